This design comes from an exercise in tuning for small area, a short achievable clock period and few clock cycles on the open sky130 flow, not from production work. RTL that was checked went through simulation tests only; none was proved equivalent to the original. Runs are listed by start time; runs that overlapped did not see each other's results, and the first one shown may already differ from the original design. Not every run is shown, and edits may drop behaviour that the tests do not exercise. Function not checked in runs 5 to 15, 17, 18, 23 to 33, 36, 41, 53 and 56: the RTL went through the layout flow alone. Power and IR drop assume default switching activity.

**flow/run.sh**
```bash
#!/bin/bash
# synth_recipe.tcl (not shown) runs the flow's synth.tcl, then flattens the netlist and writes it again
# the make line also repeats each setting of config.mk as NAME=value (left out here)
make -C /OpenROAD-flow-scripts/flow DESIGN_CONFIG=/design/flow/config.mk WORK_HOME=/design/flow/orfs CLKGATE_MAP_FILE= SYNTH_SCRIPT=/design/flow/synth_recipe.tcl finish
```
**flow/config.mk**
```make
export PLATFORM = sky130hd
export DESIGN_NAME = cpu_hazard
export DESIGN_NICKNAME = cpu_hazard
export VERILOG_FILES = /design/flow/design.v
export SDC_FILE = /design/flow/constraint.sdc
export NUM_CORES = 4
export LEC_CHECK = 0
export CAP_MARGIN = 20
export CORE_MARGIN = 2
export CORE_UTILIZATION = 40
export SLEW_MARGIN = 20
```
**flow/constraint.sdc**
```tcl
create_clock -name core_clock -period 6.0 [get_ports {clk}]
set_input_delay 1.2000 -clock core_clock [delete_from_list [all_inputs] [get_ports {clk}]]
set_output_delay 1.2000 -clock core_clock [all_outputs]
set_load 0.01 [all_outputs]
```
**flow/design.v**
```verilog
`timescale 1ns / 1ps
module cpu_hazard(input wire clk,
           input wire rst,
           input wire enable,
           input wire start,
           output wire d_we,
           output wire [7:0] i_addr,
           output wire [7:0] d_addr,
           input  wire [15:0] i_datain,
           input  wire [15:0] d_datain,
           output wire [15:0] d_dataout,
           output wire busy
    );
    reg [7:0] pc;
    assign i_addr = pc;
    function automatic wr_reg(input [4:0] op);
      wr_reg = (op == 5'b00010) || (op == 5'b01000) || (op == 5'b10001) || (op == 5'b01010) || (op == 5'b10010)
            || (op == 5'b10000) || (op == 5'b01001) || (op == 5'b01011) || (op == 5'b01101) || (op == 5'b01110)
            || (op == 5'b01111)  || (op == 5'b00100)  || (op == 5'b00101)  || (op == 5'b00110) || (op == 5'b00111);
    endfunction
    function automatic rd_r1(input [4:0] op);
      rd_r1 = (op == 5'b00011) || (op == 5'b00010) || (op == 5'b01000) || (op == 5'b10001) || (op == 5'b01010)
           || (op == 5'b10010) || (op == 5'b01100) || (op == 5'b01101) || (op == 5'b01110) || (op == 5'b01111)
           || (op == 5'b00100) || (op == 5'b00110) || (op == 5'b00101) || (op == 5'b00111);
    endfunction
    function automatic rd_r2(input [4:0] op);
      rd_r2 = (op == 5'b01000) || (op == 5'b10001) || (op == 5'b01010) || (op == 5'b10010) || (op == 5'b01100)
           || (op == 5'b01101) || (op == 5'b01110) || (op == 5'b01111);
    endfunction
    function automatic rd_r0(input [4:0] op);
      rd_r0 = (op == 5'b10000) || (op == 5'b01011) || (op == 5'b01001) || (op == 5'b11001) || (op == 5'b11010)
           || (op == 5'b11011) || (op == 5'b11100) || (op == 5'b11101) || (op == 5'b11110) || (op == 5'b11111)
           || (op == 5'b00011);
    endfunction
    function automatic set_flags(input [4:0] op);
      set_flags = (op == 5'b01100) || (op == 5'b01000) || (op == 5'b01001) || (op == 5'b10001) || (op == 5'b01010)
               || (op == 5'b01011) || (op == 5'b10010) || (op == 5'b10000);
    endfunction
    reg state;
    reg next_state;
    reg [15:0] wb_ir;
    reg [15:0] id_ir;
    reg [15:0] ex_ir;
    reg [15:0] mem_ir;
    reg [15:0] reg_A;
    reg [15:0] reg_B;
    reg [15:0] smdr;
    reg [15:0] smdr1;
    reg [15:0] reg_C;
    reg [15:0] reg_C1;
    reg [15:0] gr [0:7];
    reg [15:0] ALUo;
    reg alu_cf;
    reg cf, nf, zf;
    reg dw;
    assign busy = state;
    always @(posedge clk or negedge rst)
    begin
      if (!rst) state <= 1'b0;
      else state <= next_state;
    end
    always @(*)
    begin
      case (state)
        1'b0: if (enable == 1 && start == 1) next_state = 1'b1;
               else next_state = 1'b0;
        default: if (enable == 0 || wb_ir[15:11] == 5'b00001) next_state = 1'b0;
               else next_state = 1'b1;
      endcase
    end
    wire branch_taken = ((ex_ir[15:11] == 5'b11010) && (zf == 1)) || ((ex_ir[15:11] == 5'b11100) && (nf == 1))
                     || ((ex_ir[15:11] == 5'b11011) && (zf == 0)) || ((ex_ir[15:11] == 5'b11101) && (nf == 0))
                     || ((ex_ir[15:11] == 5'b11110) && (cf == 1)) || ((ex_ir[15:11] == 5'b11111) && (cf == 0))
                     || (ex_ir[15:11] == 5'b11001);
    wire [4:0] if_op = i_datain[15:11];
    wire load_use = (id_ir[15:11] == 5'b00010) &&
                    ((rd_r1(if_op) && id_ir[10:8] == i_datain[6:4]) ||
                     (rd_r2(if_op) && id_ir[10:8] == i_datain[2:0]) ||
                     (rd_r0(if_op) && id_ir[10:8] == i_datain[10:8]));
    always @(posedge clk or negedge rst)
    begin
      if (!rst)
      begin
        id_ir <= 16'b0;
        pc <= 8'b0;
      end
      else if (state == 1'b1)
      begin
        if (branch_taken)
        begin
          pc <= ALUo[7:0];
          id_ir <= 16'b0;
        end
        else if (id_ir[15:11] == 5'b11000)
        begin
          pc <= id_ir[7:0];
          id_ir <= 16'b0;
        end
        else if (load_use)
        begin
          pc <= pc;
          id_ir <= 16'b0;
        end
        else
        begin
          pc <= pc + 1;
          id_ir <= i_datain;
        end
      end
    end
    function automatic [15:0] fwd(input [2:0] r);
      if (wr_reg(ex_ir[15:11]) && ex_ir[15:11] != 5'b00010 && ex_ir[10:8] == r)
        fwd = ALUo;
      else if (wr_reg(mem_ir[15:11]) && mem_ir[10:8] == r)
        fwd = (mem_ir[15:11] == 5'b00010) ? d_datain : reg_C;
      else if (wr_reg(wb_ir[15:11]) && wb_ir[10:8] == r)
        fwd = reg_C1;
      else
        fwd = gr[r];
    endfunction
    wire [4:0] id_op = id_ir[15:11];
    always @(posedge clk or negedge rst)
    begin
      if (!rst)
      begin
        ex_ir <= 0;
        reg_A <= 0;
        reg_B <= 0;
        smdr <= 0;
      end
      else if (state == 1'b1)
      begin
        if (branch_taken)
        begin
          ex_ir <= 16'b0;
          reg_A <= 16'b0;
          reg_B <= 16'b0;
        end
        else
        begin
          ex_ir <= id_ir;
          if (rd_r0(id_op) && id_op != 5'b00011)
            reg_A <= fwd(id_ir[10:8]);
          else if (rd_r1(id_op))
            reg_A <= fwd(id_ir[6:4]);
          if (id_op == 5'b00010 || id_op == 5'b00011 || id_op == 5'b00100 || id_op == 5'b00110
              || id_op == 5'b00101 || id_op == 5'b00111)
            reg_B <= {12'b0, id_ir[3:0]};
          else if (id_op == 5'b10000)
            reg_B <= {id_ir[7:0], 8'b0};
          else if (rd_r0(id_op))
            reg_B <= {8'b0, id_ir[7:0]};
          else if (rd_r2(id_op))
            reg_B <= fwd(id_ir[2:0]);
        end
        if (id_op == 5'b00011)
          smdr <= fwd(id_ir[10:8]);
      end
    end
    always @(*)
    begin
      alu_cf = cf;
      ALUo = reg_A + reg_B;
      case (ex_ir[15:11])
        5'b01000, 5'b01001, 5'b10000: {alu_cf, ALUo} = {1'b0, reg_A} + {1'b0, reg_B};
        5'b10001:              {alu_cf, ALUo} = {1'b0, reg_A} + {1'b0, reg_B} + {16'b0, cf};
        5'b01010, 5'b01011, 5'b01100:  {alu_cf, ALUo} = {1'b0, reg_A} - {1'b0, reg_B};
        5'b10010:              {alu_cf, ALUo} = {1'b0, reg_A} - {1'b0, reg_B} - {16'b0, cf};
        5'b01101:               ALUo = reg_A & reg_B;
        5'b01110:                ALUo = reg_A | reg_B;
        5'b01111:               ALUo = reg_A ^ reg_B;
        5'b00100, 5'b00101:         ALUo = reg_A << reg_B[3:0];
        5'b00110:               ALUo = reg_A >> reg_B[3:0];
        5'b00111:               ALUo = $signed(reg_A) >>> reg_B[3:0];
        default:            ALUo = reg_A + reg_B;
      endcase
    end
    always @(posedge clk or negedge rst)
    begin
      if (!rst)
      begin
        mem_ir <= 0;
        reg_C <= 0;
        zf <= 0;
        nf <= 0;
        cf <= 0;
        dw <= 0;
        smdr1 <= 0;
      end
      else if (state == 1'b1)
      begin
        mem_ir <= ex_ir;
        reg_C <= ALUo;
        smdr1 <= smdr;
        if (set_flags(ex_ir[15:11]))
        begin
          zf <= (ALUo == 0);
          nf <= ALUo[15];
          cf <= alu_cf;
        end
        dw <= (ex_ir[15:11] == 5'b00011);
      end
    end
    assign d_addr = reg_C[7:0];
    assign d_dataout = smdr1;
    assign d_we = dw;
    always @(posedge clk or negedge rst)
    begin
      if (!rst)
      begin
        wb_ir <= 0;
        reg_C1 <= 0;
      end
      else if (state == 1'b1)
      begin
        wb_ir <= mem_ir;
        if (mem_ir[15:11] == 5'b00010)
          reg_C1 <= d_datain;
        else
          reg_C1 <= reg_C;
      end
    end
    integer k;
    always @(posedge clk or negedge rst)
    begin
      if (!rst)
      begin
        for (k = 0; k < 8; k = k + 1) gr[k] <= 16'b0;
      end
      else if (state == 1'b1)
      begin
        if (wr_reg(wb_ir[15:11]))
          gr[wb_ir[10:8]] <= reg_C1;
      end
    end
endmodule
```
==> summary.md, run 1 <==
| Metric | Value |
|---|---|
| Fin Clk Skew | 0.0241 ns |
| Top FF cell, synth | dfrtp_1 |
| Leakage power total | 10.0 nW |
| Slowest CP cell | a21oi_1 |
| Total CTS buffers | 35 |
| P_sw | 8.87 mW |
| Initial antenna violation count | 0 |
| Die Ht | 239 um |
| Setup TNS | 0 ns |
| Fmax | 0.206 GHz |
| Post-CTS setup buffer count | 0 |
| CTS resizes | 0 |
| Routability-driven placement congestion ratio | 0.994 |
| Post-place instance area | 0.0235 mm^2 |
| Clk pwr share | 13.7% |
| Grt ovf | 0 |
| DR pass1 iterations | 13 |
| Crit path launch type | register |
| Layout cells sized above 1 | 17.4% |
| Unrepaired setup endpoints after global routing | false |
| Placeable Area | 0.0550 mm^2 |
| DRT antenna net count | 0 |
| Count of pins over their slew limit | 0 |
| Worst Setup End Kind | register |
| Largest net degree at the start of global routing | 93 |
| CTS tree | yes |
| Starting Density | 40.3% |
| Ys async rst share | 100% |
| FF/Latch Area | 0.00694 mm^2 |
| Post-Syn Area per Cell | 8.87 um^2 |
| Clock slew at reported path FFs | 0.07 ns |
| Period utilization | 80.8% |
| Wire per inst | 26.8 um |
| Critical path fanouts, max | 13 |
| CP arrival | 5.32 ns |
| Dpl hpwl | 61700 um |
| Hold Vio Cnt, Final | 0 |
| H-tree depth | 2 |
| Ys Warns | 2 |
| Worst hold path class | register to register |
| Multi-input gate area | 0.0140 mm^2 |
| Tmin final | 4.85 ns |
| Outcome | finished clean |
| First DRT Iteration DRCs | 2567 |
| Seq pwr share | 23.4% |
| Internal | 8.37 mW |
| Hold buffers post-CTS | 0 |
| DR vias/cell | 6.51 |
| Filler cells | 5317 |
| Area Growth Syn to Fin | 11.8% |
| Vias | 21.1k |
| I/O Buffers | 69 |
| CP Class | register to register |
| Number of max-cap violations | 0 |
| First-pass GRT wire length | 130000 um |
| Clk root buf | clkbuf_16 |
| Die area | 0.0573 mm^2 |
| Cells along the critical path | inv_1 > ha_1 > a21oi_1 > o22ai_1 > and4_1 > nor4b_4 > nand4_4 > xnor2_1 > a221oi_1 > or4b_1 > o21ai_1 |
| Commonest non-fill, non-tap cell in the layout | dfrtp_1 |
| Max Buffers Root-to-Sink | 3 |
| Register bit total from synthesis | 277 |
| Commonest non-fill, non-tap cells in the layout | 270 x dfrtp_1, 222 x nor2_1, 199 x o21ai_0 |
| Die W | 239 um |
| VDD IR max | 0.275 mV |
| Clock latency (worst-skew pair) | 0.56 ns |
| Pwr Total | 17.2 mW |
| Post-Route WL | 87100 um |
| Mapped Cells | 2500 |
| Vias in the first global route | 20.0k |
| Antenna cells | 0 |
| Mapped cell area | 0.0222 mm^2 |
| Worst slew pin tran | 1.30 ns |
| Max transition margin | 13.1% |
| Sequential element share of the synthesized area | 31.3% |
| Comb power frac | 62.9% |
| WP data required | 6.46 ns |
| Final setup fails | 0 |
| Ports | 70 |
| Synth unique cells | 111 |
| Sink Count | 277 |
| Total global-route track usage | 30.2% |
| CP peak stage delay | 0.81 ns |
| Post-synth EDFFs | 0 |
| Num rows | 86 |
| DRC viols | 0 |
| Design area | 0.0248 mm^2 |
| Nets | 2564 |
| Switching share of total power | 51.5% |
| Cell Pwr Density | 696 mW/mm^2 |
==> layout make-up <==
class | count | share of cell area (%)
clock buffers | 45 | 3.98
clock inverters | 15 | 1.13
inverters | 96 | 1.45
multi-input cells | 1923 | 56.7
flip-flops and latches | 277 | 28.0
well taps | 748 | 3.78
repair buffers | 139 | 4.98
==> sequential cells by signal, summed over array words and instances, names as in the netlist <==
signal,count
cf,1
dw,1
ex_ir,8
gr,128
id_ir,16
mem_ir,8
nf,1
pc,8
reg_A,16
reg_B,16
reg_C,16
reg_C1,16
smdr,16
smdr1,16
state,1
wb_ir,8
zf,1
==> routing by layer <==
metal | share of wire (%) | GRT usage (%) | vias to the layer above
li1 | - | - | 9151
met1 | 40 | 40.3 | 10500
met2 | 46 | 47.8 | 1223
met3 | 9.5 | 4.82 | 242
met4 | 4.7 | 14.1 | 0
met5 | 0 | 0 | -
==> path summary, 6_finish.rpt <==
kind,start,endpoint,slack (ns),cells past startpoint
min in group asynchronous,rst,gr[7][7],0.62,1
worst min register to register,smdr1[14],smdr1[14],0.51,1
max in group asynchronous,rst,reg_C1[11],4.09,2
worst min-delay path,smdr1[14],smdr1[14],0.51,1
worst max-delay path,reg_A[4],zf,1.15,11
worst max register to register,reg_A[4],zf,1.15,11
==> logic make-up (layout without fill, tap and decap cells) <==
kind of cell,after synthesis,after routing,synth area share (%)
adder cells (fa/ha/maj),56,56,3.23
multiplexers,357,357,19.5
AO/OA/AOI/OAI,747,747,22.3
buffers and inverters,300,295,5.58
AND/OR/NAND/NOR,685,685,14.9
XOR/XNOR,78,78,3.22
flip-flops,277,277,31.3
==> Yosys cell counts, types with 12 or more instances <==
cell      count  area share, %
clkbuf_1    139            2.4
buf_1        23           0.39
nand2b_1     15           0.42
ha_1         54            3.0
a31oi_1      22           0.62
nand3_1      66            1.5
o22ai_1      36            1.0
xnor2_1      39            1.5
nor3_1       42           0.95
a221oi_1     19           0.75
a211oi_1     19           0.64
nand4_1      26           0.73
o211ai_1     39            1.3
mux4_2       40            4.1
nand2_1     186            3.1
inv_1        90            1.5
xor2_1       35            1.4
nor2b_1      39            1.1
nor2_1      223            3.8
mux2_2      189            9.6
a22oi_1      39            1.3
a22o_1       15           0.59
mux2i_1     127            5.7
o21ai_0     200            4.5
o221ai_1     24           0.95
o21a_1       12           0.41
a21oi_1     177            4.0
buf_2        25           0.56
dfrtp_1     277             31
==> power by group through the flow <==
| stage | Sequential [mW] | Clock, mW | Combinational [mW] |
|---|---|---|---|
| 4_1_cts | 3.98 | 2.39 | 10.6 |
| 3_3_place_gp | 3.95 | 0 | 10.5 |
| 3_5_place_dp | 4.01 | 0 | 10.5 |
| 2_1_floorplan | 3.34 | 0 | 7.51 |
| 5_1_grt | 4.14 | 2.46 | 11.5 |
| 6_report | 4.03 | 2.36 | 10.9 |
==> worst max-delay path, delay by kind of cell (launching register included) <==
family	cells	cell delay, ns
AOI/OAI and AO/OA	4	1.94
xor gates and xnor gates	1	0.18
adders and majority gates	1	0.49
buffers and inverters	1	0.09
DFF	1	0.56
and+or+nand+nor	4	1.49
==> stage by stage <==
step                      cells  util, %  worst slack (ns)  hold slack [ns]
after global routing       3243     45.1             0.870            0.528
after detailed placement   3183     42.8              1.26            0.499
after CTS                  3243     45.1              1.27            0.513
final                      3243     45.1              1.15            0.507
after floorplan            2500        -              1.90            0.450
after global placement     3183     42.8              1.45            0.489
Testbench counts, summed over its fixed seeds: cycles 104,304.
==> run 2: changes to the inputs <==
==> flow/design.v (replaced) <==
`timescale 1ns / 1ps
module cpu_hazard(input wire clk,
           input wire rst,
           input wire enable,
           input wire start,
           output wire d_we,
           output wire [7:0] i_addr,
           output wire [7:0] d_addr,
           input  wire [15:0] i_datain,
           input  wire [15:0] d_datain,
           output wire [15:0] d_dataout,
           output wire busy
    );
    reg state;
    reg [7:0] pc;
    reg [15:0] gr [0:7];
    reg zf, nf, cf;
    assign i_addr = pc;
    assign busy = state;
    wire ex = state & enable;
    wire [4:0] op = i_datain[15:11];
    wire [2:0] rd = i_datain[10:8];
    wire [2:0] r1 = i_datain[6:4];
    wire [2:0] r2 = i_datain[2:0];
    wire [7:0] imm8 = i_datain[7:0];
    wire [3:0] imm4 = i_datain[3:0];
    wire op_halt  = (op == 5'b00001);
    wire op_load  = (op == 5'b00010);
    wire op_store = (op == 5'b00011);
    wire op_shl   = (op == 5'b00100) || (op == 5'b00101);
    wire op_srl   = (op == 5'b00110);
    wire op_sra   = (op == 5'b00111);
    wire op_and   = (op == 5'b01101);
    wire op_or    = (op == 5'b01110);
    wire op_xor   = (op == 5'b01111);
    wire op_ldih  = (op == 5'b10000);
    wire op_imm   = (op == 5'b01001) || (op == 5'b01011);
    wire op_sub   = (op == 5'b01010) || (op == 5'b01011) || (op == 5'b01100) || (op == 5'b10010);
    wire op_addc  = (op == 5'b10001);
    wire op_subc  = (op == 5'b10010);
    wire op_ctl   = (op[4:3] == 2'b11);             
    wire op_arith = (op == 5'b01000) || (op == 5'b01001) || (op == 5'b01010) || (op == 5'b01011) || (op == 5'b01100)
                 || (op == 5'b10000) || (op == 5'b10001) || (op == 5'b10010);
    wire wr_reg   = op_load || op_shl || op_srl || op_sra || op_and || op_or || op_xor
                 || (op_arith && op != 5'b01100);
    wire a_is_rd = op_imm || op_ldih || op_ctl;
    wire [2:0] ra = a_is_rd ? rd : r1;
    wire [2:0] rb = op_store ? rd : r2;
    wire [15:0] A = gr[ra];
    wire [15:0] Bv = gr[rb];
    wire [15:0] B = op_ldih ? {imm8, 8'b0} : (op_imm || op_ctl) ? {8'b0, imm8} : Bv;
    wire cin = op_sub ? ~(op_subc & cf) : (op_addc & cf);
    wire [16:0] sum = {1'b0, A} + {1'b0, (op_sub ? ~B : B)} + {16'b0, cin};
    wire alu_cf = op_sub ? ~sum[16] : sum[16];
    reg [15:0] res;
    always @(*)
    begin
      if (op_shl)      res = A << imm4;
      else if (op_srl) res = A >> imm4;
      else if (op_sra) res = $signed(A) >>> imm4;
      else if (op_and) res = A & Bv;
      else if (op_or)  res = A | Bv;
      else if (op_xor) res = A ^ Bv;
      else             res = sum[15:0];
    end
    assign d_addr = A[7:0] + {4'b0, imm4};
    assign d_dataout = Bv;
    assign d_we = ex & op_store;
    wire taken = (op == 5'b11001) || ((op == 5'b11010) && zf) || ((op == 5'b11011) && !zf)
              || ((op == 5'b11100) && nf) || ((op == 5'b11101) && !nf)
              || ((op == 5'b11110) && cf) || ((op == 5'b11111) && !cf);
    always @(posedge clk or negedge rst)
    begin
      if (!rst) state <= 1'b0;
      else if (!state) state <= enable & start;
      else state <= enable & ~op_halt;
    end
    always @(posedge clk or negedge rst)
    begin
      if (!rst) pc <= 8'b0;
      else if (ex)
      begin
        if (op == 5'b11000) pc <= imm8;
        else if (taken) pc <= sum[7:0];
        else if (!op_halt) pc <= pc + 8'd1;
      end
    end
    always @(posedge clk or negedge rst)
    begin
      if (!rst)
      begin
        zf <= 1'b0;
        nf <= 1'b0;
        cf <= 1'b0;
      end
      else if (ex && op_arith)
      begin
        zf <= (sum[15:0] == 16'b0);
        nf <= sum[15];
        cf <= alu_cf;
      end
    end
    integer k;
    always @(posedge clk or negedge rst)
    begin
      if (!rst)
      begin
        for (k = 0; k < 8; k = k + 1) gr[k] <= 16'b0;
      end
      else if (ex && wr_reg)
        gr[rd] <= op_load ? d_datain : res;
    end
endmodule
==> summary.md, run 2 <==
| Metric | Value |
|---|---|
| Crit path launch type | input pin |
| Leakage power total | 7.96 nW (-21%) |
| Total CTS buffers | 17 (-51%) |
| Clock latency (worst-skew pair) | 0.46 ns (-0.10 ns) |
| CP arrival | 4.66 ns (-0.66 ns) |
| Ys Warns | 2 (unchanged) |
| Initial antenna violation count | 0 (unchanged) |
| Biggest register | gr |
| Placeable Area | 0.0334 mm^2 (-39%) |
| Dpl hpwl | 50500 um (-18%) |
| WHS | 0.505 ns (-0.00207 ns) |
| Synth Area in Adders | 4.88% (+1.7 points) |
| Die Ht | 188 um (-22%) |
| Largest family of logic cells by synthesized area | compound AO/OA/AOI/OAI gates |
| Top cells by instance count after synthesis | 235 x nand2_1, 140 x dfrtp_1, 132 x nor2_1, 104 x o21ai_0, 96 x a21oi_1 |
| Grt ovf | 0 (unchanged) |
| First DRT Iteration DRCs | 1549 (-40%) |
| Area fraction in compound gates after synthesis | 28.0% (+5.7 points) |
| Post-Syn Area per Cell | 8.09 um^2 (-8.7%) |
| Wire per inst | 26.2 um (-2.6%) |
| Routability-driven placement congestion ratio | 1.04 (+4.8%) |
| Cell Pwr Density | 313 mW/mm^2 (-55%) |
| Number of max-cap violations | 0 (unchanged) |
| Synth Area in XOR/XNOR | 2.46% (-0.76 points) |
| Max reg flops | 128 (unchanged) |
| DRC viols | 0 (unchanged) |
| Max Buffers Root-to-Sink | 2 (-1) |
| FF/Latch Area | 0.00350 mm^2 (-50%) |
| VDD IR max | 0.232 mV (-15%) |
| Pwr Total | 5.68 mW (-67%) |
| Slowest CP cell | or4b_4 |
| Starting Density | 40.4% (+0.066 points) |
| Worst path top cell family by delay | buffers and inverters |
| Post-synth top area share | 26.0% (-5.3 points) |
| Mapped Cells | 1665 (-33%) |
| Top FF cell, synth | dfrtp_1 |
| Commonest non-fill, non-tap cells in the layout | 345 x buf_4, 232 x nand2_1, 140 x dfrtp_1 |
| Antenna cells | 0 (unchanged) |
| Ports | 70 (unchanged) |
| Commonest non-fill, non-tap cell in the layout | buf_4 |
| Filler cells | 3215 (-40%) |
| Synth Area in Simple Gates | 19.7% (+4.8 points) |
| Ys async rst share | 100% (unchanged) |
| GR Layer Usage met3 | 5.45% (+0.63 points) |
| Nets | 2085 (-19%) |
| Post-synth EDFFs | 0 (unchanged) |
| Met3 WL | 5150 um (-38%) |
| Vias | 15.5k (-27%) |
| Fmax | 0.171 GHz (-17%) |
| Multi-input gate area | 0.00961 mm^2 (-32%) |
| Synth top area cells | dfrtp_1 26%, nand2_1 6.5%, mux2_2 5.3% |
| Total global-route track usage | 36.3% (+6.2 points) |
| Worst reg-to-reg setup slack | 1.83 ns (+0.68 ns) |
| Die W | 188 um (-22%) |
| Num rows | 67 (-22%) |
| Worst slew pin tran | 0.878 ns (-0.417 ns) |
| Count of pins over their slew limit | 0 (unchanged) |
| Biggest regs | gr: 128 flops, pc: 8 flops |
| DP Cell Count | 2412 (-24%) |
| Met2 Routed Length | 29000 um (-27%) |
| Register bit total from synthesis | 140 (-49%) |
| H-tree depth | 4 (+2) |
| Mux contribution to synthesized area | 13.2% (-6.3 points) |
| Cells along the critical path | dlygate4sd2_1 > or4b_4 > and3_4 > buf_12 > buf_12 > mux2i_4 > o22ai_2 > a31oi_2 > a21oi_2 > inv_1 > ha_1 > a21o_1 > a21oi_2 > buf_4 > buf_4 > xnor2_1 > buf_4 > dlygate4sd2_1 |
| Dominant cell type by area after synthesis | dfrtp_1 |
| Worst Setup End Kind | primary output |
| Fin Clk Skew | 0.0125 ns (-0.0117 ns) |
| Largest net degree at the start of global routing | 64 (-31%) |
| Outcome | finished clean |
| WP data required | 4.80 ns (-1.66 ns) |
| Mapped cell area | 0.0135 mm^2 (-39%) |
## run 2: cell types whose count changed after synthesis, moves of 33 or more
cell      previous run  this run
dfrtp_1            277       140
mux2_2             189        63
o21ai_0            200       104
nor2_1             223       132
mux2i_1            127        45
a21oi_1            177        96
clkbuf_1           139        82
nand2_1            186       235
inv_1               90        57
## run 2: what timing repair did
action,in CTS,in global routing
resized for setup,44,70
gates cloned,0,1
setup buffers,8,7
hold endpoints to repair,0,0
pin swaps,14,30
endpoints found under the setup margin,66,118
## run 2: final cells by class
| class | instances | share of cell area [%] |
|---|---|---|
| Multi-Input combinational cell | 1343 | 53.0 |
| Timing Repair Buffer | 437 | 20.0 |
| Sequential cell | 140 | 19.3 |
| Tap cell | 448 | 3.09 |
| Clock buffer | 19 | 2.44 |
| Inverter | 60 | 1.26 |
| Clock inverter | 13 | 0.856 |
## run 2: final timing paths
| path | depth (start not counted) | start | endpoint |
|---|---|---|---|
| setup / recovery | 18 | i_datain[15] | d_addr[3] |
| hold / removal | 1 | state | state |
| setup reg to reg | 17 | gr[5][0] | gr[6][6] |
| hold reg to reg | 1 | state | state |
| max in group asynchronous | 2 | rst | gr[7][13] |
| min in group asynchronous | 1 | rst | pc[2] |
## run 2: worst register-to-register path: stages, from the launching register on
cell and delay [ns]:
dfrtp_1 0.48, a22oi_2 0.12, a21oi_1 0.15, a31oi_1 0.07, a21oi_2 0.20, nand2_1 0.08
a21oi_1 0.19, xnor2_1 0.11, fa_2 0.38, fa_2 0.43, a22oi_1 0.17, o31ai_1 0.11
a21oi_2 0.16, nor3b_1 0.07, or4_4 0.55, a211o_4 0.39, a21oi_4 0.24, mux2_2 0.19
## run 2: stage by stage
stage	TNS, ns	utilization (%)	instance area (um^2)
6_report	0	54.3	18100
5_1_grt	-0.00442	54.3	18100
4_1_cts	0	53.4	17800
3_5_place_dp	-56.29	51.0	17000
3_3_place_gp	-55.03	50.9	17000
2_1_floorplan	0	-	13500
## run 2: where the power goes
| part | switching [mW] | internal, mW | total, mW |
|---|---|---|---|
| clock network | 0.475 | 0.634 | 1.11 |
| registers | 0.277 | 1.19 | 1.47 |
| logic | 1.66 | 1.43 | 3.10 |
| total | 2.42 | 3.26 | 5.68 |
Testbench counts for the RTL of run 2, summed over its fixed seeds: cycles 82,088.
==> run 3: changes to the inputs <==
==> flow/design.v (replaced) <==
`timescale 1ns / 1ps
module cpu_hazard(input wire clk,
           input wire rst,
           input wire enable,
           input wire start,
           output wire d_we,
           output wire [7:0] i_addr,
           output wire [7:0] d_addr,
           input  wire [15:0] i_datain,
           input  wire [15:0] d_datain,
           output wire [15:0] d_dataout,
           output wire busy
    );
    reg state;
    reg [7:0] pc;
    reg [15:0] gr [0:7];
    reg zf, nf, cf;
    reg [15:0] ex_a;           
    reg [15:0] ex_b;           
    reg [3:0]  ex_sh;          
    reg [2:0]  ex_rd;          
    reg        ex_wr;          
    reg        ex_load;
    reg        ex_store;
    reg        ex_flags;       
    reg        ex_sub;         
    reg        ex_addc;
    reg        ex_subc;
    reg        ex_shl, ex_srl, ex_sra, ex_and, ex_or, ex_xor;
    assign i_addr = pc;
    assign busy = state;
    wire ex = state & enable;
    wire cin = ex_sub ? ~(ex_subc & cf) : (ex_addc & cf);
    wire [16:0] sum = {1'b0, ex_a} + {1'b0, (ex_sub ? ~ex_b : ex_b)} + {16'b0, cin};
    wire alu_cf = ex_sub ? ~sum[16] : sum[16];
    wire alu_zf = (sum[15:0] == 16'b0);
    wire alu_nf = sum[15];
    reg [15:0] res;
    always @(*)
    begin
      if (ex_shl)      res = ex_a << ex_sh;
      else if (ex_srl) res = ex_a >> ex_sh;
      else if (ex_sra) res = $signed(ex_a) >>> ex_sh;
      else if (ex_and) res = ex_a & ex_b;
      else if (ex_or)  res = ex_a | ex_b;
      else if (ex_xor) res = ex_a ^ ex_b;
      else             res = sum[15:0];
    end
    wire [15:0] wd = ex_load ? d_datain : res;
    assign d_addr = ex_a[7:0] + {4'b0, ex_sh};
    assign d_dataout = ex_b;
    assign d_we = ex_store;
    wire zf_n = ex_flags ? alu_zf : zf;
    wire nf_n = ex_flags ? alu_nf : nf;
    wire cf_n = ex_flags ? alu_cf : cf;
    always @(posedge clk or negedge rst)
    begin
      if (!rst)
      begin
        zf <= 1'b0;
        nf <= 1'b0;
        cf <= 1'b0;
      end
      else
      begin
        zf <= zf_n;
        nf <= nf_n;
        cf <= cf_n;
      end
    end
    integer k;
    always @(posedge clk or negedge rst)
    begin
      if (!rst)
      begin
        for (k = 0; k < 8; k = k + 1) gr[k] <= 16'b0;
      end
      else if (ex_wr)
        gr[ex_rd] <= wd;
    end
    wire [4:0] op = i_datain[15:11];
    wire [2:0] rd = i_datain[10:8];
    wire [2:0] r1 = i_datain[6:4];
    wire [2:0] r2 = i_datain[2:0];
    wire [7:0] imm8 = i_datain[7:0];
    wire [3:0] imm4 = i_datain[3:0];
    wire op_halt  = (op == 5'b00001);
    wire op_load  = (op == 5'b00010);
    wire op_store = (op == 5'b00011);
    wire op_shl   = (op == 5'b00100) || (op == 5'b00101);
    wire op_srl   = (op == 5'b00110);
    wire op_sra   = (op == 5'b00111);
    wire op_and   = (op == 5'b01101);
    wire op_or    = (op == 5'b01110);
    wire op_xor   = (op == 5'b01111);
    wire op_ldih  = (op == 5'b10000);
    wire op_imm   = (op == 5'b01001) || (op == 5'b01011);
    wire op_sub   = (op == 5'b01010) || (op == 5'b01011) || (op == 5'b01100) || (op == 5'b10010);
    wire op_addc  = (op == 5'b10001);
    wire op_subc  = (op == 5'b10010);
    wire op_jump  = (op == 5'b11000);
    wire op_br    = (op[4:3] == 2'b11) && !op_jump;   
    wire op_arith = (op == 5'b01000) || (op == 5'b01001) || (op == 5'b01010) || (op == 5'b01011) || (op == 5'b01100)
                 || (op == 5'b10000) || (op == 5'b10001) || (op == 5'b10010);
    wire wr_reg   = op_load || op_shl || op_srl || op_sra || op_and || op_or || op_xor
                 || (op_arith && op != 5'b01100);
    wire a_is_rd  = op_imm || op_ldih;
    wire [15:0] v_rd = (ex_wr && ex_rd == rd) ? wd : gr[rd];
    wire [15:0] v_r1 = (ex_wr && ex_rd == r1) ? wd : gr[r1];
    wire [15:0] v_r2 = (ex_wr && ex_rd == r2) ? wd : gr[r2];
    wire br_stall = op_br && ex_wr && (ex_rd == rd);
    wire [7:0] target = gr[rd][7:0] + imm8;
    wire taken = (op == 5'b11001) || ((op == 5'b11010) && zf_n) || ((op == 5'b11011) && !zf_n)
              || ((op == 5'b11100) && nf_n) || ((op == 5'b11101) && !nf_n)
              || ((op == 5'b11110) && cf_n) || ((op == 5'b11111) && !cf_n);
    wire go = ex && !br_stall;      
    always @(posedge clk or negedge rst)
    begin
      if (!rst) state <= 1'b0;
      else if (!state) state <= enable & start;
      else state <= enable & ~op_halt;
    end
    always @(posedge clk or negedge rst)
    begin
      if (!rst) pc <= 8'b0;
      else if (go)
      begin
        if (op_jump) pc <= imm8;
        else if (taken) pc <= target;
        else if (!op_halt) pc <= pc + 8'd1;
      end
    end
    always @(posedge clk or negedge rst)
    begin
      if (!rst)
      begin
        ex_wr <= 1'b0;
        ex_load <= 1'b0;
        ex_store <= 1'b0;
        ex_flags <= 1'b0;
      end
      else
      begin
        ex_wr <= go && wr_reg;
        ex_load <= go && op_load;
        ex_store <= go && op_store;
        ex_flags <= go && op_arith;
      end
    end
    always @(posedge clk)
    begin
      ex_rd <= rd;
      ex_sub <= op_sub;
      ex_addc <= op_addc;
      ex_subc <= op_subc;
      ex_shl <= op_shl;
      ex_srl <= op_srl;
      ex_sra <= op_sra;
      ex_and <= op_and;
      ex_or <= op_or;
      ex_xor <= op_xor;
      ex_sh <= imm4;
      ex_a <= a_is_rd ? v_rd : v_r1;
      ex_b <= op_ldih ? {imm8, 8'b0} : op_imm ? {8'b0, imm8} : op_store ? v_rd : v_r2;
    end
endmodule
==> summary.md, run 3 <==
| Metric | Value |
|---|---|
| Hold Vio Cnt, Final | 0 |
| Starting Density | 40.6% (+0.19 points) |
| Top FF cell, synth | dfrtp_1 |
| Placeable Area | 0.0377 mm^2 (+13%) |
| WP data required | 6.29 ns (+1.49 ns) |
| Clk root buf | clkbuf_16 |
| Fin Clk Skew | 0.0126 ns (+0.000103 ns) |
| Cell Pwr Density | 369 mW/mm^2 (+18%) |
| Sequential element share of the synthesized area | 29.9% |
| Routability-driven placement congestion ratio | 1.02 (-1.6%) |
| Biggest register | gr |
| Worst hold path class | register to register |
| Outcome | finished clean |
| Most used cell, CP | a211oi_1 |
| Logic power comb | 3.00 mW (-3%) |
| Clock latency (worst-skew pair) | 0.45 ns (about the same) |
| Sequential cell power | 2.15 mW (+46%) |
| Clk pwr share | 17.6% (-1.9 points) |
| CP Class | register to register |
| Antenna cells | 0 (unchanged) |
| Worst path top cell family by delay | compound AO/OA/AOI/OAI gates |
| Commonest non-fill, non-tap cell in the layout | nand2_1 |
| Hold buffers post-CTS | 0 |
| Ports | 70 (unchanged) |
| Worst slew pin tran | 1.15 ns (+0.274 ns) |
| DR pass1 iterations | 6 |
| Comb power frac | 48.0% (-6.5 points) |
| Largest net degree at the start of global routing | 103 (+61%) |
| Register bit total from synthesis | 192 (+37%) |
| CP arrival | 4.84 ns (+0.18 ns) |
| Unrepaired setup endpoints after global routing | false |
| Fmax | 0.220 GHz (+29%) |
| Critical path buffers and inverters | 2 |
| Setup TNS | 0 ns (unchanged) |
| Fin util | 44.9% (-9.4 points) |
| Synth unique cells | 80 |
| Initial antenna violation count | 0 (unchanged) |
| Vias | 14.8k (-4.3%) |
| Count of pins over their slew limit | 0 (unchanged) |
| Critical path fanouts, max | 18 |
| Top power group | combinational cells |
| Final setup fails | 0 |
| Commonest non-fill, non-tap cells in the layout | 267 x nand2_1, 238 x o21ai_0, 147 x nor2_1 |
| Biggest regs | gr: 128 flops, ex_a: 16 flops, ex_b: 16 flops |
| Mapped Cells | 1883 (+13%) |
| Period utilization | 75.8% |
| Dominant cell type by area after synthesis | dfrtp_1 |
| First-pass GRT wire length | 88700 um |
| WHS | 0.503 ns (-0.00209 ns) |
| Number of max-cap violations | 0 (unchanged) |
| Total CTS buffers | 17 (unchanged) |
| VDD IR max | 0.160 mV (-31%) |
| P_sw | 2.81 mW (+16%) |
| Most common cell in the netlist | nand2_1 |
| Die area | 0.0398 mm^2 |
| DRC viols | 0 (unchanged) |
| Area Growth Syn to Fin | 10.7% |
| Die Ht | 199 um (+6.4%) |
| Post-CTS setup buffer count | 0 (-8) |
| Top cells by instance count after synthesis | 267 x nand2_1, 238 x o21ai_0, 147 x nor2_1, 144 x dfrtp_1, 135 x clkbuf_1 |
| Post-Syn Area per Cell | 8.12 um^2 (+0.30%) |
| Dpl hpwl | 41800 um (-17%) |
| Clock slew at reported path FFs | 0.08 ns |
| Max reg flops | 128 (unchanged) |
| Post-synth EDFFs | 0 (unchanged) |
| Layout cells sized above 1 | 10.2% |
| Num rows | 71 (+6.0%) |
| Max transition margin | 23.2% |
| Nets | 1963 (-5.9%) |
| First DRT Iteration DRCs | 1692 (+9.2%) |
| Synth top area cells | dfrtp_1 24%, o21ai_0 7.8%, mux4_2 7.4% |
| Seq pwr share | 34.4% (+8.5 points) |
| Ys async rst share | 75.0% (-25 points) |
| Total global-route track usage | 29.6% (-6.7 points) |
| DRT antenna net count | 0 |
| I/O Buffers | 69 |
| Crit path launch type | register |
| H-tree depth | 4 (unchanged) |
| Clock group power | 1.10 mW (about the same) |
| CTS resizes | 0 (-100%) |
| Leakage power total | 7.25 nW (-8.9%) |
| Post-synth top area share | 23.6% (-2.4 points) |
| Internal | 3.44 mW (+5.4%) |
| Wire per inst | 24.4 um (-6.7%) |
| CP peak stage delay | 0.88 ns |
| Sink Count | 192 |
| Worst reg-to-reg setup slack | 1.45 ns (-0.38 ns) |
| CTS tree | yes |
| Worst Setup End Kind | register |
| Mapped cell area | 0.0153 mm^2 (+13%) |
| Vias in the first global route | 14.2k |
| Tmin final | 4.55 ns |
| Die W | 199 um (+6.4%) |
| Max Buffers Root-to-Sink | 2 (unchanged) |
| Slowest CP cell | o221ai_1 |
| Grt ovf | 0 (unchanged) |
| Post-Route WL | 58200 um |
| Cells along the critical path | buf_4 > xor2_1 > fa_1 > inv_1 > fa_1 > nand2b_1 > a21oi_1 > xor2_1 > a211oi_1 > o31ai_1 > a221o_1 > o221ai_1 > o21ai_0 > a211oi_1 > a211oi_1 |
| Ys Warns | 2 (unchanged) |
| Switching share of total power | 45.0% (+2.5 points) |
| DR vias/cell | 6.20 |
-- run 3: cell types whose count changed in the layout (fill, tap and decap cells not counted), moves of 17 or more --
cell	change
nand2_1	+35
mux4_2	+27
a21oi_1	+39
o21ai_0	+142
dfxtp_1	+47
mux2i_1	+20
ha_1	+17
buf_4	-292
o31ai_1	-22
xor2_1	+21
nor2_1	+20
mux2_2	-40
o21ai_1	-38
-- run 3: per-stage QoR --
step / cells / power [mW] / worst slack, ns / cell area [um^2]
6_report: 2386 / 6.25 / 1.45 / 16900
5_1_grt: 2386 / 6.64 / 1.17 / 16900
4_1_cts: 2384 / 6.21 / 1.54 / 16900
3_5_place_dp: 2352 / 5.10 / 1.53 / 16400
3_3_place_gp: 2352 / 5.06 / 1.49 / 16400
2_1_floorplan: 1883 / 3.93 / 1.60 / 15300
-- run 3: routing by layer --
| metal | GRT usage (%) | up-vias | routed length (um) |
|---|---|---|---|
| met1 | 39.6 | 7096 | 24500 |
| li1 | - | 6811 | - |
| met3 | 3.97 | 159 | 4360 |
| met2 | 48.0 | 723 | 26700 |
| met5 | 0 | - | 0 |
| met4 | 13.1 | 0 | 2660 |
-- run 3: worst paths after layout --
| kind | from | endpoint | depth (start not counted) |
|---|---|---|---|
| setup / recovery | ex_sub | ex_b[4] | 15 |
| hold / removal | gr[1][11] | gr[1][11] | 2 |
| setup reg to reg | ex_sub | ex_b[4] | 15 |
| hold reg to reg | gr[1][11] | gr[1][11] | 2 |
| max in group asynchronous | rst | pc[0] | 2 |
| min in group asynchronous | rst | gr[2][6] | 1 |
-- run 3: cells by family after synthesis --
family / after synthesis / share of synthesized area (%)
buffers and inverters: 236 / 5.89
AO/OA/AOI/OAI: 627 / 25.9
multiplexers: 135 / 13.1
adder cells (fa/ha/maj): 65 / 5.52
AND/OR/NAND/NOR: 573 / 16.6
flip-flops: 192 / 29.9
XOR/XNOR: 55 / 3.15
-- run 3: cell type report --
cell class                 count  area [um^2]
tap                          511          639
sequential                   192         4570
timing repair buffer         124         1080
clock inverter                13          101
multi-input combinational   1455         9830
fill                        3812        20700
inverter                      72          270
clock buffer                  19          443
Testbench counts for the RTL of run 3, summed over its fixed seeds: cycles 82,400.
==> run 4: changes to the inputs <==
--- a/flow/config.mk
+++ b/flow/config.mk
@@ -7,2 +7,3 @@
 export LEC_CHECK = 0
+export ABC_CLOCK_PERIOD_IN_PS = 3000
 export CAP_MARGIN = 20
@@ -10,2 +11,3 @@
 export CORE_UTILIZATION = 40
+export SETUP_SLACK_MARGIN = 2.5
 export SLEW_MARGIN = 20
==> summary.md, run 4 <==
| Metric | Value |
|---|---|
| Worst reg2reg startpoint | cf |
| Switching share of total power | 43.8% (-1.2 points) |
| Top FF cell, synth | dfrtp_1 |
| Ys async rst share | 75.0% (unchanged) |
| Post-Syn Area per Cell | 8.12 um^2 (unchanged) |
| VDD IR max | 0.173 mV (+8.0%) |
| Starting Density | 40.6% (unchanged) |
| Crit path launch type | register |
| Layout cells sized above 1 | 20.3% (+10 points) |
| Worst slew pin tran | 1.20 ns (+0.0491 ns) |
| CLK BUF | 21 (+2) |
| DP Cell Count | 2352 (unchanged) |
| Nets | 2017 (+2.8%) |
| Worst Setup End Kind | register |
| Multi-input gates | 1455 (unchanged) |
| Mapped cell area | 0.0153 mm^2 (unchanged) |
| Vias | 15.6k (+5.1%) |
| Met1 usage | 39.6% (about the same) |
| Tmin final | 4.01 ns (-0.534 ns) |
| Crit. Startpoint | cf |
| DR vias/cell | 6.37 (+2.8%) |
| Critical path fanouts, max | 7 (-11) |
| Non-clock buffers | 177 (+43%) |
| Worst-case reg-to-reg path depth | 15 (unchanged) |
| Wire per inst | 24.8 um (+1.6%) |
| Final setup fails | 0 (unchanged) |
| Synth unique cells | 80 (unchanged) |
| Sequential share of cell area | 24.8% (-2.1 points) |
| Worst hold path class | register to register |
| Non-clk buf share | 9.06% (+2.7 points) |
| Max reg flops | 128 (unchanged) |
| First-pass GRT wire length | 90700 um (+2.2%) |
| Largest net degree at the start of global routing | 94 (-8.7%) |
| WP data required | 6.33 ns (+0.04 ns) |
| Placeable Area | 0.0377 mm^2 (unchanged) |
| Period utilization | 66.9% (-8.9 points) |
| Non-CTS inverters | 73 (+1.4%) |
| Post-place instance area | 0.0164 mm^2 (+0.50%) |
| FF/Latch Area | 0.00459 mm^2 (+0.58%) |
| Max transition margin | 19.7% (-3.5 points) |
| Post-Route WL | 60500 um (+3.9%) |
| Design area | 0.0185 mm^2 (+9.2%) |
| Mapped Cells | 1883 (unchanged) |
| Clock slew at reported path FFs | 0.07 ns (about the same) |
| Multi-input gate area | 0.0107 mm^2 (+8.7%) |
| Hold buffers post-CTS | 0 (unchanged) |
| Register bit total from synthesis | 192 (unchanged) |
| Commonest non-fill, non-tap cell in the layout | nand2_1 |
| Non-Filler Instances | 2441 (+2.3%) |
| Hold Vio Cnt, Final | 0 (unchanged) |
| Final clock-cell share | 3.24% (+0.027 points) |
| Unrepaired setup endpoints after global routing | true |
| Number of max-cap violations | 0 (unchanged) |
| CP arrival | 4.35 ns (-0.49 ns) |
| Total CTS buffers | 17 (unchanged) |
| Dominant cell type by area after synthesis | dfrtp_1 |
| Filler cells | 3647 (-4.3%) |
| Post-synth top area share | 23.6% (unchanged) |
| Internal | 4.05 mW (+18%) |
| Grt ovf | 0 (unchanged) |
| Most Crowded Layer GR | met2 |
| Outcome | finished clean |
| Synth top area cells | dfrtp_1 24%, o21ai_0 7.8%, mux4_2 7.4% |
| Initial antenna violation count | 0 (unchanged) |
| H-tree depth | 4 (unchanged) |
| Post-CTS setup buffer count | 29 (+29) |
| Sequential element share of the synthesized area | 29.9% (unchanged) |
| Max Buffers Root-to-Sink | 2 (unchanged) |
| Comb power frac | 53.9% (+5.9 points) |
| Seq pwr share | 29.7% (-4.7 points) |
| DRC viols | 0 (unchanged) |
==> run 4: cell count changes in the layout (fill, tap and decap cells not counted), moves of 11 or more <==
cell,previous run,this run
a21oi_1,128,109
a21oi_2,0,15
buf_4,53,82
buf_6,2,16
dfxtp_1,47,36
o21ai_0,238,185
o21ai_1,5,16
o21ai_2,0,39
==> run 4: power by group through the flow <==
stage / sequential (mW) / clock [mW] / combinational, mW
floorplan: 1.96 / 0 / 2.01
global placement: 2.12 / 0 / 2.92
detailed placement: 2.14 / 0 / 2.96
CTS: 2.11 / 1.20 / 3.27
global route: 2.18 / 1.25 / 4.16
finish: 2.14 / 1.18 / 3.89
==> run 4: critical path: stages, from the launching register on <==
cell and delay, ns:
dfrtp_1 0.43, a21oi_2 0.09, a31oi_2 0.20, fa_2 0.25
inv_2 0.04, fa_2 0.35, nand2b_4 0.17, a211oi_4 0.44
o21ai_2 0.14, a2111oi_4 0.35, nand3_2 0.16, or4_4 0.53
o211ai_4 0.26, o21ai_4 0.14, mux2i_1 0.23, o22ai_1 0.11
==> run 4: metrics by stage <==
stage                     power, mW  hold WS (ns)  setup slack, ns  util (%)
final                          7.21         0.494             1.99      49.1
after global routing           7.59         0.519             1.81      49.1
after CTS                      6.58         0.502             2.16      46.8
after detailed placement       5.10         0.484             1.38      43.6
after global placement         5.04         0.465             1.40      43.6
after floorplan                3.97         0.450             2.42         -
==> run 4: per-layer routing <==
metal  vias to the layer above  part of all wire, %
met5                         -                    0
li1                       6939                    -
met2                       848                   46
met1                      7574                   41
met3                       189                  8.1
met4                         0                  5.2
==> run 4: worst min-delay path by stage <==
stage                    from        end  depth (start not counted)
global route        gr[1][11]  gr[1][11]                          2
global placement    gr[1][11]  gr[1][11]                          2
detailed placement  gr[1][11]  gr[1][11]                          2
finish              gr[1][11]  gr[1][11]                          2
CTS                 gr[1][11]  gr[1][11]                          2
floorplan           gr[1][11]  gr[1][11]                          2
==> run 4: logic make-up after synthesis <==
group | after synthesis | share of synthesized area (%)
AOI/OAI and AO/OA | 627 | 25.9
xor gates and xnor gates | 55 | 3.15
adders and majority gates | 65 | 5.52
buffers and inverters | 236 | 5.89
DFF | 192 | 29.9
muxes | 135 | 13.1
and+or+nand+nor | 573 | 16.6
==> run 5: changes to the inputs <==
--- a/flow/design.v
+++ b/flow/design.v
@@ -17,2 +17,32 @@
     reg zf, nf, cf;
+    function automatic [8:0] add8(input [7:0] x, input [7:0] y, input ci);
+      reg [7:0] p, g, pp, gg;
+      integer d, i;
+      begin
+        p = x ^ y;
+        g = x & y;
+        gg = g;
+        pp = p;
+        gg[0] = g[0] | (p[0] & ci);
+        for (d = 1; d < 8; d = d * 2)
+          for (i = 7; i >= d; i = i - 1)
+          begin
+            gg[i] = gg[i] | (pp[i] & gg[i - d]);
+            pp[i] = pp[i] & pp[i - d];
+          end
+        add8 = {gg[7], p ^ {gg[6:0], ci}};
+      end
+    endfunction
+    function automatic [7:0] inc8(input [7:0] x);
+      integer i;
+      reg c;
+      begin
+        c = 1'b1;
+        for (i = 0; i < 8; i = i + 1)
+        begin
+          inc8[i] = x[i] ^ c;
+          c = c & x[i];
+        end
+      end
+    endfunction
     reg [15:0] ex_a;           
@@ -33,5 +63,23 @@
     wire cin = ex_sub ? ~(ex_subc & cf) : (ex_addc & cf);
-    wire [16:0] sum = {1'b0, ex_a} + {1'b0, (ex_sub ? ~ex_b : ex_b)} + {16'b0, cin};
+    wire [15:0] y = ex_sub ? ~ex_b : ex_b;
+    wire [15:0] ap = ex_a ^ y;
+    wire [15:0] ag = ex_a & y;
+    wire [15:0] ao = ex_a | y;
+    reg [15:0] kg, kp;
+    integer d, i;
+    always @(*)
+    begin
+      kg = ag;
+      kp = ap;
+      kg[0] = ag[0] | (ap[0] & cin);
+      for (d = 1; d < 16; d = d * 2)
+        for (i = 15; i >= d; i = i - 1)
+        begin
+          kg[i] = kg[i] | (kp[i] & kg[i - d]);
+          kp[i] = kp[i] & kp[i - d];
+        end
+    end
+    wire [16:0] sum = {kg[15], ap ^ {kg[14:0], cin}};
     wire alu_cf = ex_sub ? ~sum[16] : sum[16];
-    wire alu_zf = (sum[15:0] == 16'b0);
+    wire alu_zf = (ap == {ao[14:0], cin});
     wire alu_nf = sum[15];
@@ -49,3 +97,4 @@
     wire [15:0] wd = ex_load ? d_datain : res;
-    assign d_addr = ex_a[7:0] + {4'b0, ex_sh};
+    wire [8:0] d_sum = add8(ex_a[7:0], {4'b0, ex_sh}, 1'b0);
+    assign d_addr = d_sum[7:0];
     assign d_dataout = ex_b;
@@ -111,3 +160,5 @@
     wire br_stall = op_br && ex_wr && (ex_rd == rd);
-    wire [7:0] target = gr[rd][7:0] + imm8;
+    wire [15:0] g_rd = gr[rd];
+    wire [8:0] t_sum = add8(g_rd[7:0], imm8, 1'b0);
+    wire [7:0] target = t_sum[7:0];
     wire taken = (op == 5'b11001) || ((op == 5'b11010) && zf_n) || ((op == 5'b11011) && !zf_n)
@@ -129,3 +180,3 @@
         else if (taken) pc <= target;
-        else if (!op_halt) pc <= pc + 8'd1;
+        else if (!op_halt) pc <= inc8(pc);
       end
--- a/flow/config.mk
+++ b/flow/config.mk
@@ -7,3 +7,2 @@
 export LEC_CHECK = 0
-export ABC_CLOCK_PERIOD_IN_PS = 3000
 export CAP_MARGIN = 20
@@ -11,3 +10,3 @@
 export CORE_UTILIZATION = 40
-export SETUP_SLACK_MARGIN = 2.5
+export SETUP_SLACK_MARGIN = 3.5
 export SLEW_MARGIN = 20
==> summary.md, run 5 <==
| Metric | Value |
|---|---|
| Synth top area cells | dfrtp_1 23%, o21ai_0 7.1%, mux4_2 6.9% |
| Sequential element share of the synthesized area | 28.7% (-1.1 points) |
| Final setup fails | 0 (unchanged) |
| Internal | 4.32 mW (+6.6%) |
| DRC viols | 0 (unchanged) |
| Cells along the critical path | buf_16 > mux2_4 > a22o_1 > a221oi_2 > a21oi_2 > ha_2 > fa_2 > a21o_1 > a21o_1 > a21o_1 > a21oi_2 > xnor2_1 > nand2_1 > o211ai_1 |
| Synth Area in Simple Gates | 15.6% (-0.98 points) |
| Max reg flops | 128 (unchanged) |
| DP Cell Count | 2381 (+1.2%) |
| Worst Setup End Kind | register |
| Nets | 2109 (+4.6%) |
| Mux contribution to synthesized area | 13.4% (+0.26 points) |
| Mapped Cells | 1930 (+2.5%) |
| Hold depth | 2 (unchanged) |
| Critical path fanouts, max | 4 (-3) |
| Grt ovf | 0 (unchanged) |
| Seq pwr share | 27.9% (-1.8 points) |
| Wire per inst | 24.6 um (-0.62%) |
| H-tree depth | 4 (unchanged) |
| Switching share of total power | 44.5% (+0.72 points) |
| Post-Route WL | 62000 um (+2.6%) |
| Slowest CP cell | fa_2 |
| Most used cell, CP | a21o_1 |
| Total CTS buffers | 17 (unchanged) |
| Period utilization | 58.1% (-8.8 points) |
| Critical path buffers and inverters | 1 (unchanged) |
| Placeable Area | 0.0389 mm^2 (+3.3%) |
| Largest net degree at the start of global routing | 105 (+12%) |
| Ys async rst share | 75.0% (unchanged) |
| Layout cells sized above 1 | 30.4% (+10 points) |
| Hold Path End | gr[1][7] |
| WP data required | 6.37 ns (+0.04 ns) |
| Clock latency (worst-skew pair) | 0.46 ns |
| DR vias/cell | 6.40 (+0.46%) |
| Area fraction in compound gates after synthesis | 25.2% (-0.69 points) |
| Top cells by instance count after synthesis | 253 x nand2_1, 226 x o21ai_0, 144 x dfrtp_1, 126 x nor2_1, 122 x a21oi_1 |
| Unrepaired setup endpoints after global routing | true |
| Hold_sp | gr[1][7] |
| Clock slew at reported path FFs | 0.08 ns (about the same) |
| Max transition margin | 35.3% (+16 points) |
| Non-Filler Instances | 2519 (+3.2%) |
| Worst-case reg-to-reg path depth | 15 (unchanged) |
| Routability-driven placement congestion ratio | 1.02 |
| Synth Area in Adders | 6.81% (+1.3 points) |
| Outcome | finished clean |
| Cell Pwr Density | 383 mW/mm^2 |
| Clk root buf | clkbuf_16 |
| Mapped cell area | 0.0159 mm^2 (+3.9%) |
| Hold buffers post-CTS | 0 (unchanged) |
| VDD IR max | 0.245 mV (+41%) |
| Post-Syn Area per Cell | 8.23 um^2 (+1.4%) |
| Hold Vio Cnt, Final | 0 (unchanged) |
| Tmin final | 3.49 ns (-0.527 ns) |
| Synth unique cells | 99 (+24%) |
| Comb power frac | 58.0% (+4.1 points) |
| Vias | 16.1k (+3.7%) |
| First-pass GRT wire length | 94800 um (+4.6%) |
| Largest family of logic cells by synthesized area | compound AO/OA/AOI/OAI gates |
| Worst reg2reg startpoint | ex_sub |
| Top FF cell, synth | dfrtp_1 |
| Starting Density | 40.8% (+0.23 points) |
| Initial antenna violation count | 0 (unchanged) |
| Commonest non-fill, non-tap cell in the layout | nand2_1 |
| Number of max-cap violations | 0 (unchanged) |
| Vias in the first global route | 15.4k |
| Post-synth top area share | 22.7% (-0.89 points) |
| Worst hold path class | register to register |
| Max Buffers Root-to-Sink | 2 (unchanged) |
| Register bit total from synthesis | 192 (unchanged) |
| CP peak stage delay | 0.35 ns (-0.18 ns) |
| CP arrival | 3.86 ns (-0.49 ns) |
-- run 5: metrics by stage --
stage	worst slack [ns]	total power [mW]	util (%)	hold WS, ns	cell area (um^2)
after floorplan	2.26	4.30	-	0.450	16500
after global placement	1.43	5.23	43.8	0.468	17000
after detailed placement	1.32	5.27	43.8	0.476	17000
after CTS	2.55	7.38	50.8	0.482	19800
after global routing	2.43	8.19	52.2	0.515	20300
final	2.51	7.78	52.2	0.479	20300
-- run 5: how the worst max path moves through the flow --
stage / startpoint / slack [ns] / cells after the start / end
after floorplan: i_datain[9] / 2.26 / 14 / pc[6]
after global placement: i_datain[10] / 1.43 / 14 / pc[6]
after detailed placement: i_datain[10] / 1.32 / 14 / pc[6]
after CTS: i_datain[9] / 2.55 / 14 / pc[6]
after global routing: i_datain[9] / 2.43 / 14 / pc[6]
final: i_datain[9] / 2.51 / 14 / pc[6]
-- run 5: final cells by class --
type / instances / area (um^2)
Fill cell: 3584 / 18600
Multi-Input combinational cell: 1472 / 11900
Sequential cell: 192 / 4640
Timing Repair Buffer: 210 / 2230
Tap cell: 518 / 648
Clock buffer: 18 / 439
Inverter: 96 / 388
Clock inverter: 13 / 108
-- run 5: power groups by stage --
stage | Clock [mW] | Sequential (mW) | Combinational, mW
floorplan | 0 | 1.93 | 2.37
global placement | 0 | 2.14 | 3.09
detailed placement | 0 | 2.16 | 3.12
CTS | 1.12 | 2.14 | 4.12
global route | 1.17 | 2.20 | 4.82
finish | 1.10 | 2.17 | 4.52
-- run 5: per-layer routing --
| layer | vias up | share of wire [%] | global-route usage, % |
|---|---|---|---|
| met4 | 0 | 5.5 | 14.8 |
| li1 | 7160 | - | - |
| met2 | 826 | 46 | 46.7 |
| met1 | 7957 | 41 | 40.2 |
| met3 | 177 | 7.9 | 4.87 |
| met5 | - | 0 | 0 |
-- run 5: kinds of logic (layout without fill, tap and decap cells) --
| group | Yosys count | count (layout) |
|---|---|---|
| AOI/OAI and AO/OA | 628 | 628 |
| buffers and inverters | 266 | 337 |
| xor gates and xnor gates | 57 | 57 |
| adders and majority gates | 84 | 84 |
| DFF | 192 | 192 |
| and+or+nand+nor | 557 | 557 |
| muxes | 146 | 146 |
==> run 6: changes to the inputs <==
--- a/flow/config.mk
+++ b/flow/config.mk
@@ -10,3 +10,3 @@
 export CORE_UTILIZATION = 40
-export SETUP_SLACK_MARGIN = 3.5
+export SETUP_SLACK_MARGIN = 2.5
 export SLEW_MARGIN = 20
==> summary.md, run 6 <==
| Metric | Value |
|---|---|
| Outcome | finished clean |
| Worst reg-to-reg setup slack | 2.56 ns |
| Max Buffers Root-to-Sink | 2 (unchanged) |
| Slowest CP cell | fa_2 |
| Biggest register | gr |
| Tmin final | 3.50 ns (+0.00987 ns) |
| Leakage power total | 7.88 nW |
| CP peak stage delay | 0.35 ns (about the same) |
| Die Ht | 203 um |
| Crit path launch type | input pin |
| Post-synth top area share | 22.7% (unchanged) |
| Unrepaired setup endpoints after global routing | true |
| Die W | 203 um |
| Period utilization | 58.3% (+0.16 points) |
| Routability-driven placement congestion ratio | 0.991 (-2.8%) |
| Vias in the first global route | 14.8k (-3.9%) |
| Placeable Area | 0.0389 mm^2 (unchanged) |
| Top cells by instance count after synthesis | 253 x nand2_1, 226 x o21ai_0, 144 x dfrtp_1, 126 x nor2_1, 122 x a21oi_1 |
| Dominant cell type by area after synthesis | dfrtp_1 |
| Commonest non-fill, non-tap cell in the layout | nand2_1 |
| DR pass1 iterations | 5 |
| Starting Density | 40.8% (unchanged) |
| Fmax | 0.286 GHz |
| Cells along the critical path | buf_16 > mux2_4 > a22o_1 > a221oi_2 > a21oi_2 > ha_2 > fa_2 > a21o_1 > a21o_1 > a21o_1 > a21oi_2 > xnor2_1 > nand2_1 > o211ai_1 |
| Antenna cells | 0 |
| Setup TNS | 0 ns |
| Ys Warns | 2 |
| CTS tree | yes |
| Ys async rst share | 75.0% (unchanged) |
| CP arrival | 3.87 ns (about the same) |
| WP data required | 6.37 ns (about the same) |
| Critical path buffers and inverters | 1 (unchanged) |
| Clock latency (worst-skew pair) | 0.46 ns (about the same) |
| Largest net degree at the start of global routing | 99 (-5.7%) |
| Cell Pwr Density | 367 mW/mm^2 (-4.2%) |
| Max reg flops | 128 (unchanged) |
| Worst hold path class | register to register |
| Hold buffers post-CTS | 0 (unchanged) |
| Register bit total from synthesis | 192 (unchanged) |
| Biggest regs | gr: 128 flops, ex_a: 16 flops, ex_b: 16 flops |
| Number of max-cap violations | 0 (unchanged) |
| Worst slew pin tran | 0.991 ns |
| Top FF cell, synth | dfrtp_1 |
| Initial antenna violation count | 0 (unchanged) |
| Clock slew at reported path FFs | 0.08 ns (about the same) |
| VDD IR max | 0.279 mV (+14%) |
| Mapped cell area | 0.0159 mm^2 (unchanged) |
| Most used cell, CP | a21o_1 |
| First-pass GRT wire length | 91700 um (-3.2%) |
| Dpl hpwl | 41900 um |
| Clk root buf | clkbuf_16 |
| Post-Route WL | 60000 um (-3.2%) |
| I/O Buffers | 69 |
| Total CTS buffers | 17 (unchanged) |
| Max transition margin | 33.7% (-1.6 points) |
| Ports | 70 |
| Critical path fanouts, max | 10 (+6) |
| H-tree depth | 4 (unchanged) |
| Vias | 15.6k (-3.5%) |
| Layout cells sized above 1 | 16.4% (-14 points) |
| Nets | 2057 (-2.5%) |
| Die area | 0.0413 mm^2 |
| Area Growth Syn to Fin | 16.0% |
| Fin Clk Skew | 0.0148 ns |
| Pwr Total | 6.76 mW (-13%) |
| Sink Count | 192 |
| Mapped Cells | 1930 (unchanged) |
| Worst path top cell family by delay | compound AO/OA/AOI/OAI gates |
| Post-synth EDFFs | 0 |
| First DRT Iteration DRCs | 1733 |
| Worst Setup End Kind | register |
| Most common cell in the netlist | nand2_1 |
| DR vias/cell | 6.31 (-1.5%) |
| Total global-route track usage | 29.0% |
| Hold Vio Cnt, Final | 0 (unchanged) |
| DRC viols | 0 (unchanged) |
| Grt ovf | 0 (unchanged) |
| Synth top area cells | dfrtp_1 23%, o21ai_0 7.1%, mux4_2 6.9% |
| Wire per inst | 24.3 um (-1.2%) |
| Count of pins over their slew limit | 0 |
| Commonest non-fill, non-tap cells in the layout | 251 x nand2_1, 218 x o21ai_0, 144 x dfrtp_1 |
| CP Class | input pin to register |
| Sequential element share of the synthesized area | 28.7% (unchanged) |
| Synth unique cells | 99 (unchanged) |
| DRT antenna net count | 0 |
| Post-Syn Area per Cell | 8.23 um^2 (unchanged) |
| Num rows | 72 |
| Final setup fails | 0 (unchanged) |
==> run 6: cell counts after synthesis <==
Identical to the previous run, type by type.
==> run 6: where the power goes <==
part / internal (mW) / switching (mW) / leakage, nW
sequential: 1.63 / 0.499 / 1.97
clock: 0.636 / 0.579 / 0.303
combinational: 1.51 / 1.91 / 5.61
==> run 6: metrics by stage <==
stage	std cells	hold slack [ns]	cell area, um^2	util (%)	setup WS (ns)
floorplan	1930	0.450	16000	-	2.26
global placement	2390	0.466	16800	43.1	1.48
detailed placement	2390	0.474	16800	43.1	1.41
CTS	2444	0.492	17900	46.0	2.45
global route	2468	0.502	18400	47.4	2.38
finish	2468	0.490	18400	47.4	2.50
==> run 6: area by class of cell <==
cell class,instances,area [um^2]
multi-input combinational,1473,10600
fill,3833,20500
clock inverter,15,194
tap,518,648
inverter,96,374
clock buffer,17,425
sequential,192,4590
timing repair buffer,157,1560
==> run 6: final timing paths <==
path / from / end / cells after the start
hold / removal: gr[1][2] / gr[1][2] / 2
min in group asynchronous: rst / gr[5][9] / 1
setup reg to reg: ex_sub / ex_a[5] / 15
max in group asynchronous: rst / gr[5][0] / 2
setup / recovery: i_datain[9] / pc[6] / 14
hold reg to reg: gr[1][2] / gr[1][2] / 2
==> run 6: kinds of logic after synthesis <==
kind of cell | share of synthesized area (%)
and+or+nand+nor | 15.6
muxes | 13.4
AOI/OAI and AO/OA | 25.2
DFF | 28.7
buffers and inverters | 7.14
xor gates and xnor gates | 3.14
adders and majority gates | 6.81
==> run 6: what timing repair did <==
action                     in CTS  in global routing
pin swaps                      11                 37
gates resized for setup        83                 68
gates cloned                    4                  2
setup endpoints to repair     115                108
setup buffers                  18                 22
==> run 6: per-layer routing <==
metal | global-route usage [%] | routed length [um] | part of all wire [%] | vias up
met5 | 0 | 0 | 0 | -
met3 | 4.39 | 4750 | 7.9 | 143
li1 | - | - | - | 7031
met2 | 44.7 | 27000 | 45 | 815
met1 | 39.5 | 25200 | 42 | 7572
met4 | 14.8 | 3050 | 5.1 | 0
==> run 6: tightest hold or removal path: stages, from the launching register on <==
cell	delay, ns
dfrtp_1	0.35
nand2_1	0.04
o21ai_0	0.06
==> run 7: changes to the inputs <==
--- a/flow/design.v
+++ b/flow/design.v
@@ -13,6 +13,2 @@
     );
-    reg state;
-    reg [7:0] pc;
-    reg [15:0] gr [0:7];
-    reg zf, nf, cf;
     function automatic [8:0] add8(input [7:0] x, input [7:0] y, input ci);
@@ -47,2 +43,10 @@
     endfunction
+    function automatic [15:0] rev16(input [15:0] x);
+      integer i;
+      for (i = 0; i < 16; i = i + 1) rev16[i] = x[15 - i];
+    endfunction
+    reg state;
+    reg [7:0] pc;
+    reg [15:0] gr [0:7];
+    reg zf, nf, cf;
     reg [15:0] ex_a;           
@@ -58,3 +62,4 @@
     reg        ex_subc;
-    reg        ex_shl, ex_srl, ex_sra, ex_and, ex_or, ex_xor;
+    reg        ex_sra;         
+    reg        ex_s_add, ex_s_and, ex_s_or, ex_s_xor, ex_s_shr, ex_s_shl;
     assign i_addr = pc;
@@ -81,17 +86,10 @@
     end
-    wire [16:0] sum = {kg[15], ap ^ {kg[14:0], cin}};
-    wire alu_cf = ex_sub ? ~sum[16] : sum[16];
+    wire [15:0] sum = ap ^ {kg[14:0], cin};
+    wire alu_cf = ex_sub ? ~kg[15] : kg[15];
     wire alu_zf = (ap == {ao[14:0], cin});
     wire alu_nf = sum[15];
-    reg [15:0] res;
-    always @(*)
-    begin
-      if (ex_shl)      res = ex_a << ex_sh;
-      else if (ex_srl) res = ex_a >> ex_sh;
-      else if (ex_sra) res = $signed(ex_a) >>> ex_sh;
-      else if (ex_and) res = ex_a & ex_b;
-      else if (ex_or)  res = ex_a | ex_b;
-      else if (ex_xor) res = ex_a ^ ex_b;
-      else             res = sum[15:0];
-    end
+    wire [31:0] shr = {{16{ex_sra & ex_a[15]}}, ex_a} >> ex_sh;
+    wire [15:0] res = ({16{ex_s_add}} & sum) | ({16{ex_s_and}} & ag) | ({16{ex_s_or}} & ao)
+                    | ({16{ex_s_xor}} & ap) | ({16{ex_s_shr}} & shr[15:0])
+                    | ({16{ex_s_shl}} & rev16(shr[15:0]));
     wire [15:0] wd = ex_load ? d_datain : res;
@@ -156,3 +154,4 @@
     wire a_is_rd  = op_imm || op_ldih;
-    wire [15:0] v_rd = (ex_wr && ex_rd == rd) ? wd : gr[rd];
+    wire [15:0] g_rd = gr[rd];
+    wire [15:0] v_rd = (ex_wr && ex_rd == rd) ? wd : g_rd;
     wire [15:0] v_r1 = (ex_wr && ex_rd == r1) ? wd : gr[r1];
@@ -160,5 +159,3 @@
     wire br_stall = op_br && ex_wr && (ex_rd == rd);
-    wire [15:0] g_rd = gr[rd];
     wire [8:0] t_sum = add8(g_rd[7:0], imm8, 1'b0);
-    wire [7:0] target = t_sum[7:0];
     wire taken = (op == 5'b11001) || ((op == 5'b11010) && zf_n) || ((op == 5'b11011) && !zf_n)
@@ -179,3 +176,3 @@
         if (op_jump) pc <= imm8;
-        else if (taken) pc <= target;
+        else if (taken) pc <= t_sum[7:0];
         else if (!op_halt) pc <= inc8(pc);
@@ -206,10 +203,11 @@
       ex_subc <= op_subc;
-      ex_shl <= op_shl;
-      ex_srl <= op_srl;
       ex_sra <= op_sra;
-      ex_and <= op_and;
-      ex_or <= op_or;
-      ex_xor <= op_xor;
+      ex_s_add <= op_arith;
+      ex_s_and <= op_and;
+      ex_s_or <= op_or;
+      ex_s_xor <= op_xor;
+      ex_s_shr <= op_srl || op_sra;
+      ex_s_shl <= op_shl;
       ex_sh <= imm4;
-      ex_a <= a_is_rd ? v_rd : v_r1;
+      ex_a <= a_is_rd ? v_rd : op_shl ? rev16(v_r1) : v_r1;
       ex_b <= op_ldih ? {imm8, 8'b0} : op_imm ? {8'b0, imm8} : op_store ? v_rd : v_r2;
==> summary.md, run 7 <==
| Metric | Value |
|---|---|
| Number of max-cap violations | 0 (unchanged) |
| Post-Syn Area per Cell | 8.31 um^2 (+0.92%) |
| Internal | 3.40 mW (-9.9%) |
| Met2 Routed Length | 25900 um (-4.1%) |
| Total global-route track usage | 29.0% (+0.044 points) |
| Hold depth | 2 (unchanged) |
| Sink Count | 193 (+0.52%) |
| DRT antenna net count | 0 (unchanged) |
| Crit path launch type | register |
| Outcome | finished clean |
| Worst hold path class | register to register |
| Worst reg2reg startpoint | ex_sub |
| Fin Clk Skew | 0.0158 ns (+0.000990 ns) |
| Initial antenna violation count | 0 (unchanged) |
| Top cells by instance count after synthesis | 236 x nand2_1, 201 x o21ai_0, 144 x dfrtp_1, 114 x clkbuf_1 |
| Placeable Area | 0.0356 mm^2 (-8.6%) |
| Area fraction in compound gates after synthesis | 27.5% (+2.3 points) |
| First DRT Iteration DRCs | 1510 (-13%) |
| Most Crowded Layer GR | met2 |
| Cell Pwr Density | 338 mW/mm^2 (-7.8%) |
| Switching share of total power | 41.5% (-2.7 points) |
| CP arrival | 3.92 ns (+0.05 ns) |
| Dpl hpwl | 39100 um (-6.7%) |
| Routability-driven placement congestion ratio | 1.01 (+1.6%) |
| Logic power comb | 2.53 mW (-26%) |
| Dominant cell type by area after synthesis | dfrtp_1 |
| Hold buffers post-CTS | 0 (unchanged) |
| Setup TNS | 0 ns (unchanged) |
| Worst-case reg-to-reg path depth | 16 (+1) |
| Largest family of logic cells by synthesized area | compound AO/OA/AOI/OAI gates |
| Layout cells sized above 1 | 18.0% (+1.6 points) |
| Register bit total from synthesis | 193 (+0.52%) |
| Total CTS buffers | 17 (unchanged) |
| Max Buffers Root-to-Sink | 2 (unchanged) |
| Mapped cell area | 0.0144 mm^2 (-9.1%) |
| GR Layer Usage met3 | 4.09% (-0.31 points) |
| Commonest non-fill, non-tap cell in the layout | nand2_1 |
| Die area | 0.0376 mm^2 (-8.9%) |
| Unrepaired setup endpoints after global routing | true |
| H-tree depth | 4 (unchanged) |
| Worst Setup End Kind | register |
| Synth Area in XOR/XNOR | 3.64% (+0.50 points) |
| Mapped Cells | 1739 (-9.9%) |
| I/O Buffers | 69 (unchanged) |
| Ys async rst share | 74.6% (-0.39 points) |
| Count of pins over their slew limit | 0 (unchanged) |
| Sequential element share of the synthesized area | 31.7% (+3.0 points) |
| Final setup fails | 0 (unchanged) |
| Synth top area cells | dfrtp_1 25%, o21ai_0 7.0%, dfxtp_1 6.8% |
| Leakage power total | 7.09 nW (-10%) |
| Seq pwr share | 34.9% (+3.4 points) |
| Commonest non-fill, non-tap cells in the layout | 233 x nand2_1, 193 x o21ai_0, 144 x dfrtp_1 |
| Post-Route WL | 56100 um (-6.6%) |
| M1 WL | 22400 um (-11%) |
| Critical path fanouts, max | 7 (-3) |
| WP data required | 6.31 ns (-0.06 ns) |
| Synth unique cells | 80 (-19%) |
| Starting Density | 40.6% (-0.21 points) |
| Synth Area in Simple Gates | 14.3% (-1.3 points) |
| Most common cell in the netlist | nand2_1 |
| Met2 Use GR | 47.6% (+2.9 points) |
| Tmin final | 3.61 ns (+0.111 ns) |
| Sequential cell power | 2.03 mW (-5%) |
| CP Class | register to register |
| First-pass GRT wire length | 84600 um (-7.8%) |
| DR vias/cell | 6.37 (+1.1%) |
| Die W | 194 um (-4.6%) |
| Hold Path End | gr[4][7] |
| Biggest regs | gr: 128 flops, ex_a: 16 flops, ex_b: 16 flops |
| Met1 usage | 37.9% (-1.6 points) |
| Period utilization | 60.1% (+1.9 points) |
-- run 7: cells by family (layout without fill, tap and decap cells) --
group | Yosys count | after routing
AOI/OAI and AO/OA | 619 | 619
xor gates and xnor gates | 60 | 60
adders and majority gates | 53 | 53
buffers and inverters | 224 | 251
DFF | 193 | 193
muxes | 123 | 123
and+or+nand+nor | 467 | 468
-- run 7: what timing repair did --
| action | 4_1_cts | 5_1_grt |
|---|---|---|
| resized for setup | 97 | 87 |
| setup buffers | 22 | 23 |
| gates cloned | 3 | 1 |
| endpoints found under the hold margin | 0 | 0 |
| setup endpoints to repair | 119 | 45 |
| pin swaps | 16 | 21 |
-- run 7: how the worst max path moves through the flow --
| stage | startpoint | to | slack [ns] | cells after the start |
|---|---|---|---|---|
| 2_1_floorplan | i_datain[8] | pc[6] | 2.35 | 15 |
| 3_3_place_gp | i_datain[9] | pc[6] | 1.31 | 14 |
| 3_5_place_dp | i_datain[9] | pc[6] | 1.27 | 14 |
| 4_1_cts | ex_sh[0] | d_addr[6] | 2.33 | 10 |
| 5_1_grt | ex_sub | pc[3] | 2.32 | 16 |
| 6_report | ex_sub | pc[2] | 2.39 | 16 |
-- run 7: stage by stage --
stage / instances / hold slack, ns / utilization (%) / worst slack [ns] / cell area (um^2)
global route: 2228 / 0.528 / 48.3 / 2.32 / 17200
floorplan: 1739 / 0.459 / - / 2.35 / 14500
global placement: 2147 / 0.494 / 43.1 / 1.31 / 15300
detailed placement: 2147 / 0.503 / 43.1 / 1.27 / 15300
CTS: 2204 / 0.515 / 46.6 / 2.33 / 16600
finish: 2228 / 0.520 / 48.3 / 2.39 / 17200
-- run 7: worst max-delay path, stage by stage, from the launching register on --
cell      delay, ns
dfxtp_4        0.40
buf_12         0.16
a21oi_4        0.11
a31oi_2        0.06
fa_2           0.42
inv_2          0.06
fa_2           0.20
nor2b_2        0.05
o31a_1         0.33
a311oi_2       0.37
nand2_2        0.19
a211oi_4       0.31
o21bai_4       0.12
mux2i_4        0.20
buf_12         0.15
mux2i_1        0.18
o221ai_1       0.13
-- run 7: area by class of cell --
class	instances	area, um^2
clock inverters	15	215
well taps	461	577
clock buffers	17	425
multi-input cells	1323	9640
inverters	69	274
repair buffers	150	1440
flip-flops and latches	193	4610
fillers	3452	18400
==> run 8: changes to the inputs <==
--- a/flow/design.v
+++ b/flow/design.v
@@ -13,20 +13,2 @@
     );
-    function automatic [8:0] add8(input [7:0] x, input [7:0] y, input ci);
-      reg [7:0] p, g, pp, gg;
-      integer d, i;
-      begin
-        p = x ^ y;
-        g = x & y;
-        gg = g;
-        pp = p;
-        gg[0] = g[0] | (p[0] & ci);
-        for (d = 1; d < 8; d = d * 2)
-          for (i = 7; i >= d; i = i - 1)
-          begin
-            gg[i] = gg[i] | (pp[i] & gg[i - d]);
-            pp[i] = pp[i] & pp[i - d];
-          end
-        add8 = {gg[7], p ^ {gg[6:0], ci}};
-      end
-    endfunction
     function automatic [7:0] inc8(input [7:0] x);
@@ -72,17 +54,5 @@
     wire [15:0] ao = ex_a | y;
-    reg [15:0] kg, kp;
-    integer d, i;
-    always @(*)
-    begin
-      kg = ag;
-      kp = ap;
-      kg[0] = ag[0] | (ap[0] & cin);
-      for (d = 1; d < 16; d = d * 2)
-        for (i = 15; i >= d; i = i - 1)
-        begin
-          kg[i] = kg[i] | (kp[i] & kg[i - d]);
-          kp[i] = kp[i] & kp[i - d];
-        end
-    end
-    wire [15:0] sum = ap ^ {kg[14:0], cin};
+    wire [15:0] sum;
+    wire [15:0] kg;
+    cpu_add16 u_add(.ap(ap), .ag(ag), .ci(cin), .s(sum), .co(kg[15]));
     wire alu_cf = ex_sub ? ~kg[15] : kg[15];
@@ -95,3 +65,4 @@
     wire [15:0] wd = ex_load ? d_datain : res;
-    wire [8:0] d_sum = add8(ex_a[7:0], {4'b0, ex_sh}, 1'b0);
+    wire [8:0] d_sum;
+    cpu_add8 u_dadd(.x(ex_a[7:0]), .y({4'b0, ex_sh}), .ci(1'b0), .s(d_sum));
     assign d_addr = d_sum[7:0];
@@ -159,3 +130,4 @@
     wire br_stall = op_br && ex_wr && (ex_rd == rd);
-    wire [8:0] t_sum = add8(g_rd[7:0], imm8, 1'b0);
+    wire [8:0] t_sum;
+    cpu_add8 u_tadd(.x(g_rd[7:0]), .y(imm8), .ci(1'b0), .s(t_sum));
     wire taken = (op == 5'b11001) || ((op == 5'b11010) && zf_n) || ((op == 5'b11011) && !zf_n)
@@ -215 +187,37 @@
 endmodule
+module cpu_add8(input wire [7:0] x, input wire [7:0] y, input wire ci, output wire [8:0] s);
+    reg [7:0] gg, pp;
+    integer d, i;
+    always @(*)
+    begin
+      gg = x & y;
+      pp = x ^ y;
+      gg[0] = gg[0] | (pp[0] & ci);
+      for (d = 1; d < 8; d = d * 2)
+        for (i = 7; i >= d; i = i - 1)
+        begin
+          gg[i] = gg[i] | (pp[i] & gg[i - d]);
+          pp[i] = pp[i] & pp[i - d];
+        end
+    end
+    assign s = {gg[7], (x ^ y) ^ {gg[6:0], ci}};
+endmodule
+module cpu_add16(input wire [15:0] ap, input wire [15:0] ag, input wire ci,
+                 output wire [15:0] s, output wire co);
+    reg [15:0] kg, kp;
+    integer d, i;
+    always @(*)
+    begin
+      kg = ag;
+      kp = ap;
+      kg[0] = ag[0] | (ap[0] & ci);
+      for (d = 1; d < 16; d = d * 2)
+        for (i = 15; i >= d; i = i - 1)
+        begin
+          kg[i] = kg[i] | (kp[i] & kg[i - d]);
+          kp[i] = kp[i] & kp[i - d];
+        end
+    end
+    assign s = ap ^ {kg[14:0], ci};
+    assign co = kg[15];
+endmodule
--- a/flow/config.mk
+++ b/flow/config.mk
@@ -12 +12,3 @@
 export SLEW_MARGIN = 20
+export SYNTH_HIERARCHICAL = 1
+export SYNTH_MINIMUM_KEEP_SIZE = 0
==> summary.md, run 8 <==
| Metric | Value |
|---|---|
| Comb power frac | 47.4% |
| Setup TNS | 0 ns (unchanged) |
| Antenna cells | 0 |
| DRC viols | 0 |
| Post-Route WL | 54200 um (-3.3%) |
| Period utilization | 64.3% (+4.2 points) |
| Switching share of total power | 41.4% (-0.10 points) |
| Routability-driven placement congestion ratio | 0.957 (-5.0%) |
| Vias | 14.2k |
| Fmax | 0.259 GHz |
| Worst hold path class | register to register |
| Die W | 197 um (+1.5%) |
| Max transition margin | 22.3% |
| Sequential cell power | 2.03 mW (about the same) |
| WP data required | 6.32 ns (about the same) |
| Grt ovf | 0 |
| Crit path launch type | register |
| H-tree depth | 4 (unchanged) |
| Max Used Layer | met4 |
| Leakage power total | 7.45 nW (+5.2%) |
| Worst slew pin tran | 1.16 ns |
| Clk pwr share | 19.4% |
| CP arrival | 4.18 ns (+0.26 ns) |
| Clk root buf | clkbuf_16 |
| I/O Buffers | 69 (unchanged) |
| Number of max-cap violations | 0 (unchanged) |
| Hold Vio Cnt, Final | 0 |
| Met2 Routed Length | 25300 um (-2.3%) |
| Cell Pwr Density | 337 mW/mm^2 (-0.37%) |
| Met3 WL | 3710 um |
| Area Growth Syn to Fin | 21.4% |
| Total global-route track usage | 28.0% (-1.0 points) |
| Vias in the first global route | 13.5k |
| M1 WL | 23000 um (+2.7%) |
| Clock latency (worst-skew pair) | 0.45 ns |
| Post-Syn Area per Cell | 8.57 um^2 (+3.2%) |
| Mapped Cells | 1738 (-0.058%) |
| Clock group power | 1.18 mW |
| Filler cells | 3472 (+0.58%) |
| DRT antenna net count | 0 (unchanged) |
| Dpl hpwl | 38300 um (-2.0%) |
| First DRT Iteration DRCs | 1377 (-8.8%) |
| Hold buffers post-CTS | 0 (unchanged) |
| DR pass1 iterations | 6 |
| First-pass GRT wire length | 83200 um (-1.6%) |
| Starting Density | 40.7% (+0.069 points) |
| Mapped cell area | 0.0149 mm^2 (+3.1%) |
| Clock slew at reported path FFs | 0.08 ns |
| Commonest non-fill, non-tap cells in the layout | 224 x nand2_1, 144 x dfrtp_1, 143 x o21ai_0 |
| Internal | 3.57 mW (+5.1%) |
| Worst Setup End Kind | register |
| Pwr Total | 6.09 mW |
| Unrepaired setup endpoints after global routing | true |
| CTS tree | yes |
| Logic power comb | 2.88 mW (+14%) |
| Layout cells sized above 1 | 22.6% (+4.6 points) |
| Commonest non-fill, non-tap cell in the layout | nand2_1 |
| Sink Count | 193 (unchanged) |
| Biggest regs | gr: 128 flops, ex_a: 16 flops, ex_b: 16 flops |
| DR vias/cell | 6.28 (-1.5%) |
| Seq pwr share | 33.3% (-1.6 points) |
| Die Ht | 197 um |
| Initial antenna violation count | 0 (unchanged) |
| Final setup fails | 0 (unchanged) |
| Max Buffers Root-to-Sink | 2 (unchanged) |
| Placeable Area | 0.0366 mm^2 (+2.9%) |
| VDD IR max | 0.227 mV |
| Num rows | 70 |
| Ports | 70 |
| Count of pins over their slew limit | 0 (unchanged) |
| Biggest register | gr |
| Nets | 1866 |
| Fin Clk Skew | 0.0127 ns (-0.00305 ns) |
| Total CTS buffers | 17 (unchanged) |
| Die area | 0.0388 mm^2 (+3.0%) |
| Multi-input gate area | 0.0105 mm^2 (+8.5%) |
| P_sw | 2.52 mW |
| Wire per inst | 24.1 um |
| Tmin final | 3.86 ns (+0.252 ns) |
| WHS | 0.491 ns (-0.0287 ns) |
| Top power group | combinational cells |
| Outcome | finished clean |
| Largest net degree at the start of global routing | 97 |
| FF/Latch Area | 0.00460 mm^2 (-0.19%) |
| Critical path fanouts, max | 8 (+1) |
| Max reg flops | 128 |
| CP Class | register to register |
| Ys Warns | 10 |
[run 8: area by class of cell]
class / instances / area share [%]
repair buffers: 155 / 8.55
well taps: 468 / 3.24
clock buffers: 17 / 2.35
multi-input cells: 1325 / 57.8
clock inverters: 15 / 0.906
inverters: 80 / 1.70
flip-flops and latches: 193 / 25.4
[run 8: routing by layer]
layer | track usage, % | vias to the layer above
li1 | - | 6454
met1 | 37.9 | 6976
met2 | 44.9 | 613
met3 | 3.92 | 111
met4 | 11.9 | 0
met5 | 0 | -
[run 8: path summary, 6_finish.rpt]
| kind | start | cells past startpoint | to | slack, ns |
|---|---|---|---|---|
| worst max-delay path | ex_sub | 16 | ex_a[7] | 2.14 |
| worst min-delay path | gr[1][2] | 2 | gr[1][2] | 0.49 |
| worst max register to register | ex_sub | 16 | ex_a[7] | 2.14 |
| worst min register to register | gr[1][2] | 2 | gr[1][2] | 0.49 |
| max in group asynchronous | rst | 2 | gr[7][5] | 4.00 |
| min in group asynchronous | rst | 1 | gr[7][7] | 0.83 |
[run 8: what timing repair did]
action | 4_1_cts | 5_1_grt
setup endpoints to repair | 160 | 141
setup buffers | 25 | 26
gates resized for setup | 94 | 222
gates cloned | 1 | 0
pin swaps | 37 | 96
[run 8: through the flow]
stage / setup WS [ns] / std cells / util (%) / area [um^2]
6_report: 2.14 / 2253 / 49.4 / 18100
5_1_grt: 2.00 / 2253 / 49.4 / 18100
4_1_cts: 2.17 / 2227 / 46.7 / 17100
3_5_place_dp: 1.25 / 2169 / 43.4 / 15900
3_3_place_gp: 1.33 / 2169 / 43.4 / 15900
2_1_floorplan: 2.33 / 1743 / - / 15100
[run 8: worst max-delay path: stages (launching register included)]
cell and delay (ns):
dfxtp_4 0.43, buf_12 0.19, buf_12 0.12, xor2_4 0.14, inv_2 0.07, ha_4 0.31
o21ai_2 0.08, a22oi_2 0.24, o22a_2 0.27, xor2_2 0.09, a222oi_1 0.65, o211ai_1 0.18
o32ai_1 0.32, buf_4 0.25, o22ai_4 0.10, mux2i_1 0.16, a21oi_1 0.08
==> run 9: changes to the inputs <==
--- a/flow/design.v
+++ b/flow/design.v
@@ -13,2 +13,20 @@
     );
+    function automatic [8:0] add8(input [7:0] x, input [7:0] y, input ci);
+      reg [7:0] p, g, pp, gg;
+      integer d, i;
+      begin
+        p = x ^ y;
+        g = x & y;
+        gg = g;
+        pp = p;
+        gg[0] = g[0] | (p[0] & ci);
+        for (d = 1; d < 8; d = d * 2)
+          for (i = 7; i >= d; i = i - 1)
+          begin
+            gg[i] = gg[i] | (pp[i] & gg[i - d]);
+            pp[i] = pp[i] & pp[i - d];
+          end
+        add8 = {gg[7], p ^ {gg[6:0], ci}};
+      end
+    endfunction
     function automatic [7:0] inc8(input [7:0] x);
@@ -42,4 +60,3 @@
     reg        ex_sub;         
-    reg        ex_addc;
-    reg        ex_subc;
+    reg        ex_cin;         
     reg        ex_sra;         
@@ -49,10 +66,21 @@
     wire ex = state & enable;
-    wire cin = ex_sub ? ~(ex_subc & cf) : (ex_addc & cf);
-    wire [15:0] y = ex_sub ? ~ex_b : ex_b;
-    wire [15:0] ap = ex_a ^ y;
-    wire [15:0] ag = ex_a & y;
-    wire [15:0] ao = ex_a | y;
-    wire [15:0] sum;
-    wire [15:0] kg;
-    cpu_add16 u_add(.ap(ap), .ag(ag), .ci(cin), .s(sum), .co(kg[15]));
+    wire cin = ex_cin;
+    wire [15:0] ap = ex_a ^ ex_b;
+    wire [15:0] ag = ex_a & ex_b;
+    wire [15:0] ao = ex_a | ex_b;
+    reg [15:0] kg, kp;
+    integer d, i;
+    always @(*)
+    begin
+      kg = ag;
+      kp = ap;
+      kg[0] = ag[0] | (ap[0] & cin);
+      for (d = 1; d < 16; d = d * 2)
+        for (i = 15; i >= d; i = i - 1)
+        begin
+          kg[i] = kg[i] | (kp[i] & kg[i - d]);
+          kp[i] = kp[i] & kp[i - d];
+        end
+    end
+    wire [15:0] sum = ap ^ {kg[14:0], cin};
     wire alu_cf = ex_sub ? ~kg[15] : kg[15];
@@ -61,8 +89,6 @@
     wire [31:0] shr = {{16{ex_sra & ex_a[15]}}, ex_a} >> ex_sh;
-    wire [15:0] res = ({16{ex_s_add}} & sum) | ({16{ex_s_and}} & ag) | ({16{ex_s_or}} & ao)
-                    | ({16{ex_s_xor}} & ap) | ({16{ex_s_shr}} & shr[15:0])
-                    | ({16{ex_s_shl}} & rev16(shr[15:0]));
-    wire [15:0] wd = ex_load ? d_datain : res;
-    wire [8:0] d_sum;
-    cpu_add8 u_dadd(.x(ex_a[7:0]), .y({4'b0, ex_sh}), .ci(1'b0), .s(d_sum));
+    wire [15:0] wd = ({16{ex_s_add}} & sum) | ({16{ex_s_and}} & ag) | ({16{ex_s_or}} & ao)
+                   | ({16{ex_s_xor}} & ap) | ({16{ex_s_shr}} & shr[15:0])
+                   | ({16{ex_s_shl}} & rev16(shr[15:0])) | ({16{ex_load}} & d_datain);
+    wire [8:0] d_sum = add8(ex_a[7:0], {4'b0, ex_sh}, 1'b0);
     assign d_addr = d_sum[7:0];
@@ -130,4 +156,3 @@
     wire br_stall = op_br && ex_wr && (ex_rd == rd);
-    wire [8:0] t_sum;
-    cpu_add8 u_tadd(.x(g_rd[7:0]), .y(imm8), .ci(1'b0), .s(t_sum));
+    wire [8:0] t_sum = add8(g_rd[7:0], imm8, 1'b0);
     wire taken = (op == 5'b11001) || ((op == 5'b11010) && zf_n) || ((op == 5'b11011) && !zf_n)
@@ -173,4 +198,3 @@
       ex_sub <= op_sub;
-      ex_addc <= op_addc;
-      ex_subc <= op_subc;
+      ex_cin <= op_sub ? ~(op_subc & cf_n) : (op_addc & cf_n);
       ex_sra <= op_sra;
@@ -184,40 +208,4 @@
       ex_a <= a_is_rd ? v_rd : op_shl ? rev16(v_r1) : v_r1;
-      ex_b <= op_ldih ? {imm8, 8'b0} : op_imm ? {8'b0, imm8} : op_store ? v_rd : v_r2;
+      ex_b <= {16{op_sub}} ^ (op_ldih ? {imm8, 8'b0} : op_imm ? {8'b0, imm8} : op_store ? v_rd : v_r2);
     end
 endmodule
-module cpu_add8(input wire [7:0] x, input wire [7:0] y, input wire ci, output wire [8:0] s);
-    reg [7:0] gg, pp;
-    integer d, i;
-    always @(*)
-    begin
-      gg = x & y;
-      pp = x ^ y;
-      gg[0] = gg[0] | (pp[0] & ci);
-      for (d = 1; d < 8; d = d * 2)
-        for (i = 7; i >= d; i = i - 1)
-        begin
-          gg[i] = gg[i] | (pp[i] & gg[i - d]);
-          pp[i] = pp[i] & pp[i - d];
-        end
-    end
-    assign s = {gg[7], (x ^ y) ^ {gg[6:0], ci}};
-endmodule
-module cpu_add16(input wire [15:0] ap, input wire [15:0] ag, input wire ci,
-                 output wire [15:0] s, output wire co);
-    reg [15:0] kg, kp;
-    integer d, i;
-    always @(*)
-    begin
-      kg = ag;
-      kp = ap;
-      kg[0] = ag[0] | (ap[0] & ci);
-      for (d = 1; d < 16; d = d * 2)
-        for (i = 15; i >= d; i = i - 1)
-        begin
-          kg[i] = kg[i] | (kp[i] & kg[i - d]);
-          kp[i] = kp[i] & kp[i - d];
-        end
-    end
-    assign s = ap ^ {kg[14:0], ci};
-    assign co = kg[15];
-endmodule
--- a/flow/config.mk
+++ b/flow/config.mk
@@ -10,5 +10,3 @@
 export CORE_UTILIZATION = 40
-export SETUP_SLACK_MARGIN = 2.5
+export SETUP_SLACK_MARGIN = 3.2
 export SLEW_MARGIN = 20
-export SYNTH_HIERARCHICAL = 1
-export SYNTH_MINIMUM_KEEP_SIZE = 0
==> summary.md, run 9 <==
| Metric | Value |
|---|---|
| Clock slew at reported path FFs | 0.07 ns (about the same) |
| Nets | 1891 (+1.3%) |
| DP Cell Count | 2137 (-1.5%) |
| RR Endpoint | pc[2] |
| Fmax | 0.289 GHz (+11%) |
| CP arrival | 2.26 ns (-1.92 ns) |
| Post-synth top area share | 24.8% |
| H-tree depth | 4 (unchanged) |
| I/O Buffers | 69 (unchanged) |
| Mapped cell area | 0.0145 mm^2 (-2.4%) |
| Clock latency (worst-skew pair) | 0.47 ns (+0.02 ns) |
| CP endpoint | d_addr[6] |
| Fin Clk Skew | 0.0162 ns (+0.00348 ns) |
| Final setup fails | 0 (unchanged) |
| Ys async rst share | 75.0% |
| Antenna cells | 0 (unchanged) |
| Synth top area cells | dfrtp_1 25%, dfxtp_1 6.6%, mux4_2 5.7% |
| Max Buffers Root-to-Sink | 2 (unchanged) |
| CP Class | register to primary output |
| Leakage power total | 7.39 nW (-0.84%) |
| DRT antenna net count | 0 (unchanged) |
| Sink Count | 192 (-0.52%) |
| Fin util | 51.9% (+2.5 points) |
| Worst-case reg-to-reg path depth | 12 (-4) |
| Post-Syn Area per Cell | 8.43 um^2 (-1.6%) |
| DR pass1 iterations | 6 (unchanged) |
| DR vias/cell | 6.38 (+1.6%) |
| Hold Vio Cnt, Final | 0 (unchanged) |
| Worst reg-to-reg setup slack | 2.55 ns (+0.41 ns) |
| Grt ovf | 0 (unchanged) |
| Routability-driven placement congestion ratio | 0.953 (-0.41%) |
| First DRT Iteration DRCs | 1881 (+37%) |
| Wire per inst | 25.0 um (+3.7%) |
| Crit. Startpoint | ex_a[0] |
| Non-Filler Instances | 2276 (+1.0%) |
| Outcome | finished clean |
| Cell Pwr Density | 344 mW/mm^2 (+2.0%) |
| Max transition margin | 29.9% (+7.6 points) |
| Area Growth Syn to Fin | 27.5% |
| Ys Warns | 2 (-8) |
| Post-synth EDFFs | 0 |
| Die area | 0.0379 mm^2 (-2.4%) |
| Pre-CTS setup slack | 0.916 ns (-0.336 ns) |
| Worst slew pin tran | 1.05 ns (-0.112 ns) |
| Max reg flops | 128 (unchanged) |
| Worst Setup End Kind | primary output |
| Ports | 70 (unchanged) |
| Worst hold path class | register to register |
| Placeable Area | 0.0357 mm^2 (-2.6%) |
| Die W | 195 um (-1.2%) |
| First-pass GRT wire length | 85200 um (+2.4%) |
| Count of pins over their slew limit | 0 (unchanged) |
| Die Ht | 195 um (-1.2%) |
| Largest net degree at the start of global routing | 110 (+13%) |
| Top FF cell, synth | dfrtp_1 |
| Commonest non-fill, non-tap cells in the layout | 195 x nand2_1, 144 x dfrtp_1, 139 x nor2_1 |
| GR Layer Usage met3 | 4.46% (+0.54 points) |
| Unrepaired setup endpoints after global routing | true |
| Dominant cell type by area after synthesis | dfrtp_1 |
| Met2 Use GR | 47.2% (+2.3 points) |
| Initial antenna violation count | 0 (unchanged) |
| Biggest regs | gr: 128 flops, ex_a: 16 flops, ex_b: 16 flops |
| CTS tree | yes |
| Post-Route WL | 56800 um (+4.8%) |
| Critical path fanouts, max | 4 (-4) |
| DRC viols | 0 (unchanged) |
| VDD IR max | 0.185 mV (-19%) |
| Starting Density | 40.7% (+0.071 points) |
| Number of max-cap violations | 0 (unchanged) |
| Total global-route track usage | 29.3% (+1.3 points) |
| Synth unique cells | 87 |
| Most common cell in the netlist | nand2_1 |
| Setup TNS | 0 ns (unchanged) |
| Dpl hpwl | 39000 um (+1.9%) |
| Multi-input gate area | 0.0103 mm^2 (-1.2%) |
| Commonest non-fill, non-tap cell in the layout | nand2_1 |
| Num rows | 69 (-1.4%) |
| Most Crowded Layer GR | met2 |
| Top cells by instance count after synthesis | 201 x nand2_1, 161 x a21oi_1, 156 x o21ai_0, 148 x nor2_1, 144 x dfrtp_1 |
| Crit path launch type | register |
| Mapped Cells | 1724 (-0.81%) |
| Met1 usage | 39.2% (+1.2 points) |
| Filler cells | 3302 (-4.9%) |
| WP data required | 4.80 ns (-1.52 ns) |
| Sequential element share of the synthesized area | 31.4% |
| Biggest register | gr |
| FF/Latch Area | 0.00461 mm^2 (+0.24%) |
| Vias in the first global route | 13.5k (-0.015%) |
| Clk root buf | clkbuf_16 |
| Layout cells sized above 1 | 29.0% (+6.3 points) |
| Worst setup margin | 2.54 ns (+0.397 ns) |
| Period utilization | 57.7% (-6.6 points) |
| Tmin final | 3.46 ns (-0.397 ns) |
| Register bit total from synthesis | 192 |
| Worst reg2reg startpoint | ex_a[0] |
| Total CTS buffers | 17 (unchanged) |
| Vias | 14.5k (+2.6%) |
## run 9: kinds of logic after synthesis
logic type               count (synthesis)  share of synthesized area (%)
buffers and inverters                  222                           6.26
XOR/XNOR                                55                           3.41
flip-flops                             192                           31.4
AND/OR/NAND/NOR                        484                           14.6
AO/OA/AOI/OAI                          588                           26.4
adder cells (fa/ha/maj)                 53                           4.77
multiplexers                           130                           13.2
## run 9: worst min path at each step
stage,depth (start not counted),from,end
floorplan,2,gr[7][13],gr[7][13]
global placement,2,gr[3][11],gr[3][11]
detailed placement,2,gr[5][14],gr[5][14]
CTS,2,gr[5][14],gr[5][14]
global route,2,gr[5][14],gr[5][14]
finish,2,gr[5][14],gr[5][14]
## run 9: layout make-up
type	instances	share of cell area (%)
Clock buffer	17	2.30
Clock inverter	15	0.905
Inverter	68	1.51
Multi-Input combinational cell	1312	55.8
Sequential cell	192	24.9
Tap cell	461	3.11
Timing Repair Buffer	211	11.5
## run 9: worst max-delay path, cell delays in order, from the launching register on
cell,delay [ns]
dfxtp_4,0.42
buf_6,0.12
ha_4,0.13
inv_2,0.04
fa_2,0.40
nor2b_1,0.13
o21ai_1,0.07
nand2b_1,0.12
nand3_2,0.10
xnor2_2,0.13
buf_2,0.14
## run 9: power breakdown
group          internal, mW  switching (mW)
clock network         0.595           0.587
logic                  1.47            1.64
registers              1.61           0.460
## run 9: stage by stage
stage	cell area (um^2)	hold WS, ns	total power, mW
after floorplan	14800	0.477	3.53
after global placement	15500	0.509	4.35
after detailed placement	15500	0.524	4.38
after CTS	17600	0.544	5.94
after global routing	18500	0.579	6.67
final	18500	0.540	6.36
## run 9: repair_timing
item,in CTS,in global routing
pin swaps,79,90
endpoints found under the setup margin,185,146
cloned,4,1
hold buffers,0,0
gates resized for setup,272,202
setup buffers,74,28
## run 9: per-layer routing
metal  vias up  share of wire (%)
met3       163                8.3
met1      7070                 41
met2       817                 46
met5         -                  0
met4         0                5.1
li1       6471                  -
==> run 10: changes to the inputs <==
--- a/flow/config.mk
+++ b/flow/config.mk
@@ -10,3 +10,3 @@
 export CORE_UTILIZATION = 40
-export SETUP_SLACK_MARGIN = 3.2
+export SETUP_SLACK_MARGIN = 2.5
 export SLEW_MARGIN = 20
==> summary.md, run 10 <==
| Metric | Value |
|---|---|
| Outcome | finished clean |
| First DRT Iteration DRCs | 1385 (-26%) |
| Non-CTS inverters | 68 (unchanged) |
| Filler cells | 3421 (+3.6%) |
| Worst slew pin tran | 1.17 ns (+0.117 ns) |
| DR pass1 iterations | 6 (unchanged) |
| Crit path launch type | register |
| Top FF cell, synth | dfrtp_1 |
| Nets | 1833 (-3.1%) |
| CLK BUF | 18 (+1) |
| Final clock-cell share | 3.75% (+0.54 points) |
| Fraction of area in multi-input gates | 55.9% (+0.081 points) |
| Post-synth top area share | 24.8% (unchanged) |
| Mapped cell area | 0.0145 mm^2 (unchanged) |
| First-pass GRT wire length | 82300 um (-3.4%) |
| Setup TNS | 0 ns (unchanged) |
| Logic power comb | 2.53 mW (-19%) |
| Commonest non-fill, non-tap cell in the layout | nand2_1 |
| Hold Vio Cnt, Final | 0 (unchanged) |
| Clock group power | 1.24 mW (+5%) |
| Most Crowded Layer GR | met2 |
| Placeable Area | 0.0357 mm^2 (unchanged) |
| Max Buffers Root-to-Sink | 2 (unchanged) |
| Synth unique cells | 87 (unchanged) |
| Number of max-cap violations | 0 (unchanged) |
| M1 WL | 23300 um (+0.77%) |
| Largest net degree at the start of global routing | 98 (-11%) |
| VDD IR max | 0.269 mV (+45%) |
| Hold_sp | gr[7][9] |
| Well Taps | 461 (unchanged) |
| Clock latency (worst-skew pair) | 0.46 ns (about the same) |
| Max-area cell class | multi-input combinational cells |
| Total global-route track usage | 28.2% (-1.1 points) |
| Clock slew at reported path FFs | 0.08 ns (about the same) |
| Unrepaired setup endpoints after global routing | true |
| Total CTS buffers | 17 (unchanged) |
| Ys async rst share | 75.0% (unchanged) |
| Clk pwr share | 21.3% (+2.7 points) |
| Most common cell in the netlist | nand2_1 |
| Cell Pwr Density | 345 mW/mm^2 (+0.38%) |
| Non-clock buffers | 155 (-27%) |
| Count of pins over their slew limit | 0 (unchanged) |
| DR vias/cell | 6.18 (-3.1%) |
| FF/Latch Area | 0.00459 mm^2 (-0.41%) |
| Met2 Routed Length | 23600 um (-9.6%) |
| Mapped Cells | 1724 (unchanged) |
| Max reg flops | 128 (unchanged) |
| Top cells by instance count after synthesis | 201 x nand2_1, 161 x a21oi_1, 156 x o21ai_0, 148 x nor2_1, 144 x dfrtp_1 |
| Non-clk buf share | 8.18% (-3.3 points) |
| Biggest register | gr |
| Worst Setup End Kind | register |
| Hold buffers post-CTS | 0 (unchanged) |
| Clk root buf | clkbuf_16 |
| Antenna cells | 0 (unchanged) |
| Num rows | 69 (unchanged) |
| CP Class | register to register |
| Vias in the first global route | 13.3k (-1.2%) |
| Switching share of total power | 41.1% (-1.1 points) |
| Worst-case reg-to-reg path depth | 11 (-1) |
| Vias | 13.7k (-5.6%) |
| Synth top area cells | dfrtp_1 25%, dfxtp_1 6.6%, mux4_2 5.7% |
| Hold Path End | gr[7][9] |
| Max Used Layer | met4 |
| Die area | 0.0379 mm^2 (unchanged) |
| Routability-driven placement congestion ratio | 0.981 (+2.9%) |
| Hold depth | 2 (unchanged) |
| Sequential cell power | 2.05 mW (about the same) |
| Post-Route WL | 53100 um (-6.5%) |
| Critical path fanouts, max | 7 (+3) |
| Design area | 0.0169 mm^2 (-8.8%) |
| Leakage power total | 6.84 nW (-7.5%) |
| CTS tree | yes |
| Final setup fails | 0 (unchanged) |
| Layout cells sized above 1 | 16.6% (-12 points) |
| Sequential share of cell area | 27.2% (+2.3 points) |
| Worst reg2reg startpoint | ex_a[0] |
| Dominant cell type by area after synthesis | dfrtp_1 |
| Die Ht | 195 um (unchanged) |
| Ports | 70 (unchanged) |
| Met1 usage | 39.0% (-0.15 points) |
| Starting Density | 40.7% (unchanged) |
| Biggest regs | gr: 128 flops, ex_a: 16 flops, ex_b: 16 flops |
| Post-synth EDFFs | 0 (unchanged) |
| Met3 WL | 3830 um (-19%) |
| Register bit total from synthesis | 192 (unchanged) |
| Fmax | 0.282 GHz (-2.2%) |
| Internal | 3.43 mW (-6.6%) |
| I/O Buffers | 69 (unchanged) |
| Ys Warns | 2 (unchanged) |
| Comb power frac | 43.5% (-5.4 points) |
| Sink Count | 192 (unchanged) |
| Dpl hpwl | 38200 um (-2.2%) |
| RR Endpoint | pc[6] |
| Area Growth Syn to Fin | 16.3% |
| Multi-input gates | 1310 (-0.15%) |
| Sequential element share of the synthesized area | 31.4% (unchanged) |
| P_sw | 2.40 mW (-11%) |
| H-tree depth | 4 (unchanged) |
| DRC viols | 0 (unchanged) |
| Worst hold path class | register to register |
| GR Layer Usage met3 | 5.05% (+0.59 points) |
| Worst reg-to-reg setup slack | 2.46 ns (-0.09 ns) |
-- run 10: cell types whose count changed in the layout (fill, tap and decap cells not counted), sizes merged --
cell and change:
buf -58, dlymetal6s2s +3, bufinv +2, bufbuf -2, clkinvlp -1, clkdlybuf4s15 +1, dlygate4sd2 -2, clkdlybuf4s50 +5
nand4 -2, inv -2, clkbuf -2
-- run 10: stage by stage --
step | cells | total power [mW] | hold WS (ns) | worst slack [ns] | utilization [%]
2_1_floorplan | 1724 | 3.51 | 0.477 | 2.24 | -
3_3_place_gp | 2141 | 4.32 | 0.503 | 1.00 | 43.5
3_5_place_dp | 2141 | 4.34 | 0.518 | 0.876 | 43.5
4_1_cts | 2203 | 5.71 | 0.537 | 2.34 | 46.5
5_1_grt | 2218 | 6.15 | 0.566 | 2.35 | 47.4
6_report | 2218 | 5.83 | 0.532 | 2.46 | 47.4
-- run 10: how the worst max path moves through the flow --
stage / from / endpoint / slack [ns] / cells after the start
global placement: i_datain[9] / pc[6] / 1.00 / 16
finish: ex_a[0] / pc[6] / 2.46 / 11
global route: i_datain[10] / pc[6] / 2.35 / 17
floorplan: i_datain[9] / pc[6] / 2.24 / 17
detailed placement: i_datain[9] / pc[6] / 0.88 / 16
CTS: ex_a[1] / d_addr[5] / 2.34 / 7
-- run 10: repair_timing --
item,CTS,global route
cloned,0,1
resized for setup,84,48
setup endpoints to repair,66,37
setup buffers,30,14
pin swaps,22,27
-- run 10: logic make-up (layout without fill, tap and decap cells) --
kind of cell,count (synthesis),count (layout),share of synthesized area (%)
multiplexers,130,130,13.2
XOR/XNOR,55,55,3.41
buffers and inverters,222,255,6.26
adder cells (fa/ha/maj),53,53,4.77
AO/OA/AOI/OAI,588,588,26.4
AND/OR/NAND/NOR,484,484,14.6
flip-flops,192,192,31.4
-- run 10: critical path, stage by stage, from the launching register on --
cell      delay (ns)
dfxtp_4         0.40
fa_2            0.42
fa_2            0.38
a211oi_2        0.29
o21ai_2         0.12
o221a_4         0.26
o31ai_4         0.32
a31oi_4         0.15
xnor3_1         0.20
or3_4           0.35
and2_4          0.18
a311o_1         0.35
==> run 11: changes to the inputs <==
--- a/flow/design.v
+++ b/flow/design.v
@@ -13,4 +13,4 @@
     );
-    function automatic [8:0] add8(input [7:0] x, input [7:0] y, input ci);
-      reg [7:0] p, g, pp, gg;
+    function automatic [7:0] add8(input [7:0] x, input [7:0] y);
+      reg [7:0] p, g, t, gg, tt;
       integer d, i;
@@ -19,5 +19,5 @@
         g = x & y;
+        t = x | y;
         gg = g;
-        pp = p;
-        gg[0] = g[0] | (p[0] & ci);
+        tt = t;
         for (d = 1; d < 8; d = d * 2)
@@ -25,6 +25,9 @@
           begin
-            gg[i] = gg[i] | (pp[i] & gg[i - d]);
-            pp[i] = pp[i] & pp[i - d];
+            if (d == 1 && i == 1)
+              gg[1] = g[1] | ((t[1] & x[0]) & y[0]);
+            else
+              gg[i] = gg[i] | (tt[i] & gg[i - d]);
+            tt[i] = tt[i] & tt[i - d];
           end
-        add8 = {gg[7], p ^ {gg[6:0], ci}};
+        add8 = p ^ {gg[6:0], 1'b0};
       end
@@ -33,10 +36,5 @@
       integer i;
-      reg c;
-      begin
-        c = 1'b1;
+      begin
         for (i = 0; i < 8; i = i + 1)
-        begin
-          inc8[i] = x[i] ^ c;
-          c = c & x[i];
-        end
+          inc8[i] = x[i] ^ ((i == 0) ? 1'b1 : &(x | ~((8'd1 << i) - 8'd1)));
       end
@@ -49,3 +47,4 @@
     reg [7:0] pc;
-    reg [15:0] gr [0:7];
+    reg [15:0] gr [0:7];       
+    reg [7:0]  vld;            
     reg zf, nf, cf;
@@ -70,3 +69,3 @@
     wire [15:0] ao = ex_a | ex_b;
-    reg [15:0] kg, kp;
+    reg [15:0] kg, kt;
     integer d, i;
@@ -75,4 +74,3 @@
       kg = ag;
-      kp = ap;
-      kg[0] = ag[0] | (ap[0] & cin);
+      kt = ao;
       for (d = 1; d < 16; d = d * 2)
@@ -80,8 +78,9 @@
         begin
-          kg[i] = kg[i] | (kp[i] & kg[i - d]);
-          kp[i] = kp[i] & kp[i - d];
+          kg[i] = kg[i] | (kt[i] & kg[i - d]);
+          kt[i] = kt[i] & kt[i - d];
         end
     end
-    wire [15:0] sum = ap ^ {kg[14:0], cin};
-    wire alu_cf = ex_sub ? ~kg[15] : kg[15];
+    wire [16:0] carry = {kg | (kt & {16{cin}}), cin};
+    wire [15:0] sum = ap ^ carry[15:0];
+    wire alu_cf = ex_sub ? ~carry[16] : carry[16];
     wire alu_zf = (ap == {ao[14:0], cin});
@@ -92,4 +91,3 @@
                    | ({16{ex_s_shl}} & rev16(shr[15:0])) | ({16{ex_load}} & d_datain);
-    wire [8:0] d_sum = add8(ex_a[7:0], {4'b0, ex_sh}, 1'b0);
-    assign d_addr = d_sum[7:0];
+    assign d_addr = add8(ex_a[7:0], {4'b0, ex_sh});
     assign d_dataout = ex_b;
@@ -114,11 +112,11 @@
     end
-    integer k;
-    always @(posedge clk or negedge rst)
-    begin
-      if (!rst)
-      begin
-        for (k = 0; k < 8; k = k + 1) gr[k] <= 16'b0;
-      end
-      else if (ex_wr)
+    always @(posedge clk)
+    begin
+      if (ex_wr)
         gr[ex_rd] <= wd;
+    end
+    always @(posedge clk or negedge rst)
+    begin
+      if (!rst) vld <= 8'b0;
+      else if (ex_wr) vld[ex_rd] <= 1'b1;
     end
@@ -151,8 +149,9 @@
     wire a_is_rd  = op_imm || op_ldih;
-    wire [15:0] g_rd = gr[rd];
+    wire [15:0] g_rd = gr[rd] & {16{vld[rd]}};
     wire [15:0] v_rd = (ex_wr && ex_rd == rd) ? wd : g_rd;
-    wire [15:0] v_r1 = (ex_wr && ex_rd == r1) ? wd : gr[r1];
-    wire [15:0] v_r2 = (ex_wr && ex_rd == r2) ? wd : gr[r2];
+    wire [15:0] v_r1 = (ex_wr && ex_rd == r1) ? wd : (gr[r1] & {16{vld[r1]}});
+    wire [15:0] v_r2 = (ex_wr && ex_rd == r2) ? wd : (gr[r2] & {16{vld[r2]}});
     wire br_stall = op_br && ex_wr && (ex_rd == rd);
-    wire [8:0] t_sum = add8(g_rd[7:0], imm8, 1'b0);
+    wire [7:0] target;
+    cpu_add8 u_target(.x(g_rd[7:0]), .y(imm8), .s(target));
     wire taken = (op == 5'b11001) || ((op == 5'b11010) && zf_n) || ((op == 5'b11011) && !zf_n)
@@ -173,3 +172,3 @@
         if (op_jump) pc <= imm8;
-        else if (taken) pc <= t_sum[7:0];
+        else if (taken) pc <= target;
         else if (!op_halt) pc <= inc8(pc);
@@ -211 +210,25 @@
 endmodule
+module cpu_add8(input wire [7:0] x, input wire [7:0] y, output wire [7:0] s);
+  function automatic [7:0] add8(input [7:0] x, input [7:0] y);
+    reg [7:0] p, g, t, gg, tt;
+    integer d, i;
+    begin
+    p = x ^ y;
+    g = x & y;
+    t = x | y;
+    gg = g;
+    tt = t;
+    for (d = 1; d < 8; d = d * 2)
+      for (i = 7; i >= d; i = i - 1)
+      begin
+      if (d == 1 && i == 1)
+        gg[1] = g[1] | ((t[1] & x[0]) & y[0]);
+      else
+        gg[i] = gg[i] | (tt[i] & gg[i - d]);
+      tt[i] = tt[i] & tt[i - d];
+      end
+    add8 = p ^ {gg[6:0], 1'b0};
+    end
+  endfunction
+  assign s = add8(x, y);
+endmodule
--- a/flow/config.mk
+++ b/flow/config.mk
@@ -12 +12,3 @@
 export SLEW_MARGIN = 20
+export SYNTH_HIERARCHICAL = 1
+export SYNTH_MINIMUM_KEEP_SIZE = 0
==> summary.md, run 11 <==
| Metric | Value |
|---|---|
| CP Class | register to primary output |
| Setup TNS | 0 ns (unchanged) |
| Number of max-cap violations | 0 (unchanged) |
| Leakage power total | 6.07 nW (-11%) |
| Critical path buffers and inverters | 3 (+3) |
| Worst-case reg-to-reg path depth | 10 (-1) |
| First DRT Iteration DRCs | 1083 (-22%) |
| Post-Route WL | 46600 um (-12%) |
| Most common cell in the netlist | edfxtp_1 |
| DR vias/cell | 6.25 (+1.1%) |
| Synth top area cells | edfxtp_1 27%, mux4_2 18%, dfxtp_1 6.7% |
| Vias in the first global route | 11.2k (-15%) |
| M1 WL | 19100 um (-18%) |
| Routability-driven placement congestion ratio | 0.950 (-3.2%) |
| Hold Path End | vld[5] |
| Nets | 1461 (-20%) |
| Cells along the critical path | clkinvlp_4 > ha_2 > inv_2 > a31oi_2 > nor2_1 > nor2_1 > nor2_1 > nor2_1 > or3_1 > xnor2_1 > buf_2 |
| Area Growth Syn to Fin | 15.2% |
| Worst Setup End Kind | primary output |
| I/O Buffers | 69 (unchanged) |
| Starting Density | 40.6% (-0.12 points) |
| Total CTS buffers | 17 (unchanged) |
| Biggest regs | gr: 128 flops, ex_a: 16 flops, ex_b: 16 flops |
| Crit path launch type | register |
| Met2 Routed Length | 22100 um (-6.2%) |
| Clk root buf | clkbuf_16 |
| Total global-route track usage | 24.3% (-3.9 points) |
| Worst reg2reg startpoint | ex_a[0] |
| Register bit total from synthesis | 200 (+4.2%) |
| Critical path fanouts, max | 4 (-3) |
| RR Endpoint | pc[6] |
| Ys async rst share | 12.0% (-63 points) |
| Most Crowded Layer GR | met2 |
| Die Ht | 194 um (-0.26%) |
| Vias | 11.5k (-16%) |
| Count of pins over their slew limit | 0 (unchanged) |
| Top FF cell, synth | edfxtp_1 |
| Largest net degree at the start of global routing | 25 (-74%) |
| Antenna cells | 0 (unchanged) |
| Synth unique cells | 80 (-8.0%) |
| Outcome | finished clean |
| Mapped Cells | 1317 (-24%) |
| H-tree depth | 4 (unchanged) |
| DR pass1 iterations | 5 (-1) |
| Die area | 0.0377 mm^2 (-0.53%) |
| Max reg flops | 128 (unchanged) |
| Worst hold path class | register to register |
| Fmax | 0.292 GHz (+3.4%) |
| Dpl hpwl | 34000 um (-11%) |
| Layout cells sized above 1 | 22.2% (+5.6 points) |
| DRC viols | 0 (unchanged) |
| Worst reg-to-reg setup slack | 2.57 ns (+0.12 ns) |
| CP peak stage delay | 0.41 ns (about the same) |
| VDD IR max | 0.211 mV (-22%) |
| Worst slew pin tran | 1.05 ns (-0.119 ns) |
| Max Buffers Root-to-Sink | 2 (unchanged) |
| Filler cells | 3268 (-4.5%) |
| Top cells by instance count after synthesis | 128 x edfxtp_1, 117 x mux4_2, 98 x nand2_1, 87 x nor2_1 |
| Met3 WL | 3530 um (-7.7%) |
| Dominant cell type by area after synthesis | edfxtp_1 |
| Mapped cell area | 0.0144 mm^2 (-0.54%) |
| Worst setup margin | 2.57 ns (+0.117 ns) |
| Clock slew at reported path FFs | 0.08 ns (about the same) |
| Max Used Layer | met4 |
| Final setup fails | 0 (unchanged) |
| Most used cell, CP | nor2_1 |
| Post-synth EDFFs | 128 (+128) |
| Hold_sp | vld[5] |
| Cell Pwr Density | 273 mW/mm^2 (-21%) |
| Clock latency (worst-skew pair) | 0.45 ns (about the same) |
| CTS tree | yes |
[run 11: cell count changes in the layout (fill, tap and decap cells not counted), moves of 22 or more]
cell / delta
a21oi_1: -91
buf_4: -37
dfrtp_1: -120
edfxtp_1: +128
mux2_2: -22
mux4_2: +80
nand2_1: -104
nor2_1: -62
o21ai_0: -73
[run 11: report_power, final]
group | internal, mW | switching, mW
Clock | 0.627 | 0.566
Sequential | 1.60 | 0.161
Combinational | 0.702 | 0.891
[run 11: worst max path at each step]
stage | start | to | slack (ns) | cells after the start
floorplan | i_datain[8] | pc[6] | 2.46 | 12
global placement | i_datain[10] | pc[1] | 1.59 | 9
detailed placement | i_datain[10] | pc[1] | 1.35 | 9
CTS | ex_a[1] | d_addr[6] | 2.39 | 11
global route | ex_a[1] | d_addr[6] | 2.42 | 11
finish | ex_a[1] | d_addr[6] | 2.57 | 11
[run 11: stage by stage]
stage	hold WS (ns)	std cells	power, mW	instance area (um^2)	utilization (%)
after floorplan	0.464	1317	2.74	14500	-
after global placement	0.492	1785	3.27	15600	43.8
after detailed placement	0.507	1785	3.28	15600	43.8
after CTS	0.524	1823	4.48	16400	46.0
after global routing	0.563	1838	4.74	16600	46.8
final	0.522	1838	4.55	16600	46.8
[run 11: Yosys stat by module (local to each module, per instance)]
module	cells inside	area [um^2]
cpu_hazard	1247	14000
cpu_add8	70	493
[run 11: cells by family (layout without fill, tap and decap cells)]
logic type | Yosys count | in the layout | share of synthesized area, %
AOI/OAI and AO/OA | 307 | 307 | 14.4
xor gates and xnor gates | 60 | 60 | 3.64
adders and majority gates | 61 | 61 | 5.33
buffers and inverters | 176 | 236 | 4.77
DFF | 200 | 200 | 37.4
muxes | 201 | 201 | 24.1
and+or+nand+nor | 312 | 312 | 10.4
[run 11: what timing repair did]
action / CTS / global route
pin swaps: 0 / 9
setup endpoints to repair: 83 / 46
gates resized for setup: 50 / 70
cloned: 0 / 1
setup buffers: 6 / 13
[run 11: area by class of cell]
type | instances | area, um^2 | share of cell area [%]
Inverter | 85 | 332 | 1.99
Multi-Input combinational cell | 941 | 8620 | 51.8
Tap cell | 461 | 577 | 3.47
Sequential cell | 200 | 5430 | 32.6
Clock inverter | 14 | 166 | 1.00
Clock buffer | 18 | 429 | 2.58
Timing Repair Buffer | 119 | 1090 | 6.52
==> run 12: changes to the inputs <==
--- a/flow/design.v
+++ b/flow/design.v
@@ -154,4 +154,3 @@
     wire br_stall = op_br && ex_wr && (ex_rd == rd);
-    wire [7:0] target;
-    cpu_add8 u_target(.x(g_rd[7:0]), .y(imm8), .s(target));
+    wire [7:0] target = add8(g_rd[7:0], imm8);
     wire taken = (op == 5'b11001) || ((op == 5'b11010) && zf_n) || ((op == 5'b11011) && !zf_n)
@@ -210,25 +209 @@
 endmodule
-module cpu_add8(input wire [7:0] x, input wire [7:0] y, output wire [7:0] s);
-  function automatic [7:0] add8(input [7:0] x, input [7:0] y);
-    reg [7:0] p, g, t, gg, tt;
-    integer d, i;
-    begin
-    p = x ^ y;
-    g = x & y;
-    t = x | y;
-    gg = g;
-    tt = t;
-    for (d = 1; d < 8; d = d * 2)
-      for (i = 7; i >= d; i = i - 1)
-      begin
-      if (d == 1 && i == 1)
-        gg[1] = g[1] | ((t[1] & x[0]) & y[0]);
-      else
-        gg[i] = gg[i] | (tt[i] & gg[i - d]);
-      tt[i] = tt[i] & tt[i - d];
-      end
-    add8 = p ^ {gg[6:0], 1'b0};
-    end
-  endfunction
-  assign s = add8(x, y);
-endmodule
--- a/flow/config.mk
+++ b/flow/config.mk
@@ -12,3 +12 @@
 export SLEW_MARGIN = 20
-export SYNTH_HIERARCHICAL = 1
-export SYNTH_MINIMUM_KEEP_SIZE = 0
==> summary.md, run 12 <==
| Metric | Value |
|---|---|
| Sequential element share of the synthesized area | 37.4% |
| Final setup fails | 0 (unchanged) |
| CP peak stage delay | 0.55 ns (+0.14 ns) |
| Setup TNS | 0 ns (unchanged) |
| Die Ht | 194 um (about the same) |
| Initial antenna violation count | 0 |
| Wire per inst | 25.9 um |
| DR vias/cell | 6.24 (-0.10%) |
| Fmax | 0.293 GHz (+0.46%) |
| Count of pins over their slew limit | 0 (unchanged) |
| Max transition margin | 45.2% |
| Crit path launch type | register |
| Sink Count | 200 |
| Commonest non-fill, non-tap cells in the layout | 128 x edfxtp_1, 127 x nand2_1, 114 x mux4_2 |
| Max Used Layer | met4 |
| Hold buffers post-CTS | 0 |
| Cell Pwr Density | 270 mW/mm^2 (-1.2%) |
| Register bit total from synthesis | 200 (unchanged) |
| Outcome | finished clean |
| Critical path buffers and inverters | 1 (-2) |
| Slowest CP cell | dfxtp_1 |
| Synth unique cells | 83 (+3.8%) |
| Post-Route WL | 48400 um (+3.9%) |
| Met2 Routed Length | 23900 um (+8.1%) |
| Period utilization | 56.8% |
| VDD IR max | 0.205 mV (-2.9%) |
| Tmin final | 3.41 ns |
| Number of max-cap violations | 0 (unchanged) |
| Die W | 194 um |
| Ports | 70 |
| WP data required | 6.30 ns |
| Ys Warns | 1 |
| Top FF cell, synth | edfxtp_1 |
| GR Layer Usage met3 | 3.72% |
| DP Cell Count | 1805 (+1.1%) |
| Grt ovf | 0 |
| Dominant cell type by area after synthesis | edfxtp_1 |
| DR pass1 iterations | 5 (unchanged) |
| Max reg flops | 128 (unchanged) |
| Hold Vio Cnt, Final | 0 |
| Nets | 1492 (+2.1%) |
| I/O Buffers | 69 (unchanged) |
| Biggest regs | gr: 128 flops, ex_a: 16 flops, ex_b: 16 flops |
| CTS tree | yes |
| Post-Syn Area per Cell | 10.8 um^2 |
| Commonest non-fill, non-tap cell in the layout | edfxtp_1 |
| Critical path fanouts, max | 6 (+2) |
| Ys async rst share | 12.0% (unchanged) |
| Routability-driven placement congestion ratio | 0.954 (+0.40%) |
| CP Class | register to register |
| Placeable Area | 0.0356 mm^2 |
| Worst path top cell family by delay | compound AO/OA/AOI/OAI gates |
| Most common cell in the netlist | nand2_1 |
| Stages on the worst setup path | 11 (unchanged) |
| Post-synth top area share | 26.6% |
| Vias in the first global route | 11.4k (+1.6%) |
| Fin Clk Skew | 0.0191 ns |
| Most Crowded Layer GR | met2 |
| Clock slew at reported path FFs | 0.08 ns (about the same) |
| Cells along the critical path | inv_1 > ha_1 > nor4_4 > nand2_1 > a31o_2 > a31oi_1 > mux2i_1 > a21oi_2 > o22ai_1 > mux2i_1 > o21ai_0 |
| Area Growth Syn to Fin | 15.7% |
| Fin util | 47.1% (+0.27 points) |
| Num rows | 69 |
| Biggest register | gr |
| Mapped cell area | 0.0145 mm^2 (+0.15%) |
| Filler cells | 3326 (+1.8%) |
| First DRT Iteration DRCs | 1152 (+6.4%) |
| Max Buffers Root-to-Sink | 2 (unchanged) |
| Clock latency (worst-skew pair) | 0.46 ns (about the same) |
| Worst reg-to-reg setup slack | 2.59 ns (+0.02 ns) |
| Total global-route track usage | 25.4% (+1.1 points) |
| Worst Setup End Kind | register |
| Met1 usage | 32.7% |
| Mapped Cells | 1340 (+1.7%) |
| Unrepaired setup endpoints after global routing | true |
| Non-Filler Instances | 1870 (+1.7%) |
| Starting Density | 40.7% (+0.060 points) |
| DRC viols | 0 (unchanged) |
| M1 WL | 19600 um (+2.9%) |
| Leakage power total | 6.11 nW (+0.66%) |
| Post-synth EDFFs | 128 (unchanged) |
| Dpl hpwl | 35900 um (+5.4%) |
| Synth top area cells | edfxtp_1 27%, mux4_2 18%, dfxtp_1 6.6% |
| Worst hold path class | register to register |
| Vias | 11.7k (+1.6%) |
| Die area | 0.0377 mm^2 (+0.14%) |
| DRT antenna net count | 0 |
| Total CTS buffers | 17 (unchanged) |
| CP arrival | 3.71 ns |
| Worst slew pin tran | 0.820 ns (-0.228 ns) |
| Most used cell, CP | mux2i_1 |
| Layout cells sized above 1 | 22.4% (+0.15 points) |
| Hold depth | 1 |
| Clk root buf | clkbuf_16 |
| Largest net degree at the start of global routing | 38 (+52%) |
| First-pass GRT wire length | 72300 um |
| Met3 WL | 3310 um (-6.3%) |
| Top cells by instance count after synthesis | 129 x nand2_1, 128 x edfxtp_1, 114 x mux4_2, 83 x inv_1, 76 x nor2_1 |
| H-tree depth | 4 (unchanged) |
| Met2 Use GR | 43.7% |
| Worst-case reg-to-reg path depth | 11 (+1) |
-- run 12: cell count changes after synthesis, moves of 6 or more --
cell      before  now
nor2_1        87   76
nor4_1        11    5
nand3_1       10   23
nand2b_1      16   10
nor3_1        21   30
a21o_1         2   14
nand2_1       98  129
clkbuf_1      65   59
o21ai_0       82   66
a211oi_1       5   13
mux2i_1       79   54
-- run 12: what timing repair did --
| action | in CTS | in global routing |
|---|---|---|
| buffers inserted | 13 | 18 |
| endpoints found under the setup margin | 52 | 36 |
| resized for setup | 52 | 63 |
| pin swaps | 2 | 11 |
| gates cloned | 0 | 0 |
-- run 12: layout make-up --
type / count / area [um^2] / share of cell area (%)
timing repair buffer: 128 / 1170 / 7.02
inverter: 85 / 342 / 2.04
tap: 461 / 577 / 3.45
antenna: 1 / 2.50 / 0.0149
clock inverter: 15 / 191 / 1.14
multi-input combinational: 963 / 8600 / 51.4
clock buffer: 17 / 425 / 2.54
sequential: 200 / 5430 / 32.4
-- run 12: where the power goes --
| group | internal [mW] | switching (mW) |
|---|---|---|
| Combinational | 0.682 | 0.902 |
| Sequential | 1.60 | 0.147 |
| Clock | 0.605 | 0.587 |
| Total | 2.89 | 1.64 |
-- run 12: path summary, 6_finish.rpt --
check | start | end
min in group asynchronous | rst | vld[7]
worst max register to register | ex_a[11] | ex_a[2]
max in group asynchronous | rst | pc[0]
worst min-delay path | vld[1] | vld[1]
worst min register to register | vld[1] | vld[1]
worst max-delay path | ex_a[11] | ex_a[2]
-- run 12: cells by family (layout without fill, tap and decap cells) --
logic type | count (synthesis) | after routing | share of synthesized area, %
compound gates | 321 | 321 | 15.2
xor+xnor | 65 | 65 | 3.93
fa+ha+maj | 61 | 61 | 5.33
buf+inv | 177 | 245 | 5.00
flops | 200 | 200 | 37.4
mux | 174 | 174 | 22.2
other cells | 0 | 1 | 0
simple gates | 342 | 342 | 11.0
-- run 12: per-stage QoR --
step                hold slack [ns]  worst slack (ns)  cell area (um^2)  total power, mW
detailed placement            0.493              1.32             15500             3.25
finish                        0.515              2.59             16700             4.52
global route                  0.540              2.40             16700             4.72
global placement              0.492              1.34             15600             3.26
CTS                           0.514              2.40             16400             4.47
floorplan                     0.455              2.48             14600             2.70
==> run 13: changes to the inputs <==
--- a/flow/config.mk
+++ b/flow/config.mk
@@ -10,3 +10,3 @@
 export CORE_UTILIZATION = 40
-export SETUP_SLACK_MARGIN = 2.5
+export SETUP_SLACK_MARGIN = 3.5
 export SLEW_MARGIN = 20
==> summary.md, run 13 <==
| Metric | Value |
|---|---|
| Clock slew at reported path FFs | 0.08 ns (about the same) |
| Post-Syn Area per Cell | 10.8 um^2 (unchanged) |
| Clk pwr share | 23.7% (-2.6 points) |
| Worst reg-to-reg setup slack | 2.76 ns (+0.17 ns) |
| Die area | 0.0377 mm^2 (unchanged) |
| Fmax | 0.302 GHz (+3.1%) |
| Worst slew pin tran | 0.893 ns (+0.0723 ns) |
| Die W | 194 um (unchanged) |
| Post-synth top area share | 26.6% (unchanged) |
| Num rows | 69 (unchanged) |
| Post-synth EDFFs | 128 (unchanged) |
| Starting Density | 40.7% (unchanged) |
| CP Class | register to primary output |
| Tmin final | 3.31 ns (-0.101 ns) |
| P_sw | 1.89 mW (+16%) |
| Nets | 1620 (+8.6%) |
| Synth Area in Adders | 5.33% (unchanged) |
| Max reg flops | 128 (unchanged) |
| Antenna cells | 0 (-1) |
| Final setup fails | 0 (unchanged) |
| WP data required | 4.80 ns (-1.50 ns) |
| Fin Clk Skew | 0.0157 ns (-0.00345 ns) |
| Mux contribution to synthesized area | 22.2% (unchanged) |
| Unrepaired setup endpoints after global routing | true |
| DR pass1 iterations | 6 (+1) |
| Comb power frac | 42.1% (+7.1 points) |
| Multi-input gate area | 0.00995 mm^2 (+16%) |
| First DRT Iteration DRCs | 1554 (+35%) |
| Biggest regs | gr: 128 flops, ex_a: 16 flops, ex_b: 16 flops |
| Sequential element share of the synthesized area | 37.4% (unchanged) |
| Layout cells sized above 1 | 41.9% (+20 points) |
| CP endpoint | d_addr[6] |
| Post-place instance area | 0.0157 mm^2 (+1.1%) |
| Commonest non-fill, non-tap cell in the layout | edfxtp_1 |
| DRT antenna net count | 0 (unchanged) |
| Hold depth | 1 (unchanged) |
| Die Ht | 194 um (unchanged) |
| Ys Warns | 1 (unchanged) |
| Commonest non-fill, non-tap cells in the layout | 128 x edfxtp_1, 124 x nand2_1, 117 x buf_4 |
| CTS tree | yes |
| DRC viols | 0 (unchanged) |
| DR vias/cell | 6.37 (+2.1%) |
| Outcome | finished clean |
| Worst Setup End Kind | primary output |
| Synth unique cells | 83 (unchanged) |
| CTS resizes | 472 (+810%) |
| Ys async rst share | 12.0% (unchanged) |
| Mapped cell area | 0.0145 mm^2 (unchanged) |
| Critical path fanouts, max | 4 (-2) |
| Area Growth Syn to Fin | 35.0% |
| Max Buffers Root-to-Sink | 2 (unchanged) |
| Hold buffers post-CTS | 0 (unchanged) |
| Register bit total from synthesis | 200 (unchanged) |
| Hold Vio Cnt, Final | 0 (unchanged) |
| Area fraction in compound gates after synthesis | 15.2% (unchanged) |
| Synth top area cells | edfxtp_1 27%, mux4_2 18%, dfxtp_1 6.6% |
| Cell Pwr Density | 262 mW/mm^2 (-3.0%) |
| Vias | 12.7k (+9.0%) |
| Clock latency (worst-skew pair) | 0.46 ns (about the same) |
| Internal | 3.23 mW (+12%) |
| Ports | 70 (unchanged) |
| Synth Area in XOR/XNOR | 3.93% (unchanged) |
| Routability-driven placement congestion ratio | 0.943 (-1.1%) |
| Synth Area in Simple Gates | 11.0% (unchanged) |
| Filler cells | 3018 (-9.3%) |
| Design area | 0.0195 mm^2 (+17%) |
| Switching share of total power | 37.0% (+0.83 points) |
| VDD IR max | 0.247 mV (+21%) |
| Setup TNS | 0 ns (unchanged) |
| CP arrival | 2.11 ns (-1.60 ns) |
| Dominant cell type by area after synthesis | edfxtp_1 |
==> run 13: cell types whose count changed in the layout (fill, tap and decap cells not counted), sizes merged, moves of 2 or more <==
cell,previous run,this run
clkdlybuf4s15,0,2
clkdlybuf4s50,51,15
dlymetal6s2s,4,1
inv,88,86
clkbuf,21,19
bufbuf,0,2
buf,66,204
dlygate4sd2,3,30
==> run 13: worst max-delay path, stage by stage (launching register included) <==
cell     delay [ns]
dfxtp_4        0.40
inv_4          0.05
ha_4           0.15
inv_4          0.05
a31oi_4        0.08
nor2_1         0.09
nor2_1         0.05
nor2_1         0.11
nor2_2         0.06
or3_4          0.33
xnor2_2        0.14
buf_2          0.14
==> run 13: power by group through the flow <==
| stage | sequential, mW | combinational, mW | clock [mW] |
|---|---|---|---|
| finish | 1.75 | 2.16 | 1.21 |
| detailed placement | 1.79 | 1.50 | 0 |
| global route | 1.76 | 2.27 | 1.29 |
| CTS | 1.75 | 1.95 | 1.23 |
| global placement | 1.78 | 1.50 | 0 |
| floorplan | 1.72 | 1.03 | 0 |
==> run 13: metal layers <==
metal / global-route usage, % / part of all wire (%) / wire [um] / up-vias
met5: 0 / 0 / 0 / -
met4: 12.4 / 4.8 / 2570 / 0
met3: 4.16 / 7.7 / 4100 / 176
met2: 45.1 / 48 / 25200 / 740
met1: 36.1 / 40 / 21000 / 6342
li1: - / - / - / 5470
==> run 13: layout make-up <==
class                      count  area share, %
multi-input combinational    963           50.9
tap                          461           2.95
inverter                      85           1.86
clock buffer                  17           2.18
clock inverter                15           1.09
timing repair buffer         256           12.9
sequential                   200           28.1
==> run 13: metrics by stage <==
step                      hold WS (ns)  setup slack [ns]  std cells  utilization (%)
after floorplan                  0.455              2.48       1340                -
after global placement           0.488              1.69       1801             44.2
after detailed placement         0.489              1.63       1801             44.2
after CTS                        0.507              2.68       1962             53.2
after global routing             0.532              2.58       1997             54.9
final                            0.514              2.69       1997             54.9
==> run 13: how the worst min path moves through the flow <==
stage	start	end	slack [ns]
2_1_floorplan	vld[2]	vld[2]	0.45
3_3_place_gp	vld[7]	vld[7]	0.49
3_5_place_dp	vld[7]	vld[7]	0.49
4_1_cts	vld[7]	vld[7]	0.51
5_1_grt	vld[7]	vld[7]	0.53
6_report	vld[7]	vld[7]	0.51
==> run 14: changes to the inputs <==
--- a/flow/config.mk
+++ b/flow/config.mk
@@ -10,3 +10,3 @@
 export CORE_UTILIZATION = 40
-export SETUP_SLACK_MARGIN = 3.5
+export SETUP_SLACK_MARGIN = 3.0
 export SLEW_MARGIN = 20
==> summary.md, run 14 <==
| Metric | Value |
|---|---|
| Most common cell in the netlist | nand2_1 |
| DR vias/cell | 6.29 (-1.3%) |
| Worst reg2reg startpoint | ex_sh[1] |
| Hold buffers post-CTS | 0 (unchanged) |
| Synth Area in XOR/XNOR | 3.93% (unchanged) |
| Die Ht | 194 um (unchanged) |
| Mux contribution to synthesized area | 22.2% (unchanged) |
| Dominant cell type by area after synthesis | edfxtp_1 |
| Area Growth Syn to Fin | 25.5% |
| First DRT Iteration DRCs | 1285 (-17%) |
| Count of pins over their slew limit | 0 |
| Grt ovf | 0 |
| Tmin final | 3.36 ns (+0.0564 ns) |
| Fmax | 0.297 GHz (-1.7%) |
| Total global-route track usage | 26.5% |
| Biggest regs | gr: 128 flops, ex_a: 16 flops, ex_b: 16 flops |
| Clock slew at reported path FFs | 0.07 ns (about the same) |
| Area fraction in compound gates after synthesis | 15.2% (unchanged) |
| Wire per inst | 26.3 um |
| Top FF cell, synth | edfxtp_1 |
| CP endpoint | pc[5] |
| CP Class | input pin to register |
| Synth top area cells | edfxtp_1 27%, mux4_2 18%, dfxtp_1 6.6% |
| Worst-case reg-to-reg path depth | 13 |
| Fin Clk Skew | 0.0117 ns (-0.00395 ns) |
| Max reg flops | 128 (unchanged) |
| Clock latency (worst-skew pair) | 0.46 ns (about the same) |
| Starting Density | 40.7% (unchanged) |
| Comb power frac | 39.5% (-2.6 points) |
| DR pass1 iterations | 6 (unchanged) |
| Ports | 70 (unchanged) |
| Post-place instance area | 0.0156 mm^2 (-1.0%) |
| Largest net degree at the start of global routing | 38 |
| Post-Syn Area per Cell | 10.8 um^2 (unchanged) |
| Synth Area in Adders | 5.33% (unchanged) |
| Register bit total from synthesis | 200 (unchanged) |
| CTS tree | yes |
| Number of max-cap violations | 0 |
| Leakage power total | 6.61 nW |
| I/O Buffers | 69 |
| Post-Route WL | 50800 um |
| Max Buffers Root-to-Sink | 2 (unchanged) |
| Top cells by instance count after synthesis | 129 x nand2_1, 128 x edfxtp_1, 114 x mux4_2, 83 x inv_1, 76 x nor2_1 |
| Unrepaired setup endpoints after global routing | true |
| Ys Warns | 1 (unchanged) |
| Synth Area in Simple Gates | 11.0% (unchanged) |
| Antenna cells | 0 (unchanged) |
| Max transition margin | 51.3% |
| Vias | 12.1k (-4.6%) |
| Biggest register | gr |
| Ys async rst share | 12.0% (unchanged) |
| Hold Vio Cnt, Final | 0 (unchanged) |
| Internal | 3.03 mW (-6.2%) |
| Synth unique cells | 83 (unchanged) |
| Num rows | 69 (unchanged) |
| Worst hold path class | register to register |
| Worst Setup End Kind | register |
| Clk pwr share | 23.7% (about the same) |
| Dpl hpwl | 36000 um |
| Setup TNS | 0 ns (unchanged) |
| H-tree depth | 4 |
| CP arrival | 3.73 ns (+1.62 ns) |
| Die area | 0.0377 mm^2 (unchanged) |
| Commonest non-fill, non-tap cell in the layout | edfxtp_1 |
| Clk root buf | clkbuf_16 |
| P_sw | 1.75 mW (-7.4%) |
| Vias in the first global route | 11.8k |
| Post-synth EDFFs | 128 (unchanged) |
| Final setup fails | 0 (unchanged) |
| Routability-driven placement congestion ratio | 0.970 (+2.9%) |
| Hold Path End | zf |
| DRT antenna net count | 0 (unchanged) |
| Sequential element share of the synthesized area | 37.4% (unchanged) |
| Worst reg-to-reg setup slack | 2.96 ns (+0.20 ns) |
| Commonest non-fill, non-tap cells in the layout | 128 x edfxtp_1, 125 x nand2_1, 114 x mux4_2 |
| Outcome | finished clean |
| Initial antenna violation count | 0 |
| Mapped cell area | 0.0145 mm^2 (unchanged) |
| VDD IR max | 0.290 mV (+17%) |
| First-pass GRT wire length | 76000 um |
| Die W | 194 um (unchanged) |
| Layout cells sized above 1 | 34.2% (-7.7 points) |
| WP data required | 6.36 ns (+1.56 ns) |
| Sink Count | 200 |
| Crit path launch type | input pin |
| Placeable Area | 0.0356 mm^2 |
| Nets | 1554 (-4.1%) |
| Switching share of total power | 36.7% (-0.30 points) |
| Seq pwr share | 36.8% |
| Critical path fanouts, max | 6 (+2) |
| Period utilization | 56.1% |
| Mapped Cells | 1340 |
| RR Endpoint | ex_b[4] |
| DRC viols | 0 (unchanged) |
| Hold depth | 2 (+1) |
| Crit. Startpoint | i_datain[10] |
| Cell Pwr Density | 263 mW/mm^2 (+0.46%) |
| Post-synth top area share | 26.6% (unchanged) |
| Total CTS buffers | 17 |
| Hold_sp | zf |
| Design area | 0.0182 mm^2 (-7.1%) |
| Worst slew pin tran | 0.730 ns (-0.163 ns) |
| Largest family of logic cells by synthesized area | multiplexers |
run 14: power by group through the flow:
stage	registers, mW	logic, mW	clock network [mW]
2_1_floorplan	1.72	0.981	0
3_3_place_gp	1.78	1.48	0
3_5_place_dp	1.78	1.48	0
4_1_cts	1.75	1.68	1.16
5_1_grt	1.77	2.01	1.21
6_report	1.76	1.89	1.14
run 14: stage by stage:
| step | setup slack (ns) | hold WS (ns) | total power [mW] | instances | util (%) |
|---|---|---|---|---|---|
| 5_1_grt | 2.55 | 0.548 | 4.99 | 1931 | 51.1 |
| 3_3_place_gp | 1.36 | 0.494 | 3.26 | 1806 | 43.8 |
| 2_1_floorplan | 2.48 | 0.455 | 2.70 | 1340 | - |
| 4_1_cts | 2.63 | 0.514 | 4.59 | 1887 | 48.5 |
| 3_5_place_dp | 1.34 | 0.489 | 3.27 | 1806 | 43.7 |
| 6_report | 2.64 | 0.512 | 4.78 | 1931 | 51.1 |
run 14: critical path: stages:
cell and delay [ns]:
buf_8 0.08, buf_12 0.10, mux4_2 0.49, mux2i_1 0.14, buf_4 0.19, buf_6 0.11
nor2_4 0.04, ha_4 0.17, nor2b_4 0.11, o21a_1 0.19, o21bai_1 0.13, a21oi_1 0.09
nor2_1 0.18, buf_4 0.15, xnor2_2 0.12, a21oi_2 0.04, o31ai_1 0.19
run 14: routing by layer:
metal / wire length [um] / track usage [%] / up-vias / share of wire, %
li1: - / - / 5352 / -
met1: 20300 / 34.4 / 6156 / 40
met2: 24900 / 44.1 / 521 / 49
met3: 3450 / 4.31 / 113 / 6.8
met4: 2120 / 11.4 / 0 / 4.2
met5: 0 / 0 / - / 0
run 14: what timing repair did:
| item | CTS | global route |
|---|---|---|
| buffers inserted | 46 | 44 |
| gates resized for setup | 224 | 143 |
| hold endpoints to repair | 0 | 0 |
| endpoints found under the setup margin | 166 | 61 |
| gates cloned | 3 | 0 |
| pin swaps | 43 | 67 |
run 14: layout make-up:
cell class              count  area, um^2
multi-input cells         963        9370
repair buffers            190        1820
clock buffers              18         429
flip-flops and latches    200        5470
clock inverters            14         144
fillers                  3140       17400
well taps                 461         577
inverters                  85         350
==> run 15: changes to the inputs <==
--- a/flow/design.v
+++ b/flow/design.v
@@ -53,2 +53,3 @@
     reg [3:0]  ex_sh;          
+    reg [7:0]  ex_addr;        
     reg [2:0]  ex_rd;          
@@ -91,3 +92,3 @@
                    | ({16{ex_s_shl}} & rev16(shr[15:0])) | ({16{ex_load}} & d_datain);
-    assign d_addr = add8(ex_a[7:0], {4'b0, ex_sh});
+    assign d_addr = ex_addr;
     assign d_dataout = ex_b;
@@ -205,2 +206,3 @@
       ex_sh <= imm4;
+      ex_addr <= add8(v_r1[7:0], {4'b0, imm4});
       ex_a <= a_is_rd ? v_rd : op_shl ? rev16(v_r1) : v_r1;
--- a/flow/config.mk
+++ b/flow/config.mk
@@ -10,3 +10,3 @@
 export CORE_UTILIZATION = 40
-export SETUP_SLACK_MARGIN = 3.0
+export SETUP_SLACK_MARGIN = 2.5
 export SLEW_MARGIN = 20
==> summary.md, run 15 <==
| Metric | Value |
|---|---|
| Hold depth | 2 (unchanged) |
| Worst hold path class | register to register |
| Mapped Cells | 1292 (-3.6%) |
| DRC viols | 0 (unchanged) |
| Synth Area in Simple Gates | 9.96% (-1.0 points) |
| Sequential element share of the synthesized area | 38.5% (+1.2 points) |
| Hold Path End | zf |
| Commonest non-fill, non-tap cell in the layout | edfxtp_1 |
| Fmax | 0.281 GHz (-5.5%) |
| Dpl hpwl | 33400 um (-7.3%) |
| Critical path buffers and inverters | 1 (-4) |
| Biggest register | gr |
| DR vias/cell | 6.22 (-1.0%) |
| Max reg flops | 128 (unchanged) |
| Setup TNS | 0 ns (unchanged) |
| Max Buffers Root-to-Sink | 3 (+1) |
| Period utilization | 59.3% (+3.3 points) |
| Commonest non-fill, non-tap cells in the layout | 128 x edfxtp_1, 117 x mux4_2, 101 x nand2_1 |
| Most common cell in the netlist | edfxtp_1 |
| Placeable Area | 0.0356 mm^2 (unchanged) |
| Worst reg-to-reg setup slack | 2.44 ns (-0.52 ns) |
| Mux contribution to synthesized area | 23.5% (+1.3 points) |
| Slowest CP cell | or4_4 |
| Clk root buf | clkbuf_16 |
| CP arrival | 4.01 ns (+0.28 ns) |
| CTS tree | yes |
| Hold Vio Cnt, Final | 0 (unchanged) |
| Synth Area in Adders | 5.16% (-0.17 points) |
| Max transition margin | 33.2% (-18 points) |
| Post-place instance area | 0.0155 mm^2 (-0.10%) |
| Ys async rst share | 11.5% (-0.46 points) |
| FF/Latch Area | 0.00560 mm^2 (+2.4%) |
| Outcome | finished clean |
| Ports | 70 (unchanged) |
| Num rows | 69 (unchanged) |
| Final setup fails | 0 (unchanged) |
| I/O Buffers | 69 (unchanged) |
| Sink Count | 208 (+4.0%) |
| Tmin final | 3.56 ns (+0.196 ns) |
| Area Growth Syn to Fin | 18.7% |
| Worst slew pin tran | 0.992 ns (+0.262 ns) |
| Largest family of logic cells by synthesized area | multiplexers |
| Worst-case reg-to-reg path depth | 12 (-1) |
| Dominant cell type by area after synthesis | edfxtp_1 |
| WHS | 0.467 ns (-0.0448 ns) |
| Wire per inst | 24.8 um (-5.6%) |
| Ys Warns | 1 (unchanged) |
| Layout cells sized above 1 | 24.9% (-9.3 points) |
| Die Ht | 194 um (about the same) |
| CP peak stage delay | 0.55 ns (+0.06 ns) |
| Routability-driven placement congestion ratio | 0.961 (-0.95%) |
| Worst reg2reg startpoint | ex_b[11] |
| Starting Density | 40.6% (-0.049 points) |
| CP Class | register to register |
| Synth Area in XOR/XNOR | 3.39% (-0.54 points) |
| Post-Route WL | 45900 um (-9.7%) |
| Count of pins over their slew limit | 0 (unchanged) |
| WP data required | 6.45 ns (+0.09 ns) |
| First-pass GRT wire length | 69100 um (-9.1%) |
| Vias | 11.5k (-5.3%) |
| Initial antenna violation count | 0 (unchanged) |
| Design area | 0.0172 mm^2 (-5.6%) |
| Post-synth top area share | 26.6% (+0.032 points) |
| Synth top area cells | edfxtp_1 27%, mux4_2 18%, dfxtp_1 7.8% |
| Worst Setup End Kind | register |
| Filler cells | 3235 (+3.0%) |
| H-tree depth | 1 (-3) |
| DR pass1 iterations | 5 (-1) |
| Multi-input gate area | 0.00854 mm^2 (-8.9%) |
| Grt ovf | 0 (unchanged) |
| Hold_sp | zf |
run 15: cell types whose count changed in the layout (fill, tap and decap cells not counted), moves of 13 or more:
cell and change:
a21oi_1 +22, buf_4 -33, buf_6 -13, dfxtp_1 +21
inv_1 +16, mux2i_1 +21, nand2_1 -24
run 15: final cells by class:
type,count,share of cell area (%)
Clock inverter,5,0.372
Sequential cell,208,32.7
Tap cell,461,3.36
Inverter,94,2.12
Clock buffer,39,4.49
Timing Repair Buffer,136,7.22
Multi-Input combinational cell,904,49.8
run 15: stage by stage:
step,setup WS (ns),util [%],cells
after floorplan,2.45,-,1292
after global placement,1.44,43.7,1765
after detailed placement,1.39,43.7,1765
after CTS,2.37,46.7,1824
after global routing,2.38,48.2,1847
final,2.44,48.2,1847
run 15: worst register-to-register path, cell delays in order (launching register included):
cell and delay, ns:
dfxtp_4 0.36, inv_1 0.06, ha_4 0.18, or4_4 0.55
or3_4 0.43, a2111oi_4 0.46, nor2_1 0.08, or3b_4 0.28
xnor2_4 0.09, o21ai_4 0.30, a21oi_4 0.12, a211oi_4 0.33
mux2i_1 0.25
run 15: routing by layer:
metal | GRT usage, % | vias up | part of all wire (%)
met5 | 0 | - | 0
li1 | - | 5102 | -
met1 | 32.0 | 5674 | 40
met2 | 39.1 | 580 | 47
met4 | 9.68 | 0 | 4.7
met3 | 2.75 | 137 | 7.8
run 15: cells by family after synthesis:
family	Yosys count
muxes	192
adders and majority gates	59
xor gates and xnor gates	56
DFF	208
AOI/OAI and AO/OA	301
and+or+nand+nor	296
buffers and inverters	180
run 15: worst max-delay path by stage:
stage,cells past startpoint,slack [ns],endpoint,startpoint
floorplan,15,2.45,pc[6],i_datain[9]
finish,12,2.44,ex_b[15],ex_b[11]
global placement,15,1.44,ex_addr[7],i_datain[6]
CTS,11,2.37,ex_addr[6],ex_sh[0]
global route,12,2.38,ex_a[7],ex_b[3]
detailed placement,15,1.39,ex_addr[7],i_datain[6]
run 15: report_power, final:
part           total (mW)  internal (mW)  switching, mW
sequential           1.81           1.66          0.144
combinational        1.54          0.700          0.836
clock                1.48          0.886          0.596
total                4.82           3.25           1.58
run 15: what timing repair did:
item,4_1_cts,5_1_grt
endpoints found under the setup margin,49,33
pin swaps,9,24
buffers inserted,15,23
resized for setup,42,85
==> run 16: changes to the inputs <==
--- a/flow/design.v
+++ b/flow/design.v
@@ -151,5 +151,17 @@
     wire [15:0] g_rd = gr[rd] & {16{vld[rd]}};
-    wire [15:0] v_rd = (ex_wr && ex_rd == rd) ? wd : g_rd;
-    wire [15:0] v_r1 = (ex_wr && ex_rd == r1) ? wd : (gr[r1] & {16{vld[r1]}});
-    wire [15:0] v_r2 = (ex_wr && ex_rd == r2) ? wd : (gr[r2] & {16{vld[r2]}});
+    wire [15:0] g_r1 = gr[r1] & {16{vld[r1]}};
+    wire [15:0] g_r2 = gr[r2] & {16{vld[r2]}};
+    wire f_rd = ex_wr && (ex_rd == rd);
+    wire f_r1 = ex_wr && (ex_rd == r1);
+    wire f_r2 = ex_wr && (ex_rd == r2);
+    wire [15:0] v_r1 = f_r1 ? wd : g_r1;
+    wire a_fwd = a_is_rd ? f_rd : f_r1;
+    wire [15:0] a_reg = a_is_rd ? g_rd : op_shl ? rev16(g_r1) : g_r1;
+    wire [15:0] a_wd = op_shl ? rev16(wd) : wd;
+    wire [15:0] a_next = a_fwd ? a_wd : a_reg;
+    wire b_imm = op_ldih || op_imm;
+    wire b_fwd = !b_imm && (op_store ? f_rd : f_r2);
+    wire [15:0] b_reg = {16{op_sub}} ^ (op_ldih ? {imm8, 8'b0} : op_imm ? {8'b0, imm8} : op_store ? g_rd : g_r2);
+    wire [15:0] b_wd = {16{op_sub}} ^ wd;
+    wire [15:0] b_next = b_fwd ? b_wd : b_reg;
     wire br_stall = op_br && ex_wr && (ex_rd == rd);
@@ -166,2 +178,4 @@
     end
+    wire [7:0] pc_seq = !go ? pc : op_jump ? imm8 : op_halt ? pc : inc8(pc);
+    wire take = go && op_br && taken;
     always @(posedge clk or negedge rst)
@@ -169,8 +183,3 @@
       if (!rst) pc <= 8'b0;
-      else if (go)
-      begin
-        if (op_jump) pc <= imm8;
-        else if (taken) pc <= target;
-        else if (!op_halt) pc <= inc8(pc);
-      end
+      else pc <= take ? target : pc_seq;
     end
@@ -207,4 +216,4 @@
       ex_addr <= add8(v_r1[7:0], {4'b0, imm4});
-      ex_a <= a_is_rd ? v_rd : op_shl ? rev16(v_r1) : v_r1;
-      ex_b <= {16{op_sub}} ^ (op_ldih ? {imm8, 8'b0} : op_imm ? {8'b0, imm8} : op_store ? v_rd : v_r2);
+      ex_a <= a_next;
+      ex_b <= b_next;
     end
==> summary.md, run 16 <==
| Metric | Value |
|---|---|
| Dominant cell type by area after synthesis | edfxtp_1 |
| Initial antenna violation count | 0 (unchanged) |
| Sequential element share of the synthesized area | 38.4% (-0.11 points) |
| Final setup fails | 0 (unchanged) |
| Design area | 0.0167 mm^2 (-2.4%) |
| DP Cell Count | 1814 (+2.8%) |
| Hold Vio Cnt, Final | 0 (unchanged) |
| Non-Filler Instances | 1876 (+1.6%) |
| Pre-CTS setup slack | 1.36 ns (-0.0331 ns) |
| H-tree depth | 1 (unchanged) |
| Worst Setup End Kind | register |
| Mapped Cells | 1338 (+3.6%) |
| Ys Warns | 1 (unchanged) |
| Worst slew pin tran | 0.999 ns (+0.00739 ns) |
| CTS tree | yes |
| Critical path buffers and inverters | 3 (+2) |
| CP peak stage delay | 0.53 ns (-0.02 ns) |
| Setup TNS | 0 ns (unchanged) |
| I/O Buffers | 69 (unchanged) |
| Wire per inst | 24.6 um (-0.75%) |
| Placeable Area | 0.0357 mm^2 (+0.24%) |
| Count of pins over their slew limit | 0 (unchanged) |
| Switching share of total power | 34.0% (+1.3 points) |
| Worst hold path class | register to register |
| Worst path top cell family by delay | compound AO/OA/AOI/OAI gates |
| DRT antenna net count | 0 |
| Comb power frac | 33.0% (+1.2 points) |
| Clk root buf | clkbuf_16 |
| Period utilization | 56.4% (-3.0 points) |
| Worst-case reg-to-reg path depth | 11 (-1) |
| Most common cell in the netlist | nand2_1 |
| WHS | 0.502 ns (+0.0354 ns) |
| Filler cells | 3268 (+1.0%) |
| Post-synth top area share | 26.5% (-0.076 points) |
| CP endpoint | pc[7] |
| CP arrival | 3.80 ns (-0.21 ns) |
| Top FF cell, synth | edfxtp_1 |
| Crit. Startpoint | i_datain[9] |
| Max Buffers Root-to-Sink | 3 (unchanged) |
| DR pass1 iterations | 24 (+19) |
| Clk pwr share | 28.6% (-2.1 points) |
| Area Growth Syn to Fin | 15.5% |
| P_sw | 1.62 mW (+2.7%) |
| Max reg flops | 128 (unchanged) |
| Worst reg-to-reg setup slack | 2.66 ns (+0.22 ns) |
| DRC viols | 0 (unchanged) |
| Max transition margin | 32.8% (-0.36 points) |
| Worst setup margin | 2.62 ns (+0.179 ns) |
| WP data required | 6.42 ns (-0.03 ns) |
| Starting Density | 40.6% (about the same) |
| Synth top area cells | edfxtp_1 27%, mux4_2 18%, dfxtp_1 7.7% |
| Stages on the worst setup path | 15 (+3) |
| Die Ht | 194 um (+0.14%) |
| DR vias/cell | 6.14 (-1.3%) |
| FF/Latch Area | 0.00558 mm^2 (-0.51%) |
| Dpl hpwl | 33700 um (+0.91%) |
| Routability-driven placement congestion ratio | 0.980 (+2.0%) |
| Grt ovf | 0 (unchanged) |
| Num rows | 69 (unchanged) |
| CP Class | input pin to register |
| Antenna cells | 0 |
| Worst reg2reg startpoint | ex_a[8] |
| Ports | 70 (unchanged) |
| Commonest non-fill, non-tap cells in the layout | 132 x nand2_1, 128 x edfxtp_1, 116 x mux4_2 |
| Outcome | finished clean |
| First-pass GRT wire length | 69800 um (+1.1%) |
| Fmax | 0.296 GHz (+5.3%) |
| Sink Count | 208 (unchanged) |
| Post-Route WL | 46200 um (+0.81%) |
| Post-place instance area | 0.0157 mm^2 (+0.68%) |
| Commonest non-fill, non-tap cell in the layout | nand2_1 |
-- run 16: cell count changes in the layout (fill, tap and decap cells not counted), sizes merged, moves of 15 or more --
cell	change
xnor2	+17
o21ai	+15
a21oi	-28
nor2	+33
buf	-15
mux2i	-23
nand2	+30
-- run 16: timing repair --
action	CTS	global route
setup buffers	10	9
hold buffers	0	0
pin swaps	3	6
gates cloned	1	0
resized for setup	36	38
setup endpoints to repair	53	44
-- run 16: cells by family after synthesis --
logic type,Yosys count,synth area share (%)
XOR/XNOR,70,4.23
buffers and inverters,176,4.82
AND/OR/NAND/NOR,345,10.7
flip-flops,208,38.4
adder cells (fa/ha/maj),60,5.23
AO/OA/AOI/OAI,304,14.2
multiplexers,175,22.4
-- run 16: power by group through the flow --
| stage | logic [mW] | clock network (mW) | registers, mW |
|---|---|---|---|
| 3_3_place_gp | 1.49 | 0 | 1.85 |
| 4_1_cts | 1.53 | 1.39 | 1.82 |
| 5_1_grt | 1.69 | 1.44 | 1.84 |
| 2_1_floorplan | 0.988 | 0 | 1.81 |
| 3_5_place_dp | 1.50 | 0 | 1.85 |
| 6_report | 1.57 | 1.36 | 1.82 |
-- run 16: layout make-up --
cell class                      instances  area share (%)
Clock buffer                           30            3.90
Clock inverter                         12           0.471
Inverter                               89            2.07
Multi-Input combinational cell        954            49.9
Sequential cell                       208            33.3
Tap cell                              461            3.44
Timing Repair Buffer                  121            6.87
Timing Repair inverter                  1          0.0448
-- run 16: routing by layer --
metal,routed length [um],up-vias,GRT usage [%],share of wire [%]
met5,0,-,0,0
met4,1390,0,7.21,3.0
met3,3690,101,4.25,8.0
met2,21500,512,39.2,47
met1,19600,5759,33.6,42
li1,-,5144,-,-
-- run 16: how the worst min path moves through the flow --
| stage | start | to | slack [ns] | cells past startpoint |
|---|---|---|---|---|
| final | vld[6] | vld[6] | 0.50 | 1 |
| after global placement | vld[6] | vld[6] | 0.48 | 1 |
| after floorplan | vld[6] | vld[6] | 0.45 | 1 |
| after CTS | vld[6] | vld[6] | 0.50 | 1 |
| after global routing | vld[6] | vld[6] | 0.52 | 1 |
| after detailed placement | vld[6] | vld[6] | 0.49 | 1 |
Testbench counts for the RTL of run 16, summed over its fixed seeds: cycles 82,400.
==> run 17: changes to the inputs <==
--- a/flow/design.v
+++ b/flow/design.v
@@ -66,28 +66,9 @@
     wire ex = state & enable;
-    wire cin = ex_cin;
-    wire [15:0] ap = ex_a ^ ex_b;
-    wire [15:0] ag = ex_a & ex_b;
-    wire [15:0] ao = ex_a | ex_b;
-    reg [15:0] kg, kt;
-    integer d, i;
-    always @(*)
-    begin
-      kg = ag;
-      kt = ao;
-      for (d = 1; d < 16; d = d * 2)
-        for (i = 15; i >= d; i = i - 1)
-        begin
-          kg[i] = kg[i] | (kt[i] & kg[i - d]);
-          kt[i] = kt[i] & kt[i - d];
-        end
-    end
-    wire [16:0] carry = {kg | (kt & {16{cin}}), cin};
-    wire [15:0] sum = ap ^ carry[15:0];
-    wire alu_cf = ex_sub ? ~carry[16] : carry[16];
-    wire alu_zf = (ap == {ao[14:0], cin});
-    wire alu_nf = sum[15];
-    wire [31:0] shr = {{16{ex_sra & ex_a[15]}}, ex_a} >> ex_sh;
-    wire [15:0] wd = ({16{ex_s_add}} & sum) | ({16{ex_s_and}} & ag) | ({16{ex_s_or}} & ao)
-                   | ({16{ex_s_xor}} & ap) | ({16{ex_s_shr}} & shr[15:0])
-                   | ({16{ex_s_shl}} & rev16(shr[15:0])) | ({16{ex_load}} & d_datain);
+    wire [15:0] wd;
+    wire alu_c16, alu_zf, alu_nf;
+    cpu_alu u_alu(.a(ex_a), .b(ex_b), .cin(ex_cin), .sh(ex_sh), .sra(ex_sra),
+                  .s_add(ex_s_add), .s_and(ex_s_and), .s_or(ex_s_or), .s_xor(ex_s_xor),
+                  .s_shr(ex_s_shr), .s_shl(ex_s_shl), .load(ex_load), .ld(d_datain),
+                  .wd(wd), .c16(alu_c16), .zf(alu_zf), .nf(alu_nf));
+    wire alu_cf = ex_sub ? ~alu_c16 : alu_c16;
     assign d_addr = ex_addr;
@@ -157,2 +138,4 @@
     wire [15:0] v_r1 = f_r1 ? wd : g_r1;
+    wire [7:0] addr_next;
+    cpu_add8 u_addr(.x(v_r1[7:0]), .y({4'b0, imm4}), .s(addr_next));
     wire a_fwd = a_is_rd ? f_rd : f_r1;
@@ -167,3 +150,4 @@
     wire br_stall = op_br && ex_wr && (ex_rd == rd);
-    wire [7:0] target = add8(g_rd[7:0], imm8);
+    wire [7:0] target;
+    cpu_add8 u_target(.x(g_rd[7:0]), .y(imm8), .s(target));
     wire taken = (op == 5'b11001) || ((op == 5'b11010) && zf_n) || ((op == 5'b11011) && !zf_n)
@@ -215,3 +199,3 @@
       ex_sh <= imm4;
-      ex_addr <= add8(v_r1[7:0], {4'b0, imm4});
+      ex_addr <= addr_next;
       ex_a <= a_next;
@@ -220 +204,60 @@
 endmodule
+module cpu_add8(input wire [7:0] x, input wire [7:0] y, output wire [7:0] s);
+    function automatic [7:0] add8(input [7:0] x, input [7:0] y);
+      reg [7:0] p, g, t, gg, tt;
+      integer d, i;
+      begin
+        p = x ^ y;
+        g = x & y;
+        t = x | y;
+        gg = g;
+        tt = t;
+        for (d = 1; d < 8; d = d * 2)
+          for (i = 7; i >= d; i = i - 1)
+          begin
+            if (d == 1 && i == 1)
+              gg[1] = g[1] | ((t[1] & x[0]) & y[0]);
+            else
+              gg[i] = gg[i] | (tt[i] & gg[i - d]);
+            tt[i] = tt[i] & tt[i - d];
+          end
+        add8 = p ^ {gg[6:0], 1'b0};
+      end
+    endfunction
+    assign s = add8(x, y);
+endmodule
+module cpu_alu(input wire [15:0] a, input wire [15:0] b, input wire cin, input wire [3:0] sh,
+               input wire sra, input wire s_add, input wire s_and, input wire s_or,
+               input wire s_xor, input wire s_shr, input wire s_shl, input wire load,
+               input wire [15:0] ld,
+               output wire [15:0] wd, output wire c16, output wire zf, output wire nf);
+    function automatic [15:0] rev16(input [15:0] x);
+      integer i;
+      for (i = 0; i < 16; i = i + 1) rev16[i] = x[15 - i];
+    endfunction
+    wire [15:0] ap = a ^ b;
+    wire [15:0] ag = a & b;
+    wire [15:0] ao = a | b;
+    reg [15:0] kg, kt;
+    integer d, i;
+    always @(*)
+    begin
+      kg = ag;
+      kt = ao;
+      for (d = 1; d < 16; d = d * 2)
+        for (i = 15; i >= d; i = i - 1)
+        begin
+          kg[i] = kg[i] | (kt[i] & kg[i - d]);
+          kt[i] = kt[i] & kt[i - d];
+        end
+    end
+    wire [16:0] carry = {kg | (kt & {16{cin}}), cin};
+    wire [15:0] sum = ap ^ carry[15:0];
+    assign zf = (ap == {ao[14:0], cin});
+    assign nf = sum[15];
+    wire [31:0] shr = {{16{sra & a[15]}}, a} >> sh;
+    assign wd = ({16{s_add}} & sum) | ({16{s_and}} & ag) | ({16{s_or}} & ao)
+                   | ({16{s_xor}} & ap) | ({16{s_shr}} & shr[15:0])
+                   | ({16{s_shl}} & rev16(shr[15:0])) | ({16{load}} & ld);
+    assign c16 = carry[16];
+endmodule
--- a/flow/config.mk
+++ b/flow/config.mk
@@ -12 +12,3 @@
 export SLEW_MARGIN = 20
+export SYNTH_HIERARCHICAL = 1
+export SYNTH_MINIMUM_KEEP_SIZE = 0
==> summary.md, run 17 <==
| Metric | Value |
|---|---|
| Hold Vio Cnt, Final | 0 (unchanged) |
| Commonest non-fill, non-tap cells in the layout | 128 x edfxtp_1, 107 x mux4_2, 105 x inv_1 |
| Period utilization | 56.8% (+0.45 points) |
| CP arrival | 3.87 ns (+0.07 ns) |
| H-tree depth | 1 (unchanged) |
| Hold_sp | vld[6] |
| Ys async rst share | 11.5% |
| Setup TNS | 0 ns (unchanged) |
| VDD IR max | 0.329 mV |
| Tmin final | 3.41 ns |
| Post-synth EDFFs | 128 |
| WP data required | 6.46 ns (+0.04 ns) |
| Total global-route track usage | 24.9% |
| Worst-case reg-to-reg path depth | 11 (unchanged) |
| Filler cells | 3375 (+3.3%) |
| I/O Buffers | 69 (unchanged) |
| Unrepaired setup endpoints after global routing | true |
| Worst path top cell family by delay | simple AND/OR/NAND/NOR gates |
| Layout cells sized above 1 | 27.7% |
| Slowest CP cell | or4b_1 |
| Cell Pwr Density | 281 mW/mm^2 |
| Crit path launch type | input pin |
| Num rows | 71 (+2.9%) |
| Ys Warns | 9 (+8) |
| Ports | 70 (unchanged) |
| Clock latency (worst-skew pair) | 0.56 ns |
| Met3 WL | 4410 um (+20%) |
| Worst reg-to-reg setup slack | 2.61 ns (-0.05 ns) |
| Area Growth Syn to Fin | 20.3% |
| Biggest regs | gr: 128 flops, ex_a: 16 flops, ex_b: 16 flops |
| Number of max-cap violations | 0 |
| DR vias/cell | 6.15 (+0.25%) |
| Leakage power total | 6.63 nW |
| Final setup fails | 0 (unchanged) |
| Die area | 0.0397 mm^2 |
| Pwr Total | 5.16 mW |
| Commonest non-fill, non-tap cell in the layout | edfxtp_1 |
| DR pass1 iterations | 5 (-79%) |
| M1 WL | 20100 um (+2.3%) |
| Outcome | finished clean |
| Largest net degree at the start of global routing | 39 |
| CTS tree | yes |
| Critical path fanouts, max | 26 |
| Starting Density | 40.6% (-0.051 points) |
| Met2 Routed Length | 23200 um (+7.9%) |
| Top FF cell, synth | edfxtp_1 |
| Fmax | 0.293 GHz (-0.79%) |
| Stages on the worst setup path | 6 (-9) |
| Dpl hpwl | 34900 um (+3.5%) |
| Max Buffers Root-to-Sink | 3 (unchanged) |
| Hold Path End | vld[6] |
| Grt ovf | 0 (unchanged) |
| Cells along the critical path | clkdlybuf4s50_1 > or4b_1 > a21o_2 > and2_4 > a22oi_1 > xnor2_1 |
| Vias in the first global route | 12.1k |
| Worst slew pin tran | 1.11 ns (+0.107 ns) |
| First-pass GRT wire length | 74100 um (+6.0%) |
| First DRT Iteration DRCs | 1161 |
| Routability-driven placement congestion ratio | 0.947 (-3.4%) |
| Total CTS buffers | 24 |
| CP peak stage delay | 0.67 ns (+0.14 ns) |
| RR Endpoint | ex_addr[6] |
| Fin Clk Skew | 0.0214 ns |
| Vias | 12.4k |
| Placeable Area | 0.0376 mm^2 (+5.4%) |
| CP endpoint | ex_b[1] |
| Wire per inst | 24.4 um (-0.85%) |
| Synth unique cells | 88 |
| Max Used Layer | met4 |
| Initial antenna violation count | 0 (unchanged) |
| DRC viols | 0 (unchanged) |
| DRT antenna net count | 0 (unchanged) |
| Clock slew at reported path FFs | 0.06 ns |
| Worst hold path class | register to register |
| Hold depth | 1 (unchanged) |
| Die Ht | 199 um (+2.5%) |
| Dominant cell type by area after synthesis | edfxtp_1 |
| Mapped Cells | 1410 (+5.4%) |
| Hold buffers post-CTS | 0 (unchanged) |
| Register bit total from synthesis | 208 |
| DP Cell Count | 1931 (+6.4%) |
| Crit. Startpoint | i_datain[14] |
| Worst reg2reg startpoint | ex_sh[1] |
| Post-synth top area share | 25.2% (-1.3 points) |
| Critical path buffers and inverters | 1 (-2) |
| Sink Count | 208 (unchanged) |
| Post-Route WL | 49300 um (+6.7%) |
| Nets | 1594 |
| Mapped cell area | 0.0153 mm^2 |
| CP Class | input pin to register |
| Count of pins over their slew limit | 0 (unchanged) |
| Clk root buf | clkbuf_16 |
| Sequential element share of the synthesized area | 36.5% (-1.9 points) |
| Top cells by instance count after synthesis | 128 x edfxtp_1, 110 x inv_1, 107 x mux4_2, 104 x nand2_1, 90 x nor2_1 |
| Fin util | 48.8% |
| Worst Setup End Kind | register |
| Max transition margin | 26.1% (-6.7 points) |
| Die W | 199 um |
| Biggest register | gr |
| Non-Filler Instances | 2019 (+7.6%) |
| Max reg flops | 128 (unchanged) |
| Synth top area cells | edfxtp_1 25%, mux4_2 16%, dfxtp_1 7.3% |
| Most common cell in the netlist | edfxtp_1 |
| Antenna cells | 0 (unchanged) |
| Post-Syn Area per Cell | 10.8 um^2 |
[run 17: cell count changes in the layout (fill, tap and decap cells not counted), sizes merged, moves of 13 or more]
cell   delta
o21ai    -24
o31a     +21
xor2     +15
buf      +20
nor2     -15
inv      +27
nand2    -27
nand3    +44
a21o     -13
nor3     +15
xnor2    -29
mux2     +27
[run 17: area by class of cell]
class                   instances  area [um^2]  share of cell area [%]
multi-input cells            1000         9530                    51.9
flip-flops and latches        208         5620                    30.6
repair buffers                142         1330                    7.27
clock buffers                  32          672                    3.66
well taps                     511          639                    3.48
inverters                     114          428                    2.33
clock inverters                12          135                   0.736
[run 17: stage by stage]
step	hold WS [ns]	area, um^2	worst slack, ns
3_5_place_dp	0.481	16400	1.31
4_1_cts	0.500	17800	2.48
2_1_floorplan	0.447	15400	2.35
3_3_place_gp	0.472	16400	1.37
5_1_grt	0.527	18400	2.43
6_report	0.509	18400	2.59
[run 17: cell families after synthesis]
logic type	synth area share, %
xor+xnor	3.21
compound gates	14.6
buf+inv	5.90
simple gates	12.2
flops	36.5
mux	22.0
other cells	0.0246
fa+ha+maj	5.63
[run 17: repair_timing]
action                                  4_1_cts  5_1_grt
pin swaps                                    10       23
endpoints found under the setup margin       47       42
gates resized for setup                      95       88
cloned                                        1        0
setup buffers                                14       29
[run 17: power by group]
part | internal (mW) | switching, mW | leakage [nW]
logic | 0.824 | 1.03 | 4.29
clock network | 0.878 | 0.606 | 0.388
registers | 1.68 | 0.143 | 1.95
total | 3.39 | 1.78 | 6.63
[run 17: per-module statistics from Yosys (local to each module, per instance)]
module	area, um^2	cells	times used	flip-flops and latches
cpu_add8	493	70	2	0
cpu_alu	2780	389	1	0
cpu_hazard	11500	881	1	208
[run 17: metal layers]
layer / track usage (%) / vias to the layer above
met1: 33.5 / 6251
li1: - / 5522
met4: 7.99 / 0
met5: 0 / -
met3: 4.88 / 103
met2: 40.4 / 549
[run 17: worst reg2reg max path: cells and delay by family (launching register included)]
kind                       cells  cell delay [ns]
adders and majority gates      1             0.21
muxes                          3             1.15
and+or+nand+nor                3             0.62
buffers and inverters          1             0.07
DFF                            1             0.44
AOI/OAI and AO/OA              3             0.79
==> run 18: changes to the inputs <==
==> flow/design.v: back to that of run 12 <==
--- a/flow/config.mk
+++ b/flow/config.mk
@@ -10,5 +10,2 @@
 export CORE_UTILIZATION = 40
-export SETUP_SLACK_MARGIN = 2.5
 export SLEW_MARGIN = 20
-export SYNTH_HIERARCHICAL = 1
-export SYNTH_MINIMUM_KEEP_SIZE = 0
==> summary.md, run 18 <==
| Metric | Value |
|---|---|
| Outcome | finished clean |
| Total CTS buffers | 17 (-29%) |
| Fmax | 0.222 GHz (-24%) |
| Multi-input gate area | 0.00835 mm^2 (-12%) |
| Post-Route WL | 46900 um (-5.0%) |
| Post-Syn Area per Cell | 10.8 um^2 (-0.20%) |
| Grt ovf | 0 (unchanged) |
| Top cells by instance count after synthesis | 129 x nand2_1, 128 x edfxtp_1, 114 x mux4_2, 83 x inv_1, 76 x nor2_1 |
| Setup TNS | 0 ns (unchanged) |
| Starting Density | 40.7% (+0.083 points) |
| Fin Clk Skew | 0.0151 ns (-0.00629 ns) |
| Mapped cell area | 0.0145 mm^2 (-5.2%) |
| CP Class | input pin to register |
| Most common cell in the netlist | nand2_1 |
| Unrepaired setup endpoints after global routing | false |
| WP data required | 6.36 ns (-0.10 ns) |
| Dpl hpwl | 35700 um (+2.3%) |
| CTS resizes | 0 (-100%) |
| Hold Vio Cnt, Final | 0 (unchanged) |
| First DRT Iteration DRCs | 936 (-19%) |
| Die area | 0.0377 mm^2 (-5.0%) |
| Clock slew at reported path FFs | 0.07 ns (about the same) |
| H-tree depth | 4 (+3) |
| Post-CTS setup buffer count | 0 (-14) |
| DR pass1 iterations | 6 (+1) |
| Wire per inst | 25.5 um (+4.4%) |
| First-pass GRT wire length | 71000 um (-4.1%) |
| Biggest register | gr |
| Filler cells | 3325 (-1.5%) |
| Die Ht | 194 um (-2.6%) |
| Vias in the first global route | 11.1k (-8.4%) |
| Sink Count | 200 (-3.8%) |
| DR vias/cell | 6.20 (+0.72%) |
| Post-place instance area | 0.0155 mm^2 (-5.5%) |
| Ports | 70 (unchanged) |
| CP peak stage delay | 0.66 ns (about the same) |
| Layout cells sized above 1 | 15.8% (-12 points) |
| Routability-driven placement congestion ratio | 0.947 (about the same) |
| Number of max-cap violations | 0 (unchanged) |
| Synth unique cells | 83 (-5.7%) |
| Post-synth top area share | 26.6% (+1.4 points) |
| Die W | 194 um (-2.6%) |
| Commonest non-fill, non-tap cells in the layout | 129 x nand2_1, 128 x edfxtp_1, 114 x mux4_2 |
| Final setup fails | 0 (unchanged) |
| Hold buffers post-CTS | 0 (unchanged) |
| Design area | 0.0161 mm^2 (-12%) |
| Post-synth EDFFs | 128 (unchanged) |
| DRT antenna net count | 0 (unchanged) |
| Placeable Area | 0.0356 mm^2 (-5.3%) |
| Antenna cells | 0 (unchanged) |
| Register bit total from synthesis | 200 (-3.8%) |
| Ys Warns | 1 (-8) |
| Biggest regs | gr: 128 flops, ex_a: 16 flops, ex_b: 16 flops |
| Max transition margin | 25.5% (-0.62 points) |
| Mapped Cells | 1340 (-5.0%) |
| Clk root buf | clkbuf_16 |
| Synth top area cells | edfxtp_1 27%, mux4_2 18%, dfxtp_1 6.6% |
| Period utilization | 75.1% (+18 points) |
| Area Growth Syn to Fin | 11.3% |
| Cells along the critical path | clkdlybuf4s50_1 > buf_4 > mux4_2 > mux2i_1 > nor2_1 > ha_1 > nor2b_1 > o21a_1 > o21bai_1 > a21oi_1 > nor2_1 > o31ai_1 > xnor2_1 > a21oi_1 > o31ai_1 |
| Initial antenna violation count | 0 (unchanged) |
| VDD IR max | 0.307 mV (-6.9%) |
| Dominant cell type by area after synthesis | edfxtp_1 |
| Crit path launch type | input pin |
| Worst slew pin tran | 1.11 ns (+0.00626 ns) |
| CP arrival | 4.87 ns (+1.00 ns) |
| Critical path buffers and inverters | 2 (+1) |
| Count of pins over their slew limit | 0 (unchanged) |
| Leakage power total | 5.87 nW (-11%) |
| Cell Pwr Density | 272 mW/mm^2 (-3.2%) |
| Nets | 1461 (-8.3%) |
| Top FF cell, synth | edfxtp_1 |
| Max Buffers Root-to-Sink | 2 (-1) |
| Pwr Total | 4.39 mW (-15%) |
| Commonest non-fill, non-tap cell in the layout | nand2_1 |
| Clock latency (worst-skew pair) | 0.46 ns (-0.10 ns) |
| Ys async rst share | 12.0% (+0.46 points) |
| Tmin final | 4.51 ns (+1.10 ns) |
| Total global-route track usage | 24.8% (-0.089 points) |
| Worst Setup End Kind | register |
| Sequential element share of the synthesized area | 37.4% (+0.87 points) |
| Worst path top cell family by delay | multiplexers |
| Critical path fanouts, max | 12 (-54%) |
| CTS tree | yes |
| Worst hold path class | register to register |
| FF/Latch Area | 0.00541 mm^2 (-3.8%) |
| I/O Buffers | 69 (unchanged) |
| Vias | 11.4k (-8.3%) |
| Num rows | 69 (-2.8%) |
| Slowest CP cell | mux2i_1 |
| DRC viols | 0 (unchanged) |
| Largest net degree at the start of global routing | 38 (-2.6%) |
| Max reg flops | 128 (unchanged) |
## run 18: per-layer routing
metal  vias up  track usage, %  part of all wire (%)
li1       5157               -                     -
met1      5632            33.1                    41
met2       522            40.8                    48
met3        81            3.39                   7.2
met4         0            10.3                   3.9
met5         -               0                     0
## run 18: kinds of logic after synthesis
group | after synthesis | synth area share, %
compound gates | 321 | 15.2
flops | 200 | 37.4
xor+xnor | 65 | 3.93
buf+inv | 177 | 5.00
fa+ha+maj | 61 | 5.33
simple gates | 342 | 11.0
mux | 174 | 22.2
## run 18: layout make-up
cell class	count	area share [%]
repair buffers	97	5.41
multi-input cells	963	51.8
well taps	461	3.58
clock buffers	18	2.66
flip-flops and latches	200	33.6
clock inverters	14	0.971
inverters	85	1.98
## run 18: metrics by stage
stage	util [%]	std cells	worst slack (ns)	hold slack, ns
2_1_floorplan	-	1340	2.05	0.455
3_3_place_gp	43.6	1806	0.993	0.477
3_5_place_dp	43.6	1806	1.00	0.490
4_1_cts	45.3	1838	1.50	0.506
5_1_grt	45.3	1838	1.22	0.544
6_report	45.3	1838	1.49	0.510
## run 18: worst paths after layout
path / from / to / slack [ns] / cells after the start
min: vld[2] / vld[2] / 0.51 / 1
max: i_datain[10] / pc[7] / 1.49 / 15
max in group asynchronous: rst / state / 4.63 / 2
min reg2reg: vld[2] / vld[2] / 0.51 / 1
min in group asynchronous: rst / vld[4] / 1.11 / 2
max reg2reg: ex_b[1] / ex_b[10] / 1.94 / 10
## run 18: power by group
group / internal, mW / leakage [nW] / switching (mW)
logic: 0.624 / 3.71 / 0.848
clock network: 0.592 / 0.291 / 0.568
registers: 1.60 / 1.88 / 0.154
total: 2.82 / 5.87 / 1.57
==> run 19: changes to the inputs <==
--- a/flow/design.v
+++ b/flow/design.v
@@ -53,2 +53,3 @@
     reg [3:0]  ex_sh;          
+    reg [7:0]  ex_addr;        
     reg [2:0]  ex_rd;          
@@ -91,3 +92,3 @@
                    | ({16{ex_s_shl}} & rev16(shr[15:0])) | ({16{ex_load}} & d_datain);
-    assign d_addr = add8(ex_a[7:0], {4'b0, ex_sh});
+    assign d_addr = ex_addr;
     assign d_dataout = ex_b;
@@ -150,5 +151,17 @@
     wire [15:0] g_rd = gr[rd] & {16{vld[rd]}};
-    wire [15:0] v_rd = (ex_wr && ex_rd == rd) ? wd : g_rd;
-    wire [15:0] v_r1 = (ex_wr && ex_rd == r1) ? wd : (gr[r1] & {16{vld[r1]}});
-    wire [15:0] v_r2 = (ex_wr && ex_rd == r2) ? wd : (gr[r2] & {16{vld[r2]}});
+    wire [15:0] g_r1 = gr[r1] & {16{vld[r1]}};
+    wire [15:0] g_r2 = gr[r2] & {16{vld[r2]}};
+    wire f_rd = ex_wr && (ex_rd == rd);
+    wire f_r1 = ex_wr && (ex_rd == r1);
+    wire f_r2 = ex_wr && (ex_rd == r2);
+    wire [15:0] v_r1 = f_r1 ? wd : g_r1;
+    wire a_fwd = a_is_rd ? f_rd : f_r1;
+    wire [15:0] a_reg = a_is_rd ? g_rd : op_shl ? rev16(g_r1) : g_r1;
+    wire [15:0] a_wd = op_shl ? rev16(wd) : wd;
+    wire [15:0] a_next = a_fwd ? a_wd : a_reg;
+    wire b_imm = op_ldih || op_imm;
+    wire b_fwd = !b_imm && (op_store ? f_rd : f_r2);
+    wire [15:0] b_reg = {16{op_sub}} ^ (op_ldih ? {imm8, 8'b0} : op_imm ? {8'b0, imm8} : op_store ? g_rd : g_r2);
+    wire [15:0] b_wd = {16{op_sub}} ^ wd;
+    wire [15:0] b_next = b_fwd ? b_wd : b_reg;
     wire br_stall = op_br && ex_wr && (ex_rd == rd);
@@ -165,2 +178,4 @@
     end
+    wire [7:0] pc_seq = !go ? pc : op_jump ? imm8 : op_halt ? pc : inc8(pc);
+    wire take = go && op_br && taken;
     always @(posedge clk or negedge rst)
@@ -168,8 +183,3 @@
       if (!rst) pc <= 8'b0;
-      else if (go)
-      begin
-        if (op_jump) pc <= imm8;
-        else if (taken) pc <= target;
-        else if (!op_halt) pc <= inc8(pc);
-      end
+      else pc <= take ? target : pc_seq;
     end
@@ -205,4 +215,5 @@
       ex_sh <= imm4;
-      ex_a <= a_is_rd ? v_rd : op_shl ? rev16(v_r1) : v_r1;
-      ex_b <= {16{op_sub}} ^ (op_ldih ? {imm8, 8'b0} : op_imm ? {8'b0, imm8} : op_store ? v_rd : v_r2);
+      ex_addr <= add8(v_r1[7:0], {4'b0, imm4});
+      ex_a <= a_next;
+      ex_b <= b_next;
     end
--- a/flow/config.mk
+++ b/flow/config.mk
@@ -7,2 +7,3 @@
 export LEC_CHECK = 0
+export ABC_AREA = 1
 export CAP_MARGIN = 20
@@ -10,2 +11,3 @@
 export CORE_UTILIZATION = 40
+export SETUP_SLACK_MARGIN = 2.5
 export SLEW_MARGIN = 20
==> summary.md, run 19 <==
| Metric | Value |
|---|---|
| Fmax | 0.296 GHz (+33%) |
| Setup TNS | 0 ns (unchanged) |
| Worst reg2reg startpoint | ex_a[15] |
| Placeable Area | 0.0377 mm^2 (+5.9%) |
| DRC viols | 0 (unchanged) |
| Starting Density | 40.6% (-0.076 points) |
| I/O Buffers | 69 (unchanged) |
| Die area | 0.0398 mm^2 (+5.6%) |
| Ys Warns | 1 (unchanged) |
| H-tree depth | 1 (-3) |
| WP data required | 6.46 ns (+0.10 ns) |
| Antenna cells | 0 (unchanged) |
| Dpl hpwl | 41600 um (+17%) |
| Biggest register | gr |
| Max Buffers Root-to-Sink | 3 (+1) |
| Tmin final | 3.38 ns (-1.13 ns) |
| Top cells by instance count after synthesis | 454 x nand2_1, 369 x o21ai_0, 202 x nor2_1, 191 x a21oi_1, 163 x inv_1 |
| Worst Setup End Kind | register |
| Worst path top cell family by delay | compound AO/OA/AOI/OAI gates |
| Biggest regs | gr: 128 flops, ex_a: 16 flops, ex_b: 16 flops |
| Die Ht | 200 um (+2.7%) |
| Count of pins over their slew limit | 0 (unchanged) |
| CTS tree | yes |
| Synth unique cells | 64 (-23%) |
| Sequential element share of the synthesized area | 36.4% (-0.97 points) |
| Mapped cell area | 0.0153 mm^2 (+5.7%) |
| Design area | 0.0174 mm^2 (+7.8%) |
| RR Endpoint | ex_addr[7] |
| Leakage power total | 7.16 nW (+22%) |
| Area Growth Syn to Fin | 13.5% |
| VDD IR max | 0.207 mV (-32%) |
| CP peak stage delay | 0.64 ns (-0.02 ns) |
| CP Class | input pin to register |
| Hold Path End | vld[2] |
| Commonest non-fill, non-tap cell in the layout | nand2_1 |
| Sink Count | 208 (+4.0%) |
| Hold_sp | vld[2] |
| Clock slew at reported path FFs | 0.06 ns (about the same) |
| Outcome | finished clean |
| Initial antenna violation count | 1 (+1) |
| Critical path fanouts, max | 71 (+59) |
| Worst reg-to-reg setup slack | 2.76 ns (+0.82 ns) |
| CP arrival | 3.84 ns (-1.03 ns) |
| Most common cell in the netlist | nand2_1 |
| Crit path launch type | input pin |
| Dominant cell type by area after synthesis | edfxtp_1 |
| Max reg flops | 128 (unchanged) |
| Num rows | 71 (+2.9%) |
| Fin Clk Skew | 0.0397 ns (+0.0246 ns) |
| Slowest CP cell | buf_4 |
| Final setup fails | 0 (unchanged) |
| Post-Route WL | 58900 um (+26%) |
| DP Cell Count | 2621 (+45%) |
| Routability-driven placement congestion ratio | 0.939 (-0.84%) |
| Clock latency (worst-skew pair) | 0.56 ns (+0.10 ns) |
| DR vias/cell | 5.74 (-7.4%) |
| Vias | 15.5k (+36%) |
| Vias in the first global route | 14.2k (+29%) |
| Worst slew pin tran | 0.852 ns (-0.261 ns) |
| Largest net degree at the start of global routing | 105 (+180%) |
| Die W | 200 um (+2.7%) |
| Post-place instance area | 0.0162 mm^2 (+4.3%) |
| Pwr Total | 4.55 mW (+3.6%) |
| Register bit total from synthesis | 208 (+4.0%) |
| Unrepaired setup endpoints after global routing | true |
| Post-Syn Area per Cell | 7.17 um^2 (-34%) |
| Layout cells sized above 1 | 9.08% (-6.7 points) |
| Total global-route track usage | 29.0% (+4.2 points) |
| Worst-case reg-to-reg path depth | 16 (+6) |
| Wire per inst | 21.9 um (-14%) |
| Ports | 70 (unchanged) |
[run 19: layout make-up]
type | instances | area, um^2 | share of cell area [%]
multi-input combinational | 1617 | 8450 | 48.7
clock inverter | 12 | 103 | 0.591
tap | 511 | 639 | 3.68
clock buffer | 32 | 693 | 3.99
sequential | 208 | 5570 | 32.1
timing repair buffer | 120 | 1150 | 6.61
inverter | 190 | 749 | 4.32
timing repair inverter | 2 | 10.0 | 0.0576
[run 19: cell families after synthesis]
| logic type | after synthesis | share of synthesized area (%) |
|---|---|---|
| AND/OR/NAND/NOR | 806 | 22.3 |
| AO/OA/AOI/OAI | 710 | 25.2 |
| buffers and inverters | 308 | 8.79 |
| multiplexers | 1 | 0.0654 |
| adder cells (fa/ha/maj) | 60 | 4.96 |
| flip-flops | 208 | 36.4 |
| XOR/XNOR | 40 | 2.29 |
[run 19: where the power goes]
| part | leakage (nW) | internal (mW) | switching, mW |
|---|---|---|---|
| clock | 0.400 | 0.858 | 0.620 |
| combinational | 4.81 | 0.453 | 0.867 |
| sequential | 1.95 | 1.64 | 0.104 |
| total | 7.16 | 2.96 | 1.59 |
[run 19: worst max path at each step]
stage / startpoint / endpoint / slack [ns] / cells past startpoint
final: i_datain[1] / ex_b[13] / 2.62 / 11
after global routing: i_datain[9] / pc[5] / 2.45 / 19
after floorplan: i_datain[5] / ex_addr[7] / 2.58 / 19
after CTS: i_datain[8] / pc[5] / 2.43 / 21
after global placement: i_datain[8] / pc[5] / 1.63 / 21
after detailed placement: i_datain[8] / pc[5] / 1.55 / 21
[run 19: routing by layer]
| layer | share of wire, % | global-route usage [%] |
|---|---|---|
| met2 | 46 | 47.6 |
| met3 | 8.1 | 4.57 |
| met5 | 0.029 | 0 |
| met4 | 4.2 | 11.6 |
| met1 | 42 | 38.2 |
[run 19: what timing repair did]
action | in CTS | in global routing
hold buffers | 0 | 0
pin swaps | 2 | 4
resized for setup | 14 | 40
buffers inserted | 6 | 19
cloned | 0 | 2
endpoints found under the hold margin | 0 | 0
setup endpoints to repair | 21 | 29
[run 19: through the flow]
step / util [%] / worst slack [ns]
2_1_floorplan: - / 2.58
3_3_place_gp: 43.0 / 1.63
3_5_place_dp: 43.0 / 1.55
4_1_cts: 45.4 / 2.43
5_1_grt: 46.1 / 2.45
6_report: 46.1 / 2.62
Testbench counts for the RTL of run 19, summed over its fixed seeds: cycles 82,400.
==> run 20: changes to the inputs <==
--- a/flow/config.mk
+++ b/flow/config.mk
@@ -7,6 +7,5 @@
 export LEC_CHECK = 0
-export ABC_AREA = 1
 export CAP_MARGIN = 20
 export CORE_MARGIN = 2
-export CORE_UTILIZATION = 40
+export CORE_UTILIZATION = 60
 export SETUP_SLACK_MARGIN = 2.5
==> summary.md, run 20 <==
| Metric | Value |
|---|---|
| Dpl hpwl | 32700 um (-21%) |
| Final setup fails | 0 (unchanged) |
| I/O Buffers | 69 (unchanged) |
| H-tree depth | 1 (unchanged) |
| Worst reg-to-reg setup slack | 2.58 ns (-0.18 ns) |
| Synth unique cells | 73 (+14%) |
| Worst Setup End Kind | register |
| Outcome | finished clean |
| Sequential element share of the synthesized area | 38.4% (+2.0 points) |
| Initial antenna violation count | 0 (-1) |
| CP arrival | 3.88 ns (+0.04 ns) |
| Seq pwr share | 38.8% (+0.3 points) |
| Commonest non-fill, non-tap cell in the layout | nand2_1 |
| Post-synth top area share | 26.5% |
| Most common cell in the netlist | nand2_1 |
| Fin util | 70.2% (+24 points) |
| Synth Area in XOR/XNOR | 4.23% (+1.9 points) |
| Sink Count | 208 (unchanged) |
| Placeable Area | 0.0236 mm^2 (-37%) |
| Biggest regs | gr: 128 flops, ex_a: 16 flops, ex_b: 16 flops |
| Count of pins over their slew limit | 0 (unchanged) |
| VDD IR max | 0.310 mV (+49%) |
| Die W | 159 um (-20%) |
| Num rows | 56 (-21%) |
| P_sw | 1.58 mW (-0.69%) |
| Register bit total from synthesis | 208 (unchanged) |
| Setup TNS | 0 ns (unchanged) |
| Crit path launch type | input pin |
| Fmax | 0.288 GHz (-2.7%) |
| Mux contribution to synthesized area | 22.4% (+22 points) |
| Starting Density | 61.4% (+21 points) |
| Die area | 0.0254 mm^2 (-36%) |
| CP Class | input pin to register |
| Biggest register | gr |
| Die Ht | 159 um (-20%) |
| Total global-route track usage | 35.2% (+6.2 points) |
| Vias in the first global route | 11.4k (-20%) |
| Hold buffers post-CTS | 0 (unchanged) |
| Ys Warns | 1 (unchanged) |
| Dominant cell type by area after synthesis | edfxtp_1 |
| Ports | 70 (unchanged) |
| Worst slew pin tran | 1.11 ns (+0.263 ns) |
| Max Buffers Root-to-Sink | 3 (unchanged) |
| DR vias/cell | 6.78 (+18%) |
| Worst setup margin | 2.53 ns (-0.0946 ns) |
| Switching share of total power | 33.6% (-1.3 points) |
| Post-Syn Area per Cell | 10.8 um^2 (+51%) |
| Layout cells sized above 1 | 19.5% (+10 points) |
| Wire per inst | 26.3 um (+20%) |
| Top cells by instance count after synthesis | 133 x nand2_1, 128 x edfxtp_1, 116 x mux4_2, 107 x nor2_1, 86 x inv_1 |
| Critical path fanouts, max | 18 (-75%) |
| Design area | 0.0166 mm^2 (-4.5%) |
| WP data required | 6.40 ns (-0.06 ns) |
| Clk pwr share | 27.9% (-4.6 points) |
| CTS tree | yes |
| Crit. Startpoint | i_datain[9] |
| RR Endpoint | ex_addr[5] |
| Post-Route WL | 45500 um (-23%) |
| Leakage power total | 6.28 nW (-12%) |
| Comb power frac | 33.3% (+4.3 points) |
| Worst-case reg-to-reg path depth | 12 (-4) |
| Fin Clk Skew | 0.0242 ns (-0.0155 ns) |
| Synth Area in Adders | 5.23% (+0.27 points) |
| Largest net degree at the start of global routing | 34 (-68%) |
| Worst reg2reg startpoint | ex_sh[0] |
| Routability-driven placement congestion ratio | 0.946 (+0.76%) |
| Unrepaired setup endpoints after global routing | true |
| Synth Area in Simple Gates | 10.7% (-12 points) |
| Max reg flops | 128 (unchanged) |
| FF/Latch Area | 0.00557 mm^2 (about the same) |
| Mapped cell area | 0.0145 mm^2 (-5.2%) |
==> run 20: worst min-delay path by stage <==
stage	startpoint	to	slack, ns	depth (start not counted)
global route	vld[3]	vld[3]	0.53	1
global placement	vld[7]	vld[7]	0.49	1
CTS	vld[7]	vld[7]	0.51	1
detailed placement	vld[3]	vld[3]	0.49	1
floorplan	vld[6]	vld[6]	0.45	1
finish	vld[7]	vld[7]	0.51	1
==> run 20: power groups by stage <==
stage,registers [mW],logic [mW],clock network (mW)
floorplan,1.81,0.988,0
CTS,1.82,1.51,1.33
detailed placement,1.84,1.48,0
finish,1.82,1.56,1.31
global placement,1.84,1.46,0
global route,1.83,1.68,1.39
==> run 20: area by class of cell <==
type / count / share of cell area, %
clock buffer: 31 / 3.77
tap: 319 / 2.41
sequential: 208 / 33.6
clock inverter: 9 / 0.490
multi-input combinational: 954 / 50.5
inverter: 89 / 2.06
timing repair buffer: 122 / 7.17
==> run 20: timing repair <==
item	CTS	global route
buffers inserted	5	10
gates cloned	0	3
gates resized for setup	33	34
pin swaps	2	2
setup endpoints to repair	56	43
==> run 20: per-stage QoR <==
stage / cells / total power, mW
floorplan: 1338 / 2.80
global placement: 1674 / 3.30
detailed placement: 1674 / 3.32
CTS: 1719 / 4.65
global route: 1732 / 4.89
finish: 1732 / 4.70
==> run 20: cells by family (layout without fill, tap and decap cells) <==
family,after synthesis,count (layout)
and+or+nand+nor,345,345
AOI/OAI and AO/OA,304,304
DFF,208,208
buffers and inverters,176,251
muxes,175,175
xor gates and xnor gates,70,70
adders and majority gates,60,60
==> run 20: worst max-delay path: stages <==
cell and delay, ns:
clkbuf_4 0.32, mux4_2 0.55, mux2i_1 0.32, nor2_2 0.09, ha_2 0.21, nor2b_1 0.13, o21a_1 0.19, o21bai_1 0.13
a21oi_1 0.08, nor2_1 0.17, o21bai_1 0.08, a21oi_1 0.16, xnor2_1 0.14, a21oi_1 0.08
==> run 20: layer usage <==
layer / share of wire, % / global-route usage [%] / up-vias
met2: 49 / 59.2 / 691
met1: 38 / 46.9 / 5781
met5: 0 / 0 / -
met3: 8.7 / 4.38 / 136
met4: 4.6 / 14.3 / 0
li1: - / - / 5142
==> run 21: changes to the inputs <==
==> flow/flow/run.sh (new file) <==
#!/bin/bash
# Layout flow: the standard ORFS flow (standard synthesis, floorplan, power grid,
# placement, CTS, routing) with two changes to how the resizer works:
#  - ports are buffered with a plain buffer (buf_4) instead of the delay cell the
#    platform picks by default;
#  - the resizer may change a cell to any equivalent cell, not only one with the
#    same footprint (MATCH_CELL_FOOTPRINT=0).
# ORFS writes each step's full log under orfs/logs; make's own output goes to flow.log.
set -euo pipefail
bash standard.sh MATCH_CELL_FOOTPRINT=0 "BUFFER_PORTS_ARGS=-buffer_cell sky130_fd_sc_hd__buf_4" finish > flow.log 2>&1
==> flow/standard.sh (new file) <==
#!/bin/bash
# synth_recipe.tcl (not shown) runs the flow's synth.tcl, then flattens the netlist and writes it again
# the make line also repeats each setting of config.mk as NAME=value (left out here)
make -C /OpenROAD-flow-scripts/flow DESIGN_CONFIG=/design/flow/config.mk WORK_HOME=/design/flow/orfs CLKGATE_MAP_FILE= SYNTH_SCRIPT=/design/flow/synth_recipe.tcl "${@:-finish}"
--- a/flow/config.mk
+++ b/flow/config.mk
@@ -9,3 +9,3 @@
 export CORE_MARGIN = 2
-export CORE_UTILIZATION = 60
+export CORE_UTILIZATION = 40
 export SETUP_SLACK_MARGIN = 2.5
removed: flow/run.sh
==> summary.md, run 21 <==
| Metric | Value |
|---|---|
| Comb power frac | 32.8% (-0.5 points) |
| Count of pins over their slew limit | 0 (unchanged) |
| Slowest CP cell | or4_1 |
| Max reg flops | 128 (unchanged) |
| Mapped cell area | 0.0145 mm^2 (unchanged) |
| DP Cell Count | 1800 (+7.5%) |
| Total global-route track usage | 23.6% (-12 points) |
| Biggest regs | gr: 128 flops, ex_a: 16 flops, ex_b: 16 flops |
| Layout cells sized above 1 | 22.5% (+3.0 points) |
| Wire per inst | 24.4 um (-7.2%) |
| Routability-driven placement congestion ratio | 0.986 (+4.2%) |
| Synth unique cells | 73 (unchanged) |
| Fin Clk Skew | 0.0258 ns (+0.00165 ns) |
| Non-Filler Instances | 1859 (+7.3%) |
| Die Ht | 194 um (+22%) |
| Sink Count | 208 (unchanged) |
| Commonest non-fill, non-tap cell in the layout | nand2_1 |
| H-tree depth | 1 (unchanged) |
| Post-Route WL | 45300 um (-0.44%) |
| Top cells by instance count after synthesis | 133 x nand2_1, 128 x edfxtp_1, 116 x mux4_2, 107 x nor2_1, 86 x inv_1 |
| Initial antenna violation count | 0 (unchanged) |
| I/O Buffers | 69 (unchanged) |
| Num rows | 69 (+23%) |
| P_sw | 1.62 mW (+2.6%) |
| CTS tree | yes |
| Most common cell in the netlist | nand2_1 |
| CP Class | register to register |
| Most used cell, CP | a211oi_1 |
| Max transition margin | 30.0% |
| Ports | 70 (unchanged) |
| VDD IR max | 0.204 mV (-34%) |
| Post-Syn Area per Cell | 10.8 um^2 (unchanged) |
| CP peak stage delay | 0.63 ns (+0.08 ns) |
| Area Growth Syn to Fin | 13.6% |
| Grt ovf | 0 |
| Met2 Routed Length | 21100 um (-6.0%) |
| Starting Density | 40.6% (-21 points) |
| Seq pwr share | 38.7% (about the same) |
| DR vias/cell | 6.19 (-8.8%) |
| Die W | 194 um (+22%) |
| Met3 WL | 3660 um (-7.2%) |
| Critical path fanouts, max | 10 (-8) |
| Dominant cell type by area after synthesis | edfxtp_1 |
| Critical path buffers and inverters | 2 (+1) |
| Register bit total from synthesis | 208 (unchanged) |
| Leakage power total | 6.26 nW (-0.28%) |
| WP data required | 6.37 ns (-0.03 ns) |
| Dpl hpwl | 32600 um (-0.39%) |
| Unrepaired setup endpoints after global routing | true |
| Switching share of total power | 34.3% (+0.70 points) |
| Worst path top cell family by delay | compound AO/OA/AOI/OAI gates |
| Biggest register | gr |
| Crit path launch type | register |
| Largest net degree at the start of global routing | 43 (+26%) |
| Met2 Use GR | 38.0% (-21 points) |
| Sequential element share of the synthesized area | 38.4% (unchanged) |
| Die area | 0.0378 mm^2 (+49%) |
| Final setup fails | 0 (unchanged) |
| Placeable Area | 0.0357 mm^2 (+51%) |
| Hold buffers post-CTS | 0 (unchanged) |
| Ys Warns | 1 (unchanged) |
| Vias in the first global route | 11.1k (-2.9%) |
| Fmax | 0.290 GHz (+0.54%) |
| Most Crowded Layer GR | met2 |
| Clk pwr share | 28.6% (+0.7 points) |
| Outcome | finished clean |
| GR Layer Usage met3 | 3.00% (-1.4 points) |
| Met1 usage | 33.5% (-13 points) |
| Worst Setup End Kind | register |
| Post-synth top area share | 26.5% (unchanged) |
| Cells along the critical path | inv_1 > ha_1 > or4_1 > a211oi_1 > o21ai_0 > a211oi_1 > nand3b_1 > buf_4 > mux2i_1 > a21oi_1 |
[run 21: cell types whose count changed in the layout (fill, tap and decap cells not counted), moves of 4 or more]
cell	change
buf_4	+57
buf_2	-4
clkdlybuf4s50_1	-57
clkinv_1	+4
[run 21: kinds of logic (layout without fill, tap and decap cells)]
group | count (synthesis) | count (layout) | share of synthesized area, %
compound gates | 304 | 304 | 14.2
xor+xnor | 70 | 70 | 4.23
fa+ha+maj | 60 | 60 | 5.23
flops | 208 | 208 | 38.4
simple gates | 345 | 345 | 10.7
buf+inv | 176 | 236 | 4.82
mux | 175 | 175 | 22.4
[run 21: final timing paths]
path	startpoint	endpoint	slack [ns]	cells after the start
worst min register to register	vld[7]	vld[7]	0.51	1
worst max-delay path	ex_a[11]	pc[2]	2.55	10
worst max register to register	ex_a[11]	pc[2]	2.55	10
min in group asynchronous	rst	vld[6]	0.55	1
worst min-delay path	vld[7]	vld[7]	0.51	1
max in group asynchronous	rst	nf	5.18	1
[run 21: power by group through the flow]
stage	Clock, mW	Combinational [mW]	Sequential, mW
floorplan	0	0.987	1.81
global placement	0	1.46	1.85
detailed placement	0	1.46	1.85
CTS	1.37	1.50	1.82
global route	1.43	1.67	1.84
finish	1.35	1.55	1.83
[run 21: cell type report]
cell class / instances / area, um^2 / share of cell area, %
Clock inverter: 11 / 109 / 0.661
Multi-Input combinational cell: 954 / 8370 / 50.8
Sequential cell: 208 / 5580 / 33.9
Timing Repair Buffer: 108 / 905 / 5.49
Tap cell: 461 / 577 / 3.50
Inverter: 89 / 334 / 2.03
Clock buffer: 28 / 604 / 3.67
[run 21: repair_timing]
| action | CTS | global route |
|---|---|---|
| pin swaps | 3 | 2 |
| gates resized for setup | 19 | 28 |
| cloned | 0 | 1 |
| buffers inserted | 11 | 8 |
| setup endpoints to repair | 79 | 52 |
[run 21: stage by stage]
stage	setup WS, ns	total power [mW]	instance area, um^2	hold slack (ns)	utilization (%)
5_1_grt	2.49	4.94	16500	0.533	46.2
6_report	2.55	4.72	16500	0.511	46.2
3_5_place_dp	1.65	3.31	15400	0.497	43.2
3_3_place_gp	1.68	3.31	15400	0.485	43.2
2_1_floorplan	2.39	2.79	14600	0.455	-
4_1_cts	2.45	4.69	16300	0.514	45.7
==> run 22: changes to the inputs <==
--- a/flow/config.mk
+++ b/flow/config.mk
@@ -10,3 +10,3 @@
 export CORE_UTILIZATION = 40
-export SETUP_SLACK_MARGIN = 2.5
+export SETUP_SLACK_MARGIN = 3.0
 export SLEW_MARGIN = 20
==> summary.md, run 22 <==
| Metric | Value |
|---|---|
| Outcome | finished clean |
| Clock slew at reported path FFs | 0.06 ns |
| Total CTS buffers | 23 |
| Dpl hpwl | 32700 um (+0.24%) |
| Met3 WL | 3080 um (-16%) |
| Critical path fanouts, max | 7 (-3) |
| Max reg flops | 128 (unchanged) |
| Antenna cells | 0 |
| Worst slew pin tran | 1.01 ns |
| WP data required | 6.41 ns (+0.04 ns) |
| Die Ht | 194 um (unchanged) |
| Worst-case reg-to-reg path depth | 11 (+1) |
| Placeable Area | 0.0357 mm^2 (unchanged) |
| Slowest CP cell | mux4_2 |
| Grt ovf | 0 (unchanged) |
| Hold buffers post-CTS | 0 (unchanged) |
| Synth Area in Simple Gates | 10.7% (unchanged) |
| RR Endpoint | ex_addr[7] |
| Biggest regs | gr: 128 flops, ex_a: 16 flops, ex_b: 16 flops |
| Most used cell, CP | a21oi_1 |
| Starting Density | 40.6% (unchanged) |
| Hold Vio Cnt, Final | 0 |
| H-tree depth | 1 (unchanged) |
| Tmin final | 3.18 ns |
| Num rows | 69 (unchanged) |
| Ports | 70 (unchanged) |
| Most common cell in the netlist | nand2_1 |
| Layout cells sized above 1 | 30.2% (+7.8 points) |
| Largest net degree at the start of global routing | 43 (unchanged) |
| Met2 Routed Length | 21600 um (+2.7%) |
| Post-synth EDFFs | 128 |
| Filler cells | 3167 |
| Period utilization | 53.0% |
| Top FF cell, synth | edfxtp_1 |
| Vias | 11.5k |
| M1 WL | 19700 um |
| Cell Pwr Density | 280 mW/mm^2 |
| Nets | 1508 |
| Setup TNS | 0 ns |
| Max Used Layer | met4 |
| DRT antenna net count | 0 |
| Worst Setup End Kind | register |
| Worst hold path class | register to register |
| First-pass GRT wire length | 70600 um |
| Area fraction in compound gates after synthesis | 14.2% (unchanged) |
| VDD IR max | 0.193 mV (-5.7%) |
| Hold Path End | vld[6] |
| Routability-driven placement congestion ratio | 0.938 (-4.9%) |
| Final setup fails | 0 (unchanged) |
| Cells along the critical path | buf_16 > mux4_2 > mux2i_4 > a21o_1 > ha_2 > nor2b_1 > o21a_1 > o21bai_1 > a21oi_1 > nor2_1 > o21bai_1 > a21oi_1 > xnor2_1 > a21oi_1 |
| Synth unique cells | 73 (unchanged) |
| Leakage power total | 6.48 nW (+3.5%) |
| Total global-route track usage | 24.3% (+0.62 points) |
| Hold depth | 1 (unchanged) |
| Vias in the first global route | 11.4k (+2.8%) |
| Dominant cell type by area after synthesis | edfxtp_1 |
| Ys Warns | 1 (unchanged) |
| Post-Route WL | 46300 um (+2.1%) |
| Crit path launch type | input pin |
| Hold_sp | vld[6] |
| DRC viols | 0 |
| Sink Count | 208 (unchanged) |
| Biggest register | gr |
| Sequential element share of the synthesized area | 38.4% (unchanged) |
| Unrepaired setup endpoints after global routing | true |
| Mux contribution to synthesized area | 22.4% (unchanged) |
| Synth Area in Adders | 5.23% (unchanged) |
| Wire per inst | 24.5 um (+0.61%) |
| Clk root buf | clkbuf_16 |
| Commonest non-fill, non-tap cell in the layout | edfxtp_1 |
| CP arrival | 3.59 ns |
| Max Buffers Root-to-Sink | 3 |
| Initial antenna violation count | 0 (unchanged) |
| Count of pins over their slew limit | 0 (unchanged) |
| Die W | 194 um (unchanged) |
| Number of max-cap violations | 0 |
| I/O Buffers | 69 (unchanged) |
| Post-synth top area share | 26.5% (unchanged) |
| Fmax | 0.314 GHz (+8.5%) |
| Ys async rst share | 11.5% |
| CP Class | input pin to register |
| Die area | 0.0378 mm^2 (unchanged) |
| Worst reg-to-reg setup slack | 2.93 ns (+0.38 ns) |
| Stages on the worst setup path | 14 (+4) |
| Area Growth Syn to Fin | 19.3% |
| Register bit total from synthesis | 208 (unchanged) |
| First DRT Iteration DRCs | 1021 |
| DR pass1 iterations | 25 |
| Worst path top cell family by delay | compound AO/OA/AOI/OAI gates |
| Clock latency (worst-skew pair) | 0.54 ns |
| DR vias/cell | 6.12 (-1.1%) |
| Top cells by instance count after synthesis | 133 x nand2_1, 128 x edfxtp_1, 116 x mux4_2, 107 x nor2_1, 86 x inv_1 |
| Worst reg2reg startpoint | ex_sh[0] |
| CTS tree | yes |
| Critical path buffers and inverters | 1 (-1) |
| Commonest non-fill, non-tap cells in the layout | 128 x edfxtp_1, 127 x nand2_1, 117 x mux4_2, 117 x buf_4, 94 x nor2_1 |
| Post-Syn Area per Cell | 10.8 um^2 (unchanged) |
| Synth top area cells | edfxtp_1 27%, mux4_2 18%, dfxtp_1 7.7% |
| CP peak stage delay | 0.52 ns (-0.11 ns) |
| Mapped cell area | 0.0145 mm^2 (unchanged) |
| Mapped Cells | 1338 |
| Fin Clk Skew | 0.0276 ns (+0.00174 ns) |
| Synth Area in XOR/XNOR | 4.23% (unchanged) |
| Largest family of logic cells by synthesized area | multiplexers |
| Max transition margin | 32.4% (+2.4 points) |
| WHS | 0.516 ns (+0.00490 ns) |
## run 22: cell counts after synthesis
Identical to the previous run, type by type.
## run 22: final cells by class
cell class | instances | area, um^2 | area share, %
clock inverter | 9 | 68.8 | 0.398
clock buffer | 30 | 612 | 3.54
multi-input combinational | 955 | 8870 | 51.3
sequential | 208 | 5600 | 32.4
tap | 461 | 577 | 3.33
timing repair buffer | 135 | 1230 | 7.09
inverter | 89 | 349 | 2.02
## run 22: report_power, final
group          leakage, nW  total, mW  internal, mW  switching [mW]
Clock                0.336       1.31         0.725           0.580
Combinational         4.20       1.71         0.763           0.943
Sequential            1.95       1.83          1.68           0.153
Total                 6.48       4.85          3.17            1.68
## run 22: per-stage QoR
stage	total power [mW]	area, um^2	worst slack, ns	cells	utilization (%)
after floorplan	2.82	14800	2.41	1338	-
after global placement	3.32	15500	1.68	1799	43.5
after detailed placement	3.32	15500	1.63	1799	43.5
after CTS	4.73	16800	2.87	1873	47.2
after global routing	5.06	17300	2.67	1887	48.5
final	4.85	17300	2.82	1887	48.5
## run 22: worst max path at each step
stage,start,endpoint,slack [ns]
floorplan,i_datain[9],pc[7],2.41
finish,i_datain[9],pc[7],2.82
CTS,i_datain[9],pc[7],2.87
detailed placement,i_datain[9],pc[7],1.63
global route,i_datain[9],pc[7],2.67
global placement,i_datain[9],pc[7],1.68
## run 22: routing by layer
layer  vias to the layer above  track usage, %
li1                       5183               -
met1                      5747            33.1
met2                       503            39.9
met5                         -               0
met4                         0            8.26
met3                       116            3.47
## run 22: logic make-up after synthesis
group / after synthesis
simple gates: 345
compound gates: 304
flops: 208
buf+inv: 176
mux: 175
xor+xnor: 70
fa+ha+maj: 60
## run 22: what timing repair did
action | CTS | global route
gates cloned | 2 | 1
hold endpoints to repair | 0 | 0
setup endpoints to repair | 178 | 92
gates resized for setup | 86 | 86
pin swaps | 14 | 30
setup buffers | 33 | 13
==> run 23: changes to the inputs <==
--- a/flow/design.v
+++ b/flow/design.v
@@ -53,3 +53,2 @@
     reg [3:0]  ex_sh;          
-    reg [7:0]  ex_addr;        
     reg [2:0]  ex_rd;          
@@ -88,3 +87,4 @@
     wire alu_nf = sum[15];
-    wire [31:0] shr = {{16{ex_sra & ex_a[15]}}, ex_a} >> ex_sh;
+    wire [15:0] sh_in = ex_s_shl ? rev16(ex_a) : ex_a;
+    wire [31:0] shr = {{16{ex_sra & ex_a[15]}}, sh_in} >> ex_sh;
     wire [15:0] wd = ({16{ex_s_add}} & sum) | ({16{ex_s_and}} & ag) | ({16{ex_s_or}} & ao)
@@ -92,3 +92,3 @@
                    | ({16{ex_s_shl}} & rev16(shr[15:0])) | ({16{ex_load}} & d_datain);
-    assign d_addr = ex_addr;
+    assign d_addr = add8(ex_a[7:0], {4'b0, ex_sh});
     assign d_dataout = ex_b;
@@ -156,7 +156,5 @@
     wire f_r2 = ex_wr && (ex_rd == r2);
-    wire [15:0] v_r1 = f_r1 ? wd : g_r1;
     wire a_fwd = a_is_rd ? f_rd : f_r1;
-    wire [15:0] a_reg = a_is_rd ? g_rd : op_shl ? rev16(g_r1) : g_r1;
-    wire [15:0] a_wd = op_shl ? rev16(wd) : wd;
-    wire [15:0] a_next = a_fwd ? a_wd : a_reg;
+    wire [15:0] a_reg = a_is_rd ? g_rd : g_r1;
+    wire [15:0] a_next = a_fwd ? wd : a_reg;
     wire b_imm = op_ldih || op_imm;
@@ -215,3 +213,2 @@
       ex_sh <= imm4;
-      ex_addr <= add8(v_r1[7:0], {4'b0, imm4});
       ex_a <= a_next;
--- a/flow/config.mk
+++ b/flow/config.mk
@@ -10,3 +10,3 @@
 export CORE_UTILIZATION = 40
-export SETUP_SLACK_MARGIN = 3.0
+export SETUP_SLACK_MARGIN = 2.5
 export SLEW_MARGIN = 20
==> summary.md, run 23 <==
| Metric | Value |
|---|---|
| Non-Filler Instances | 1791 (-5.1%) |
| H-tree depth | 4 (+3) |
| CP arrival | 2.32 ns (-1.27 ns) |
| Clk root buf | clkbuf_16 |
| P_sw | 1.47 mW (-12%) |
| Biggest regs | gr: 128 flops, ex_a: 16 flops, ex_b: 16 flops |
| Worst slew pin tran | 0.935 ns (-0.0758 ns) |
| Clk pwr share | 29.4% (+2.5 points) |
| Fin Clk Skew | 0.0180 ns (-0.00955 ns) |
| Die Ht | 191 um (-1.9%) |
| Leakage power total | 6.09 nW (-6.1%) |
| First DRT Iteration DRCs | 1142 (+12%) |
| Die W | 191 um (-1.9%) |
| Largest net degree at the start of global routing | 43 (unchanged) |
| Post-place instance area | 0.0150 mm^2 (-3.5%) |
| Num rows | 68 (-1.4%) |
| Layout cells sized above 1 | 25.1% (-5.1 points) |
| Clock latency (worst-skew pair) | 0.45 ns (-0.09 ns) |
| Starting Density | 40.5% (-0.17 points) |
| Mapped cell area | 0.0139 mm^2 (-3.8%) |
| Area Growth Syn to Fin | 14.3% |
| DR vias/cell | 6.10 (-0.31%) |
| Final setup fails | 0 (unchanged) |
| Unrepaired setup endpoints after global routing | true |
| Count of pins over their slew limit | 0 (unchanged) |
| Multi-input gate area | 0.00804 mm^2 (-9.3%) |
| Sink Count | 200 (-3.8%) |
| Worst hold path class | register to register |
| DRT antenna net count | 0 (unchanged) |
| Dpl hpwl | 31100 um (-4.8%) |
| Switching share of total power | 35.0% (+0.34 points) |
| Filler cells | 3180 (+0.41%) |
| Number of max-cap violations | 0 (unchanged) |
| First-pass GRT wire length | 66000 um (-6.5%) |
| Fmax | 0.284 GHz (-9.5%) |
| Synth unique cells | 78 (+6.8%) |
| CTS tree | yes |
| Total CTS buffers | 17 (-26%) |
| Max Buffers Root-to-Sink | 2 (-1) |
| Clock slew at reported path FFs | 0.08 ns (+0.02 ns) |
| Worst setup margin | 2.48 ns (-0.335 ns) |
| Fin util | 46.3% (-2.3 points) |
| Worst Setup End Kind | primary output |
| Dominant cell type by area after synthesis | edfxtp_1 |
| WHS | 0.526 ns (+0.00987 ns) |
| Post-synth EDFFs | 128 (unchanged) |
| Post-Route WL | 43900 um (-5.0%) |
| Routability-driven placement congestion ratio | 0.957 (+2.0%) |
| Seq pwr share | 40.5% (+2.7 points) |
| Top FF cell, synth | edfxtp_1 |
| Grt ovf | 0 (unchanged) |
| Placeable Area | 0.0345 mm^2 (-3.4%) |
| Post-CTS setup buffer count | 4 (-88%) |
| Post-synth top area share | 27.6% (+1.0 points) |
| Antenna cells | 0 (unchanged) |
| Vias in the first global route | 10.6k (-6.9%) |
| Wire per inst | 24.5 um (about the same) |
| Most common cell in the netlist | nand2_1 |
| Die area | 0.0364 mm^2 (-3.7%) |
| Vias | 10.9k (-5.4%) |
| Nets | 1421 (-5.8%) |
| Commonest non-fill, non-tap cell in the layout | nand2_1 |
| Ys async rst share | 12.0% (+0.46 points) |
| Period utilization | 58.6% (+5.6 points) |
| Outcome | finished clean |
| Cell Pwr Density | 264 mW/mm^2 (-5.6%) |
| Comb power frac | 30.1% (-5.1 points) |
| Pwr Total | 4.21 mW (-13%) |
| Sequential element share of the synthesized area | 38.8% (+0.35 points) |
| Tmin final | 3.52 ns (+0.335 ns) |
| Hold Vio Cnt, Final | 0 (unchanged) |
run 23: cell types whose count changed after synthesis, sizes merged, moves of 11 or more:
cell and change:
nand2 +33, o21ai -27, a21o -21, nor2 -14, o211ai -12, inv +11
nor2b -11
run 23: cell families after synthesis:
| family | count (synthesis) | share of synthesized area (%) |
|---|---|---|
| simple gates | 337 | 10.4 |
| compound gates | 264 | 13.1 |
| flops | 200 | 38.8 |
| buf+inv | 178 | 4.96 |
| mux | 164 | 22.8 |
| xor+xnor | 69 | 4.33 |
| fa+ha+maj | 62 | 5.62 |
run 23: metal layers:
metal	routed length, um	vias to the layer above	GRT usage, %
met5	0	-	0
met4	958	0	6.83
met3	3300	57	3.05
met2	21000	500	40.5
met1	18700	5490	33.6
li1	-	4881	-
run 23: power by group through the flow:
| stage | Combinational [mW] | Clock [mW] | Sequential [mW] |
|---|---|---|---|
| after global placement | 1.20 | 0 | 1.73 |
| after detailed placement | 1.20 | 0 | 1.74 |
| after CTS | 1.23 | 1.26 | 1.71 |
| after floorplan | 0.817 | 0 | 1.69 |
| after global routing | 1.37 | 1.31 | 1.72 |
| final | 1.27 | 1.24 | 1.71 |
run 23: final timing paths:
check | to | cells past startpoint | startpoint | slack, ns
hold / removal | vld[3] | 1 | vld[3] | 0.53
setup reg to reg | pc[4] | 12 | ex_a[4] | 2.61
hold reg to reg | vld[3] | 1 | vld[3] | 0.53
max in group asynchronous | pc[7] | 1 | rst | 5.09
min in group asynchronous | vld[7] | 1 | rst | 0.64
setup / recovery | d_addr[6] | 11 | ex_a[1] | 2.48
run 23: cell type report:
cell class / instances / share of cell area, %
Multi-Input combinational cell: 896 / 50.5
Tap cell: 455 / 3.57
Timing Repair Buffer: 107 / 5.45
Sequential cell: 200 / 34.1
Clock inverter: 15 / 1.28
Clock buffer: 17 / 2.67
Inverter: 101 / 2.44
run 23: worst max-delay path: stages, from the launching register on:
cell and delay (ns):
dfxtp_4 0.37, inv_1 0.11, ha_1 0.21, inv_1 0.07
a31oi_1 0.12, nor2_1 0.11, nor2_1 0.05, nor2_1 0.08
nor2_1 0.07, or3_1 0.36, xnor2_2 0.17, buf_4 0.15
==> run 24: changes to the inputs <==
--- a/flow/config.mk
+++ b/flow/config.mk
@@ -10,3 +10,3 @@
 export CORE_UTILIZATION = 40
-export SETUP_SLACK_MARGIN = 2.5
+export SETUP_SLACK_MARGIN = 3.0
 export SLEW_MARGIN = 20
==> summary.md, run 24 <==
| Metric | Value |
|---|---|
| Antenna cells | 0 (unchanged) |
| Setup TNS | 0 ns |
| Max reg flops | 128 |
| Vias in the first global route | 11.1k (+4.8%) |
| Register bit total from synthesis | 200 |
| Starting Density | 40.5% (unchanged) |
| Synth unique cells | 78 (unchanged) |
| Biggest register | gr |
| Worst-case reg-to-reg path depth | 13 (+1) |
| Dominant cell type by area after synthesis | edfxtp_1 |
| Period utilization | 56.7% (-2.0 points) |
| Synth top area cells | edfxtp_1 28%, mux4_2 20%, dfxtp_1 6.9% |
| Post-synth top area share | 27.6% (unchanged) |
| WP data required | 4.80 ns |
| Worst reg-to-reg setup slack | 2.60 ns (about the same) |
| CP arrival | 2.20 ns (-0.12 ns) |
| Worst hold path class | register to register |
| Mapped Cells | 1274 |
| Initial antenna violation count | 0 |
| Leakage power total | 6.38 nW (+4.7%) |
| Most common cell in the netlist | nand2_1 |
| Commonest non-fill, non-tap cells in the layout | 164 x nand2_1, 128 x edfxtp_1, 122 x mux4_2 |
| Total global-route track usage | 25.2% |
| Largest net degree at the start of global routing | 43 (unchanged) |
| Hold Vio Cnt, Final | 0 (unchanged) |
| Mapped cell area | 0.0139 mm^2 (unchanged) |
| Area Growth Syn to Fin | 22.1% |
| First DRT Iteration DRCs | 1121 (-1.8%) |
| Top FF cell, synth | edfxtp_1 |
| Worst setup margin | 2.60 ns (+0.117 ns) |
| Fmax | 0.294 GHz (+3.4%) |
| Final setup fails | 0 (unchanged) |
| Hold depth | 1 (unchanged) |
| Ys Warns | 1 |
| Fin util | 49.4% (+3.2 points) |
| Post-synth EDFFs | 128 (unchanged) |
| DRC viols | 0 |
| Wire per inst | 24.6 um (+0.19%) |
| Critical path fanouts, max | 2 |
| First-pass GRT wire length | 68300 um (+3.5%) |
| Nets | 1465 (+3.1%) |
| Clock latency (worst-skew pair) | 0.45 ns (about the same) |
| Die Ht | 191 um (unchanged) |
| WHS | 0.523 ns (-0.00287 ns) |
| Design area | 0.0170 mm^2 |
| DP Cell Count | 1744 |
| Dpl hpwl | 30400 um (-2.2%) |
| Unrepaired setup endpoints after global routing | true |
| RR Endpoint | pc[7] |
| H-tree depth | 4 (unchanged) |
| Total CTS buffers | 17 (unchanged) |
| Biggest regs | gr: 128 flops, ex_a: 16 flops, ex_b: 16 flops |
| DR vias/cell | 6.10 (about the same) |
| CTS tree | yes |
| I/O Buffers | 69 |
| DRT antenna net count | 0 (unchanged) |
| Top cells by instance count after synthesis | 166 x nand2_1, 128 x edfxtp_1, 122 x mux4_2, 96 x inv_1, 93 x nor2_1 |
| Commonest non-fill, non-tap cell in the layout | nand2_1 |
| Tmin final | 3.40 ns (-0.117 ns) |
| CP Class | register to primary output |
| Non-Filler Instances | 1835 (+2.5%) |
| Worst reg2reg startpoint | ex_a[4] |
| Vias | 11.2k (+2.5%) |
| Cell Pwr Density | 255 mW/mm^2 (-3.4%) |
| Number of max-cap violations | 0 (unchanged) |
| Clock slew at reported path FFs | 0.08 ns (about the same) |
| Placeable Area | 0.0345 mm^2 (unchanged) |
| Max Buffers Root-to-Sink | 2 (unchanged) |
| Post-Route WL | 45100 um (+2.7%) |
| Sink Count | 200 (unchanged) |
| Num rows | 68 (unchanged) |
| VDD IR max | 0.231 mV |
| Pre-CTS setup slack | 1.50 ns |
| Grt ovf | 0 (unchanged) |
| Fin Clk Skew | 0.0191 ns (+0.00107 ns) |
| Ports | 70 |
| Post-place instance area | 0.0150 mm^2 (about the same) |
| Worst Setup End Kind | primary output |
| DR pass1 iterations | 5 |
| Layout cells sized above 1 | 33.6% (+8.5 points) |
| Count of pins over their slew limit | 0 (unchanged) |
| Sequential element share of the synthesized area | 38.8% (unchanged) |
| Hold Path End | vld[5] |
| Crit path launch type | register |
| Post-Syn Area per Cell | 10.9 um^2 |
| Hold_sp | vld[5] |
| Max transition margin | 33.9% |
| Pwr Total | 4.35 mW (+3.2%) |
| Die W | 191 um (unchanged) |
| Clk root buf | clkbuf_16 |
| Routability-driven placement congestion ratio | 0.997 (+4.2%) |
| Ys async rst share | 12.0% (unchanged) |
| Outcome | finished clean |
| Die area | 0.0364 mm^2 (unchanged) |
| Worst slew pin tran | 0.991 ns (+0.0562 ns) |
[run 24: changes by cell type in the layout (fill, tap and decap cells not counted), sizes merged]
cell,change
clkinvlp,+2
clkbuf,+2
buf,+42
inv,-7
o21bai,+1
clkinv,+4
[run 24: what timing repair did]
item	CTS	global route
endpoints found under the setup margin	169	118
endpoints found under the hold margin	0	0
setup buffers	34	22
gates cloned	3	0
pin swaps	44	41
hold buffers	0	0
gates resized for setup	158	68
[run 24: cells by family after synthesis]
| kind of cell | synth area share (%) |
|---|---|
| AND/OR/NAND/NOR | 10.4 |
| AO/OA/AOI/OAI | 13.1 |
| flip-flops | 38.8 |
| buffers and inverters | 4.96 |
| multiplexers | 22.8 |
| XOR/XNOR | 4.33 |
| adder cells (fa/ha/maj) | 5.62 |
[run 24: report_power, final]
group / internal [mW] / total (mW) / switching, mW
clock: 0.592 / 1.16 / 0.570
combinational: 0.676 / 1.48 / 0.808
sequential: 1.58 / 1.70 / 0.123
total: 2.85 / 4.35 / 1.50
[run 24: worst max-delay path by stage]
stage,startpoint,end,depth (start not counted)
6_report,ex_sh[1],d_addr[7],11
2_1_floorplan,i_datain[8],pc[6],14
5_1_grt,ex_sh[2],d_addr[6],9
3_5_place_dp,i_datain[8],pc[6],13
3_3_place_gp,i_datain[8],pc[6],13
4_1_cts,ex_sh[1],d_addr[6],11
[run 24: area by class of cell]
type / instances / area, um^2
Tap cell: 455 / 569
Timing Repair Buffer: 150 / 1400
Clock buffer: 18 / 429
Multi-Input combinational cell: 897 / 8590
Sequential cell: 200 / 5460
Inverter: 101 / 419
Fill cell: 3057 / 17400
Clock inverter: 14 / 156
[run 24: critical path, stage by stage (launching register included)]
cell        delay (ns)
dfxtp_4           0.38
clkinvlp_4        0.11
ha_4              0.18
inv_4             0.06
buf_4             0.10
a21oi_2           0.05
nor2_1            0.14
nor2_2            0.06
o21bai_1          0.18
nand4_1           0.12
xnor2_1           0.22
buf_4             0.15
[run 24: per-layer routing]
| layer | GRT usage, % | up-vias | share of wire, % |
|---|---|---|---|
| met5 | 0 | - | 0 |
| li1 | - | 4972 | - |
| met1 | 33.7 | 5571 | 42 |
| met4 | 8.56 | 0 | 3.1 |
| met3 | 4.62 | 88 | 7.8 |
| met2 | 41.3 | 568 | 47 |
==> run 25: changes to the inputs <==
--- a/flow/config.mk
+++ b/flow/config.mk
@@ -7,2 +7,3 @@
 export LEC_CHECK = 0
+export ABC_CLOCK_PERIOD_IN_PS = 1500
 export CAP_MARGIN = 20
@@ -10,3 +11,3 @@
 export CORE_UTILIZATION = 40
-export SETUP_SLACK_MARGIN = 3.0
+export SETUP_SLACK_MARGIN = 2.5
 export SLEW_MARGIN = 20
==> summary.md, run 25 <==
| Metric | Value |
|---|---|
| Outcome | finished clean |
| Worst slew pin tran | 0.935 ns (-0.0562 ns) |
| Dominant cell type by area after synthesis | edfxtp_1 |
| Mapped Cells | 1274 (unchanged) |
| CP arrival | 2.32 ns (+0.12 ns) |
| I/O Buffers | 69 (unchanged) |
| Most used cell, CP | nor2_1 |
| Period utilization | 58.6% (+2.0 points) |
| Fin Clk Skew | 0.0180 ns (-0.00107 ns) |
| Worst Setup End Kind | primary output |
| Die W | 191 um (unchanged) |
| Fmax | 0.284 GHz (-3.3%) |
| Largest net degree at the start of global routing | 43 (unchanged) |
| Slowest CP cell | dfxtp_4 |
| Leakage power total | 6.09 nW (-4.5%) |
| WP data required | 4.80 ns (about the same) |
| Max reg flops | 128 (unchanged) |
| Hold Vio Cnt, Final | 0 (unchanged) |
| M1 WL | 18700 um (-0.81%) |
| Max transition margin | 37.6% (+3.8 points) |
| Sequential element share of the synthesized area | 38.8% (unchanged) |
| First DRT Iteration DRCs | 1142 (+1.9%) |
| Clock slew at reported path FFs | 0.08 ns (about the same) |
| Top cells by instance count after synthesis | 166 x nand2_1, 128 x edfxtp_1, 122 x mux4_2, 96 x inv_1, 93 x nor2_1 |
| Cell Pwr Density | 264 mW/mm^2 (+3.5%) |
| Die area | 0.0364 mm^2 (unchanged) |
| Max Buffers Root-to-Sink | 2 (unchanged) |
| Routability-driven placement congestion ratio | 0.957 (-4.1%) |
| Post-place instance area | 0.0150 mm^2 (about the same) |
| Synth unique cells | 78 (unchanged) |
| Post-Syn Area per Cell | 10.9 um^2 (unchanged) |
| WHS | 0.526 ns (+0.00287 ns) |
| Biggest register | gr |
| CP peak stage delay | 0.37 ns (about the same) |
| Crit path launch type | register |
| Met3 WL | 3300 um (-6.4%) |
| Starting Density | 40.5% (unchanged) |
| Worst path top cell family by delay | simple AND/OR/NAND/NOR gates |
| Top FF cell, synth | edfxtp_1 |
| Count of pins over their slew limit | 0 (unchanged) |
| Ports | 70 (unchanged) |
| DRC viols | 0 (unchanged) |
| Mapped cell area | 0.0139 mm^2 (unchanged) |
| Clk root buf | clkbuf_16 |
| Largest family of logic cells by synthesized area | multiplexers |
| Biggest regs | gr: 128 flops, ex_a: 16 flops, ex_b: 16 flops |
| Critical path fanouts, max | 3 (+1) |
| Post-Route WL | 43900 um (-2.6%) |
| Layout cells sized above 1 | 25.1% (-8.5 points) |
| Ys async rst share | 12.0% (unchanged) |
| Post-synth top area share | 27.6% (unchanged) |
| Mux contribution to synthesized area | 22.8% (unchanged) |
| Clock latency (worst-skew pair) | 0.45 ns (about the same) |
| Ys Warns | 1 (unchanged) |
| Area fraction in compound gates after synthesis | 13.1% (unchanged) |
| Critical path buffers and inverters | 3 (-1) |
| Grt ovf | 0 (unchanged) |
| CP Class | register to primary output |
| Placeable Area | 0.0345 mm^2 (unchanged) |
| Wire per inst | 24.5 um (-0.19%) |
| First-pass GRT wire length | 66000 um (-3.4%) |
| Total global-route track usage | 24.4% (-0.82 points) |
| Most common cell in the netlist | nand2_1 |
| Num rows | 68 (unchanged) |
| H-tree depth | 4 (unchanged) |
| Synth top area cells | edfxtp_1 28%, mux4_2 20%, dfxtp_1 6.9% |
| Antenna cells | 0 (unchanged) |
| Synth Area in Simple Gates | 10.4% (unchanged) |
| VDD IR max | 0.223 mV (-3.6%) |
| CTS tree | yes |
| Cells along the critical path | inv_1 > ha_1 > inv_1 > a31oi_1 > nor2_1 > nor2_1 > nor2_1 > nor2_1 > or3_1 > xnor2_2 > buf_4 |
run 25: cell counts after synthesis:
No cell type changed its count.
run 25: timing repair:
item,4_1_cts,5_1_grt
gates cloned,0,1
setup buffers,4,6
resized for setup,37,22
pin swaps,0,3
setup endpoints to repair,73,51
run 25: final cells by class:
type                       count  area [um^2]
fill                        3180        18500
clock inverter                15          204
clock buffer                  17          425
timing repair buffer         107          868
tap                          455          569
sequential                   200         5440
inverter                     101          389
multi-input combinational    896         8040
run 25: metal layers:
| metal | vias to the layer above | track usage [%] |
|---|---|---|
| met5 | - | 0 |
| met4 | 0 | 6.83 |
| met3 | 57 | 3.05 |
| met2 | 500 | 40.5 |
| met1 | 5490 | 33.6 |
| li1 | 4881 | - |
run 25: worst reg2reg max path, delay by kind of cell, from the launching register on:
kind	cells	cell delay [ns]
compound gates	6	1.46
simple gates	2	0.73
buf+inv	3	0.45
flops	1	0.42
fa+ha+maj	1	0.24
run 25: power breakdown:
part	switching, mW	total [mW]	internal, mW	leakage, nW
combinational	0.722	1.27	0.545	3.89
clock	0.620	1.24	0.618	0.305
sequential	0.131	1.71	1.58	1.89
run 25: path summary, 6_finish.rpt:
path	start	to	slack [ns]	depth (start not counted)
hold reg to reg	vld[3]	vld[3]	0.53	1
setup / recovery	ex_a[1]	d_addr[6]	2.48	11
max in group asynchronous	rst	pc[7]	5.09	1
hold / removal	vld[3]	vld[3]	0.53	1
min in group asynchronous	rst	vld[7]	0.64	1
setup reg to reg	ex_a[4]	pc[4]	2.61	12
run 25: per-stage QoR:
stage | power (mW) | util (%) | worst slack (ns) | cells
2_1_floorplan | 2.50 | - | 2.39 | 1274
3_3_place_gp | 2.93 | 43.5 | 1.45 | 1748
3_5_place_dp | 2.94 | 43.5 | 1.44 | 1748
4_1_cts | 4.20 | 45.8 | 2.38 | 1784
5_1_grt | 4.40 | 46.3 | 2.39 | 1791
6_report | 4.21 | 46.3 | 2.48 | 1791
run 25: cell families (layout without fill, tap and decap cells):
group                    after synthesis  count (layout)
adder cells (fa/ha/maj)               62              62
flip-flops                           200             200
AND/OR/NAND/NOR                      337             337
AO/OA/AOI/OAI                        264             264
multiplexers                         164             164
buffers and inverters                178             240
XOR/XNOR                              69              69
==> run 26: changes to the inputs <==
--- a/flow/config.mk
+++ b/flow/config.mk
@@ -7,6 +7,5 @@
 export LEC_CHECK = 0
-export ABC_CLOCK_PERIOD_IN_PS = 1500
 export CAP_MARGIN = 20
 export CORE_MARGIN = 2
-export CORE_UTILIZATION = 40
+export CORE_UTILIZATION = 55
 export SETUP_SLACK_MARGIN = 2.5
==> summary.md, run 26 <==
| Metric | Value |
|---|---|
| Outcome | finished clean |
| Max transition margin | 29.2% (-8.5 points) |
| Critical path buffers and inverters | 3 (unchanged) |
| CP Class | register to primary output |
| Critical path fanouts, max | 3 (unchanged) |
| I/O Buffers | 69 (unchanged) |
| Layout cells sized above 1 | 25.3% (+0.26 points) |
| Sequential element share of the synthesized area | 38.8% (unchanged) |
| Starting Density | 55.7% (+15 points) |
| Worst setup margin | 2.44 ns (-0.0385 ns) |
| Ys Warns | 1 (unchanged) |
| Num rows | 58 (-15%) |
| Stages on the worst setup path | 11 (unchanged) |
| Wire per inst | 24.9 um (+1.6%) |
| Ys async rst share | 12.0% (unchanged) |
| Most common cell in the netlist | nand2_1 |
| Die area | 0.0267 mm^2 (-27%) |
| Period utilization | 59.3% (+0.64 points) |
| H-tree depth | 4 (unchanged) |
| WP data required | 4.80 ns (about the same) |
| Slowest CP cell | dfxtp_4 |
| DRC viols | 0 (unchanged) |
| Count of pins over their slew limit | 0 (unchanged) |
| Biggest regs | gr: 128 flops, ex_a: 16 flops, ex_b: 16 flops |
| Max reg flops | 128 (unchanged) |
| Worst slew pin tran | 1.06 ns (+0.127 ns) |
| Clk pwr share | 28.3% (-1.1 points) |
| Antenna cells | 0 (unchanged) |
| CTS tree | yes |
| Mapped cell area | 0.0139 mm^2 (unchanged) |
| First-pass GRT wire length | 62700 um (-5.0%) |
| Switching share of total power | 34.8% (-0.18 points) |
| Biggest register | gr |
| Max Buffers Root-to-Sink | 2 (unchanged) |
| Leakage power total | 6.08 nW (-0.15%) |
| Routability-driven placement congestion ratio | 0.982 (+2.6%) |
| Most used cell, CP | nor2_1 |
| Mapped Cells | 1274 (unchanged) |
| CP endpoint | d_addr[6] |
| Dominant cell type by area after synthesis | edfxtp_1 |
| Hold Vio Cnt, Final | 0 (unchanged) |
| Clock latency (worst-skew pair) | 0.45 ns (about the same) |
| Cells along the critical path | inv_1 > ha_1 > inv_1 > a31oi_1 > nor2_1 > nor2_1 > nor2_1 > nor2_2 > or3_1 > xnor2_1 > buf_4 |
| Synth unique cells | 78 (unchanged) |
| Area fraction in compound gates after synthesis | 13.1% (unchanged) |
| First DRT Iteration DRCs | 1275 (+12%) |
| Comb power frac | 30.5% (+0.4 points) |
| WHS | 0.522 ns (-0.00386 ns) |
| VDD IR max | 0.197 mV (-11%) |
| Grt ovf | 0 (unchanged) |
| P_sw | 1.44 mW (-2.4%) |
| Worst path top cell family by delay | simple AND/OR/NAND/NOR gates |
| Fin Clk Skew | 0.0238 ns (+0.00584 ns) |
| Fmax | 0.281 GHz (-1.1%) |
| Placeable Area | 0.0250 mm^2 (-27%) |
| Crit path launch type | register |
| Mux contribution to synthesized area | 22.8% (unchanged) |
| Synth top area cells | edfxtp_1 28%, mux4_2 20%, dfxtp_1 6.9% |
| CP peak stage delay | 0.37 ns (about the same) |
| CP arrival | 2.36 ns (+0.04 ns) |
| Synth Area in Simple Gates | 10.4% (unchanged) |
| Ports | 70 (unchanged) |
| Post-synth top area share | 27.6% (unchanged) |
| Die W | 163 um (-14%) |
| Clock slew at reported path FFs | 0.08 ns (about the same) |
| Post-Syn Area per Cell | 10.9 um^2 (unchanged) |
| Worst reg2reg startpoint | ex_a[8] |
| Hold_sp | vld[5] |
| Worst reg-to-reg setup slack | 2.56 ns (-0.05 ns) |
| Seq pwr share | 41.2% (+0.7 points) |
| Internal | 2.69 mW (-1.7%) |
run 26: metrics by stage:
step / utilization [%] / area [um^2] / total power, mW / std cells
after global routing: 63.2 / 15800 / 4.31 / 1668
final: 63.2 / 15800 / 4.13 / 1668
after detailed placement: 59.0 / 14800 / 2.91 / 1618
after CTS: 62.2 / 15600 / 4.09 / 1653
after global placement: 59.0 / 14800 / 2.90 / 1618
after floorplan: - / 14000 / 2.50 / 1274
run 26: power groups by stage:
stage / Combinational [mW] / Clock (mW) / Sequential (mW)
3_5_place_dp: 1.17 / 0 / 1.73
5_1_grt: 1.36 / 1.24 / 1.71
3_3_place_gp: 1.17 / 0 / 1.73
4_1_cts: 1.20 / 1.18 / 1.70
2_1_floorplan: 0.817 / 0 / 1.69
6_report: 1.26 / 1.17 / 1.70
run 26: worst min path at each step:
stage               endpoint  slack [ns]
detailed placement    vld[5]        0.50
finish                vld[5]        0.52
global placement      vld[5]        0.50
floorplan                 zf        0.46
CTS                   vld[5]        0.52
global route          vld[5]        0.54
run 26: area by class of cell:
class	count	area, um^2
Timing Repair Buffer	110	898
Fill cell	2084	9220
Multi-Input combinational cell	896	8080
Inverter	101	387
Clock inverter	14	178
Sequential cell	200	5430
Tap cell	330	413
Clock buffer	17	425
run 26: logic make-up (layout without fill, tap and decap cells):
| group | count (synthesis) | in the layout |
|---|---|---|
| buf+inv | 178 | 242 |
| simple gates | 337 | 337 |
| compound gates | 264 | 264 |
| xor+xnor | 69 | 69 |
| fa+ha+maj | 62 | 62 |
| mux | 164 | 164 |
| flops | 200 | 200 |
run 26: layer usage:
layer / global-route usage [%] / vias up / share of wire (%)
met5: 0 / - / 0
met4: 10.5 / 0 / 2.8
met3: 5.51 / 71 / 7.4
met2: 53.0 / 500 / 49
met1: 42.3 / 5362 / 41
li1: - / 4881 / -
run 26: worst register-to-register path, cell delays in order, from the launching register on:
cell and delay [ns]:
dfxtp_1 0.45, inv_1 0.10, ha_1 0.27, or2_0 0.31, or3_1 0.38, a21oi_2 0.20
o311ai_2 0.22, o31a_1 0.36, o211a_4 0.30, a2111oi_4 0.46, a221oi_1 0.14, a21oi_1 0.19
run 26: what timing repair did:
action,CTS,global route
pin swaps,1,3
gates cloned,1,0
endpoints found under the setup margin,86,79
gates resized for setup,33,30
setup buffers,3,14
==> run 27: changes to the inputs <==
--- a/flow/flow/run.sh
+++ b/flow/flow/run.sh
@@ -3,3 +3,3 @@
 # placement, CTS, routing) with two changes to how the resizer works:
-#  - ports are buffered with a plain buffer (buf_4) instead of the delay cell the
+#  - ports are buffered with a plain buffer (buf_2) instead of the delay cell the
 #    platform picks by default;
@@ -9,2 +9,2 @@
 set -euo pipefail
-bash standard.sh MATCH_CELL_FOOTPRINT=0 "BUFFER_PORTS_ARGS=-buffer_cell sky130_fd_sc_hd__buf_4" finish > flow.log 2>&1
+bash standard.sh MATCH_CELL_FOOTPRINT=0 "BUFFER_PORTS_ARGS=-buffer_cell sky130_fd_sc_hd__buf_2" finish > flow.log 2>&1
--- a/flow/config.mk
+++ b/flow/config.mk
@@ -9,3 +9,4 @@
 export CORE_MARGIN = 2
-export CORE_UTILIZATION = 55
+export CORE_UTILIZATION = 40
+export CTS_BUF_LIST = sky130_fd_sc_hd__clkbuf_4 sky130_fd_sc_hd__clkbuf_8
 export SETUP_SLACK_MARGIN = 2.5
==> summary.md, run 27 <==
| Metric | Value |
|---|---|
| Outcome | finished clean |
| Commonest non-fill, non-tap cells in the layout | 166 x nand2_1, 128 x edfxtp_1, 122 x mux4_2 |
| Synth top area cells | edfxtp_1 28%, mux4_2 20%, dfxtp_1 6.9% |
| Vias | 11.1k |
| Placeable Area | 0.0345 mm^2 (+38%) |
| Total global-route track usage | 24.2% |
| DR pass1 iterations | 6 |
| Post-synth EDFFs | 128 |
| Hold Vio Cnt, Final | 0 (unchanged) |
| Final setup fails | 0 |
| Starting Density | 40.5% (-15 points) |
| Routability-driven placement congestion ratio | 0.976 (-0.58%) |
| Max Buffers Root-to-Sink | 2 (unchanged) |
| Cells along the critical path | clkinvlp_4 > ha_4 > inv_4 > a31oi_4 > nor2_1 > nor2_1 > nor2_1 > nor2_2 > or3_1 > xnor2_1 > buf_2 |
| Worst slew pin tran | 0.889 ns (-0.173 ns) |
| Max reg flops | 128 (unchanged) |
| First DRT Iteration DRCs | 1107 (-13%) |
| Max transition margin | 40.6% (+11 points) |
| CP arrival | 2.27 ns (-0.09 ns) |
| Worst path top cell family by delay | simple AND/OR/NAND/NOR gates |
| Die area | 0.0364 mm^2 (+37%) |
| Number of max-cap violations | 0 |
| Post-synth top area share | 27.6% (unchanged) |
| Unrepaired setup endpoints after global routing | true |
| Largest net degree at the start of global routing | 41 |
| Mapped Cells | 1274 (unchanged) |
| Area Growth Syn to Fin | 13.9% |
| Grt ovf | 0 (unchanged) |
| Post-place instance area | 0.0148 mm^2 (+0.44%) |
| Register bit total from synthesis | 200 |
| Layout cells sized above 1 | 27.6% (+2.2 points) |
| Pwr Total | 3.88 mW (-6.2%) |
| Seq pwr share | 43.8% (+2.6 points) |
| Biggest regs | gr: 128 flops, ex_a: 16 flops, ex_b: 16 flops |
| CP Class | register to primary output |
| Worst hold path class | register to register |
| Top FF cell, synth | edfxtp_1 |
| Period utilization | 57.9% (-1.4 points) |
| Fmax | 0.288 GHz (+2.5%) |
| DR vias/cell | 6.11 |
| VDD IR max | 0.176 mV (-11%) |
| Post-Syn Area per Cell | 10.9 um^2 (unchanged) |
| Most common cell in the netlist | nand2_1 |
| WP data required | 4.80 ns (about the same) |
| Tmin final | 3.47 ns |
| Most used cell, CP | nor2_1 |
| Biggest register | gr |
| Count of pins over their slew limit | 0 (unchanged) |
| Ys Warns | 1 (unchanged) |
| Worst setup margin | 2.53 ns (+0.0852 ns) |
| CTS tree | yes |
| Clock latency (worst-skew pair) | 0.49 ns (+0.04 ns) |
| Clk pwr share | 23.0% (-5.3 points) |
| H-tree depth | 4 (unchanged) |
| WHS | 0.527 ns (+0.00505 ns) |
| Initial antenna violation count | 0 |
| Slowest CP cell | dfxtp_4 |
| Critical path buffers and inverters | 3 (unchanged) |
| DRC viols | 0 (unchanged) |
| Comb power frac | 33.1% (+2.6 points) |
| Antenna cells | 0 (unchanged) |
| Sequential element share of the synthesized area | 38.8% (unchanged) |
| Post-Route WL | 43800 um |
| Mapped cell area | 0.0139 mm^2 (unchanged) |
| Leakage power total | 6.06 nW (-0.31%) |
| Critical path fanouts, max | 2 (-1) |
| Nets | 1445 |
| Ys async rst share | 12.0% (unchanged) |
| CP peak stage delay | 0.38 ns (about the same) |
| Internal | 2.49 mW (-7.6%) |
| Total CTS buffers | 17 |
| Dominant cell type by area after synthesis | edfxtp_1 |
| Pre-CTS setup slack | 1.26 ns |
| Vias in the first global route | 10.7k |
| Wire per inst | 24.1 um (-3.1%) |
| Clk root buf | clkbuf_8 |
| Design area | 0.0159 mm^2 (+0.49%) |
| Crit path launch type | register |
| I/O Buffers | 69 (unchanged) |
| Ports | 70 (unchanged) |
| DRT antenna net count | 0 |
| Hold buffers post-CTS | 0 |
| First-pass GRT wire length | 66000 um (+5.2%) |
| Num rows | 68 (+17%) |
| Clock slew at reported path FFs | 0.11 ns (+0.03 ns) |
| Die Ht | 191 um |
| Worst Setup End Kind | primary output |
| Dpl hpwl | 31100 um |
| Fin Clk Skew | 0.0342 ns (+0.0104 ns) |
| P_sw | 1.38 mW (-3.6%) |
| Cell Pwr Density | 244 mW/mm^2 |
| Die W | 191 um (+17%) |
| Synth unique cells | 78 (unchanged) |
| Top cells by instance count after synthesis | 166 x nand2_1, 128 x edfxtp_1, 122 x mux4_2, 96 x inv_1, 93 x nor2_1 |
| Setup TNS | 0 ns |
| Sink Count | 200 |
| Commonest non-fill, non-tap cell in the layout | nand2_1 |
| Switching share of total power | 35.7% (+0.95 points) |
==> run 27: cell count changes in the layout (fill, tap and decap cells not counted), sizes merged <==
cell / before / now
bufinv: 0 / 1
clkinvlp: 2 / 5
clkinv: 11 / 4
clkbuf: 18 / 22
buf: 109 / 129
inv: 102 / 103
==> run 27: power by group through the flow <==
stage          clock [mW]  sequential, mW  combinational (mW)
2_1_floorplan           0            1.69               0.817
3_3_place_gp            0            1.72                1.17
3_5_place_dp            0            1.73                1.18
4_1_cts             0.908            1.69                1.22
5_1_grt             0.956            1.71                1.39
6_report            0.892            1.70                1.28
==> run 27: logic make-up after synthesis <==
family	after synthesis	share of synthesized area, %
xor+xnor	69	4.33
compound gates	264	13.1
fa+ha+maj	62	5.62
simple gates	337	10.4
buf+inv	178	4.96
mux	164	22.8
flops	200	38.8
==> run 27: routing by layer <==
metal  track usage, %  vias to the layer above  routed length [um]  part of all wire [%]
met2             38.5                      517               20400                    46
li1                 -                     4929                   -                     -
met5                0                        -                   0                     0
met1             33.8                     5571               18600                    42
met3             4.14                       79                3570                   8.2
met4             7.42                        0                1310                   3.0
==> run 27: stage by stage <==
stage,util [%],instances
2_1_floorplan,-,1274
3_3_place_gp,43.0,1749
3_5_place_dp,43.1,1751
4_1_cts,44.8,1790
5_1_grt,46.1,1815
6_report,46.1,1815
==> run 27: final timing paths <==
| kind | start | end | slack, ns | cells after the start |
|---|---|---|---|---|
| hold reg to reg | vld[7] | vld[7] | 0.53 | 1 |
| hold / removal | vld[7] | vld[7] | 0.53 | 1 |
| max in group asynchronous | rst | pc[6] | 4.87 | 1 |
| setup reg to reg | ex_a[5] | pc[4] | 2.63 | 12 |
| min in group asynchronous | rst | pc[1] | 0.70 | 1 |
| setup / recovery | ex_sh[1] | d_addr[6] | 2.53 | 11 |
==> run 27: what timing repair did <==
item	in CTS	in global routing
setup endpoints to repair	82	69
gates resized for setup	38	53
pin swaps	0	15
setup buffers	7	24
gates cloned	0	1
==> run 27: area by class of cell <==
class	instances	area, um^2
sequential	200	5440
clock buffer	20	263
multi-input combinational	896	8160
clock inverter	12	134
inverter	101	389
tap	455	569
fill	3186	18600
timing repair buffer	131	935
==> run 28: changes to the inputs <==
--- a/flow/design.v
+++ b/flow/design.v
@@ -150,5 +150,19 @@
     wire a_is_rd  = op_imm || op_ldih;
-    wire [15:0] g_rd = gr[rd] & {16{vld[rd]}};
-    wire [15:0] g_r1 = gr[r1] & {16{vld[r1]}};
-    wire [15:0] g_r2 = gr[r2] & {16{vld[r2]}};
+    wire [7:0] s_rd = (8'd1 << rd) & vld;
+    wire [7:0] s_r1 = (8'd1 << r1) & vld;
+    wire [7:0] s_r2 = (8'd1 << r2) & vld;
+    reg [15:0] g_rd, g_r1, g_r2;
+    integer m;
+    always @(*)
+    begin
+      g_rd = 16'b0;
+      g_r1 = 16'b0;
+      g_r2 = 16'b0;
+      for (m = 0; m < 8; m = m + 1)
+      begin
+        g_rd = g_rd | (gr[m] & {16{s_rd[m]}});
+        g_r1 = g_r1 | (gr[m] & {16{s_r1[m]}});
+        g_r2 = g_r2 | (gr[m] & {16{s_r2[m]}});
+      end
+    end
     wire f_rd = ex_wr && (ex_rd == rd);
--- a/flow/flow/run.sh
+++ b/flow/flow/run.sh
@@ -3,3 +3,3 @@
 # placement, CTS, routing) with two changes to how the resizer works:
-#  - ports are buffered with a plain buffer (buf_2) instead of the delay cell the
+#  - ports are buffered with a plain buffer (buf_4) instead of the delay cell the
 #    platform picks by default;
@@ -9,2 +9,2 @@
 set -euo pipefail
-bash standard.sh MATCH_CELL_FOOTPRINT=0 "BUFFER_PORTS_ARGS=-buffer_cell sky130_fd_sc_hd__buf_2" finish > flow.log 2>&1
+bash standard.sh MATCH_CELL_FOOTPRINT=0 "BUFFER_PORTS_ARGS=-buffer_cell sky130_fd_sc_hd__buf_4" finish > flow.log 2>&1
--- a/flow/config.mk
+++ b/flow/config.mk
@@ -10,3 +10,2 @@
 export CORE_UTILIZATION = 40
-export CTS_BUF_LIST = sky130_fd_sc_hd__clkbuf_4 sky130_fd_sc_hd__clkbuf_8
 export SETUP_SLACK_MARGIN = 2.5
==> summary.md, run 28 <==
| Metric | Value |
|---|---|
| Hold Vio Cnt, Final | 0 (unchanged) |
| Ys Warns | 1 (unchanged) |
| Fin Clk Skew | 0.0174 ns (-0.0169 ns) |
| Num rows | 66 (-2.9%) |
| Cell Pwr Density | 276 mW/mm^2 (+13%) |
| WP data required | 4.80 ns (about the same) |
| Cells along the critical path | clkinvlp_4 > ha_1 > inv_2 > a31oi_4 > nor2_2 > nor2_1 > nor2_1 > nor2_1 > or3_4 > xnor2_2 > buf_4 |
| Routability-driven placement congestion ratio | 0.978 (+0.25%) |
| Worst-case reg-to-reg path depth | 11 (-1) |
| Most used cell, CP | nor2_1 |
| Fmax | 0.286 GHz (-0.90%) |
| Wire per inst | 26.6 um (+10%) |
| Die area | 0.0345 mm^2 (-5.2%) |
| Top cells by instance count after synthesis | 149 x a22oi_1, 128 x edfxtp_1, 97 x nor2_1, 87 x clkbuf_1, 81 x nand2_1 |
| Post-synth EDFFs | 128 (unchanged) |
| Synth Area in Simple Gates | 13.6% (+3.2 points) |
| CP arrival | 2.30 ns (+0.03 ns) |
| CP Class | register to primary output |
| DRC viols | 0 (unchanged) |
| Logic power comb | 1.30 mW (about the same) |
| Clk root buf | clkbuf_16 |
| Unrepaired setup endpoints after global routing | true |
| Clock slew at reported path FFs | 0.09 ns (-0.02 ns) |
| Outcome | finished clean |
| Most common cell in the netlist | a22oi_1 |
| Largest family of logic cells by synthesized area | compound AO/OA/AOI/OAI gates |
| Vias | 12.1k (+9.2%) |
| First-pass GRT wire length | 72900 um (+10%) |
| VDD IR max | 0.197 mV (+12%) |
| Sequential cell power | 1.74 mW (+2%) |
| Initial antenna violation count | 0 (unchanged) |
| Synth Area in Adders | 5.83% (+0.22 points) |
| Mapped Cells | 1357 (+6.5%) |
| Placeable Area | 0.0325 mm^2 (-5.6%) |
| Worst Setup End Kind | primary output |
| Layout cells sized above 1 | 18.5% (-9.1 points) |
| Nets | 1495 (+3.5%) |
| Post-synth top area share | 29.1% (+1.5 points) |
| Worst slew pin tran | 1.10 ns (+0.207 ns) |
| Commonest non-fill, non-tap cell in the layout | a22oi_1 |
| DR vias/cell | 6.54 (+6.9%) |
| Vias in the first global route | 11.6k (+7.7%) |
| H-tree depth | 4 (unchanged) |
| Sequential element share of the synthesized area | 40.9% (+2.2 points) |
| Slowest CP cell | dfxtp_4 |
| Clk pwr share | 28.0% (+5.0 points) |
| Starting Density | 40.6% (+0.13 points) |
| Critical path fanouts, max | 2 (unchanged) |
| Sink Count | 200 (unchanged) |
| Biggest register | gr |
| P_sw | 1.52 mW (+10%) |
| Area fraction in compound gates after synthesis | 24.8% (+12 points) |
| Switching share of total power | 36.1% (+0.33 points) |
| Max transition margin | 26.9% (-14 points) |
| Synth top area cells | edfxtp_1 29%, a22oi_1 8.5%, dfxtp_1 7.3% |
| Period utilization | 58.4% (+0.53 points) |
| Hold buffers post-CTS | 0 (unchanged) |
| Area Growth Syn to Fin | 15.8% |
| Tmin final | 3.50 ns (+0.0316 ns) |
| Top power group | sequential cells |
| Grt ovf | 0 (unchanged) |
| CTS tree | yes |
| Final setup fails | 0 (unchanged) |
| Biggest regs | gr: 128 flops, ex_a: 16 flops, ex_b: 16 flops |
| Die W | 186 um (-2.6%) |
| Ys async rst share | 12.0% (unchanged) |
| Synth Area in XOR/XNOR | 4.50% (+0.17 points) |
| Total global-route track usage | 28.5% (+4.3 points) |
| Max reg flops | 128 (unchanged) |
| Leakage power total | 5.61 nW (-7.5%) |
| DRT antenna net count | 0 (unchanged) |
-- run 28: changes by cell type after synthesis, moves of 31 or more --
cell / delta
clkbuf_1: +31
a22o_1: +32
nand4_1: +35
nand2_1: -85
mux4_2: -110
a22oi_1: +121
-- run 28: worst paths after layout --
path / endpoint / start / slack (ns)
max in group asynchronous: cf / rst / 5.09
hold reg to reg: vld[7] / vld[7] / 0.56
setup / recovery: d_addr[6] / ex_sh[1] / 2.50
setup reg to reg: ex_b[14] / ex_a[3] / 2.58
hold / removal: vld[7] / vld[7] / 0.56
min in group asynchronous: vld[2] / rst / 0.65
-- run 28: layer usage --
layer / vias up / wire length, um / track usage (%)
li1: 5329 / - / -
met1: 5815 / 19800 / 37.2
met2: 805 / 22200 / 45.7
met3: 163 / 4800 / 5.44
met4: 0 / 2440 / 13.3
met5: - / 0 / 0
-- run 28: final cells by class --
class	instances	area, um^2	share of cell area [%]
clock buffers	18	429	2.80
well taps	442	553	3.61
multi-input cells	980	7480	48.9
clock inverters	14	166	1.09
flip-flops and latches	200	5430	35.5
repair buffers	122	950	6.20
inverters	77	297	1.94
-- run 28: critical path: cells and delay by family (launching register included) --
kind,cells,cell delay (ns)
DFF,1,0.39
adders and majority gates,1,0.18
buffers and inverters,3,0.32
xor gates and xnor gates,1,0.16
AOI/OAI and AO/OA,1,0.12
and+or+nand+nor,5,0.66
-- run 28: cells by family after synthesis --
family / count (synthesis)
AO/OA/AOI/OAI: 455
AND/OR/NAND/NOR: 354
flip-flops: 200
buffers and inverters: 178
XOR/XNOR: 67
adder cells (fa/ha/maj): 61
multiplexers: 42
-- run 28: timing repair --
item	in CTS	in global routing
gates resized for setup	31	34
cloned	0	1
buffers inserted	13	11
pin swaps	2	12
endpoints found under the setup margin	98	41
hold endpoints to repair	0	0
-- run 28: per-stage QoR --
step / util (%) / setup slack [ns] / cell area, um^2 / total power, mW / std cells
floorplan: - / 2.33 / 13300 / 2.51 / 1357
global placement: 43.9 / 1.65 / 14300 / 2.99 / 1795
detailed placement: 43.9 / 1.58 / 14300 / 2.99 / 1795
finish: 47.0 / 2.50 / 15300 / 4.22 / 1853
CTS: 46.3 / 2.43 / 15100 / 4.17 / 1840
global route: 47.0 / 2.39 / 15300 / 4.40 / 1853
==> run 29: changes to the inputs <==
--- a/flow/flow/run.sh
+++ b/flow/flow/run.sh
@@ -3,3 +3,3 @@
 # placement, CTS, routing) with two changes to how the resizer works:
-#  - ports are buffered with a plain buffer (buf_4) instead of the delay cell the
+#  - ports are buffered with a plain buffer (buf_2) instead of the delay cell the
 #    platform picks by default;
@@ -9,2 +9,2 @@
 set -euo pipefail
-bash standard.sh MATCH_CELL_FOOTPRINT=0 "BUFFER_PORTS_ARGS=-buffer_cell sky130_fd_sc_hd__buf_4" finish > flow.log 2>&1
+bash standard.sh MATCH_CELL_FOOTPRINT=0 "BUFFER_PORTS_ARGS=-buffer_cell sky130_fd_sc_hd__buf_2" finish > flow.log 2>&1
==> summary.md, run 29 <==
| Metric | Value |
|---|---|
| Outcome | finished clean |
| Area Growth Syn to Fin | 15.4% |
| Non-Filler Instances | 1867 (+0.76%) |
| Mapped cell area | 0.0132 mm^2 |
| VDD IR max | 0.227 mV (+15%) |
| Setup TNS | 0 ns |
| Total CTS buffers | 17 |
| DRC viols | 0 (unchanged) |
| Mux contribution to synthesized area | 5.02% |
| Placeable Area | 0.0325 mm^2 (unchanged) |
| Post-Syn Area per Cell | 9.74 um^2 |
| Num rows | 66 (unchanged) |
| Crit path launch type | register |
| Synth Area in XOR/XNOR | 4.50% (unchanged) |
| Synth unique cells | 83 |
| Ys async rst share | 12.0% (unchanged) |
| Ys Warns | 1 (unchanged) |
| First-pass GRT wire length | 71000 um (-2.6%) |
| Antenna cells | 0 |
| Sink Count | 200 (unchanged) |
| Biggest regs | gr: 128 flops, ex_a: 16 flops, ex_b: 16 flops |
| Unrepaired setup endpoints after global routing | true |
| Largest family of logic cells by synthesized area | compound AO/OA/AOI/OAI gates |
| Cell Pwr Density | 274 mW/mm^2 (-0.68%) |
| Die area | 0.0345 mm^2 (unchanged) |
| Max reg flops | 128 (unchanged) |
| Vias in the first global route | 11.4k (-1.1%) |
| Starting Density | 40.6% (unchanged) |
| Count of pins over their slew limit | 0 |
| Register bit total from synthesis | 200 |
| Routability-driven placement congestion ratio | 1.00 (+2.6%) |
| Die Ht | 186 um |
| Slowest CP cell | dfxtp_4 |
| Worst path top cell family by delay | simple AND/OR/NAND/NOR gates |
| Clk root buf | clkbuf_16 |
| Vias | 12.1k (+0.099%) |
| Synth top area cells | edfxtp_1 29%, a22oi_1 8.5%, dfxtp_1 7.3% |
| I/O Buffers | 69 |
| Top cells by instance count after synthesis | 149 x a22oi_1, 128 x edfxtp_1, 97 x nor2_1, 87 x clkbuf_1, 81 x nand2_1 |
| Tmin final | 3.54 ns (+0.0328 ns) |
| Max transition margin | 26.0% (-0.89 points) |
| DR vias/cell | 6.49 (-0.65%) |
| Fin util | 46.9% (-0.18 points) |
| First DRT Iteration DRCs | 1446 |
| Grt ovf | 0 (unchanged) |
| Area fraction in compound gates after synthesis | 24.8% (unchanged) |
| Cells along the critical path | clkinvlp_4 > ha_1 > inv_2 > a31oi_2 > nor2_1 > nor2_1 > nor2_1 > nor2_1 > or3_4 > xnor2_2 > buf_2 |
| Post-Route WL | 48300 um |
| Commonest non-fill, non-tap cell in the layout | a22oi_1 |
| Sequential element share of the synthesized area | 40.9% (unchanged) |
| Most used cell, CP | nor2_1 |
| DR pass1 iterations | 9 |
| Synth Area in Simple Gates | 13.6% (unchanged) |
| Post-synth EDFFs | 128 (unchanged) |
| WHS | 0.542 ns |
| Nets | 1509 (+0.94%) |
| Hold Vio Cnt, Final | 0 (unchanged) |
| CP Class | register to primary output |
| Initial antenna violation count | 0 (unchanged) |
| Wire per inst | 25.9 um (-2.7%) |
| Final setup fails | 0 (unchanged) |
| Fmax | 0.283 GHz (-0.93%) |
| Biggest register | gr |
| Worst Setup End Kind | primary output |
| Leakage power total | 5.66 nW (+0.83%) |
| Layout cells sized above 1 | 19.0% (+0.52 points) |
| Ports | 70 |
| DRT antenna net count | 0 (unchanged) |
| Post-synth top area share | 29.1% (unchanged) |
| Fin Clk Skew | 0.0161 ns (-0.00125 ns) |
| Mapped Cells | 1357 (unchanged) |
| Top FF cell, synth | edfxtp_1 |
| Critical path buffers and inverters | 3 (unchanged) |
| Worst hold path class | register to register |
| Dominant cell type by area after synthesis | edfxtp_1 |
| Hold buffers post-CTS | 0 (unchanged) |
| Dpl hpwl | 33800 um |
| Largest net degree at the start of global routing | 38 |
| CP arrival | 2.34 ns (+0.04 ns) |
| Commonest non-fill, non-tap cells in the layout | 149 x a22oi_1, 128 x edfxtp_1, 95 x nor2_1 |
| Die W | 186 um (unchanged) |
| Clock latency (worst-skew pair) | 0.46 ns |
| Period utilization | 58.9% (+0.55 points) |
| Most common cell in the netlist | a22oi_1 |
| Clock slew at reported path FFs | 0.08 ns (about the same) |
| WP data required | 4.80 ns (about the same) |
| CP peak stage delay | 0.42 ns |
| Synth Area in Adders | 5.83% (unchanged) |
| Max Buffers Root-to-Sink | 2 |
| H-tree depth | 4 (unchanged) |
| Critical path fanouts, max | 7 (+5) |
| CTS tree | yes |
| Worst slew pin tran | 1.11 ns (+0.0141 ns) |
| DP Cell Count | 1793 (-0.11%) |
| Total global-route track usage | 27.6% (-0.92 points) |
| Number of max-cap violations | 0 |
[run 29: cell counts after synthesis]
Identical to the previous run, type by type.
[run 29: layout make-up]
class / instances / area [um^2]
multi-input cells: 979 / 7460
flip-flops and latches: 200 / 5430
well taps: 442 / 553
clock inverters: 15 / 184
inverters: 77 / 297
repair buffers: 137 / 902
fillers: 3113 / 17300
clock buffers: 17 / 425
[run 29: through the flow]
stage | area [um^2] | worst slack, ns | power, mW
2_1_floorplan | 13300 | 2.33 | 2.51
5_1_grt | 15200 | 2.37 | 4.36
4_1_cts | 14900 | 2.26 | 4.14
3_3_place_gp | 14100 | 1.49 | 2.93
3_5_place_dp | 14100 | 1.47 | 2.94
6_report | 15200 | 2.46 | 4.18
[run 29: layer usage]
metal  track usage (%)  share of wire [%]
met1              36.0                 40
met2              44.2                 45
met3              4.83                9.3
met4              13.6                5.2
met5                 0                  0
[run 29: power by group]
| part | switching [mW] | internal [mW] | total [mW] |
|---|---|---|---|
| Combinational | 0.754 | 0.499 | 1.25 |
| Sequential | 0.144 | 1.60 | 1.74 |
| Clock | 0.611 | 0.573 | 1.18 |
[run 29: repair_timing]
action                     in CTS  in global routing
setup buffers                  14                 28
setup endpoints to repair      99                 44
pin swaps                       1                 10
resized for setup              33                 30
[run 29: path summary, 6_finish.rpt]
kind | slack (ns) | startpoint | cells past startpoint | endpoint
max in group asynchronous | 4.85 | rst | 1 | cf
worst min-delay path | 0.54 | vld[2] | 1 | vld[2]
worst min register to register | 0.54 | vld[2] | 1 | vld[2]
min in group asynchronous | 0.74 | rst | 1 | vld[7]
worst max-delay path | 2.46 | ex_sh[1] | 11 | d_addr[6]
worst max register to register | 2.62 | ex_a[4] | 11 | pc[3]
[run 29: worst reg2reg max path: stages, from the launching register on]
cell     delay [ns]
dfxtp_1        0.47
ha_1           0.31
nor2b_1        0.16
o21ai_0        0.42
a21oi_1        0.18
or4_1          0.53
nand3_1        0.20
mux2_1         0.38
a21oi_4        0.15
buf_12         0.14
nor3_1         0.06
a221o_1        0.27
[run 29: cell families after synthesis]
| kind of cell | count (synthesis) |
|---|---|
| xor gates and xnor gates | 67 |
| buffers and inverters | 178 |
| muxes | 42 |
| AOI/OAI and AO/OA | 455 |
| and+or+nand+nor | 354 |
| DFF | 200 |
| adders and majority gates | 61 |
==> run 30: changes to the inputs <==
--- a/flow/config.mk
+++ b/flow/config.mk
@@ -10,3 +10,3 @@
 export CORE_UTILIZATION = 40
-export SETUP_SLACK_MARGIN = 2.5
+export SETUP_SLACK_MARGIN = 3.0
 export SLEW_MARGIN = 20
==> summary.md, run 30 <==
| Metric | Value |
|---|---|
| Wire per inst | 26.1 um (+1.0%) |
| Outcome | finished clean |
| VDD IR max | 0.235 mV (+3.2%) |
| Sink Count | 200 (unchanged) |
| Post-Syn Area per Cell | 9.74 um^2 (unchanged) |
| Mapped Cells | 1357 (unchanged) |
| Cell Pwr Density | 265 mW/mm^2 (-3.2%) |
| Dpl hpwl | 33800 um (+0.13%) |
| Hold Vio Cnt, Final | 0 (unchanged) |
| DR vias/cell | 6.52 (+0.46%) |
| DP Cell Count | 1791 (-0.11%) |
| Worst hold path class | register to register |
| Crit path launch type | register |
| Layout cells sized above 1 | 30.1% (+11 points) |
| Ys Warns | 1 (unchanged) |
| Largest net degree at the start of global routing | 33 (-13%) |
| Post-synth top area share | 29.1% (unchanged) |
| Num rows | 66 (unchanged) |
| Register bit total from synthesis | 200 (unchanged) |
| Area Growth Syn to Fin | 25.2% |
| Fin Clk Skew | 0.0176 ns (+0.00149 ns) |
| First DRT Iteration DRCs | 1815 (+26%) |
| Post-synth EDFFs | 128 (unchanged) |
| Fin util | 50.9% (+4.0 points) |
| Max Buffers Root-to-Sink | 2 (unchanged) |
| Number of max-cap violations | 0 (unchanged) |
| Ys async rst share | 12.0% (unchanged) |
| Unrepaired setup endpoints after global routing | true |
| Clk root buf | clkbuf_16 |
| Commonest non-fill, non-tap cells in the layout | 142 x a22oi_1, 128 x edfxtp_1, 85 x buf_4 |
| CTS tree | yes |
| Clock slew at reported path FFs | 0.08 ns (about the same) |
| Biggest regs | gr: 128 flops, ex_a: 16 flops, ex_b: 16 flops |
| FF/Latch Area | 0.00547 mm^2 (+0.83%) |
| Antenna cells | 0 (unchanged) |
| DR pass1 iterations | 9 (unchanged) |
| Synth unique cells | 83 (unchanged) |
| Vias | 12.5k (+3.2%) |
| Ports | 70 (unchanged) |
| Count of pins over their slew limit | 0 (unchanged) |
| Filler cells | 2945 (-5.4%) |
| Grt ovf | 0 (unchanged) |
| Post-place instance area | 0.0141 mm^2 (+0.25%) |
| Mapped cell area | 0.0132 mm^2 (unchanged) |
| Biggest register | gr |
| Design area | 0.0165 mm^2 (+8.5%) |
| H-tree depth | 4 (unchanged) |
| Worst slew pin tran | 1.10 ns (-0.00825 ns) |
| Routability-driven placement congestion ratio | 0.991 (-1.3%) |
| Post-Route WL | 50100 um (+3.8%) |
| Multi-input gate area | 0.00814 mm^2 (+9.2%) |
| CP Class | register to primary output |
| Synth top area cells | edfxtp_1 29%, a22oi_1 8.5%, dfxtp_1 7.3% |
| Pwr Total | 4.39 mW (+5.1%) |
| Critical path fanouts, max | 18 (+11) |
| Vias in the first global route | 11.9k (+4.5%) |
| Top cells by instance count after synthesis | 149 x a22oi_1, 128 x edfxtp_1, 97 x nor2_1, 87 x clkbuf_1, 81 x nand2_1 |
| Hold buffers post-CTS | 0 (unchanged) |
| Commonest non-fill, non-tap cell in the layout | a22oi_1 |
| Top FF cell, synth | edfxtp_1 |
| Final setup fails | 0 (unchanged) |
| Most common cell in the netlist | a22oi_1 |
| Die W | 186 um (unchanged) |
| Sequential element share of the synthesized area | 40.9% (unchanged) |
| First-pass GRT wire length | 74100 um (+4.3%) |
| Dominant cell type by area after synthesis | edfxtp_1 |
| Total global-route track usage | 28.8% (+1.2 points) |
| Initial antenna violation count | 0 (unchanged) |
| DRC viols | 0 (unchanged) |
| Die area | 0.0345 mm^2 (unchanged) |
| Starting Density | 40.6% (unchanged) |
| Leakage power total | 6.09 nW (+7.7%) |
| Clock latency (worst-skew pair) | 0.46 ns (about the same) |
| Period utilization | 57.4% (-1.5 points) |
| Pre-CTS setup slack | 1.53 ns (+0.0545 ns) |
| Worst setup margin | 2.56 ns (+0.0912 ns) |
| DRT antenna net count | 0 (unchanged) |
| Nets | 1560 (+3.4%) |
| Total CTS buffers | 17 (unchanged) |
| WHS | 0.561 ns (+0.0193 ns) |
| WP data required | 4.80 ns (about the same) |
| Placeable Area | 0.0325 mm^2 (unchanged) |
| Setup TNS | 0 ns (unchanged) |
| Max reg flops | 128 (unchanged) |
| Tmin final | 3.44 ns (-0.0912 ns) |
| I/O Buffers | 69 (unchanged) |
| Die Ht | 186 um (unchanged) |
| CP arrival | 2.24 ns (-0.10 ns) |
| Max transition margin | 26.5% (+0.47 points) |
| Worst Setup End Kind | primary output |
| Non-Filler Instances | 1918 (+2.7%) |
| Fmax | 0.290 GHz (+2.6%) |
==> run 30: routing by layer <==
layer	share of wire [%]	global-route usage [%]
met5	0	0
met4	5.4	15.2
met1	40	37.5
met3	8.9	5.32
met2	46	45.5
==> run 30: cell families (layout without fill, tap and decap cells) <==
| group | count (synthesis) | in the layout | synth area share [%] |
|---|---|---|---|
| adder cells (fa/ha/maj) | 61 | 61 | 5.83 |
| flip-flops | 200 | 200 | 40.9 |
| multiplexers | 42 | 42 | 5.02 |
| AO/OA/AOI/OAI | 455 | 457 | 24.8 |
| buffers and inverters | 178 | 295 | 5.28 |
| AND/OR/NAND/NOR | 354 | 354 | 13.6 |
| XOR/XNOR | 67 | 67 | 4.50 |
==> run 30: critical path, stage by stage (launching register included) <==
cell        delay, ns
dfxtp_4          0.48
clkinvlp_4       0.24
ha_1             0.25
nor2_1           0.14
nor2_2           0.06
or3_4            0.34
xnor2_2          0.13
buf_2            0.15
==> run 30: timing repair <==
| action | CTS | global route |
|---|---|---|
| gates cloned | 4 | 2 |
| resized for setup | 182 | 82 |
| setup buffers | 59 | 29 |
| setup endpoints to repair | 176 | 93 |
| pin swaps | 51 | 36 |
==> run 30: where the power goes <==
group	switching, mW	total, mW	internal [mW]
clock	0.587	1.16	0.571
sequential	0.147	1.75	1.60
combinational	0.838	1.48	0.644
==> run 30: layout make-up <==
type | instances | share of cell area (%)
multi-input combinational | 981 | 49.2
sequential | 200 | 33.1
timing repair buffer | 186 | 8.97
tap | 442 | 3.34
clock buffer | 19 | 2.68
inverter | 77 | 1.85
clock inverter | 13 | 0.885
==> run 30: final timing paths <==
| kind | slack [ns] | to | depth (start not counted) | start |
|---|---|---|---|---|
| max in group asynchronous | 4.83 | nf | 1 | rst |
| hold reg to reg | 0.56 | pc[1] | 1 | pc[1] |
| setup / recovery | 2.56 | d_addr[6] | 7 | ex_sh[3] |
| min in group asynchronous | 0.75 | vld[1] | 1 | rst |
| setup reg to reg | 2.95 | pc[5] | 12 | ex_a[3] |
| hold / removal | 0.56 | pc[1] | 1 | pc[1] |
==> run 31: changes to the inputs <==
--- a/flow/design.v
+++ b/flow/design.v
@@ -53,4 +53,3 @@
     reg [3:0]  ex_sh;          
-    reg [2:0]  ex_rd;          
-    reg        ex_wr;          
+    reg [7:0]  ex_wsel;        
     reg        ex_load;
@@ -113,6 +112,8 @@
     end
+    integer k;
     always @(posedge clk)
     begin
-      if (ex_wr)
-        gr[ex_rd] <= wd;
+      for (k = 0; k < 8; k = k + 1)
+        if (ex_wsel[k])
+          gr[k] <= wd;
     end
@@ -121,3 +122,3 @@
       if (!rst) vld <= 8'b0;
-      else if (ex_wr) vld[ex_rd] <= 1'b1;
+      else vld <= vld | ex_wsel;
     end
@@ -150,6 +151,12 @@
     wire a_is_rd  = op_imm || op_ldih;
-    wire [7:0] s_rd = (8'd1 << rd) & vld;
-    wire [7:0] s_r1 = (8'd1 << r1) & vld;
-    wire [7:0] s_r2 = (8'd1 << r2) & vld;
-    reg [15:0] g_rd, g_r1, g_r2;
+    wire [7:0] o_rd = 8'd1 << rd;
+    wire [7:0] o_r1 = 8'd1 << r1;
+    wire [7:0] o_r2 = 8'd1 << r2;
+    wire [7:0] s_a = a_is_rd ? o_rd : o_r1;
+    wire [7:0] s_b = op_store ? o_rd : o_r2;
+    wire [7:0] e_a = s_a & vld;
+    wire [7:0] e_b = s_b & vld;
+    wire [7:0] e_t = o_rd & vld;
+    reg [15:0] g_a, g_b;
+    reg [7:0] g_t;
     integer m;
@@ -157,25 +164,21 @@
     begin
-      g_rd = 16'b0;
-      g_r1 = 16'b0;
-      g_r2 = 16'b0;
+      g_a = 16'b0;
+      g_b = 16'b0;
+      g_t = 8'b0;
       for (m = 0; m < 8; m = m + 1)
       begin
-        g_rd = g_rd | (gr[m] & {16{s_rd[m]}});
-        g_r1 = g_r1 | (gr[m] & {16{s_r1[m]}});
-        g_r2 = g_r2 | (gr[m] & {16{s_r2[m]}});
-      end
-    end
-    wire f_rd = ex_wr && (ex_rd == rd);
-    wire f_r1 = ex_wr && (ex_rd == r1);
-    wire f_r2 = ex_wr && (ex_rd == r2);
-    wire a_fwd = a_is_rd ? f_rd : f_r1;
-    wire [15:0] a_reg = a_is_rd ? g_rd : g_r1;
-    wire [15:0] a_next = a_fwd ? wd : a_reg;
+        g_a = g_a | (gr[m] & {16{e_a[m]}});
+        g_b = g_b | (gr[m] & {16{e_b[m]}});
+        g_t = g_t | (gr[m][7:0] & {8{e_t[m]}});
+      end
+    end
+    wire a_fwd = |(s_a & ex_wsel);
+    wire [15:0] a_next = a_fwd ? wd : g_a;
     wire b_imm = op_ldih || op_imm;
-    wire b_fwd = !b_imm && (op_store ? f_rd : f_r2);
-    wire [15:0] b_reg = {16{op_sub}} ^ (op_ldih ? {imm8, 8'b0} : op_imm ? {8'b0, imm8} : op_store ? g_rd : g_r2);
+    wire b_fwd = !b_imm && |(s_b & ex_wsel);
+    wire [15:0] b_reg = {16{op_sub}} ^ (op_ldih ? {imm8, 8'b0} : op_imm ? {8'b0, imm8} : g_b);
     wire [15:0] b_wd = {16{op_sub}} ^ wd;
     wire [15:0] b_next = b_fwd ? b_wd : b_reg;
-    wire br_stall = op_br && ex_wr && (ex_rd == rd);
-    wire [7:0] target = add8(g_rd[7:0], imm8);
+    wire br_stall = op_br && |(o_rd & ex_wsel);
+    wire [7:0] target = add8(g_t, imm8);
     wire taken = (op == 5'b11001) || ((op == 5'b11010) && zf_n) || ((op == 5'b11011) && !zf_n)
@@ -201,3 +204,3 @@
       begin
-        ex_wr <= 1'b0;
+        ex_wsel <= 8'b0;
         ex_load <= 1'b0;
@@ -208,3 +211,3 @@
       begin
-        ex_wr <= go && wr_reg;
+        ex_wsel <= (go && wr_reg) ? o_rd : 8'b0;
         ex_load <= go && op_load;
@@ -216,3 +219,2 @@
     begin
-      ex_rd <= rd;
       ex_sub <= op_sub;
--- a/flow/flow/run.sh
+++ b/flow/flow/run.sh
@@ -3,3 +3,3 @@
 # placement, CTS, routing) with two changes to how the resizer works:
-#  - ports are buffered with a plain buffer (buf_2) instead of the delay cell the
+#  - ports are buffered with a plain buffer (buf_4) instead of the delay cell the
 #    platform picks by default;
@@ -9,2 +9,2 @@
 set -euo pipefail
-bash standard.sh MATCH_CELL_FOOTPRINT=0 "BUFFER_PORTS_ARGS=-buffer_cell sky130_fd_sc_hd__buf_2" finish > flow.log 2>&1
+bash standard.sh MATCH_CELL_FOOTPRINT=0 "BUFFER_PORTS_ARGS=-buffer_cell sky130_fd_sc_hd__buf_4" finish > flow.log 2>&1
--- a/flow/config.mk
+++ b/flow/config.mk
@@ -10,3 +10,3 @@
 export CORE_UTILIZATION = 40
-export SETUP_SLACK_MARGIN = 3.0
+export SETUP_SLACK_MARGIN = 2.5
 export SLEW_MARGIN = 20
==> summary.md, run 31 <==
| Metric | Value |
|---|---|
| Period utilization | 58.3% (+0.89 points) |
| Pwr Total | 4.51 mW (+2.8%) |
| Leakage power total | 5.84 nW (-4.2%) |
| Sink Count | 204 (+2.0%) |
| Number of max-cap violations | 0 (unchanged) |
| Register bit total from synthesis | 204 (+2.0%) |
| Synth top area cells | edfxtp_1 30%, a22oi_1 7.9%, dfxtp_1 7.0% |
| Pre-CTS setup slack | 1.58 ns (+0.0512 ns) |
| Clk root buf | clkbuf_16 |
| Commonest non-fill, non-tap cell in the layout | buf_4 |
| Vias | 11.6k (-7.5%) |
| Count of pins over their slew limit | 0 (unchanged) |
| Synth unique cells | 85 (+2.4%) |
| Starting Density | 40.7% (+0.10 points) |
| CP arrival | 3.94 ns (+1.70 ns) |
| Mapped Cells | 1275 (-6.0%) |
| Mapped cell area | 0.0128 mm^2 (-2.8%) |
| Post-Syn Area per Cell | 10.1 um^2 (+3.5%) |
| Worst hold path class | register to register |
| VDD IR max | 0.192 mV (-18%) |
| Num rows | 65 (-1.5%) |
| Die Ht | 183 um (-1.4%) |
| Critical path fanouts, max | 16 (-2) |
| Grt ovf | 0 (unchanged) |
| Commonest non-fill, non-tap cells in the layout | 134 x buf_4, 131 x a22oi_1, 128 x edfxtp_1 |
| Ys async rst share | 15.2% (+3.2 points) |
| I/O Buffers | 69 (unchanged) |
| DRC viols | 0 (unchanged) |
| Clock slew at reported path FFs | 0.06 ns (-0.02 ns) |
| Tmin final | 3.50 ns (+0.0535 ns) |
| Outcome | finished clean |
| Fin Clk Skew | 0.0312 ns (+0.0136 ns) |
| Die area | 0.0336 mm^2 (-2.7%) |
| Die W | 183 um (-1.4%) |
| Final setup fails | 0 (unchanged) |
| CTS resizes | 59 (-68%) |
| Post-synth top area share | 29.9% (+0.83 points) |
| Worst slew pin tran | 1.14 ns (+0.0407 ns) |
| Biggest register | gr |
| WP data required | 6.45 ns (+1.65 ns) |
| CTS tree | yes |
| Nets | 1462 (-6.3%) |
| Cell Pwr Density | 293 mW/mm^2 (+10%) |
| Ports | 70 (unchanged) |
| Post-Route WL | 46500 um (-7.2%) |
| Wire per inst | 26.0 um (-0.36%) |
| First DRT Iteration DRCs | 1556 (-14%) |
| Top cells by instance count after synthesis | 135 x a22oi_1, 128 x edfxtp_1, 93 x inv_1, 88 x nor2_1, 62 x nand2_1 |
| Post-synth EDFFs | 128 (unchanged) |
| Placeable Area | 0.0316 mm^2 (-3.0%) |
| Most common cell in the netlist | a22oi_1 |
| Top FF cell, synth | edfxtp_1 |
| Filler cells | 2903 (-1.4%) |
| H-tree depth | 1 (-3) |
| FF/Latch Area | 0.00555 mm^2 (+1.4%) |
| Ys Warns | 2 (+1) |
| Dominant cell type by area after synthesis | edfxtp_1 |
| Hold buffers post-CTS | 0 (unchanged) |
| DR pass1 iterations | 9 (unchanged) |
| First-pass GRT wire length | 68000 um (-8.2%) |
| Max transition margin | 23.8% (-2.6 points) |
| Total CTS buffers | 23 (+6) |
| Antenna cells | 0 (unchanged) |
| Largest net degree at the start of global routing | 32 (-3.0%) |
| DR vias/cell | 6.48 (-0.64%) |
| Vias in the first global route | 10.9k (-8.9%) |
| Max reg flops | 128 (unchanged) |
| Multi-input gate area | 0.00695 mm^2 (-15%) |
| Post-CTS setup buffer count | 20 (-66%) |
| Crit path launch type | input pin |
| Setup TNS | 0 ns (unchanged) |
| CP Class | input pin to register |
| Routability-driven placement congestion ratio | 0.982 (-0.88%) |
| Area Growth Syn to Fin | 19.9% |
| Biggest regs | gr: 128 flops, ex_a: 16 flops, ex_b: 16 flops |
| Sequential element share of the synthesized area | 43.0% (+2.1 points) |
| Hold Vio Cnt, Final | 0 (unchanged) |
| DRT antenna net count | 0 (unchanged) |
| Fmax | 0.286 GHz (-1.5%) |
| Total global-route track usage | 26.7% (-2.0 points) |
| Dpl hpwl | 32000 um (-5.6%) |
| Layout cells sized above 1 | 24.3% (-5.9 points) |
| Clock latency (worst-skew pair) | 0.55 ns (+0.09 ns) |
| Worst Setup End Kind | register |
| Unrepaired setup endpoints after global routing | true |
| Max Buffers Root-to-Sink | 3 (+1) |
| Initial antenna violation count | 0 (unchanged) |
| Worst setup margin | 2.50 ns (-0.0535 ns) |
## run 31: changes by cell type in the layout (fill, tap and decap cells not counted), sizes merged, moves of 15 or more
| cell | change |
|---|---|
| a221oi | -26 |
| buf | -35 |
| o21ai | -16 |
| a22oi | -15 |
| a22o | -19 |
| nand2 | -18 |
## run 31: report_power, final
group,switching (mW),internal [mW]
clock,0.588,0.821
sequential,0.158,1.63
combinational,0.744,0.574
total,1.49,3.02
## run 31: final cells by class
| class | count | area share [%] |
|---|---|---|
| Tap cell | 402 | 3.26 |
| Inverter | 96 | 2.46 |
| Timing Repair Buffer | 152 | 8.29 |
| Clock inverter | 14 | 0.909 |
| Sequential cell | 204 | 36.0 |
| Multi-Input combinational cell | 890 | 45.1 |
| Clock buffer | 28 | 3.99 |
## run 31: final timing paths
kind	slack [ns]	end	depth (start not counted)	start
hold / removal	0.53	zf	2	zf
min in group asynchronous	0.60	vld[3]	1	rst
setup reg to reg	2.54	pc[1]	12	ex_a[7]
max in group asynchronous	5.08	pc[3]	1	rst
hold reg to reg	0.53	zf	2	zf
setup / recovery	2.50	ex_b[2]	13	i_datain[15]
## run 31: stage by stage
step                utilization (%)  hold WS [ns]  cells  area, um^2
CTS                            47.0         0.534   1750       14800
finish                         48.8         0.533   1786       15400
floorplan                         -         0.454   1275       13000
global route                   48.8         0.550   1786       15400
global placement               43.6         0.518   1688       13800
detailed placement             43.6         0.520   1688       13800
## run 31: metal layers
metal  wire length (um)  track usage, %  share of wire [%]
met3               4810            5.68                 10
met1              18100            34.6                 39
met2              21300            43.2                 46
met4               2290            11.9                4.9
met5                  0               0                  0
## run 31: kinds of logic after synthesis
logic type / share of synthesized area, %
AO/OA/AOI/OAI: 21.8
XOR/XNOR: 4.08
adder cells (fa/ha/maj): 5.80
buffers and inverters: 5.87
flip-flops: 43.0
multiplexers: 6.45
AND/OR/NAND/NOR: 13.1
## run 31: critical path: stages
cell      delay, ns
buf_6          0.12
nand3b_1       0.19
or3_4          0.49
buf_4          0.17
mux2_2         0.24
nor2_2         0.03
buf_4          0.23
a222oi_1       0.33
nand3_1        0.12
a21oi_1        0.34
a21oi_1        0.13
mux2i_1        0.18
xnor2_1        0.16
==> run 32: changes to the inputs <==
--- a/flow/design.v
+++ b/flow/design.v
@@ -86,7 +86,19 @@
     wire alu_nf = sum[15];
-    wire [15:0] sh_in = ex_s_shl ? rev16(ex_a) : ex_a;
-    wire [31:0] shr = {{16{ex_sra & ex_a[15]}}, sh_in} >> ex_sh;
+    wire fill = ex_sra & ex_a[15];
+    reg [15:0] sx, sy;
+    integer sk, si;
+    always @(*)
+    begin
+      sx = ex_a;
+      for (sk = 0; sk < 4; sk = sk + 1)
+      begin
+        for (si = 0; si < 16; si = si + 1)
+          sy[si] = (ex_s_shl & ex_sh[sk] & ((si >= (1 << sk)) ? sx[(si - (1 << sk)) & 15] : 1'b0))
+                 | (ex_s_shr & ex_sh[sk] & ((si + (1 << sk) <= 15) ? sx[(si + (1 << sk)) & 15] : fill))
+                 | (~ex_sh[sk] & sx[si]);
+        sx = sy;
+      end
+    end
     wire [15:0] wd = ({16{ex_s_add}} & sum) | ({16{ex_s_and}} & ag) | ({16{ex_s_or}} & ao)
-                   | ({16{ex_s_xor}} & ap) | ({16{ex_s_shr}} & shr[15:0])
-                   | ({16{ex_s_shl}} & rev16(shr[15:0])) | ({16{ex_load}} & d_datain);
+                   | ({16{ex_s_xor}} & ap) | ({16{ex_s_shr | ex_s_shl}} & sx) | ({16{ex_load}} & d_datain);
     assign d_addr = add8(ex_a[7:0], {4'b0, ex_sh});
@@ -155,3 +167,4 @@
     wire [7:0] s_a = a_is_rd ? o_rd : o_r1;
-    wire [7:0] s_b = op_store ? o_rd : o_r2;
+    wire b_imm = op_ldih || op_imm;
+    wire [7:0] s_b = b_imm ? 8'b0 : op_store ? o_rd : o_r2;
     wire [7:0] e_a = s_a & vld;
@@ -176,5 +189,4 @@
     wire [15:0] a_next = a_fwd ? wd : g_a;
-    wire b_imm = op_ldih || op_imm;
-    wire b_fwd = !b_imm && |(s_b & ex_wsel);
-    wire [15:0] b_reg = {16{op_sub}} ^ (op_ldih ? {imm8, 8'b0} : op_imm ? {8'b0, imm8} : g_b);
+    wire b_fwd = |(s_b & ex_wsel);
+    wire [15:0] b_reg = {16{op_sub}} ^ (g_b | ({16{op_ldih}} & {imm8, 8'b0}) | ({16{op_imm}} & {8'b0, imm8}));
     wire [15:0] b_wd = {16{op_sub}} ^ wd;
==> summary.md, run 32 <==
| Metric | Value |
|---|---|
| Outcome | finished clean |
| Number of max-cap violations | 0 (unchanged) |
| CP Class | register to primary output |
| Hold buffers post-CTS | 0 (unchanged) |
| CTS tree | yes |
| Post-synth top area share | 28.6% (-1.3 points) |
| Setup TNS | 0 ns (unchanged) |
| Ports | 70 (unchanged) |
| Ys async rst share | 15.2% (unchanged) |
| Clock latency (worst-skew pair) | 0.52 ns (-0.03 ns) |
| VDD IR max | 0.157 mV (-18%) |
| Critical path fanouts, max | 2 (-14) |
| Worst hold path class | register to register |
| Hold Vio Cnt, Final | 0 (unchanged) |
| Dpl hpwl | 33800 um (+5.8%) |
| Total CTS buffers | 23 (unchanged) |
| Leakage power total | 5.85 nW (+0.23%) |
| Fmax | 0.287 GHz (+0.24%) |
| CP peak stage delay | 0.36 ns (-0.13 ns) |
| Max Buffers Root-to-Sink | 3 (unchanged) |
| Post-Syn Area per Cell | 9.75 um^2 (-3.3%) |
| Vias in the first global route | 11.6k (+6.4%) |
| H-tree depth | 1 (unchanged) |
| Ys Warns | 2 (unchanged) |
| DRC viols | 0 (unchanged) |
| Post-Route WL | 48900 um (+5.2%) |
| Worst path top cell family by delay | simple AND/OR/NAND/NOR gates |
| Die Ht | 187 um (+2.3%) |
| Antenna cells | 0 (unchanged) |
| Mapped Cells | 1380 (+8.2%) |
| Largest net degree at the start of global routing | 36 (+13%) |
| Unrepaired setup endpoints after global routing | true |
| Worst Setup End Kind | primary output |
| Worst slew pin tran | 1.14 ns (-0.000369 ns) |
| DRT antenna net count | 0 (unchanged) |
| Top cells by instance count after synthesis | 128 x edfxtp_1, 115 x a22oi_1, 86 x nand2_1, 80 x inv_1, 73 x nor2_1 |
| Die area | 0.0351 mm^2 (+4.6%) |
| Clk root buf | clkbuf_16 |
| WP data required | 4.80 ns (-1.65 ns) |
| Filler cells | 3116 (+7.3%) |
| Tmin final | 3.49 ns (-0.00849 ns) |
| Cell Pwr Density | 281 mW/mm^2 (-4.1%) |
| Fin Clk Skew | 0.0289 ns (-0.00233 ns) |
| Slowest CP cell | dfxtp_4 |
| Area Growth Syn to Fin | 16.3% |
| Biggest register | gr |
| Num rows | 67 (+3.1%) |
| Biggest regs | gr: 128 flops, ex_a: 16 flops, ex_b: 16 flops |
| Max reg flops | 128 (unchanged) |
| Post-synth EDFFs | 128 (unchanged) |
| Sink Count | 204 (unchanged) |
| Count of pins over their slew limit | 0 (unchanged) |
| Synth unique cells | 92 (+8.2%) |
| CP arrival | 2.29 ns (-1.65 ns) |
| DR vias/cell | 6.49 (about the same) |
| Routability-driven placement congestion ratio | 0.956 (-2.6%) |
| Register bit total from synthesis | 204 (unchanged) |
| Wire per inst | 25.9 um (-0.54%) |
| Period utilization | 58.2% (-0.14 points) |
| I/O Buffers | 69 (unchanged) |
| Starting Density | 40.4% (-0.30 points) |
| Max transition margin | 23.4% (-0.39 points) |
| First DRT Iteration DRCs | 2073 (+33%) |
| Die W | 187 um (+2.3%) |
| Initial antenna violation count | 0 (unchanged) |
| First-pass GRT wire length | 73000 um (+7.3%) |
| Most used cell, CP | nor2_1 |
| DR pass1 iterations | 10 (+1) |
| Layout cells sized above 1 | 20.6% (-3.7 points) |
| Synth top area cells | edfxtp_1 29%, dfxtp_1 6.7%, a22oi_1 6.4% |
| Total global-route track usage | 26.9% (+0.15 points) |
| Placeable Area | 0.0333 mm^2 (+5.5%) |
| Top FF cell, synth | edfxtp_1 |
| Nets | 1519 (+3.9%) |
| Cells along the critical path | buf_12 > inv_4 > buf_8 > ha_4 > inv_4 > a31oi_4 > nor2_1 > nor2_1 > nor2_1 > nor2_1 > or3_1 > xnor2_1 > buf_4 |
| Clock slew at reported path FFs | 0.06 ns (about the same) |
| Mapped cell area | 0.0135 mm^2 (+4.7%) |
| Commonest non-fill, non-tap cell in the layout | edfxtp_1 |
| Commonest non-fill, non-tap cells in the layout | 128 x edfxtp_1, 115 x a22oi_1, 114 x buf_4 |
| Dominant cell type by area after synthesis | edfxtp_1 |
| Grt ovf | 0 (unchanged) |
| Sequential element share of the synthesized area | 41.0% (-1.9 points) |
| Crit path launch type | register |
| Final setup fails | 0 (unchanged) |
| Critical path buffers and inverters | 5 (+2) |
| Vias | 12.3k (+5.9%) |
| Most common cell in the netlist | edfxtp_1 |
| Pwr Total | 4.40 mW (-2.6%) |
## run 32: metrics by stage
step           setup slack [ns]  hold slack (ns)  std cells  utilization (%)  instance area [um^2]
3_3_place_gp               1.39            0.468       1815             42.7                 14200
5_1_grt                    2.43            0.522       1890             47.0                 15600
2_1_floorplan              2.14            0.438       1380                -                 13500
3_5_place_dp               1.39            0.485       1815             42.7                 14200
6_report                   2.51            0.493       1890             47.0                 15600
4_1_cts                    2.42            0.500       1873             46.1                 15300
## run 32: layout make-up
| class | instances | area, um^2 | share of cell area (%) |
|---|---|---|---|
| Multi-Input combinational cell | 986 | 7390 | 47.2 |
| Sequential cell | 204 | 5560 | 35.5 |
| Timing Repair Buffer | 127 | 1050 | 6.71 |
| Clock buffer | 26 | 597 | 3.82 |
| Tap cell | 448 | 561 | 3.58 |
| Inverter | 84 | 324 | 2.07 |
| Clock inverter | 15 | 166 | 1.06 |
## run 32: report_power, final
part,switching (mW),leakage [nW],internal (mW)
Sequential,0.156,1.97,1.62
Combinational,0.699,3.52,0.500
Clock,0.573,0.364,0.846
## run 32: cells by family (layout without fill, tap and decap cells)
group,Yosys count,count (layout),synth area share (%)
compound gates,464,465,26.4
simple gates,379,379,14.8
flops,204,204,41.0
buf+inv,191,252,6.33
fa+ha+maj,57,57,5.36
xor+xnor,55,55,3.58
mux,30,30,2.45
## run 32: timing repair
| action | 4_1_cts | 5_1_grt |
|---|---|---|
| resized for setup | 54 | 49 |
| setup buffers | 15 | 17 |
| pin swaps | 11 | 22 |
| setup endpoints to repair | 108 | 79 |
| cloned | 2 | 0 |
## run 32: final timing paths
check                      startpoint         to  slack, ns  cells past startpoint
min reg2reg                        zf         zf       0.49                      2
min in group asynchronous         rst     vld[6]       0.63                      1
max reg2reg                   ex_a[3]  gr[4][14]       2.58                     11
min                                zf         zf       0.49                      2
max                          ex_sh[1]  d_addr[6]       2.51                     13
max in group asynchronous         rst   ex_flags       5.05                      1
## run 32: tightest hold or removal path, cell delays in order, from the launching register on
cell and delay, ns:
dfrtp_1 0.33, nand2b_1 0.07, nand2_1 0.06
## run 32: per-layer routing
layer,global-route usage [%],part of all wire [%]
met5,0,0
met3,4.86,10
met2,42.1,44
met4,11.4,4.9
met1,36.7,40
==> run 33: changes to the inputs <==
--- a/flow/design.v
+++ b/flow/design.v
@@ -103,3 +103,13 @@
                    | ({16{ex_s_xor}} & ap) | ({16{ex_s_shr | ex_s_shl}} & sx) | ({16{ex_load}} & d_datain);
-    assign d_addr = add8(ex_a[7:0], {4'b0, ex_sh});
+    wire [3:0] da_p = ex_a[3:0] ^ ex_sh;
+    wire [3:0] da_g = ex_a[3:0] & ex_sh;
+    wire [3:0] da_t = ex_a[3:0] | ex_sh;
+    wire da_c1 = da_g[0];
+    wire da_c2 = da_g[1] | ((da_t[1] & ex_a[0]) & ex_sh[0]);
+    wire da_c3 = da_g[2] | (da_t[2] & da_g[1]) | (da_t[2] & da_t[1] & da_g[0]);
+    wire da_c4 = da_g[3] | (da_t[3] & da_g[2]) | (da_t[3] & da_t[2] & da_g[1])
+               | (da_t[3] & da_t[2] & da_t[1] & da_g[0]);
+    wire [3:0] da_hi = ex_a[7:4];
+    wire [3:0] da_inc = {da_hi[3] ^ (&da_hi[2:0]), da_hi[2] ^ (&da_hi[1:0]), da_hi[1] ^ da_hi[0], ~da_hi[0]};
+    assign d_addr = {da_c4 ? da_inc : da_hi, da_p ^ {da_c3, da_c2, da_c1, 1'b0}};
     assign d_dataout = ex_b;
==> summary.md, run 33 <==
| Metric | Value |
|---|---|
| Outcome | finished clean |
| Placeable Area | 0.0325 mm^2 (-2.2%) |
| Worst hold path class | register to register |
| Pwr Total | 4.40 mW (+0.17%) |
| Top FF cell, synth | edfxtp_1 |
| VDD IR max | 0.214 mV (+37%) |
| Number of max-cap violations | 0 (unchanged) |
| Ys async rst share | 15.2% (unchanged) |
| Layout cells sized above 1 | 18.1% (-2.5 points) |
| Mapped Cells | 1372 (-0.58%) |
| Num rows | 66 (-1.5%) |
| DP Cell Count | 1812 (-0.17%) |
| Starting Density | 40.7% (+0.30 points) |
| DRT antenna net count | 0 (unchanged) |
| Post-Route WL | 50900 um (+4.0%) |
| Most common cell in the netlist | a22oi_1 |
| Dominant cell type by area after synthesis | edfxtp_1 |
| Antenna cells | 0 (unchanged) |
| Commonest non-fill, non-tap cells in the layout | 133 x a22oi_1, 128 x edfxtp_1, 107 x buf_4 |
| Commonest non-fill, non-tap cell in the layout | a22oi_1 |
| I/O Buffers | 69 (unchanged) |
| DRC viols | 0 (unchanged) |
| Crit path launch type | register |
| Total global-route track usage | 29.2% (+2.3 points) |
| Fin Clk Skew | 0.0233 ns (-0.00558 ns) |
| CP arrival | 3.68 ns (+1.39 ns) |
| Routability-driven placement congestion ratio | 0.975 (+2.0%) |
| Synth top area cells | edfxtp_1 29%, a22oi_1 7.6%, dfxtp_1 6.8% |
| H-tree depth | 1 (unchanged) |
| Biggest register | gr |
| Leakage power total | 5.80 nW (-0.84%) |
| Worst Setup End Kind | register |
| Post-synth EDFFs | 128 (unchanged) |
| WP data required | 6.22 ns (+1.42 ns) |
| Final setup fails | 0 (unchanged) |
| Non-Filler Instances | 1876 (-0.74%) |
| Clk root buf | clkbuf_16 |
| CTS tree | yes |
| Post-Syn Area per Cell | 9.66 um^2 (-0.93%) |
| Wire per inst | 27.1 um (+4.8%) |
| Area Growth Syn to Fin | 15.7% |
| Initial antenna violation count | 0 (unchanged) |
| CP Class | register to register |
| Die Ht | 186 um (-0.74%) |
| Critical path buffers and inverters | 2 (-3) |
| Nets | 1513 (-0.39%) |
| Clock latency (worst-skew pair) | 0.54 ns (+0.02 ns) |
| DR vias/cell | 6.61 (+1.8%) |
| Top cells by instance count after synthesis | 134 x a22oi_1, 128 x edfxtp_1, 97 x nor2_1, 96 x inv_1, 65 x nand2_1 |
| Max reg flops | 128 (unchanged) |
| Ys Warns | 2 (unchanged) |
| Fmax | 0.289 GHz (+0.94%) |
| Worst slew pin tran | 1.14 ns (-0.00212 ns) |
| Die area | 0.0346 mm^2 (-1.5%) |
| Synth unique cells | 87 (-5.4%) |
| Clock slew at reported path FFs | 0.06 ns (about the same) |
| Biggest regs | gr: 128 flops, ex_a: 16 flops, ex_b: 16 flops |
| Max transition margin | 23.8% (+0.40 points) |
| Critical path fanouts, max | 23 (+21) |
| Ports | 70 (unchanged) |
| First DRT Iteration DRCs | 1978 (-4.6%) |
| Vias in the first global route | 11.9k (+2.5%) |
| DR pass1 iterations | 7 (-3) |
| Cell Pwr Density | 287 mW/mm^2 (+2.3%) |
| Tmin final | 3.46 ns (-0.0324 ns) |
| Period utilization | 57.6% (-0.54 points) |
| Mapped cell area | 0.0132 mm^2 (-1.5%) |
| CP peak stage delay | 0.55 ns (+0.19 ns) |
| Register bit total from synthesis | 204 (unchanged) |
| Max Buffers Root-to-Sink | 3 (unchanged) |
| Grt ovf | 0 (unchanged) |
| Total CTS buffers | 23 (unchanged) |
| Slowest CP cell | a211oi_2 |
| Sink Count | 204 (unchanged) |
| Post-synth top area share | 29.0% (+0.44 points) |
| Setup TNS | 0 ns (unchanged) |
| Unrepaired setup endpoints after global routing | true |
| Sequential element share of the synthesized area | 41.7% (+0.63 points) |
| Hold Vio Cnt, Final | 0 (unchanged) |
| First-pass GRT wire length | 75200 um (+3.0%) |
| Worst path top cell family by delay | compound AO/OA/AOI/OAI gates |
| Die W | 186 um (-0.74%) |
| Largest net degree at the start of global routing | 37 (+2.8%) |
| Count of pins over their slew limit | 0 (unchanged) |
| Dpl hpwl | 34600 um (+2.3%) |
| Vias | 12.4k (+1.1%) |
| Cells along the critical path | buf_4 > a22oi_1 > a21oi_1 > a221oi_1 > nor3_1 > o311ai_0 > o21ai_0 > a211oi_2 > inv_1 |
==> run 33: cell types whose count changed after synthesis, moves of 16 or more <==
cell,change
a22oi_1,+19
inv_1,+16
nand2_1,-21
nor2_1,+24
clkbuf_1,+16
buf_2,-20
==> run 33: worst min-delay path: cells and delay by family, from the launching register on <==
| kind | cells | cell delay [ns] |
|---|---|---|
| and+or+nand+nor | 2 | 0.13 |
| DFF | 1 | 0.33 |
==> run 33: cell type report <==
class / count / area (um^2)
repair inverters: 1 / 5.00
well taps: 442 / 553
multi-input cells: 974 / 7200
flip-flops and latches: 204 / 5550
fillers: 3085 / 17200
inverters: 101 / 393
clock inverters: 12 / 100
clock buffers: 30 / 664
repair buffers: 112 / 865
==> run 33: worst paths after layout <==
check | start | endpoint | slack (ns) | cells past startpoint
max in group asynchronous | rst | nf | 5.05 | 1
max | ex_s_shr | gr[5][7] | 2.54 | 9
min in group asynchronous | rst | ex_wsel[0] | 0.61 | 1
min | zf | zf | 0.49 | 2
min reg2reg | zf | zf | 0.49 | 2
max reg2reg | ex_s_shr | gr[5][7] | 2.54 | 9
==> run 33: power breakdown <==
group	switching [mW]	internal, mW	leakage [nW]
clock	0.591	0.828	0.382
sequential	0.146	1.62	1.95
combinational	0.729	0.486	3.47
==> run 33: layer usage <==
metal	global-route usage [%]	part of all wire, %
met1	39.7	40
met2	45.6	44
met3	4.75	11
met4	13.2	5.0
met5	0	0
==> run 33: cells by family after synthesis <==
family / after synthesis / synth area share (%)
XOR/XNOR: 55 / 3.64
multiplexers: 44 / 3.51
buffers and inverters: 195 / 5.99
AND/OR/NAND/NOR: 362 / 14.2
flip-flops: 204 / 41.7
AO/OA/AOI/OAI: 452 / 25.3
adder cells (fa/ha/maj): 60 / 5.72
==> run 33: repair_timing <==
item,4_1_cts,5_1_grt
gates cloned,1,1
pin swaps,8,13
buffers inserted,14,6
gates resized for setup,54,36
endpoints found under the setup margin,127,66
hold buffers,0,0
==> run 33: per-stage QoR <==
stage               instance area [um^2]  util (%)  hold slack (ns)  setup slack, ns
finish                             15300      47.1            0.488             2.54
global route                       15300      47.1            0.539             2.40
CTS                                15100      46.5            0.483             2.43
detailed placement                 14100      43.4            0.462             1.61
global placement                   14100      43.4            0.464             1.61
floorplan                          13300         -            0.438             2.45
==> run 34: changes to the inputs <==
--- a/flow/design.v
+++ b/flow/design.v
@@ -86,30 +86,8 @@
     wire alu_nf = sum[15];
-    wire fill = ex_sra & ex_a[15];
-    reg [15:0] sx, sy;
-    integer sk, si;
-    always @(*)
-    begin
-      sx = ex_a;
-      for (sk = 0; sk < 4; sk = sk + 1)
-      begin
-        for (si = 0; si < 16; si = si + 1)
-          sy[si] = (ex_s_shl & ex_sh[sk] & ((si >= (1 << sk)) ? sx[(si - (1 << sk)) & 15] : 1'b0))
-                 | (ex_s_shr & ex_sh[sk] & ((si + (1 << sk) <= 15) ? sx[(si + (1 << sk)) & 15] : fill))
-                 | (~ex_sh[sk] & sx[si]);
-        sx = sy;
-      end
-    end
+    wire [15:0] sh_in = ex_s_shl ? rev16(ex_a) : ex_a;
+    wire [31:0] shr = {{16{ex_sra & ex_a[15]}}, sh_in} >> ex_sh;
     wire [15:0] wd = ({16{ex_s_add}} & sum) | ({16{ex_s_and}} & ag) | ({16{ex_s_or}} & ao)
-                   | ({16{ex_s_xor}} & ap) | ({16{ex_s_shr | ex_s_shl}} & sx) | ({16{ex_load}} & d_datain);
-    wire [3:0] da_p = ex_a[3:0] ^ ex_sh;
-    wire [3:0] da_g = ex_a[3:0] & ex_sh;
-    wire [3:0] da_t = ex_a[3:0] | ex_sh;
-    wire da_c1 = da_g[0];
-    wire da_c2 = da_g[1] | ((da_t[1] & ex_a[0]) & ex_sh[0]);
-    wire da_c3 = da_g[2] | (da_t[2] & da_g[1]) | (da_t[2] & da_t[1] & da_g[0]);
-    wire da_c4 = da_g[3] | (da_t[3] & da_g[2]) | (da_t[3] & da_t[2] & da_g[1])
-               | (da_t[3] & da_t[2] & da_t[1] & da_g[0]);
-    wire [3:0] da_hi = ex_a[7:4];
-    wire [3:0] da_inc = {da_hi[3] ^ (&da_hi[2:0]), da_hi[2] ^ (&da_hi[1:0]), da_hi[1] ^ da_hi[0], ~da_hi[0]};
-    assign d_addr = {da_c4 ? da_inc : da_hi, da_p ^ {da_c3, da_c2, da_c1, 1'b0}};
+                   | ({16{ex_s_xor}} & ap) | ({16{ex_s_shr}} & shr[15:0])
+                   | ({16{ex_s_shl}} & rev16(shr[15:0])) | ({16{ex_load}} & d_datain);
+    assign d_addr = add8(ex_a[7:0], {4'b0, ex_sh});
     assign d_dataout = ex_b;
--- a/flow/config.mk
+++ b/flow/config.mk
@@ -10,3 +10,3 @@
 export CORE_UTILIZATION = 40
-export SETUP_SLACK_MARGIN = 2.5
+export SETUP_SLACK_MARGIN = 2.2
 export SLEW_MARGIN = 20
==> summary.md, run 34 <==
| Metric | Value |
|---|---|
| Outcome | finished clean |
| Met3 WL | 4560 um (-17%) |
| DR pass1 iterations | 8 (+1) |
| DRT antenna net count | 0 (unchanged) |
| DR vias/cell | 6.50 (-1.7%) |
| Period utilization | 62.3% (+4.7 points) |
| Post-synth top area share | 30.0% (+0.96 points) |
| Cells along the critical path | inv_1 > ha_1 > inv_1 > a31oi_1 > nor2_1 > nor2_1 > nor2_1 > nor2_1 > or3_1 > xnor2_1 > buf_4 |
| Commonest non-fill, non-tap cells in the layout | 128 x edfxtp_1, 126 x a22oi_1, 91 x buf_4 |
| Max Buffers Root-to-Sink | 3 (unchanged) |
| Count of pins over their slew limit | 0 (unchanged) |
| Worst reg-to-reg setup slack | 2.33 ns (-0.21 ns) |
| CP arrival | 2.54 ns (-1.14 ns) |
| Max reg flops | 128 (unchanged) |
| Sink Count | 204 (unchanged) |
| Mapped Cells | 1261 (-8.1%) |
| Top cells by instance count after synthesis | 128 x edfxtp_1, 126 x a22oi_1, 91 x inv_1, 81 x nor2_1, 67 x nand2_1 |
| Crit path launch type | register |
| Largest net degree at the start of global routing | 32 (-14%) |
| Worst hold path class | register to register |
| Most common cell in the netlist | edfxtp_1 |
| Wire per inst | 26.1 um (-3.7%) |
| Post-Syn Area per Cell | 10.2 um^2 (+5.3%) |
| Nets | 1384 (-8.5%) |
| Mapped cell area | 0.0128 mm^2 (-3.2%) |
| Ys async rst share | 15.2% (unchanged) |
| Cell Pwr Density | 301 mW/mm^2 (+4.7%) |
| Routability-driven placement congestion ratio | 0.952 (-2.3%) |
| Dominant cell type by area after synthesis | edfxtp_1 |
| Worst slew pin tran | 1.12 ns (-0.0216 ns) |
| First-pass GRT wire length | 65900 um (-12%) |
| H-tree depth | 1 (unchanged) |
| Total CTS buffers | 22 (-4.3%) |
| Fmax | 0.267 GHz (-7.5%) |
| Total global-route track usage | 26.2% (-2.9 points) |
| Met2 Routed Length | 19900 um (-11%) |
| Biggest regs | gr: 128 flops, ex_a: 16 flops, ex_b: 16 flops |
| Post-place instance area | 0.0136 mm^2 (-3.6%) |
| Unrepaired setup endpoints after global routing | true |
| Starting Density | 40.6% (-0.078 points) |
| Filler cells | 2955 (-4.2%) |
| Multi-input gate area | 0.00666 mm^2 (-7.4%) |
| Max transition margin | 25.1% (+1.3 points) |
| Final setup fails | 0 (unchanged) |
| Post-Route WL | 44600 um (-12%) |
| Initial antenna violation count | 0 (unchanged) |
| Antenna cells | 0 (unchanged) |
| Vias | 11.1k (-10%) |
| Num rows | 65 (-1.5%) |
| CP peak stage delay | 0.45 ns (-0.10 ns) |
| I/O Buffers | 69 (unchanged) |
| Setup TNS | 0 ns (unchanged) |
| Fin Clk Skew | 0.0217 ns (-0.00166 ns) |
| Max Used Layer | met4 |
| Synth top area cells | edfxtp_1 30%, a22oi_1 7.4%, dfxtp_1 7.0% |
| Clk root buf | clkbuf_16 |
| Biggest register | gr |
| Number of max-cap violations | 0 (unchanged) |
| Layout cells sized above 1 | 17.6% (-0.45 points) |
| Fin util | 45.9% (-1.2 points) |
| Die Ht | 183 um (-1.6%) |
| Clock slew at reported path FFs | 0.06 ns (about the same) |
| CP Class | register to primary output |
| M1 WL | 18000 um (-12%) |
| Vias in the first global route | 10.6k (-11%) |
| Top FF cell, synth | edfxtp_1 |
| Clock latency (worst-skew pair) | 0.52 ns (-0.02 ns) |
| Dpl hpwl | 31400 um (-9.1%) |
| Critical path fanouts, max | 7 (-70%) |
| Post-synth EDFFs | 128 (unchanged) |
| Slowest CP cell | dfxtp_2 |
[run 34: power breakdown]
part	switching (mW)	total (mW)	internal, mW
sequential	0.161	1.79	1.63
clock	0.559	1.39	0.831
combinational	0.675	1.17	0.499
total	1.39	4.36	2.96
[run 34: logic make-up (layout without fill, tap and decap cells)]
family                     Yosys count  in the layout  synth area share (%)
buffers and inverters              180            224                  5.82
xor gates and xnor gates            57             57                  3.89
adders and majority gates           58             58                  5.72
and+or+nand+nor                    321            321                  12.7
AOI/OAI and AO/OA                  375            376                  21.8
muxes                               66             66                  7.03
DFF                                204            204                  43.0
[run 34: final cells by class]
class                   instances  share of cell area, %
clock inverters                15                   1.12
multi-input cells             878                   46.0
repair buffers                 91                   4.72
well taps                     402                   3.47
flip-flops and latches        204                   38.2
clock buffers                  25                   4.03
inverters                      93                   2.44
[run 34: stage by stage]
step                      std cells  hold slack [ns]  total power, mW  setup slack [ns]
final                          1708            0.494             4.36              2.26
after global routing           1708            0.552             4.55              2.13
after CTS                      1706            0.496             4.34              2.18
after detailed placement       1665            0.482             2.95              1.57
after global placement         1665            0.470             2.95              1.60
after floorplan                1261            0.442             2.52              2.26
[run 34: final timing paths]
kind,startpoint,endpoint,depth (start not counted)
min in group asynchronous,rst,ex_wsel[2],1
max reg2reg,ex_a[5],pc[1],11
max,ex_a[1],d_addr[6],11
min,nf,nf,2
max in group asynchronous,rst,nf,1
min reg2reg,nf,nf,2
[run 34: timing repair]
item / in CTS / in global routing
cloned: 0 / 1
buffers inserted: 1 / 1
pin swaps: 1 / 1
hold buffers: 0 / 0
endpoints found under the setup margin: 42 / 40
gates resized for setup: 13 / 22
[run 34: per-layer routing]
layer	vias up	global-route usage, %
met3	134	4.21
met5	-	0
met4	0	12.7
met2	730	40.2
li1	4871	-
met1	5362	36.1
[run 34: worst reg2reg max path, stage by stage, from the launching register on]
cell and delay [ns]:
dfxtp_2 0.49, inv_1 0.11, ha_1 0.26, nor3_1 0.32, nand2_1 0.12, a211o_1 0.34, a21oi_1 0.38, mux2_2 0.39
o22a_1 0.23, a2111oi_4 0.46, nor3_2 0.14, a221o_1 0.33
Testbench counts for the RTL of run 34, summed over its fixed seeds: cycles 82,400.
==> run 35: changes to the inputs <==
--- a/flow/config.mk
+++ b/flow/config.mk
@@ -10,3 +10,3 @@
 export CORE_UTILIZATION = 40
-export SETUP_SLACK_MARGIN = 2.2
+export SETUP_SLACK_MARGIN = 2.8
 export SLEW_MARGIN = 20
==> summary.md, run 35 <==
| Metric | Value |
|---|---|
| Wire per inst | 27.2 um (+4.0%) |
| CP arrival | 2.29 ns (-0.25 ns) |
| Top FF cell, synth | edfxtp_1 |
| H-tree depth | 1 (unchanged) |
| Post-Route WL | 50400 um (+13%) |
| Dpl hpwl | 32100 um (+2.1%) |
| Post-synth top area share | 30.0% (unchanged) |
| Layout cells sized above 1 | 37.6% (+20 points) |
| Max transition margin | 18.4% (-6.7 points) |
| DR pass1 iterations | 6 (-2) |
| Biggest register | gr |
| Hold Path End | nf |
| Largest net degree at the start of global routing | 32 (unchanged) |
| Total global-route track usage | 27.9% (+1.7 points) |
| Slowest CP cell | dfxtp_4 |
| Worst reg2reg startpoint | ex_a[1] |
| I/O Buffers | 69 (unchanged) |
| Sink Count | 204 (unchanged) |
| Mux contribution to synthesized area | 7.03% (unchanged) |
| Biggest regs | gr: 128 flops, ex_a: 16 flops, ex_b: 16 flops |
| Largest family of logic cells by synthesized area | compound AO/OA/AOI/OAI gates |
| Fin Clk Skew | 0.0311 ns (+0.00941 ns) |
| Fin util | 54.2% (+8.3 points) |
| Antenna cells | 0 (unchanged) |
| Fmax | 0.287 GHz (+7.2%) |
| Number of max-cap violations | 0 (unchanged) |
| Clock latency (worst-skew pair) | 0.53 ns (about the same) |
| WHS | 0.508 ns (+0.0142 ns) |
| Most common cell in the netlist | edfxtp_1 |
| Multi-input gate area | 0.00764 mm^2 (+15%) |
| Crit path launch type | register |
| Period utilization | 58.1% (-4.2 points) |
| Pwr Total | 4.72 mW (+8.3%) |
| DRC viols | 0 |
| Clk root buf | clkbuf_16 |
| DR vias/cell | 6.50 (about the same) |
| Outcome | finished clean |
| Nets | 1532 (+11%) |
| Clock slew at reported path FFs | 0.06 ns (about the same) |
| RR Endpoint | ex_a[4] |
| Total CTS buffers | 23 (+4.5%) |
| Unrepaired setup endpoints after global routing | true |
| Count of pins over their slew limit | 0 (unchanged) |
| Worst-case reg-to-reg path depth | 11 (unchanged) |
| Cells along the critical path | clkinvlp_4 > ha_4 > inv_4 > buf_6 > buf_6 > buf_6 > a21oi_2 > nor2_1 > nor2_1 > o21bai_1 > nand4_1 > xnor2_1 > buf_4 |
| Area fraction in compound gates after synthesis | 21.8% (unchanged) |
| First-pass GRT wire length | 70600 um (+7.1%) |
| Vias in the first global route | 11.1k (+5.2%) |
| Synth Area in Simple Gates | 12.7% (unchanged) |
| DRT antenna net count | 0 (unchanged) |
| Hold_sp | nf |
| Mapped Cells | 1261 (unchanged) |
| Synth Area in XOR/XNOR | 3.89% (unchanged) |
| Dominant cell type by area after synthesis | edfxtp_1 |
| Synth Area in Adders | 5.72% (unchanged) |
| Hold depth | 2 (unchanged) |
| Die Ht | 183 um (unchanged) |
| Final setup fails | 0 (unchanged) |
| Ys Warns | 2 |
| Post-synth EDFFs | 128 (unchanged) |
| Synth top area cells | edfxtp_1 30%, a22oi_1 7.4%, dfxtp_1 7.0% |
| Setup TNS | 0 ns (unchanged) |
| Max Buffers Root-to-Sink | 3 (unchanged) |
| Worst reg-to-reg setup slack | 2.75 ns (+0.42 ns) |
| Post-Syn Area per Cell | 10.2 um^2 (unchanged) |
| Initial antenna violation count | 0 (unchanged) |
| Vias | 12.1k (+8.7%) |
| Worst slew pin tran | 1.22 ns (+0.101 ns) |
| Ys async rst share | 15.2% (unchanged) |
| CP peak stage delay | 0.39 ns (-0.06 ns) |
| Num rows | 65 (unchanged) |
[run 35: what timing repair did]
item | CTS | global route
setup endpoints to repair | 180 | 117
pin swaps | 43 | 106
buffers inserted | 60 | 77
gates cloned | 3 | 10
gates resized for setup | 150 | 148
hold buffers | 0 | 0
[run 35: cell type report]
cell class | instances | area share (%)
inverters | 93 | 2.14
clock inverters | 17 | 1.15
clock buffers | 24 | 3.39
well taps | 402 | 2.94
multi-input cells | 882 | 44.7
repair buffers | 234 | 12.9
flip-flops and latches | 204 | 32.7
[run 35: worst max-delay path, delay by kind of cell, from the launching register on]
family                     cells  cell delay (ns)
AOI/OAI and AO/OA              2             0.21
xor gates and xnor gates       1             0.16
adders and majority gates      1             0.17
buffers and inverters          6             0.56
DFF                            1             0.39
and+or+nand+nor                3             0.29
[run 35: layer usage]
layer  vias up  global-route usage [%]  part of all wire (%)
li1       5186                       -                     -
met1      5878                    37.5                    39
met2       821                    43.5                    45
met3       174                    5.32                   9.9
met4         0                    13.4                   5.8
met5         -                       0                     0
[run 35: through the flow]
stage | setup WS, ns | cells
5_1_grt | 2.34 | 1856
3_5_place_dp | 1.66 | 1665
4_1_cts | 2.42 | 1769
2_1_floorplan | 2.48 | 1261
3_3_place_gp | 1.53 | 1665
6_report | 2.51 | 1856
[run 35: worst max path at each step]
stage	depth (start not counted)	slack [ns]	from	to
after global routing	13	2.34	ex_a[1]	d_addr[7]
after floorplan	17	2.48	i_datain[10]	pc[7]
final	13	2.51	ex_a[1]	d_addr[7]
after global placement	8	1.53	i_datain[14]	ex_b[10]
after detailed placement	10	1.66	i_datain[11]	pc[2]
after CTS	11	2.42	ex_a[1]	d_addr[6]
[run 35: logic make-up after synthesis]
logic type,count (synthesis)
AOI/OAI and AO/OA,375
and+or+nand+nor,321
DFF,204
buffers and inverters,180
muxes,66
adders and majority gates,58
xor gates and xnor gates,57
[run 35: where the power goes]
group / internal (mW) / switching [mW] / total [mW]
Combinational: 0.662 / 0.807 / 1.47
Clock: 0.875 / 0.579 / 1.45
Sequential: 1.64 / 0.159 / 1.80
==> run 36: changes to the inputs <==
--- a/flow/design.v
+++ b/flow/design.v
@@ -91,3 +91,13 @@
                    | ({16{ex_s_shl}} & rev16(shr[15:0])) | ({16{ex_load}} & d_datain);
-    assign d_addr = add8(ex_a[7:0], {4'b0, ex_sh});
+    wire [3:0] da_p = ex_a[3:0] ^ ex_sh;
+    wire [3:0] da_g = ex_a[3:0] & ex_sh;
+    wire [3:0] da_t = ex_a[3:0] | ex_sh;
+    wire da_c1 = da_g[0];
+    wire da_c2 = da_g[1] | ((da_t[1] & ex_a[0]) & ex_sh[0]);
+    wire da_c3 = da_g[2] | (da_t[2] & da_g[1]) | (da_t[2] & da_t[1] & da_g[0]);
+    wire da_c4 = da_g[3] | (da_t[3] & da_g[2]) | (da_t[3] & da_t[2] & da_g[1])
+               | (da_t[3] & da_t[2] & da_t[1] & da_g[0]);
+    wire [3:0] da_hi = ex_a[7:4];
+    wire [3:0] da_inc = {da_hi[3] ^ (&da_hi[2:0]), da_hi[2] ^ (&da_hi[1:0]), da_hi[1] ^ da_hi[0], ~da_hi[0]};
+    assign d_addr = {da_c4 ? da_inc : da_hi, da_p ^ {da_c3, da_c2, da_c1, 1'b0}};
     assign d_dataout = ex_b;
@@ -183,5 +193,8 @@
     wire [7:0] target = add8(g_t, imm8);
-    wire taken = (op == 5'b11001) || ((op == 5'b11010) && zf_n) || ((op == 5'b11011) && !zf_n)
-              || ((op == 5'b11100) && nf_n) || ((op == 5'b11101) && !nf_n)
-              || ((op == 5'b11110) && cf_n) || ((op == 5'b11111) && !cf_n);
+    wire sel_z = (op[2:1] == 2'b01);
+    wire sel_n = (op[2:1] == 2'b10);
+    wire sel_c = (op[2:1] == 2'b11);
+    wire t_reg = ((sel_z & zf) | (sel_n & nf) | (sel_c & cf)) ^ op[0];
+    wire t_alu = ((sel_z & alu_zf) | (sel_n & alu_nf) | (sel_c & alu_cf)) ^ op[0];
+    wire taken = (op[2:1] == 2'b00) | (ex_flags ? t_alu : t_reg);
     wire go = ex && !br_stall;      
--- a/flow/config.mk
+++ b/flow/config.mk
@@ -10,3 +10,3 @@
 export CORE_UTILIZATION = 40
-export SETUP_SLACK_MARGIN = 2.8
+export SETUP_SLACK_MARGIN = 2.5
 export SLEW_MARGIN = 20
==> summary.md, run 36 <==
| Metric | Value |
|---|---|
| Die area | 0.0337 mm^2 |
| Top FF cell, synth | edfxtp_1 |
| Post-Syn Area per Cell | 10.2 um^2 (+0.67%) |
| CP arrival | 3.92 ns (+1.63 ns) |
| CP peak stage delay | 0.57 ns (+0.18 ns) |
| First DRT Iteration DRCs | 1953 |
| Crit path launch type | input pin |
| WP data required | 6.42 ns |
| GR Layer Usage met3 | 5.71% (+0.38 points) |
| Most common cell in the netlist | edfxtp_1 |
| Die Ht | 184 um (+0.29%) |
| Die W | 184 um |
| Cells along the critical path | buf_4 > or4b_4 > a21oi_4 > buf_4 > a21oi_2 > and2_1 > buf_6 > a222oi_1 > nand3_1 > a221o_1 > mux2_4 > xnor2_2 |
| VDD IR max | 0.158 mV |
| DR pass1 iterations | 8 (+2) |
| Commonest non-fill, non-tap cells in the layout | 128 x edfxtp_1, 122 x buf_4, 111 x a22oi_1 |
| Max reg flops | 128 |
| Fin Clk Skew | 0.0153 ns (-0.0157 ns) |
| Pwr Total | 4.64 mW (-1.6%) |
| Initial antenna violation count | 0 (unchanged) |
| Count of pins over their slew limit | 0 (unchanged) |
| I/O Buffers | 69 (unchanged) |
| Sequential element share of the synthesized area | 42.8% |
| DP Cell Count | 1666 (+0.060%) |
| Worst path top cell family by delay | compound AO/OA/AOI/OAI gates |
| Tmin final | 3.50 ns |
| Post-Route WL | 47200 um (-6.4%) |
| Final setup fails | 0 (unchanged) |
| CP Class | input pin to register |
| Vias in the first global route | 11.2k (+0.38%) |
| Worst hold path class | register to register |
| Grt ovf | 0 |
| Critical path fanouts, max | 16 |
| Largest net degree at the start of global routing | 32 (unchanged) |
| Num rows | 65 (unchanged) |
| Period utilization | 58.3% (+0.21 points) |
| Outcome | finished clean |
| Fmax | 0.286 GHz (-0.36%) |
| Cell Pwr Density | 301 mW/mm^2 |
| Fin util | 48.7% (-5.4 points) |
| Max transition margin | 23.1% (+4.6 points) |
| Sink Count | 204 (unchanged) |
| Clock slew at reported path FFs | 0.06 ns (about the same) |
| Filler cells | 2836 |
| Commonest non-fill, non-tap cell in the layout | edfxtp_1 |
| H-tree depth | 1 (unchanged) |
| Number of max-cap violations | 0 (unchanged) |
| Total CTS buffers | 24 (+4.3%) |
| Ys async rst share | 15.2% (unchanged) |
| Setup TNS | 0 ns (unchanged) |
| Total global-route track usage | 27.3% (-0.59 points) |
| Dpl hpwl | 31900 um (-0.42%) |
| Mapped cell area | 0.0129 mm^2 |
| Nets | 1431 (-6.6%) |
| Slowest CP cell | or4b_4 |
| Max Used Layer | met4 |
| Clock latency (worst-skew pair) | 0.54 ns (about the same) |
| Leakage power total | 5.96 nW |
| M1 WL | 18900 um (-5.2%) |
| FF/Latch Area | 0.00556 mm^2 |
| Most used cell, CP | buf_4 |
| Area Growth Syn to Fin | 19.5% |
| Biggest register | gr |
| Unrepaired setup endpoints after global routing | true |
| Layout cells sized above 1 | 24.9% (-13 points) |
| Critical path buffers and inverters | 3 (-3) |
| Placeable Area | 0.0316 mm^2 |
| Multi-input gate area | 0.00702 mm^2 (-8.1%) |
| Post-synth top area share | 29.8% (-0.17 points) |
| Post-synth EDFFs | 128 (unchanged) |
| Synth top area cells | edfxtp_1 30%, dfxtp_1 7.0%, a22oi_1 6.5% |
| Met2 Use GR | 42.5% (-0.99 points) |
| Synth unique cells | 78 |
| Mapped Cells | 1260 (-0.079%) |
| Hold Vio Cnt, Final | 0 |
| CTS tree | yes |
| Dominant cell type by area after synthesis | edfxtp_1 |
| Antenna cells | 0 (unchanged) |
| Worst Setup End Kind | register |
| Top cells by instance count after synthesis | 128 x edfxtp_1, 112 x a22oi_1, 101 x inv_1, 70 x nand2_1 |
| Most Crowded Layer GR | met2 |
| Met1 usage | 36.3% (-1.2 points) |
| Ports | 70 |
| Max Buffers Root-to-Sink | 3 (unchanged) |
| Vias | 11.6k (-4.0%) |
| Met3 WL | 4890 um (-1.7%) |
| DRC viols | 0 (unchanged) |
| First-pass GRT wire length | 69400 um (-1.7%) |
| Starting Density | 40.8% |
| DRT antenna net count | 0 (unchanged) |
| DR vias/cell | 6.59 (+1.5%) |
| Hold buffers post-CTS | 0 (unchanged) |
| Ys Warns | 2 (unchanged) |
| Routability-driven placement congestion ratio | 0.974 |
| Biggest regs | gr: 128 flops, ex_a: 16 flops, ex_b: 16 flops |
| Register bit total from synthesis | 204 |
| Met2 Routed Length | 20800 um (-7.9%) |
| Clk root buf | clkbuf_16 |
| Non-Filler Instances | 1756 (-5.4%) |
| Wire per inst | 26.9 um (-1.0%) |
| Worst slew pin tran | 1.15 ns (-0.0694 ns) |
==> run 36: cell count changes after synthesis, sizes merged, moves of 4 or more <==
cell    change
o21ai       -5
nor2       -22
a22oi      -14
nor3        +8
inv         +9
nand3      +11
a22o       +10
xor2        -4
nand3b      -5
mux2i       -4
or2         -4
a21oi       -5
mux2        +6
==> run 36: final timing paths <==
| check | startpoint | to | slack, ns | depth (start not counted) |
|---|---|---|---|---|
| max | i_datain[14] | ex_b[13] | 2.50 | 12 |
| min | nf | nf | 0.51 | 1 |
| max reg2reg | ex_a[3] | ex_a[7] | 2.57 | 10 |
| min reg2reg | nf | nf | 0.51 | 1 |
| max in group asynchronous | rst | ex_wsel[1] | 5.04 | 1 |
| min in group asynchronous | rst | pc[4] | 0.61 | 1 |
==> run 36: per-stage QoR <==
| step | hold slack [ns] | worst slack [ns] | area, um^2 |
|---|---|---|---|
| after CTS | 0.510 | 2.49 | 15000 |
| final | 0.513 | 2.50 | 15400 |
| after floorplan | 0.454 | 2.46 | 13000 |
| after detailed placement | 0.493 | 1.41 | 13800 |
| after global placement | 0.493 | 1.51 | 13800 |
| after global routing | 0.524 | 2.48 | 15400 |
==> run 36: layout make-up <==
cell class,count,share of cell area (%)
Multi-Input combinational cell,870,45.6
Clock inverter,19,1.74
Sequential cell,204,36.1
Tap cell,402,3.26
Timing Repair Buffer,132,6.83
Clock buffer,25,3.92
Inverter,104,2.64
==> run 36: timing repair <==
action	4_1_cts	5_1_grt
gates resized for setup	50	60
cloned	2	0
buffers inserted	15	29
pin swaps	9	22
endpoints found under the setup margin	111	58
==> run 36: power by group <==
part | switching [mW] | internal, mW
Combinational | 0.728 | 0.534
Clock | 0.627 | 0.966
Sequential | 0.158 | 1.63
Total | 1.51 | 3.13
==> run 36: kinds of logic after synthesis <==
group	share of synthesized area, %
adder cells (fa/ha/maj)	5.78
buffers and inverters	5.85
flip-flops	42.8
XOR/XNOR	3.59
multiplexers	7.73
AND/OR/NAND/NOR	12.3
AO/OA/AOI/OAI	21.9
==> run 37: changes to the inputs <==
--- a/flow/design.v
+++ b/flow/design.v
@@ -91,13 +91,3 @@
                    | ({16{ex_s_shl}} & rev16(shr[15:0])) | ({16{ex_load}} & d_datain);
-    wire [3:0] da_p = ex_a[3:0] ^ ex_sh;
-    wire [3:0] da_g = ex_a[3:0] & ex_sh;
-    wire [3:0] da_t = ex_a[3:0] | ex_sh;
-    wire da_c1 = da_g[0];
-    wire da_c2 = da_g[1] | ((da_t[1] & ex_a[0]) & ex_sh[0]);
-    wire da_c3 = da_g[2] | (da_t[2] & da_g[1]) | (da_t[2] & da_t[1] & da_g[0]);
-    wire da_c4 = da_g[3] | (da_t[3] & da_g[2]) | (da_t[3] & da_t[2] & da_g[1])
-               | (da_t[3] & da_t[2] & da_t[1] & da_g[0]);
-    wire [3:0] da_hi = ex_a[7:4];
-    wire [3:0] da_inc = {da_hi[3] ^ (&da_hi[2:0]), da_hi[2] ^ (&da_hi[1:0]), da_hi[1] ^ da_hi[0], ~da_hi[0]};
-    assign d_addr = {da_c4 ? da_inc : da_hi, da_p ^ {da_c3, da_c2, da_c1, 1'b0}};
+    assign d_addr = add8(ex_a[7:0], {4'b0, ex_sh});
     assign d_dataout = ex_b;
@@ -193,8 +183,5 @@
     wire [7:0] target = add8(g_t, imm8);
-    wire sel_z = (op[2:1] == 2'b01);
-    wire sel_n = (op[2:1] == 2'b10);
-    wire sel_c = (op[2:1] == 2'b11);
-    wire t_reg = ((sel_z & zf) | (sel_n & nf) | (sel_c & cf)) ^ op[0];
-    wire t_alu = ((sel_z & alu_zf) | (sel_n & alu_nf) | (sel_c & alu_cf)) ^ op[0];
-    wire taken = (op[2:1] == 2'b00) | (ex_flags ? t_alu : t_reg);
+    wire taken = (op == 5'b11001) || ((op == 5'b11010) && zf_n) || ((op == 5'b11011) && !zf_n)
+              || ((op == 5'b11100) && nf_n) || ((op == 5'b11101) && !nf_n)
+              || ((op == 5'b11110) && cf_n) || ((op == 5'b11111) && !cf_n);
     wire go = ex && !br_stall;      
--- a/flow/flow/run.sh
+++ b/flow/flow/run.sh
@@ -5,2 +5,4 @@
 #    platform picks by default;
+#  - after routing-stage repair, cells off the critical paths are sized down
+#    (RECOVER_POWER=100);
 #  - the resizer may change a cell to any equivalent cell, not only one with the
@@ -9,2 +11,2 @@
 set -euo pipefail
-bash standard.sh MATCH_CELL_FOOTPRINT=0 "BUFFER_PORTS_ARGS=-buffer_cell sky130_fd_sc_hd__buf_4" finish > flow.log 2>&1
+bash standard.sh MATCH_CELL_FOOTPRINT=0 RECOVER_POWER=100 "BUFFER_PORTS_ARGS=-buffer_cell sky130_fd_sc_hd__buf_4" finish > flow.log 2>&1
==> summary.md, run 37 <==
| Metric | Value |
|---|---|
| Top cells by instance count after synthesis | 128 x edfxtp_1, 126 x a22oi_1, 91 x inv_1, 81 x nor2_1, 67 x nand2_1 |
| Fmax | 0.225 GHz (-21%) |
| Nets | 1412 (-1.3%) |
| Clk root buf | clkbuf_16 |
| Cell Pwr Density | 295 mW/mm^2 (-2.0%) |
| Internal | 2.91 mW (-7.0%) |
| DR vias/cell | 6.50 (-1.5%) |
| Clock slew at reported path FFs | 0.06 ns (about the same) |
| Filler cells | 2947 (+3.9%) |
| Crit path launch type | input pin |
| Total CTS buffers | 23 (-4.2%) |
| Wire per inst | 26.3 um (-2.0%) |
| Critical path buffers and inverters | 2 (-1) |
| Max transition margin | -22.0% (-45 points) |
| Setup TNS | 0 ns (unchanged) |
| CP Class | input pin to register |
| Number of max-cap violations | 9 (+9) |
| Mapped cell area | 0.0128 mm^2 (-0.58%) |
| Unrepaired setup endpoints after global routing | true |
| Pwr Total | 4.33 mW (-6.7%) |
| Count of pins over their slew limit | 197 (+197) |
| First DRT Iteration DRCs | 1604 (-18%) |
| GR Layer Usage met3 | 4.92% (-0.78 points) |
| Die area | 0.0335 mm^2 (-0.57%) |
| Switching share of total power | 32.8% (+0.17 points) |
| Commonest non-fill, non-tap cells in the layout | 128 x edfxtp_1, 124 x a22oi_1, 86 x inv_1 |
| Vias in the first global route | 10.6k (-5.5%) |
| Synth unique cells | 81 (+3.8%) |
| Worst path top cell family by delay | simple AND/OR/NAND/NOR gates |
| Seq pwr share | 41.5% (+3.0 points) |
| Biggest regs | gr: 128 flops, ex_a: 16 flops, ex_b: 16 flops |
| Layout check failures | capacitance limit, slew limit |
| Largest net degree at the start of global routing | 32 (unchanged) |
| Hold Vio Cnt, Final | 0 (unchanged) |
| DR pass1 iterations | 7 (-1) |
| Slowest CP cell | and2_0 |
| First-pass GRT wire length | 66600 um (-4.1%) |
| Sink Count | 204 (unchanged) |
| Layout cells sized above 1 | 16.8% (-8.1 points) |
| Placeable Area | 0.0316 mm^2 (-0.26%) |
| Post-Route WL | 45700 um (-3.1%) |
| Ports | 70 (unchanged) |
| Mux contribution to synthesized area | 7.03% (-0.70 points) |
| Critical path fanouts, max | 16 (unchanged) |
| Die W | 183 um (-0.29%) |
| Post-synth top area share | 30.0% (+0.17 points) |
| Routability-driven placement congestion ratio | 1.00 (+2.7%) |
| Register bit total from synthesis | 204 (unchanged) |
| Worst Setup End Kind | register |
| Most common cell in the netlist | edfxtp_1 |
| Initial antenna violation count | 1 (+1) |
| Comb power frac | 27.2% (about the same) |
| P_sw | 1.42 mW (-6.2%) |
| Period utilization | 74.2% (+16 points) |
| Max reg flops | 128 (unchanged) |
| WP data required | 6.45 ns (+0.03 ns) |
| Area Growth Syn to Fin | 14.4% |
| Top FF cell, synth | edfxtp_1 |
| Mapped Cells | 1261 (+0.079%) |
| Cells along the critical path | clkbuf_1 > or4b_1 > a21oi_1 > clkbuf_1 > mux2i_1 > and2_0 > a22oi_1 > nand4_1 > nor2_1 > a21oi_1 |
| Post-Syn Area per Cell | 10.2 um^2 (-0.66%) |
| Commonest non-fill, non-tap cell in the layout | edfxtp_1 |
| DP Cell Count | 1662 (-0.24%) |
| Sequential element share of the synthesized area | 43.0% (+0.25 points) |
| Most Crowded Layer GR | met2 |
| CTS tree | yes |
| Synth Area in Adders | 5.72% (-0.064 points) |
| VDD IR max | 0.150 mV (-5.5%) |
| Final setup fails | 0 (unchanged) |
| Outcome | failed layout checks |
| Die Ht | 183 um (-0.29%) |
## run 37: layout make-up
class                      count  area [um^2]  share of cell area [%]
sequential                   204         5550                    37.8
timing repair buffer         118          703                    4.79
clock inverter                10         81.3                   0.554
clock buffer                  31          647                    4.41
tap                          402          503                    3.43
multi-input combinational    878         6820                    46.5
inverter                      93          364                    2.48
## run 37: per-stage QoR
step	setup WS, ns	cell area, um^2	hold slack (ns)
after floorplan	2.48	12900	0.442
after global placement	1.62	13700	0.473
after detailed placement	1.59	13700	0.478
after CTS	2.32	14500	0.500
after global routing	1.40	14700	0.547
final	1.55	14700	0.500
## run 37: path summary, 6_finish.rpt
kind	startpoint	end	slack, ns	depth (start not counted)
setup / recovery	i_datain[12]	ex_a[3]	1.55	10
hold / removal	nf	nf	0.50	2
setup reg to reg	ex_sh[0]	gr[7][6]	1.82	9
hold reg to reg	nf	nf	0.50	2
max in group asynchronous	rst	nf	3.77	1
min in group asynchronous	rst	ex_wsel[2]	1.17	1
## run 37: worst reg2reg max path, delay by kind of cell (launching register included)
kind | cells | cell delay (ns)
AOI/OAI and AO/OA | 2 | 0.90
buffers and inverters | 2 | 1.00
DFF | 1 | 0.54
muxes | 4 | 1.31
and+or+nand+nor | 1 | 0.10
## run 37: per-layer routing
metal / wire length [um] / share of wire, % / up-vias
li1: - / - / 4921
met2: 20200 / 44 / 783
met1: 18800 / 41 / 5432
met3: 4560 / 10 / 143
met4: 2160 / 4.7 / 0
met5: 0 / 0 / -
## run 37: power by group through the flow
stage | Sequential (mW) | Clock [mW] | Combinational (mW)
floorplan | 1.75 | 0 | 0.769
global placement | 1.81 | 0 | 1.13
detailed placement | 1.81 | 0 | 1.14
CTS | 1.79 | 1.37 | 1.16
global route | 1.80 | 1.44 | 1.28
finish | 1.80 | 1.36 | 1.18
## run 37: what timing repair did
action	in CTS	in global routing
gates cloned	1	0
endpoints found under the hold margin	0	0
setup endpoints to repair	70	69
setup buffers	4	28
resized for setup	43	61
pin swaps	1	19
## run 37: cell families after synthesis
| family | Yosys count |
|---|---|
| xor+xnor | 57 |
| compound gates | 375 |
| mux | 66 |
| flops | 204 |
| fa+ha+maj | 58 |
| buf+inv | 180 |
| simple gates | 321 |
Testbench counts for the RTL of run 37, summed over its fixed seeds: cycles 82,400.
==> run 38: changes to the inputs <==
--- a/flow/flow/run.sh
+++ b/flow/flow/run.sh
@@ -5,4 +5,2 @@
 #    platform picks by default;
-#  - after routing-stage repair, cells off the critical paths are sized down
-#    (RECOVER_POWER=100);
 #  - the resizer may change a cell to any equivalent cell, not only one with the
@@ -11,2 +9,2 @@
 set -euo pipefail
-bash standard.sh MATCH_CELL_FOOTPRINT=0 RECOVER_POWER=100 "BUFFER_PORTS_ARGS=-buffer_cell sky130_fd_sc_hd__buf_4" finish > flow.log 2>&1
+bash standard.sh MATCH_CELL_FOOTPRINT=0 "BUFFER_PORTS_ARGS=-buffer_cell sky130_fd_sc_hd__buf_4" finish > flow.log 2>&1
--- a/flow/config.mk
+++ b/flow/config.mk
@@ -7,3 +7,3 @@
 export LEC_CHECK = 0
-export CAP_MARGIN = 20
+export CAP_MARGIN = 5
 export CORE_MARGIN = 2
@@ -11,2 +11,2 @@
 export SETUP_SLACK_MARGIN = 2.5
-export SLEW_MARGIN = 20
+export SLEW_MARGIN = 5
==> summary.md, run 38 <==
| Metric | Value |
|---|---|
| Clk root buf | clkbuf_16 |
| Unrepaired setup endpoints after global routing | true |
| Nets | 1415 (+0.21%) |
| Seq pwr share | 40.7% (-0.8 points) |
| Worst setup margin | 2.43 ns (+0.888 ns) |
| Worst reg2reg startpoint | ex_s_shl |
| Post-synth top area share | 30.0% (unchanged) |
| First-pass GRT wire length | 66600 um (unchanged) |
| Post-Route WL | 45500 um (-0.38%) |
| Post-Syn Area per Cell | 10.2 um^2 (unchanged) |
| Max Used Layer | met4 |
| Design area | 0.0150 mm^2 (+2.4%) |
| Top cells by instance count after synthesis | 128 x edfxtp_1, 126 x a22oi_1, 91 x inv_1, 81 x nor2_1, 67 x nand2_1 |
| Switching share of total power | 32.7% (-0.11 points) |
| P_sw | 1.44 mW (+1.6%) |
| Cell Pwr Density | 294 mW/mm^2 (-0.49%) |
| Cells along the critical path | clkinvlp_4 > ha_1 > nor2_1 > nor2_1 > nor2_1 > nor2_2 > or3_4 > xnor2_2 > buf_4 |
| Hold_sp | nf |
| Total CTS buffers | 23 (unchanged) |
| Worst Setup End Kind | primary output |
| Register bit total from synthesis | 204 (unchanged) |
| Clock slew at reported path FFs | 0.06 ns (about the same) |
| Die area | 0.0335 mm^2 (unchanged) |
| First DRT Iteration DRCs | 1654 (+3.1%) |
| Die Ht | 183 um (unchanged) |
| Synth unique cells | 81 (unchanged) |
| CP Class | register to primary output |
| Commonest non-fill, non-tap cell in the layout | edfxtp_1 |
| Final setup fails | 0 (unchanged) |
| DR pass1 iterations | 8 (+1) |
| Worst reg-to-reg setup slack | 2.54 ns (+0.72 ns) |
| Mapped cell area | 0.0128 mm^2 (unchanged) |
| Outcome | finished clean |
| VDD IR max | 0.151 mV (+0.60%) |
| Critical path buffers and inverters | 2 (unchanged) |
| Pre-CTS setup slack | 1.59 ns (unchanged) |
| Met3 WL | 4530 um (-0.59%) |
| Worst path top cell family by delay | simple AND/OR/NAND/NOR gates |
| Multi-input gate area | 0.00694 mm^2 (+1.7%) |
| Wire per inst | 26.2 um (-0.55%) |
| Period utilization | 59.4% (-15 points) |
| Area Growth Syn to Fin | 17.2% |
| Hold Vio Cnt, Final | 0 (unchanged) |
| Die W | 183 um (unchanged) |
| Biggest regs | gr: 128 flops, ex_a: 16 flops, ex_b: 16 flops |
| Top FF cell, synth | edfxtp_1 |
| Commonest non-fill, non-tap cells in the layout | 128 x edfxtp_1, 124 x a22oi_1, 116 x buf_4 |
| Met2 Routed Length | 20000 um (-0.89%) |
| Comb power frac | 28.5% (+1.3 points) |
| Pwr Total | 4.41 mW (+1.9%) |
| Number of max-cap violations | 0 (-9) |
| FF/Latch Area | 0.00556 mm^2 (about the same) |
| Sink Count | 204 (unchanged) |
| Max reg flops | 128 (unchanged) |
| Critical path fanouts, max | 4 (-12) |
| RR Endpoint | ex_a[4] |
| DR vias/cell | 6.51 (+0.27%) |
| Count of pins over their slew limit | 0 (-100%) |
| Hold depth | 2 (unchanged) |
| Layout cells sized above 1 | 22.8% (+6.0 points) |
| Hold Path End | nf |
| Max transition margin | 24.8% (+47 points) |
| Mapped Cells | 1261 (unchanged) |
| Placeable Area | 0.0316 mm^2 (unchanged) |
| Filler cells | 2892 (-1.9%) |
| Largest net degree at the start of global routing | 32 (unchanged) |
| Internal | 2.97 mW (+2.1%) |
| Sequential element share of the synthesized area | 43.0% (unchanged) |
| CTS tree | yes |
| Vias in the first global route | 10.6k (unchanged) |
| WP data required | 4.80 ns (-1.65 ns) |
==> run 38: cell types whose count changed in the layout (fill, tap and decap cells not counted), sizes merged <==
cell    previous run  this run
buf               67       120
clkbuf            82        32
==> run 38: power by group through the flow <==
stage	combinational, mW	clock, mW	sequential (mW)
after floorplan	0.769	0	1.75
after global placement	1.13	0	1.81
after detailed placement	1.14	0	1.81
after CTS	1.16	1.37	1.79
after global routing	1.36	1.44	1.80
final	1.26	1.36	1.80
==> run 38: logic make-up (layout without fill, tap and decap cells) <==
| family | count (synthesis) | after routing | share of synthesized area, % |
|---|---|---|---|
| compound gates | 375 | 376 | 21.8 |
| flops | 204 | 204 | 43.0 |
| simple gates | 321 | 321 | 12.7 |
| fa+ha+maj | 58 | 58 | 5.72 |
| buf+inv | 180 | 255 | 5.82 |
| mux | 66 | 66 | 7.03 |
| xor+xnor | 57 | 57 | 3.89 |
==> run 38: stage by stage <==
step	instances	util [%]
floorplan	1261	-
global placement	1662	43.3
detailed placement	1662	43.3
CTS	1708	46.1
global route	1739	47.6
finish	1739	47.6
==> run 38: what timing repair did <==
| action | CTS | global route |
|---|---|---|
| cloned | 1 | 0 |
| hold endpoints to repair | 0 | 0 |
| setup endpoints to repair | 70 | 69 |
| pin swaps | 1 | 24 |
| resized for setup | 43 | 67 |
| setup buffers | 4 | 31 |
==> run 38: metal layers <==
metal  up-vias  global-route usage [%]
li1       4925                       -
met1      5480                    36.2
met2       796                    40.7
met3       128                    4.92
met4         0                    12.2
met5         -                       0
==> run 38: worst max-delay path by stage <==
stage	to	from	slack (ns)	depth (start not counted)
detailed placement	pc[2]	i_datain[11]	1.59	10
global placement	pc[7]	i_datain[11]	1.62	10
global route	d_addr[6]	ex_a[2]	2.37	9
CTS	d_addr[6]	ex_sh[3]	2.32	7
floorplan	pc[7]	i_datain[10]	2.48	17
finish	d_addr[6]	ex_a[2]	2.43	9
==> run 38: final cells by class <==
type                            count  area share, %
Inverter                           93           2.44
Sequential cell                   204           37.0
Timing Repair Buffer              121           6.24
Clock inverter                     10          0.541
Multi-Input combinational cell    878           46.1
Clock buffer                       31           4.30
Tap cell                          402           3.35
==> run 39: changes to the inputs <==
--- a/flow/config.mk
+++ b/flow/config.mk
@@ -7,3 +7,3 @@
 export LEC_CHECK = 0
-export CAP_MARGIN = 5
+export CAP_MARGIN = 20
 export CORE_MARGIN = 2
@@ -11,2 +11,2 @@
 export SETUP_SLACK_MARGIN = 2.5
-export SLEW_MARGIN = 5
+export SLEW_MARGIN = 20
==> summary.md, run 39 <==
| Metric | Value |
|---|---|
| Cell Pwr Density | 294 mW/mm^2 (+0.22%) |
| Clock latency (worst-skew pair) | 0.53 ns |
| Count of pins over their slew limit | 0 (unchanged) |
| First-pass GRT wire length | 66600 um (unchanged) |
| Antenna cells | 0 |
| Critical path fanouts, max | 4 (unchanged) |
| Ys Warns | 2 |
| Die Ht | 183 um (unchanged) |
| Synth unique cells | 81 (unchanged) |
| Ports | 70 |
| Slowest CP cell | dfxtp_4 |
| Nets | 1412 (-0.21%) |
| Post-Syn Area per Cell | 10.2 um^2 (unchanged) |
| Worst Setup End Kind | primary output |
| Most used cell, CP | nor2_1 |
| Synth top area cells | edfxtp_1 30%, a22oi_1 7.4%, dfxtp_1 7.0% |
| Design area | 0.0150 mm^2 (-0.32%) |
| Starting Density | 40.6% |
| Worst hold path class | register to register |
| Setup TNS | 0 ns |
| Dpl hpwl | 31000 um |
| Sequential element share of the synthesized area | 43.0% (unchanged) |
| Pwr Total | 4.41 mW (-0.10%) |
| Max transition margin | 21.5% (-3.3 points) |
| CP arrival | 2.38 ns |
| Max Buffers Root-to-Sink | 3 |
| Worst path top cell family by delay | simple AND/OR/NAND/NOR gates |
| Die area | 0.0335 mm^2 (unchanged) |
| Cells along the critical path | clkinvlp_4 > ha_1 > nor2_1 > nor2_1 > nor2_1 > nor2_2 > or3_4 > xnor2_2 > buf_4 |
| Area Growth Syn to Fin | 16.8% |
| Ys async rst share | 15.2% |
| Clk root buf | clkbuf_16 |
| Register bit total from synthesis | 204 (unchanged) |
| Hold Vio Cnt, Final | 0 (unchanged) |
| Pre-CTS setup slack | 1.59 ns (unchanged) |
| Fmax | 0.280 GHz |
| DRC viols | 0 |
| Die W | 183 um (unchanged) |
| Vias | 11.3k |
| Worst setup margin | 2.42 ns (-0.00868 ns) |
| I/O Buffers | 69 |
| Placeable Area | 0.0316 mm^2 (unchanged) |
| Leakage power total | 5.69 nW |
| Final setup fails | 0 (unchanged) |
| Tmin final | 3.58 ns |
| Post-Route WL | 45500 um (-0.10%) |
| DP Cell Count | 1662 (unchanged) |
| Total CTS buffers | 23 (unchanged) |
| VDD IR max | 0.149 mV (-0.89%) |
| Sink Count | 204 (unchanged) |
| Biggest regs | gr: 128 flops, ex_a: 16 flops, ex_b: 16 flops |
| Num rows | 65 |
| Grt ovf | 0 |
| DR vias/cell | 6.51 (-0.10%) |
| First DRT Iteration DRCs | 1571 (-5.0%) |
| Commonest non-fill, non-tap cells in the layout | 128 x edfxtp_1, 124 x a22oi_1, 114 x buf_4 |
| CP peak stage delay | 0.42 ns |
| Biggest register | gr |
| Crit path launch type | register |
| Non-Filler Instances | 1736 (-0.17%) |
| Layout cells sized above 1 | 22.5% (-0.32 points) |
| H-tree depth | 1 |
| Post-synth top area share | 30.0% (unchanged) |
| Max reg flops | 128 (unchanged) |
| Mapped cell area | 0.0128 mm^2 (unchanged) |
| Vias in the first global route | 10.6k (unchanged) |
| Largest net degree at the start of global routing | 32 (unchanged) |
| CP Class | register to primary output |
| Most common cell in the netlist | edfxtp_1 |
| Fin Clk Skew | 0.0255 ns |
| DR pass1 iterations | 10 (+2) |
| Post-place instance area | 0.0137 mm^2 |
| Hold buffers post-CTS | 0 |
| Outcome | finished clean |
| Commonest non-fill, non-tap cell in the layout | edfxtp_1 |
| Top FF cell, synth | edfxtp_1 |
| Initial antenna violation count | 1 |
| Mapped Cells | 1261 (unchanged) |
| Critical path buffers and inverters | 2 (unchanged) |
| Period utilization | 59.6% (+0.14 points) |
| Total global-route track usage | 26.4% |
| Worst slew pin tran | 1.16 ns |
| Wire per inst | 26.2 um (about the same) |
| Top cells by instance count after synthesis | 128 x edfxtp_1, 126 x a22oi_1, 91 x inv_1, 81 x nor2_1, 67 x nand2_1 |
| CTS tree | yes |
| Clock slew at reported path FFs | 0.06 ns (about the same) |
| Post-synth EDFFs | 128 |
| Routability-driven placement congestion ratio | 1.00 |
| WP data required | 4.80 ns (about the same) |
| Number of max-cap violations | 0 (unchanged) |
| Unrepaired setup endpoints after global routing | true |
| DRT antenna net count | 0 |
| Dominant cell type by area after synthesis | edfxtp_1 |
==> run 39: cell counts after synthesis <==
Identical to the previous run, type by type.
==> run 39: worst paths after layout <==
| check | start | to | slack [ns] | depth (start not counted) |
|---|---|---|---|---|
| min in group asynchronous | rst | ex_wsel[2] | 0.61 | 1 |
| min | nf | nf | 0.51 | 2 |
| max | ex_a[2] | d_addr[6] | 2.42 | 9 |
| min reg2reg | nf | nf | 0.51 | 2 |
| max in group asynchronous | rst | nf | 5.07 | 1 |
| max reg2reg | ex_a[2] | pc[1] | 2.57 | 11 |
==> run 39: layout make-up <==
class	instances	area, um^2
Clock inverter	10	81.3
Timing Repair Buffer	118	912
Multi-Input combinational cell	878	6920
Inverter	93	364
Tap cell	402	503
Fill cell	2899	16600
Sequential cell	204	5560
Clock buffer	31	647
==> run 39: timing repair <==
action	CTS	global route
pin swaps	1	19
resized for setup	43	61
setup buffers	4	28
gates cloned	1	0
setup endpoints to repair	70	69
==> run 39: metrics by stage <==
stage / hold WS, ns / util [%]
floorplan: 0.442 / -
global placement: 0.473 / 43.3
detailed placement: 0.478 / 43.3
CTS: 0.500 / 46.1
global route: 0.547 / 47.5
finish: 0.506 / 47.5
==> run 39: report_power, final <==
part	internal [mW]	switching (mW)	leakage, nW
Sequential	1.63	0.165	1.95
Combinational	0.539	0.710	3.39
Clock	0.798	0.565	0.353
==> run 39: per-layer routing <==
metal,routed length [um],GRT usage [%],part of all wire (%),up-vias
li1,-,-,-,4917
met1,18600,36.2,41,5469
met2,19900,40.7,44,774
met3,4750,4.92,10,138
met4,2190,12.2,4.8,0
met5,0,0,0,-
==> run 39: worst min-delay path, cell delays in order (launching register included) <==
cell	delay (ns)
dfrtp_1	0.33
nand2b_1	0.08
nand2_1	0.07
==> run 39: logic make-up (layout without fill, tap and decap cells) <==
family | count (synthesis) | after routing | share of synthesized area (%)
buffers and inverters | 180 | 252 | 5.82
muxes | 66 | 66 | 7.03
and+or+nand+nor | 321 | 321 | 12.7
AOI/OAI and AO/OA | 375 | 376 | 21.8
adders and majority gates | 58 | 58 | 5.72
xor gates and xnor gates | 57 | 57 | 3.89
DFF | 204 | 204 | 43.0
==> run 40: changes to the inputs <==
--- a/flow/design.v
+++ b/flow/design.v
@@ -86,8 +86,30 @@
     wire alu_nf = sum[15];
-    wire [15:0] sh_in = ex_s_shl ? rev16(ex_a) : ex_a;
-    wire [31:0] shr = {{16{ex_sra & ex_a[15]}}, sh_in} >> ex_sh;
+    wire fill = ex_sra & ex_a[15];
+    reg [15:0] sx, sy;
+    integer sk, si;
+    always @(*)
+    begin
+      sx = ex_a;
+      for (sk = 0; sk < 4; sk = sk + 1)
+      begin
+        for (si = 0; si < 16; si = si + 1)
+          sy[si] = (ex_s_shl & ex_sh[sk] & ((si >= (1 << sk)) ? sx[(si - (1 << sk)) & 15] : 1'b0))
+                 | (ex_s_shr & ex_sh[sk] & ((si + (1 << sk) <= 15) ? sx[(si + (1 << sk)) & 15] : fill))
+                 | (~ex_sh[sk] & sx[si]);
+        sx = sy;
+      end
+    end
     wire [15:0] wd = ({16{ex_s_add}} & sum) | ({16{ex_s_and}} & ag) | ({16{ex_s_or}} & ao)
-                   | ({16{ex_s_xor}} & ap) | ({16{ex_s_shr}} & shr[15:0])
-                   | ({16{ex_s_shl}} & rev16(shr[15:0])) | ({16{ex_load}} & d_datain);
-    assign d_addr = add8(ex_a[7:0], {4'b0, ex_sh});
+                   | ({16{ex_s_xor}} & ap) | ({16{ex_s_shr | ex_s_shl}} & sx) | ({16{ex_load}} & d_datain);
+    wire [3:0] da_p = ex_a[3:0] ^ ex_sh;
+    wire [3:0] da_g = ex_a[3:0] & ex_sh;
+    wire [3:0] da_t = ex_a[3:0] | ex_sh;
+    wire da_c1 = da_g[0];
+    wire da_c2 = da_g[1] | ((da_t[1] & ex_a[0]) & ex_sh[0]);
+    wire da_c3 = da_g[2] | (da_t[2] & da_g[1]) | (da_t[2] & da_t[1] & da_g[0]);
+    wire da_c4 = da_g[3] | (da_t[3] & da_g[2]) | (da_t[3] & da_t[2] & da_g[1])
+               | (da_t[3] & da_t[2] & da_t[1] & da_g[0]);
+    wire [3:0] da_hi = ex_a[7:4];
+    wire [3:0] da_inc = {da_hi[3] ^ (&da_hi[2:0]), da_hi[2] ^ (&da_hi[1:0]), da_hi[1] ^ da_hi[0], ~da_hi[0]};
+    assign d_addr = {da_c4 ? da_inc : da_hi, da_p ^ {da_c3, da_c2, da_c1, 1'b0}};
     assign d_dataout = ex_b;
@@ -183,5 +205,8 @@
     wire [7:0] target = add8(g_t, imm8);
-    wire taken = (op == 5'b11001) || ((op == 5'b11010) && zf_n) || ((op == 5'b11011) && !zf_n)
-              || ((op == 5'b11100) && nf_n) || ((op == 5'b11101) && !nf_n)
-              || ((op == 5'b11110) && cf_n) || ((op == 5'b11111) && !cf_n);
+    wire sel_z = (op[2:1] == 2'b01);
+    wire sel_n = (op[2:1] == 2'b10);
+    wire sel_c = (op[2:1] == 2'b11);
+    wire t_reg = ((sel_z & zf) | (sel_n & nf) | (sel_c & cf)) ^ op[0];
+    wire t_alu = ((sel_z & alu_zf) | (sel_n & alu_nf) | (sel_c & alu_cf)) ^ op[0];
+    wire taken = (op[2:1] == 2'b00) | (ex_flags ? t_alu : t_reg);
     wire go = ex && !br_stall;      
==> summary.md, run 40 <==
| Metric | Value |
|---|---|
| DRC viols | 0 (unchanged) |
| Worst Setup End Kind | primary output |
| Sink Count | 204 (unchanged) |
| Cell Pwr Density | 299 mW/mm^2 (+1.5%) |
| CP Class | register to primary output |
| DR pass1 iterations | 9 (-1) |
| Biggest register | gr |
| H-tree depth | 1 (unchanged) |
| Synth unique cells | 95 (+17%) |
| Pwr Total | 4.60 mW (+4.4%) |
| First DRT Iteration DRCs | 2386 (+52%) |
| Placeable Area | 0.0326 mm^2 (+3.4%) |
| Clk root buf | clkbuf_16 |
| Sequential element share of the synthesized area | 41.5% (-1.5 points) |
| Ports | 70 (unchanged) |
| Layout cells sized above 1 | 20.1% (-2.4 points) |
| Wire per inst | 26.7 um (+1.8%) |
| P_sw | 1.49 mW (+3.8%) |
| Clock group power | 1.56 mW (+15%) |
| Comb power frac | 27.1% (-1.2 points) |
| Vias in the first global route | 11.5k (+8.5%) |
| Worst hold path class | register to register |
| Tmin final | 3.44 ns (-0.135 ns) |
| Ys Warns | 2 (unchanged) |
| Die W | 186 um (+1.8%) |
| Initial antenna violation count | 0 (-1) |
| Worst-case reg-to-reg path depth | 9 (-2) |
| Biggest regs | gr: 128 flops, ex_a: 16 flops, ex_b: 16 flops |
| Register bit total from synthesis | 204 (unchanged) |
| Dpl hpwl | 34000 um (+9.8%) |
| Hold Vio Cnt, Final | 0 (unchanged) |
| Period utilization | 57.3% (-2.2 points) |
| Hold depth | 1 (-1) |
| Sequential cell power | 1.79 mW (about the same) |
| Die area | 0.0347 mm^2 (+3.5%) |
| VDD IR max | 0.196 mV (+31%) |
| Total CTS buffers | 23 (unchanged) |
| Top power group | sequential cells |
| Fmax | 0.291 GHz (+3.9%) |
| Critical path fanouts, max | 6 (+2) |
| Max transition margin | 21.3% (-0.17 points) |
| Most common cell in the netlist | a22oi_1 |
| Num rows | 66 (+1.5%) |
| Synth top area cells | edfxtp_1 29%, a22oi_1 8.0%, dfxtp_1 6.8% |
| Top cells by instance count after synthesis | 141 x a22oi_1, 128 x edfxtp_1, 89 x inv_1, 74 x nor2_1, 69 x clkbuf_1 |
| Routability-driven placement congestion ratio | 0.941 (-5.9%) |
| CP arrival | 2.24 ns (-0.14 ns) |
| Clock latency (worst-skew pair) | 0.53 ns (about the same) |
| Outcome | finished clean |
| Grt ovf | 0 (unchanged) |
| Vias | 12.3k (+8.5%) |
| Post-Route WL | 49400 um (+8.6%) |
| Post-Syn Area per Cell | 9.80 um^2 (-3.6%) |
| Dominant cell type by area after synthesis | edfxtp_1 |
| Starting Density | 40.7% (+0.098 points) |
| Commonest non-fill, non-tap cells in the layout | 141 x a22oi_1, 128 x edfxtp_1, 111 x buf_4 |
| Switching share of total power | 32.5% (-0.19 points) |
| WP data required | 4.80 ns (about the same) |
| Number of max-cap violations | 0 (unchanged) |
| CTS tree | yes |
| Largest net degree at the start of global routing | 40 (+25%) |
| Multi-input gate area | 0.00720 mm^2 (+4.1%) |
| Post-synth top area share | 28.9% (-1.0 points) |
| Total global-route track usage | 27.9% (+1.5 points) |
| Nets | 1489 (+5.5%) |
| WHS | 0.529 ns (+0.0231 ns) |
| FF/Latch Area | 0.00555 mm^2 (-0.16%) |
| Max Buffers Root-to-Sink | 3 (unchanged) |
| Leakage power total | 5.79 nW (+1.7%) |
| I/O Buffers | 69 (unchanged) |
| Post-synth EDFFs | 128 (unchanged) |
## run 40: cell count changes after synthesis, moves of 11 or more
cell | previous run | this run
a22oi_1 | 126 | 141
a221oi_1 | 32 | 19
mux4_2 | 16 | 0
nor3_1 | 12 | 24
a211oi_1 | 4 | 15
a31oi_1 | 4 | 21
and4_1 | 2 | 13
## run 40: repair_timing
item | in CTS | in global routing
setup buffers | 9 | 16
pin swaps | 3 | 12
setup endpoints to repair | 96 | 91
cloned | 0 | 1
hold buffers | 0 | 0
resized for setup | 46 | 41
## run 40: cell families (layout without fill, tap and decap cells)
family	count (synthesis)	after routing	synth area share [%]
multiplexers	47	47	3.73
adder cells (fa/ha/maj)	60	60	5.71
flip-flops	204	204	41.5
XOR/XNOR	58	58	3.82
buffers and inverters	197	251	6.02
AND/OR/NAND/NOR	341	341	13.7
AO/OA/AOI/OAI	449	449	25.4
## run 40: per-layer routing
layer	track usage [%]	part of all wire, %	up-vias
met5	0.286	0	-
met4	13.5	5.4	0
met3	4.48	10	176
met2	43.6	44	868
met1	37.8	41	5922
li1	-	-	5295
## run 40: metrics by stage
step                      util [%]  setup slack, ns  std cells  cell area (um^2)
final                         47.2             2.56       1852             15400
after global routing          47.2             2.47       1852             15400
after CTS                     46.3             2.50       1835             15100
after detailed placement      43.3             1.48       1784             14100
after global placement        43.2             1.48       1784             14100
after floorplan                  -             2.24       1356             13400
## run 40: worst paths after layout
kind / startpoint / slack [ns] / to
setup / recovery: ex_a[1] / 2.56 / d_addr[5]
hold / removal: nf / 0.53 / nf
setup reg to reg: ex_a[12] / 2.59 / pc[0]
hold reg to reg: nf / 0.53 / nf
max in group asynchronous: rst / 5.07 / ex_wsel[4]
min in group asynchronous: rst / 0.61 / ex_wsel[0]
## run 40: cell type report
cell class                      instances  share of cell area, %
Multi-Input combinational cell        955                   46.7
Sequential cell                       204                   36.0
Timing Repair Buffer                  116                   5.98
Clock buffer                           28                   3.86
Tap cell                              442                   3.59
Inverter                               93                   2.35
Clock inverter                         14                   1.50
## run 40: critical path, cell delays in order (launching register included)
cell	delay, ns
dfxtp_4	0.40
inv_4	0.12
ha_1	0.15
inv_1	0.05
a21oi_2	0.12
nor2_1	0.06
nor2_2	0.11
nor2_1	0.07
nor2_2	0.14
mux2_2	0.35
buf_4	0.14
Testbench counts for the RTL of run 40, summed over its fixed seeds: cycles 82,400.
==> run 41: changes to the inputs <==
--- a/flow/design.v
+++ b/flow/design.v
@@ -53,2 +53,4 @@
     reg [3:0]  ex_sh;          
+    reg [7:0]  ex_base;        
+    reg [3:0]  ex_off;         
     reg [7:0]  ex_wsel;        
@@ -103,7 +105,7 @@
                    | ({16{ex_s_xor}} & ap) | ({16{ex_s_shr | ex_s_shl}} & sx) | ({16{ex_load}} & d_datain);
-    wire [3:0] da_p = ex_a[3:0] ^ ex_sh;
-    wire [3:0] da_g = ex_a[3:0] & ex_sh;
-    wire [3:0] da_t = ex_a[3:0] | ex_sh;
+    wire [3:0] da_p = ex_base[3:0] ^ ex_off;
+    wire [3:0] da_g = ex_base[3:0] & ex_off;
+    wire [3:0] da_t = ex_base[3:0] | ex_off;
     wire da_c1 = da_g[0];
-    wire da_c2 = da_g[1] | ((da_t[1] & ex_a[0]) & ex_sh[0]);
+    wire da_c2 = da_g[1] | ((da_t[1] & ex_base[0]) & ex_off[0]);
     wire da_c3 = da_g[2] | (da_t[2] & da_g[1]) | (da_t[2] & da_t[1] & da_g[0]);
@@ -111,3 +113,3 @@
                | (da_t[3] & da_t[2] & da_t[1] & da_g[0]);
-    wire [3:0] da_hi = ex_a[7:4];
+    wire [3:0] da_hi = ex_base[7:4];
     wire [3:0] da_inc = {da_hi[3] ^ (&da_hi[2:0]), da_hi[2] ^ (&da_hi[1:0]), da_hi[1] ^ da_hi[0], ~da_hi[0]};
@@ -254,2 +256,4 @@
       ex_sh <= imm4;
+      ex_base <= (op_load || op_store) ? a_next[7:0] : 8'b0;
+      ex_off <= (op_load || op_store) ? imm4 : 4'b0;
       ex_a <= a_next;
==> summary.md, run 41 <==
| Metric | Value |
|---|---|
| FF/Latch Area | 0.00578 mm^2 (+4.2%) |
| Commonest non-fill, non-tap cells in the layout | 128 x edfxtp_1, 127 x buf_4, 105 x inv_1 |
| First DRT Iteration DRCs | 1892 (-21%) |
| Post-synth top area share | 28.1% (-0.84 points) |
| Total global-route track usage | 27.8% (-0.052 points) |
| Multi-input gate area | 0.00759 mm^2 (+5.4%) |
| I/O Buffers | 69 (unchanged) |
| Post-CTS setup buffer count | 20 (+11) |
| Met3 WL | 4820 um (-5.5%) |
| Post-Syn Area per Cell | 9.69 um^2 (-1.1%) |
| Leakage power total | 6.35 nW (+9.6%) |
| Most common cell in the netlist | edfxtp_1 |
| Vias | 12.6k (+2.6%) |
| Total CTS buffers | 24 (+4.3%) |
| Worst reg2reg startpoint | ex_sh[3] |
| DR pass1 iterations | 9 (unchanged) |
| Register bit total from synthesis | 216 (+5.9%) |
| Hold buffers post-CTS | 0 (unchanged) |
| Wire per inst | 26.4 um (-0.99%) |
| CTS resizes | 48 (+4.3%) |
| Layout cells sized above 1 | 20.8% (+0.73 points) |
| Ys Warns | 2 (unchanged) |
| Synth Area in Adders | 5.45% (-0.26 points) |
| M1 WL | 21300 um (+6.0%) |
| Synth Area in XOR/XNOR | 3.26% (-0.56 points) |
| Synth top area cells | edfxtp_1 28%, dfxtp_1 8.3%, dfrtp_1 5.7% |
| Hold Vio Cnt, Final | 0 (unchanged) |
| Fmax | 0.289 GHz (-0.50%) |
| Number of max-cap violations | 0 (unchanged) |
| Initial antenna violation count | 0 (unchanged) |
| RR Endpoint | gr[0][3] |
| Biggest regs | gr: 128 flops, ex_a: 16 flops, ex_b: 16 flops |
| Met1 usage | 38.7% (+0.90 points) |
| CP endpoint | pc[6] |
| Sink Count | 216 (+5.9%) |
| Post-Route WL | 51300 um (+3.9%) |
| Mapped cell area | 0.0137 mm^2 |
| Tmin final | 3.46 ns (+0.0174 ns) |
| Max Buffers Root-to-Sink | 3 (unchanged) |
| Cell Pwr Density | 287 mW/mm^2 (-3.9%) |
| Biggest register | gr |
| Cells along the critical path | buf_8 > and4b_4 > a22oi_1 > nand2_1 > nand4b_1 > inv_1 > ha_2 > nor3_1 > a2111o_1 > a21oi_2 > o21bai_1 > xor2_1 > o221ai_1 > mux2i_1 |
| Placeable Area | 0.0336 mm^2 (+3.1%) |
| WP data required | 6.45 ns (+1.65 ns) |
| Critical path fanouts, max | 19 (+13) |
| Post-synth EDFFs | 128 (unchanged) |
| CP peak stage delay | 0.42 ns (+0.02 ns) |
| Sequential element share of the synthesized area | 42.1% (+0.55 points) |
| Outcome | finished clean |
| Die W | 189 um (+1.4%) |
| Routability-driven placement congestion ratio | 0.965 (+2.6%) |
| CTS tree | yes |
| CP Class | input pin to register |
| Max Used Layer | met4 |
| CP arrival | 3.91 ns (+1.67 ns) |
| Grt ovf | 0 (unchanged) |
| Starting Density | 40.7% (about the same) |
| H-tree depth | 1 (unchanged) |
| Slowest CP cell | a2111o_1 |
| GR Layer Usage met3 | 4.43% (-0.048 points) |
| Area fraction in compound gates after synthesis | 24.7% (-0.77 points) |
| Design area | 0.0162 mm^2 (+5.4%) |
| WHS | 0.524 ns (-0.00586 ns) |
| Die area | 0.0357 mm^2 (+2.9%) |
| Largest net degree at the start of global routing | 37 (-7.5%) |
| Clk root buf | clkbuf_16 |
| Period utilization | 57.6% (+0.29 points) |
| Top cells by instance count after synthesis | 128 x edfxtp_1, 107 x inv_1, 101 x a22oi_1, 99 x nor2_1, 84 x clkbuf_1 |
| Mux contribution to synthesized area | 4.00% (+0.27 points) |
| Post-place instance area | 0.0147 mm^2 (+4.3%) |
| DRC viols | 0 (unchanged) |
run 41: changes by cell type after synthesis, moves of 11 or more:
cell / before / now
a221oi_1: 19 / 46
a22oi_1: 141 / 101
and4_1: 13 / 1
buf_2: 23 / 4
clkbuf_1: 69 / 84
dfxtp_1: 45 / 57
inv_1: 89 / 107
mux2_2: 20 / 9
mux2i_1: 27 / 40
nand3_1: 29 / 40
nand4_1: 25 / 13
nor2_1: 74 / 99
o21ai_0: 46 / 29
xnor2_1: 31 / 15
run 41: report_power, final:
group / switching (mW) / internal [mW] / total (mW) / leakage (nW)
logic: 0.754 / 0.489 / 1.24 / 3.90
clock network: 0.620 / 0.914 / 1.53 / 0.401
registers: 0.164 / 1.72 / 1.89 / 2.05
total: 1.54 / 3.12 / 4.66 / 6.35
run 41: final cells by class:
type                            instances  area share, %
Clock inverter                         17           1.33
Clock buffer                           27           3.77
Inverter                              108           2.50
Multi-Input combinational cell        990           46.7
Timing Repair Buffer                  137           6.60
Tap cell                              448           3.45
Sequential cell                       216           35.6
run 41: cell families (layout without fill, tap and decap cells):
logic type	after synthesis	after routing
AOI/OAI and AO/OA	442	443
and+or+nand+nor	386	386
DFF	216	216
buffers and inverters	207	289
adders and majority gates	59	59
xor gates and xnor gates	51	51
muxes	51	51
run 41: worst min path at each step:
stage / startpoint / end / slack, ns / cells after the start
floorplan: vld[3] / vld[3] / 0.46 / 2
global placement: zf / zf / 0.51 / 1
detailed placement: zf / zf / 0.50 / 1
CTS: zf / zf / 0.53 / 1
global route: zf / zf / 0.54 / 1
finish: zf / zf / 0.52 / 1
run 41: per-stage QoR:
stage | setup WS [ns] | std cells | util, %
after floorplan | 2.32 | 1412 | -
after detailed placement | 1.43 | 1858 | 43.8
after global placement | 1.50 | 1858 | 43.8
final | 2.54 | 1943 | 48.3
after global routing | 2.46 | 1943 | 48.3
after CTS | 2.50 | 1923 | 47.2
run 41: worst max-delay path, delay by kind of cell:
family / cells / cell delay (ns)
muxes: 1 / 0.14
xor gates and xnor gates: 1 / 0.26
and+or+nand+nor: 4 / 0.75
buffers and inverters: 2 / 0.28
adders and majority gates: 1 / 0.22
AOI/OAI and AO/OA: 5 / 1.03
==> run 42: changes to the inputs <==
--- a/flow/design.v
+++ b/flow/design.v
@@ -53,4 +53,2 @@
     reg [3:0]  ex_sh;          
-    reg [7:0]  ex_base;        
-    reg [3:0]  ex_off;         
     reg [7:0]  ex_wsel;        
@@ -105,7 +103,7 @@
                    | ({16{ex_s_xor}} & ap) | ({16{ex_s_shr | ex_s_shl}} & sx) | ({16{ex_load}} & d_datain);
-    wire [3:0] da_p = ex_base[3:0] ^ ex_off;
-    wire [3:0] da_g = ex_base[3:0] & ex_off;
-    wire [3:0] da_t = ex_base[3:0] | ex_off;
+    wire [3:0] da_p = ex_a[3:0] ^ ex_sh;
+    wire [3:0] da_g = ex_a[3:0] & ex_sh;
+    wire [3:0] da_t = ex_a[3:0] | ex_sh;
     wire da_c1 = da_g[0];
-    wire da_c2 = da_g[1] | ((da_t[1] & ex_base[0]) & ex_off[0]);
+    wire da_c2 = da_g[1] | ((da_t[1] & ex_a[0]) & ex_sh[0]);
     wire da_c3 = da_g[2] | (da_t[2] & da_g[1]) | (da_t[2] & da_t[1] & da_g[0]);
@@ -113,3 +111,3 @@
                | (da_t[3] & da_t[2] & da_t[1] & da_g[0]);
-    wire [3:0] da_hi = ex_base[7:4];
+    wire [3:0] da_hi = ex_a[7:4];
     wire [3:0] da_inc = {da_hi[3] ^ (&da_hi[2:0]), da_hi[2] ^ (&da_hi[1:0]), da_hi[1] ^ da_hi[0], ~da_hi[0]};
@@ -256,4 +254,2 @@
       ex_sh <= imm4;
-      ex_base <= (op_load || op_store) ? a_next[7:0] : 8'b0;
-      ex_off <= (op_load || op_store) ? imm4 : 4'b0;
       ex_a <= a_next;
--- a/flow/config.mk
+++ b/flow/config.mk
@@ -10,3 +10,3 @@
 export CORE_UTILIZATION = 40
-export SETUP_SLACK_MARGIN = 2.5
+export SETUP_SLACK_MARGIN = 2.3
 export SLEW_MARGIN = 20
==> summary.md, run 42 <==
| Metric | Value |
|---|---|
| Antenna cells | 0 |
| Comb power frac | 27.4% (+0.7 points) |
| Starting Density | 40.7% (about the same) |
| CP Class | input pin to register |
| Sink Count | 204 (-5.6%) |
| Slowest CP cell | and2_1 |
| Initial antenna violation count | 0 (unchanged) |
| Vias | 12.1k (-3.7%) |
| Critical path fanouts, max | 16 (-3) |
| Crit path launch type | input pin |
| Cell Pwr Density | 294 mW/mm^2 (+2.4%) |
| DR pass1 iterations | 14 (+5) |
| P_sw | 1.50 mW (-2.5%) |
| Total CTS buffers | 24 (unchanged) |
| DP Cell Count | 1786 (-3.9%) |
| Switching share of total power | 33.9% (+0.86 points) |
| CP peak stage delay | 0.81 ns (+0.39 ns) |
| I/O Buffers | 69 (unchanged) |
| Synth Area in Adders | 5.71% (+0.26 points) |
| Area fraction in compound gates after synthesis | 25.4% (+0.77 points) |
| Hold Vio Cnt, Final | 0 (unchanged) |
| Mapped cell area | 0.0133 mm^2 (-2.9%) |
| Register bit total from synthesis | 204 (-5.6%) |
| Hold depth | 2 (+1) |
| Cells along the critical path | buf_4 > and2b_1 > nand3_2 > or2_0 > a21oi_1 > and2_1 > a22oi_1 > and4_1 > a32oi_1 > xnor2_1 |
| Synth Area in XOR/XNOR | 3.82% (+0.56 points) |
| Clk root buf | clkbuf_16 |
| Hold buffers post-CTS | 0 (unchanged) |
| Most common cell in the netlist | a22oi_1 |
| Die area | 0.0347 mm^2 (-2.8%) |
| Placeable Area | 0.0326 mm^2 (-3.0%) |
| Post-Syn Area per Cell | 9.80 um^2 (+1.1%) |
| Fin util | 46.2% (-2.1 points) |
| Non-Filler Instances | 1834 (-5.6%) |
| Outcome | finished clean |
| DRC viols | 0 (unchanged) |
| Period utilization | 60.5% (+2.9 points) |
| Commonest non-fill, non-tap cell in the layout | a22oi_1 |
| Top cells by instance count after synthesis | 141 x a22oi_1, 128 x edfxtp_1, 89 x inv_1, 74 x nor2_1, 69 x clkbuf_1 |
| First DRT Iteration DRCs | 2155 (+14%) |
| Die W | 186 um (-1.4%) |
| Seq pwr share | 40.7% (+0.3 points) |
| Post-CTS setup buffer count | 0 (-100%) |
| Routability-driven placement congestion ratio | 0.975 (+1.1%) |
| Fmax | 0.275 GHz (-4.7%) |
| Ys Warns | 2 (unchanged) |
| Clk pwr share | 31.9% (-1.0 points) |
| Number of max-cap violations | 0 (unchanged) |
| Grt ovf | 0 (unchanged) |
| Sequential element share of the synthesized area | 41.5% (-0.55 points) |
| Count of pins over their slew limit | 0 |
| Max Buffers Root-to-Sink | 3 (unchanged) |
| Nets | 1470 |
| Tmin final | 3.63 ns (+0.172 ns) |
| Biggest register | gr |
| CP arrival | 4.01 ns (+0.10 ns) |
| Post-synth EDFFs | 128 (unchanged) |
| Worst-case reg-to-reg path depth | 9 |
| Layout cells sized above 1 | 16.7% (-4.1 points) |
| WP data required | 6.38 ns (-0.07 ns) |
| Total global-route track usage | 28.1% (+0.22 points) |
| CTS resizes | 16 (-67%) |
| Mux contribution to synthesized area | 3.73% (-0.27 points) |
| Leakage power total | 5.62 nW (-11%) |
| Post-Route WL | 49600 um (-3.5%) |
| CTS tree | yes |
| Commonest non-fill, non-tap cells in the layout | 141 x a22oi_1, 128 x edfxtp_1, 94 x buf_4 |
| Internal | 2.93 mW (-6.2%) |
| Post-synth top area share | 28.9% (+0.84 points) |
| Wire per inst | 27.0 um (+2.3%) |
| Biggest regs | gr: 128 flops, ex_a: 16 flops, ex_b: 16 flops |
[run 42: cell types whose count changed after synthesis, moves of 17 or more]
| cell | previous run | this run |
|---|---|---|
| a22oi_1 | 101 | 141 |
| a221oi_1 | 46 | 19 |
| nor2_1 | 99 | 74 |
| buf_2 | 4 | 23 |
| inv_1 | 107 | 89 |
| o21ai_0 | 29 | 46 |
[run 42: power by group through the flow]
stage / Sequential (mW) / Clock, mW / Combinational, mW
after global routing: 1.81 / 1.49 / 1.31
after detailed placement: 1.82 / 0 / 1.16
after floorplan: 1.75 / 0 / 0.764
final: 1.80 / 1.41 / 1.21
after CTS: 1.79 / 1.43 / 1.17
after global placement: 1.82 / 0 / 1.15
[run 42: cell type report]
| type | instances | area, um^2 | share of cell area (%) |
|---|---|---|---|
| Clock buffer | 26 | 629 | 4.18 |
| Clock inverter | 18 | 145 | 0.964 |
| Inverter | 93 | 363 | 2.41 |
| Multi-Input combinational cell | 955 | 7110 | 47.2 |
| Sequential cell | 204 | 5530 | 36.7 |
| Tap cell | 442 | 553 | 3.67 |
| Timing Repair Buffer | 96 | 724 | 4.81 |
[run 42: layer usage]
layer  wire length (um)  track usage (%)  share of wire, %  vias up
met5                  0                0                 0        -
met4               2590             13.6               5.2        0
met3               5600             6.66                11      168
met2              21800             43.6                44      833
met1              19600             36.9                40     5852
li1                   -                -                 -     5259
[run 42: critical path, delay by kind of cell]
kind	cells	cell delay, ns
compound gates	3	0.56
xor+xnor	1	0.10
buf+inv	1	0.17
simple gates	5	1.96
[run 42: final timing paths]
path | from | end | slack [ns]
max in group asynchronous | rst | ex_wsel[1] | 5.06
worst min register to register | zf | zf | 0.52
worst min-delay path | zf | zf | 0.52
min in group asynchronous | rst | vld[1] | 0.61
worst max register to register | ex_a[5] | ex_b[13] | 2.41
worst max-delay path | i_datain[15] | ex_b[14] | 2.37
[run 42: stage by stage]
stage	setup WS, ns	area, um^2	hold slack [ns]
3_5_place_dp	1.54	14100	0.511
5_1_grt	2.26	15100	0.563
6_report	2.37	15100	0.517
3_3_place_gp	1.48	14100	0.494
4_1_cts	2.30	14900	0.519
2_1_floorplan	2.22	13300	0.459
Testbench counts for the RTL of run 42, summed over its fixed seeds: cycles 82,400.
==> run 43: changes to the inputs <==
--- a/flow/config.mk
+++ b/flow/config.mk
@@ -10,3 +10,4 @@
 export CORE_UTILIZATION = 40
-export SETUP_SLACK_MARGIN = 2.3
+export PLACE_DENSITY = 0.75
+export SETUP_SLACK_MARGIN = 2.5
 export SLEW_MARGIN = 20
==> summary.md, run 43 <==
| Metric | Value |
|---|---|
| VDD IR max | 0.192 mV |
| Unrepaired setup endpoints after global routing | true |
| Antenna cells | 0 (unchanged) |
| Ports | 70 |
| Hold Vio Cnt, Final | 0 (unchanged) |
| Mapped Cells | 1356 |
| Dpl hpwl | 32400 um |
| Biggest regs | gr: 128 flops, ex_a: 16 flops, ex_b: 16 flops |
| Hold depth | 1 (-1) |
| Post-synth EDFFs | 128 (unchanged) |
| Max transition margin | 23.8% |
| Ys async rst share | 15.2% |
| CP arrival | 3.96 ns (-0.05 ns) |
| Layout cells sized above 1 | 19.0% (+2.3 points) |
| Vias in the first global route | 11.6k |
| Register bit total from synthesis | 204 (unchanged) |
| Die Ht | 186 um |
| Die area | 0.0347 mm^2 (unchanged) |
| Leakage power total | 5.66 nW (+0.62%) |
| Wire per inst | 26.0 um (-3.8%) |
| Dominant cell type by area after synthesis | edfxtp_1 |
| Area Growth Syn to Fin | 14.7% |
| Post-Route WL | 47700 um (-3.7%) |
| Max Buffers Root-to-Sink | 3 (unchanged) |
| Total CTS buffers | 23 (-4.2%) |
| CP Class | register to register |
| First-pass GRT wire length | 71000 um |
| Largest net degree at the start of global routing | 49 |
| Critical path fanouts, max | 17 (+1) |
| Worst Setup End Kind | register |
| Synth top area cells | edfxtp_1 29%, a22oi_1 8.0%, dfxtp_1 6.8% |
| Max reg flops | 128 |
| Count of pins over their slew limit | 0 (unchanged) |
| Clock latency (worst-skew pair) | 0.53 ns |
| Clock slew at reported path FFs | 0.06 ns |
| Tmin final | 3.51 ns (-0.123 ns) |
| Mapped cell area | 0.0133 mm^2 (unchanged) |
| CP peak stage delay | 0.51 ns (-0.30 ns) |
| Die W | 186 um (unchanged) |
| First DRT Iteration DRCs | 2059 (-4.5%) |
| Commonest non-fill, non-tap cells in the layout | 141 x a22oi_1, 128 x edfxtp_1, 95 x buf_4 |
| Final setup fails | 0 |
| CTS tree | yes |
| Commonest non-fill, non-tap cell in the layout | a22oi_1 |
| Synth unique cells | 95 |
| H-tree depth | 1 |
| Crit path launch type | register |
| Cell Pwr Density | 291 mW/mm^2 (-0.93%) |
| Most common cell in the netlist | a22oi_1 |
| Cells along the critical path | buf_4 > a22oi_1 > o21ai_0 > a21o_1 > o2111a_1 > or3_1 > a32oi_1 > nand4b_1 > mux2i_1 > xnor2_1 |
| Slowest CP cell | nand4b_1 |
| Top FF cell, synth | edfxtp_1 |
| DRT antenna net count | 0 |
| Total global-route track usage | 27.2% (-0.87 points) |
| DR vias/cell | 6.65 |
| Setup TNS | 0 ns |
| Initial antenna violation count | 0 (unchanged) |
| WP data required | 6.46 ns (+0.08 ns) |
| Period utilization | 58.5% (-2.0 points) |
| Pwr Total | 4.44 mW |
| Critical path buffers and inverters | 1 (unchanged) |
| Sequential element share of the synthesized area | 41.5% (unchanged) |
| Fmax | 0.285 GHz (+3.5%) |
| Worst-case reg-to-reg path depth | 10 (+1) |
| Grt ovf | 0 (unchanged) |
| Starting Density | 40.7% (unchanged) |
| Sink Count | 204 (unchanged) |
| Clk root buf | clkbuf_16 |
| Placeable Area | 0.0326 mm^2 (unchanged) |
| Biggest register | gr |
| Number of max-cap violations | 0 (unchanged) |
| Worst slew pin tran | 1.14 ns |
| Ys Warns | 2 (unchanged) |
| Post-Syn Area per Cell | 9.80 um^2 (unchanged) |
| Worst path top cell family by delay | compound AO/OA/AOI/OAI gates |
| Num rows | 66 |
| Routability-driven placement congestion ratio | 0.986 (+1.1%) |
| Worst hold path class | register to register |
| FF/Latch Area | 0.00555 mm^2 (+0.29%) |
| Top cells by instance count after synthesis | 141 x a22oi_1, 128 x edfxtp_1, 89 x inv_1, 74 x nor2_1, 69 x clkbuf_1 |
| Nets | 1473 (+0.20%) |
| Multi-input gate area | 0.00721 mm^2 (+1.4%) |
| Stages on the worst setup path | 10 (unchanged) |
| Outcome | finished clean |
| Fin util | 46.7% (+0.54 points) |
| I/O Buffers | 69 (unchanged) |
| DR pass1 iterations | 8 (-6) |
| DRC viols | 0 (unchanged) |
| Post-synth top area share | 28.9% (unchanged) |
| Filler cells | 2977 |
| Fin Clk Skew | 0.0316 ns |
| Vias | 12.2k (+0.83%) |
run 43: through the flow:
step                      area (um^2)  hold slack [ns]  setup WS [ns]  cells
after floorplan                 13400            0.459           2.24   1356
after global routing            15200            0.554           2.47   1836
after detailed placement        14100            0.501           1.58   1778
after CTS                       15000            0.522           2.44   1826
after global placement          14100            0.504           1.64   1778
final                           15200            0.526           2.49   1836
run 43: per-layer routing:
metal,vias up,GRT usage [%],wire (um),share of wire [%]
met5,-,0,0,0
met4,0,13.6,2780,5.8
met3,189,7.15,6120,13
met2,946,42.3,20900,44
met1,5827,35.1,17900,38
li1,5251,-,-,-
run 43: report_power, final:
part,internal [mW],switching (mW)
Clock,0.803,0.593
Sequential,1.63,0.170
Combinational,0.505,0.736
run 43: path summary, 6_finish.rpt:
kind	from	endpoint	slack, ns
worst max-delay path	ex_s_shl	ex_b[0]	2.49
worst min-delay path	nf	nf	0.53
worst max register to register	ex_s_shl	ex_b[0]	2.49
worst min register to register	nf	nf	0.53
max in group asynchronous	rst	ex_wsel[3]	5.06
min in group asynchronous	rst	vld[2]	0.61
run 43: layout make-up:
cell class                 instances  area share, %
tap                              442           3.63
multi-input combinational        955           47.3
timing repair buffer             100           5.20
clock inverter                    17           1.16
sequential                       204           36.4
clock buffer                      25           3.83
inverter                          93           2.45
run 43: cells by family after synthesis:
logic type,after synthesis,synth area share (%)
AOI/OAI and AO/OA,449,25.4
xor gates and xnor gates,58,3.82
adders and majority gates,60,5.71
buffers and inverters,197,6.02
DFF,204,41.5
muxes,47,3.73
and+or+nand+nor,341,13.7
run 43: timing repair:
action	4_1_cts	5_1_grt
gates cloned	0	1
buffers inserted	6	9
hold buffers	0	0
pin swaps	3	5
resized for setup	41	47
setup endpoints to repair	77	83
run 43: worst reg2reg max path, cell delays in order (launching register included):
cell and delay (ns):
dfxtp_2 0.40, buf_4 0.25, a22oi_1 0.24, o21ai_0 0.18
a21o_1 0.24, o2111a_1 0.26, or3_1 0.40, a32oi_1 0.41
nand4b_1 0.51, mux2i_1 0.39, xnor2_1 0.15
==> run 44: changes to the inputs <==
--- a/flow/config.mk
+++ b/flow/config.mk
@@ -10,3 +10,3 @@
 export CORE_UTILIZATION = 40
-export PLACE_DENSITY = 0.75
+export CTS_BUF_LIST = sky130_fd_sc_hd__clkbuf_8
 export SETUP_SLACK_MARGIN = 2.5
==> summary.md, run 44 <==
| Metric | Value |
|---|---|
| Outcome | finished clean |
| Hold Vio Cnt, Final | 0 (unchanged) |
| Layout cells sized above 1 | 20.7% (+1.7 points) |
| Critical path buffers and inverters | 3 (+2) |
| Worst slew pin tran | 1.18 ns (+0.0350 ns) |
| Num rows | 66 (unchanged) |
| First-pass GRT wire length | 72400 um (+1.9%) |
| Worst reg2reg startpoint | ex_a[1] |
| Cell Pwr Density | 285 mW/mm^2 (-2.2%) |
| Die Ht | 186 um (unchanged) |
| Commonest non-fill, non-tap cells in the layout | 141 x a22oi_1, 128 x edfxtp_1, 109 x buf_4 |
| Clk root buf | clkbuf_8 |
| Fmax | 0.289 GHz (+1.3%) |
| Vias in the first global route | 11.6k (-0.14%) |
| Nets | 1501 (+1.9%) |
| Design area | 0.0153 mm^2 (+0.66%) |
| Fin Clk Skew | 0.0451 ns (+0.0134 ns) |
| Top cells by instance count after synthesis | 141 x a22oi_1, 128 x edfxtp_1, 89 x inv_1, 74 x nor2_1, 69 x clkbuf_1 |
| Die area | 0.0347 mm^2 (unchanged) |
| CP arrival | 2.26 ns (-1.70 ns) |
| Largest net degree at the start of global routing | 35 (-29%) |
| Wire per inst | 26.5 um (+1.9%) |
| First DRT Iteration DRCs | 2142 (+4.0%) |
| Dominant cell type by area after synthesis | edfxtp_1 |
| Filler cells | 3015 (+1.3%) |
| DRT antenna net count | 0 (unchanged) |
| Crit path launch type | register |
| Sink Count | 204 (unchanged) |
| Mapped cell area | 0.0133 mm^2 (unchanged) |
| Cells along the critical path | inv_2 > ha_1 > inv_1 > a21oi_2 > nor2_1 > nor2_2 > nor2_1 > nor2_2 > mux2_4 > buf_4 |
| Top FF cell, synth | edfxtp_1 |
| Stages on the worst setup path | 10 (unchanged) |
| Starting Density | 40.7% (unchanged) |
| DR pass1 iterations | 7 (-1) |
| Ys Warns | 2 (unchanged) |
| Worst Setup End Kind | primary output |
| Dpl hpwl | 34000 um (+4.8%) |
| Vias | 12.3k (+0.43%) |
| Post-place instance area | 0.0141 mm^2 (+0.33%) |
| Max reg flops | 128 (unchanged) |
| Synth top area cells | edfxtp_1 29%, a22oi_1 8.0%, dfxtp_1 6.8% |
| Post-synth top area share | 28.9% (unchanged) |
| Total CTS buffers | 36 (+57%) |
| Synth unique cells | 95 (unchanged) |
| CP peak stage delay | 0.48 ns (-0.03 ns) |
| Crit. Startpoint | ex_a[1] |
| RR Endpoint | pc[0] |
| Hold buffers post-CTS | 0 (unchanged) |
| Worst hold path class | register to register |
| Most common cell in the netlist | a22oi_1 |
| Area Growth Syn to Fin | 15.4% |
| Critical path fanouts, max | 6 (-11) |
| Period utilization | 57.7% (-0.77 points) |
| Routability-driven placement congestion ratio | 0.941 (-4.6%) |
| Post-Route WL | 49600 um (+4.0%) |
| CP Class | register to primary output |
| Total global-route track usage | 28.1% (+0.88 points) |
| DR vias/cell | 6.55 (-1.6%) |
| Unrepaired setup endpoints after global routing | true |
| Ys async rst share | 15.2% (unchanged) |
| Antenna cells | 0 (unchanged) |
| Commonest non-fill, non-tap cell in the layout | a22oi_1 |
| Grt ovf | 0 (unchanged) |
| Leakage power total | 5.83 nW (+3.1%) |
| Sequential element share of the synthesized area | 41.5% (unchanged) |
| DRC viols | 0 (unchanged) |
| Initial antenna violation count | 0 (unchanged) |
| Final setup fails | 0 (unchanged) |
| Clock latency (worst-skew pair) | 0.56 ns (+0.03 ns) |
| Post-Syn Area per Cell | 9.80 um^2 (unchanged) |
| Worst path top cell family by delay | flip-flops |
| CTS tree | yes |
| Slowest CP cell | dfxtp_2 |
| CP endpoint | d_addr[5] |
| Mapped Cells | 1356 (unchanged) |
| Setup TNS | 0 ns (unchanged) |
| Die W | 186 um (unchanged) |
| VDD IR max | 0.122 mV (-36%) |
| Max Buffers Root-to-Sink | 3 (unchanged) |
| Tmin final | 3.46 ns (-0.0465 ns) |
| Ports | 70 (unchanged) |
| Biggest regs | gr: 128 flops, ex_a: 16 flops, ex_b: 16 flops |
| Hold depth | 1 (unchanged) |
| I/O Buffers | 69 (unchanged) |
| Worst-case reg-to-reg path depth | 10 (unchanged) |
| Worst reg-to-reg setup slack | 2.57 ns (+0.08 ns) |
| Max transition margin | 21.4% (-2.3 points) |
| Post-synth EDFFs | 128 (unchanged) |
| H-tree depth | 2 (+1) |
| Biggest register | gr |
| Clock slew at reported path FFs | 0.06 ns (about the same) |
| Number of max-cap violations | 0 (unchanged) |
| Count of pins over their slew limit | 0 (unchanged) |
| WP data required | 4.80 ns (-1.66 ns) |
| Placeable Area | 0.0326 mm^2 (unchanged) |
| Register bit total from synthesis | 204 (unchanged) |
## run 44: cell counts after synthesis
Identical to the previous run, type by type.
## run 44: cell type report
| class | instances | area (um^2) | share of cell area, % |
|---|---|---|---|
| Multi-Input combinational cell | 955 | 7200 | 46.9 |
| Sequential cell | 204 | 5550 | 36.2 |
| Timing Repair Buffer | 115 | 931 | 6.07 |
| Tap cell | 442 | 553 | 3.61 |
| Clock buffer | 38 | 523 | 3.41 |
| Inverter | 93 | 365 | 2.38 |
| Clock inverter | 27 | 216 | 1.41 |
## run 44: worst min path at each step
stage	start	endpoint
CTS	vld[3]	vld[3]
detailed placement	nf	nf
finish	nf	nf
global placement	nf	nf
global route	vld[3]	vld[3]
floorplan	vld[4]	vld[4]
## run 44: layer usage
metal  vias to the layer above  global-route usage (%)  routed length, um
li1                       5326                       -                  -
met1                      5870                    37.4              19900
met2                       888                    43.4              21600
met3                       182                    5.24               5310
met4                         0                    14.8               2790
met5                         -                       0                  0
## run 44: timing repair
item / in CTS / in global routing
pin swaps: 3 / 10
gates resized for setup: 48 / 41
setup endpoints to repair: 104 / 74
buffers inserted: 10 / 13
gates cloned: 1 / 1
## run 44: stage by stage
stage	utilization, %	total power [mW]	worst slack [ns]	instances	hold slack [ns]
after detailed placement	43.3	2.98	1.48	1784	0.509
after global routing	47.0	4.56	2.48	1874	0.548
final	47.0	4.37	2.54	1874	0.527
after floorplan	-	2.52	2.24	1356	0.459
after CTS	46.2	4.33	2.50	1860	0.529
after global placement	43.2	2.97	1.48	1784	0.498
## run 44: cells by family after synthesis
logic type | count (synthesis) | synth area share (%)
mux | 47 | 3.73
xor+xnor | 58 | 3.82
compound gates | 449 | 25.4
simple gates | 341 | 13.7
fa+ha+maj | 60 | 5.71
buf+inv | 197 | 6.02
flops | 204 | 41.5
## run 44: power by group
group          internal (mW)  total (mW)  switching (mW)
Sequential              1.63        1.80           0.161
Clock                  0.727        1.33           0.598
Combinational          0.511        1.25           0.739
==> run 45: changes to the inputs <==
==> flow/flow/run.sh (replaced) <==
#!/bin/bash
# Layout flow: the standard ORFS flow (standard synthesis, floorplan, power grid,
# placement, CTS, routing) with these changes to how the layout is made:
#  - ports are buffered with a plain buffer (buf_4) instead of the delay cell the
#    platform picks by default;
#  - the resizer may change a cell to any equivalent cell, not only one with the
#    same footprint (MATCH_CELL_FOOTPRINT=0);
#  - clock tree synthesis adds no dummy load cells (the standard CTS arguments
#    plus -dont_use_dummy_load).
# ORFS writes each step's full log under orfs/logs; make's own output goes to flow.log.
set -euo pipefail
bash standard.sh MATCH_CELL_FOOTPRINT=0 \
  "BUFFER_PORTS_ARGS=-buffer_cell sky130_fd_sc_hd__buf_4" \
  "CTS_ARGS=-sink_clustering_enable -repair_clock_nets -dont_use_dummy_load" \
  finish > flow.log 2>&1
--- a/flow/config.mk
+++ b/flow/config.mk
@@ -10,3 +10,2 @@
 export CORE_UTILIZATION = 40
-export CTS_BUF_LIST = sky130_fd_sc_hd__clkbuf_8
 export SETUP_SLACK_MARGIN = 2.5
==> summary.md, run 45 <==
| Metric | Value |
|---|---|
| Outcome | finished clean |
| Sequential element share of the synthesized area | 41.5% (unchanged) |
| Slowest CP cell | dfxtp_4 |
| Mapped cell area | 0.0133 mm^2 (unchanged) |
| Largest net degree at the start of global routing | 40 (+14%) |
| WHS | 0.529 ns (+0.00164 ns) |
| VDD IR max | 0.182 mV (+48%) |
| Layout cells sized above 1 | 19.5% (-1.2 points) |
| CP arrival | 2.23 ns (-0.03 ns) |
| Commonest non-fill, non-tap cells in the layout | 141 x a22oi_1, 128 x edfxtp_1, 111 x buf_4 |
| Worst-case reg-to-reg path depth | 9 (-1) |
| Worst slew pin tran | 1.20 ns (+0.0203 ns) |
| CTS tree | yes |
| Pwr Total | 4.24 mW (-3.1%) |
| Number of max-cap violations | 0 (unchanged) |
| Vias in the first global route | 11.4k (-1.8%) |
| Worst reg2reg startpoint | ex_a[13] |
| Die area | 0.0347 mm^2 (unchanged) |
| DR pass1 iterations | 9 (+2) |
| Synth unique cells | 95 (unchanged) |
| Post-synth EDFFs | 128 (unchanged) |
| CP Class | register to primary output |
| Period utilization | 57.2% (-0.50 points) |
| Most common cell in the netlist | a22oi_1 |
| Fmax | 0.291 GHz (+0.87%) |
| Num rows | 66 (unchanged) |
| Sink Count | 204 (unchanged) |
| Vias | 12.1k (-1.3%) |
| Cells along the critical path | inv_6 > ha_1 > inv_1 > a21oi_2 > nor2_1 > nor2_2 > nor2_1 > nor2_2 > mux2_4 > buf_4 |
| Post-place instance area | 0.0141 mm^2 (unchanged) |
| WP data required | 4.80 ns (about the same) |
| Fin Clk Skew | 0.0250 ns (-0.0201 ns) |
| Area Growth Syn to Fin | 14.5% |
| Hold_sp | nf |
| Tmin final | 3.43 ns (-0.0300 ns) |
| Hold Vio Cnt, Final | 0 (unchanged) |
| First DRT Iteration DRCs | 2072 (-3.3%) |
| I/O Buffers | 69 (unchanged) |
| Antenna cells | 0 (unchanged) |
| DR vias/cell | 6.60 (+0.89%) |
| Worst reg-to-reg setup slack | 2.61 ns (+0.04 ns) |
| Top FF cell, synth | edfxtp_1 |
| Clk root buf | clkbuf_16 |
| Nets | 1490 (-0.73%) |
| H-tree depth | 1 (-1) |
| Max transition margin | 20.1% (-1.4 points) |
| CP peak stage delay | 0.40 ns (-0.08 ns) |
| Placeable Area | 0.0326 mm^2 (unchanged) |
| Register bit total from synthesis | 204 (unchanged) |
| Top cells by instance count after synthesis | 141 x a22oi_1, 128 x edfxtp_1, 89 x inv_1, 74 x nor2_1, 69 x clkbuf_1 |
| Unrepaired setup endpoints after global routing | true |
| Filler cells | 3014 (-0.033%) |
| Starting Density | 40.7% (unchanged) |
| Worst hold path class | register to register |
| Hold buffers post-CTS | 0 (unchanged) |
| Count of pins over their slew limit | 0 (unchanged) |
| Post-Syn Area per Cell | 9.80 um^2 (unchanged) |
| Commonest non-fill, non-tap cell in the layout | a22oi_1 |
| Total CTS buffers | 23 (-36%) |
| Hold depth | 1 (unchanged) |
| Final setup fails | 0 (unchanged) |
| Routability-driven placement congestion ratio | 0.941 (unchanged) |
| Biggest regs | gr: 128 flops, ex_a: 16 flops, ex_b: 16 flops |
| Max reg flops | 128 (unchanged) |
| Ys async rst share | 15.2% (unchanged) |
| Dominant cell type by area after synthesis | edfxtp_1 |
| Critical path fanouts, max | 6 (unchanged) |
| Post-Route WL | 49200 um (-0.87%) |
| Crit path launch type | register |
| Ys Warns | 2 (unchanged) |
| Clock slew at reported path FFs | 0.06 ns (about the same) |
## run 45: layer usage
metal  global-route usage, %  vias to the layer above  share of wire, %
met5                   0.286                        -                 0
met4                    13.7                        0               5.2
met3                    4.56                      163                10
met2                    43.3                      854                44
met1                    37.4                     5818                41
li1                        -                     5276                 -
## run 45: area by class of cell
cell class | instances | area, um^2 | area share [%]
multi-input cells | 955 | 7240 | 47.6
flip-flops and latches | 204 | 5550 | 36.5
repair buffers | 117 | 932 | 6.13
clock buffers | 23 | 576 | 3.78
well taps | 442 | 553 | 3.63
inverters | 93 | 370 | 2.43
## run 45: worst max-delay path, delay by kind of cell (launching register included)
family | cells | cell delay [ns]
adders and majority gates | 1 | 0.15
DFF | 1 | 0.40
and+or+nand+nor | 4 | 0.41
buffers and inverters | 3 | 0.29
AOI/OAI and AO/OA | 1 | 0.13
muxes | 1 | 0.32
## run 45: stage by stage
| step | worst slack (ns) | utilization, % |
|---|---|---|
| final | 2.57 | 46.6 |
| after CTS | 2.50 | 45.6 |
| after floorplan | 2.24 | - |
| after global placement | 1.48 | 43.2 |
| after detailed placement | 1.48 | 43.3 |
| after global routing | 2.48 | 46.6 |
## run 45: cell families after synthesis
kind of cell / synth area share [%]
compound gates: 25.4
flops: 41.5
buf+inv: 6.02
simple gates: 13.7
mux: 3.73
xor+xnor: 3.82
fa+ha+maj: 5.71
## run 45: worst max path at each step
stage	startpoint	endpoint	slack (ns)	cells after the start
2_1_floorplan	i_datain[9]	pc[5]	2.24	15
3_3_place_gp	i_datain[15]	ex_a[10]	1.48	7
3_5_place_dp	i_datain[15]	ex_a[5]	1.48	8
4_1_cts	ex_sh[1]	d_addr[5]	2.50	10
5_1_grt	i_datain[12]	ex_a[10]	2.48	12
6_report	ex_a[1]	d_addr[5]	2.57	10
## run 45: what timing repair did
| action | 4_1_cts | 5_1_grt |
|---|---|---|
| pin swaps | 4 | 14 |
| endpoints found under the setup margin | 96 | 85 |
| buffers inserted | 7 | 19 |
| resized for setup | 49 | 48 |
| gates cloned | 0 | 1 |
| hold endpoints to repair | 0 | 0 |
## run 45: power by group
group | internal [mW] | total, mW | switching (mW)
registers | 1.63 | 1.80 | 0.163
clock network | 0.669 | 1.19 | 0.521
logic | 0.513 | 1.25 | 0.737
==> run 46: changes to the inputs <==
--- a/flow/flow/run.sh
+++ b/flow/flow/run.sh
@@ -8,3 +8,4 @@
 #  - clock tree synthesis adds no dummy load cells (the standard CTS arguments
-#    plus -dont_use_dummy_load).
+#    plus -dont_use_dummy_load),
+#    with clusters of up to 25 sinks per leaf buffer.
 # ORFS writes each step's full log under orfs/logs; make's own output goes to flow.log.
@@ -13,3 +14,3 @@
   "BUFFER_PORTS_ARGS=-buffer_cell sky130_fd_sc_hd__buf_4" \
-  "CTS_ARGS=-sink_clustering_enable -repair_clock_nets -dont_use_dummy_load" \
+  "CTS_ARGS=-sink_clustering_enable -repair_clock_nets -dont_use_dummy_load -sink_clustering_size 25" \
   finish > flow.log 2>&1
==> summary.md, run 46 <==
| Metric | Value |
|---|---|
| First DRT Iteration DRCs | 2072 (unchanged) |
| Worst hold path class | register to register |
| Die W | 186 um |
| Crit path launch type | register |
| Comb power frac | 29.5% (about the same) |
| Die Ht | 186 um |
| Mapped Cells | 1356 |
| Seq pwr share | 42.4% (about the same) |
| Placeable Area | 0.0326 mm^2 (unchanged) |
| Commonest non-fill, non-tap cell in the layout | a22oi_1 |
| Count of pins over their slew limit | 0 (unchanged) |
| WHS | 0.529 ns (unchanged) |
| Worst slew pin tran | 1.20 ns (unchanged) |
| Pwr Total | 4.24 mW (unchanged) |
| Post-Route WL | 49200 um (unchanged) |
| I/O Buffers | 69 (unchanged) |
| DRC viols | 0 |
| Leakage power total | 5.71 nW |
| Starting Density | 40.7% (unchanged) |
| Clk root buf | clkbuf_16 |
| Commonest non-fill, non-tap cells in the layout | 141 x a22oi_1, 128 x edfxtp_1, 111 x buf_4 |
| Post-place instance area | 0.0141 mm^2 (unchanged) |
| Crit. Startpoint | ex_a[1] |
| VDD IR max | 0.182 mV (unchanged) |
| Switching share of total power | 33.5% (unchanged) |
| Wire per inst | 26.8 um |
| DR pass1 iterations | 9 (unchanged) |
| Fin Clk Skew | 0.0250 ns (unchanged) |
| Most common cell in the netlist | a22oi_1 |
| Vias in the first global route | 11.4k (unchanged) |
| P_sw | 1.42 mW (unchanged) |
| Post-synth EDFFs | 128 (unchanged) |
| Multi-input gate area | 0.00724 mm^2 (unchanged) |
| Initial antenna violation count | 0 |
| Ys Warns | 2 (unchanged) |
| Top cells by instance count after synthesis | 141 x a22oi_1, 128 x edfxtp_1, 89 x inv_1, 74 x nor2_1, 69 x clkbuf_1 |
| Worst Setup End Kind | primary output |
| Post-synth top area share | 28.9% |
| Fmax | 0.291 GHz (unchanged) |
| Grt ovf | 0 |
| DR vias/cell | 6.60 (unchanged) |
| CP arrival | 2.23 ns (about the same) |
| Worst reg2reg startpoint | ex_a[13] |
| Ports | 70 |
| Total CTS buffers | 23 (unchanged) |
| Clk pwr share | 28.1% (about the same) |
| Post-Syn Area per Cell | 9.80 um^2 (unchanged) |
| Number of max-cap violations | 0 (unchanged) |
| Hold Vio Cnt, Final | 0 (unchanged) |
| CTS tree | yes |
| First-pass GRT wire length | 71500 um |
| Largest net degree at the start of global routing | 40 (unchanged) |
| Area Growth Syn to Fin | 14.5% (unchanged) |
| Vias | 12.1k (unchanged) |
| H-tree depth | 1 (unchanged) |
| Biggest register | gr |
| Period utilization | 57.2% (unchanged) |
| Synth unique cells | 95 (unchanged) |
| Antenna cells | 0 (unchanged) |
| Synth top area cells | edfxtp_1 29%, a22oi_1 8.0%, dfxtp_1 6.8% |
| Clock slew at reported path FFs | 0.06 ns (about the same) |
| Ys async rst share | 15.2% (unchanged) |
| Register bit total from synthesis | 204 (unchanged) |
| CP peak stage delay | 0.40 ns (about the same) |
| Num rows | 66 (unchanged) |
| Layout cells sized above 1 | 19.5% (unchanged) |
| Clock latency (worst-skew pair) | 0.52 ns |
| Routability-driven placement congestion ratio | 0.941 (unchanged) |
| Worst setup margin | 2.57 ns (unchanged) |
| Design area | 0.0152 mm^2 |
| Biggest regs | gr: 128 flops, ex_a: 16 flops, ex_b: 16 flops |
| Max Buffers Root-to-Sink | 3 |
| Top FF cell, synth | edfxtp_1 |
| Dominant cell type by area after synthesis | edfxtp_1 |
| Outcome | finished clean |
| Final setup fails | 0 (unchanged) |
| Internal | 2.82 mW (unchanged) |
| Mapped cell area | 0.0133 mm^2 (unchanged) |
| Slowest CP cell | dfxtp_4 |
| CP Class | register to primary output |
| Die area | 0.0347 mm^2 (unchanged) |
| Sequential element share of the synthesized area | 41.5% (unchanged) |
| Pre-CTS setup slack | 1.48 ns (unchanged) |
| FF/Latch Area | 0.00555 mm^2 (unchanged) |
| Unrepaired setup endpoints after global routing | true |
| Filler cells | 3014 (unchanged) |
| Max transition margin | 20.1% (unchanged) |
| Sink Count | 204 (unchanged) |
| Total global-route track usage | 27.7% |
| Setup TNS | 0 ns |
| Cells along the critical path | inv_6 > ha_1 > inv_1 > a21oi_2 > nor2_1 > nor2_2 > nor2_1 > nor2_2 > mux2_4 > buf_4 |
| Hold_sp | nf |
| Tmin final | 3.43 ns (unchanged) |
| Critical path fanouts, max | 6 (unchanged) |
| Cell Pwr Density | 278 mW/mm^2 |
| DRT antenna net count | 0 |
| WP data required | 4.80 ns (about the same) |
| Nets | 1490 (unchanged) |
| Dpl hpwl | 34000 um |
| Max reg flops | 128 (unchanged) |
run 46: final timing paths:
check                      slack [ns]         end  cells past startpoint
min in group asynchronous        0.62      vld[6]                      1
max in group asynchronous        5.05  ex_wsel[4]                      1
max reg2reg                      2.61       pc[0]                      9
min reg2reg                      0.53          nf                      1
min                              0.53          nf                      1
max                              2.57   d_addr[5]                     10
run 46: critical path, delay by kind of cell (launching register included):
kind            cells  cell delay [ns]
mux                 1             0.32
buf+inv             3             0.29
compound gates      1             0.13
fa+ha+maj           1             0.15
simple gates        4             0.41
flops               1             0.40
run 46: kinds of logic after synthesis:
group | count (synthesis) | synth area share (%)
simple gates | 341 | 13.7
mux | 47 | 3.73
fa+ha+maj | 60 | 5.71
compound gates | 449 | 25.4
flops | 204 | 41.5
xor+xnor | 58 | 3.82
buf+inv | 197 | 6.02
run 46: layout make-up:
class	count	area share (%)
Multi-Input combinational cell	955	47.6
Tap cell	442	3.63
Sequential cell	204	36.5
Inverter	93	2.43
Timing Repair Buffer	117	6.13
Clock buffer	23	3.78
run 46: timing repair:
action / CTS / global route
pin swaps: 4 / 14
hold buffers: 0 / 0
endpoints found under the setup margin: 96 / 85
setup buffers: 7 / 19
gates cloned: 0 / 1
resized for setup: 49 / 48
run 46: per-stage QoR:
stage / utilization (%) / cells
floorplan: - / 1356
global placement: 43.2 / 1784
detailed placement: 43.3 / 1784
CTS: 45.6 / 1814
global route: 46.6 / 1834
finish: 46.6 / 1834
run 46: metal layers:
layer  track usage [%]  vias up  share of wire (%)
met2              43.3      854                 44
met5             0.286        -                  0
met3              4.56      163                 10
met1              37.4     5818                 41
li1                  -     5276                  -
met4              13.7        0                5.2
run 46: power groups by stage:
stage | Sequential (mW) | Combinational (mW) | Clock, mW
finish | 1.80 | 1.25 | 1.19
global route | 1.80 | 1.35 | 1.26
CTS | 1.79 | 1.19 | 1.20
detailed placement | 1.81 | 1.17 | 0
global placement | 1.81 | 1.16 | 0
floorplan | 1.75 | 0.769 | 0
==> run 47: changes to the inputs <==
--- a/flow/flow/run.sh
+++ b/flow/flow/run.sh
@@ -9,3 +9,3 @@
 #    plus -dont_use_dummy_load),
-#    with clusters of up to 25 sinks per leaf buffer.
+#    with clusters of up to 40 sinks per leaf buffer.
 # ORFS writes each step's full log under orfs/logs; make's own output goes to flow.log.
@@ -14,3 +14,3 @@
   "BUFFER_PORTS_ARGS=-buffer_cell sky130_fd_sc_hd__buf_4" \
-  "CTS_ARGS=-sink_clustering_enable -repair_clock_nets -dont_use_dummy_load -sink_clustering_size 25" \
+  "CTS_ARGS=-sink_clustering_enable -repair_clock_nets -dont_use_dummy_load -sink_clustering_size 40" \
   finish > flow.log 2>&1
==> summary.md, run 47 <==
| Metric | Value |
|---|---|
| Outcome | finished clean |
| Nets | 1490 (unchanged) |
| WP data required | 4.80 ns (about the same) |
| Register bit total from synthesis | 204 (unchanged) |
| First DRT Iteration DRCs | 2124 (+2.5%) |
| Post-Route WL | 49100 um (-0.22%) |
| Sequential element share of the synthesized area | 41.5% (unchanged) |
| CP Class | register to primary output |
| DR pass1 iterations | 9 (unchanged) |
| Clock slew at reported path FFs | 0.06 ns (about the same) |
| Fin Clk Skew | 0.0222 ns (-0.00284 ns) |
| Met2 Routed Length | 21500 um (about the same) |
| Unrepaired setup endpoints after global routing | true |
| Starting Density | 40.7% (unchanged) |
| Num rows | 66 (unchanged) |
| Max Buffers Root-to-Sink | 3 (unchanged) |
| Placeable Area | 0.0326 mm^2 (unchanged) |
| Clk root buf | clkbuf_16 |
| Cell Pwr Density | 278 mW/mm^2 (about the same) |
| Hold_sp | nf |
| RR Endpoint | pc[0] |
| Met2 Use GR | 43.3% (unchanged) |
| Count of pins over their slew limit | 0 (unchanged) |
| Seq pwr share | 42.4% (about the same) |
| Worst reg2reg startpoint | ex_a[7] |
| Clk pwr share | 28.1% (about the same) |
| P_sw | 1.42 mW (-0.25%) |
| Post-Syn Area per Cell | 9.80 um^2 (unchanged) |
| Commonest non-fill, non-tap cells in the layout | 141 x a22oi_1, 128 x edfxtp_1, 111 x buf_4 |
| Die Ht | 186 um (unchanged) |
| Top cells by instance count after synthesis | 141 x a22oi_1, 128 x edfxtp_1, 89 x inv_1, 74 x nor2_1, 69 x clkbuf_1 |
| Mapped cell area | 0.0133 mm^2 (unchanged) |
| Mapped Cells | 1356 (unchanged) |
| Routability-driven placement congestion ratio | 0.941 (unchanged) |
| Met3 WL | 5090 um (-0.68%) |
| Switching share of total power | 33.5% (-0.055 points) |
| Initial antenna violation count | 0 (unchanged) |
| Worst hold path class | register to register |
| Worst slew pin tran | 1.23 ns (+0.0269 ns) |
| Mux contribution to synthesized area | 3.73% (unchanged) |
| Number of max-cap violations | 0 (unchanged) |
| GR Layer Usage met3 | 4.56% (unchanged) |
| H-tree depth | 1 (unchanged) |
| Crit. Startpoint | ex_a[1] |
| M1 WL | 19900 um (-0.73%) |
| CTS tree | yes |
| Comb power frac | 29.5% (about the same) |
| Crit path launch type | register |
| Critical path buffers and inverters | 3 (unchanged) |
| Clock latency (worst-skew pair) | 0.52 ns (about the same) |
| Final setup fails | 0 (unchanged) |
| Pwr Total | 4.23 mW (about the same) |
| Grt ovf | 0 (unchanged) |
| Most Crowded Layer GR | met2 |
| DRC viols | 0 (unchanged) |
| CP peak stage delay | 0.40 ns (about the same) |
| Wire per inst | 26.8 um (-0.22%) |
| Fmax | 0.292 GHz (+0.16%) |
| Worst-case reg-to-reg path depth | 9 (unchanged) |
| Biggest regs | gr: 128 flops, ex_a: 16 flops, ex_b: 16 flops |
| Met1 usage | 37.4% (unchanged) |
| Post-synth EDFFs | 128 (unchanged) |
| Hold buffers post-CTS | 0 (unchanged) |
| Dominant cell type by area after synthesis | edfxtp_1 |
| Synth Area in XOR/XNOR | 3.82% (unchanged) |
| Commonest non-fill, non-tap cell in the layout | a22oi_1 |
| Synth Area in Simple Gates | 13.7% (unchanged) |
| Post-synth top area share | 28.9% (unchanged) |
| Die W | 186 um (unchanged) |
| First-pass GRT wire length | 71500 um (unchanged) |
| Total global-route track usage | 27.7% (unchanged) |
[run 47: cell counts in the layout (fill, tap and decap cells not counted)]
Identical to the previous run, type by type.
[run 47: how the worst min path moves through the flow]
stage / endpoint / slack [ns] / cells past startpoint
global route: vld[3] / 0.55 / 1
floorplan: vld[4] / 0.46 / 1
finish: nf / 0.53 / 1
CTS: vld[3] / 0.53 / 1
detailed placement: nf / 0.51 / 1
global placement: nf / 0.50 / 1
[run 47: worst register-to-register path: stages, from the launching register on]
cell and delay, ns:
dfxtp_2 0.52, inv_1 0.18, ha_1 0.39, xor2_1 0.16
nand4_1 0.15, or4_1 0.52, o32a_2 0.40, a211o_2 0.43
a32o_1 0.28, o31a_1 0.23
[run 47: layout make-up]
type | count | area [um^2] | share of cell area, %
Sequential cell | 204 | 5550 | 36.5
Timing Repair Buffer | 117 | 932 | 6.13
Multi-Input combinational cell | 955 | 7240 | 47.6
Clock buffer | 23 | 576 | 3.78
Tap cell | 442 | 553 | 3.63
Inverter | 93 | 370 | 2.43
[run 47: cell families (layout without fill, tap and decap cells)]
family / after synthesis / in the layout
flops: 204 / 204
compound gates: 449 / 449
mux: 47 / 47
simple gates: 341 / 341
fa+ha+maj: 60 / 60
xor+xnor: 58 / 58
buf+inv: 197 / 233
[run 47: power by group through the flow]
stage | registers [mW] | clock network [mW] | logic (mW)
after global routing | 1.80 | 1.26 | 1.35
after detailed placement | 1.81 | 0 | 1.17
after global placement | 1.81 | 0 | 1.16
after CTS | 1.79 | 1.20 | 1.19
after floorplan | 1.75 | 0 | 0.769
final | 1.80 | 1.19 | 1.25
[run 47: what timing repair did]
| action | in CTS | in global routing |
|---|---|---|
| gates cloned | 0 | 1 |
| resized for setup | 49 | 48 |
| pin swaps | 4 | 14 |
| setup endpoints to repair | 96 | 85 |
| setup buffers | 7 | 19 |
[run 47: per-stage QoR]
step | std cells | utilization (%) | hold slack, ns | worst slack (ns)
CTS | 1814 | 45.6 | 0.530 | 2.50
global placement | 1784 | 43.2 | 0.498 | 1.48
detailed placement | 1784 | 43.3 | 0.509 | 1.48
finish | 1834 | 46.6 | 0.529 | 2.58
floorplan | 1356 | - | 0.459 | 2.24
global route | 1834 | 46.6 | 0.546 | 2.48
==> run 48: changes to the inputs <==
--- a/flow/flow/run.sh
+++ b/flow/flow/run.sh
@@ -9,3 +9,3 @@
 #    plus -dont_use_dummy_load),
-#    with clusters of up to 40 sinks per leaf buffer.
+#    with clusters of up to 30 sinks within 250 um.
 # ORFS writes each step's full log under orfs/logs; make's own output goes to flow.log.
@@ -14,3 +14,3 @@
   "BUFFER_PORTS_ARGS=-buffer_cell sky130_fd_sc_hd__buf_4" \
-  "CTS_ARGS=-sink_clustering_enable -repair_clock_nets -dont_use_dummy_load -sink_clustering_size 40" \
+  "CTS_ARGS=-sink_clustering_enable -repair_clock_nets -dont_use_dummy_load -sink_clustering_size 30 -sink_clustering_max_diameter 250" \
   finish > flow.log 2>&1
==> summary.md, run 48 <==
| Metric | Value |
|---|---|
| Top FF cell, synth | edfxtp_1 |
| Wire per inst | 26.8 um (about the same) |
| Dominant cell type by area after synthesis | edfxtp_1 |
| Die Ht | 186 um (unchanged) |
| Sequential element share of the synthesized area | 41.5% (unchanged) |
| Post-Route WL | 48700 um (-0.81%) |
| Critical path buffers and inverters | 3 (unchanged) |
| Slowest CP cell | dfxtp_2 |
| RR Endpoint | pc[0] |
| Num rows | 66 (unchanged) |
| CTS tree | yes |
| Max Buffers Root-to-Sink | 3 (unchanged) |
| Starting Density | 40.7% (unchanged) |
| Hold Path End | nf |
| Layout cells sized above 1 | 18.4% |
| Met1 usage | 37.3% (-0.15 points) |
| Die W | 186 um (unchanged) |
| Largest net degree at the start of global routing | 40 |
| Synth unique cells | 95 |
| Hold depth | 1 (unchanged) |
| I/O Buffers | 69 |
| Die area | 0.0347 mm^2 |
| Met2 Use GR | 42.8% (-0.46 points) |
| Fmax | 0.291 GHz (-0.41%) |
| Worst-case reg-to-reg path depth | 9 (unchanged) |
| Final setup fails | 0 (unchanged) |
| Synth Area in XOR/XNOR | 3.82% (unchanged) |
| Post-synth top area share | 28.9% (unchanged) |
| First-pass GRT wire length | 71100 um (-0.58%) |
| Switching share of total power | 35.2% (+1.7 points) |
| WHS | 0.543 ns (+0.0147 ns) |
| Critical path fanouts, max | 6 |
| DRT antenna net count | 0 |
| Filler cells | 3047 |
| Multi-input gate area | 0.00722 mm^2 (-0.28%) |
| Clock latency (worst-skew pair) | 0.49 ns (-0.03 ns) |
| Antenna cells | 0 |
| Nets | 1476 (-0.94%) |
| Mux contribution to synthesized area | 3.73% (unchanged) |
| First DRT Iteration DRCs | 2063 (-2.9%) |
| Area Growth Syn to Fin | 11.6% |
| FF/Latch Area | 0.00554 mm^2 (about the same) |
| Mapped cell area | 0.0133 mm^2 (unchanged) |
| Period utilization | 57.3% |
| Grt ovf | 0 (unchanged) |
| GR Layer Usage met3 | 5.10% (+0.55 points) |
| Crit path launch type | register |
| Setup TNS | 0 ns |
| Crit. Startpoint | ex_a[1] |
| Comb power frac | 33.0% (+3.5 points) |
| Pwr Total | 3.76 mW (-11%) |
| Largest family of logic cells by synthesized area | compound AO/OA/AOI/OAI gates |
| WP data required | 4.80 ns (about the same) |
| CP peak stage delay | 0.42 ns (+0.02 ns) |
| Count of pins over their slew limit | 0 (unchanged) |
| Total CTS buffers | 10 |
| Worst hold path class | register to register |
| P_sw | 1.32 mW (-6.5%) |
| Post-Syn Area per Cell | 9.80 um^2 (unchanged) |
| Top cells by instance count after synthesis | 141 x a22oi_1, 128 x edfxtp_1, 89 x inv_1, 74 x nor2_1, 69 x clkbuf_1 |
| Commonest non-fill, non-tap cell in the layout | a22oi_1 |
| H-tree depth | 1 (unchanged) |
| Outcome | finished clean |
| Max reg flops | 128 |
| Seq pwr share | 47.6% (+5.2 points) |
| Synth Area in Simple Gates | 13.7% (unchanged) |
| Ports | 70 |
| Mapped Cells | 1356 (unchanged) |
| CP arrival | 2.24 ns |
| DR vias/cell | 6.59 |
| Clk root buf | clkbuf_16 |
| Register bit total from synthesis | 204 (unchanged) |
| Worst path top cell family by delay | flip-flops |
| Worst slew pin tran | 1.21 ns (-0.0193 ns) |
| Tmin final | 3.44 ns |
| Number of max-cap violations | 0 (unchanged) |
| Max transition margin | 19.6% |
| Fin Clk Skew | 0.0312 ns (+0.00904 ns) |
| Routability-driven placement congestion ratio | 0.941 (unchanged) |
| Most Crowded Layer GR | met2 |
| Cell Pwr Density | 254 mW/mm^2 (-8.8%) |
| Most common cell in the netlist | a22oi_1 |
| Ys Warns | 2 |
| Clk pwr share | 19.4% (-8.7 points) |
| Dpl hpwl | 34000 um |
| Total global-route track usage | 27.6% (-0.15 points) |
| Biggest regs | gr: 128 flops, ex_a: 16 flops, ex_b: 16 flops |
| Commonest non-fill, non-tap cells in the layout | 141 x a22oi_1, 128 x edfxtp_1, 111 x buf_4 |
| DR pass1 iterations | 7 (-2) |
| Synth top area cells | edfxtp_1 29%, a22oi_1 8.0%, dfxtp_1 6.8% |
| Placeable Area | 0.0326 mm^2 (unchanged) |
| Unrepaired setup endpoints after global routing | true |
| Synth Area in Adders | 5.71% |
| Vias | 12.0k |
| Worst reg2reg startpoint | ex_a[12] |
| Post-synth EDFFs | 128 (unchanged) |
| VDD IR max | 0.145 mV |
| CP Class | register to primary output |
| Clock slew at reported path FFs | 0.12 ns (+0.06 ns) |
| Hold_sp | nf |
| Initial antenna violation count | 0 (unchanged) |
| DRC viols | 0 (unchanged) |
-- run 48: cell counts after synthesis --
No cell type changed its count.
-- run 48: cell families after synthesis --
logic type	after synthesis
AOI/OAI and AO/OA	449
xor gates and xnor gates	58
adders and majority gates	60
buffers and inverters	197
DFF	204
muxes	47
and+or+nand+nor	341
-- run 48: worst max path at each step --
stage                           end  slack, ns  depth (start not counted)
final                     d_addr[5]       2.56                         10
after global placement     ex_a[10]       1.48                          7
after floorplan               pc[5]       2.24                         15
after global routing      d_addr[5]       2.48                          9
after detailed placement    ex_a[5]       1.48                          8
after CTS                   ex_a[7]       2.50                         10
-- run 48: metrics by stage --
step           setup WS [ns]  utilization (%)  instance area (um^2)  cells
2_1_floorplan           2.24                -                 13400   1356
3_3_place_gp            1.48             43.2                 14100   1784
3_5_place_dp            1.48             43.3                 14100   1784
4_1_cts                 2.50             44.6                 14500   1802
5_1_grt                 2.48             45.5                 14800   1820
6_report                2.56             45.5                 14800   1820
-- run 48: area by class of cell --
| class | instances | area share, % |
|---|---|---|
| Clock buffer | 10 | 1.69 |
| Inverter | 93 | 2.43 |
| Multi-Input combinational cell | 955 | 48.7 |
| Timing Repair Buffer | 116 | 6.12 |
| Sequential cell | 204 | 37.4 |
| Tap cell | 442 | 3.73 |
-- run 48: what timing repair did --
item	in CTS	in global routing
cloned	0	0
gates resized for setup	50	36
buffers inserted	8	18
hold buffers	0	0
pin swaps	4	10
setup endpoints to repair	112	96
-- run 48: routing by layer --
| layer | part of all wire (%) | vias up | routed length (um) |
|---|---|---|---|
| met3 | 11 | 176 | 5220 |
| met4 | 5.5 | 0 | 2700 |
| met5 | 0 | - | 0 |
| met2 | 43 | 805 | 21100 |
| li1 | - | 5240 | - |
| met1 | 40 | 5767 | 19700 |
-- run 48: power groups by stage --
| stage | clock network [mW] | logic [mW] | registers, mW |
|---|---|---|---|
| 2_1_floorplan | 0 | 0.769 | 1.75 |
| 3_3_place_gp | 0 | 1.16 | 1.81 |
| 3_5_place_dp | 0 | 1.17 | 1.81 |
| 4_1_cts | 0.748 | 1.19 | 1.78 |
| 5_1_grt | 0.794 | 1.34 | 1.80 |
| 6_report | 0.731 | 1.24 | 1.79 |
==> run 49: changes to the inputs <==
==> flow/flow/run.sh (replaced) <==
#!/bin/bash
# Layout flow: the standard ORFS flow (standard synthesis, floorplan, power grid,
# placement, CTS, routing) with these changes to how the layout is made:
#  - ports are buffered with a plain buffer (buf_2) instead of the delay cell the
#    platform picks by default;
#  - the resizer may change a cell to any equivalent cell, not only one with the
#    same footprint (MATCH_CELL_FOOTPRINT=0);
#  - clock tree synthesis adds no dummy load cells (the standard CTS arguments
#    plus -dont_use_dummy_load).
# ORFS writes each step's full log under orfs/logs; make's own output goes to flow.log.
set -euo pipefail
bash standard.sh MATCH_CELL_FOOTPRINT=0 \
  "BUFFER_PORTS_ARGS=-buffer_cell sky130_fd_sc_hd__buf_2" \
  "CTS_ARGS=-sink_clustering_enable -repair_clock_nets -dont_use_dummy_load" \
  finish > flow.log 2>&1
==> summary.md, run 49 <==
| Metric | Value |
|---|---|
| Max Used Layer | met4 |
| VDD IR max | 0.166 mV (+15%) |
| Grt ovf | 0 (unchanged) |
| Commonest non-fill, non-tap cells in the layout | 141 x a22oi_1, 128 x edfxtp_1, 87 x inv_1 |
| Worst slew pin tran | 1.21 ns (+0.000375 ns) |
| Layout cells sized above 1 | 19.9% (+1.5 points) |
| Total global-route track usage | 28.1% (+0.48 points) |
| Worst setup margin | 2.57 ns (+0.00868 ns) |
| Area Growth Syn to Fin | 13.7% |
| Synth Area in XOR/XNOR | 3.82% (unchanged) |
| Clk root buf | clkbuf_16 |
| Period utilization | 57.2% (-0.14 points) |
| Sequential element share of the synthesized area | 41.5% (unchanged) |
| Number of max-cap violations | 0 (unchanged) |
| Outcome | finished clean |
| Top FF cell, synth | edfxtp_1 |
| Biggest regs | gr: 128 flops, ex_a: 16 flops, ex_b: 16 flops |
| Wire per inst | 26.8 um (about the same) |
| Synth unique cells | 95 (unchanged) |
| Synth top area cells | edfxtp_1 29%, a22oi_1 8.0%, dfxtp_1 6.8% |
| Max reg flops | 128 (unchanged) |
| Crit path launch type | register |
| Ys Warns | 2 (unchanged) |
| Die area | 0.0347 mm^2 (unchanged) |
| Worst hold path class | register to register |
| Routability-driven placement congestion ratio | 0.987 (+4.9%) |
| Fmax | 0.292 GHz (+0.25%) |
| I/O Buffers | 69 (unchanged) |
| Max transition margin | 19.6% (-0.025 points) |
| Synth Area in Simple Gates | 13.7% (unchanged) |
| Post-place instance area | 0.0139 mm^2 (-1.2%) |
| DRC viols | 0 (unchanged) |
| Post-synth top area share | 28.9% (unchanged) |
| Critical path fanouts, max | 39 (+33) |
| Final setup fails | 0 (unchanged) |
| Cell Pwr Density | 277 mW/mm^2 (+9.1%) |
| Dpl hpwl | 33800 um (-0.61%) |
| Mux contribution to synthesized area | 3.73% (unchanged) |
| First DRT Iteration DRCs | 2073 (+0.48%) |
| Commonest non-fill, non-tap cell in the layout | a22oi_1 |
| Count of pins over their slew limit | 0 (unchanged) |
| Total CTS buffers | 23 (+13) |
| Setup TNS | 0 ns (unchanged) |
| Mapped Cells | 1356 (unchanged) |
| Ports | 70 (unchanged) |
| CP Class | register to register |
| Hold buffers post-CTS | 0 (unchanged) |
| DR vias/cell | 6.52 (-1.1%) |
| DRT antenna net count | 0 (unchanged) |
| WHS | 0.529 ns (-0.0139 ns) |
| Worst-case reg-to-reg path depth | 10 (+1) |
| Met3 WL | 5060 um (-3.1%) |
| Post-Route WL | 49400 um (+1.4%) |
| Largest net degree at the start of global routing | 42 (+5.0%) |
| Worst reg2reg startpoint | ex_s_shr |
| CTS tree | yes |
| M1 WL | 20300 um (+3.2%) |
| CP arrival | 3.87 ns (+1.63 ns) |
| Die W | 186 um (unchanged) |
| Clock slew at reported path FFs | 0.06 ns (-0.06 ns) |
| RR Endpoint | ex_a[7] |
| Met2 Routed Length | 21400 um (+1.3%) |
| Pre-CTS setup slack | 1.53 ns (+0.0569 ns) |
| Antenna cells | 0 (unchanged) |
| Nets | 1499 (+1.6%) |
| Most common cell in the netlist | a22oi_1 |
| Dominant cell type by area after synthesis | edfxtp_1 |
| Register bit total from synthesis | 204 (unchanged) |
| Crit. Startpoint | ex_s_shr |
| Top cells by instance count after synthesis | 141 x a22oi_1, 128 x edfxtp_1, 89 x inv_1, 74 x nor2_1, 69 x clkbuf_1 |
| Unrepaired setup endpoints after global routing | true |
==> run 49: cell counts after synthesis <==
Identical to the previous run, type by type.
==> run 49: per-layer routing <==
layer | vias to the layer above | track usage, %
met5 | - | 0
met4 | 0 | 13.7
li1 | 5283 | -
met3 | 184 | 5.04
met1 | 5776 | 38.4
met2 | 767 | 42.9
==> run 49: critical path, cell delays in order (launching register included) <==
cell and delay, ns:
dfxtp_1 0.60, buf_6 0.35, a22oi_1 0.12, a21oi_1 0.33, nand2_1 0.10, a31oi_1 0.48
a21oi_1 0.19, a211oi_1 0.47, a2111oi_2 0.16, inv_1 0.32, mux2_2 0.22
==> run 49: timing repair <==
item                                    CTS  global route
resized for setup                        62            43
setup buffers                            10            25
pin swaps                                 4            10
endpoints found under the setup margin  105            77
==> run 49: how the worst min path moves through the flow <==
| stage | cells after the start | from | to |
|---|---|---|---|
| 6_report | 1 | nf | nf |
| 5_1_grt | 1 | cf | cf |
| 4_1_cts | 2 | zf | zf |
| 3_5_place_dp | 1 | vld[7] | vld[7] |
| 3_3_place_gp | 1 | nf | nf |
| 2_1_floorplan | 1 | vld[4] | vld[4] |
==> run 49: final cells by class <==
cell class	count	area, um^2
fillers	3044	17500
repair buffers	126	823
flip-flops and latches	204	5550
clock buffers	23	576
multi-input cells	955	7240
inverters	93	374
well taps	442	553
==> run 49: metrics by stage <==
stage	total power [mW]	std cells	util, %
6_report	4.19	1843	46.3
5_1_grt	4.36	1843	46.3
4_1_cts	4.14	1818	45.2
3_5_place_dp	2.94	1785	42.7
3_3_place_gp	2.93	1785	42.7
2_1_floorplan	2.52	1356	-
==> run 49: power breakdown <==
group | leakage, nW | switching [mW] | internal (mW) | total, mW
registers | 1.95 | 0.156 | 1.63 | 1.79
logic | 3.46 | 0.752 | 0.475 | 1.23
clock network | 0.283 | 0.498 | 0.669 | 1.17
==> run 49: logic make-up after synthesis <==
family | after synthesis
adder cells (fa/ha/maj) | 60
AND/OR/NAND/NOR | 341
AO/OA/AOI/OAI | 449
buffers and inverters | 197
multiplexers | 47
XOR/XNOR | 58
flip-flops | 204
==> run 50: changes to the inputs <==
--- a/flow/flow/run.sh
+++ b/flow/flow/run.sh
@@ -3,3 +3,3 @@
 # placement, CTS, routing) with these changes to how the layout is made:
-#  - ports are buffered with a plain buffer (buf_2) instead of the delay cell the
+#  - ports are buffered with a plain buffer (buf_4) instead of the delay cell the
 #    platform picks by default;
@@ -12,3 +12,3 @@
 bash standard.sh MATCH_CELL_FOOTPRINT=0 \
-  "BUFFER_PORTS_ARGS=-buffer_cell sky130_fd_sc_hd__buf_2" \
+  "BUFFER_PORTS_ARGS=-buffer_cell sky130_fd_sc_hd__buf_4" \
   "CTS_ARGS=-sink_clustering_enable -repair_clock_nets -dont_use_dummy_load" \
--- a/flow/config.mk
+++ b/flow/config.mk
@@ -10,3 +10,3 @@
 export CORE_UTILIZATION = 40
-export SETUP_SLACK_MARGIN = 2.5
+export SETUP_SLACK_MARGIN = 2.7
 export SLEW_MARGIN = 20
==> summary.md, run 50 <==
| Metric | Value |
|---|---|
| DR vias/cell | 6.69 (+2.6%) |
| Die Ht | 186 um |
| Num rows | 66 |
| DRT antenna net count | 0 (unchanged) |
| Dominant cell type by area after synthesis | edfxtp_1 |
| Post-synth EDFFs | 128 |
| Most common cell in the netlist | a22oi_1 |
| Routability-driven placement congestion ratio | 0.984 (-0.30%) |
| Die W | 186 um (unchanged) |
| CP arrival | 2.10 ns (-1.77 ns) |
| Final setup fails | 0 (unchanged) |
| Total CTS buffers | 24 (+4.3%) |
| Worst slew pin tran | 1.09 ns (-0.116 ns) |
| CTS resizes | 98 (+58%) |
| Worst hold path class | register to register |
| Max Buffers Root-to-Sink | 3 |
| Vias in the first global route | 11.8k |
| Dpl hpwl | 34000 um (+0.69%) |
| Worst Setup End Kind | primary output |
| Outcome | finished clean |
| Commonest non-fill, non-tap cells in the layout | 140 x a22oi_1, 131 x buf_4, 128 x edfxtp_1 |
| DR pass1 iterations | 7 |
| Post-place instance area | 0.0141 mm^2 (+1.2%) |
| Hold buffers post-CTS | 0 (unchanged) |
| Sequential element share of the synthesized area | 41.5% (unchanged) |
| Top cells by instance count after synthesis | 141 x a22oi_1, 128 x edfxtp_1, 89 x inv_1, 74 x nor2_1, 69 x clkbuf_1 |
| Critical path fanouts, max | 4 (-90%) |
| Clk root buf | clkbuf_16 |
| Leakage power total | 6.00 nW |
| Unrepaired setup endpoints after global routing | true |
| Crit path launch type | register |
| Placeable Area | 0.0326 mm^2 |
| Count of pins over their slew limit | 0 (unchanged) |
| Ports | 70 (unchanged) |
| Tmin final | 3.30 ns |
| Max reg flops | 128 (unchanged) |
| Synth unique cells | 95 (unchanged) |
| Setup TNS | 0 ns (unchanged) |
| Largest net degree at the start of global routing | 32 (-24%) |
| Fmax | 0.303 GHz (+3.8%) |
| Grt ovf | 0 (unchanged) |
| Die area | 0.0347 mm^2 (unchanged) |
| Nets | 1527 (+1.9%) |
| Pwr Total | 4.34 mW (+3.8%) |
| Post-Route WL | 51100 um (+3.6%) |
| Clock latency (worst-skew pair) | 0.54 ns |
| Pre-CTS setup slack | 1.42 ns (-0.108 ns) |
| Register bit total from synthesis | 204 (unchanged) |
| Hold Vio Cnt, Final | 0 |
| Biggest register | gr |
| First-pass GRT wire length | 73300 um |
| Max transition margin | 27.2% (+7.6 points) |
| Starting Density | 40.7% |
| Wire per inst | 27.3 um (+2.0%) |
| H-tree depth | 1 |
| Hold depth | 2 (+1) |
| Worst-case reg-to-reg path depth | 9 (-1) |
| Fin Clk Skew | 0.0638 ns |
| Number of max-cap violations | 0 (unchanged) |
| Clock slew at reported path FFs | 0.06 ns (about the same) |
| WP data required | 4.80 ns |
| Ys async rst share | 15.2% |
| DRC viols | 0 (unchanged) |
| Cell Pwr Density | 272 mW/mm^2 (-1.8%) |
| Vias | 12.5k |
| Mapped Cells | 1356 (unchanged) |
| Layout cells sized above 1 | 24.1% (+4.2 points) |
| VDD IR max | 0.229 mV (+38%) |
| Commonest non-fill, non-tap cell in the layout | a22oi_1 |
| First DRT Iteration DRCs | 1892 (-8.7%) |
| Synth top area cells | edfxtp_1 29%, a22oi_1 8.0%, dfxtp_1 6.8% |
| Worst setup margin | 2.70 ns (+0.127 ns) |
| CTS tree | yes |
| Biggest regs | gr: 128 flops, ex_a: 16 flops, ex_b: 16 flops |
| CP Class | register to primary output |
| Post-Syn Area per Cell | 9.80 um^2 |
| Ys Warns | 2 (unchanged) |
| Area Growth Syn to Fin | 20.2% |
| Design area | 0.0160 mm^2 |
| Sink Count | 204 |
| Mapped cell area | 0.0133 mm^2 |
| I/O Buffers | 69 (unchanged) |
| Total global-route track usage | 28.3% (+0.25 points) |
| Top FF cell, synth | edfxtp_1 |
| Initial antenna violation count | 0 |
| Period utilization | 55.1% (-2.1 points) |
| Post-synth top area share | 28.9% (unchanged) |
| Post-CTS setup buffer count | 29 (+19) |
-- run 50: changes by cell type in the layout (fill, tap and decap cells not counted), moves of 3 or more --
cell,delta
ha_1,-8
ha_2,+7
buf_4,+77
dfxtp_1,-10
buf_16,+3
nand3_4,+3
clkbuf_16,+10
inv_1,-3
buf_12,+3
dfxtp_4,+9
buf_2,-65
-- run 50: layer usage --
layer	share of wire, %	track usage (%)	routed length, um
met3	11	6.06	5400
met5	0	0	0
met1	40	37.5	20200
met4	6.0	15.2	3050
met2	44	43.3	22500
-- run 50: cell families after synthesis --
logic type      count (synthesis)  share of synthesized area [%]
simple gates                  341                           13.7
fa+ha+maj                      60                           5.71
compound gates                449                           25.4
xor+xnor                       58                           3.82
mux                            47                           3.73
buf+inv                       197                           6.02
flops                         204                           41.5
-- run 50: cell type report --
class                      instances  area [um^2]
fill                            2946        16700
tap                              442          553
clock buffer                      24          601
sequential                       204         5580
timing repair buffer             150         1410
multi-input combinational        958         7440
antenna                            1         2.50
inverter                          93          375
-- run 50: critical path, cell delays in order (launching register included) --
cell,delay (ns)
dfxtp_4,0.35
buf_12,0.13
ha_4,0.15
a21oi_2,0.12
nor2_1,0.06
nor2_2,0.11
nor2_2,0.07
nor2_4,0.12
mux2_2,0.35
buf_4,0.14
-- run 50: worst paths after layout --
kind | start | end | slack, ns
worst min register to register | zf | zf | 0.52
min in group asynchronous | rst | ex_wsel[6] | 0.60
max in group asynchronous | rst | nf | 5.02
worst max register to register | ex_a[11] | pc[0] | 2.77
worst max-delay path | ex_sh[0] | d_addr[5] | 2.70
worst min-delay path | zf | zf | 0.52
-- run 50: through the flow --
step / hold WS (ns) / instances / utilization (%)
2_1_floorplan: 0.459 / 1356 / -
3_3_place_gp: 0.495 / 1783 / 43.2
3_5_place_dp: 0.500 / 1783 / 43.3
4_1_cts: 0.521 / 1839 / 47.0
5_1_grt: 0.551 / 1871 / 48.9
6_report: 0.521 / 1872 / 49.0
-- run 50: power breakdown --
group / switching [mW] / internal (mW) / total [mW] / leakage [nW]
clock network: 0.515 / 0.696 / 1.21 / 0.296
registers: 0.160 / 1.64 / 1.80 / 1.96
logic: 0.773 / 0.562 / 1.34 / 3.74
==> run 51: changes to the inputs <==
--- a/flow/flow/run.sh
+++ b/flow/flow/run.sh
@@ -8,3 +8,4 @@
 #  - clock tree synthesis adds no dummy load cells (the standard CTS arguments
-#    plus -dont_use_dummy_load).
+#    plus -dont_use_dummy_load),
+#    with clusters of up to 20 sinks within 200 um.
 # ORFS writes each step's full log under orfs/logs; make's own output goes to flow.log.
@@ -13,3 +14,3 @@
   "BUFFER_PORTS_ARGS=-buffer_cell sky130_fd_sc_hd__buf_4" \
-  "CTS_ARGS=-sink_clustering_enable -repair_clock_nets -dont_use_dummy_load" \
+  "CTS_ARGS=-sink_clustering_enable -repair_clock_nets -dont_use_dummy_load -sink_clustering_size 20 -sink_clustering_max_diameter 200" \
   finish > flow.log 2>&1
--- a/flow/config.mk
+++ b/flow/config.mk
@@ -10,3 +10,3 @@
 export CORE_UTILIZATION = 40
-export SETUP_SLACK_MARGIN = 2.7
+export SETUP_SLACK_MARGIN = 2.5
 export SLEW_MARGIN = 20
==> summary.md, run 51 <==
| Metric | Value |
|---|---|
| Outcome | finished clean |
| Top FF cell, synth | edfxtp_1 |
| Ports | 70 (unchanged) |
| Biggest regs | gr: 128 flops, ex_a: 16 flops, ex_b: 16 flops |
| CTS tree | yes |
| Pre-CTS setup slack | 1.48 ns (+0.0511 ns) |
| Register bit total from synthesis | 204 (unchanged) |
| Placeable Area | 0.0326 mm^2 (unchanged) |
| CP Class | register to primary output |
| Worst Setup End Kind | primary output |
| Pwr Total | 3.91 mW (-9.9%) |
| Total CTS buffers | 14 (-42%) |
| H-tree depth | 1 (unchanged) |
| Largest net degree at the start of global routing | 40 (+25%) |
| Number of max-cap violations | 0 (unchanged) |
| Fmax | 0.291 GHz (-3.7%) |
| Design area | 0.0150 mm^2 (-6.2%) |
| Total global-route track usage | 27.6% (-0.70 points) |
| Final setup fails | 0 (unchanged) |
| Die W | 186 um (unchanged) |
| Max Buffers Root-to-Sink | 3 (unchanged) |
| Unrepaired setup endpoints after global routing | true |
| Starting Density | 40.7% (unchanged) |
| Post-synth top area share | 28.9% (unchanged) |
| Routability-driven placement congestion ratio | 0.941 (-4.3%) |
| Worst setup margin | 2.57 ns (-0.128 ns) |
| First DRT Iteration DRCs | 2074 (+9.6%) |
| Vias | 12.0k (-4.1%) |
| Non-Filler Instances | 1825 (-2.5%) |
| Max reg flops | 128 (unchanged) |
| Vias in the first global route | 11.3k (-4.1%) |
| Clock slew at reported path FFs | 0.09 ns (+0.03 ns) |
| Antenna cells | 0 (-1) |
| Most common cell in the netlist | a22oi_1 |
| Hold Vio Cnt, Final | 0 (unchanged) |
| Num rows | 66 (unchanged) |
| VDD IR max | 0.144 mV (-37%) |
| Dpl hpwl | 34000 um (about the same) |
| Setup TNS | 0 ns (unchanged) |
| Top cells by instance count after synthesis | 141 x a22oi_1, 128 x edfxtp_1, 89 x inv_1, 74 x nor2_1, 69 x clkbuf_1 |
| Mapped cell area | 0.0133 mm^2 (unchanged) |
| Hold buffers post-CTS | 0 (unchanged) |
| Critical path fanouts, max | 6 (+2) |
| Biggest register | gr |
| Synth unique cells | 95 (unchanged) |
| DR pass1 iterations | 10 (+3) |
| Die Ht | 186 um (unchanged) |
| DRC viols | 0 (unchanged) |
| Die area | 0.0347 mm^2 (unchanged) |
| DRT antenna net count | 0 (unchanged) |
| WHS | 0.535 ns (+0.0140 ns) |
| Sequential element share of the synthesized area | 41.5% (unchanged) |
| Layout cells sized above 1 | 18.9% (-5.2 points) |
| CP arrival | 2.23 ns (+0.13 ns) |
| Ys async rst share | 15.2% (unchanged) |
| Wire per inst | 26.9 um (-1.6%) |
| Worst hold path class | register to register |
| Cell Pwr Density | 261 mW/mm^2 (-3.9%) |
| Clk root buf | clkbuf_16 |
| Fin util | 45.9% (-3.0 points) |
| Leakage power total | 5.60 nW (-6.7%) |
| Ys Warns | 2 (unchanged) |
| Post-place instance area | 0.0141 mm^2 (about the same) |
| Tmin final | 3.43 ns (+0.128 ns) |
| DP Cell Count | 1784 (+0.056%) |
| I/O Buffers | 69 (unchanged) |
| Mapped Cells | 1356 (unchanged) |
| Nets | 1481 (-3.0%) |
| Period utilization | 57.2% (+2.1 points) |
| First-pass GRT wire length | 71400 um (-2.6%) |
| Worst slew pin tran | 1.21 ns (+0.117 ns) |
| Area Growth Syn to Fin | 12.7% |
| Grt ovf | 0 (unchanged) |
| Crit path launch type | register |
| Synth top area cells | edfxtp_1 29%, a22oi_1 8.0%, dfxtp_1 6.8% |
| Fin Clk Skew | 0.0511 ns (-0.0127 ns) |
| Max transition margin | 19.5% (-7.6 points) |
| WP data required | 4.80 ns (about the same) |
| Post-Syn Area per Cell | 9.80 um^2 (unchanged) |
| Post-synth EDFFs | 128 (unchanged) |
| Initial antenna violation count | 0 (unchanged) |
| Commonest non-fill, non-tap cell in the layout | a22oi_1 |
| Commonest non-fill, non-tap cells in the layout | 141 x a22oi_1, 128 x edfxtp_1, 110 x buf_4 |
| Dominant cell type by area after synthesis | edfxtp_1 |
| Sink Count | 204 (unchanged) |
| Post-Route WL | 49100 um (-4.1%) |
| DR vias/cell | 6.58 (-1.6%) |
| Count of pins over their slew limit | 0 (unchanged) |
| Clock latency (worst-skew pair) | 0.48 ns (-0.06 ns) |
-- run 51: changes by cell type in the layout (fill, tap and decap cells not counted), moves of 6 or more --
cell | previous run | this run
buf_4 | 131 | 110
clkbuf_16 | 33 | 15
dfxtp_4 | 13 | 3
dfxtp_1 | 23 | 32
ha_1 | 48 | 56
ha_2 | 9 | 3
-- run 51: final cells by class --
cell class | count | area (um^2)
Fill cell | 3025 | 17600
Multi-Input combinational cell | 955 | 7230
Sequential cell | 204 | 5550
Timing Repair Buffer | 117 | 936
Tap cell | 442 | 553
Inverter | 93 | 363
Clock buffer | 14 | 350
-- run 51: layer usage --
layer | routed length [um] | vias to the layer above | global-route usage [%]
li1 | - | 5262 | -
met1 | 20400 | 5814 | 37.7
met2 | 21400 | 777 | 42.8
met3 | 4860 | 150 | 4.75
met4 | 2480 | 0 | 12.9
met5 | 0 | - | 0.286
-- run 51: logic make-up (layout without fill, tap and decap cells) --
group,count (synthesis),count (layout),synth area share (%)
AOI/OAI and AO/OA,449,449,25.4
and+or+nand+nor,341,341,13.7
DFF,204,204,41.5
buffers and inverters,197,224,6.02
adders and majority gates,60,60,5.71
xor gates and xnor gates,58,58,3.82
muxes,47,47,3.73
-- run 51: worst max-delay path: stages (launching register included) --
cell and delay (ns):
dfxtp_2 0.41, inv_4 0.13, ha_1 0.16, inv_1 0.06, a21oi_2 0.12, nor2_1 0.06, nor2_2 0.11, nor2_1 0.07
nor2_2 0.14, mux2_2 0.35, buf_4 0.14
-- run 51: final timing paths --
check | from | end | slack [ns] | cells after the start
setup / recovery | ex_a[1] | d_addr[5] | 2.57 | 10
max in group asynchronous | rst | ex_wsel[4] | 5.04 | 1
hold / removal | nf | nf | 0.53 | 1
hold reg to reg | nf | nf | 0.53 | 1
setup reg to reg | ex_a[12] | pc[0] | 2.57 | 9
min in group asynchronous | rst | vld[0] | 0.64 | 1
-- run 51: what timing repair did --
item,CTS,global route
setup buffers,6,20
gates cloned,0,1
pin swaps,4,10
endpoints found under the setup margin,96,102
resized for setup,49,43
-- run 51: power by group --
part | total [mW] | switching [mW] | internal, mW
clock | 0.873 | 0.457 | 0.417
combinational | 1.25 | 0.737 | 0.509
sequential | 1.79 | 0.164 | 1.63
total | 3.91 | 1.36 | 2.56
==> run 52: changes to the inputs <==
==> flow/design.v: back to that of run 34 <==
==> summary.md, run 52 <==
| Metric | Value |
|---|---|
| Outcome | finished clean |
| Max reg flops | 128 (unchanged) |
| Most Crowded Layer GR | met2 |
| Clock slew at reported path FFs | 0.08 ns (about the same) |
| Largest net degree at the start of global routing | 32 (-20%) |
| Vias in the first global route | 10.5k (-6.9%) |
| Met1 usage | 36.3% (-1.3 points) |
| Fin util | 45.9% (about the same) |
| Worst Setup End Kind | primary output |
| Routability-driven placement congestion ratio | 1.00 (+6.3%) |
| Clk root buf | clkbuf_16 |
| Die Ht | 183 um (-1.7%) |
| Max Buffers Root-to-Sink | 3 (unchanged) |
| Die W | 183 um (-1.7%) |
| Vias | 11.2k (-6.7%) |
| DR pass1 iterations | 6 (-4) |
| Max transition margin | 22.8% (+3.3 points) |
| Mapped Cells | 1261 (-7.0%) |
| Placeable Area | 0.0316 mm^2 (-3.3%) |
| Layout cells sized above 1 | 20.4% (+1.5 points) |
| Mapped cell area | 0.0128 mm^2 (-3.5%) |
| Number of max-cap violations | 0 (unchanged) |
| Synth unique cells | 81 (-15%) |
| Grt ovf | 0 (unchanged) |
| Ys async rst share | 15.2% (unchanged) |
| Total global-route track usage | 26.3% (-1.4 points) |
| Pre-CTS setup slack | 1.59 ns (+0.113 ns) |
| First-pass GRT wire length | 66300 um (-7.2%) |
| Fmax | 0.279 GHz (-4.3%) |
| Ports | 70 (unchanged) |
| Final setup fails | 0 (unchanged) |
| Ys Warns | 2 (unchanged) |
| Worst slew pin tran | 1.14 ns (-0.0634 ns) |
| Most common cell in the netlist | edfxtp_1 |
| Post-synth EDFFs | 128 (unchanged) |
| DP Cell Count | 1662 (-6.8%) |
| Commonest non-fill, non-tap cell in the layout | edfxtp_1 |
| Dominant cell type by area after synthesis | edfxtp_1 |
| Critical path fanouts, max | 15 (+9) |
| Total CTS buffers | 14 (unchanged) |
| Design area | 0.0145 mm^2 (-3.2%) |
| First DRT Iteration DRCs | 1414 (-32%) |
| Area Growth Syn to Fin | 13.0% |
| Pwr Total | 3.89 mW (-0.72%) |
| DRC viols | 0 (unchanged) |
| Hold Vio Cnt, Final | 0 (unchanged) |
| Leakage power total | 5.47 nW (-2.3%) |
| CTS tree | yes |
| Register bit total from synthesis | 204 (unchanged) |
| Wire per inst | 26.5 um (-1.5%) |
| WP data required | 4.80 ns (about the same) |
| Commonest non-fill, non-tap cells in the layout | 128 x edfxtp_1, 124 x a22oi_1, 105 x buf_4 |
| Biggest register | gr |
| Crit path launch type | register |
| Post-Route WL | 45000 um (-8.3%) |
| WHS | 0.510 ns (-0.0242 ns) |
| Post-place instance area | 0.0137 mm^2 (-3.2%) |
| Fin Clk Skew | 0.0500 ns (-0.00112 ns) |
| Dpl hpwl | 31000 um (-8.9%) |
| GR Layer Usage met3 | 4.01% (-0.74 points) |
| Tmin final | 3.59 ns (+0.156 ns) |
| Setup TNS | 0 ns (unchanged) |
| Worst setup margin | 2.41 ns (-0.156 ns) |
| Clock latency (worst-skew pair) | 0.48 ns (about the same) |
| CP Class | register to primary output |
| Met2 Use GR | 40.7% (-2.1 points) |
| Antenna cells | 0 (unchanged) |
| Top cells by instance count after synthesis | 128 x edfxtp_1, 126 x a22oi_1, 91 x inv_1, 81 x nor2_1, 67 x nand2_1 |
| DR vias/cell | 6.58 (+0.12%) |
| Biggest regs | gr: 128 flops, ex_a: 16 flops, ex_b: 16 flops |
| Unrepaired setup endpoints after global routing | true |
| Starting Density | 40.6% (-0.098 points) |
| Post-synth top area share | 30.0% (+1.0 points) |
| Cell Pwr Density | 268 mW/mm^2 (+2.6%) |
| Post-Syn Area per Cell | 10.2 um^2 (+3.8%) |
| Initial antenna violation count | 1 (+1) |
| Non-Filler Instances | 1700 (-6.8%) |
| Synth top area cells | edfxtp_1 30%, a22oi_1 7.4%, dfxtp_1 7.0% |
| Period utilization | 59.8% (+2.6 points) |
| Worst hold path class | register to register |
| Sink Count | 204 (unchanged) |
| DRT antenna net count | 0 (unchanged) |
| Top FF cell, synth | edfxtp_1 |
| Nets | 1394 (-5.9%) |
| Filler cells | 2953 (-2.4%) |
| I/O Buffers | 69 (unchanged) |
| Count of pins over their slew limit | 0 (unchanged) |
| Num rows | 65 (-1.5%) |
| Die area | 0.0335 mm^2 (-3.4%) |
| H-tree depth | 1 (unchanged) |
| Sequential element share of the synthesized area | 43.0% (+1.5 points) |
| VDD IR max | 0.154 mV (+7.3%) |
| CP arrival | 2.39 ns (+0.16 ns) |
## run 52: cell types whose count changed in the layout (fill, tap and decap cells not counted), sizes merged, moves of 8 or more
cell and change:
a31oi -19, mux4 +17, a22oi -15, a211oi -12
a21oi +12, a221oi +12, nor3 -12, o21ai -12
and4 -11, a22o -10, and3 -10, o211ai +8
o31ai -8
## run 52: repair_timing
item                                    in CTS  in global routing
pin swaps                                    2                 11
cloned                                       1                  0
setup buffers                                6                 17
resized for setup                           52                 47
endpoints found under the setup margin      70                 54
hold buffers                                 0                  0
## run 52: worst max-delay path: stages, from the launching register on
cell	delay, ns
dfxtp_4	0.45
clkinvlp_4	0.12
ha_1	0.18
inv_1	0.07
a31oi_1	0.12
nor2_1	0.11
nor2_1	0.04
nor2_1	0.10
nor2_2	0.09
or3_1	0.33
xnor2_1	0.16
buf_4	0.14
## run 52: final timing paths
kind	from	end	slack, ns	cells past startpoint
min reg2reg	nf	nf	0.51	2
min	nf	nf	0.51	2
min in group asynchronous	rst	ex_wsel[2]	0.65	1
max in group asynchronous	rst	vld[2]	4.98	1
max	ex_sh[1]	d_addr[6]	2.41	11
max reg2reg	ex_s_shl	ex_a[4]	2.57	9
## run 52: logic make-up after synthesis
group / synth area share, %
AND/OR/NAND/NOR: 12.7
flip-flops: 43.0
AO/OA/AOI/OAI: 21.8
buffers and inverters: 5.82
multiplexers: 7.03
XOR/XNOR: 3.89
adder cells (fa/ha/maj): 5.72
## run 52: final cells by class
type | count | area, um^2 | area share, %
multi-input cells | 878 | 6870 | 47.4
flip-flops and latches | 204 | 5560 | 38.4
repair buffers | 109 | 846 | 5.83
well taps | 402 | 503 | 3.47
inverters | 93 | 360 | 2.49
clock buffers | 14 | 350 | 2.42
## run 52: power breakdown
group	total (mW)	internal [mW]	switching, mW	leakage (nW)
Clock	0.866	0.416	0.450	0.173
Combinational	1.23	0.527	0.700	3.35
Sequential	1.79	1.63	0.163	1.95
Total	3.89	2.57	1.31	5.47
## run 52: layer usage
metal	vias up	part of all wire [%]
li1	4861	-
met1	5428	41
met2	777	44
met3	128	9.9
met4	0	5.0
met5	-	0
Testbench counts for the RTL of run 52, summed over its fixed seeds: cycles 82,400.
==> run 53: changes to the inputs <==
--- a/flow/design.v
+++ b/flow/design.v
@@ -91,3 +91,13 @@
                    | ({16{ex_s_shl}} & rev16(shr[15:0])) | ({16{ex_load}} & d_datain);
-    assign d_addr = add8(ex_a[7:0], {4'b0, ex_sh});
+    wire [3:0] da_p = ex_a[3:0] ^ ex_sh;
+    wire [3:0] da_g = ex_a[3:0] & ex_sh;
+    wire [3:0] da_t = ex_a[3:0] | ex_sh;
+    wire da_c1 = da_g[0];
+    wire da_c2 = da_g[1] | ((da_t[1] & ex_a[0]) & ex_sh[0]);
+    wire da_c3 = da_g[2] | (da_t[2] & da_g[1]) | (da_t[2] & da_t[1] & da_g[0]);
+    wire da_c4 = da_g[3] | (da_t[3] & da_g[2]) | (da_t[3] & da_t[2] & da_g[1])
+               | (da_t[3] & da_t[2] & da_t[1] & da_g[0]);
+    wire [3:0] da_hi = ex_a[7:4];
+    wire [3:0] da_inc = {da_hi[3] ^ (&da_hi[2:0]), da_hi[2] ^ (&da_hi[1:0]), da_hi[1] ^ da_hi[0], ~da_hi[0]};
+    assign d_addr = {da_c4 ? da_inc : da_hi, da_p ^ {da_c3, da_c2, da_c1, 1'b0}};
     assign d_dataout = ex_b;
@@ -183,5 +193,8 @@
     wire [7:0] target = add8(g_t, imm8);
-    wire taken = (op == 5'b11001) || ((op == 5'b11010) && zf_n) || ((op == 5'b11011) && !zf_n)
-              || ((op == 5'b11100) && nf_n) || ((op == 5'b11101) && !nf_n)
-              || ((op == 5'b11110) && cf_n) || ((op == 5'b11111) && !cf_n);
+    wire sel_z = (op[2:1] == 2'b01);
+    wire sel_n = (op[2:1] == 2'b10);
+    wire sel_c = (op[2:1] == 2'b11);
+    wire t_reg = ((sel_z & zf) | (sel_n & nf) | (sel_c & cf)) ^ op[0];
+    wire t_alu = ((sel_z & alu_zf) | (sel_n & alu_nf) | (sel_c & alu_cf)) ^ op[0];
+    wire taken = (op[2:1] == 2'b00) | (ex_flags ? t_alu : t_reg);
     wire go = ex && !br_stall;      
==> summary.md, run 53 <==
| Metric | Value |
|---|---|
| Synth top area cells | edfxtp_1 30%, dfxtp_1 7.0%, a22oi_1 6.5% |
| Initial antenna violation count | 0 (-1) |
| Pwr Total | 3.91 mW (+0.62%) |
| Max Buffers Root-to-Sink | 3 (unchanged) |
| Worst hold path class | register to register |
| Slowest CP cell | or4b_4 |
| DRC viols | 0 (unchanged) |
| Critical path fanouts, max | 16 (+1) |
| Worst slew pin tran | 1.19 ns (+0.0488 ns) |
| Largest net degree at the start of global routing | 32 (unchanged) |
| First-pass GRT wire length | 68700 um (+3.6%) |
| Worst setup margin | 2.47 ns (+0.0607 ns) |
| Worst Setup End Kind | register |
| Die area | 0.0337 mm^2 (+0.57%) |
| Worst-case reg-to-reg path depth | 11 (+2) |
| Fmax | 0.284 GHz (+1.7%) |
| RR Endpoint | ex_b[13] |
| CP Class | input pin to register |
| FF/Latch Area | 0.00556 mm^2 (-0.11%) |
| Clk root buf | clkbuf_16 |
| Clock slew at reported path FFs | 0.09 ns (about the same) |
| Grt ovf | 0 (unchanged) |
| Dpl hpwl | 31900 um (+3.2%) |
| Cell Pwr Density | 262 mW/mm^2 (-2.2%) |
| Cells along the critical path | buf_4 > or4b_4 > a21oi_4 > buf_4 > buf_4 > a21oi_2 > and2_4 > buf_12 > a222oi_1 > nand3_1 > a221o_1 > mux2_4 > xnor2_2 |
| VDD IR max | 0.137 mV (-11%) |
| Biggest regs | gr: 128 flops, ex_a: 16 flops, ex_b: 16 flops |
| Most used cell, CP | buf_4 |
| Mapped cell area | 0.0129 mm^2 (+0.59%) |
| Pre-CTS setup slack | 1.41 ns (-0.175 ns) |
| Synth unique cells | 78 (-3.7%) |
| Dominant cell type by area after synthesis | edfxtp_1 |
| Wire per inst | 27.2 um (+2.7%) |
| I/O Buffers | 69 (unchanged) |
| Biggest register | gr |
| Outcome | finished clean |
| Number of max-cap violations | 0 (unchanged) |
| Num rows | 65 (unchanged) |
| Layout cells sized above 1 | 23.2% (+2.8 points) |
| Die Ht | 184 um (+0.29%) |
| DR pass1 iterations | 9 (+3) |
| Leakage power total | 5.73 nW (+4.7%) |
| Most common cell in the netlist | edfxtp_1 |
| Post-synth EDFFs | 128 (unchanged) |
| Vias | 11.5k (+2.3%) |
| Die W | 184 um (+0.29%) |
| Ports | 70 (unchanged) |
| Vias in the first global route | 11.1k (+5.5%) |
| Fin util | 47.1% (+1.2 points) |
| Placeable Area | 0.0316 mm^2 (+0.26%) |
| Fin Clk Skew | 0.0575 ns (+0.00757 ns) |
| Clock latency (worst-skew pair) | 0.50 ns (+0.02 ns) |
| Sink Count | 204 (unchanged) |
| First DRT Iteration DRCs | 1951 (+38%) |
| Crit path launch type | input pin |
| WP data required | 6.36 ns (+1.56 ns) |
| Hold_sp | nf |
| Top cells by instance count after synthesis | 128 x edfxtp_1, 112 x a22oi_1, 101 x inv_1, 70 x nand2_1 |
| Nets | 1419 (+1.8%) |
| Worst reg-to-reg setup slack | 2.61 ns (+0.04 ns) |
| Sequential element share of the synthesized area | 42.8% (-0.25 points) |
| Top FF cell, synth | edfxtp_1 |
| H-tree depth | 1 (unchanged) |
| Hold depth | 1 (-1) |
| Register bit total from synthesis | 204 (unchanged) |
| Routability-driven placement congestion ratio | 0.974 (-2.6%) |
| Mapped Cells | 1260 (-0.079%) |
| Setup TNS | 0 ns (unchanged) |
| Worst reg2reg startpoint | ex_a[2] |
| Max transition margin | 20.2% (-2.6 points) |
| Post-synth top area share | 29.8% (-0.17 points) |
run 53: worst max-delay path by stage:
stage                      start   endpoint  slack [ns]
floorplan           i_datain[14]   ex_b[13]        2.46
global placement    i_datain[14]   ex_a[10]        1.51
detailed placement  i_datain[14]    ex_a[6]        1.41
CTS                      ex_a[1]  d_addr[6]        2.50
global route        i_datain[11]   ex_a[11]        2.35
finish              i_datain[11]   ex_b[13]        2.47
run 53: area by class of cell:
class / count / area share (%)
Multi-Input combinational cell: 871 / 47.2
Sequential cell: 204 / 37.3
Timing Repair Buffer: 129 / 7.11
Tap cell: 402 / 3.37
Inverter: 104 / 2.73
Clock buffer: 14 / 2.35
run 53: per-stage QoR:
stage	area (um^2)	hold slack, ns	std cells
global placement	13800	0.493	1666
CTS	14400	0.517	1698
detailed placement	13800	0.493	1666
global route	14900	0.532	1724
floorplan	13000	0.454	1260
finish	14900	0.519	1724
run 53: worst max-delay path: cells and delay by family:
| family | cells | cell delay (ns) |
|---|---|---|
| buffers and inverters | 4 | 0.56 |
| XOR/XNOR | 1 | 0.13 |
| multiplexers | 1 | 0.27 |
| AO/OA/AOI/OAI | 4 | 0.83 |
| AND/OR/NAND/NOR | 3 | 0.88 |
run 53: per-layer routing:
layer / track usage, % / wire (um)
met1: 36.6 / 19300
met2: 42.0 / 20600
met3: 4.89 / 4540
met4: 12.8 / 2480
met5: 0 / 0
run 53: timing repair:
item | CTS | global route
resized for setup | 59 | 55
cloned | 3 | 1
endpoints found under the setup margin | 111 | 49
buffers inserted | 15 | 25
hold buffers | 0 | 0
pin swaps | 10 | 22
run 53: power breakdown:
group          total, mW  switching, mW  leakage [nW]  internal [mW]
clock network      0.868          0.452         0.173          0.416
registers           1.78          0.155          1.96           1.63
logic               1.26          0.728          3.60          0.532
run 53: logic make-up after synthesis:
| family | count (synthesis) | share of synthesized area, % |
|---|---|---|
| compound gates | 375 | 21.9 |
| flops | 204 | 42.8 |
| mux | 71 | 7.73 |
| buf+inv | 188 | 5.85 |
| xor+xnor | 52 | 3.59 |
| fa+ha+maj | 59 | 5.78 |
| simple gates | 311 | 12.3 |
==> run 54: changes to the inputs <==
--- a/flow/design.v
+++ b/flow/design.v
@@ -86,7 +86,19 @@
     wire alu_nf = sum[15];
-    wire [15:0] sh_in = ex_s_shl ? rev16(ex_a) : ex_a;
-    wire [31:0] shr = {{16{ex_sra & ex_a[15]}}, sh_in} >> ex_sh;
+    wire fill = ex_sra & ex_a[15];
+    reg [15:0] sx, sy;
+    integer sk, si;
+    always @(*)
+    begin
+      sx = ex_a;
+      for (sk = 0; sk < 4; sk = sk + 1)
+      begin
+        for (si = 0; si < 16; si = si + 1)
+          sy[si] = (ex_s_shl & ex_sh[sk] & ((si >= (1 << sk)) ? sx[(si - (1 << sk)) & 15] : 1'b0))
+                 | (ex_s_shr & ex_sh[sk] & ((si + (1 << sk) <= 15) ? sx[(si + (1 << sk)) & 15] : fill))
+                 | (~ex_sh[sk] & sx[si]);
+        sx = sy;
+      end
+    end
     wire [15:0] wd = ({16{ex_s_add}} & sum) | ({16{ex_s_and}} & ag) | ({16{ex_s_or}} & ao)
-                   | ({16{ex_s_xor}} & ap) | ({16{ex_s_shr}} & shr[15:0])
-                   | ({16{ex_s_shl}} & rev16(shr[15:0])) | ({16{ex_load}} & d_datain);
+                   | ({16{ex_s_xor}} & ap) | ({16{ex_s_shr | ex_s_shl}} & sx) | ({16{ex_load}} & d_datain);
     wire [3:0] da_p = ex_a[3:0] ^ ex_sh;
--- a/flow/config.mk
+++ b/flow/config.mk
@@ -10,3 +10,3 @@
 export CORE_UTILIZATION = 40
-export SETUP_SLACK_MARGIN = 2.5
+export SETUP_SLACK_MARGIN = 2.6
 export SLEW_MARGIN = 20
==> summary.md, run 54 <==
| Metric | Value |
|---|---|
| Cell Pwr Density | 258 mW/mm^2 (-1.7%) |
| Vias in the first global route | 11.5k (+3.6%) |
| Worst Setup End Kind | register |
| Max reg flops | 128 |
| Sequential element share of the synthesized area | 41.5% (-1.3 points) |
| Die W | 186 um (+1.5%) |
| Cells along the critical path | buf_4 > a22oi_1 > a211o_1 > a31oi_2 > a221oi_1 > o31ai_1 > o311a_1 > a311o_1 > mux2_2 > xnor2_1 |
| Grt ovf | 0 (unchanged) |
| Fin util | 47.2% (+0.099 points) |
| Top cells by instance count after synthesis | 141 x a22oi_1, 128 x edfxtp_1, 89 x inv_1, 74 x nor2_1, 69 x clkbuf_1 |
| Register bit total from synthesis | 204 (unchanged) |
| Final setup fails | 0 |
| P_sw | 1.38 mW (+3.5%) |
| Post-synth top area share | 28.9% (-0.87 points) |
| I/O Buffers | 69 (unchanged) |
| Placeable Area | 0.0326 mm^2 (+3.1%) |
| First DRT Iteration DRCs | 2013 (+3.2%) |
| Crit path launch type | register |
| Initial antenna violation count | 0 (unchanged) |
| Max transition margin | 25.8% (+5.6 points) |
| Synth top area cells | edfxtp_1 29%, a22oi_1 8.0%, dfxtp_1 6.8% |
| Clock latency (worst-skew pair) | 0.50 ns (about the same) |
| DRC viols | 0 (unchanged) |
| Most common cell in the netlist | a22oi_1 |
| Wire per inst | 27.2 um (-0.10%) |
| Clk pwr share | 22.0% (-0.2 points) |
| Period utilization | 56.0% |
| Synth unique cells | 95 (+22%) |
| Critical path fanouts, max | 16 (unchanged) |
| H-tree depth | 1 (unchanged) |
| Leakage power total | 5.75 nW (+0.38%) |
| Clk root buf | clkbuf_16 |
| Comb power frac | 32.5% (+0.3 points) |
| Routability-driven placement congestion ratio | 0.940 (-3.5%) |
| VDD IR max | 0.168 mV (+22%) |
| FF/Latch Area | 0.00557 mm^2 (+0.27%) |
| DP Cell Count | 1788 (+7.3%) |
| Post-synth EDFFs | 128 (unchanged) |
| Post-place instance area | 0.0141 mm^2 (+2.6%) |
| Hold buffers post-CTS | 0 (unchanged) |
| Layout cells sized above 1 | 22.2% (-0.99 points) |
| Dpl hpwl | 34100 um (+6.9%) |
| Worst slew pin tran | 1.11 ns (-0.0813 ns) |
| Design area | 0.0154 mm^2 (+3.3%) |
| Mapped Cells | 1356 (+7.6%) |
| Switching share of total power | 34.8% (+0.64 points) |
| Internal | 2.59 mW (+0.59%) |
| Die Ht | 186 um (+1.5%) |
| Biggest register | gr |
| Top FF cell, synth | edfxtp_1 |
| Dominant cell type by area after synthesis | edfxtp_1 |
| RR Endpoint | ex_b[13] |
| Outcome | finished clean |
| Worst reg-to-reg setup slack | 2.64 ns (+0.03 ns) |
| Worst hold path class | register to register |
| Nets | 1506 (+6.1%) |
| Max Buffers Root-to-Sink | 3 (unchanged) |
| Mapped cell area | 0.0133 mm^2 (+3.0%) |
| CP Class | register to register |
| Slowest CP cell | dfxtp_2 |
| Biggest regs | gr: 128 flops, ex_a: 16 flops, ex_b: 16 flops |
| Vias | 12.3k (+7.0%) |
| CP endpoint | ex_b[13] |
| Ports | 70 (unchanged) |
| DR pass1 iterations | 8 (-1) |
| Die area | 0.0347 mm^2 (+2.9%) |
| Fin Clk Skew | 0.0439 ns (-0.0136 ns) |
| WHS | 0.521 ns (+0.00167 ns) |
| First-pass GRT wire length | 72900 um (+6.2%) |
| Largest net degree at the start of global routing | 32 (unchanged) |
| Clock slew at reported path FFs | 0.08 ns (about the same) |
==> run 54: kinds of logic after synthesis <==
group	synth area share [%]
AOI/OAI and AO/OA	25.4
xor gates and xnor gates	3.82
adders and majority gates	5.71
buffers and inverters	6.02
DFF	41.5
muxes	3.73
and+or+nand+nor	13.7
==> run 54: metrics by stage <==
| stage | setup WS, ns | power (mW) |
|---|---|---|
| after floorplan | 2.24 | 2.52 |
| after global placement | 1.41 | 2.97 |
| after detailed placement | 1.48 | 2.98 |
| after CTS | 2.52 | 3.90 |
| after global routing | 2.47 | 4.15 |
| final | 2.64 | 3.97 |
==> run 54: power groups by stage <==
stage / registers, mW / logic [mW] / clock network, mW
2_1_floorplan: 1.75 / 0.769 / 0
5_1_grt: 1.81 / 1.39 / 0.943
3_3_place_gp: 1.82 / 1.15 / 0
3_5_place_dp: 1.82 / 1.16 / 0
4_1_cts: 1.79 / 1.22 / 0.889
6_report: 1.81 / 1.29 / 0.873
==> run 54: critical path: cells and delay by family (launching register included) <==
kind | cells | cell delay (ns)
mux | 1 | 0.27
compound gates | 7 | 2.04
buf+inv | 1 | 0.27
flops | 1 | 0.59
xor+xnor | 1 | 0.06
==> run 54: timing repair <==
item,4_1_cts,5_1_grt
pin swaps,14,14
resized for setup,80,61
endpoints found under the hold margin,0,0
cloned,2,0
endpoints found under the setup margin,104,66
buffers inserted,22,24
==> run 54: layer usage <==
metal | global-route usage, % | part of all wire (%) | up-vias
li1 | - | - | 5305
met1 | 38.3 | 40 | 5891
met2 | 44.5 | 44 | 873
met3 | 4.96 | 10 | 189
met4 | 13.3 | 5.4 | 0
met5 | 0 | 0 | -
==> run 54: area by class of cell <==
cell class,instances,share of cell area (%)
repair buffers,142,7.67
flip-flops and latches,204,36.2
inverters,93,2.43
multi-input cells,955,47.9
well taps,442,3.59
clock buffers,14,2.27
==> run 54: how the worst min path moves through the flow <==
stage / depth (start not counted) / slack, ns / endpoint / start
2_1_floorplan: 1 / 0.46 / vld[4] / vld[4]
3_5_place_dp: 1 / 0.50 / vld[6] / vld[6]
6_report: 2 / 0.52 / zf / zf
4_1_cts: 2 / 0.53 / zf / zf
3_3_place_gp: 1 / 0.50 / nf / nf
5_1_grt: 2 / 0.55 / zf / zf
Testbench counts for the RTL of run 54, summed over its fixed seeds: cycles 82,400.
==> run 55: changes to the inputs <==
--- a/flow/config.mk
+++ b/flow/config.mk
@@ -10,3 +10,3 @@
 export CORE_UTILIZATION = 40
-export SETUP_SLACK_MARGIN = 2.6
+export SETUP_SLACK_MARGIN = 2.4
 export SLEW_MARGIN = 20
==> summary.md, run 55 <==
| Metric | Value |
|---|---|
| Outcome | finished clean |
| Pwr Total | 3.88 mW (-2.3%) |
| Dominant cell type by area after synthesis | edfxtp_1 |
| Critical path buffers and inverters | 3 (+2) |
| Num rows | 66 |
| Clock slew at reported path FFs | 0.09 ns (about the same) |
| Worst-case reg-to-reg path depth | 9 |
| RR Endpoint | gr[3][4] |
| Clk root buf | clkbuf_16 |
| Critical path fanouts, max | 14 (-2) |
| Tmin final | 3.57 ns |
| Antenna cells | 0 |
| First DRT Iteration DRCs | 1917 (-4.8%) |
| Most common cell in the netlist | a22oi_1 |
| Biggest regs | gr: 128 flops, ex_a: 16 flops, ex_b: 16 flops |
| Layout cells sized above 1 | 17.0% (-5.2 points) |
| Stages on the worst setup path | 12 (+2) |
| Max transition margin | 25.6% (-0.23 points) |
| DR vias/cell | 6.60 |
| H-tree depth | 1 (unchanged) |
| Sequential element share of the synthesized area | 41.5% (unchanged) |
| Largest net degree at the start of global routing | 35 (+9.4%) |
| CP Class | input pin to register |
| Fin Clk Skew | 0.0454 ns (+0.00150 ns) |
| Most used cell, CP | buf_4 |
| WP data required | 6.37 ns |
| Cell Pwr Density | 264 mW/mm^2 (+2.5%) |
| Placeable Area | 0.0326 mm^2 (unchanged) |
| Number of max-cap violations | 0 |
| Grt ovf | 0 (unchanged) |
| Top cells by instance count after synthesis | 141 x a22oi_1, 128 x edfxtp_1, 89 x inv_1, 74 x nor2_1, 69 x clkbuf_1 |
| Count of pins over their slew limit | 0 |
| Period utilization | 59.5% (+3.5 points) |
| Ports | 70 (unchanged) |
| CP endpoint | ex_a[4] |
| Biggest register | gr |
| Synth unique cells | 95 (unchanged) |
| Post-synth EDFFs | 128 (unchanged) |
| Clock latency (worst-skew pair) | 0.49 ns (about the same) |
| Starting Density | 40.7% |
| Hold depth | 2 (unchanged) |
| Final setup fails | 0 (unchanged) |
| Fin util | 45.0% (-2.2 points) |
| Worst slew pin tran | 1.12 ns (+0.00569 ns) |
| Filler cells | 3098 |
| Worst path top cell family by delay | simple AND/OR/NAND/NOR gates |
| Dpl hpwl | 33400 um (-2.3%) |
| DR pass1 iterations | 9 (+1) |
| Ys Warns | 2 |
| Mapped cell area | 0.0133 mm^2 (unchanged) |
| Die area | 0.0347 mm^2 (unchanged) |
| Unrepaired setup endpoints after global routing | false |
| Post-synth top area share | 28.9% (unchanged) |
| Die W | 186 um (unchanged) |
| VDD IR max | 0.151 mV (-10%) |
| Fmax | 0.280 GHz |
| Setup TNS | 0 ns |
| Routability-driven placement congestion ratio | 0.989 (+5.3%) |
| Crit path launch type | input pin |
| Top FF cell, synth | edfxtp_1 |
| Sink Count | 204 |
| Leakage power total | 5.45 nW (-5.1%) |
| Post-Syn Area per Cell | 9.80 um^2 |
| Worst reg2reg startpoint | ex_s_shr |
| Die Ht | 186 um (unchanged) |
| Commonest non-fill, non-tap cell in the layout | a22oi_1 |
| CP peak stage delay | 0.64 ns |
| Nets | 1464 (-2.8%) |
| Hold Vio Cnt, Final | 0 |
| CP arrival | 3.94 ns |
| Commonest non-fill, non-tap cells in the layout | 141 x a22oi_1, 128 x edfxtp_1, 96 x buf_4 |
| Worst setup margin | 2.43 ns (-0.208 ns) |
| Slowest CP cell | nor2b_2 |
| Worst reg-to-reg setup slack | 2.50 ns (-0.14 ns) |
| I/O Buffers | 69 (unchanged) |
| Wire per inst | 26.7 um (-1.7%) |
| Cells along the critical path | buf_4 > and3b_1 > o21a_2 > buf_4 > nor4_1 > a21oi_1 > nor2b_2 > buf_4 > a22oi_1 > nand4_1 > nor2_1 > a21oi_1 |
| Max reg flops | 128 (unchanged) |
| Worst Setup End Kind | register |
| Crit. Startpoint | i_datain[15] |
| Vias in the first global route | 11.2k (-2.0%) |
| CTS tree | yes |
| Vias | 11.9k (-2.7%) |
| Mapped Cells | 1356 (unchanged) |
| First-pass GRT wire length | 71400 um (-2.1%) |
| Ys async rst share | 15.2% |
| Total global-route track usage | 27.5% |
| DRC viols | 0 (unchanged) |
| Worst hold path class | register to register |
| DRT antenna net count | 0 |
| Register bit total from synthesis | 204 (unchanged) |
| Synth top area cells | edfxtp_1 29%, a22oi_1 8.0%, dfxtp_1 6.8% |
| Area Growth Syn to Fin | 10.6% |
| Total CTS buffers | 14 |
| Post-Route WL | 48300 um |
| Pre-CTS setup slack | 1.49 ns (+0.00938 ns) |
| Initial antenna violation count | 0 (unchanged) |
| Max Buffers Root-to-Sink | 3 (unchanged) |
==> run 55: repair_timing <==
item | in CTS | in global routing
endpoints found under the setup margin | 86 | 63
resized for setup | 26 | 39
buffers inserted | 0 | 12
hold buffers | 0 | 0
cloned | 0 | 0
pin swaps | 0 | 6
==> run 55: kinds of logic (layout without fill, tap and decap cells) <==
| logic type | after synthesis | after routing | share of synthesized area [%] |
|---|---|---|---|
| buffers and inverters | 197 | 207 | 6.02 |
| muxes | 47 | 47 | 3.73 |
| DFF | 204 | 204 | 41.5 |
| xor gates and xnor gates | 58 | 58 | 3.82 |
| AOI/OAI and AO/OA | 449 | 449 | 25.4 |
| adders and majority gates | 60 | 60 | 5.71 |
| and+or+nand+nor | 341 | 341 | 13.7 |
==> run 55: layer usage <==
metal / vias up / GRT usage, % / share of wire [%]
li1: 5214 / - / -
met1: 5748 / 37.6 / 41
met2: 799 / 41.7 / 43
met3: 170 / 6.41 / 11
met4: 0 / 12.3 / 4.7
met5: - / 0 / 0
==> run 55: worst min path at each step <==
stage	endpoint	startpoint
2_1_floorplan	vld[4]	vld[4]
3_3_place_gp	nf	nf
3_5_place_dp	vld[7]	vld[7]
4_1_cts	vld[7]	vld[7]
5_1_grt	nf	nf
6_report	zf	zf
==> run 55: where the power goes <==
| part | total [mW] | switching, mW | internal, mW |
|---|---|---|---|
| clock | 0.869 | 0.453 | 0.416 |
| sequential | 1.79 | 0.156 | 1.63 |
| combinational | 1.23 | 0.736 | 0.490 |
| total | 3.88 | 1.34 | 2.54 |
==> run 55: stage by stage <==
step	cells	hold slack [ns]	instance area, um^2
after floorplan	1356	0.459	13400
after global placement	1782	0.497	14100
after detailed placement	1782	0.496	14100
after CTS	1796	0.521	14500
after global routing	1808	0.546	14700
final	1808	0.533	14700
==> run 55: cell type report <==
type / count / area [um^2] / share of cell area [%]
multi-input cells: 955 / 7120 / 48.5
flip-flops and latches: 204 / 5540 / 37.7
repair buffers: 100 / 762 / 5.19
well taps: 442 / 553 / 3.76
inverters: 93 / 360 / 2.45
clock buffers: 14 / 350 / 2.38
==> run 55: worst min-delay path: cells and delay by family, from the launching register on <==
| family | cells | cell delay (ns) |
|---|---|---|
| buf+inv | 1 | 0.05 |
| flops | 1 | 0.38 |
| mux | 1 | 0.06 |
==> run 56: changes to the inputs <==
--- a/flow/design.v
+++ b/flow/design.v
@@ -172,3 +172,3 @@
                  || (op_arith && op != 5'b01100);
-    wire a_is_rd  = op_imm || op_ldih;
+    wire a_is_rd  = op_imm || op_ldih || (op[4:3] == 2'b11);   
     wire [7:0] o_rd = 8'd1 << rd;
@@ -181,5 +181,3 @@
     wire [7:0] e_b = s_b & vld;
-    wire [7:0] e_t = o_rd & vld;
     reg [15:0] g_a, g_b;
-    reg [7:0] g_t;
     integer m;
@@ -189,3 +187,2 @@
       g_b = 16'b0;
-      g_t = 8'b0;
       for (m = 0; m < 8; m = m + 1)
@@ -194,3 +191,2 @@
         g_b = g_b | (gr[m] & {16{e_b[m]}});
-        g_t = g_t | (gr[m][7:0] & {8{e_t[m]}});
       end
@@ -204,3 +200,3 @@
     wire br_stall = op_br && |(o_rd & ex_wsel);
-    wire [7:0] target = add8(g_t, imm8);
+    wire [7:0] target = add8(g_a[7:0], imm8);
     wire sel_z = (op[2:1] == 2'b01);
--- a/flow/config.mk
+++ b/flow/config.mk
@@ -10,3 +10,3 @@
 export CORE_UTILIZATION = 40
-export SETUP_SLACK_MARGIN = 2.4
+export SETUP_SLACK_MARGIN = 2.5
 export SLEW_MARGIN = 20
==> summary.md, run 56 <==
| Metric | Value |
|---|---|
| Multi-input gate area | 0.00738 mm^2 (+3.6%) |
| Clk root buf | clkbuf_16 |
| Initial antenna violation count | 0 (unchanged) |
| H-tree depth | 1 (unchanged) |
| Sequential element share of the synthesized area | 42.2% (+0.70 points) |
| Number of max-cap violations | 0 (unchanged) |
| Setup TNS | 0 ns (unchanged) |
| Clock latency (worst-skew pair) | 0.49 ns (about the same) |
| Worst reg-to-reg setup slack | 2.61 ns (+0.11 ns) |
| Top FF cell, synth | edfxtp_1 |
| Hold_sp | zf |
| CP Class | input pin to register |
| Ys Warns | 2 (unchanged) |
| Leakage power total | 6.14 nW (+13%) |
| Routability-driven placement congestion ratio | 0.968 (-2.2%) |
| Antenna cells | 0 (unchanged) |
| Worst Setup End Kind | register |
| DP Cell Count | 1776 (-0.34%) |
| Clock slew at reported path FFs | 0.09 ns (about the same) |
| Worst setup margin | 2.22 ns (-0.214 ns) |
| Hold buffers post-CTS | 0 (unchanged) |
| Biggest regs | gr: 128 flops, ex_a: 16 flops, ex_b: 16 flops |
| Layout cells sized above 1 | 22.9% (+5.9 points) |
| DR vias/cell | 6.36 (-3.6%) |
| Commonest non-fill, non-tap cells in the layout | 135 x buf_4, 128 x edfxtp_1, 82 x nand2_1, 82 x nor2_1 |
| Unrepaired setup endpoints after global routing | true |
| Pre-CTS setup slack | 1.09 ns (-0.400 ns) |
| Vias | 11.8k (-1.2%) |
| Fin Clk Skew | 0.0500 ns (+0.00455 ns) |
| CP arrival | 4.17 ns (+0.23 ns) |
| Post-Route WL | 47200 um (-2.1%) |
| Worst path top cell family by delay | simple AND/OR/NAND/NOR gates |
| Num rows | 66 (unchanged) |
| Cell Pwr Density | 257 mW/mm^2 (-2.6%) |
| Max Buffers Root-to-Sink | 3 (unchanged) |
| Mapped cell area | 0.0131 mm^2 (-1.6%) |
| I/O Buffers | 69 (unchanged) |
| Nets | 1506 (+2.9%) |
| Hold Path End | zf |
| Dominant cell type by area after synthesis | edfxtp_1 |
| DRC viols | 0 (unchanged) |
| Fmax | 0.264 GHz (-5.6%) |
| Crit path launch type | input pin |
| Worst hold path class | register to register |
| Outcome | finished clean |
| CP peak stage delay | 0.57 ns (-0.07 ns) |
| CTS tree | yes |
| Top cells by instance count after synthesis | 128 x edfxtp_1, 86 x inv_1, 84 x nand2_1, 84 x nor2_1, 78 x a22oi_1 |
| Tmin final | 3.78 ns (+0.214 ns) |
| Slowest CP cell | or4b_4 |
| Die area | 0.0341 mm^2 (-1.6%) |
| Commonest non-fill, non-tap cell in the layout | buf_4 |
| Worst reg2reg startpoint | ex_s_shr |
| Total global-route track usage | 27.3% (-0.21 points) |
| Pwr Total | 4.01 mW (+3.2%) |
| Fin util | 48.1% (+3.1 points) |
| Post-synth top area share | 29.4% (+0.48 points) |
| First-pass GRT wire length | 70300 um (-1.5%) |
| Non-Filler Instances | 1853 (+2.5%) |
| Ys async rst share | 15.2% (unchanged) |
| Wire per inst | 25.5 um (-4.5%) |
| DRT antenna net count | 0 (unchanged) |
| Placeable Area | 0.0324 mm^2 (-0.76%) |
| Largest net degree at the start of global routing | 42 (+20%) |
| Worst-case reg-to-reg path depth | 11 (+2) |
| Synth top area cells | edfxtp_1 29%, dfxtp_1 6.9%, dfrtp_1 5.9% |
| DR pass1 iterations | 5 (-4) |
| FF/Latch Area | 0.00553 mm^2 (-0.23%) |
| Period utilization | 63.1% (+3.6 points) |
| Synth unique cells | 92 (-3.2%) |
| Grt ovf | 0 (unchanged) |
## run 56: worst max-delay path by stage
stage                      start     to  slack (ns)  cells past startpoint
detailed placement  i_datain[13]  pc[7]        1.09                     14
global placement    i_datain[13]  pc[7]        1.10                     14
global route        i_datain[11]  pc[7]        2.11                     15
CTS                 i_datain[12]  pc[3]        2.17                     14
finish              i_datain[11]  pc[3]        2.22                     14
floorplan           i_datain[11]  pc[7]        1.93                     14
## run 56: final cells by class
class	instances	area share, %
multi-input combinational	945	47.4
timing repair buffer	161	9.09
timing repair inverter	1	0.0482
inverter	86	2.15
sequential	204	35.5
tap	442	3.55
clock buffer	14	2.25
## run 56: tightest hold or removal path: stages, from the launching register on
cell and delay [ns]:
dfrtp_1 0.40, inv_1 0.05, o21ai_0 0.07
## run 56: logic make-up (layout without fill, tap and decap cells)
group           Yosys count  in the layout  share of synthesized area [%]
xor+xnor                 56             56                           3.75
fa+ha+maj                57             57                           5.51
flops                   204            204                           42.2
buf+inv                 177            262                           5.46
mux                      47             47                           3.80
simple gates            356            357                           14.4
compound gates          428            428                           24.9
## run 56: per-layer routing
layer / share of wire [%] / track usage [%] / vias to the layer above
met4: 4.5 / 11.7 / 0
met2: 47 / 45.2 / 694
met5: 0 / 0 / -
li1: - / - / 5268
met1: 40 / 36.0 / 5698
met3: 8.3 / 3.62 / 127
## run 56: through the flow
| step | hold WS (ns) | area (um^2) |
|---|---|---|
| finish | 0.560 | 15600 |
| global route | 0.589 | 15600 |
| CTS | 0.548 | 15200 |
| detailed placement | 0.535 | 14100 |
| global placement | 0.538 | 14100 |
| floorplan | 0.477 | 13300 |
## run 56: repair_timing
action	CTS	global route
hold endpoints to repair	0	0
resized for setup	85	67
pin swaps	29	31
setup endpoints to repair	88	80
setup buffers	45	13
cloned	4	1
## run 56: power by group
group	switching, mW	total (mW)	leakage (nW)	internal [mW]
Clock	0.450	0.866	0.173	0.416
Combinational	0.773	1.37	4.02	0.594
Sequential	0.149	1.77	1.95	1.62

-- afterwards: timing with drivers on the ports --
The flow's constraints put no driver on any port. The routed layouts listed below were extracted and timed again, unchanged, in two steps.
Step 1: set_driving_cell puts a clkbuf_16 on clk and a buf_2 on each other input, an assumption about the parent block.
Step 2 moves the port delays by t, midway between the first and last clock arrival at a register: inputs arrive t later, outputs are due t later. That takes back most of the time a late clock gives input paths.
a / b / c = ideal / step 1 / step 2; a / b = the first two.
run | shift t [ns] | setup WS [ns] | latest minus earliest clock arrival (ns) | slew at the worst register clock pin (ns)
run 1 | 0.606 | 1.149 / 1.149 / 1.149 | 0.026 / 0.026 | 0.07 / 0.07
run 2 | 0.509 | 0.143 / 0.120 / -0.305 | 0.013 / 0.012 | 0.07 / 0.07
run 3 | 0.497 | 1.451 / 1.451 / 1.445 | 0.016 / 0.016 | 0.08 / 0.08
run 4 | 0.491 | 1.985 / 1.985 / 1.713 | 0.011 / 0.011 | 0.08 / 0.08
run 5 | 0.504 | 2.512 / 2.408 / 1.904 | 0.016 / 0.016 | 0.08 / 0.08
run 6 | 0.506 | 2.502 / 2.381 / 1.874 | 0.017 / 0.017 | 0.08 / 0.08
run 7 | 0.504 | 2.391 / 2.391 / 2.062 | 0.015 / 0.016 | 0.08 / 0.08
run 8 | 0.500 | 2.139 / 2.139 / 1.781 | 0.014 / 0.014 | 0.08 / 0.08
run 9 | 0.508 | 2.536 / 2.463 / 1.954 | 0.017 / 0.017 | 0.09 / 0.09
run 10 | 0.509 | 2.458 / 2.458 / 1.978 | 0.014 / 0.014 | 0.08 / 0.08
run 11 | 0.492 | 2.575 / 2.521 / 2.123 | 0.019 / 0.019 | 0.08 / 0.08
run 12 | 0.499 | 2.591 / 2.562 / 2.070 | 0.019 / 0.019 | 0.09 / 0.09
run 13 | 0.500 | 2.692 / 2.642 / 2.189 | 0.016 / 0.016 | 0.08 / 0.08
run 14 | 0.503 | 2.635 / 2.629 / 2.126 | 0.012 / 0.012 | 0.08 / 0.08
run 15 | 0.586 | 2.440 / 2.440 / 2.041 | 0.024 / 0.024 | 0.06 / 0.06
run 16 | 0.589 | 2.618 / 2.590 / 2.000 | 0.023 / 0.023 | 0.07 / 0.07
run 17 | 0.601 | 2.591 / 2.609 / 2.015 | 0.022 / 0.021 | 0.07 / 0.07
run 18 | 0.498 | 1.492 / 1.512 / 1.014 | 0.015 / 0.016 | 0.08 / 0.08
run 19 | 0.599 | 2.622 / 2.651 / 2.052 | 0.040 / 0.041 | 0.07 / 0.07
run 20 | 0.570 | 2.527 / 2.556 / 1.986 | 0.024 / 0.024 | 0.07 / 0.07
run 21 | 0.578 | 2.546 / 2.546 / 2.023 | 0.027 / 0.026 | 0.07 / 0.07
run 22 | 0.579 | 2.818 / 2.680 / 2.101 | 0.028 / 0.028 | 0.07 / 0.07
run 23 | 0.493 | 2.482 / 2.422 / 1.929 | 0.018 / 0.018 | 0.08 / 0.08
run 24 | 0.492 | 2.599 / 2.549 / 2.057 | 0.019 / 0.019 | 0.08 / 0.08
run 25 | 0.493 | 2.482 / 2.422 / 1.929 | 0.018 / 0.018 | 0.08 / 0.08
run 26 | 0.490 | 2.444 / 2.393 / 2.107 | 0.024 / 0.024 | 0.09 / 0.09
run 27 | 0.524 | 2.529 / 2.482 / 2.077 | 0.034 / 0.035 | 0.12 / 0.12
run 28 | 0.500 | 2.497 / 2.448 / 2.061 | 0.018 / 0.018 | 0.09 / 0.09
run 29 | 0.499 | 2.465 / 2.413 / 2.113 | 0.016 / 0.017 | 0.09 / 0.09
run 30 | 0.497 | 2.556 / 2.506 / 2.194 | 0.018 / 0.018 | 0.08 / 0.08
run 31 | 0.584 | 2.502 / 2.453 / 1.869 | 0.032 / 0.032 | 0.07 / 0.07
run 32 | 0.562 | 2.511 / 2.458 / 1.992 | 0.029 / 0.029 | 0.07 / 0.07
run 33 | 0.577 | 2.543 / 2.496 / 2.008 | 0.024 / 0.024 | 0.06 / 0.06
run 34 | 0.555 | 2.261 / 2.214 / 1.814 | 0.021 / 0.022 | 0.06 / 0.06
run 35 | 0.563 | 2.513 / 2.464 / 2.074 | 0.032 / 0.032 | 0.07 / 0.07
run 36 | 0.579 | 2.500 / 2.527 / 1.948 | 0.016 / 0.016 | 0.07 / 0.07
run 37 | 0.560 | 1.546 / 1.567 / 1.006 | 0.023 / 0.023 | 0.06 / 0.06
run 38 | 0.562 | 2.434 / 2.386 / 2.053 | 0.024 / 0.023 | 0.06 / 0.06
run 39 | 0.561 | 2.425 / 2.377 / 2.041 | 0.026 / 0.025 | 0.06 / 0.06
run 40 | 0.575 | 2.560 / 2.507 / 2.036 | 0.013 / 0.013 | 0.07 / 0.07
run 41 | 0.591 | 2.542 / 2.525 / 1.955 | 0.036 / 0.035 | 0.06 / 0.06
run 42 | 0.569 | 2.370 / 2.365 / 1.813 | 0.024 / 0.023 | 0.07 / 0.07
run 43 | 0.562 | 2.493 / 2.493 / 1.997 | 0.032 / 0.032 | 0.07 / 0.07
run 44 | 0.584 | 2.539 / 2.492 / 2.043 | 0.047 / 0.047 | 0.07 / 0.07
run 45 | 0.560 | 2.569 / 2.517 / 2.067 | 0.025 / 0.025 | 0.06 / 0.06
run 46 | 0.560 | 2.569 / 2.517 / 2.067 | 0.025 / 0.025 | 0.06 / 0.06
run 47 | 0.558 | 2.575 / 2.523 / 2.068 | 0.022 / 0.022 | 0.06 / 0.06
run 48 | 0.520 | 2.561 / 2.511 / 2.082 | 0.031 / 0.032 | 0.13 / 0.13
run 49 | 0.556 | 2.570 / 2.559 / 2.060 | 0.028 / 0.028 | 0.06 / 0.06
run 50 | 0.560 | 2.696 / 2.577 / 2.017 | 0.064 / 0.064 | 0.06 / 0.06
run 51 | 0.512 | 2.569 / 2.515 / 2.092 | 0.051 / 0.051 | 0.09 / 0.09
run 52 | 0.505 | 2.413 / 2.366 / 2.086 | 0.050 / 0.050 | 0.09 / 0.09
run 53 | 0.524 | 2.473 / 2.498 / 1.974 | 0.058 / 0.057 | 0.10 / 0.10
run 54 | 0.521 | 2.637 / 2.618 / 2.144 | 0.044 / 0.044 | 0.10 / 0.10
run 55 | 0.520 | 2.430 / 2.436 / 1.917 | 0.046 / 0.047 | 0.10 / 0.10
run 56 | 0.517 | 2.216 / 2.133 / 1.616 | 0.050 / 0.050 | 0.09 / 0.09
With both steps, setup timing fails in run 2, where it was met with ideal ports. For run 22, which loses most, drivers alone change the setup slack by -0.138 ns; drivers and shift together by -0.717 ns.
